Background: an optimization exercise with open tools, aiming at small area, a short achievable clock period and few clock cycles. Do not read the settings as production practice.
RTL that was checked went through simulation tests only; none was proved equivalent to the original.
The runs stand in the order in which they began. Some may have run side by side, so a run need not build on the results above it, and the first need not be the original design.
The series may have gaps, and a smaller design here may also do less where the tests do not look.
For runs 2 to 15, 17, 20, 24 to 26 and 35, only the layout was checked, not whether the RTL still works.
No activity file was given, so power comes from the tool's default toggle rates.

[design/flow/run.sh]
#!/bin/bash
# synth_recipe.tcl (not shown) runs the flow's synth.tcl, then flattens the netlist and writes it again
# the make line also repeats each setting of config.mk as NAME=value (left out here)
make -C /OpenROAD-flow-scripts/flow DESIGN_CONFIG=/design/flow/config.mk WORK_HOME=/design/flow/orfs CLKGATE_MAP_FILE= SYNTH_SCRIPT=/design/flow/synth_recipe.tcl finish
[design/flow/config.mk]
export PLATFORM = sky130hd
export DESIGN_NAME = SME
export DESIGN_NICKNAME = SME
export VERILOG_FILES = /design/flow/design.v
export SDC_FILE = /design/flow/constraint.sdc
export NUM_CORES = 4
export LEC_CHECK = 0
export CAP_MARGIN = 20
export CORE_MARGIN = 2
export CORE_UTILIZATION = 40
export SLEW_MARGIN = 20
[design/flow/constraint.sdc]
create_clock -name core_clock -period 6.0 [get_ports {clk}]
set_input_delay 1.2000 -clock core_clock [delete_from_list [all_inputs] [get_ports {clk}]]
set_output_delay 1.2000 -clock core_clock [all_outputs]
set_load 0.01 [all_outputs]
[design/flow/design.v]
module SME(clk,reset,chardata,isstring,ispattern,valid,match,match_index);
input clk;
input reset;
input [7:0] chardata;
input isstring;
input ispattern;
output match;
output [4:0] match_index;
output valid;
parameter S_idle = 3'b000 ;
parameter S_comp = 3'b001 ;
parameter S_finish = 3'b110 ;
parameter open = 2'b00 ;
parameter ending = 2'b01 ;
parameter space = 2'b10 ;
parameter others = 2'b11 ;
integer i ;
reg [7:0] string_mem[0:31];  
reg [7:0] pat_mem[0:7];  
reg [7:0] pattern[0:7];  
reg change_string, isstring_ff;  
reg start_compare, ispattern_ff;  
reg refresh_pat ;
reg var_length ;
reg [7:0] word_length_bi ;
reg [2:0] word_length_sum ;
reg [4:0] countdown;
reg found_it;
reg check_var;
reg [2:0]state_w, state_r ;
reg [2:0]progress_pat;
reg [4:0]progress_str;
assign valid = (state_r==S_finish) ;
assign match_index = countdown ;
assign match = found_it ;
always @(*) begin
    case(state_r)
        S_idle : begin
            if(start_compare) state_w = S_comp ;
            else state_w = S_idle ;
        end
        S_comp : begin
            if(found_it) state_w = S_finish ; 
            else begin
                if(countdown!=5'd0) state_w = S_comp ;
                else begin
                    state_w = S_finish ;
                end
            end
        end
        S_finish : begin
            state_w = S_idle ;
        end
        default : state_w = S_idle ;
    endcase
end
always @(*) begin
    change_string = (!isstring_ff & isstring) ;
    start_compare = ispattern_ff & !ispattern ; 
    refresh_pat = ispattern & !ispattern_ff ;
end
always @(*) begin
    if(pat_mem[0]==8'h5E) begin
        for(i=0;i<7;i=i+1) pattern[i] = pat_mem[i+1] ;
        pattern[7] = 8'h00 ;
    end
    else begin
        for(i=0;i<8;i=i+1) pattern[i] = pat_mem[i] ;
    end
end
always @(*) begin
    found_it = 
    (
    (word_length_sum==1)? (pattern[0]==string_mem[0]) :
    (word_length_sum==2)? (pattern[0]==string_mem[0])&&(pattern[1]==string_mem[1]) :
    (word_length_sum==3)? (pattern[0]==string_mem[0])&&(pattern[1]==string_mem[1])&&(pattern[2]==string_mem[2]):
    (word_length_sum==4)? (pattern[0]==string_mem[0])&&(pattern[1]==string_mem[1])&&(pattern[2]==string_mem[2])&&(pattern[3]==string_mem[3]):
    (word_length_sum==5)? (pattern[0]==string_mem[0])&&(pattern[1]==string_mem[1])&&(pattern[2]==string_mem[2])&&(pattern[3]==string_mem[3])&&(pattern[4]==string_mem[4]):
    (word_length_sum==6)? (pattern[0]==string_mem[0])&&(pattern[1]==string_mem[1])&&(pattern[2]==string_mem[2])&&(pattern[3]==string_mem[3])&&(pattern[4]==string_mem[4])&&(pattern[5]==string_mem[5]):
    (word_length_sum==7)? (pattern[0]==string_mem[0])&&(pattern[1]==string_mem[1])&&(pattern[2]==string_mem[2])&&(pattern[3]==string_mem[3])&&(pattern[4]==string_mem[4])&&(pattern[5]==string_mem[5])&&(pattern[6]==string_mem[6]):
    (word_length_sum==8)? (pattern[0]==string_mem[0])&&(pattern[1]==string_mem[1])&&(pattern[2]==string_mem[2])&&(pattern[3]==string_mem[3])&&(pattern[4]==string_mem[4])&&(pattern[5]==string_mem[5])&&(pattern[6]==string_mem[6])&&(pattern[7]==string_mem[7]) :
    0 );
end
always @(*) begin
    check_var = (chardata==8'h5E)||(chardata==8'h2E)||(chardata==8'h2A) ;  
end
always @(*) begin
    var_length = (pat_mem[0]==8'h2A)|| (pat_mem[1]==8'h2A)|| (pat_mem[2]==8'h2A)|| (pat_mem[3]==8'h2A)|| (pat_mem[4]==8'h2A)|| (pat_mem[5]==8'h2A)||(pat_mem[6]==8'h2A)||(pat_mem[7]==8'h2A) ;
end
always @(*) begin
    if(pat_mem[0]==8'h5E) begin
        for(i=1;i<8;i=i+1) begin
            word_length_bi[i] = (pat_mem[i]!=8'hff) && (pat_mem[i]!=8'h24) ;
        end
        word_length_bi[0] = 0 ; 
    end
    else if (var_length) begin
        for(i=0;i<8;i=i+1) begin
            word_length_bi[i] = 1 ;
        end
    end
    else begin
        for(i=0;i<8;i=i+1) begin
            word_length_bi[i] = (pat_mem[i]!=8'hff) && (pat_mem[i]!=8'h24) ;
        end
    end
end
always @(*) begin
    if(pat_mem[0]==8'h5E) begin  
        word_length_sum[2:0] = (!pat_mem[2])? 1: (!pat_mem[3])? 2:  (!pat_mem[4])? 3:  (!pat_mem[5])? 4:  (!pat_mem[6])? 5:  (!pat_mem[7])? 6 : 7 ;
    end
    else begin  
        word_length_sum[2:0] = (!pat_mem[1])? 1:(!pat_mem[2])? 2: (!pat_mem[3])? 3:  (!pat_mem[4])? 4:  (!pat_mem[5])? 5:  (!pat_mem[6])?6 : (!pat_mem[7])? 7 : 0 ;
    end
end
always @(posedge clk or posedge reset) begin
    if(reset) begin
        isstring_ff <= 1'b0 ;
        ispattern_ff <= 1'b0 ;
    end
    else begin
        isstring_ff <= isstring ;
        ispattern_ff <= ispattern ;
    end
end
always @(posedge clk or posedge reset) begin
    if(reset) begin
        for(i=0;i<32;i=i+1) begin
            string_mem[i] <= 0 ;
        end
    end
    else begin
        if(isstring) begin
            string_mem[0] <= (progress_str==0)? chardata : string_mem[0] ;
            for(i=1;i<32;i=i+1) begin
                if(i==progress_str) string_mem[i] <= chardata ;
                else string_mem[i] <= string_mem[i] ;
           end
        end
        else begin 
            if(state_r==S_comp) begin
                for(i=0;i<31;i=i+1) begin
                    string_mem[i] <= string_mem[i+1] ;
                end
                string_mem[31] <= string_mem[0] ;
            end
            else if (state_r==S_finish) begin
                for(i=0;i<32;i=i+1) begin
                    string_mem[i] <= string_mem[i] ;
                end
            end
            else begin
                for(i=0;i<32;i=i+1) begin
                    string_mem[i] <= string_mem[i] ;
                end
            end
        end
    end
end
always @(posedge clk or posedge reset) begin
    if(reset) begin
        progress_pat <= 0 ;
        progress_str <= 0 ;
    end
    else begin
        if(ispattern) begin
            progress_pat <= progress_pat + 3'd1 ;
            progress_str <= 0 ;
        end
        else if (isstring) begin
            progress_pat <= 0 ;
            progress_str <= progress_str + 3'd1 ;
        end
        else begin
            progress_pat <= 0 ;
            progress_str <= 0 ;
        end
    end
end
always @(posedge clk or posedge reset) begin
    if(reset) begin
        countdown <= 0 ;
    end
    else begin
        if(start_compare || (state_r== S_comp) )  countdown <= countdown + 1 ;
        else countdown <= 0 ;
    end
end
always @(posedge clk or posedge reset) begin
    if(reset) begin
            for(i=0;i<8;i=i+1) begin
                pat_mem[i] <= 8'hff ;
            end
    end
    else begin
        if(ispattern) begin
            pat_mem[0] <= (progress_pat==0)? chardata : pat_mem[0] ;
            for(i=1;i<8;i=i+1) begin
                if(i==progress_pat) pat_mem[i] <= chardata ;
                else pat_mem[i] <= pat_mem[i] ;
           end
        end
        else if (progress_pat!=3'd0) begin
            for(i=1;i<8;i=i+1) begin
                if(i==progress_pat) pat_mem[i] <= 8'h00 ;
                else pat_mem[i] <= pat_mem[i] ;
           end
        end
        else begin 
            for(i=0;i<8;i=i+1) begin
                pat_mem[i] <= pat_mem[i] ;
            end
        end
    end
end
always @(posedge clk or posedge reset) begin
    if(reset) begin
        state_r <= S_idle ;
    end
    else begin
        state_r <= state_w ;
    end
end
endmodule
==> impl_metrics.json, run 1 <==
{
  "post-cts-setup-buffers": 0,
  "status": "finished clean",
  "cts-root-buf": "clkbuf_16",
  "wl_met1_um": 19040,
  "fin_crit_ps": 5383,
  "swShare": 0.3397,
  "cts_tree": "yes",
  "hold_violations": 0,
  "overflow": 0,
  "place.port_buffers": 18,
  "top_layer": "met4",
  "antenna_found_initial": 1,
  "pwr-share-comb": 0.229,
  "cp_max_fo": 10,
  "hpwlAfterDp_um": 26020,
  "required_ps": 4800,
  "setup_violations": 0,
  "timing.fmax_ghz": 0.1858,
  "worst-path-buf-inv": 2,
  "grt_pass1_wl_um": 66060,
  "ys_seq_area_frac": 0.5440,
  "gp_congestion": 0.9521,
  "peakVddDrop_v": 0.0001903,
  "die_x_um": 201.5,
  "dp_slack_ps": 1220,
  "cap_viol_max_count": 0,
  "die_h_um": 201.5,
  "cp_slowest_cell": "nor4_4",
  "coreArea_um2": 38560,
  "synth-async-reset-ratio": 1.000,
  "p_sw_uw": 2621,
  "final-max-slew-violation-count": 0,
  "yosys.cell_types.count": 66,
  "holdBufCountCts": 0,
  "clk_pin_slew_worst_paths_ps": 60,
  "nets": 1691,
  "pin_count": 19,
  "clkSinkCount": 336,
  "hold_path_class": "flop to flop",
  "p_per_area_nw_per_um2": 443.6,
  "synth.top_cells.by_area": "dfrtp_1 (44%), a21oi_1 (15%), dfstp_2 (11%)",
  "finalCritPeriodShare": 0.8972,
  "grt_max_degree": 185,
  "grt_pass1_vias": 11720,
  "synth_area_per_cell_um2": 9.141,
  "cts_resized": 0,
  "rows": 72,
  "critical_path.cell_chain": "nand4b_4 -> nor4_4 -> buf_4 -> mux2i_1 -> nor2_1 -> or4_1 -> nor4_2 -> o311ai_1 -> a21boi_1 -> clkdlybuf4s50_1",
  "p_leak_uw": 0.006949,
  "drt_iter0_markers": 1023,
  "rsz0062_at_grt": "false",
  "synth_top_area_frac": 0.4362,
  "clk_latency_ps": 540,
  "finalSetupTns_ps": 0,
  "dr.pass1.iters": 6,
  "synth_seq_cells": 336,
  "via_count": 12280,
  "drc": 0,
  "drt-total-wl_um": 41060,
  "critPathLaunchType": "flop",
  "wl_met3_um": 2162,
  "cpPeakStageDelay_ps": 640,
  "synth_edf_count": 0,
  "slew_headroom": 0.3233,
  "p_clk_frac": 0.287,
  "vias_per_cell": 5.556,
  "start_util": 0.4047,
  "netlist_area_um2": 15600,
  "cts_max_level": 2,
  "yosysTopAreaCell": "dfrtp_1",
  "dr_wl_met2_um": 18440,
  "power.share.sequential": 0.484,
  "clock_skew_ps": 15.85,
  "synth_nets": 1733,
  "setup_ws_ps": 616.9,
  "routedWlPerCell_um": 18.57,
  "synthCells": 1707,
  "grt_use_total": 0.2020,
  "clk_path_buf_depth": 3,
  "worst_slew_pin_slew_ps": 1008,
  "synthToLayoutAreaGrowth_pct": 11.47,
  "dieArea_um2": 40600,
  "crit_family": "simple AND/OR/NAND/NOR gates",
  "drive_above_1_share": 0.1047,
  "synth-main-ff-cell": "dfrtp_1",
  "crit_type": "flop to primary output",
  "ant_nets": 0,
  "cp-end-kind": "primary output",
  "numCtsBuffers": 37,
  "arrival_ps": 4180,
  "p_int_uw": 5094,
  "ys_warn_count": 4
}
## sequential cells by signal (all words and copies together), names as in the netlist
name,cells
string_mem,256
pat_mem,64
countdown,5
progress_str,5
progress_pat,3
state_r,2
ispattern_ff,1
## worst register-to-register path, cell delays in order, from the launching register on
cell and delay [ps]:
dfstp_2 570, nand4b_4 190, nor4_4 640, buf_4 330, mux2i_1 210, nor2_1 50
or4_1 490, nor4_2 160, o311ai_1 200, a21o_1 200
## cell families after synthesis
kind of cell	Yosys count	share of synthesized area
buffers and inverters	143	0.03672
muxes	25	0.01692
xor gates and xnor gates	62	0.03480
adders and majority gates	14	0.01123
DFF	336	0.5440
AOI/OAI and AO/OA	665	0.2268
and+or+nand+nor	462	0.1295
## cells in the final DEF, fill, tap and decap left out, types with 5 or more instances in the layout
cell type        netlist  routed
o21ai_2                0      13
o21ai_0              114     114
a21oi_1              463     462
nor3_1                11      11
mux2_2                 8       8
clkinv_2               0       5
nor2_1               222     219
clkbuf_8               0       8
clkdlybuf4s50_1        0      18
nand3_1               21      21
xor2_1                42      42
nand2_1              133     133
o22ai_1                5       5
a31oi_1                5       5
nor2b_1               14      14
a22o_1                14      14
clkbuf_16              0      38
and2_2                 0       7
dfrtp_1              272     272
nor4_1                18      18
buf_4                  0      10
xnor2_1               20      20
o21ai_1               24      11
mux2i_1               16      16
and2_1                14       7
dfstp_2               64      64
ha_1                  14      14
or4_1                  5       5
nand2b_1               7       7
inv_1                 28      27
clkbuf_1             108      10
## worst paths after layout
path,start,slack (ps),depth (start not counted),endpoint
min reg2reg,string_mem[18][7]$_DFFE_PP0P_,480,2,string_mem[18][7]$_DFFE_PP0P_
max reg2reg,pat_mem[0][3]$_DFFE_PP1P_,2850,9,state_r[0]$_DFF_PP0_
max,pat_mem[0][3]$_DFFE_PP1P_,620,10,match
min,string_mem[18][7]$_DFFE_PP0P_,480,2,string_mem[18][7]$_DFFE_PP0P_
max in group asynchronous,reset,3900,4,progress_pat[0]$_DFF_PP0_
min in group asynchronous,reset,1120,3,string_mem[11][0]$_DFFE_PP0P_
## synth_stat cells, drive strengths merged, types with 7 or more instances
library cell / n
nor4: 20
a22o: 14
xor2: 42
mux2i: 17
nor3: 11
clkbuf: 108
nor2b: 14
nand3: 21
a21oi: 465
nor2: 222
nand2: 133
dfrtp: 272
xnor2: 20
o21ai: 138
mux2: 8
inv: 29
and2: 14
dfstp: 64
nand2b: 7
ha: 14
## stage by stage
stage / std cells / instance area [um^2] / util / hold WS [ps] / power [uW]
floorplan: 1707 / 15610 / - / 450.1 / 4861
global placement: 2140 / 16100 / 0.4176 / 466.4 / 5443
detailed placement: 2140 / 16110 / 0.4178 / 471.1 / 5498
CTS: 2205 / 17290 / 0.4483 / 483.8 / 7750
global route: 2209 / 17390 / 0.4510 / 505.2 / 8190
finish: 2211 / 17390 / 0.4511 / 477.5 / 7715
## power by group through the flow
stage | clock network [uW] | logic, uW | registers, uW
finish | 2210 | 1760 | 3740
global route | 2360 | 2010 | 3820
CTS | 2270 | 1760 | 3720
detailed placement | 0 | 1750 | 3750
global placement | 0 | 1700 | 3740
floorplan | 0 | 1360 | 3500
## cell type report
type	instances	area (um^2)
antenna	2	5.005
clock buffer	56	1099
clock inverter	9	76.32
fill	3815	21160
inverter	30	121.4
multi-input combinational	1228	6625
sequential	336	8488
tap	518	648.1
timing repair buffer	32	330.3
## routing by layer
layer / track usage / vias to the layer above
li1: - / 5869
met1: 0.2872 / 5996
met2: 0.3097 / 335
met3: 0.03401 / 84
met4: 0.07721 / 0
met5: 0 / -
Testbench counts, summed over its fixed seeds: cycles 10,295.
==> inputs of run 2 (changes only) <==
==> design/flow/design.v (replaced) <==
module SME(clk,reset,chardata,isstring,ispattern,valid,match,match_index);
input clk;
input reset;
input [7:0] chardata;
input isstring;
input ispattern;
output match;
output [4:0] match_index;
output valid;
integer i;
reg [7:0] S [0:31];      
reg [7:0] pst [2:7];     
reg [4:0] off;           
reg [4:0] wp;            
reg       pat_ff;        
reg [3:0] jcnt;          
reg       caret;         
reg       stopped;       
reg       rep;           
reg       rend;          
reg [31:0] c;            
reg [4:0] b;             
reg [4:0] nb;            
reg [4:0] d;             
reg       valid_r, match_r;
reg [4:0] idx_r;
assign valid = valid_r;
assign match = match_r;
assign match_index = idx_r;
wire       pv   = ispattern | rep;
wire [7:0] rsrc = (jcnt[2:0] == 3'd2) ? pst[2] :
                  (jcnt[2:0] == 3'd3) ? pst[3] :
                  (jcnt[2:0] == 3'd4) ? pst[4] :
                  (jcnt[2:0] == 3'd5) ? pst[5] :
                  (jcnt[2:0] == 3'd6) ? pst[6] :
                  (jcnt[2:0] == 3'd7) ? pst[7] : 8'h00;
wire [7:0] src  = rep ? rsrc : chardata;
wire       first = (jcnt == 4'd0);
wire       isC  = (src == 8'h5E);
wire       zero = (src == 8'h00);
wire       stopc = zero & (~caret | (jcnt != 4'd1));
wire       cmp  = first ? ~isC : (~stopped & ~stopc);
reg [31:0] eq;
always @(*) begin
    for (i = 0; i < 32; i = i + 1) eq[i] = (S[i] == src);
end
wire [31:0] x = (first ? 32'hFFFFFFFF : c) & eq;
wire term    = pat_ff & ~ispattern;
wire repgo   = term & caret & (jcnt == 4'd1);
wire endc    = (term & ~repgo) | rend;
wire noterm  = ~caret & ~stopped & jcnt[3];
reg [31:0] M;
always @(*) begin
    for (i = 0; i < 32; i = i + 1) M[i] = (i >= b);
end
wire [31:0] hi = c & M;
wire [31:0] v  = (|hi) ? hi : c;
reg  [31:0] f;
reg         seen;
always @(*) begin
    seen = 1'b0;
    for (i = 0; i < 32; i = i + 1) begin
        f[i] = v[i] & ~seen;
        seen = seen | v[i];
    end
end
reg [4:0] ks;
always @(*) begin
    ks = 5'd0;
    for (i = 0; i < 32; i = i + 1) if (f[i]) ks = ks | i[4:0];
end
wire found = (|c) & ~noterm;
wire nxt   = |(f & {c[0], c[31:1]});
wire [4:0] idx  = ks + nb;
wire [4:0] offn = ks + d;
wire [4:0] off_next = (endc & found) ? offn : off;
always @(posedge clk or posedge reset) begin
    if (reset) begin
        for (i = 0; i < 32; i = i + 1) S[i] <= 8'h00;
    end else if (isstring) begin
        for (i = 0; i < 32; i = i + 1) if (wp == i) S[i] <= chardata;
    end
end
always @(posedge clk or posedge reset) begin
    if (reset) begin
        for (i = 2; i < 8; i = i + 1) pst[i] <= 8'hFF;
    end else begin
        for (i = 2; i < 8; i = i + 1) begin
            if (ispattern && jcnt == i) pst[i] <= chardata;
            else if (term && jcnt == i) pst[i] <= 8'h00;
        end
    end
end
always @(posedge clk or posedge reset) begin
    if (reset) begin
        off <= 5'd0;
        wp <= 5'd0;
        pat_ff <= 1'b0;
        jcnt <= 4'd0;
        caret <= 1'b0;
        stopped <= 1'b0;
        rep <= 1'b0;
        rend <= 1'b0;
        c <= 32'd0;
        b <= 5'd0;
        nb <= 5'd0;
        d <= 5'd0;
        valid_r <= 1'b0;
        match_r <= 1'b0;
        idx_r <= 5'd0;
    end else begin
        pat_ff <= ispattern;
        off <= off_next;
        wp <= isstring ? wp + 5'd1 : off_next;
        if (pv) jcnt <= jcnt + 4'd1;
        else if (repgo) jcnt <= 4'd1;
        else jcnt <= 4'd0;
        rep <= repgo | (rep & (jcnt != 4'd7));
        rend <= rep & (jcnt == 4'd7);
        if (pv) begin
            if (first) begin
                caret <= isC;
                stopped <= 1'b0;
                c <= isC ? 32'hFFFFFFFF : {x[30:0], x[31]};
                b <= off + {4'd0, ~isC};
                nb <= 5'd2 - off - {4'd0, ~isC};
                d <= 5'd1 - {4'd0, ~isC};
            end else begin
                if (stopc) stopped <= 1'b1;
                if (cmp) begin
                    c <= {x[30:0], x[31]};
                    b <= b + 5'd1;
                    nb <= nb - 5'd1;
                    d <= d - 5'd1;
                end
            end
        end
        valid_r <= endc;
        if (endc) begin
            match_r <= found & nxt;
            idx_r <= found ? idx : 5'd1;
        end
    end
end
endmodule
==> run 2 against run 1 <==
Total power rose by 85%. Critical endpoint is now wp[4]$_DFF_PP0_. Setup slack got worse by 210 ps. Clock power rose by 19%. Non-clock buffer count rose by 45.
==> impl_metrics.json, run 2 <==
{
  "hold_path_class": "flop to flop",
  "p_leak_uw": 0.009948,
  "clk_pin_slew_worst_paths_ps": 70,
  "place.port_buffers": 18,
  "clk_latency_ps": 590,
  "synth_compound_area_frac": 0.1321,
  "ys_seq_area_frac": 0.4576,
  "dieArea_um2": 53710,
  "top_regs": "S (256), pst (48), c (32)",
  "netlist_area_um2": 20750,
  "synthMuxAreaShare": 0.1468,
  "rsz0062_at_grt": "false",
  "synth-async-reset-ratio": 1.000,
  "hpwlAfterDp_um": 40140,
  "arrival_ps": 6090,
  "synth_top_area_frac": 0.3968,
  "holdBufCountCts": 0,
  "worstHoldStart": "idx_r[1]$_DFFE_PP0P_",
  "die_x_um": 231.7,
  "synthTopCellsByCount": "dfrtp_1 (329), mux2_2 (259), xor2_1 (137)",
  "ant_nets": 0,
  "synthCells": 1848,
  "finalCritPeriodShare": 0.9324,
  "crit_type": "flop to flop",
  "hold_violations": 0,
  "peakVddDrop_v": 0.0002987,
  "cp-end-kind": "flop",
  "largest_reg_flops": 256,
  "finalSetupTns_ps": 0,
  "synth_edf_count": 0,
  "synth-simple-area-share": 0.09227,
  "yosys.cell_count.top_type": "dfrtp_1",
  "grt_pass1_wl_um": 96500,
  "cp_max_fo": 26,
  "drc": 0,
  "regToRegEndpoint": "wp[4]$_DFF_PP0_",
  "clk_path_buf_depth": 3,
  "status": "finished clean",
  "antenna_found_initial": 0,
  "synth_fa_ha_area_frac": 0.02219,
  "gp_congestion": 0.9621,
  "timing.fmax_ghz": 0.1788,
  "ys_warn_count": 3,
  "final_util": 0.4518,
  "antenna_cells": 0,
  "coreArea_um2": 51300,
  "grt_pass1_vias": 15080,
  "cts-root-buf": "clkbuf_16",
  "synth_seq_cells": 377,
  "layout_commonest_cell": "dfrtp_1",
  "drive_above_1_share": 0.2629,
  "r2r-start": "b[1]$_DFFE_PP0P_",
  "grt_use_total": 0.2375,
  "fillerInstances": 4808,
  "drt_iter0_markers": 1280,
  "fin_crit_ps": 5594,
  "critPathLaunchType": "flop",
  "drt-total-wl_um": 63350,
  "numCtsBuffers": 44,
  "synth_xor_xnor_area_share": 0.1140,
  "cts_max_level": 2,
  "yosys.cell_types.count": 95,
  "clock_skew_ps": 49.74,
  "top_register": "S",
  "rrSetupSlack_ps": 410,
  "routedWlPerCell_um": 24.76,
  "dr.pass1.iters": 8,
  "layout_common_cells": "dfrtp_1 (329), mux2_2 (259), xor2_1 (137)",
  "synth_area_per_cell_um2": 11.23,
  "required_ps": 6500,
  "synth_top_family_by_area": "multiplexers",
  "via_count": 15000,
  "synth_nets": 1895,
  "synth-main-ff-cell": "dfrtp_1",
  "crit_start": "b[1]$_DFFE_PP0P_",
  "cts_tree": "yes",
  "rows": 83,
  "slew_headroom": 0.2874,
  "worst_slew_pin_slew_ps": 1069,
  "synthToLayoutAreaGrowth_pct": 11.72,
  "post-cts-setup-buffers": 0,
  "p_per_area_nw_per_um2": 614.8,
  "yosysTopAreaCell": "dfrtp_1",
  "synth.top_cells.by_area": "dfrtp_1 (40%), mux2_2 (14%), dfstp_2 (6.1%)",
  "cap_viol_max_count": 0,
  "start_util": 0.4044,
  "clkSinkCount": 377,
  "grt_max_degree": 115,
  "overflow": 0,
  "rr_worst_depth": 21,
  "nets": 1894,
  "crit_path_end": "wp[4]$_DFF_PP0_",
  "die_h_um": 231.7,
  "vias_per_cell": 5.863,
  "setup_violations": 0,
  "final-max-slew-violation-count": 0,
  "pin_count": 19
}
## run 2: through the flow
step / hold WS [ps] / power, uW / std cells / setup slack [ps] / area, um^2
detailed placement: 474.2 / 11580 / 2481 / 362.2 / 21790
global route: 517.0 / 15120 / 2559 / 2.882 / 23180
floorplan: 488.7 / 9506 / 1848 / -224.9 / 20750
finish: 475.1 / 14250 / 2559 / 405.8 / 23180
CTS: 487.2 / 14240 / 2559 / 365.7 / 23180
global placement: 464.0 / 11480 / 2481 / 539.7 / 21790
## run 2: area by class of cell
cell class              count  area, um^2  share of cell area
clock buffers              68        1281             0.05527
clock inverters            10       111.4            0.004804
inverters                  43       167.7            0.007233
multi-input cells        1304       10640              0.4591
flip-flops and latches    377        9494              0.4096
well taps                 680       850.8             0.03671
repair buffers             77       633.1             0.02731
## run 2: critical path, cell delays in order, from the launching register on
cell and delay [ps]:
dfrtp_1 400, inv_1 130, ha_1 210, o21bai_2 250, a2111oi_1 380, nor2_1 100, a211oi_1 320, and4_2 430
buf_12 210, a21o_1 170, a21oi_1 150, nand4_4 200, nor3_2 100, a221oi_1 390, nand4_1 240, ha_1 280
fa_1 410, a21o_1 190, a21oi_1 170, xnor2_1 160, or4b_1 480, a31oi_1 170
## run 2: layer usage
metal | global-route usage | share of wire | up-vias | wire, um
li1 | - | - | 6684 | -
met1 | 0.3570 | 0.49 | 7768 | 30900
met2 | 0.3570 | 0.43 | 458 | 27490
met3 | 0.03168 | 0.054 | 93 | 3431
met4 | 0.06571 | 0.024 | 0 | 1526
met5 | 0 | 0 | - | 0
## run 2: worst min-delay path by stage
stage / slack [ps] / to / cells after the start
3_5_place_dp: 470 / idx_r[4]$_DFFE_PP0P_ / 2
6_report: 480 / idx_r[1]$_DFFE_PP0P_ / 2
4_1_cts: 490 / idx_r[1]$_DFFE_PP0P_ / 2
2_1_floorplan: 490 / valid_r$_DFF_PP0_ / 2
3_3_place_gp: 460 / idx_r[3]$_DFFE_PP0P_ / 2
5_1_grt: 520 / idx_r[4]$_DFFE_PP0P_ / 2
## run 2: timing repair
action,in CTS,in global routing
setup endpoints to repair,0,1
endpoints found under the hold margin,0,0
resized for setup,0,1
## run 2: logic make-up after synthesis
family | after synthesis
mux | 272
buf+inv | 167
xor+xnor | 270
fa+ha+maj | 35
compound gates | 361
simple gates | 366
flops | 377
## run 2: report_power, final
group / switching (uW) / internal (uW)
Sequential: 999 / 3770
Clock: 1100 / 1510
Combinational: 3850 / 3010
==> inputs of run 3 (changes only) <==
==> design/flow/design.v (replaced) <==
module SME(clk,reset,chardata,isstring,ispattern,valid,match,match_index);
input clk;
input reset;
input [7:0] chardata;
input isstring;
input ispattern;
output match;
output [4:0] match_index;
output valid;
integer i;
reg [7:0] S [0:31];      
reg [7:0] pst [2:7];     
reg [4:0] off;           
reg [4:0] wp;            
reg       str_ff;        
reg       pat_ff;        
reg [3:0] jcnt;          
reg       rep;           
reg       rend;          
reg       valid_r;
reg       caret;         
reg       stopped;       
reg [31:0] c;            
reg [4:0] b;             
reg [4:0] nb;            
reg [4:0] d;             
reg       match_r;
reg [4:0] idx_r;
assign valid = valid_r;
assign match = match_r;
assign match_index = idx_r;
function [6:0] pe32;
    input [31:0] v;
    input [31:0] pb;
    reg [31:0] a, p;
    reg [4:0] ix [0:31];
    integer n, k;
    begin
        a = v; p = pb;
        for (k = 0; k < 32; k = k + 1) ix[k] = 5'd0;
        for (n = 0; n < 5; n = n + 1) begin
            for (k = 0; k < 32; k = k + 1) begin
                if (k % (2 << n) == 0) begin
                    if (!a[k]) begin
                        ix[k] = ix[k + (1 << n)] | (5'd1 << n);
                        p[k] = p[k + (1 << n)];
                    end
                    a[k] = a[k] | a[k + (1 << n)];
                end
            end
        end
        pe32 = {a[0], p[0], ix[0]};
    end
endfunction
wire       pv   = ispattern | rep;
reg  [7:0] rsrc;
always @(*) begin
    case (jcnt[2:0])
        3'd2: rsrc = pst[2];
        3'd3: rsrc = pst[3];
        3'd4: rsrc = pst[4];
        3'd5: rsrc = pst[5];
        3'd6: rsrc = pst[6];
        3'd7: rsrc = pst[7];
        default: rsrc = 8'h00;
    endcase
end
wire [7:0] src   = rep ? rsrc : chardata;
wire       first = (jcnt == 4'd0);
wire       isC   = (src == 8'h5E);
wire       zero  = (src == 8'h00);
wire       stopc = zero & (~caret | (jcnt != 4'd1));
wire       cmpn  = ~stopped & ~stopc;       
reg [31:0] eq;
always @(*) begin
    for (i = 0; i < 32; i = i + 1) eq[i] = (S[i] == src);
end
wire [31:0] x = (first ? 32'hFFFFFFFF : c) & eq;
wire term   = pat_ff & ~ispattern;
wire repgo  = term & caret & (jcnt == 4'd1);
wire endc   = (term & ~repgo) | rend;
wire noterm = ~caret & ~stopped & jcnt[3];
reg [31:0] M;
always @(*) begin
    for (i = 0; i < 32; i = i + 1) M[i] = (i >= b);
end
wire [31:0] pr = c & {c[0], c[31:1]};
wire [6:0] pa = pe32(c & M, pr & M);
wire [6:0] pc = pe32(c, pr);
wire [4:0] ks  = pa[6] ? pa[4:0] : pc[4:0];
wire       nxt = pa[6] ? pa[5] : pc[5];
wire found = pc[6] & ~noterm;
wire [4:0] idx  = ks + nb;
wire [4:0] offn = ks + d;
wire [4:0] slot = str_ff ? wp : off;
always @(posedge clk or posedge reset) begin
    if (reset) begin
        for (i = 0; i < 32; i = i + 1) S[i] <= 8'h00;
    end else if (isstring) begin
        for (i = 0; i < 32; i = i + 1) if (slot == i) S[i] <= chardata;
    end
end
always @(posedge clk or posedge reset) begin
    if (reset) begin
        for (i = 2; i < 8; i = i + 1) pst[i] <= 8'hFF;
    end else begin
        for (i = 2; i < 8; i = i + 1)
            if ((ispattern | term) && jcnt == i) pst[i] <= ispattern ? chardata : 8'h00;
    end
end
always @(posedge clk or posedge reset) begin
    if (reset) begin
        off <= 5'd0;
        wp <= 5'd0;
        str_ff <= 1'b0;
        pat_ff <= 1'b0;
        jcnt <= 4'd0;
        rep <= 1'b0;
        rend <= 1'b0;
        valid_r <= 1'b0;
    end else begin
        str_ff <= isstring;
        pat_ff <= ispattern;
        if (endc & found) off <= offn;
        wp <= slot + 5'd1;
        if (pv) jcnt <= jcnt + 4'd1;
        else if (repgo) jcnt <= 4'd1;
        else jcnt <= 4'd0;
        rep <= repgo | (rep & (jcnt != 4'd7));
        rend <= rep & (jcnt == 4'd7);
        valid_r <= endc;
    end
end
always @(posedge clk) begin
    if (pv) begin
        if (first) begin
            caret <= isC;
            stopped <= 1'b0;
            c <= isC ? 32'hFFFFFFFF : {x[30:0], x[31]};
            b <= isC ? off : off + 5'd1;
            nb <= isC ? 5'd2 - off : 5'd1 - off;
            d <= isC ? 5'd1 : 5'd0;
        end else begin
            if (stopc) stopped <= 1'b1;
            if (cmpn) begin
                c <= {x[30:0], x[31]};
                b <= b + 5'd1;
                nb <= nb - 5'd1;
                d <= d - 5'd1;
            end
        end
    end
    if (endc) begin
        match_r <= found & nxt;
        idx_r <= found ? idx : 5'd1;
    end
end
endmodule
==> run 3 against run 2 <==
Global-route usage fell by 1.8 points. Clock-buffer cell count rose by 2. Sequential power rose by 8.4%. Combinational power fell by 12%. Clock power fell by 3%. Core utilization fell by 0.63 points. Synthesized cell count fell by 3.7%. Still clean. Via count fell by 7.4%. Clock skew fell by 37 ps. Synthesized area fell by 2.4%. Worst hold slack improved by 3.1 ps. Register-to-register slack improved by 1000 ps.
==> impl_metrics.json, run 3 <==
{
  "hold_path_class": "flop to flop",
  "nets": 1798,
  "clk_path_buf_depth": 3,
  "hold_violations": 0,
  "yosys.cell_count.top_type": "dfrtp_1",
  "holdPathStages": 2,
  "dieArea_um2": 52460,
  "cap_viol_max_count": 0,
  "synth_nets": 1822,
  "synthCells": 1779,
  "dr.pass1.iters": 5,
  "p_leak_uw": 0.009428,
  "top_register": "S",
  "grt.met2_usage": 0.3600,
  "cpPeakStageDelay_ps": 790,
  "antenna_found_initial": 0,
  "top_regs": "S (256), pst (48), c (32)",
  "grt_pass1_wl_um": 88460,
  "ant_nets": 0,
  "coreArea_um2": 50070,
  "overflow": 0,
  "vias_per_cell": 5.647,
  "arrival_ps": 4890,
  "setup_ws_ps": 1412,
  "hpwlAfterDp_um": 34500,
  "start_util": 0.4046,
  "cts_resized": 0,
  "synth-main-ff-cell": "dfrtp_1",
  "regToRegEndpoint": "idx_r[4]$_SDFFCE_PN0N_",
  "cts-root-buf": "clkbuf_16",
  "crit_type": "flop to flop",
  "dp_slack_ps": 1471,
  "drive_above_1_share": 0.2420,
  "fin_crit_ps": 4588,
  "ys_warn_count": 5,
  "rsz0062_at_grt": "false",
  "cp-end-kind": "flop",
  "synthToLayoutAreaGrowth_pct": 10.10,
  "timing.fmax_ghz": 0.2179,
  "critPathLaunchType": "flop",
  "synth_area_per_cell_um2": 11.39,
  "cts_max_level": 2,
  "peakVddDrop_v": 0.0002778,
  "rr_worst_depth": 16,
  "yosysTopAreaCell": "dfrtp_1",
  "ys_seq_area_frac": 0.4834,
  "drt-total-wl_um": 56770,
  "worstHoldStart": "pst[6][5]$_DFFE_PP1P_",
  "grt_pass1_vias": 14350,
  "via_count": 13900,
  "r2r-start": "b[4]$_DFFE_PP_",
  "slew_headroom": 0.3281,
  "grtUsageMet3": 0.02851,
  "synth-async-reset-ratio": 0.8545,
  "yosys.cell_types.count": 79,
  "clk_pin_slew_worst_paths_ps": 60,
  "worst-path-buf-inv": 3,
  "drt_iter0_markers": 912,
  "rows": 82,
  "antenna_cells": 0,
  "layout_common_cells": "dfrtp_1 (275), mux2_2 (258), xor2_1 (168)",
  "setup_violations": 0,
  "clk_latency_ps": 570,
  "required_ps": 6300,
  "worst_slew_pin_slew_ps": 1000,
  "critical_path.cell_chain": "inv_1 -> o311a_1 -> a2111o_1 -> nand2b_1 -> a21oi_1 -> o21ai_1 -> a311oi_1 -> ha_1 -> inv_1 -> fa_1 -> inv_1 -> a21o_1 -> a21oi_1 -> xor2_1 -> xnor2_1 -> nor2_1",
  "grt_use_total": 0.2196,
  "synth_edf_count": 55,
  "synth_seq_cells": 378,
  "final-max-slew-violation-count": 0,
  "finalSetupTns_ps": 0,
  "routedWlPerCell_um": 23.07,
  "gp_congestion": 0.9078,
  "cp_slowest_cell": "edfxtp_1",
  "status": "finished clean",
  "layout_commonest_cell": "dfrtp_1",
  "netlist_area_um2": 20260,
  "cp_max_fo": 18,
  "synthTopCellsByCount": "dfrtp_1 (275), mux2_2 (258), xor2_1 (168)",
  "clock_skew_ps": 12.47,
  "holdBufCountCts": 0,
  "top_usage_layer": "met2",
  "die_h_um": 229.1,
  "drc": 0,
  "grt_max_degree": 116,
  "die_x_um": 229.1,
  "pin_count": 19,
  "numCtsBuffers": 44,
  "largest_reg_flops": 256,
  "use_met1": 0.3032,
  "finalCritPeriodShare": 0.7647,
  "rrSetupSlack_ps": 1410,
  "clkSinkCount": 378,
  "p_per_area_nw_per_um2": 617.6,
  "hold_end": "pst[6][5]$_DFFE_PP1P_",
  "critPathMostFrequentCell": "inv_1",
  "synth_top_area_frac": 0.3397,
  "cts_tree": "yes",
  "place.port_buffers": 18,
  "crit_family": "compound AO/OA/AOI/OAI gates",
  "post-cts-setup-buffers": 0,
  "synth.top_cells.by_area": "dfrtp_1 (34%), mux2_2 (14%), edfxtp_1 (8.2%)"
}
[run 3: cell count changes in the layout (fill, tap and decap cells not counted), sizes merged, moves of 20 or more]
cell / delta
a22o: -31
a31oi: -20
buf: -32
dfrtp: -54
edfxtp: +55
nand3: +30
nor4: -28
o211ai: -20
o21ai: +30
o22a: -23
xor2: +31
[run 3: how the worst max path moves through the flow]
stage / from / end / slack (ps) / depth (start not counted)
2_1_floorplan: reset / S[0][0]$_DFFE_PP0P_ / 530 / 1
3_3_place_gp: b[4]$_DFFE_PP_ / idx_r[4]$_SDFFCE_PN0N_ / 1620 / 16
3_5_place_dp: b[1]$_DFFE_PP_ / idx_r[4]$_SDFFCE_PN0N_ / 1470 / 17
4_1_cts: b[1]$_DFFE_PP_ / idx_r[4]$_SDFFCE_PN0N_ / 1460 / 17
5_1_grt: b[0]$_DFFE_PP_ / idx_r[4]$_SDFFCE_PN0N_ / 1050 / 18
6_report: b[4]$_DFFE_PP_ / idx_r[4]$_SDFFCE_PN0N_ / 1410 / 16
[run 3: report_power, final]
part / total [uW] / internal [uW] / switching [uW]
clock: 2540 / 1480 / 1050
combinational: 6070 / 2680 / 3390
sequential: 5170 / 4020 / 1150
[run 3: logic make-up after synthesis]
kind of cell               synth area share
muxes                                0.1474
xor gates and xnor gates             0.1223
AOI/OAI and AO/OA                    0.1075
buffers and inverters               0.03687
and+or+nand+nor                     0.08264
adders and majority gates           0.01989
DFF                                  0.4834
[run 3: layout make-up]
type                       count  area (um^2)
tap                          672        840.8
sequential                   378         9794
multi-input combinational   1233         9751
timing repair buffer          45        367.9
clock inverter                10        48.80
clock buffer                  70         1301
inverter                      53        202.7
fill                        4744        27760
[run 3: tightest hold or removal path: cells and delay by family, from the launching register on]
family          cells  cell delay (ps)
simple gates        1               40
flops               1              370
compound gates      1               70
[run 3: metal layers]
metal | vias to the layer above | part of all wire
li1 | 6278 | -
met1 | 7203 | 0.46
met2 | 311 | 0.47
met3 | 106 | 0.038
met4 | 0 | 0.030
met5 | - | 0
[run 3: metrics by stage]
step / hold WS [ps] / area (um^2) / std cells / power (uW) / utilization
floorplan: 456.8 / 20260 / 1779 / 9498 / -
global placement: 468.5 / 20950 / 2381 / 11100 / 0.4185
detailed placement: 477.0 / 20950 / 2381 / 11260 / 0.4185
CTS: 482.2 / 22300 / 2461 / 13830 / 0.4454
global route: 494.3 / 22310 / 2461 / 14700 / 0.4455
finish: 478.2 / 22310 / 2461 / 13780 / 0.4455
==> inputs of run 4 (changes only) <==
--- a/design/flow/config.mk
+++ b/design/flow/config.mk
@@ -5,7 +5,9 @@
 export SDC_FILE = /design/flow/constraint.sdc
 export NUM_CORES = 4
 export LEC_CHECK = 0
+export ABC_CLOCK_PERIOD_IN_PS = 2000
 export CAP_MARGIN = 20
 export CORE_MARGIN = 2
 export CORE_UTILIZATION = 40
+export SETUP_SLACK_MARGIN = 3.6
 export SLEW_MARGIN = 20
==> run 4 against run 3 <==
Combinational power increased by 54%. First-iteration DRC count increased by 22%. Clock-buffer cell count increased by 2. Design area increased by 18%. Maximum frequency increased by 23%. Sequential cell count unchanged. Critical endpoint is now off[4]$_DFFE_PP0P_. Sequential power decreased by 1%. Non-clock buffer count increased by 184. Clock power increased by 2%. Worst hold slack improved by 5.6 ps. Routed wire length increased by 15%.
==> impl_metrics.json, run 4 <==
{
  "critPathLaunchType": "flop",
  "peakVddDrop_v": 0.0002545,
  "overflow": 0,
  "hold_violations": 0,
  "via_count": 15060,
  "ys_seq_area_frac": 0.4834,
  "required_ps": 6450,
  "die_h_um": 229.1,
  "place_area_um2": 21140,
  "final_util": 0.5249,
  "rr_worst_depth": 16,
  "fin_crit_ps": 3744,
  "synth-async-reset-ratio": 0.8545,
  "clock_skew_ps": 12.10,
  "clk_latency_ps": 570,
  "status": "finished clean",
  "dieArea_um2": 52460,
  "numCtsBuffers": 43,
  "clkSinkCount": 378,
  "clk_path_buf_depth": 3,
  "start_util": 0.4046,
  "clk_pin_slew_worst_paths_ps": 60,
  "yosys.cell_types.count": 79,
  "top_regs": "S (256), pst (48), c (32)",
  "cts-root-buf": "clkbuf_16",
  "layout_commonest_cell": "dfrtp_1",
  "layout_common_cells": "dfrtp_1 (272), mux2_2 (258), xor2_1 (141)",
  "drt-total-wl_um": 65430,
  "synth_edf_count": 55,
  "cap_viol_max_count": 0,
  "pin_count": 19,
  "hpwlAfterDp_um": 35230,
  "yosysTopAreaCell": "dfrtp_1",
  "synth_top_area_frac": 0.3397,
  "rsz0062_at_grt": "true",
  "die_x_um": 229.1,
  "p_total_uw": 17060,
  "gp_congestion": 0.8973,
  "hold_path_class": "flop to flop",
  "fillerInstances": 4328,
  "antenna_cells": 0,
  "finalSetupTns_ps": 0,
  "routedWlPerCell_um": 24.70,
  "netlist_area_um2": 20260,
  "drc": 0,
  "p_leak_uw": 0.01103,
  "regToRegEndpoint": "off[4]$_DFFE_PP0P_",
  "grt_pass1_wl_um": 96500,
  "drt_iter0_markers": 1113,
  "place.port_buffers": 18,
  "rrSetupSlack_ps": 2260,
  "final-max-slew-violation-count": 0,
  "synthCells": 1779,
  "nets": 1986,
  "cp_max_fo": 6,
  "slew_headroom": 0.3420,
  "synth_seq_cells": 378,
  "vias_per_cell": 5.687,
  "crit_type": "flop to flop",
  "largest_reg_flops": 256,
  "timing.fmax_ghz": 0.2671,
  "grt_max_degree": 81,
  "ant_nets": 0,
  "cts_max_level": 2,
  "cts_tree": "yes",
  "holdBufCountCts": 0,
  "synth_nets": 1822,
  "synth_area_per_cell_um2": 11.39,
  "ys_warn_count": 5,
  "synthTopCellsByCount": "dfrtp_1 (275), mux2_2 (258), xor2_1 (168)",
  "antenna_found_initial": 0,
  "finalCritPeriodShare": 0.6239,
  "dr.pass1.iters": 5,
  "top_register": "S",
  "grt_use_total": 0.2418,
  "fin_area_um2": 26280,
  "setup_violations": 0,
  "crit_start": "b[1]$_DFFE_PP_",
  "synth.top_cells.by_area": "dfrtp_1 (34%), mux2_2 (14%), edfxtp_1 (8.2%)",
  "synth-main-ff-cell": "dfrtp_1",
  "p_per_area_nw_per_um2": 649.0,
  "arrival_ps": 4200,
  "rows": 82,
  "worst_slew_pin_slew_ps": 984.9,
  "yosys.cell_count.top_type": "dfrtp_1",
  "r2r-start": "b[1]$_DFFE_PP_",
  "coreArea_um2": 50070,
  "grt_pass1_vias": 15190,
  "crit_path_end": "off[4]$_DFFE_PP0P_",
  "cp-end-kind": "flop",
  "drive_above_1_share": 0.4244,
  "synthToLayoutAreaGrowth_pct": 29.72
}
[run 4: changes by cell type in the layout (fill, tap and decap cells not counted), sizes merged, moves of 2 or more]
cell and delta:
clkinv -3, clkbuf +10, clkdlybuf4s50 -9, bufinv +2
bufbuf +4, buf +179, nand2 +4
[run 4: area by class of cell]
type / count / area (um^2) / share of cell area
well taps: 672 / 840.8 / 0.03199
multi-input cells: 1237 / 11350 / 0.4317
inverters: 53 / 215.2 / 0.008189
repair inverters: 1 / 5.005 / 0.0001904
clock buffers: 72 / 1287 / 0.04899
repair buffers: 229 / 2703 / 0.1028
clock inverters: 7 / 85.08 / 0.003237
flip-flops and latches: 378 / 9798 / 0.3728
[run 4: layer usage]
layer,track usage,share of wire,up-vias
met4,0.09943,0.041,0
met5,0,0,-
li1,-,-,6650
met3,0.04569,0.065,156
met2,0.3779,0.46,500
met1,0.3306,0.43,7758
[run 4: worst min-delay path by stage]
stage / from / to / cells past startpoint
floorplan: pst[2][4]$_DFFE_PP1P_ / pst[2][4]$_DFFE_PP1P_ / 2
global placement: pst[6][1]$_DFFE_PP1P_ / pst[6][1]$_DFFE_PP1P_ / 2
detailed placement: pst[2][5]$_DFFE_PP1P_ / pst[2][5]$_DFFE_PP1P_ / 2
CTS: pst[2][5]$_DFFE_PP1P_ / pst[2][5]$_DFFE_PP1P_ / 2
global route: pst[2][7]$_DFFE_PP1P_ / pst[2][7]$_DFFE_PP1P_ / 2
finish: pst[2][5]$_DFFE_PP1P_ / pst[2][5]$_DFFE_PP1P_ / 2
[run 4: power by group]
group | internal [uW] | switching [uW] | leakage (uW)
registers | 4010 | 1110 | 0.00457
clock network | 1540 | 1050 | 0.000670
logic | 4530 | 4810 | 0.00579
[run 4: critical path, stage by stage, from the launching register on]
cell and delay, ps:
edfxtp_1 400, buf_6 130, inv_4 40, ha_4 150, o21bai_4 200, o211a_1 240, a2111o_1 420, nand3b_1 230
a211oi_4 300, a311oi_2 180, ha_2 240, fa_2 350, a21o_1 180, a21oi_2 150, xor2_1 200, xnor2_1 150
o21ai_1 70
[run 4: cell families after synthesis]
group / Yosys count / synth area share
AO/OA/AOI/OAI: 301 / 0.1075
multiplexers: 266 / 0.1474
AND/OR/NAND/NOR: 352 / 0.08264
adder cells (fa/ha/maj): 31 / 0.01989
flip-flops: 378 / 0.4834
XOR/XNOR: 283 / 0.1223
buffers and inverters: 168 / 0.03687
[run 4: through the flow]
stage	instances	setup slack [ps]	hold slack, ps
finish	2649	2256	483.8
global route	2649	2091	502.9
CTS	2571	2189	484.2
detailed placement	2381	1656	475.9
global placement	2381	1687	473.2
floorplan	1779	530.4	456.8
[run 4: timing repair]
item / in CTS / in global routing
gates cloned: 17 / 6
gates resized for setup: 245 / 162
buffers inserted: 94 / 72
pin swaps: 79 / 111
hold endpoints to repair: 0 / 0
setup endpoints to repair: 700 / 458
==> inputs of run 5 (changes only) <==
--- a/design/flow/design.v
+++ b/design/flow/design.v
@@ -21,9 +21,9 @@
 reg       caret;         
 reg       stopped;       
 reg [31:0] c;            
-reg [4:0] b;             
+reg [31:0] M;            
 reg [4:0] nb;            
-reg [4:0] d;             
+reg [7:0] rb;            
 reg       match_r;
 reg [4:0] idx_r;
 assign valid = valid_r;
@@ -32,40 +32,45 @@
 function [6:0] pe32;
     input [31:0] v;
     input [31:0] pb;
+    input [4:0] add;
     reg [31:0] a, p;
-    reg [4:0] ix [0:31];
+    reg [5:0] sm [0:31];
+    reg h;
     integer n, k;
     begin
         a = v; p = pb;
-        for (k = 0; k < 32; k = k + 1) ix[k] = 5'd0;
+        for (k = 0; k < 32; k = k + 1) sm[k] = 6'd0;
         for (n = 0; n < 5; n = n + 1) begin
             for (k = 0; k < 32; k = k + 1) begin
                 if (k % (2 << n) == 0) begin
-                    if (!a[k]) begin
-                        ix[k] = ix[k + (1 << n)] | (5'd1 << n);
+                    h = ~a[k];
+                    if (h) begin
+                        sm[k] = sm[k + (1 << n)];
                         p[k] = p[k + (1 << n)];
                     end
+                    sm[k] = (sm[k] & ((6'd1 << n) - 6'd1)) |
+                            (({5'd0, sm[k][n]} + {5'd0, h} + {5'd0, add[n]}) << n);
                     a[k] = a[k] | a[k + (1 << n)];
                 end
             end
         end
-        pe32 = {a[0], p[0], ix[0]};
+        pe32 = {a[0], p[0], sm[0][4:0]};
     end
 endfunction
 wire       pv   = ispattern | rep;
-reg  [7:0] rsrc;
+reg  [7:0] rnext;                
 always @(*) begin
     case (jcnt[2:0])
-        3'd2: rsrc = pst[2];
-        3'd3: rsrc = pst[3];
-        3'd4: rsrc = pst[4];
-        3'd5: rsrc = pst[5];
-        3'd6: rsrc = pst[6];
-        3'd7: rsrc = pst[7];
-        default: rsrc = 8'h00;
+        3'd1: rnext = pst[2];
+        3'd2: rnext = pst[3];
+        3'd3: rnext = pst[4];
+        3'd4: rnext = pst[5];
+        3'd5: rnext = pst[6];
+        3'd6: rnext = pst[7];
+        default: rnext = 8'h00;
     endcase
 end
-wire [7:0] src   = rep ? rsrc : chardata;
+wire [7:0] src   = rep ? rb : chardata;
 wire       first = (jcnt == 4'd0);
 wire       isC   = (src == 8'h5E);
 wire       zero  = (src == 8'h00);
@@ -80,18 +85,21 @@
 wire repgo  = term & caret & (jcnt == 4'd1);
 wire endc   = (term & ~repgo) | rend;
 wire noterm = ~caret & ~stopped & jcnt[3];
-reg [31:0] M;
-always @(*) begin
-    for (i = 0; i < 32; i = i + 1) M[i] = (i >= b);
-end
 wire [31:0] pr = c & {c[0], c[31:1]};
-wire [6:0] pa = pe32(c & M, pr & M);
-wire [6:0] pc = pe32(c, pr);
-wire [4:0] ks  = pa[6] ? pa[4:0] : pc[4:0];
+wire [6:0] pa = pe32(c & M, pr & M, nb);
+wire [6:0] pc = pe32(c, pr, nb);
+wire [4:0] idx = pa[6] ? pa[4:0] : pc[4:0];
 wire       nxt = pa[6] ? pa[5] : pc[5];
 wire found = pc[6] & ~noterm;
-wire [4:0] idx  = ks + nb;
-wire [4:0] offn = ks + d;
+wire [4:0] offn = idx + offm1;    
+wire [4:0] offm1 = off - 5'd1;
+reg [31:0] T0, T1;                
+always @(*) begin
+    for (i = 0; i < 32; i = i + 1) begin
+        T0[i] = (i >= off);
+        T1[i] = (i >= off + 1) | (off == 5'd31);
+    end
+end
 wire [4:0] slot = str_ff ? wp : off;
 always @(posedge clk or posedge reset) begin
     if (reset) begin
@@ -137,19 +145,18 @@
             caret <= isC;
             stopped <= 1'b0;
             c <= isC ? 32'hFFFFFFFF : {x[30:0], x[31]};
-            b <= isC ? off : off + 5'd1;
+            M <= isC ? T0 : T1;
             nb <= isC ? 5'd2 - off : 5'd1 - off;
-            d <= isC ? 5'd1 : 5'd0;
         end else begin
             if (stopc) stopped <= 1'b1;
             if (cmpn) begin
                 c <= {x[30:0], x[31]};
-                b <= b + 5'd1;
+                M <= M[30] ? {M[30:0], 1'b0} : 32'hFFFFFFFF;
                 nb <= nb - 5'd1;
-                d <= d - 5'd1;
             end
         end
     end
+    rb <= rep ? rnext : 8'h00;
     if (endc) begin
         match_r <= found & nxt;
         idx_r <= found ? idx : 5'd1;
==> design/flow/config.mk (replaced) <==
export PLATFORM = sky130hd
export DESIGN_NAME = SME
export DESIGN_NICKNAME = SME
export VERILOG_FILES = /design/flow/design.v
export SDC_FILE = /design/flow/constraint.sdc
export NUM_CORES = 4
export LEC_CHECK = 0
export CAP_MARGIN = 20
export CORE_MARGIN = 2
export CORE_UTILIZATION = 40
export SETUP_SLACK_MARGIN = 3.7
export SLEW_MARGIN = 20
==> run 5 against run 4 <==
Synthesized area increased by 12%. Sequential cell count increased by 30. Synthesized cell count increased by 12%. Still clean on timing, DRC and antenna. Clock-buffer cell count decreased by 2.
==> impl_metrics.json, run 5 <==
{
  "hpwlAfterDp_um": 41860,
  "crit_type": "flop to flop",
  "fin_crit_ps": 4452,
  "synth-main-ff-cell": "dfrtp_1",
  "rr_worst_depth": 20,
  "cts_max_level": 2,
  "synthCells": 2001,
  "synth_area_per_cell_um2": 11.30,
  "dp_slack_ps": 1201,
  "gp_congestion": 0.9123,
  "required_ps": 6520,
  "cts-root-buf": "clkbuf_16",
  "clk_latency_ps": 600,
  "hold_violations": 0,
  "dieArea_um2": 58430,
  "rrSetupSlack_ps": 1550,
  "whs_ps": 475.4,
  "largest_reg_flops": 256,
  "synth_seq_cells": 408,
  "setup_ws_ps": 1549,
  "setup_violations": 0,
  "layout_commonest_cell": "dfrtp_1",
  "die_x_um": 241.7,
  "drt-total-wl_um": 76550,
  "ys_warn_count": 5,
  "top_register": "S",
  "timing.fmax_ghz": 0.2246,
  "routedWlPerCell_um": 24.92,
  "crit_path_end": "off[4]$_DFFE_PP0P_",
  "synthToLayoutAreaGrowth_pct": 36.06,
  "ys_seq_area_frac": 0.4696,
  "layout_common_cells": "dfrtp_1 (269), mux2_2 (268), buf_4 (176)",
  "place.port_buffers": 18,
  "final-max-slew-violation-count": 0,
  "cap_viol_max_count": 0,
  "rsz0062_at_grt": "true",
  "holdBufCountCts": 0,
  "synth_nets": 2089,
  "dr.pass1.iters": 6,
  "hold_path_class": "flop to flop",
  "synth_edf_count": 77,
  "grt_max_degree": 130,
  "crit_start": "c[8]$_DFFE_PP_",
  "r2r-start": "c[8]$_DFFE_PP_",
  "peakVddDrop_v": 0.0003647,
  "numCtsBuffers": 46,
  "coreArea_um2": 56170,
  "critPathLaunchType": "flop",
  "synth-async-reset-ratio": 0.7917,
  "cts_tree": "yes",
  "p_leak_uw": 0.01275,
  "ant_nets": 0,
  "cp_max_fo": 6,
  "overflow": 0,
  "rows": 87,
  "clock_skew_ps": 26.76,
  "clk_pin_slew_worst_paths_ps": 60,
  "grt_pass1_wl_um": 114600,
  "via_count": 17660,
  "regToRegEndpoint": "off[4]$_DFFE_PP0P_",
  "vias_per_cell": 5.747,
  "p_per_area_nw_per_um2": 681.4,
  "grt_use_total": 0.2562,
  "arrival_ps": 4970,
  "netlist_area_um2": 22610,
  "nets": 2366,
  "status": "finished clean",
  "drive_above_1_share": 0.4512,
  "worst_slew_pin_slew_ps": 922.6,
  "antenna_found_initial": 0,
  "drc": 0,
  "start_util": 0.4025,
  "clkSinkCount": 408,
  "finalSetupTns_ps": 0,
  "die_h_um": 241.7,
  "pin_count": 19,
  "yosys.cell_count.top_type": "dfrtp_1",
  "slew_headroom": 0.3843,
  "finalCritPeriodShare": 0.7419,
  "cp-end-kind": "flop",
  "clk_path_buf_depth": 3,
  "top_regs": "S (256), pst (48)",
  "synth.top_cells.by_area": "dfrtp_1 (30%), mux2_2 (14%), edfxtp_1 (10%)",
  "drt_iter0_markers": 1677,
  "antenna_cells": 0,
  "yosysTopAreaCell": "dfrtp_1",
  "grt_pass1_vias": 17870,
  "yosys.cell_types.count": 77,
  "synth_top_area_frac": 0.3044,
  "synthTopCellsByCount": "dfrtp_1 (275), mux2_2 (272), o21ai_0 (146)",
  "holdPathStages": 2
}
-- run 5: final cells by class --
cell class | count | area [um^2]
Clock inverter | 16 | 133.9
Inverter | 54 | 222.7
Timing Repair Buffer | 354 | 4388
Timing Repair inverter | 3 | 37.54
Sequential cell | 408 | 10630
Fill cell | 4610 | 25410
Clock buffer | 70 | 1384
Multi-Input combinational cell | 1411 | 13020
Tap cell | 756 | 945.9
-- run 5: logic make-up after synthesis --
family          Yosys count  share of synthesized area
buf+inv                 183                    0.03393
flops                   408                     0.4696
fa+ha+maj                76                    0.05169
xor+xnor                273                     0.1058
simple gates            392                    0.08811
compound gates          365                     0.1003
mux                     304                     0.1506
-- run 5: through the flow --
stage	util	power, uW	cell area (um^2)	cells
2_1_floorplan	-	11640	23180	2001
3_3_place_gp	0.4235	13660	23790	2682
3_5_place_dp	0.4235	13860	23790	2682
4_1_cts	0.5278	19810	29640	3017
5_1_grt	0.5476	22120	30760	3072
6_report	0.5476	20960	30760	3072
-- run 5: power breakdown --
group          internal [uW]  switching [uW]
Combinational           6290            6210
Clock                   1640            1200
Sequential              4420            1190
-- run 5: routing by layer --
| metal | GRT usage | vias up | wire length [um] |
|---|---|---|---|
| li1 | - | 7725 | - |
| met1 | 0.3430 | 9096 | 32380 |
| met2 | 0.4178 | 675 | 36190 |
| met3 | 0.03219 | 160 | 4321 |
| met4 | 0.1129 | 0 | 3657 |
| met5 | 0 | - | 0 |
-- run 5: critical path, cell delays in order, from the launching register on --
cell and delay [ps]:
edfxtp_1 480, buf_4 190, a21oi_2 160, ha_2 210, fa_2 190, mux2i_2 70, fa_2 320, mux2_4 280
fa_1 430, mux2_4 280, nor2_4 120, a31oi_4 50, ha_4 270, inv_2 40, ha_4 240, a21oi_2 150
xor2_1 180, xnor2_1 100, or3_1 320, a21oi_2 140, xor2_1 160
-- run 5: worst min-delay path by stage --
stage,startpoint,endpoint
after floorplan,pst[6][5]$_DFFE_PP1P_,pst[6][5]$_DFFE_PP1P_
after global placement,pst[6][2]$_DFFE_PP1P_,pst[6][2]$_DFFE_PP1P_
after detailed placement,pst[7][5]$_DFFE_PP1P_,pst[7][5]$_DFFE_PP1P_
after CTS,pst[7][5]$_DFFE_PP1P_,pst[7][5]$_DFFE_PP1P_
after global routing,pst[2][4]$_DFFE_PP1P_,pst[2][4]$_DFFE_PP1P_
final,pst[2][2]$_DFFE_PP1P_,pst[2][2]$_DFFE_PP1P_
-- run 5: repair_timing --
| item | in CTS | in global routing |
|---|---|---|
| buffers inserted | 216 | 52 |
| gates cloned | 33 | 3 |
| setup endpoints to repair | 464 | 513 |
| gates resized for setup | 393 | 119 |
| hold endpoints to repair | 0 | 0 |
| pin swaps | 146 | 86 |
==> inputs of run 6 (changes only) <==
--- a/design/flow/config.mk
+++ b/design/flow/config.mk
@@ -8,5 +8,4 @@
 export CAP_MARGIN = 20
 export CORE_MARGIN = 2
 export CORE_UTILIZATION = 40
-export SETUP_SLACK_MARGIN = 3.7
 export SLEW_MARGIN = 20
==> run 6 against run 5 <==
Combinational power is 38% lower. Cell count down 10%. Die area unchanged. Core utilization decreased by 10 points. Total power fell by 22%. Global-route usage is 4.6 points lower. Critical path type unchanged. Largest cell class unchanged.
==> impl_metrics.json, run 6 <==
{
  "cp-end-kind": "flop",
  "p_leak_uw": 0.01020,
  "wl_met3_um": 2975,
  "synth-main-ff-cell": "dfrtp_1",
  "drt_iter0_markers": 1128,
  "p_int_uw": 9601,
  "swShare": 0.4148,
  "yosys.cell_types.count": 77,
  "synth_edf_count": 77,
  "regToRegEndpoint": "off[4]$_DFFE_PP0P_",
  "top_regs": "S (256), pst (48)",
  "power.share.sequential": 0.347,
  "die_x_um": 241.7,
  "setup_violations": 0,
  "antenna_found_initial": 0,
  "rows": 87,
  "grt_max_degree": 122,
  "clk_path_buf_depth": 3,
  "numCtsBuffers": 47,
  "die_h_um": 241.7,
  "synth.top_cells.by_area": "dfrtp_1 (30%), mux2_2 (14%), edfxtp_1 (10%)",
  "clkSinkCount": 408,
  "synthToLayoutAreaGrowth_pct": 10.97,
  "clk_latency_ps": 600,
  "hpwlAfterDp_um": 40120,
  "largest_reg_flops": 256,
  "post-cts-setup-buffers": 0,
  "yosysTopAreaCell": "dfrtp_1",
  "finalSetupTns_ps": 0,
  "p_sw_uw": 6804,
  "cts_tree": "yes",
  "grt_pass1_wl_um": 96550,
  "via_count": 15610,
  "cap_viol_max_count": 0,
  "rsz0062_at_grt": "false",
  "top_register": "S",
  "rrSetupSlack_ps": 1120,
  "drc": 0,
  "synth_top_area_frac": 0.3044,
  "pwr-share-comb": 0.474,
  "crit_path_end": "off[4]$_DFFE_PP0P_",
  "required_ps": 6510,
  "gp_congestion": 0.9248,
  "p_per_area_nw_per_um2": 654.0,
  "dieArea_um2": 58430,
  "grt_use_total": 0.2107,
  "slew_headroom": 0.3472,
  "drt-total-wl_um": 61510,
  "whs_ps": 476.2,
  "fin_cells": 2761,
  "hold_path_class": "flop to flop",
  "peakVddDrop_v": 0.0003497,
  "place.port_buffers": 18,
  "worst_slew_pin_slew_ps": 979.2,
  "clk_pin_slew_worst_paths_ps": 60,
  "grt_pass1_vias": 16010,
  "yosys.cell_count.top_type": "dfrtp_1",
  "crit_start": "c[0]$_DFFE_PP_",
  "nets": 2058,
  "timing.fmax_ghz": 0.2047,
  "synth_nets": 2089,
  "start_util": 0.4025,
  "overflow": 0,
  "wl_met1_um": 28490,
  "synth-async-reset-ratio": 0.7917,
  "layout_common_cells": "dfrtp_1 (275), mux2_2 (272), o21ai_0 (146)",
  "ys_seq_area_frac": 0.4696,
  "final-max-slew-violation-count": 0,
  "hold_violations": 0,
  "synth_seq_cells": 408,
  "dr.pass1.iters": 6,
  "holdBufCountCts": 0,
  "synthTopCellsByCount": "dfrtp_1 (275), mux2_2 (272), o21ai_0 (146)",
  "dr_wl_met2_um": 28660,
  "status": "finished clean",
  "arrival_ps": 5400,
  "cts_max_level": 2,
  "critPathLaunchType": "flop",
  "p_clk_frac": 0.179,
  "top_layer": "met4",
  "drive_above_1_share": 0.2309,
  "rr_worst_depth": 17,
  "cts_resized": 0,
  "cp_max_fo": 12,
  "routedWlPerCell_um": 22.28,
  "crit_type": "flop to flop",
  "pin_count": 19,
  "fin_crit_ps": 4885,
  "coreArea_um2": 56170,
  "ys_warn_count": 5,
  "synth_area_per_cell_um2": 11.30,
  "dp_cells": 2677,
  "layout_commonest_cell": "dfrtp_1",
  "ant_nets": 0,
  "cts-root-buf": "clkbuf_16",
  "r2r-start": "c[0]$_DFFE_PP_",
  "synthCells": 2001,
  "antenna_cells": 0,
  "clock_skew_ps": 29.35,
  "vias_per_cell": 5.653,
  "finalCritPeriodShare": 0.8141,
  "netlist_area_um2": 22610
}
## run 6: kinds of logic (layout without fill, tap and decap cells)
group,Yosys count,after routing,share of synthesized area
flops,408,408,0.4696
mux,304,304,0.1506
xor+xnor,273,273,0.1058
buf+inv,183,187,0.03393
compound gates,365,365,0.1003
simple gates,392,392,0.08811
fa+ha+maj,76,76,0.05169
## run 6: worst min-delay path by stage
stage          slack [ps]  cells after the start                    end             startpoint
2_1_floorplan         460                      2  pst[7][4]$_DFFE_PP1P_  pst[7][4]$_DFFE_PP1P_
3_3_place_gp          460                      2  pst[6][2]$_DFFE_PP1P_  pst[6][2]$_DFFE_PP1P_
3_5_place_dp          470                      2  pst[7][7]$_DFFE_PP1P_  pst[7][7]$_DFFE_PP1P_
4_1_cts               480                      2  pst[7][7]$_DFFE_PP1P_  pst[7][7]$_DFFE_PP1P_
5_1_grt               500                      2  pst[3][6]$_DFFE_PP1P_  pst[3][6]$_DFFE_PP1P_
6_report              480                      2  pst[2][5]$_DFFE_PP1P_  pst[2][5]$_DFFE_PP1P_
## run 6: power groups by stage
stage	sequential, uW	clock (uW)	combinational (uW)
after global routing	5880	3100	8630
final	5700	2930	7780
after floorplan	5190	0	6060
after CTS	5690	3000	7790
after detailed placement	5730	0	7740
after global placement	5660	0	7610
## run 6: worst max-delay path, cell delays in order (launching register included)
cell and delay [ps]:
edfxtp_1 610, nor4_2 600, inv_1 230, fa_1 420
mux2_2 290, fa_1 420, mux2_2 280, nor2_1 100
a31oi_1 90, ha_1 310, inv_1 40, ha_1 310
a21oi_1 170, xor2_1 190, xnor2_1 100, or3_1 330
a21oi_2 150, xor2_1 150
## run 6: stage by stage
step | setup WS [ps] | area, um^2 | util | power [uW]
global route | 865.3 | 25090 | 0.4466 | 17610
global placement | 1220 | 23500 | 0.4184 | 13280
floorplan | 530.4 | 22610 | - | 11250
CTS | 1143 | 25090 | 0.4466 | 16470
detailed placement | 1178 | 23500 | 0.4184 | 13470
finish | 1115 | 25090 | 0.4466 | 16410
## run 6: final cells by class
| type | instances | area, um^2 |
|---|---|---|
| fill | 5267 | 31080 |
| multi-input combinational | 1410 | 11310 |
| sequential | 408 | 10620 |
| clock buffer | 67 | 1395 |
| tap | 756 | 945.9 |
| timing repair buffer | 49 | 427.9 |
| inverter | 54 | 206.4 |
| clock inverter | 17 | 187.7 |
## run 6: layer usage
metal | vias up | track usage
met2 | 371 | 0.3406
met3 | 89 | 0.03285
met4 | 0 | 0.05646
li1 | 7085 | -
met5 | - | 0
met1 | 8064 | 0.2948
==> inputs of run 7 (changes only) <==
--- a/design/flow/design.v
+++ b/design/flow/design.v
@@ -35,7 +35,7 @@
     input [4:0] add;
     reg [31:0] a, p;
     reg [5:0] sm [0:31];
-    reg h;
+    reg h, t;
     integer n, k;
     begin
         a = v; p = pb;
@@ -48,13 +48,38 @@
                         sm[k] = sm[k + (1 << n)];
                         p[k] = p[k + (1 << n)];
                     end
-                    sm[k] = (sm[k] & ((6'd1 << n) - 6'd1)) |
-                            (({5'd0, sm[k][n]} + {5'd0, h} + {5'd0, add[n]}) << n);
+                    t = sm[k][n];
+                    sm[k][n] = t ^ h ^ add[n];
+                    sm[k][n+1] = (t & h) | (t & add[n]) | (h & add[n]);
                     a[k] = a[k] | a[k + (1 << n)];
                 end
             end
         end
         pe32 = {a[0], p[0], sm[0][4:0]};
+    end
+endfunction
+function [4:0] add5;
+    input [4:0] a, b;
+    reg cy;
+    integer n;
+    begin
+        cy = 1'b0;
+        for (n = 0; n < 5; n = n + 1) begin
+            add5[n] = a[n] ^ b[n] ^ cy;
+            cy = (a[n] & b[n]) | (cy & (a[n] ^ b[n]));
+        end
+    end
+endfunction
+function [31:0] thermo;
+    input [4:0] a;
+    reg on;
+    integer n;
+    begin
+        on = 1'b0;
+        for (n = 0; n < 32; n = n + 1) begin
+            on = on | (a == n);
+            thermo[n] = on;
+        end
     end
 endfunction
 wire       pv   = ispattern | rep;
@@ -91,15 +116,10 @@
 wire [4:0] idx = pa[6] ? pa[4:0] : pc[4:0];
 wire       nxt = pa[6] ? pa[5] : pc[5];
 wire found = pc[6] & ~noterm;
-wire [4:0] offn = idx + offm1;    
+wire [4:0] offn = add5(idx, offm1);    
 wire [4:0] offm1 = off - 5'd1;
-reg [31:0] T0, T1;                
-always @(*) begin
-    for (i = 0; i < 32; i = i + 1) begin
-        T0[i] = (i >= off);
-        T1[i] = (i >= off + 1) | (off == 5'd31);
-    end
-end
+wire [31:0] T0 = thermo(off);                           
+wire [31:0] T1 = T0[30] ? {T0[30:0], 1'b0} : 32'hFFFFFFFF;  
 wire [4:0] slot = str_ff ? wp : off;
 always @(posedge clk or posedge reset) begin
     if (reset) begin
==> run 7 against run 6 <==
Cell count is 1.7% lower. Synthesized cell count rose by 0.25%. Setup slack improved by 84 ps. Still clean.
==> impl_metrics.json, run 7 <==
{
  "required_ps": 6460,
  "post-cts-setup-buffers": 0,
  "regToRegEndpoint": "off[4]$_DFFE_PP0P_",
  "via_count": 15750,
  "gp_congestion": 0.9318,
  "synth_area_per_cell_um2": 11.00,
  "cts_tree": "yes",
  "p_total_uw": 15610,
  "hpwlAfterDp_um": 41280,
  "hold_path_class": "flop to flop",
  "finalCritPeriodShare": 0.8000,
  "coreArea_um2": 54770,
  "cp_slowest_cell": "edfxtp_1",
  "yosys.cell_types.count": 73,
  "fin_cells": 2713,
  "p_sw_uw": 6510,
  "final_util": 0.4463,
  "r2r-start": "c[8]$_DFFE_PP_",
  "cts_max_level": 2,
  "rr_worst_depth": 20,
  "numCtsBuffers": 46,
  "synth-main-ff-cell": "dfrtp_1",
  "netlist_area_um2": 22060,
  "p_per_area_nw_per_um2": 638.7,
  "cp-end-kind": "flop",
  "clock_skew_ps": 52.78,
  "synth_seq_cells": 408,
  "setup_violations": 0,
  "drive_above_1_share": 0.2250,
  "dp_cells": 2628,
  "largest_reg_flops": 256,
  "clk_latency_ps": 640,
  "grt_use_total": 0.2251,
  "crit_type": "flop to flop",
  "top_register": "S",
  "crit_start": "c[8]$_DFFE_PP_",
  "ys_seq_area_frac": 0.4812,
  "p_clk_frac": 0.179,
  "die_x_um": 238.8,
  "p_int_uw": 9103,
  "timing.fmax_ghz": 0.2083,
  "antenna_found_initial": 0,
  "grt_max_degree": 114,
  "drt_iter0_markers": 1194,
  "cp_max_fo": 8,
  "layout_common_cells": "dfrtp_1 (275), mux2_2 (267), xnor2_1 (156)",
  "pwr-share-comb": 0.460,
  "fillerInstances": 5071,
  "critical_path.cell_chain": "buf_4 -> a22oi_1 -> nand4_1 -> nor3_2 -> and2_1 -> nand2_1 -> a31oi_1 -> o21a_1 -> nor2_1 -> ha_1 -> inv_1 -> fa_1 -> inv_1 -> fa_1 -> fa_1 -> xor2_1 -> xnor2_1 -> o31a_1 -> o21ai_1 -> xnor2_1",
  "ys_warn_count": 5,
  "rows": 86,
  "dieArea_um2": 57050,
  "clk_path_buf_depth": 3,
  "place.port_buffers": 18,
  "synth_nets": 2058,
  "layout_commonest_cell": "dfrtp_1",
  "slew_headroom": 0.2328,
  "holdPathStages": 2,
  "yosys.cell_count.top_type": "dfrtp_1",
  "synthCells": 2006,
  "ant_nets": 0,
  "clk_pin_slew_worst_paths_ps": 60,
  "swShare": 0.4170,
  "yosysTopAreaCell": "dfrtp_1",
  "drt-total-wl_um": 64090,
  "arrival_ps": 5260,
  "critPathMostFrequentCell": "fa_1",
  "peakVddDrop_v": 0.0003148,
  "rsz0062_at_grt": "false",
  "nets": 2024,
  "routedWlPerCell_um": 23.62,
  "hold_end": "pst[2][5]$_DFFE_PP1P_",
  "cts_resized": 0,
  "fin_crit_ps": 4800,
  "p_leak_uw": 0.01000,
  "status": "finished clean",
  "synth.top_cells.by_area": "dfrtp_1 (31%), mux2_2 (14%), edfxtp_1 (10%)",
  "power.share.sequential": 0.361,
  "cts-root-buf": "clkbuf_16",
  "synthToLayoutAreaGrowth_pct": 10.81,
  "final-max-slew-violation-count": 0,
  "dr.pass1.iters": 6,
  "worstHoldStart": "pst[2][5]$_DFFE_PP1P_",
  "top_regs": "S (256), pst (48)",
  "synth_edf_count": 77,
  "hold_violations": 0,
  "worst_slew_pin_slew_ps": 1141,
  "grt_pass1_wl_um": 97500,
  "overflow": 0,
  "die_h_um": 238.8,
  "rrSetupSlack_ps": 1200,
  "synth-async-reset-ratio": 0.7917,
  "finalSetupTns_ps": 0,
  "cap_viol_max_count": 0,
  "start_util": 0.4028,
  "pin_count": 19,
  "drc": 0,
  "synthTopCellsByCount": "dfrtp_1 (275), mux2_2 (267), xnor2_1 (156)",
  "synth_top_area_frac": 0.3119,
  "grt_pass1_vias": 15660,
  "cpPeakStageDelay_ps": 550,
  "critPathLaunchType": "flop",
  "antenna_cells": 0,
  "vias_per_cell": 5.805,
  "clkSinkCount": 408,
  "holdBufCountCts": 0
}
## run 7: stage by stage
stage / hold slack [ps] / worst slack [ps] / area [um^2]
3_5_place_dp: 469.7 / 1302 / 22930
5_1_grt: 489.2 / 803.6 / 24450
2_1_floorplan: 454.9 / 333.7 / 22060
3_3_place_gp: 465.6 / 1304 / 22930
4_1_cts: 478.3 / 1259 / 24440
6_report: 478.7 / 1200 / 24450
## run 7: layout make-up
type,instances,area [um^2],share of cell area
clock buffers,68,1346,0.05507
well taps,704,880.8,0.03603
repair buffers,52,425.4,0.01740
multi-input cells,1421,10850,0.4439
flip-flops and latches,408,10620,0.4342
clock inverters,17,161.4,0.006603
inverters,43,165.2,0.006756
## run 7: routing by layer
metal	track usage	part of all wire
met3	0.03233	0.050
met4	0.08617	0.035
met5	0	0
met2	0.3545	0.45
met1	0.3144	0.46
## run 7: worst max-delay path by stage
stage,to,slack [ps],depth (start not counted)
2_1_floorplan,M[0]$_DFFE_PP_,330,5
3_5_place_dp,off[4]$_DFFE_PP0P_,1300,20
5_1_grt,off[4]$_DFFE_PP0P_,800,20
3_3_place_gp,off[4]$_DFFE_PP0P_,1300,20
4_1_cts,off[4]$_DFFE_PP0P_,1260,20
6_report,off[4]$_DFFE_PP0P_,1200,20
## run 7: cells by family after synthesis
family	count (synthesis)	share of synthesized area
buffers and inverters	177	0.03193
XOR/XNOR	265	0.1052
AND/OR/NAND/NOR	457	0.1007
adder cells (fa/ha/maj)	40	0.02371
multiplexers	287	0.1457
AO/OA/AOI/OAI	372	0.1116
flip-flops	408	0.4812
## run 7: power by group through the flow
stage | Combinational (uW) | Sequential [uW] | Clock, uW
finish | 7180 | 5640 | 2790
global route | 7840 | 5820 | 2950
CTS | 7160 | 5630 | 2850
detailed placement | 7130 | 5670 | 0
global placement | 7090 | 5600 | 0
floorplan | 5520 | 5120 | 0
## run 7: worst max-delay path: cells and delay by family (launching register included)
family                     cells  cell delay [ps]
and+or+nand+nor                5             1010
buffers and inverters          3              360
DFF                            1              550
xor gates and xnor gates       3              550
AOI/OAI and AO/OA              5             1000
adders and majority gates      4             1180
==> inputs of run 8 (changes only) <==
--- a/design/flow/config.mk
+++ b/design/flow/config.mk
@@ -8,4 +8,5 @@
 export CAP_MARGIN = 20
 export CORE_MARGIN = 2
 export CORE_UTILIZATION = 40
+export SETUP_SLACK_MARGIN = 3.7
 export SLEW_MARGIN = 20
==> run 8 against run 7 <==
Still clean. First-iteration DRC count increased by 44%. Critical path depth decreased by 1. Sequential cell count unchanged. Maximum frequency up 13%.
==> impl_metrics.json, run 8 <==
{
  "synthToLayoutAreaGrowth_pct": 31.20,
  "slew_headroom": 0.4055,
  "crit_type": "flop to flop",
  "routedWlPerCell_um": 25.22,
  "cts-root-buf": "clkbuf_16",
  "antenna_cells": 0,
  "synth.top_cells.by_area": "dfrtp_1 (31%), mux2_2 (14%), edfxtp_1 (10%)",
  "synth_top_area_frac": 0.3119,
  "clk_path_buf_depth": 3,
  "peakVddDrop_v": 0.0002953,
  "setup_ws_ps": 1749,
  "finalSetupTns_ps": 0,
  "regToRegEndpoint": "off[4]$_DFFE_PP0P_",
  "gp_congestion": 0.9295,
  "grt_max_degree": 103,
  "die_h_um": 238.8,
  "swShare": 0.4129,
  "p_clk_frac": 0.144,
  "synth_seq_cells": 408,
  "ys_warn_count": 5,
  "p_per_area_nw_per_um2": 670.1,
  "p_sw_uw": 8007,
  "cpPeakStageDelay_ps": 480,
  "worst_slew_pin_slew_ps": 885.9,
  "antenna_found_initial": 0,
  "synthTopCellsByCount": "dfrtp_1 (275), mux2_2 (267), xnor2_1 (156)",
  "clock_skew_ps": 15.84,
  "synth_area_per_cell_um2": 11.00,
  "worstHoldStart": "pst[2][3]$_DFFE_PP1P_",
  "vias_per_cell": 5.899,
  "final-max-slew-violation-count": 0,
  "cp_slowest_cell": "edfxtp_1",
  "synthCells": 2006,
  "start_util": 0.4028,
  "dr.pass1.iters": 6,
  "clk_pin_slew_worst_paths_ps": 60,
  "setup_violations": 0,
  "netlist_area_um2": 22060,
  "pwr-share-comb": 0.568,
  "fin_crit_ps": 4251,
  "r2r-start": "c[25]$_DFFE_PP_",
  "via_count": 17370,
  "cap_viol_max_count": 0,
  "crit_family": "adder cells",
  "power.share.sequential": 0.288,
  "holdBufCountCts": 0,
  "drc": 0,
  "cp-end-kind": "flop",
  "finalCritPeriodShare": 0.7084,
  "hold_path_class": "flop to flop",
  "dieArea_um2": 57050,
  "grt_use_total": 0.2545,
  "synth-main-ff-cell": "dfrtp_1",
  "clk_latency_ps": 590,
  "layout_common_cells": "dfrtp_1 (268), mux2_2 (266), buf_4 (155)",
  "coreArea_um2": 54770,
  "drt-total-wl_um": 74260,
  "synth_edf_count": 77,
  "holdPathStages": 2,
  "synth_nets": 2058,
  "drt_iter0_markers": 1725,
  "largest_reg_flops": 256,
  "ys_seq_area_frac": 0.4812,
  "yosysTopAreaCell": "dfrtp_1",
  "required_ps": 6460,
  "rr_worst_depth": 19,
  "ant_nets": 0,
  "critPathLaunchType": "flop",
  "layout_commonest_cell": "dfrtp_1",
  "hold_violations": 0,
  "synth-async-reset-ratio": 0.7917,
  "rrSetupSlack_ps": 1750,
  "cts_max_level": 2,
  "clkSinkCount": 408,
  "p_int_uw": 11390,
  "pin_count": 19,
  "drive_above_1_share": 0.4295,
  "numCtsBuffers": 46,
  "nets": 2257,
  "hold_end": "pst[2][3]$_DFFE_PP1P_",
  "cp_max_fo": 5,
  "status": "finished clean",
  "critPathMostFrequentCell": "fa_2",
  "yosys.cell_count.top_type": "dfrtp_1",
  "yosys.cell_types.count": 73,
  "top_register": "S",
  "timing.fmax_ghz": 0.2353,
  "cts_tree": "yes",
  "top_regs": "S (256), pst (48)",
  "critical_path.cell_chain": "buf_4 -> inv_1 -> a211oi_2 -> ha_1 -> mux2i_1 -> a211o_1 -> a31oi_2 -> o22ai_1 -> mux2i_1 -> xnor2_2 -> fa_2 -> inv_2 -> fa_2 -> fa_2 -> xor2_1 -> xnor2_1 -> nor4_1 -> o21ai_1 -> xnor2_1",
  "place.port_buffers": 18,
  "dp_slack_ps": 1410,
  "overflow": 0,
  "rsz0062_at_grt": "true",
  "rows": 86,
  "arrival_ps": 4710,
  "grt_pass1_wl_um": 109900,
  "die_x_um": 238.8,
  "hpwlAfterDp_um": 39910,
  "p_leak_uw": 0.01189,
  "worst-path-buf-inv": 3,
  "grt_pass1_vias": 17470
}
-- run 8: changes by cell type in the layout (fill, tap and decap cells not counted), sizes merged --
cell,previous run,this run
inv,42,43
clkinv,17,14
nand2,155,158
bufbuf,0,4
clkbuf,68,69
clkinvlp,1,4
bufinv,0,1
clkdlybuf4s15,0,2
buf,41,270
clkdlybuf4s50,11,1
-- run 8: worst max path at each step --
stage | from | endpoint | slack, ps | depth (start not counted)
final | c[25]$_DFFE_PP_ | off[4]$_DFFE_PP0P_ | 1750 | 19
after global routing | c[21]$_DFFE_PP_ | off[4]$_DFFE_PP0P_ | 1640 | 17
after floorplan | reset | S[0][0]$_DFFE_PP0P_ | 530 | 1
after detailed placement | c[9]$_DFFE_PP_ | off[4]$_DFFE_PP0P_ | 1410 | 20
after CTS | c[9]$_DFFE_PP_ | off[4]$_DFFE_PP0P_ | 1810 | 20
after global placement | c[9]$_DFFE_PP_ | off[4]$_DFFE_PP0P_ | 1450 | 19
-- run 8: through the flow --
stage                       util  hold WS [ps]  cell area [um^2]  cells  power, uW
after global placement    0.4231         462.0             23170   2625      12810
after detailed placement  0.4233         470.7             23180   2625      12940
final                     0.5285         476.3             28950   2944      19400
after floorplan                -         454.9             22570   2006      10970
after global routing      0.5285         499.8             28950   2944      20370
after CTS                 0.5056         479.4             27690   2891      18210
-- run 8: worst min-delay path, delay by kind of cell (launching register included) --
family | cells | cell delay [ps]
compound gates | 1 | 60
simple gates | 1 | 40
flops | 1 | 370
-- run 8: what timing repair did --
action	in CTS	in global routing
endpoints found under the hold margin	0	0
setup buffers	159	47
setup endpoints to repair	465	554
gates cloned	24	6
gates resized for setup	291	166
pin swaps	81	77
-- run 8: power by group through the flow --
stage | combinational (uW) | sequential, uW | clock (uW)
floorplan | 5860 | 5110 | 0
finish | 11000 | 5580 | 2790
global placement | 7120 | 5690 | 0
global route | 11700 | 5730 | 2940
detailed placement | 7180 | 5760 | 0
CTS | 9860 | 5510 | 2840
-- run 8: final cells by class --
type	instances	area, um^2
clock inverters	18	142.6
well taps	704	880.8
flip-flops and latches	408	10630
inverters	43	172.7
clock buffers	65	1334
fillers	4570	25820
multi-input cells	1424	12470
repair buffers	281	3307
repair inverters	1	5.005
-- run 8: cells by family (layout without fill, tap and decap cells) --
family | after synthesis | count (layout) | share of synthesized area
buf+inv | 177 | 408 | 0.03193
mux | 287 | 287 | 0.1457
fa+ha+maj | 40 | 40 | 0.02371
flops | 408 | 408 | 0.4812
compound gates | 372 | 372 | 0.1116
simple gates | 457 | 460 | 0.1007
xor+xnor | 265 | 265 | 0.1052
-- run 8: layer usage --
metal  vias up  part of all wire  global-route usage
li1       7642                 -                   -
met1      8940              0.44              0.3543
met2       623              0.46              0.3998
met3       162             0.065             0.04284
met4         0             0.038             0.09186
met5         -                 0                   0
==> inputs of run 9 (changes only) <==
--- a/design/flow/design.v
+++ b/design/flow/design.v
@@ -23,6 +23,7 @@
 reg [31:0] c;            
 reg [31:0] M;            
 reg [4:0] nb;            
+reg [4:0] d;             
 reg [7:0] rb;            
 reg       match_r;
 reg [4:0] idx_r;
@@ -32,30 +33,25 @@
 function [6:0] pe32;
     input [31:0] v;
     input [31:0] pb;
-    input [4:0] add;
     reg [31:0] a, p;
-    reg [5:0] sm [0:31];
-    reg h, t;
+    reg [4:0] ix [0:31];
     integer n, k;
     begin
         a = v; p = pb;
-        for (k = 0; k < 32; k = k + 1) sm[k] = 6'd0;
+        for (k = 0; k < 32; k = k + 1) ix[k] = 5'd0;
         for (n = 0; n < 5; n = n + 1) begin
             for (k = 0; k < 32; k = k + 1) begin
                 if (k % (2 << n) == 0) begin
-                    h = ~a[k];
-                    if (h) begin
-                        sm[k] = sm[k + (1 << n)];
+                    if (!a[k]) begin
+                        ix[k] = ix[k + (1 << n)];
                         p[k] = p[k + (1 << n)];
                     end
-                    t = sm[k][n];
-                    sm[k][n] = t ^ h ^ add[n];
-                    sm[k][n+1] = (t & h) | (t & add[n]) | (h & add[n]);
+                    ix[k][n] = ~a[k];
                     a[k] = a[k] | a[k + (1 << n)];
                 end
             end
         end
-        pe32 = {a[0], p[0], sm[0][4:0]};
+        pe32 = {a[0], p[0], ix[0]};
     end
 endfunction
 function [4:0] add5;
@@ -65,8 +61,8 @@
     begin
         cy = 1'b0;
         for (n = 0; n < 5; n = n + 1) begin
-            add5[n] = a[n] ^ b[n] ^ cy;
-            cy = (a[n] & b[n]) | (cy & (a[n] ^ b[n]));
+            add5[n] = cy ? ~(a[n] ^ b[n]) : (a[n] ^ b[n]);
+            cy = (a[n] ^ b[n]) ? cy : a[n];
         end
     end
 endfunction
@@ -111,13 +107,13 @@
 wire endc   = (term & ~repgo) | rend;
 wire noterm = ~caret & ~stopped & jcnt[3];
 wire [31:0] pr = c & {c[0], c[31:1]};
-wire [6:0] pa = pe32(c & M, pr & M, nb);
-wire [6:0] pc = pe32(c, pr, nb);
-wire [4:0] idx = pa[6] ? pa[4:0] : pc[4:0];
+wire [6:0] pa = pe32(c & M, pr & M);
+wire [6:0] pc = pe32(c, pr);
+wire [4:0] ks  = pa[6] ? pa[4:0] : pc[4:0];    
+wire [4:0] idx = add5(ks, nb);
 wire       nxt = pa[6] ? pa[5] : pc[5];
 wire found = pc[6] & ~noterm;
-wire [4:0] offn = add5(idx, offm1);    
-wire [4:0] offm1 = off - 5'd1;
+wire [4:0] offn = add5(ks, d);         
 wire [31:0] T0 = thermo(off);                           
 wire [31:0] T1 = T0[30] ? {T0[30:0], 1'b0} : 32'hFFFFFFFF;  
 wire [4:0] slot = str_ff ? wp : off;
@@ -167,12 +163,14 @@
             c <= isC ? 32'hFFFFFFFF : {x[30:0], x[31]};
             M <= isC ? T0 : T1;
             nb <= isC ? 5'd2 - off : 5'd1 - off;
+            d <= isC ? 5'd1 : 5'd0;
         end else begin
             if (stopc) stopped <= 1'b1;
             if (cmpn) begin
                 c <= {x[30:0], x[31]};
                 M <= M[30] ? {M[30:0], 1'b0} : 32'hFFFFFFFF;
                 nb <= nb - 5'd1;
+                d <= d - 5'd1;
             end
         end
     end
--- a/design/flow/config.mk
+++ b/design/flow/config.mk
@@ -8,5 +8,5 @@
 export CAP_MARGIN = 20
 export CORE_MARGIN = 2
 export CORE_UTILIZATION = 40
-export SETUP_SLACK_MARGIN = 3.7
+export SETUP_SLACK_MARGIN = 3.5
 export SLEW_MARGIN = 20
==> run 9 against run 8 <==
Critical path depth shrank 2. Sequential cell count grew 5. Maximum frequency grew 19%. Synthesized cell count down 1.3%. Critical endpoint is now idx_r[4]$_SDFFCE_PN0N_.
==> impl_metrics.json, run 9 <==
{
  "status": "finished clean",
  "die_x_um": 237.6,
  "vias_per_cell": 6.001,
  "p_leak_uw": 0.01127,
  "clk_latency_ps": 590,
  "synth_top_area_frac": 0.3154,
  "synthTopCellsByCount": "dfrtp_1 (275), mux2_2 (270), nand2_1 (191)",
  "rsz0062_at_grt": "true",
  "ys_warn_count": 5,
  "clock_skew_ps": 19.52,
  "antenna_cells": 0,
  "synth_edf_count": 82,
  "finalCritPeriodShare": 0.5936,
  "start_util": 0.4047,
  "netlist_area_um2": 21820,
  "dieArea_um2": 56440,
  "holdBufCountCts": 0,
  "worst_slew_pin_slew_ps": 784.0,
  "wl_met1_um": 31280,
  "drc": 0,
  "yosys.cell_count.top_type": "dfrtp_1",
  "synthToLayoutAreaGrowth_pct": 27.71,
  "synth-main-ff-cell": "dfrtp_1",
  "crit_type": "flop to flop",
  "dr.pass1.iters": 6,
  "drive_above_1_share": 0.3928,
  "timing.fmax_ghz": 0.2808,
  "cts_max_level": 2,
  "grt_max_degree": 121,
  "die_h_um": 237.6,
  "nets": 2173,
  "synth_nets": 2013,
  "setup_violations": 0,
  "hold_violations": 0,
  "synthCells": 1979,
  "p_per_area_nw_per_um2": 648.4,
  "synth_seq_cells": 413,
  "ant_nets": 0,
  "arrival_ps": 3900,
  "layout_common_cells": "mux2_2 (270), dfrtp_1 (268), xnor2_1 (168)",
  "finalSetupTns_ps": 0,
  "yosysTopAreaCell": "dfrtp_1",
  "overflow": 0,
  "whs_ps": 478.8,
  "cts-root-buf": "clkbuf_16",
  "yosys.cell_types.count": 81,
  "place.port_buffers": 18,
  "critPathLaunchType": "flop",
  "dr_wl_met2_um": 33590,
  "top_regs": "S (256), pst (48)",
  "cap_viol_max_count": 0,
  "coreArea_um2": 53920,
  "clk_pin_slew_worst_paths_ps": 60,
  "grt_pass1_wl_um": 109200,
  "peakVddDrop_v": 0.0002674,
  "routedWlPerCell_um": 25.70,
  "clkSinkCount": 413,
  "hpwlAfterDp_um": 38840,
  "antenna_found_initial": 2,
  "cts_tree": "yes",
  "wl_met3_um": 5965,
  "cp-end-kind": "flop",
  "via_count": 17220,
  "synth-async-reset-ratio": 0.7821,
  "grt_pass1_vias": 17460,
  "synth_area_per_cell_um2": 11.03,
  "p_total_uw": 18070,
  "grt_use_total": 0.2561,
  "hold_path_class": "flop to flop",
  "cp_max_fo": 4,
  "pin_count": 19,
  "top_register": "S",
  "ys_seq_area_frac": 0.4933,
  "drt_iter0_markers": 1816,
  "required_ps": 6330,
  "rows": 85,
  "layout_commonest_cell": "mux2_2",
  "fin_crit_ps": 3562,
  "final-max-slew-violation-count": 0,
  "drt-total-wl_um": 73760,
  "synth.top_cells.by_area": "dfrtp_1 (32%), mux2_2 (14%), edfxtp_1 (11%)",
  "slew_headroom": 0.4762,
  "clk_path_buf_depth": 3,
  "gp_congestion": 0.9003,
  "top_layer": "met5",
  "final_util": 0.5168,
  "numCtsBuffers": 46,
  "largest_reg_flops": 256
}
run 9: cell count changes after synthesis, moves of 17 or more:
cell,change
nor2_1,+21
xor2_1,-23
xnor2_1,+17
o22ai_1,+24
nand3_1,-20
a2111oi_0,+26
a21oi_1,-36
nor4_1,-22
buf_2,-17
nand2_1,+36
run 9: area by class of cell:
| class | count | area, um^2 |
|---|---|---|
| Fill cell | 4606 | 26050 |
| Multi-Input combinational cell | 1400 | 11710 |
| Sequential cell | 413 | 10780 |
| Timing Repair Buffer | 242 | 2918 |
| Clock buffer | 72 | 1369 |
| Tap cell | 696 | 870.8 |
| Inverter | 36 | 138.9 |
| Clock inverter | 11 | 80.08 |
run 9: through the flow:
stage	setup slack (ps)	cells	cell area, um^2
after floorplan	530.4	1979	22290
after global placement	1883	2591	22830
after CTS	2477	2827	26890
after global routing	2350	2870	27870
after detailed placement	1829	2592	22850
final	2438	2870	27870
run 9: path summary, 6_finish.rpt:
path                                        from                      to  slack (ps)  depth (start not counted)
setup / recovery                 c[23]$_DFFE_PP_  idx_r[4]$_SDFFCE_PN0N_        2440                         17
hold / removal             pst[2][0]$_DFFE_PP1P_   pst[2][0]$_DFFE_PP1P_         480                          2
setup reg to reg                 c[23]$_DFFE_PP_  idx_r[4]$_SDFFCE_PN0N_        2440                         17
hold reg to reg            pst[2][0]$_DFFE_PP1P_   pst[2][0]$_DFFE_PP1P_         480                          2
max in group asynchronous                  reset    S[30][2]$_DFFE_PP0P_        3760                          4
min in group asynchronous                  reset   pst[6][7]$_DFFE_PP1P_        1270                          2
run 9: worst max-delay path: stages, from the launching register on:
cell	delay [ps]
edfxtp_1	480
buf_4	180
buf_6	120
a22oi_2	170
nand3_2	140
o211ai_1	230
a22o_1	220
a221oi_4	90
a31oi_4	230
a221oi_4	110
ha_2	220
buf_4	140
nand2_1	80
o21ai_2	90
o32ai_4	330
a21boi_2	100
o21a_1	190
o21ba_1	170
run 9: timing repair:
action,in CTS,in global routing
setup endpoints to repair,453,325
gates resized for setup,270,109
endpoints found under the hold margin,0,0
pin swaps,55,39
cloned,19,9
buffers inserted,133,34
run 9: layer usage:
layer | track usage | up-vias
li1 | - | 7432
met1 | 0.3498 | 8740
met2 | 0.4050 | 835
met3 | 0.04680 | 215
met4 | 0.09815 | 2
met5 | 0 | -
run 9: cells by family (layout without fill, tap and decap cells):
kind of cell | Yosys count | in the layout | synth area share
AND/OR/NAND/NOR | 470 | 473 | 0.09943
flip-flops | 413 | 413 | 0.4933
AO/OA/AOI/OAI | 360 | 360 | 0.1134
multiplexers | 284 | 284 | 0.1458
XOR/XNOR | 259 | 259 | 0.1040
buffers and inverters | 169 | 361 | 0.03050
adder cells (fa/ha/maj) | 24 | 24 | 0.01365
run 9: power by group:
part / leakage [uW] / internal (uW) / switching (uW)
Clock: 0.000717 / 1570 / 1170
Sequential: 0.00486 / 4450 / 1270
Combinational: 0.00569 / 4590 / 5010
Total: 0.0113 / 10600 / 7460
==> inputs of run 10 (changes only) <==
--- a/design/flow/config.mk
+++ b/design/flow/config.mk
@@ -8,5 +8,4 @@
 export CAP_MARGIN = 20
 export CORE_MARGIN = 2
 export CORE_UTILIZATION = 40
-export SETUP_SLACK_MARGIN = 3.5
 export SLEW_MARGIN = 20
==> run 10 against run 9 <==
Clock skew rose by 18 ps. Global-route usage fell by 4.3 points. Sequential cell count did not move. Critical path depth fell by 4. Register-to-register slack got worse by 690 ps. Worst hold slack improved by 1.2 ps. Cell count fell by 6.8%. Maximum frequency fell by 16%. Die area did not move. Routed wire length fell by 19%. Total power fell by 17%. Critical endpoint unchanged.
==> impl_metrics.json, run 10 <==
{
  "rsz0062_at_grt": "false",
  "synth_nets": 2013,
  "peakVddDrop_v": 0.0002831,
  "cts-root-buf": "clkbuf_16",
  "finalSetupTns_ps": 0,
  "synth-main-ff-cell": "dfrtp_1",
  "ys_seq_area_frac": 0.4933,
  "cpPeakStageDelay_ps": 590,
  "swShare": 0.4046,
  "yosys.cell_count.top_type": "dfrtp_1",
  "rr_worst_depth": 13,
  "cts_max_level": 2,
  "clock_skew_ps": 37.03,
  "power.share.sequential": 0.383,
  "hold_end": "pst[7][1]$_DFFE_PP1P_",
  "place_area_um2": 22670,
  "hold_violations": 0,
  "nets": 1974,
  "synth_seq_cells": 413,
  "netlist_area_um2": 21820,
  "layout_common_cells": "dfrtp_1 (275), mux2_2 (270), nand2_1 (191)",
  "synth_area_per_cell_um2": 11.03,
  "synthCells": 1979,
  "crit_type": "flop to flop",
  "grt_max_degree": 180,
  "critPathLaunchType": "flop",
  "fillerInstances": 4932,
  "clk_latency_ps": 620,
  "antenna_cells": 0,
  "p_int_uw": 8933,
  "rows": 85,
  "required_ps": 6340,
  "cap_viol_max_count": 0,
  "clkSinkCount": 413,
  "pwr-share-comb": 0.431,
  "arrival_ps": 4590,
  "gp_congestion": 0.9429,
  "synthToLayoutAreaGrowth_pct": 10.83,
  "rrSetupSlack_ps": 1750,
  "cp_max_fo": 10,
  "top_regs": "S (256), pst (48)",
  "fin_crit_ps": 4250,
  "p_clk_frac": 0.186,
  "die_h_um": 237.6,
  "synthTopCellsByCount": "dfrtp_1 (275), mux2_2 (270), nand2_1 (191)",
  "p_per_area_nw_per_um2": 620.4,
  "yosys.cell_types.count": 81,
  "coreArea_um2": 53920,
  "r2r-start": "c[20]$_DFFE_PP_",
  "fin_area_um2": 24180,
  "place.port_buffers": 18,
  "p_sw_uw": 6071,
  "final-max-slew-violation-count": 0,
  "synthMuxAreaShare": 0.1458,
  "grt_pass1_vias": 15600,
  "numCtsBuffers": 46,
  "vias_per_cell": 5.785,
  "drc": 0,
  "cp-end-kind": "flop",
  "timing.fmax_ghz": 0.2353,
  "regToRegEndpoint": "idx_r[4]$_SDFFCE_PN0N_",
  "status": "finished clean",
  "synth-simple-area-share": 0.09943,
  "synth_top_family_by_area": "multiplexers",
  "top_register": "S",
  "drive_above_1_share": 0.2305,
  "synth_compound_area_frac": 0.1134,
  "p_leak_uw": 0.009671,
  "synth_top_area_frac": 0.3154,
  "yosysTopAreaCell": "dfrtp_1",
  "setup_violations": 0,
  "slew_headroom": 0.2933,
  "clk_pin_slew_worst_paths_ps": 60,
  "synth_edf_count": 82,
  "layout_commonest_cell": "dfrtp_1",
  "via_count": 15470,
  "pin_count": 19,
  "dieArea_um2": 56440,
  "crit_family": "compound AO/OA/AOI/OAI gates",
  "hpwlAfterDp_um": 36820,
  "cts_resized": 0,
  "largest_reg_flops": 256,
  "synth_xor_xnor_area_share": 0.1040,
  "ys_warn_count": 5,
  "cts_tree": "yes",
  "synth_fa_ha_area_frac": 0.01365,
  "die_x_um": 237.6,
  "grt_pass1_wl_um": 93200,
  "hold_path_class": "flop to flop",
  "routedWlPerCell_um": 22.41,
  "regArea_um2": 10770,
  "cp_slowest_cell": "edfxtp_1",
  "dr.pass1.iters": 6,
  "critPathMostFrequentCell": "o32ai_1",
  "worstHoldStart": "pst[7][1]$_DFFE_PP1P_",
  "drt-total-wl_um": 59940,
  "grt_use_total": 0.2135,
  "post-cts-setup-buffers": 0,
  "multiInputGateArea_um2": 10510,
  "worst_slew_pin_slew_ps": 1052,
  "finalCritPeriodShare": 0.7084,
  "start_util": 0.4047,
  "synth.top_cells.by_area": "dfrtp_1 (32%), mux2_2 (14%), edfxtp_1 (11%)",
  "ant_nets": 0,
  "holdBufCountCts": 0,
  "worst-path-buf-inv": 0,
  "drt_iter0_markers": 1242,
  "holdPathStages": 2,
  "synth-async-reset-ratio": 0.7821,
  "antenna_found_initial": 0,
  "clk_path_buf_depth": 3,
  "overflow": 0,
  "critical_path.cell_chain": "or4_1 -> nor4b_2 -> o2111ai_1 -> nand3_1 -> a31oi_1 -> a221oi_1 -> ha_1 -> nand2_1 -> o32ai_1 -> o32ai_1 -> a21boi_1 -> nor3_1 -> o21ba_1"
}
## run 10: cell types whose count changed in the layout (fill, tap and decap cells not counted), sizes merged
| cell | change |
|---|---|
| inv | -1 |
| bufbuf | -10 |
| nand2 | -3 |
| clkinv | +5 |
| clkdlybuf4s50 | +9 |
| clkbuf | -7 |
| clkdlybuf4s15 | -1 |
| dlygate4sd2 | -8 |
| buf | -180 |
## run 10: worst reg2reg max path: cells and delay by family, from the launching register on
kind,cells,cell delay [ps]
AOI/OAI and AO/OA,7,1780
and+or+nand+nor,5,1310
DFF,1,590
adders and majority gates,1,320
## run 10: how the worst max path moves through the flow
| stage | from | end | slack [ps] | cells past startpoint |
|---|---|---|---|---|
| detailed placement | c[22]$_DFFE_PP_ | idx_r[4]$_SDFFCE_PN0N_ | 1860 | 13 |
| finish | c[20]$_DFFE_PP_ | idx_r[4]$_SDFFCE_PN0N_ | 1750 | 13 |
| floorplan | chardata[2] | M[0]$_DFFE_PP_ | 60 | 8 |
| CTS | c[20]$_DFFE_PP_ | idx_r[4]$_SDFFCE_PN0N_ | 1820 | 13 |
| global route | c[20]$_DFFE_PP_ | idx_r[4]$_SDFFCE_PN0N_ | 1460 | 13 |
| global placement | c[21]$_DFFE_PP_ | idx_r[4]$_SDFFCE_PN0N_ | 1970 | 13 |
## run 10: cell families (layout without fill, tap and decap cells)
logic type	after synthesis	count (layout)
simple gates	470	470
compound gates	360	360
fa+ha+maj	24	24
flops	413	413
mux	284	284
xor+xnor	259	259
buf+inv	169	168
## run 10: cell type report
| type | count | area share |
|---|---|---|
| multi-input cells | 1397 | 0.4346 |
| inverters | 36 | 0.005743 |
| repair buffers | 46 | 0.01604 |
| flip-flops and latches | 413 | 0.4452 |
| clock buffers | 71 | 0.05650 |
| clock inverters | 15 | 0.005950 |
| well taps | 696 | 0.03601 |
## run 10: per-layer routing
metal  track usage  wire [um]  vias to the layer above
met5             0          0                        -
met4       0.05813       1289                        0
met3       0.03043       3556                       97
met2        0.3425      27670                      461
met1        0.3025      27420                     7882
li1              -          -                     7029
## run 10: per-stage QoR
stage	cells	utilization	setup WS (ps)	power, uW	hold WS [ps]
after floorplan	1979	-	63.15	10310	455.6
after global placement	2588	0.4204	1967	11990	466.2
after detailed placement	2588	0.4204	1861	12200	473.7
after CTS	2674	0.4484	1816	15010	482.2
after global routing	2674	0.4485	1462	15990	500.5
final	2674	0.4485	1750	15000	480.0
## run 10: power by group through the flow
stage / logic [uW] / registers, uW / clock network (uW)
detailed placement: 6430 / 5770 / 0
global route: 7110 / 5920 / 2960
finish: 6470 / 5750 / 2790
floorplan: 5150 / 5160 / 0
CTS: 6450 / 5730 / 2840
global placement: 6290 / 5700 / 0
==> inputs of run 11 (changes only) <==
--- a/design/flow/design.v
+++ b/design/flow/design.v
@@ -68,13 +68,14 @@
 endfunction
 function [31:0] thermo;
     input [4:0] a;
-    reg on;
-    integer n;
+    reg le;
+    integer n, k;
     begin
-        on = 1'b0;
-        for (n = 0; n < 32; n = n + 1) begin
-            on = on | (a == n);
-            thermo[n] = on;
+        for (k = 0; k < 32; k = k + 1) begin
+            le = 1'b1;                       
+            for (n = 0; n < 5; n = n + 1)
+                le = (a[n] == k[n]) ? le : k[n];
+            thermo[k] = le;
         end
     end
 endfunction
@@ -93,8 +94,8 @@
 end
 wire [7:0] src   = rep ? rb : chardata;
 wire       first = (jcnt == 4'd0);
-wire       isC   = (src == 8'h5E);
-wire       zero  = (src == 8'h00);
+wire       isC   = rep ? (rb == 8'h5E) : (chardata == 8'h5E);
+wire       zero  = rep ? (rb == 8'h00) : (chardata == 8'h00);
 wire       stopc = zero & (~caret | (jcnt != 4'd1));
 wire       cmpn  = ~stopped & ~stopc;       
 reg [31:0] eq;
@@ -160,24 +161,30 @@
         if (first) begin
             caret <= isC;
             stopped <= 1'b0;
+        end else if (stopc) stopped <= 1'b1;
+    end
+    rb <= rep ? rnext : 8'h00;
+    match_r <= found & nxt;
+    idx_r <= found ? idx : 5'd1;
+end
+always @(posedge clk or posedge reset) begin
+    if (reset) begin
+        c <= 32'd0;
+        M <= 32'd0;
+        nb <= 5'd0;
+        d <= 5'd0;
+    end else if (pv) begin
+        if (first) begin
             c <= isC ? 32'hFFFFFFFF : {x[30:0], x[31]};
             M <= isC ? T0 : T1;
             nb <= isC ? 5'd2 - off : 5'd1 - off;
             d <= isC ? 5'd1 : 5'd0;
-        end else begin
-            if (stopc) stopped <= 1'b1;
-            if (cmpn) begin
-                c <= {x[30:0], x[31]};
-                M <= M[30] ? {M[30:0], 1'b0} : 32'hFFFFFFFF;
-                nb <= nb - 5'd1;
-                d <= d - 5'd1;
-            end
+        end else if (cmpn) begin
+            c <= {x[30:0], x[31]};
+            M <= M[30] ? {M[30:0], 1'b0} : 32'hFFFFFFFF;
+            nb <= nb - 5'd1;
+            d <= d - 5'd1;
         end
-    end
-    rb <= rep ? rnext : 8'h00;
-    if (endc) begin
-        match_r <= found & nxt;
-        idx_r <= found ? idx : 5'd1;
     end
 end
 endmodule
--- a/design/flow/config.mk
+++ b/design/flow/config.mk
@@ -8,4 +8,5 @@
 export CAP_MARGIN = 20
 export CORE_MARGIN = 2
 export CORE_UTILIZATION = 40
+export SETUP_SLACK_MARGIN = 3.5
 export SLEW_MARGIN = 20
==> run 11 against run 10 <==
Worst hold slack got worse by 3.2 ps. Sequential share of layout area shrank 7.2 points. First-iteration DRC count grew 31%. Setup slack improved by 710 ps. Core utilization increased by 6.8 points. Critical path type unchanged. Clock skew is 14 ps lower. Via count is 11% higher. Still clean on timing, DRC and antenna. Highest routed layer unchanged. Total power increased by 15%. Clock power up 3%. Clock-buffer cell count grew 3. Non-clock buffer count is 154 higher. Combinational power grew 44%.
==> impl_metrics.json, run 11 <==
{
  "status": "finished clean",
  "clk_path_buf_depth": 3,
  "place.port_buffers": 18,
  "clkSinkCount": 413,
  "timing.fmax_ghz": 0.2826,
  "yosys.cell_count.top_type": "dfrtp_1",
  "cts_tree": "yes",
  "fin_area_um2": 27750,
  "worst_slew_pin_slew_ps": 892.4,
  "largest_reg_flops": 256,
  "place_area_um2": 22720,
  "hold_violations": 0,
  "drc": 0,
  "cts-root-buf": "clkbuf_16",
  "nets": 2196,
  "synth-main-ff-cell": "dfrtp_1",
  "finalCritPeriodShare": 0.5897,
  "grt_pass1_vias": 16530,
  "rows": 85,
  "vias_per_cell": 5.932,
  "dieArea_um2": 56190,
  "cap_viol_max_count": 0,
  "p_leak_uw": 0.01174,
  "critPathMostFrequentCell": "a22o_1",
  "numCtsBuffers": 47,
  "cp-end-kind": "flop",
  "arrival_ps": 4000,
  "via_count": 17140,
  "synthToLayoutAreaGrowth_pct": 27.74,
  "gp_congestion": 0.9132,
  "fin_cells": 2890,
  "critical_path.cell_chain": "a32o_1 -> a22o_1 -> a22o_1 -> a22o_1 -> a22o_1 -> a22o_1 -> a221oi_4 -> a2bb2oi_4 -> ha_4 -> inv_2 -> nor2_2 -> a221oi_2 -> o31ai_2 -> maj3_2 -> xnor2_1 -> a21oi_1",
  "pin_count": 19,
  "setup_violations": 0,
  "clk_pin_slew_worst_paths_ps": 60,
  "fillerInstances": 4555,
  "multiInputGateArea_um2": 12100,
  "coreArea_um2": 53710,
  "synthTopCellsByCount": "dfrtp_1 (349), mux2_2 (264), nand2_1 (205)",
  "ys_seq_area_frac": 0.4757,
  "overflow": 0,
  "fin_crit_ps": 3538,
  "dp_slack_ps": 1879,
  "required_ps": 6460,
  "yosysTopAreaCell": "dfrtp_1",
  "drive_above_1_share": 0.3897,
  "layout_commonest_cell": "dfrtp_1",
  "clock_skew_ps": 22.79,
  "routedWlPerCell_um": 24.69,
  "top_register": "S",
  "synth.top_cells.by_area": "dfrtp_1 (40%), mux2_2 (14%), xnor2_1 (5.8%)",
  "start_util": 0.4045,
  "cp_max_fo": 5,
  "regArea_um2": 10360,
  "grt_use_total": 0.2335,
  "grt_max_degree": 116,
  "peakVddDrop_v": 0.0003582,
  "cts_max_level": 2,
  "hpwlAfterDp_um": 37260,
  "ant_nets": 0,
  "synth_area_per_cell_um2": 10.61,
  "grt_pass1_wl_um": 100900,
  "hold_path_class": "flop to flop",
  "die_h_um": 237.1,
  "critPathLaunchType": "flop",
  "top_regs": "S (256), pst (48)",
  "die_x_um": 237.1,
  "p_per_area_nw_per_um2": 621.8,
  "synthCells": 2048,
  "synth_seq_cells": 413,
  "synth_edf_count": 2,
  "yosys.cell_types.count": 72,
  "slew_headroom": 0.4036,
  "ys_warn_count": 5,
  "cpPeakStageDelay_ps": 470,
  "rsz0062_at_grt": "true",
  "synth-async-reset-ratio": 0.9613,
  "dr.pass1.iters": 7,
  "layout_common_cells": "dfrtp_1 (327), mux2_2 (264), nand2_1 (147)",
  "drt_iter0_markers": 1630,
  "drt-total-wl_um": 71360,
  "netlist_area_um2": 21720,
  "antenna_found_initial": 1,
  "final-max-slew-violation-count": 0,
  "clk_latency_ps": 600,
  "synth_top_area_frac": 0.4020,
  "dp_cells": 2649,
  "cp_slowest_cell": "dfrtp_1",
  "synth_nets": 2087,
  "setup_ws_ps": 2462,
  "crit_type": "flop to flop",
  "antenna_cells": 0
}
[run 11: area by class of cell]
| class | instances | area share |
|---|---|---|
| clock buffers | 74 | 0.05036 |
| multi-input cells | 1456 | 0.4359 |
| clock inverters | 12 | 0.004644 |
| repair buffers | 200 | 0.09843 |
| flip-flops and latches | 413 | 0.3735 |
| inverters | 39 | 0.005771 |
| well taps | 696 | 0.03138 |
[run 11: layer usage]
layer,wire [um],vias to the layer above,track usage
met5,0,-,0
met4,3018,0,0.07852
met3,4864,199,0.03369
met2,32690,713,0.3752
met1,30780,8779,0.3244
li1,-,7452,-
[run 11: worst paths after layout]
check | start | to | slack, ps | depth (start not counted)
worst max register to register | M[12]$_DFFE_PP0P_ | off[4]$_DFFE_PP0P_ | 2460 | 16
worst max-delay path | M[12]$_DFFE_PP0P_ | off[4]$_DFFE_PP0P_ | 2460 | 16
max in group asynchronous | reset | jcnt[2]$_DFF_PP0_ | 3990 | 3
worst min-delay path | pst[2][3]$_DFFE_PP1P_ | pst[2][3]$_DFFE_PP1P_ | 480 | 2
worst min register to register | pst[2][3]$_DFFE_PP1P_ | pst[2][3]$_DFFE_PP1P_ | 480 | 2
min in group asynchronous | reset | S[23][7]$_DFFE_PP0P_ | 920 | 2
[run 11: kinds of logic after synthesis]
group	after synthesis	share of synthesized area
mux	279	0.1440
xor+xnor	280	0.1129
compound gates	384	0.1155
simple gates	477	0.1008
flops	413	0.4757
buf+inv	184	0.03358
fa+ha+maj	31	0.01757
[run 11: repair_timing]
| action | in CTS | in global routing |
|---|---|---|
| setup buffers | 61 | 56 |
| gates resized for setup | 169 | 258 |
| gates cloned | 14 | 24 |
| hold endpoints to repair | 0 | 0 |
| pin swaps | 33 | 79 |
| setup endpoints to repair | 394 | 350 |
| hold buffers | 0 | 0 |
[run 11: per-stage QoR]
step	setup TNS, ps	power, uW	util	hold WS (ps)
4_1_cts	0	15460	0.4793	480.0
6_report	0	17260	0.5167	476.8
3_3_place_gp	0	11450	0.4231	467.4
2_1_floorplan	-176110	10100	-	432.5
3_5_place_dp	0	11650	0.4231	471.4
5_1_grt	0	18080	0.5167	499.2
[run 11: report_power, final]
part	switching, uW	leakage (uW)	internal, uW
combinational	4890	0.00593	4410
clock	1210	0.000754	1650
sequential	1040	0.00506	4050
total	7150	0.0117	10100
[run 11: critical path, delay by kind of cell, from the launching register on]
| family | cells | cell delay, ps |
|---|---|---|
| xor gates and xnor gates | 1 | 110 |
| adders and majority gates | 2 | 430 |
| and+or+nand+nor | 1 | 120 |
| DFF | 1 | 470 |
| AOI/OAI and AO/OA | 11 | 2210 |
| buffers and inverters | 1 | 50 |
==> inputs of run 12 (changes only) <==
--- a/design/flow/config.mk
+++ b/design/flow/config.mk
@@ -5,6 +5,7 @@
 export SDC_FILE = /design/flow/constraint.sdc
 export NUM_CORES = 4
 export LEC_CHECK = 0
+export ABC_CLOCK_PERIOD_IN_PS = 2500
 export CAP_MARGIN = 20
 export CORE_MARGIN = 2
 export CORE_UTILIZATION = 40
==> run 12 against run 11 <==
Routed wire length did not move. Via count stayed put. Maximum frequency unchanged. Sequential cell count did not move. Largest power group unchanged. Cell count unchanged. Die area stayed put. Still clean on timing, DRC and antenna. Synthesized area is the same. Critical path type unchanged.
==> impl_metrics.json, run 12 <==
{
  "grt_pass1_vias": 16530,
  "synth_seq_cells": 413,
  "clock_skew_ps": 22.79,
  "die_h_um": 237.1,
  "synthToLayoutAreaGrowth_pct": 27.74,
  "synth_fa_ha_area_frac": 0.01757,
  "wl_met1_um": 30780,
  "netlist_area_um2": 21720,
  "hold_path_class": "flop to flop",
  "p_leak_uw": 0.01174,
  "start_util": 0.4045,
  "numCtsBuffers": 47,
  "synthMuxAreaShare": 0.1440,
  "synth_nets": 2087,
  "die_x_um": 237.1,
  "dr.pass1.iters": 7,
  "swShare": 0.4142,
  "dieArea_um2": 56190,
  "dp_cells": 2649,
  "crit_family": "compound AO/OA/AOI/OAI gates",
  "nets": 2196,
  "synth_top_area_frac": 0.4020,
  "yosys.cell_types.count": 72,
  "clk_pin_slew_worst_paths_ps": 60,
  "cp_slowest_cell": "dfrtp_1",
  "fin_crit_ps": 3538,
  "synth_compound_area_frac": 0.1155,
  "coreArea_um2": 53710,
  "grt_pass1_wl_um": 100900,
  "gp_congestion": 0.9132,
  "drt_iter0_markers": 1630,
  "layout_common_cells": "dfrtp_1 (327), mux2_2 (264), nand2_1 (147)",
  "clk_path_buf_depth": 3,
  "crit_type": "flop to flop",
  "p_per_area_nw_per_um2": 621.8,
  "synth_top_family_by_area": "multiplexers",
  "cp-end-kind": "flop",
  "required_ps": 6460,
  "clk_latency_ps": 600,
  "timing.fmax_ghz": 0.2826,
  "cp_max_fo": 5,
  "drt-total-wl_um": 71360,
  "fin_area_um2": 27750,
  "routedWlPerCell_um": 24.69,
  "vias_per_cell": 5.932,
  "wl_met3_um": 4864,
  "top_layer": "met4",
  "synth_xor_xnor_area_share": 0.1129,
  "place_area_um2": 22720,
  "slew_headroom": 0.4036,
  "cts-root-buf": "clkbuf_16",
  "setup_violations": 0,
  "rsz0062_at_grt": "true",
  "drc": 0,
  "synth-simple-area-share": 0.1008,
  "clkSinkCount": 413,
  "holdBufCountCts": 0,
  "synth_area_per_cell_um2": 10.61,
  "largest_reg_flops": 256,
  "hpwlAfterDp_um": 37260,
  "pwr-share-comb": 0.539,
  "top_regs": "S (256), pst (48)",
  "synthCells": 2048,
  "grt_use_total": 0.2335,
  "pin_count": 19,
  "arrival_ps": 4000,
  "worst_slew_pin_slew_ps": 892.4,
  "critPathMostFrequentCell": "a22o_1",
  "layout_commonest_cell": "dfrtp_1",
  "p_sw_uw": 7148,
  "finalCritPeriodShare": 0.5897,
  "critical_path.cell_chain": "a32o_1 -> a22o_1 -> a22o_1 -> a22o_1 -> a22o_1 -> a22o_1 -> a221oi_4 -> a2bb2oi_4 -> ha_4 -> inv_2 -> nor2_2 -> a221oi_2 -> o31ai_2 -> maj3_2 -> xnor2_1 -> a21oi_1",
  "synth-main-ff-cell": "dfrtp_1",
  "cap_viol_max_count": 0,
  "p_int_uw": 10110,
  "fillerInstances": 4555,
  "cpPeakStageDelay_ps": 470,
  "drive_above_1_share": 0.3897,
  "critPathLaunchType": "flop",
  "rows": 85,
  "ys_seq_area_frac": 0.4757,
  "top_register": "S",
  "status": "finished clean",
  "synth_edf_count": 2,
  "peakVddDrop_v": 0.0003582,
  "synth-async-reset-ratio": 0.9613,
  "final-max-slew-violation-count": 0,
  "overflow": 0,
  "yosysTopAreaCell": "dfrtp_1",
  "dr_wl_met2_um": 32690,
  "cts_tree": "yes",
  "ys_warn_count": 5,
  "p_clk_frac": 0.166,
  "power.share.sequential": 0.295,
  "synthTopCellsByCount": "dfrtp_1 (349), mux2_2 (264), nand2_1 (205)",
  "yosys.cell_count.top_type": "dfrtp_1",
  "synth.top_cells.by_area": "dfrtp_1 (40%), mux2_2 (14%), xnor2_1 (5.8%)",
  "fin_cells": 2890,
  "hold_violations": 0,
  "grt_max_degree": 116,
  "antenna_found_initial": 1,
  "cts_max_level": 2,
  "worst-path-buf-inv": 1,
  "ant_nets": 0,
  "via_count": 17140,
  "place.port_buffers": 18,
  "antenna_cells": 0
}
run 12: timing repair:
action                                  CTS  global route
buffers inserted                         61            56
pin swaps                                33            79
endpoints found under the setup margin  394           350
gates resized for setup                 169           258
cloned                                   14            24
run 12: per-stage QoR:
stage               setup TNS, ps  power [uW]  utilization  worst slack, ps  hold WS [ps]
finish                          0       17260       0.5167             2462         476.8
global route                    0       18080       0.5167             2349         499.2
CTS                             0       15460       0.4793             2495         480.0
detailed placement              0       11650       0.4231             1879         471.4
global placement                0       11450       0.4231             1958         467.4
floorplan                 -176110       10100            -           -504.6         432.5
run 12: path summary, 6_finish.rpt:
| path | start | endpoint | slack, ps | depth (start not counted) |
|---|---|---|---|---|
| worst max register to register | M[12]$_DFFE_PP0P_ | off[4]$_DFFE_PP0P_ | 2460 | 16 |
| worst max-delay path | M[12]$_DFFE_PP0P_ | off[4]$_DFFE_PP0P_ | 2460 | 16 |
| worst min register to register | pst[2][3]$_DFFE_PP1P_ | pst[2][3]$_DFFE_PP1P_ | 480 | 2 |
| max in group asynchronous | reset | jcnt[2]$_DFF_PP0_ | 3990 | 3 |
| worst min-delay path | pst[2][3]$_DFFE_PP1P_ | pst[2][3]$_DFFE_PP1P_ | 480 | 2 |
| min in group asynchronous | reset | S[23][7]$_DFFE_PP0P_ | 920 | 2 |
run 12: power by group through the flow:
stage,clock (uW),sequential [uW],combinational [uW]
6_report,2860,5090,9300
5_1_grt,3020,5220,9840
4_1_cts,2900,5000,7550
3_5_place_dp,0,5060,6580
3_3_place_gp,0,5000,6450
2_1_floorplan,0,4730,5370
run 12: tightest hold or removal path, delay by kind of cell (launching register included):
family,cells,cell delay [ps]
flops,1,360
compound gates,1,60
simple gates,1,40
run 12: logic make-up (layout without fill, tap and decap cells):
group,after synthesis,in the layout
fa+ha+maj,31,31
buf+inv,184,325
mux,279,279
simple gates,477,482
compound gates,384,384
flops,413,413
xor+xnor,280,280
run 12: area by class of cell:
| class | instances | area, um^2 | area share |
|---|---|---|---|
| well taps | 696 | 870.8 | 0.03138 |
| inverters | 39 | 160.2 | 0.005771 |
| repair buffers | 200 | 2731 | 0.09843 |
| clock buffers | 74 | 1398 | 0.05036 |
| flip-flops and latches | 413 | 10360 | 0.3735 |
| clock inverters | 12 | 128.9 | 0.004644 |
| multi-input cells | 1456 | 12100 | 0.4359 |
run 12: layer usage:
metal | GRT usage | up-vias
met4 | 0.07852 | 0
met5 | 0 | -
met1 | 0.3244 | 8779
li1 | - | 7452
met3 | 0.03369 | 199
met2 | 0.3752 | 713
==> inputs of run 13 (changes only) <==
--- a/design/flow/design.v
+++ b/design/flow/design.v
@@ -111,10 +111,13 @@
 wire [6:0] pa = pe32(c & M, pr & M);
 wire [6:0] pc = pe32(c, pr);
 wire [4:0] ks  = pa[6] ? pa[4:0] : pc[4:0];    
-wire [4:0] idx = add5(ks, nb);
 wire       nxt = pa[6] ? pa[5] : pc[5];
 wire found = pc[6] & ~noterm;
-wire [4:0] offn = add5(ks, d);         
+reg       end2;          
+reg       fnd_r, nxt_r;
+reg [4:0] ks_r;
+wire [4:0] idx  = add5(ks_r, nb);
+wire [4:0] offn = add5(ks_r, d);         
 wire [31:0] T0 = thermo(off);                           
 wire [31:0] T1 = T0[30] ? {T0[30:0], 1'b0} : 32'hFFFFFFFF;  
 wire [4:0] slot = str_ff ? wp : off;
@@ -143,17 +146,19 @@
         rep <= 1'b0;
         rend <= 1'b0;
         valid_r <= 1'b0;
+        end2 <= 1'b0;
     end else begin
         str_ff <= isstring;
         pat_ff <= ispattern;
-        if (endc & found) off <= offn;
+        if (end2 & fnd_r) off <= offn;
         wp <= slot + 5'd1;
         if (pv) jcnt <= jcnt + 4'd1;
         else if (repgo) jcnt <= 4'd1;
         else jcnt <= 4'd0;
         rep <= repgo | (rep & (jcnt != 4'd7));
         rend <= rep & (jcnt == 4'd7);
-        valid_r <= endc;
+        end2 <= endc;
+        valid_r <= end2;
     end
 end
 always @(posedge clk) begin
@@ -164,8 +169,11 @@
         end else if (stopc) stopped <= 1'b1;
     end
     rb <= rep ? rnext : 8'h00;
-    match_r <= found & nxt;
-    idx_r <= found ? idx : 5'd1;
+    fnd_r <= found;
+    nxt_r <= nxt;
+    ks_r <= ks;
+    match_r <= fnd_r & nxt_r;
+    idx_r <= fnd_r ? idx : 5'd1;
 end
 always @(posedge clk or posedge reset) begin
     if (reset) begin
==> design/flow/config.mk (replaced) <==
export PLATFORM = sky130hd
export DESIGN_NAME = SME
export DESIGN_NICKNAME = SME
export VERILOG_FILES = /design/flow/design.v
export SDC_FILE = /design/flow/constraint.sdc
export NUM_CORES = 4
export LEC_CHECK = 0
export CAP_MARGIN = 20
export CORE_MARGIN = 2
export CORE_UTILIZATION = 40
export SETUP_SLACK_MARGIN = 3.6
export SLEW_MARGIN = 20
==> run 13 against run 12 <==
Non-clock buffer count fell by 31. Largest power group unchanged. Design area fell by 1.5%. Critical path depth fell by 5. First-iteration DRC count fell by 14%. Critical path type is now input pin to flop. Clock-buffer cell count fell by 9. Clock power fell by 2%.
==> impl_metrics.json, run 13 <==
{
  "status": "finished clean",
  "numCtsBuffers": 47,
  "whs_ps": 393.5,
  "synthTopCellsByCount": "dfrtp_1 (350), mux2_2 (267), xnor2_1 (240)",
  "die_h_um": 239.5,
  "drive_above_1_share": 0.3633,
  "grt_max_degree": 152,
  "synth.top_cells.by_area": "dfrtp_1 (39%), mux2_2 (14%), xnor2_1 (9.5%)",
  "hold_violations": 0,
  "antenna_found_initial": 1,
  "crit_family": "buffers and inverters",
  "grt_use_total": 0.2440,
  "pin_count": 19,
  "peakVddDrop_v": 0.0002849,
  "dieArea_um2": 57350,
  "fin_crit_ps": 2479,
  "clk_latency_ps": 580,
  "layout_commonest_cell": "dfrtp_1",
  "ys_warn_count": 5,
  "synth-async-reset-ratio": 0.9454,
  "p_total_uw": 17070,
  "synth_edf_count": 2,
  "cpPeakStageDelay_ps": 340,
  "synthToLayoutAreaGrowth_pct": 23.25,
  "rr_worst_depth": 11,
  "p_per_area_nw_per_um2": 624.5,
  "nets": 2129,
  "layout_common_cells": "dfrtp_1 (342), mux2_2 (265), xnor2_1 (239)",
  "ant_nets": 0,
  "critPathMostFrequentCell": "buf_12",
  "top_register": "S",
  "routedWlPerCell_um": 24.03,
  "drc": 0,
  "largest_reg_flops": 256,
  "p_sw_uw": 7033,
  "holdBufCountCts": 0,
  "final-max-slew-violation-count": 0,
  "fillerInstances": 4776,
  "cp_max_fo": 5,
  "timing.fmax_ghz": 0.4033,
  "power.share.sequential": 0.324,
  "holdPathStages": 0,
  "yosys.cell_types.count": 90,
  "coreArea_um2": 54990,
  "cp.depth": 11,
  "synth_seq_cells": 421,
  "grt_pass1_vias": 16850,
  "synth-main-ff-cell": "dfrtp_1",
  "ys_seq_area_frac": 0.4734,
  "critPathLaunchType": "input pin",
  "vias_per_cell": 5.715,
  "slew_headroom": 0.4108,
  "netlist_area_um2": 22180,
  "gp_congestion": 0.8737,
  "synthCells": 2016,
  "overflow": 0,
  "worst_slew_pin_slew_ps": 883.8,
  "required_ps": 6510,
  "rows": 86,
  "worst-path-buf-inv": 6,
  "synth_nets": 2055,
  "setup_violations": 0,
  "via_count": 16410,
  "clkSinkCount": 421,
  "swShare": 0.4120,
  "yosys.cell_count.top_type": "dfrtp_1",
  "clk_path_buf_depth": 3,
  "die_x_um": 239.5,
  "pwr-share-comb": 0.513,
  "cp_slowest_cell": "nor4_1",
  "clk_pin_slew_worst_paths_ps": 60,
  "grt_pass1_wl_um": 105600,
  "cp-end-kind": "flop",
  "hpwlAfterDp_um": 39460,
  "synth_top_area_frac": 0.3949,
  "rsz0062_at_grt": "true",
  "p_int_uw": 10040,
  "critical_path.cell_chain": "buf_12 -> buf_12 -> buf_6 -> mux2i_4 -> buf_12 -> buf_12 -> buf_4 -> xnor2_1 -> nor4_1 -> o2111ai_1 -> a22oi_2",
  "cts-root-buf": "clkbuf_16",
  "yosysTopAreaCell": "dfrtp_1",
  "cts_max_level": 2,
  "p_clk_frac": 0.163,
  "start_util": 0.4034,
  "drt-total-wl_um": 68990,
  "dr.pass1.iters": 7,
  "p_leak_uw": 0.01132,
  "top_regs": "S (256), pst (48)",
  "hold_path_class": "flop to flop",
  "drt_iter0_markers": 1396,
  "synth_area_per_cell_um2": 11.00,
  "clock_skew_ps": 10.43,
  "finalCritPeriodShare": 0.4132,
  "cts_tree": "yes",
  "crit_type": "input pin to flop",
  "place.port_buffers": 18,
  "cap_viol_max_count": 0,
  "arrival_ps": 2990
}
==> run 13: cell count changes after synthesis, sizes merged, moves of 9 or more <==
cell     change
o2111ai     +18
xnor2       +95
o211ai       -9
a22o        -14
clkbuf      -44
buf         +46
nor3        +28
nor2        -37
o21ai       -20
nand2       -41
xor2        -94
==> run 13: cells by family after synthesis <==
group                    synth area share
AO/OA/AOI/OAI                      0.1166
XOR/XNOR                           0.1110
adder cells (fa/ha/maj)           0.01794
buffers and inverters             0.03864
flip-flops                         0.4734
multiplexers                       0.1486
AND/OR/NAND/NOR                   0.09382
==> run 13: path summary, 6_finish.rpt <==
path | from | to | slack (ps)
worst max-delay path | chardata[5] | c[31]$_DFFE_PP0P_ | 3520
worst min-delay path | end2$_DFF_PP0_ | valid_r$_DFF_PP0_ | 390
worst max register to register | jcnt[0]$_DFF_PP0_ | c[31]$_DFFE_PP0P_ | 3540
worst min register to register | end2$_DFF_PP0_ | valid_r$_DFF_PP0_ | 390
max in group asynchronous | reset | c[24]$_DFFE_PP0P_ | 3840
min in group asynchronous | reset | nb[2]$_DFFE_PP0P_ | 970
==> run 13: timing repair <==
action / CTS / global route
pin swaps: 36 / 55
setup endpoints to repair: 392 / 287
gates cloned: 18 / 1
gates resized for setup: 211 / 107
buffers inserted: 84 / 17
==> run 13: final cells by class <==
cell class,instances,area [um^2],area share
Inverter,40,175.2,0.006408
Multi-Input combinational cell,1411,12010,0.4394
Clock buffer,65,1304,0.04769
Antenna cell,1,2.502,0.00009154
Timing Repair Buffer,169,2251,0.08234
Tap cell,748,935.9,0.03424
Sequential cell,421,10510,0.3846
Clock inverter,16,145.1,0.005309
==> run 13: per-layer routing <==
metal  vias up  global-route usage  share of wire
li1       7338                   -              -
met1      8415              0.3228           0.43
met2       497              0.3970           0.47
met3       157             0.03515          0.054
met4         0              0.1110          0.046
met5         -                   0              0
==> run 13: stage by stage <==
| stage | worst slack [ps] | instance area (um^2) | util | TNS [ps] | std cells |
|---|---|---|---|---|---|
| after floorplan | -518.6 | 22510 | - | -181510 | 2016 |
| after global placement | 1709 | 23090 | 0.4199 | 0 | 2669 |
| after detailed placement | 1618 | 23090 | 0.4200 | 0 | 2669 |
| after CTS | 3496 | 26650 | 0.4847 | 0 | 2852 |
| after global routing | 3480 | 27330 | 0.4971 | 0 | 2870 |
| final | 3521 | 27340 | 0.4972 | 0 | 2871 |
==> run 13: power groups by stage <==
stage / combinational [uW] / sequential, uW / clock, uW
after detailed placement: 6620 / 5480 / 0
final: 8750 / 5530 / 2790
after global routing: 9350 / 5680 / 2960
after global placement: 6490 / 5420 / 0
after floorplan: 5470 / 4900 / 0
after CTS: 8130 / 5460 / 2850
==> inputs of run 14 (changes only) <==
--- a/design/flow/design.v
+++ b/design/flow/design.v
@@ -111,13 +111,10 @@
 wire [6:0] pa = pe32(c & M, pr & M);
 wire [6:0] pc = pe32(c, pr);
 wire [4:0] ks  = pa[6] ? pa[4:0] : pc[4:0];    
+wire [4:0] idx = add5(ks, nb);
 wire       nxt = pa[6] ? pa[5] : pc[5];
 wire found = pc[6] & ~noterm;
-reg       end2;          
-reg       fnd_r, nxt_r;
-reg [4:0] ks_r;
-wire [4:0] idx  = add5(ks_r, nb);
-wire [4:0] offn = add5(ks_r, d);         
+wire [4:0] offn = add5(ks, d);         
 wire [31:0] T0 = thermo(off);                           
 wire [31:0] T1 = T0[30] ? {T0[30:0], 1'b0} : 32'hFFFFFFFF;  
 wire [4:0] slot = str_ff ? wp : off;
@@ -146,19 +143,17 @@
         rep <= 1'b0;
         rend <= 1'b0;
         valid_r <= 1'b0;
-        end2 <= 1'b0;
     end else begin
         str_ff <= isstring;
         pat_ff <= ispattern;
-        if (end2 & fnd_r) off <= offn;
+        if (endc & found) off <= offn;
         wp <= slot + 5'd1;
         if (pv) jcnt <= jcnt + 4'd1;
         else if (repgo) jcnt <= 4'd1;
         else jcnt <= 4'd0;
         rep <= repgo | (rep & (jcnt != 4'd7));
         rend <= rep & (jcnt == 4'd7);
-        end2 <= endc;
-        valid_r <= end2;
+        valid_r <= endc;
     end
 end
 always @(posedge clk) begin
@@ -169,11 +164,8 @@
         end else if (stopc) stopped <= 1'b1;
     end
     rb <= rep ? rnext : 8'h00;
-    fnd_r <= found;
-    nxt_r <= nxt;
-    ks_r <= ks;
-    match_r <= fnd_r & nxt_r;
-    idx_r <= fnd_r ? idx : 5'd1;
+    match_r <= found & nxt;
+    idx_r <= found ? idx : 5'd1;
 end
 always @(posedge clk or posedge reset) begin
     if (reset) begin
--- a/design/flow/config.mk
+++ b/design/flow/config.mk
@@ -7,6 +7,6 @@
 export LEC_CHECK = 0
 export CAP_MARGIN = 20
 export CORE_MARGIN = 2
-export CORE_UTILIZATION = 40
-export SETUP_SLACK_MARGIN = 3.6
+export CORE_UTILIZATION = 60
+export SETUP_SLACK_MARGIN = 3.0
 export SLEW_MARGIN = 20
==> run 14 against run 13 <==
Still clean. Total power shrank 11%. Sequential share of layout area grew 4.0 points. Sequential cell count shrank 8. Critical path type is now flop to flop.
==> impl_metrics.json, run 14 <==
{
  "critPathLaunchType": "flop",
  "layout_commonest_cell": "dfrtp_1",
  "dr.pass1.iters": 18,
  "nets": 2074,
  "arrival_ps": 4020,
  "ys_seq_area_frac": 0.4757,
  "vias_per_cell": 6.386,
  "rsz0062_at_grt": "true",
  "fillerInstances": 2763,
  "peakVddDrop_v": 0.0003507,
  "critPathMostFrequentCell": "a22o_1",
  "clk_pin_slew_worst_paths_ps": 60,
  "cpPeakStageDelay_ps": 390,
  "layout_common_cells": "dfrtp_1 (332), mux2_2 (264), nand2_1 (199)",
  "yosys.cell_types.count": 72,
  "numCtsBuffers": 45,
  "crit_type": "flop to flop",
  "critical_path.cell_chain": "nand2_2 -> a32o_1 -> a22o_1 -> a22o_1 -> a22o_1 -> a22o_1 -> a22o_1 -> a221oi_2 -> a2bb2oi_2 -> ha_2 -> buf_4 -> a221oi_1 -> o31ai_2 -> maj3_2 -> xnor2_2 -> a21oi_2",
  "clkSinkCount": 413,
  "grt_pass1_wl_um": 97480,
  "synthTopCellsByCount": "dfrtp_1 (349), mux2_2 (264), nand2_1 (205)",
  "grt_pass1_vias": 16000,
  "top_regs": "S (256), pst (48)",
  "drc": 0,
  "cts_tree": "yes",
  "place.port_buffers": 18,
  "yosysTopAreaCell": "dfrtp_1",
  "synthToLayoutAreaGrowth_pct": 12.16,
  "synth_nets": 2087,
  "yosys.cell_count.top_type": "dfrtp_1",
  "timing.fmax_ghz": 0.2794,
  "rows": 69,
  "cts_max_level": 2,
  "synth_top_area_frac": 0.4020,
  "finalSetupTns_ps": 0,
  "coreArea_um2": 35660,
  "setup_ws_ps": 2420,
  "dieArea_um2": 37750,
  "largest_reg_flops": 256,
  "worst_slew_pin_slew_ps": 960.1,
  "antenna_found_initial": 0,
  "cp_max_fo": 2,
  "clk_latency_ps": 600,
  "start_util": 0.6093,
  "final_util": 0.6834,
  "grt_use_total": 0.3403,
  "hpwlAfterDp_um": 38020,
  "gp_congestion": 0.9580,
  "drive_above_1_share": 0.2656,
  "die_x_um": 194.3,
  "final-max-slew-violation-count": 0,
  "grt_max_degree": 157,
  "pin_count": 19,
  "crit_family": "compound AO/OA/AOI/OAI gates",
  "drt_iter0_markers": 1561,
  "finalCritPeriodShare": 0.5966,
  "overflow": 0,
  "worst-path-buf-inv": 1,
  "clk_path_buf_depth": 3,
  "routedWlPerCell_um": 25.06,
  "fin_crit_ps": 3580,
  "synth_edf_count": 2,
  "p_leak_uw": 0.01045,
  "netlist_area_um2": 21720,
  "hold_path_class": "flop to flop",
  "synth-async-reset-ratio": 0.9613,
  "top_register": "S",
  "synth.top_cells.by_area": "dfrtp_1 (40%), mux2_2 (14%), xnor2_1 (5.8%)",
  "dp_slack_ps": 1853,
  "required_ps": 6440,
  "status": "finished clean",
  "ant_nets": 0,
  "drt-total-wl_um": 63470,
  "die_h_um": 194.3,
  "cp-end-kind": "flop",
  "ys_warn_count": 5,
  "synth-main-ff-cell": "dfrtp_1",
  "cap_viol_max_count": 0,
  "cts-root-buf": "clkbuf_16",
  "synth_area_per_cell_um2": 10.61,
  "whs_ps": 480.0,
  "slew_headroom": 0.3599,
  "synthCells": 2048,
  "clock_skew_ps": 25.26,
  "cp_slowest_cell": "dfrtp_1",
  "p_per_area_nw_per_um2": 623.3,
  "synth_seq_cells": 413,
  "setup_violations": 0,
  "hold_violations": 0,
  "via_count": 16180
}
run 14: final cells by class:
| cell class | count | area, um^2 | area share |
|---|---|---|---|
| sequential | 413 | 10360 | 0.4250 |
| timing repair buffer | 81 | 745.7 | 0.03060 |
| antenna | 1 | 2.502 | 0.0001027 |
| inverter | 39 | 158.9 | 0.006521 |
| multi-input combinational | 1455 | 11070 | 0.4544 |
| clock inverter | 10 | 101.3 | 0.004159 |
| clock buffer | 73 | 1353 | 0.05551 |
| tap | 461 | 576.8 | 0.02367 |
run 14: metrics by stage:
step | power [uW] | cell area (um^2) | instances
2_1_floorplan | 9795 | 21870 | 2048
3_3_place_gp | 11580 | 22330 | 2414
3_5_place_dp | 11700 | 22330 | 2414
4_1_cts | 14850 | 24180 | 2523
5_1_grt | 16040 | 24360 | 2532
6_report | 15190 | 24370 | 2533
run 14: worst min-delay path: stages (launching register included):
cell and delay, ps:
dfstp_2 370, nand2_1 40, o21ai_0 60
run 14: power by group:
| part | switching, uW | internal (uW) |
|---|---|---|
| logic | 4140 | 3270 |
| clock network | 1150 | 1590 |
| registers | 997 | 4040 |
| total | 6290 | 8900 |
run 14: timing repair:
action,in CTS,in global routing
cloned,3,1
gates resized for setup,57,33
setup buffers,23,8
hold buffers,0,0
pin swaps,10,7
endpoints found under the setup margin,79,139
hold endpoints to repair,0,0
run 14: cell families after synthesis:
| kind of cell | Yosys count | share of synthesized area |
|---|---|---|
| AND/OR/NAND/NOR | 477 | 0.1008 |
| flip-flops | 413 | 0.4757 |
| AO/OA/AOI/OAI | 384 | 0.1155 |
| XOR/XNOR | 280 | 0.1129 |
| multiplexers | 279 | 0.1440 |
| buffers and inverters | 184 | 0.03358 |
| adder cells (fa/ha/maj) | 31 | 0.01757 |
run 14: path summary, 6_finish.rpt:
check	from	end	cells past startpoint	slack, ps
worst min-delay path	pst[6][7]$_DFFE_PP1P_	pst[6][7]$_DFFE_PP1P_	2	480
min in group asynchronous	reset	S[20][2]$_DFFE_PP0P_	2	970
worst max register to register	M[13]$_DFFE_PP0P_	off[4]$_DFFE_PP0P_	16	2420
worst max-delay path	M[13]$_DFFE_PP0P_	off[4]$_DFFE_PP0P_	16	2420
worst min register to register	pst[6][7]$_DFFE_PP1P_	pst[6][7]$_DFFE_PP1P_	2	480
max in group asynchronous	reset	S[7][2]$_DFFE_PP0P_	3	3820
run 14: metal layers:
layer	GRT usage	part of all wire	vias up
met5	0	0	-
li1	-	-	7202
met1	0.4879	0.44	8195
met4	0.1063	0.027	0
met2	0.5048	0.44	669
met3	0.09376	0.091	110
==> inputs of run 15 (changes only) <==
--- a/design/flow/design.v
+++ b/design/flow/design.v
@@ -111,10 +111,13 @@
 wire [6:0] pa = pe32(c & M, pr & M);
 wire [6:0] pc = pe32(c, pr);
 wire [4:0] ks  = pa[6] ? pa[4:0] : pc[4:0];    
-wire [4:0] idx = add5(ks, nb);
 wire       nxt = pa[6] ? pa[5] : pc[5];
 wire found = pc[6] & ~noterm;
-wire [4:0] offn = add5(ks, d);         
+reg       end2;          
+reg       fnd_r, nxt_r;
+reg [4:0] ks_r;
+wire [4:0] idx  = add5(ks_r, nb);
+wire [4:0] offn = add5(ks_r, d);         
 wire [31:0] T0 = thermo(off);                           
 wire [31:0] T1 = T0[30] ? {T0[30:0], 1'b0} : 32'hFFFFFFFF;  
 wire [4:0] slot = str_ff ? wp : off;
@@ -143,17 +146,19 @@
         rep <= 1'b0;
         rend <= 1'b0;
         valid_r <= 1'b0;
+        end2 <= 1'b0;
     end else begin
         str_ff <= isstring;
         pat_ff <= ispattern;
-        if (endc & found) off <= offn;
+        if (end2 & fnd_r) off <= offn;
         wp <= slot + 5'd1;
         if (pv) jcnt <= jcnt + 4'd1;
         else if (repgo) jcnt <= 4'd1;
         else jcnt <= 4'd0;
         rep <= repgo | (rep & (jcnt != 4'd7));
         rend <= rep & (jcnt == 4'd7);
-        valid_r <= endc;
+        end2 <= endc;
+        valid_r <= end2;
     end
 end
 always @(posedge clk) begin
@@ -164,8 +169,11 @@
         end else if (stopc) stopped <= 1'b1;
     end
     rb <= rep ? rnext : 8'h00;
-    match_r <= found & nxt;
-    idx_r <= found ? idx : 5'd1;
+    fnd_r <= found;
+    nxt_r <= nxt;
+    ks_r <= ks;
+    match_r <= fnd_r & nxt_r;
+    idx_r <= fnd_r ? idx : 5'd1;
 end
 always @(posedge clk or posedge reset) begin
     if (reset) begin
--- a/design/flow/config.mk
+++ b/design/flow/config.mk
@@ -8,5 +8,5 @@
 export CAP_MARGIN = 20
 export CORE_MARGIN = 2
 export CORE_UTILIZATION = 60
-export SETUP_SLACK_MARGIN = 3.0
+export SETUP_SLACK_MARGIN = 3.6
 export SLEW_MARGIN = 20
==> run 15 against run 14 <==
Combinational power increased by 21%. Total power increased by 15%. Synthesized area increased by 2.1%. Synthesized cell count decreased by 1.6%. Cell count increased by 2.8%. Critical path depth decreased by 7. Design area increased by 11%. Non-clock buffer count increased by 97.
==> impl_metrics.json, run 15 <==
{
  "whs_ps": 405.2,
  "p_per_area_nw_per_um2": 644.7,
  "hold_path_class": "flop to flop",
  "synth_edf_count": 2,
  "synth.top_cells.by_area": "dfrtp_1 (39%), mux2_2 (14%), xnor2_1 (9.5%)",
  "top_regs": "S (256), pst (48)",
  "netlist_area_um2": 22180,
  "cp_max_fo": 15,
  "clock_skew_ps": 25.42,
  "required_ps": 6500,
  "clk_path_buf_depth": 3,
  "worst_slew_pin_slew_ps": 953.4,
  "setup_violations": 0,
  "crit_type": "input pin to flop",
  "synthToLayoutAreaGrowth_pct": 22.43,
  "dieArea_um2": 38520,
  "cts_tree": "yes",
  "p_total_uw": 17510,
  "grt_pass1_vias": 16450,
  "dr.pass1.iters": 5,
  "timing.fmax_ghz": 0.4076,
  "vias_per_cell": 6.413,
  "cpPeakStageDelay_ps": 390,
  "arrival_ps": 2950,
  "via_count": 16690,
  "p_leak_uw": 0.01143,
  "rsz0062_at_grt": "true",
  "grt_pass1_wl_um": 102800,
  "die_h_um": 196.3,
  "hpwlAfterDp_um": 36780,
  "ys_seq_area_frac": 0.4734,
  "synth_area_per_cell_um2": 11.00,
  "final-max-slew-violation-count": 0,
  "rr_worst_depth": 7,
  "drt_iter0_markers": 1479,
  "fillerInstances": 2417,
  "drt-total-wl_um": 68240,
  "rows": 70,
  "cp_slowest_cell": "nor4_2",
  "holdPathStages": 0,
  "cts_max_level": 2,
  "nets": 2136,
  "synthCells": 2016,
  "coreArea_um2": 36520,
  "synth-main-ff-cell": "dfrtp_1",
  "clk_pin_slew_worst_paths_ps": 60,
  "crit_start": "chardata[4]",
  "routedWlPerCell_um": 26.22,
  "cap_viol_max_count": 0,
  "start_util": 0.6073,
  "cp.depth": 9,
  "finalCritPeriodShare": 0.4089,
  "cts-root-buf": "clkbuf_16",
  "clkSinkCount": 421,
  "top_register": "S",
  "status": "finished clean",
  "r2r-start": "str_ff$_DFF_PP0_",
  "synth-async-reset-ratio": 0.9454,
  "crit_family": "buffers and inverters",
  "hold_violations": 0,
  "rrSetupSlack_ps": 3560,
  "cp-end-kind": "flop",
  "gp_congestion": 0.9299,
  "multiInputGateArea_um2": 11840,
  "yosys.cell_types.count": 90,
  "die_x_um": 196.3,
  "critPathMostFrequentCell": "buf_12",
  "drive_above_1_share": 0.3558,
  "grt_max_degree": 171,
  "synth_top_area_frac": 0.3949,
  "worst-path-buf-inv": 4,
  "slew_headroom": 0.3644,
  "overflow": 0,
  "ys_warn_count": 5,
  "numCtsBuffers": 46,
  "yosys.cell_count.top_type": "dfrtp_1",
  "layout_commonest_cell": "dfrtp_1",
  "yosysTopAreaCell": "dfrtp_1",
  "peakVddDrop_v": 0.0003494,
  "place.port_buffers": 18,
  "antenna_found_initial": 1,
  "regArea_um2": 10520,
  "synth_seq_cells": 421,
  "crit_path_end": "c[21]$_DFFE_PP0P_",
  "critPathLaunchType": "input pin",
  "regToRegEndpoint": "S[10][5]$_DFFE_PP0P_",
  "synthTopCellsByCount": "dfrtp_1 (350), mux2_2 (267), xnor2_1 (240)",
  "pin_count": 19,
  "clk_latency_ps": 600,
  "critical_path.cell_chain": "buf_2 -> buf_12 -> mux2i_4 -> buf_12 -> buf_16 -> xnor2_1 -> nor4_2 -> o2111ai_2 -> a22oi_2",
  "drc": 0,
  "fin_crit_ps": 2453,
  "layout_common_cells": "dfrtp_1 (337), mux2_2 (265), xnor2_1 (233)",
  "synth_nets": 2055,
  "grt_use_total": 0.3552,
  "ant_nets": 0,
  "largest_reg_flops": 256
}
## run 15: area by class of cell
class,instances,area share
antenna,2,0.0001843
clock inverter,8,0.005069
tap,468,0.02156
multi-input combinational,1410,0.4359
sequential,421,0.3876
timing repair buffer,178,0.08852
clock buffer,76,0.05483
inverter,40,0.006359
## run 15: cell families (layout without fill, tap and decap cells)
family | after synthesis | in the layout | synth area share
simple gates | 428 | 428 | 0.09382
flops | 421 | 421 | 0.4734
compound gates | 377 | 379 | 0.1166
mux | 289 | 289 | 0.1486
xor+xnor | 281 | 281 | 0.1110
buf+inv | 187 | 302 | 0.03864
fa+ha+maj | 33 | 33 | 0.01794
other cells | 0 | 2 | 0
## run 15: power breakdown
| group | internal [uW] | leakage (uW) | switching (uW) |
|---|---|---|---|
| logic | 4420 | 0.00548 | 4520 |
| registers | 4200 | 0.00515 | 1340 |
| clock network | 1830 | 0.000800 | 1210 |
| total | 10400 | 0.0114 | 7060 |
## run 15: through the flow
step	setup slack (ps)	instances	utilization	setup TNS (ps)	cell area, um^2
after floorplan	-518.6	2016	-	-181510	22510
after global placement	1848	2385	0.6214	0	22690
after detailed placement	1757	2385	0.6214	0	22690
after CTS	3573	2565	0.7190	0	26260
after global routing	3488	2601	0.7433	0	27150
final	3547	2603	0.7435	0	27150
## run 15: timing repair
item	in CTS	in global routing
pin swaps	24	50
gates resized for setup	174	116
cloned	19	4
hold buffers	0	0
setup endpoints to repair	391	269
buffers inserted	77	32
## run 15: layer usage
metal / wire length (um) / track usage / vias up
met4: 3899 / 0.1636 / 0
li1: - / - / 7376
met5: 0 / 0 / -
met2: 30650 / 0.5485 / 699
met3: 5296 / 0.04899 / 199
met1: 28400 / 0.5010 / 8419
## run 15: how the worst min path moves through the flow
stage	start	to
floorplan	end2$_DFF_PP0_	valid_r$_DFF_PP0_
global placement	end2$_DFF_PP0_	valid_r$_DFF_PP0_
detailed placement	end2$_DFF_PP0_	valid_r$_DFF_PP0_
CTS	end2$_DFF_PP0_	valid_r$_DFF_PP0_
global route	end2$_DFF_PP0_	valid_r$_DFF_PP0_
finish	end2$_DFF_PP0_	valid_r$_DFF_PP0_
==> inputs of run 16 (changes only) <==
--- a/design/flow/design.v
+++ b/design/flow/design.v
@@ -21,9 +21,7 @@
 reg       caret;         
 reg       stopped;       
 reg [31:0] c;            
-reg [31:0] M;            
-reg [4:0] nb;            
-reg [4:0] d;             
+reg [4:0] b;             
 reg [7:0] rb;            
 reg       match_r;
 reg [4:0] idx_r;
@@ -107,6 +105,7 @@
 wire repgo  = term & caret & (jcnt == 4'd1);
 wire endc   = (term & ~repgo) | rend;
 wire noterm = ~caret & ~stopped & jcnt[3];
+wire [31:0] M  = thermo(b);                
 wire [31:0] pr = c & {c[0], c[31:1]};
 wire [6:0] pa = pe32(c & M, pr & M);
 wire [6:0] pc = pe32(c, pr);
@@ -116,10 +115,8 @@
 reg       end2;          
 reg       fnd_r, nxt_r;
 reg [4:0] ks_r;
-wire [4:0] idx  = add5(ks_r, nb);
-wire [4:0] offn = add5(ks_r, d);         
-wire [31:0] T0 = thermo(off);                           
-wire [31:0] T1 = T0[30] ? {T0[30:0], 1'b0} : 32'hFFFFFFFF;  
+wire [4:0] idx  = add5(ks_r, 5'd2 - b);   
+wire [4:0] offn = add5(idx, off - 5'd1);   
 wire [4:0] slot = str_ff ? wp : off;
 always @(posedge clk or posedge reset) begin
     if (reset) begin
@@ -178,20 +175,14 @@
 always @(posedge clk or posedge reset) begin
     if (reset) begin
         c <= 32'd0;
-        M <= 32'd0;
-        nb <= 5'd0;
-        d <= 5'd0;
+        b <= 5'd0;
     end else if (pv) begin
         if (first) begin
             c <= isC ? 32'hFFFFFFFF : {x[30:0], x[31]};
-            M <= isC ? T0 : T1;
-            nb <= isC ? 5'd2 - off : 5'd1 - off;
-            d <= isC ? 5'd1 : 5'd0;
+            b <= isC ? off : off + 5'd1;
         end else if (cmpn) begin
             c <= {x[30:0], x[31]};
-            M <= M[30] ? {M[30:0], 1'b0} : 32'hFFFFFFFF;
-            nb <= nb - 5'd1;
-            d <= d - 5'd1;
+            b <= b + 5'd1;
         end
     end
 end
==> run 16 against run 15 <==
Non-clock buffer count is 1 lower. Total power is 10% lower. Sequential share of layout area is 0.39 points higher. Core utilization is 0.81 points higher. Maximum frequency is 5.3% lower. Synthesized area is 10% lower. Routed wire length is 9.0% lower. Cell count is 9.6% lower. Synthesized cell count is 12% lower. Critical endpoint is now ks_r[0]$_DFF_P_.
==> impl_metrics.json, run 16 <==
{
  "cp_slowest_cell": "or4b_4",
  "setup_ws_ps": 3410,
  "cts-root-buf": "clkbuf_16",
  "ant_nets": 0,
  "p_leak_uw": 0.01046,
  "grt_pass1_wl_um": 89930,
  "timing.fmax_ghz": 0.3861,
  "largest_reg_flops": 256,
  "die_x_um": 186.2,
  "routedWlPerCell_um": 26.40,
  "cpPeakStageDelay_ps": 560,
  "rsz0062_at_grt": "true",
  "ys_seq_area_frac": 0.4807,
  "hpwlAfterDp_um": 34280,
  "pin_count": 19,
  "p_per_area_nw_per_um2": 641.8,
  "cts_tree": "yes",
  "yosys.cell_types.count": 84,
  "critical_path.cell_chain": "inv_2 -> ha_4 -> or3b_4 -> a21oi_4 -> or2_4 -> or4b_4 -> nor3_4 -> o21ai_2 -> a311oi_2 -> nor3_1",
  "synth.top_cells.by_area": "dfrtp_1 (39%), mux2_2 (15%), xor2_1 (8.3%)",
  "synth_top_area_frac": 0.3933,
  "finalCritPeriodShare": 0.4317,
  "regArea_um2": 9598,
  "dr.pass1.iters": 6,
  "antenna_cells": 0,
  "rows": 66,
  "clock_skew_ps": 22.24,
  "drt_iter0_markers": 1376,
  "fillerInstances": 2125,
  "place.port_buffers": 18,
  "drt-total-wl_um": 62090,
  "synthToLayoutAreaGrowth_pct": 23.09,
  "fin_crit_ps": 2590,
  "nets": 1911,
  "arrival_ps": 3020,
  "clk_path_buf_depth": 3,
  "dp_slack_ps": 1628,
  "synthTopCellsByCount": "dfrtp_1 (313), mux2_2 (265), xor2_1 (188)",
  "clkSinkCount": 384,
  "worst-path-buf-inv": 1,
  "synth_nets": 1799,
  "synth_area_per_cell_um2": 11.28,
  "multiInputGateArea_um2": 10650,
  "synthCells": 1766,
  "cp_max_fo": 4,
  "overflow": 0,
  "hold_violations": 0,
  "final-max-slew-violation-count": 0,
  "start_util": 0.6106,
  "grt_use_total": 0.3505,
  "setup_violations": 0,
  "numCtsBuffers": 42,
  "cap_viol_max_count": 0,
  "final_util": 0.7516,
  "synth_edf_count": 2,
  "antenna_found_initial": 0,
  "cp-end-kind": "flop",
  "hold_path_class": "flop to flop",
  "status": "finished clean",
  "clk_latency_ps": 560,
  "top_regs": "S (256), pst (48), c (32)",
  "dieArea_um2": 34670,
  "worstHoldStart": "end2$_DFF_PP0_",
  "required_ps": 6430,
  "grt_max_degree": 138,
  "dp_cells": 2136,
  "holdBufCountCts": 0,
  "via_count": 14940,
  "yosysTopAreaCell": "dfrtp_1",
  "yosys.cell_count.top_type": "dfrtp_1",
  "vias_per_cell": 6.350,
  "layout_common_cells": "dfrtp_1 (300), mux2_2 (264), xor2_1 (181)",
  "slew_headroom": 0.4824,
  "critPathLaunchType": "flop",
  "r2r-start": "b[0]$_DFFE_PP0P_",
  "peakVddDrop_v": 0.0004853,
  "cts_max_level": 2,
  "die_h_um": 186.2,
  "top_register": "S",
  "whs_ps": 387.4,
  "finalSetupTns_ps": 0,
  "grt_pass1_vias": 14510,
  "netlist_area_um2": 19920,
  "clk_pin_slew_worst_paths_ps": 60,
  "worst_slew_pin_slew_ps": 776.3,
  "gp_congestion": 0.9292,
  "fin_cells": 2352,
  "layout_commonest_cell": "dfrtp_1",
  "ys_warn_count": 5,
  "drive_above_1_share": 0.3780,
  "drc": 0,
  "crit_family": "simple AND/OR/NAND/NOR gates",
  "crit_type": "flop to flop",
  "synth_seq_cells": 384,
  "crit_start": "b[0]$_DFFE_PP0P_",
  "synth-main-ff-cell": "dfrtp_1",
  "coreArea_um2": 32620,
  "synth-async-reset-ratio": 0.9401
}
-- run 16: cell count changes after synthesis, moves of 14 or more --
cell,before,now
nand2_1,162,112
nand3_1,22,43
a22o_1,25,1
xnor2_1,240,97
buf_4,20,6
o2111ai_1,33,17
dfrtp_1,350,313
a22oi_1,22,6
o22a_1,0,32
nor3_1,48,18
a21oi_1,74,50
o21ai_0,99,82
nor2_2,0,15
xor2_1,41,188
-- run 16: timing repair --
item,in CTS,in global routing
cloned,9,6
setup buffers,79,46
setup endpoints to repair,486,384
pin swaps,37,50
gates resized for setup,182,96
-- run 16: layout make-up --
cell class / count / area share
Clock buffer: 64 / 0.05078
Sequential cell: 384 / 0.3915
Tap cell: 442 / 0.02256
Multi-Input combinational cell: 1233 / 0.4346
Clock inverter: 12 / 0.004491
Inverter: 39 / 0.006328
Timing Repair inverter: 1 / 0.0002041
Timing Repair Buffer: 177 / 0.08957
-- run 16: metal layers --
metal / wire (um) / GRT usage
met5: 0 / 0
met4: 2947 / 0.1291
met3: 4236 / 0.05958
met2: 28750 / 0.5587
met1: 26150 / 0.4859
-- run 16: kinds of logic after synthesis --
family / after synthesis / share of synthesized area
DFF: 384 / 0.4807
muxes: 279 / 0.1582
and+or+nand+nor: 346 / 0.08594
buffers and inverters: 151 / 0.03286
xor gates and xnor gates: 285 / 0.1253
adders and majority gates: 25 / 0.01539
AOI/OAI and AO/OA: 296 / 0.1015
-- run 16: final timing paths --
| check | depth (start not counted) | end | slack, ps |
|---|---|---|---|
| max in group asynchronous | 3 | S[7][6]$_DFFE_PP0P_ | 3840 |
| max | 10 | ks_r[0]$_DFF_P_ | 3410 |
| min reg2reg | 0 | valid_r$_DFF_PP0_ | 390 |
| min | 0 | valid_r$_DFF_PP0_ | 390 |
| min in group asynchronous | 2 | c[28]$_DFFE_PP0P_ | 1100 |
| max reg2reg | 10 | ks_r[0]$_DFF_P_ | 3410 |
-- run 16: power breakdown --
part           switching [uW]  total, uW  internal (uW)
Clock                    1080       2560           1480
Combinational            4100       8060           3950
Sequential               1240       5110           3870
-- run 16: metrics by stage --
step / area [um^2] / power [uW]
after floorplan: 20300 / 9603
after global placement: 20500 / 10980
after detailed placement: 20500 / 11120
after CTS: 23590 / 14900
after global routing: 24520 / 16490
final: 24520 / 15730
Testbench counts for the RTL of run 16, summed over its fixed seeds: cycles 3,383.
==> inputs of run 17 (changes only) <==
--- a/design/flow/design.v
+++ b/design/flow/design.v
@@ -28,28 +28,34 @@
 assign valid = valid_r;
 assign match = match_r;
 assign match_index = idx_r;
-function [6:0] pe32;
-    input [31:0] v;
-    input [31:0] pb;
-    reg [31:0] a, p;
-    reg [4:0] ix [0:31];
+function [6:0] pe8;
+    input [7:0] v;
+    input [23:0] pl;
+    reg [7:0] a;
+    reg [5:0] q [0:7];       
     integer n, k;
     begin
-        a = v; p = pb;
-        for (k = 0; k < 32; k = k + 1) ix[k] = 5'd0;
-        for (n = 0; n < 5; n = n + 1) begin
-            for (k = 0; k < 32; k = k + 1) begin
+        a = v;
+        for (k = 0; k < 8; k = k + 1) q[k] = {3'd0, pl[3*k +: 3]};
+        for (n = 0; n < 3; n = n + 1) begin
+            for (k = 0; k < 8; k = k + 1) begin
                 if (k % (2 << n) == 0) begin
-                    if (!a[k]) begin
-                        ix[k] = ix[k + (1 << n)];
-                        p[k] = p[k + (1 << n)];
-                    end
-                    ix[k][n] = ~a[k];
+                    if (!a[k]) q[k] = q[k + (1 << n)];
+                    q[k][3 + n] = ~a[k];
                     a[k] = a[k] | a[k + (1 << n)];
                 end
             end
         end
-        pe32 = {a[0], p[0], ix[0]};
+        pe8 = {a[0], q[0]};
+    end
+endfunction
+function [3:0] pe4;
+    input [3:0] v;
+    input [3:0] pb;
+    begin
+        pe4[3]   = |v;
+        pe4[2:1] = v[0] ? 2'd0 : v[1] ? 2'd1 : v[2] ? 2'd2 : 2'd3;
+        pe4[0]   = v[0] ? pb[0] : v[1] ? pb[1] : v[2] ? pb[2] : pb[3];
     end
 endfunction
 function [4:0] add5;
@@ -105,18 +111,32 @@
 wire repgo  = term & caret & (jcnt == 4'd1);
 wire endc   = (term & ~repgo) | rend;
 wire noterm = ~caret & ~stopped & jcnt[3];
-wire [31:0] M  = thermo(b);                
 wire [31:0] pr = c & {c[0], c[31:1]};
-wire [6:0] pa = pe32(c & M, pr & M);
-wire [6:0] pc = pe32(c, pr);
-wire [4:0] ks  = pa[6] ? pa[4:0] : pc[4:0];    
-wire       nxt = pa[6] ? pa[5] : pc[5];
+wire [3:0]  ml = {1'b1, b[1:0] != 2'd3, ~b[1], b[1:0] == 2'd0};   
+reg  [7:0]  anyU, anyA;
+reg  [23:0] plU, plA;
+reg  [3:0]  gu, gm;
+always @(*) begin
+    for (i = 0; i < 8; i = i + 1) begin
+        gu = pe4(c[4*i +: 4], pr[4*i +: 4]);
+        gm = pe4(c[4*i +: 4] & ml, pr[4*i +: 4]);
+        anyU[i] = gu[3];
+        plU[3*i +: 3] = gu[2:0];
+        anyA[i] = (i > b[4:2]) ? gu[3] : (i == b[4:2]) ? gm[3] : 1'b0;
+        plA[3*i +: 3] = (i == b[4:2]) ? gm[2:0] : gu[2:0];
+    end
+end
+wire [6:0] pa = pe8(anyA, plA);
+wire [6:0] pc = pe8(anyU, plU);
+wire [4:0] ks  = pa[6] ? {pa[5:3], pa[2:1]} : {pc[5:3], pc[2:1]};   
+wire       nxt = pa[6] ? pa[0] : pc[0];
 wire found = pc[6] & ~noterm;
 reg       end2;          
 reg       fnd_r, nxt_r;
 reg [4:0] ks_r;
-wire [4:0] idx  = add5(ks_r, 5'd2 - b);   
-wire [4:0] offn = add5(idx, off - 5'd1);   
+reg  [4:0] nb_r, d_r;
+wire [4:0] idx  = add5(ks_r, nb_r);     
+wire [4:0] offn = add5(ks_r, d_r);      
 wire [4:0] slot = str_ff ? wp : off;
 always @(posedge clk or posedge reset) begin
     if (reset) begin
@@ -169,6 +189,8 @@
     fnd_r <= found;
     nxt_r <= nxt;
     ks_r <= ks;
+    nb_r <= 5'd2 - b;
+    d_r <= off - b + 5'd1;
     match_r <= fnd_r & nxt_r;
     idx_r <= fnd_r ? idx : 5'd1;
 end
==> run 17 against run 16 <==
Still clean on timing, DRC and antenna. Sequential share of layout area is 0.99 points higher. Global-route usage decreased by 2.1 points. Clock-buffer cell count decreased by 3. First-iteration DRC count shrank 1.8%. Clock power increased by 5%. Setup slack better by 130 ps. Synthesized area rose by 3.7%. Cell count rose by 1.1%. Routed wire length shrank 2.9%. Critical path type unchanged. Highest routed layer unchanged.
==> impl_metrics.json, run 17 <==
{
  "status": "finished clean",
  "grt_max_degree": 151,
  "slew_headroom": 0.4738,
  "synth_nets": 1898,
  "p_per_area_nw_per_um2": 637.5,
  "holdBufCountCts": 0,
  "cp-end-kind": "flop",
  "vias_per_cell": 6.304,
  "worstHoldStart": "end2$_DFF_PP0_",
  "synthToLayoutAreaGrowth_pct": 18.16,
  "synth.top_cells.by_area": "dfrtp_1 (38%), mux2_2 (14%), xnor2_1 (8.5%)",
  "synth-async-reset-ratio": 0.9162,
  "timing.fmax_ghz": 0.4063,
  "coreArea_um2": 33700,
  "worst_slew_pin_slew_ps": 789.3,
  "drt-total-wl_um": 60300,
  "netlist_area_um2": 20660,
  "antenna_cells": 0,
  "cap_viol_max_count": 0,
  "gp_congestion": 0.9055,
  "layout_common_cells": "dfrtp_1 (298), mux2_2 (265), xnor2_1 (199)",
  "critPathLaunchType": "flop",
  "via_count": 15000,
  "hold_path_class": "flop to flop",
  "synth_top_area_frac": 0.3791,
  "finalCritPeriodShare": 0.4102,
  "clkSinkCount": 394,
  "dp_cells": 2226,
  "cp_max_fo": 12,
  "required_ps": 6440,
  "pin_count": 19,
  "synthTopCellsByCount": "dfrtp_1 (313), mux2_2 (265), xnor2_1 (200)",
  "setup_ws_ps": 3539,
  "dp_slack_ps": 1886,
  "hpwlAfterDp_um": 33850,
  "yosysTopAreaCell": "dfrtp_1",
  "synth_area_per_cell_um2": 11.10,
  "drc": 0,
  "synth-main-ff-cell": "dfrtp_1",
  "die_x_um": 189.6,
  "grt_use_total": 0.3298,
  "fin_crit_ps": 2461,
  "arrival_ps": 2900,
  "crit_start": "b[1]$_DFFE_PP0P_",
  "clock_skew_ps": 11.37,
  "ant_nets": 0,
  "routedWlPerCell_um": 25.35,
  "layout_commonest_cell": "dfrtp_1",
  "synthCells": 1862,
  "setup_violations": 0,
  "drive_above_1_share": 0.3382,
  "die_h_um": 189.6,
  "largest_reg_flops": 256,
  "clk_pin_slew_worst_paths_ps": 60,
  "cts-root-buf": "clkbuf_16",
  "clk_latency_ps": 570,
  "ys_seq_area_frac": 0.4731,
  "rows": 67,
  "yosys.cell_types.count": 88,
  "overflow": 0,
  "grt_pass1_wl_um": 90040,
  "numCtsBuffers": 42,
  "p_leak_uw": 0.01008,
  "rrSetupSlack_ps": 3540,
  "fin_cells": 2379,
  "rsz0062_at_grt": "true",
  "top_regs": "S (256), pst (48), c (32)",
  "final-max-slew-violation-count": 0,
  "fillerInstances": 2384,
  "cts_max_level": 2,
  "r2r-start": "b[1]$_DFFE_PP0P_",
  "cts_tree": "yes",
  "crit_type": "flop to flop",
  "place.port_buffers": 18,
  "yosys.cell_count.top_type": "dfrtp_1",
  "dr.pass1.iters": 8,
  "grt_pass1_vias": 15130,
  "peakVddDrop_v": 0.0003971,
  "synth_edf_count": 2,
  "clk_path_buf_depth": 3,
  "start_util": 0.6131,
  "synth_seq_cells": 394,
  "ys_warn_count": 5,
  "dieArea_um2": 35930,
  "top_register": "S",
  "antenna_found_initial": 0,
  "nets": 1935,
  "drt_iter0_markers": 1351,
  "hold_violations": 0
}
[run 17: cell types whose count changed after synthesis, moves of 15 or more]
cell     delta
a22o_1     +15
o22a_1     -28
nor3_1     +16
xor2_1    -122
nor2_2     +15
nor2b_1    +17
xnor2_1   +103
nor2_1     +19
a21oi_1    +28
nand3_1    -16
[run 17: kinds of logic after synthesis]
kind of cell / Yosys count / share of synthesized area
XOR/XNOR: 266 / 0.1128
multiplexers: 282 / 0.1555
flip-flops: 394 / 0.4731
AND/OR/NAND/NOR: 414 / 0.1014
adder cells (fa/ha/maj): 30 / 0.01781
buffers and inverters: 166 / 0.03609
AO/OA/AOI/OAI: 310 / 0.1034
[run 17: cell type report]
| type | count | area, um^2 | share of cell area |
|---|---|---|---|
| flip-flops and latches | 394 | 9798 | 0.4014 |
| multi-input cells | 1303 | 10900 | 0.4465 |
| clock inverters | 15 | 197.7 | 0.008098 |
| well taps | 448 | 560.5 | 0.02296 |
| inverters | 39 | 153.9 | 0.006304 |
| repair buffers | 119 | 1565 | 0.06412 |
| clock buffers | 61 | 1236 | 0.05064 |
[run 17: final timing paths]
check                      cells past startpoint                 end
setup / recovery                              11       nxt_r$_DFF_P_
hold / removal                                 0   valid_r$_DFF_PP0_
setup reg to reg                              11       nxt_r$_DFF_P_
hold reg to reg                                0   valid_r$_DFF_PP0_
max in group asynchronous                      3   c[24]$_DFFE_PP0P_
min in group asynchronous                      2  off[2]$_DFFE_PP0P_
[run 17: per-stage QoR]
stage          area (um^2)  power (uW)  hold WS (ps)  setup TNS [ps]    util
6_report             24410       15560         431.4               0  0.7244
2_1_floorplan        20940        9771         354.0          -337.9       -
4_1_cts              23870       15030         435.5               0  0.7082
5_1_grt              24410       16400         463.4               0  0.7244
3_3_place_gp         21190       11190         423.9               0  0.6287
3_5_place_dp         21190       11350         421.2               0  0.6287
[run 17: report_power, final]
part	switching [uW]	total [uW]	internal, uW	leakage [uW]
combinational	3920	7680	3760	0.00460
clock	1080	2700	1610	0.000710
sequential	1270	5190	3920	0.00477
total	6270	15600	9290	0.0101
[run 17: routing by layer]
layer | GRT usage | vias up | wire, um
met5 | 0 | - | 0
met4 | 0.1160 | 0 | 2548
met3 | 0.05128 | 152 | 4006
met2 | 0.5259 | 554 | 27900
met1 | 0.4627 | 7642 | 25850
li1 | - | 6650 | -
[run 17: worst max-delay path, stage by stage, from the launching register on]
cell and delay, ps:
dfrtp_2 400, buf_8 120, clkinvlp_4 110, ha_4 200, buf_12 150, and2_4 170, o41ai_4 270, o21ai_2 150
nor3_4 280, o221ai_2 140, a31oi_1 210, o32ai_2 120
[run 17: timing repair]
action	4_1_cts	5_1_grt
buffers inserted	40	23
gates cloned	7	7
pin swaps	22	11
endpoints found under the setup margin	404	314
gates resized for setup	170	46
==> inputs of run 18 (changes only) <==
--- a/design/flow/design.v
+++ b/design/flow/design.v
@@ -101,12 +101,12 @@
 wire       isC   = rep ? (rb == 8'h5E) : (chardata == 8'h5E);
 wire       zero  = rep ? (rb == 8'h00) : (chardata == 8'h00);
 wire       stopc = zero & (~caret | (jcnt != 4'd1));
-wire       cmpn  = ~stopped & ~stopc;       
+wire       skip  = first ? isC : (stopped | stopc);
 reg [31:0] eq;
 always @(*) begin
     for (i = 0; i < 32; i = i + 1) eq[i] = (S[i] == src);
 end
-wire [31:0] x = (first ? 32'hFFFFFFFF : c) & eq;
+wire [31:0] x = (first ? 32'hFFFFFFFF : c) & (eq | {32{skip}});
 wire term   = pat_ff & ~ispattern;
 wire repgo  = term & caret & (jcnt == 4'd1);
 wire endc   = (term & ~repgo) | rend;
@@ -199,13 +199,8 @@
         c <= 32'd0;
         b <= 5'd0;
     end else if (pv) begin
-        if (first) begin
-            c <= isC ? 32'hFFFFFFFF : {x[30:0], x[31]};
-            b <= isC ? off : off + 5'd1;
-        end else if (cmpn) begin
-            c <= {x[30:0], x[31]};
-            b <= b + 5'd1;
-        end
+        c <= {x[30:0], x[31]};
+        b <= first ? (isC ? off : off + 5'd1) : b + 5'd1;
     end
 end
 endmodule
==> run 18 against run 17 <==
Total power shrank 2.6%. Die area down 0.12%. Core utilization shrank 0.46 points. Critical path type is now input pin to flop. Non-clock buffer count is 8 lower. Design area decreased by 0.64%. Clock power shrank 3%. Still clean. Synthesized area shrank 0.13%. Synthesized cell count is 0.11% lower. Sequential power decreased by 3%. Maximum frequency grew 1.3%.
==> impl_metrics.json, run 18 <==
{
  "status": "finished clean",
  "arrival_ps": 2880,
  "antenna_found_initial": 0,
  "synth_top_area_frac": 0.3796,
  "top_regs": "S (256), pst (48), c (32)",
  "grt_max_degree": 132,
  "largest_reg_flops": 256,
  "setup_violations": 0,
  "regArea_um2": 9799,
  "final_util": 0.7197,
  "peakVddDrop_v": 0.0003244,
  "p_leak_uw": 0.009757,
  "clkSinkCount": 394,
  "ant_nets": 0,
  "routedWlPerCell_um": 24.96,
  "cts_max_level": 2,
  "rsz0062_at_grt": "true",
  "timing.fmax_ghz": 0.4116,
  "grt_use_total": 0.3300,
  "hold_violations": 0,
  "synthCells": 1860,
  "drc": 0,
  "clock_skew_ps": 12.21,
  "via_count": 14960,
  "worst_slew_pin_slew_ps": 695.6,
  "gp_congestion": 0.8754,
  "p_per_area_nw_per_um2": 624.6,
  "start_util": 0.6123,
  "drt-total-wl_um": 59190,
  "crit_type": "input pin to flop",
  "layout_commonest_cell": "dfrtp_1",
  "nets": 1929,
  "rows": 67,
  "cts_tree": "yes",
  "top_register": "S",
  "place.port_buffers": 18,
  "holdBufCountCts": 0,
  "grt_pass1_vias": 14890,
  "cpPeakStageDelay_ps": 380,
  "synth_seq_cells": 394,
  "cp_slowest_cell": "mux2_2",
  "ys_warn_count": 5,
  "ys_seq_area_frac": 0.4737,
  "finalCritPeriodShare": 0.4049,
  "slew_headroom": 0.5337,
  "cp_max_fo": 8,
  "clk_latency_ps": 580,
  "dieArea_um2": 35890,
  "vias_per_cell": 6.308,
  "clk_pin_slew_worst_paths_ps": 60,
  "synth_edf_count": 2,
  "antenna_cells": 0,
  "yosys.cell_count.top_type": "dfrtp_1",
  "place_area_um2": 21160,
  "cp-end-kind": "flop",
  "clk_path_buf_depth": 3,
  "cts-root-buf": "clkbuf_16",
  "synth_area_per_cell_um2": 11.09,
  "layout_common_cells": "dfrtp_1 (297), xnor2_1 (278), mux2_2 (267)",
  "fillerInstances": 2400,
  "overflow": 0,
  "multiInputGateArea_um2": 10900,
  "final-max-slew-violation-count": 0,
  "synthToLayoutAreaGrowth_pct": 17.55,
  "p_total_uw": 15150,
  "pin_count": 19,
  "grt_pass1_wl_um": 90660,
  "coreArea_um2": 33700,
  "numCtsBuffers": 43,
  "synth-main-ff-cell": "dfrtp_1",
  "dr.pass1.iters": 5,
  "drt_iter0_markers": 1510,
  "synth_nets": 1896,
  "fin_area_um2": 24250,
  "fin_crit_ps": 2429,
  "hold_path_class": "flop to flop",
  "hpwlAfterDp_um": 34830,
  "synth-async-reset-ratio": 0.9162,
  "critical_path.cell_chain": "dlygate4sd2_1 -> and2_1 -> nand2_1 -> nor2_4 -> mux2_2",
  "yosys.cell_types.count": 84,
  "die_h_um": 189.4,
  "yosysTopAreaCell": "dfrtp_1",
  "synthTopCellsByCount": "dfrtp_1 (313), xnor2_1 (278), mux2_2 (267)",
  "finalSetupTns_ps": 0,
  "die_x_um": 189.4,
  "synth.top_cells.by_area": "dfrtp_1 (38%), mux2_2 (15%), xnor2_1 (12%)",
  "critPathLaunchType": "input pin",
  "cap_viol_max_count": 0,
  "netlist_area_um2": 20630,
  "required_ps": 6450,
  "drive_above_1_share": 0.3385
}
## run 18: cell types whose count changed after synthesis, sizes merged, moves of 13 or more
| cell | previous run | this run |
|---|---|---|
| nor3 | 35 | 10 |
| nand3 | 27 | 12 |
| o2111ai | 24 | 1 |
| nor4 | 36 | 76 |
| nor2 | 109 | 66 |
| xnor2 | 200 | 278 |
| o22ai | 8 | 21 |
| o21ai | 74 | 130 |
| xor2 | 66 | 8 |
## run 18: area by class of cell
| class | count | area share |
|---|---|---|
| Multi-Input combinational cell | 1301 | 0.4494 |
| Clock inverter | 15 | 0.005726 |
| Timing Repair inverter | 1 | 0.0002063 |
| Sequential cell | 394 | 0.4040 |
| Clock buffer | 60 | 0.05040 |
| Tap cell | 448 | 0.02311 |
| Timing Repair Buffer | 111 | 0.06046 |
| Inverter | 41 | 0.006655 |
## run 18: cells by family after synthesis
| family | share of synthesized area |
|---|---|
| simple gates | 0.09381 |
| buf+inv | 0.03469 |
| fa+ha+maj | 0.01783 |
| xor+xnor | 0.1214 |
| compound gates | 0.1026 |
| flops | 0.4737 |
| mux | 0.1560 |
## run 18: routing by layer
layer | up-vias | GRT usage | part of all wire
met5 | - | 0 | 0
met4 | 0 | 0.1252 | 0.036
met3 | 134 | 0.04856 | 0.060
met2 | 521 | 0.5131 | 0.46
met1 | 7675 | 0.4712 | 0.44
li1 | 6627 | - | -
## run 18: worst paths after layout
kind | start | endpoint | slack [ps] | depth (start not counted)
worst max-delay path | isstring | S[3][6]$_DFFE_PP0P_ | 3570 | 5
worst min-delay path | end2$_DFF_PP0_ | valid_r$_DFF_PP0_ | 380 | 0
worst max register to register | b[1]$_DFFE_PP0N_ | ks_r[0]$_DFF_P_ | 3580 | 11
worst min register to register | end2$_DFF_PP0_ | valid_r$_DFF_PP0_ | 380 | 0
max in group asynchronous | reset | b[2]$_DFFE_PP0N_ | 3830 | 3
min in group asynchronous | reset | S[14][0]$_DFFE_PP0P_ | 1090 | 2
## run 18: critical path, delay by kind of cell
kind	cells	cell delay, ps
and+or+nand+nor	3	950
muxes	1	380
buffers and inverters	1	350
## run 18: what timing repair did
item                       CTS  global route
setup endpoints to repair  343           172
cloned                       3             9
setup buffers               32            28
hold endpoints to repair     0             0
pin swaps                   17            27
resized for setup          150            78
## run 18: metrics by stage
stage	std cells	setup WS, ps	hold WS [ps]
CTS	2334	3601	384.9
detailed placement	2224	1778	372.0
floorplan	1860	-1.080	354.0
global placement	2224	1765	363.7
finish	2371	3571	378.9
global route	2371	3483	413.8
## run 18: power breakdown
| part | switching (uW) | total, uW | internal [uW] |
|---|---|---|---|
| combinational | 3800 | 7500 | 3700 |
| sequential | 1130 | 5040 | 3910 |
| clock | 1100 | 2610 | 1510 |
Testbench counts for the RTL of run 18, summed over its fixed seeds: cycles 3,383.
==> inputs of run 19 (changes only) <==
--- a/design/flow/config.mk
+++ b/design/flow/config.mk
@@ -8,5 +8,5 @@
 export CAP_MARGIN = 20
 export CORE_MARGIN = 2
 export CORE_UTILIZATION = 60
-export SETUP_SLACK_MARGIN = 3.6
+export SETUP_SLACK_MARGIN = 3.3
 export SLEW_MARGIN = 20
==> run 19 against run 18 <==
Sequential cell count is the same. Global-route usage shrank 1.0 points. First-iteration DRC count shrank 26%. Sequential share of layout area grew 2.5 points. Clock-buffer cell count grew 9. Still clean on timing, DRC and antenna. Clock skew grew 3.7 ps. Combinational power shrank 14%. Clock power shrank 5%. Design area shrank 5.9%. Core utilization shrank 4.3 points. Worst hold slack gained 17 ps. Register-to-register slack lost 290 ps.
==> impl_metrics.json, run 19 <==
{
  "cp-end-kind": "flop",
  "cp_slowest_cell": "clkdlybuf4s50_1",
  "place.port_buffers": 18,
  "routedWlPerCell_um": 24.12,
  "yosysTopAreaCell": "dfrtp_1",
  "start_util": 0.6123,
  "cts-root-buf": "clkbuf_16",
  "p_leak_uw": 0.009187,
  "peakVddDrop_v": 0.0004070,
  "synth_edf_count": 2,
  "synthTopCellsByCount": "dfrtp_1 (313), xnor2_1 (278), mux2_2 (267)",
  "drc": 0,
  "required_ps": 6440,
  "layout_common_cells": "dfrtp_1 (308), xnor2_1 (278), mux2_2 (267)",
  "finalCritPeriodShare": 0.4714,
  "cp_max_fo": 8,
  "whs_ps": 395.9,
  "crit_family": "simple AND/OR/NAND/NOR gates",
  "synth_top_area_frac": 0.3796,
  "fin_crit_ps": 2828,
  "grt_max_degree": 122,
  "cts_tree": "yes",
  "worstHoldStart": "end2$_DFF_PP0_",
  "ant_nets": 0,
  "overflow": 0,
  "r2r-start": "str_ff$_DFF_PP0_",
  "dr.pass1.iters": 5,
  "rsz0062_at_grt": "true",
  "gp_congestion": 0.9475,
  "synth_seq_cells": 394,
  "grt_use_total": 0.3197,
  "setup_violations": 0,
  "clk_pin_slew_worst_paths_ps": 60,
  "drt_iter0_markers": 1120,
  "ys_seq_area_frac": 0.4737,
  "status": "finished clean",
  "timing.fmax_ghz": 0.3535,
  "synth.top_cells.by_area": "dfrtp_1 (38%), mux2_2 (15%), xnor2_1 (12%)",
  "clk_latency_ps": 570,
  "final-max-slew-violation-count": 0,
  "coreArea_um2": 33700,
  "synth_nets": 1896,
  "hpwlAfterDp_um": 34300,
  "synthCells": 1860,
  "worst-path-buf-inv": 1,
  "top_regs": "S (256), pst (48), c (32)",
  "arrival_ps": 3270,
  "cts_max_level": 2,
  "pin_count": 19,
  "grt_pass1_vias": 14790,
  "holdBufCountCts": 0,
  "grt_pass1_wl_um": 87990,
  "hold_violations": 0,
  "yosys.cell_types.count": 84,
  "ys_warn_count": 5,
  "crit_start": "isstring",
  "finalSetupTns_ps": 0,
  "worst_slew_pin_slew_ps": 1037,
  "critPathLaunchType": "input pin",
  "netlist_area_um2": 20630,
  "die_x_um": 189.4,
  "cap_viol_max_count": 0,
  "synthToLayoutAreaGrowth_pct": 10.60,
  "holdPathStages": 0,
  "synth-main-ff-cell": "dfrtp_1",
  "antenna_cells": 0,
  "clkSinkCount": 394,
  "antenna_found_initial": 0,
  "via_count": 14560,
  "yosys.cell_count.top_type": "dfrtp_1",
  "numCtsBuffers": 42,
  "drt-total-wl_um": 55710,
  "clock_skew_ps": 15.96,
  "p_per_area_nw_per_um2": 610.0,
  "cp.depth": 5,
  "largest_reg_flops": 256,
  "top_register": "S",
  "slew_headroom": 0.3084,
  "die_h_um": 189.4,
  "layout_commonest_cell": "dfrtp_1",
  "crit_type": "input pin to flop",
  "synth-async-reset-ratio": 0.9162,
  "p_total_uw": 13920,
  "rows": 67,
  "critical_path.cell_chain": "clkdlybuf4s50_1 -> and2_1 -> nand2_1 -> nor2_4 -> mux2_2",
  "rr_worst_depth": 4,
  "rrSetupSlack_ps": 3290,
  "nets": 1867,
  "cpPeakStageDelay_ps": 610,
  "drive_above_1_share": 0.2718,
  "clk_path_buf_depth": 3,
  "dieArea_um2": 35890,
  "vias_per_cell": 6.305,
  "synth_area_per_cell_um2": 11.09,
  "hold_path_class": "flop to flop"
}
==> run 19: cell type report <==
type | count | area (um^2)
inverters | 41 | 161.4
well taps | 448 | 560.5
fillers | 2619 | 10880
clock buffers | 69 | 1274
clock inverters | 6 | 33.78
repair buffers | 51 | 519.2
flip-flops and latches | 394 | 9783
multi-input cells | 1301 | 10490
==> run 19: cells by family after synthesis <==
family                     share of synthesized area
DFF                                           0.4737
and+or+nand+nor                              0.09381
AOI/OAI and AO/OA                             0.1026
xor gates and xnor gates                      0.1214
muxes                                         0.1560
buffers and inverters                        0.03469
adders and majority gates                    0.01783
==> run 19: report_power, final <==
part	internal, uW	leakage, uW	total, uW	switching [uW]
Sequential	3900	0.00481	5010	1110
Clock	1440	0.000645	2490	1050
Combinational	3070	0.00374	6420	3350
Total	8410	0.00919	13900	5510
==> run 19: final timing paths <==
kind / end
min in group asynchronous: S[25][7]$_DFFE_PP0P_
setup reg to reg: S[11][0]$_DFFE_PP0P_
setup / recovery: S[13][5]$_DFFE_PP0P_
max in group asynchronous: b[1]$_DFFE_PP0N_
hold reg to reg: valid_r$_DFF_PP0_
hold / removal: valid_r$_DFF_PP0_
==> run 19: per-layer routing <==
metal,vias to the layer above,GRT usage,share of wire
li1,6492,-,-
met2,536,0.5113,0.47
met4,0,0.1023,0.028
met3,107,0.04615,0.062
met5,-,0,0
met1,7429,0.4525,0.44
==> run 19: timing repair <==
action                     CTS  global route
setup endpoints to repair  242           264
resized for setup           37            53
gates cloned                 1             0
setup buffers                5             6
pin swaps                    2             8
==> run 19: per-stage QoR <==
step | setup slack (ps) | util | cell area (um^2) | std cells
4_1_cts | 3200 | 0.6684 | 22530 | 2304
3_3_place_gp | 2112 | 0.6234 | 21010 | 2223
5_1_grt | 3133 | 0.6772 | 22820 | 2310
3_5_place_dp | 1941 | 0.6234 | 21010 | 2223
2_1_floorplan | -1.080 | - | 20640 | 1860
6_report | 3172 | 0.6772 | 22820 | 2310
==> inputs of run 20 (changes only) <==
--- a/design/flow/design.v
+++ b/design/flow/design.v
@@ -22,26 +22,28 @@
 reg       stopped;       
 reg [31:0] c;            
 reg [4:0] b;             
+reg [3:0] ML;            
+reg [7:0] GT, GE;        
 reg [7:0] rb;            
 reg       match_r;
 reg [4:0] idx_r;
 assign valid = valid_r;
 assign match = match_r;
 assign match_index = idx_r;
-function [6:0] pe8;
+function [9:0] pe8;
     input [7:0] v;
-    input [23:0] pl;
+    input [47:0] pl;
     reg [7:0] a;
-    reg [5:0] q [0:7];       
+    reg [8:0] q [0:7];       
     integer n, k;
     begin
         a = v;
-        for (k = 0; k < 8; k = k + 1) q[k] = {3'd0, pl[3*k +: 3]};
+        for (k = 0; k < 8; k = k + 1) q[k] = {3'd0, pl[6*k +: 6]};
         for (n = 0; n < 3; n = n + 1) begin
             for (k = 0; k < 8; k = k + 1) begin
                 if (k % (2 << n) == 0) begin
                     if (!a[k]) q[k] = q[k + (1 << n)];
-                    q[k][3 + n] = ~a[k];
+                    q[k][6 + n] = ~a[k];
                     a[k] = a[k] | a[k + (1 << n)];
                 end
             end
@@ -49,13 +51,25 @@
         pe8 = {a[0], q[0]};
     end
 endfunction
-function [3:0] pe4;
+function [6:0] pe4;
     input [3:0] v;
-    input [3:0] pb;
-    begin
-        pe4[3]   = |v;
-        pe4[2:1] = v[0] ? 2'd0 : v[1] ? 2'd1 : v[2] ? 2'd2 : 2'd3;
-        pe4[0]   = v[0] ? pb[0] : v[1] ? pb[1] : v[2] ? pb[2] : pb[3];
+    input [23:0] pl;
+    begin
+        pe4[6]   = |v;
+        pe4[5:0] = v[0] ? pl[5:0] : v[1] ? pl[11:6] : v[2] ? pl[17:12] : pl[23:18];
+    end
+endfunction
+function [2:0] add3;
+    input [2:0] a, b;
+    input ci;
+    reg cy;
+    integer n;
+    begin
+        cy = ci;
+        for (n = 0; n < 3; n = n + 1) begin
+            add3[n] = cy ? ~(a[n] ^ b[n]) : (a[n] ^ b[n]);
+            cy = (a[n] ^ b[n]) ? cy : a[n];
+        end
     end
 endfunction
 function [4:0] add5;
@@ -111,33 +125,40 @@
 wire repgo  = term & caret & (jcnt == 4'd1);
 wire endc   = (term & ~repgo) | rend;
 wire noterm = ~caret & ~stopped & jcnt[3];
+wire [4:0]  nb = 5'd2 - b;
 wire [31:0] pr = c & {c[0], c[31:1]};
-wire [3:0]  ml = {1'b1, b[1:0] != 2'd3, ~b[1], b[1:0] == 2'd0};   
+reg  [23:0] lab;         
 reg  [7:0]  anyU, anyA;
-reg  [23:0] plU, plA;
-reg  [3:0]  gu, gm;
+reg  [47:0] plU, plA;
+reg  [6:0]  gu, gm;
+reg  [2:0]  t;
 always @(*) begin
+    for (i = 0; i < 4; i = i + 1) begin
+        t = i[1:0] + nb[1:0];
+        lab[6*i +: 6] = {(i[1:0] + {1'b0, nb[1:0]}) > 3'd3 ? 1'b1 : 1'b0, t[1:0], i[1:0], 1'b0};
+    end
     for (i = 0; i < 8; i = i + 1) begin
-        gu = pe4(c[4*i +: 4], pr[4*i +: 4]);
-        gm = pe4(c[4*i +: 4] & ml, pr[4*i +: 4]);
-        anyU[i] = gu[3];
-        plU[3*i +: 3] = gu[2:0];
-        anyA[i] = (i > b[4:2]) ? gu[3] : (i == b[4:2]) ? gm[3] : 1'b0;
-        plA[3*i +: 3] = (i == b[4:2]) ? gm[2:0] : gu[2:0];
-    end
-end
-wire [6:0] pa = pe8(anyA, plA);
-wire [6:0] pc = pe8(anyU, plU);
-wire [4:0] ks  = pa[6] ? {pa[5:3], pa[2:1]} : {pc[5:3], pc[2:1]};   
-wire       nxt = pa[6] ? pa[0] : pc[0];
-wire found = pc[6] & ~noterm;
-reg       end2;          
-reg       fnd_r, nxt_r;
-reg [4:0] ks_r;
-reg  [4:0] nb_r, d_r;
-wire [4:0] idx  = add5(ks_r, nb_r);     
-wire [4:0] offn = add5(ks_r, d_r);      
-wire [4:0] slot = str_ff ? wp : off;
+        gu = pe4(c[4*i +: 4], lab | {5'd0, pr[4*i+3], 5'd0, pr[4*i+2], 5'd0, pr[4*i+1], 5'd0, pr[4*i]});
+        gm = pe4(c[4*i +: 4] & ML, lab | {5'd0, pr[4*i+3], 5'd0, pr[4*i+2], 5'd0, pr[4*i+1], 5'd0, pr[4*i]});
+        anyU[i] = gu[6];
+        plU[6*i +: 6] = gu[5:0];
+        anyA[i] = (GT[i] & gu[6]) | (GE[i] & gm[6]);
+        plA[6*i +: 6] = GE[i] ? gm[5:0] : gu[5:0];
+    end
+end
+wire [9:0] pa = pe8(anyA, plA);
+wire [9:0] pc = pe8(anyU, plU);
+wire [2:0] gs  = pa[9] ? pa[8:6] : pc[8:6];         
+wire [5:0] ps  = pa[9] ? pa[5:0] : pc[5:0];         
+wire [4:0] idx = {add3(gs, nb[4:2], ps[5]), ps[4:3]};
+wire [4:0] ks  = {gs, ps[2:1]};                      
+wire       nxt = ps[0];
+wire found = pc[9] & ~noterm;
+reg        pend;         
+reg  [4:0] ks_r, d_r;
+wire [4:0] offe = pend ? add5(ks_r, d_r) : off;      
+wire [4:0] slot = str_ff ? wp : offe;
+wire [4:0] bn = first ? (isC ? offe : offe + 5'd1) : b + 5'd1;
 always @(posedge clk or posedge reset) begin
     if (reset) begin
         for (i = 0; i < 32; i = i + 1) S[i] <= 8'h00;
@@ -163,19 +184,19 @@
         rep <= 1'b0;
         rend <= 1'b0;
         valid_r <= 1'b0;
-        end2 <= 1'b0;
+        pend <= 1'b0;
     end else begin
         str_ff <= isstring;
         pat_ff <= ispattern;
-        if (end2 & fnd_r) off <= offn;
+        off <= offe;
         wp <= slot + 5'd1;
         if (pv) jcnt <= jcnt + 4'd1;
         else if (repgo) jcnt <= 4'd1;
         else jcnt <= 4'd0;
         rep <= repgo | (rep & (jcnt != 4'd7));
         rend <= rep & (jcnt == 4'd7);
-        end2 <= endc;
-        valid_r <= end2;
+        valid_r <= endc;
+        pend <= endc & found;
     end
 end
 always @(posedge clk) begin
@@ -186,21 +207,26 @@
         end else if (stopc) stopped <= 1'b1;
     end
     rb <= rep ? rnext : 8'h00;
-    fnd_r <= found;
-    nxt_r <= nxt;
     ks_r <= ks;
-    nb_r <= 5'd2 - b;
     d_r <= off - b + 5'd1;
-    match_r <= fnd_r & nxt_r;
-    idx_r <= fnd_r ? idx : 5'd1;
+    match_r <= found & nxt;
+    idx_r <= found ? idx : 5'd1;
 end
 always @(posedge clk or posedge reset) begin
     if (reset) begin
         c <= 32'd0;
         b <= 5'd0;
+        ML <= 4'd0;
+        GT <= 8'd0;
+        GE <= 8'd0;
     end else if (pv) begin
         c <= {x[30:0], x[31]};
-        b <= first ? (isC ? off : off + 5'd1) : b + 5'd1;
+        b <= bn;
+        ML <= {1'b1, bn[1:0] != 2'd3, ~bn[1], bn[1:0] == 2'd0};
+        for (i = 0; i < 8; i = i + 1) begin
+            GT[i] <= (i > bn[4:2]);
+            GE[i] <= (i == bn[4:2]);
+        end
     end
 end
 endmodule
--- a/design/flow/config.mk
+++ b/design/flow/config.mk
@@ -8,5 +8,5 @@
 export CAP_MARGIN = 20
 export CORE_MARGIN = 2
 export CORE_UTILIZATION = 60
-export SETUP_SLACK_MARGIN = 3.3
+export SETUP_SLACK_MARGIN = 3.6
 export SLEW_MARGIN = 20
==> run 20 against run 19 <==
Still clean. Routed wire length grew 44%. Register-to-register slack worse by 410 ps. Synthesized cell count rose by 16%. Setup slack worse by 290 ps. Clock skew is 21 ps higher. Critical endpoint is now idx_r[4]$_SDFF_PN0_. Highest routed layer unchanged.
==> impl_metrics.json, run 20 <==
{
  "grt_pass1_vias": 18300,
  "synthCells": 2164,
  "dp_slack_ps": 1931,
  "synthToLayoutAreaGrowth_pct": 30.32,
  "routedWlPerCell_um": 27.84,
  "dr.pass1.iters": 8,
  "critPathLaunchType": "flop",
  "p_leak_uw": 0.01311,
  "drc": 0,
  "fin_area_um2": 29660,
  "drt_iter0_markers": 1833,
  "fin_crit_ps": 3119,
  "rsz0062_at_grt": "true",
  "place.port_buffers": 18,
  "clkSinkCount": 407,
  "ant_nets": 0,
  "synth_nets": 2201,
  "yosys.cell_types.count": 84,
  "clk_latency_ps": 610,
  "cp-end-kind": "flop",
  "die_x_um": 198.8,
  "hold_path_class": "flop to flop",
  "holdBufCountCts": 0,
  "arrival_ps": 3590,
  "synth_area_per_cell_um2": 10.52,
  "synth-async-reset-ratio": 0.9361,
  "synth_edf_count": 2,
  "synth.top_cells.by_area": "dfrtp_1 (37%), mux2_2 (12%), xor2_1 (10%)",
  "drt-total-wl_um": 80110,
  "antenna_found_initial": 1,
  "top_register": "S",
  "synth_seq_cells": 407,
  "cts_max_level": 2,
  "pin_count": 19,
  "status": "finished clean",
  "required_ps": 6470,
  "nets": 2367,
  "largest_reg_flops": 256,
  "die_h_um": 198.8,
  "vias_per_cell": 6.586,
  "synth_top_area_frac": 0.3662,
  "coreArea_um2": 37490,
  "cap_viol_max_count": 0,
  "yosys.cell_count.top_type": "dfrtp_1",
  "setup_ws_ps": 2881,
  "numCtsBuffers": 45,
  "dieArea_um2": 39500,
  "hpwlAfterDp_um": 39650,
  "peakVddDrop_v": 0.0003343,
  "via_count": 18950,
  "gp_congestion": 0.9460,
  "ys_warn_count": 5,
  "synth-main-ff-cell": "dfrtp_1",
  "final-max-slew-violation-count": 0,
  "finalCritPeriodShare": 0.5198,
  "synthTopCellsByCount": "dfrtp_1 (333), xor2_1 (263), mux2_2 (239)",
  "yosysTopAreaCell": "dfrtp_1",
  "top_regs": "S (256), pst (48), c (32)",
  "start_util": 0.6071,
  "cts_tree": "yes",
  "layout_commonest_cell": "dfrtp_1",
  "final_util": 0.7911,
  "slew_headroom": 0.5204,
  "worst_slew_pin_slew_ps": 719.4,
  "grt_pass1_wl_um": 112400,
  "cts-root-buf": "clkbuf_16",
  "clock_skew_ps": 36.71,
  "setup_violations": 0,
  "ys_seq_area_frac": 0.4453,
  "rows": 71,
  "netlist_area_um2": 22760,
  "clk_pin_slew_worst_paths_ps": 60,
  "drive_above_1_share": 0.3799,
  "crit_type": "flop to flop",
  "layout_common_cells": "dfrtp_1 (302), xor2_1 (262), mux2_4 (245)",
  "timing.fmax_ghz": 0.3206,
  "cp_max_fo": 2,
  "overflow": 0,
  "hold_violations": 0,
  "place_area_um2": 23750,
  "clk_path_buf_depth": 3,
  "p_per_area_nw_per_um2": 659.8,
  "grt_use_total": 0.3758,
  "grt_max_degree": 176
}
==> run 20: cells by family (layout without fill, tap and decap cells) <==
| family | count (synthesis) | in the layout | share of synthesized area |
|---|---|---|---|
| adder cells (fa/ha/maj) | 27 | 27 | 0.01539 |
| other | 0 | 2 | 0 |
| flip-flops | 407 | 407 | 0.4453 |
| XOR/XNOR | 296 | 296 | 0.1139 |
| multiplexers | 305 | 305 | 0.1525 |
| AND/OR/NAND/NOR | 537 | 539 | 0.1223 |
| buffers and inverters | 204 | 400 | 0.03546 |
| AO/OA/AOI/OAI | 388 | 390 | 0.1151 |
==> run 20: worst paths after layout <==
check | slack (ps) | to | cells after the start | startpoint
worst max-delay path | 2880 | idx_r[4]$_SDFF_PN0_ | 11 | c[1]$_DFFE_PP0N_
worst min-delay path | 480 | pst[2][1]$_DFFE_PP1P_ | 2 | pst[2][1]$_DFFE_PP1P_
worst max register to register | 2880 | idx_r[4]$_SDFF_PN0_ | 11 | c[1]$_DFFE_PP0N_
worst min register to register | 480 | pst[2][1]$_DFFE_PP1P_ | 2 | pst[2][1]$_DFFE_PP1P_
max in group asynchronous | 3980 | c[15]$_DFFE_PP0N_ | 3 | reset
min in group asynchronous | 1070 | S[22][5]$_DFFE_PP0P_ | 2 | reset
==> run 20: repair_timing <==
item | 4_1_cts | 5_1_grt
pin swaps | 79 | 78
resized for setup | 377 | 125
setup buffers | 163 | 58
gates cloned | 8 | 9
setup endpoints to repair | 385 | 623
==> run 20: area by class of cell <==
| type | count | area [um^2] |
|---|---|---|
| clock buffer | 73 | 1343 |
| fill | 2253 | 7831 |
| tap | 511 | 639.4 |
| clock inverter | 8 | 75.07 |
| multi-input combinational | 1557 | 13900 |
| timing repair buffer | 279 | 3327 |
| inverter | 40 | 180.2 |
| antenna | 2 | 5.005 |
| sequential | 407 | 10190 |
==> run 20: metal layers <==
layer | share of wire | global-route usage
met5 | 0 | 0
met4 | 0.068 | 0.1929
met3 | 0.092 | 0.06952
met2 | 0.44 | 0.5672
met1 | 0.40 | 0.5196
==> run 20: worst max-delay path: stages (launching register included) <==
cell and delay, ps:
dfrtp_4 470, or4_4 560, a22o_4 300, nor4_4 260
buf_4 180, o31ai_4 80, nor2_2 140, o22ai_2 130
fa_2 370, maj3_2 330, xnor2_1 150, nor2_1 60
==> run 20: power by group <==
part	internal [uW]	switching, uW	total (uW)	leakage [uW]
sequential	4080	1100	5180	0.00493
combinational	5520	6130	11700	0.00749
clock	1540	1200	2740	0.000694
total	11100	8430	19600	0.0131
==> run 20: stage by stage <==
step	hold WS [ps]	total power (uW)	TNS, ps	instances
global placement	446.2	12880	0	2555
global route	492.7	20370	0	2875
finish	477.6	19570	0	2877
CTS	479.0	17990	0	2808
floorplan	416.7	11280	-93510	2164
detailed placement	452.1	13060	0	2556
==> inputs of run 21 (changes only) <==
==> design/flow/design.v: back to that of run 18 <==
--- a/design/flow/config.mk
+++ b/design/flow/config.mk
@@ -8,5 +8,8 @@
 export CAP_MARGIN = 20
 export CORE_MARGIN = 2
 export CORE_UTILIZATION = 60
+export CTS_BUF_LIST = sky130_fd_sc_hd__clkbuf_8 sky130_fd_sc_hd__clkbuf_16
+export CTS_CLUSTER_DIAMETER = 80
+export CTS_CLUSTER_SIZE = 30
 export SETUP_SLACK_MARGIN = 3.6
 export SLEW_MARGIN = 20
==> run 21 against run 20 <==
Still clean. Register-to-register slack improved by 640 ps. Die area decreased by 9.1%. Sequential cell count down 13. Synthesized cell count decreased by 14%. Maximum frequency increased by 26%. Sequential share of layout area increased by 7.5 points. Setup slack gained 640 ps. Routed wire length is 28% lower. Cell count is 20% lower. Sequential power shrank 3%. Critical path type unchanged. Largest cell class unchanged.
==> impl_metrics.json, run 21 <==
{
  "status": "finished clean",
  "grt_use_total": 0.3225,
  "place.port_buffers": 18,
  "rrSetupSlack_ps": 3520,
  "rr_worst_depth": 10,
  "ys_seq_area_frac": 0.4737,
  "synth_nets": 1896,
  "top_register": "S",
  "multiInputGateArea_um2": 10840,
  "synth.top_cells.by_area": "dfrtp_1 (38%), mux2_2 (15%), xnor2_1 (12%)",
  "clk_pin_slew_worst_paths_ps": 110,
  "whs_ps": 393.3,
  "synthToLayoutAreaGrowth_pct": 13.43,
  "drive_above_1_share": 0.3206,
  "holdBufCountCts": 0,
  "final_util": 0.6945,
  "rows": 67,
  "worst_slew_pin_slew_ps": 759.6,
  "vias_per_cell": 6.314,
  "synth_area_per_cell_um2": 11.09,
  "largest_reg_flops": 256,
  "synth_seq_cells": 394,
  "dieArea_um2": 35890,
  "cts-root-buf": "clkbuf_16",
  "timing.fmax_ghz": 0.4037,
  "synth_xor_xnor_area_share": 0.1214,
  "drt-total-wl_um": 57850,
  "hold_violations": 0,
  "crit_type": "flop to flop",
  "arrival_ps": 2940,
  "grt_max_degree": 132,
  "clock_skew_ps": 41.08,
  "synthMuxAreaShare": 0.1560,
  "antenna_cells": 0,
  "clkSinkCount": 394,
  "finalCritPeriodShare": 0.4128,
  "coreArea_um2": 33700,
  "final-max-slew-violation-count": 0,
  "p_per_area_nw_per_um2": 605.4,
  "cts_tree": "yes",
  "required_ps": 6470,
  "synth_fa_ha_area_frac": 0.01783,
  "cp-end-kind": "flop",
  "synth_top_area_frac": 0.3796,
  "regToRegEndpoint": "nxt_r$_DFF_P_",
  "start_util": 0.6123,
  "synth-async-reset-ratio": 0.9162,
  "drt_iter0_markers": 1394,
  "overflow": 0,
  "regArea_um2": 9793,
  "synth_compound_area_frac": 0.1026,
  "cts_max_level": 1,
  "place_area_um2": 21160,
  "hold_end": "valid_r$_DFF_PP0_",
  "synth_top_family_by_area": "multiplexers",
  "ant_nets": 0,
  "dp_cells": 2224,
  "yosys.cell_types.count": 84,
  "ys_warn_count": 5,
  "synth-main-ff-cell": "dfrtp_1",
  "synthCells": 1860,
  "via_count": 14610,
  "hold_path_class": "flop to flop",
  "setup_violations": 0,
  "cp_max_fo": 5,
  "hpwlAfterDp_um": 34830,
  "synthTopCellsByCount": "dfrtp_1 (313), xnor2_1 (278), mux2_2 (267)",
  "nets": 1885,
  "cap_viol_max_count": 0,
  "clk_latency_ps": 590,
  "grt_pass1_vias": 14740,
  "critPathLaunchType": "flop",
  "netlist_area_um2": 20630,
  "slew_headroom": 0.4908,
  "worstHoldStart": "end2$_DFF_PP0_",
  "clk_path_buf_depth": 3,
  "die_x_um": 189.4,
  "numCtsBuffers": 22,
  "grt_pass1_wl_um": 89200,
  "fin_area_um2": 23400,
  "antenna_found_initial": 1,
  "holdPathStages": 0,
  "pin_count": 19,
  "dr.pass1.iters": 6,
  "fin_crit_ps": 2477,
  "p_leak_uw": 0.009343,
  "routedWlPerCell_um": 25.01,
  "top_regs": "S (256), pst (48), c (32)",
  "gp_congestion": 0.8754,
  "die_h_um": 189.4,
  "synth_edf_count": 2,
  "peakVddDrop_v": 0.0003742,
  "layout_common_cells": "dfrtp_1 (300), xnor2_1 (278), mux2_2 (267)",
  "drc": 0,
  "layout_commonest_cell": "dfrtp_1",
  "yosys.cell_count.top_type": "dfrtp_1",
  "fin_cells": 2313,
  "rsz0062_at_grt": "true",
  "synth-simple-area-share": 0.09381,
  "yosysTopAreaCell": "dfrtp_1",
  "p_total_uw": 14170,
  "fillerInstances": 2479,
  "r2r-start": "b[1]$_DFFE_PP0N_"
}
[run 21: final cells by class]
| class | instances | area share |
|---|---|---|
| Clock buffer | 24 | 0.02518 |
| Clock inverter | 16 | 0.01123 |
| Inverter | 41 | 0.006897 |
| Multi-Input combinational cell | 1301 | 0.4630 |
| Sequential cell | 394 | 0.4184 |
| Tap cell | 448 | 0.02395 |
| Timing Repair Buffer | 88 | 0.05106 |
| Timing Repair inverter | 1 | 0.0002138 |
[run 21: report_power, final]
part / internal, uW / switching, uW
clock: 876 / 1050
combinational: 3520 / 3690
sequential: 3890 / 1140
[run 21: through the flow]
step	setup TNS [ps]	setup slack, ps
3_3_place_gp	0	1765
2_1_floorplan	-337.9	-1.080
6_report	0	3523
3_5_place_dp	0	1778
4_1_cts	0	3589
5_1_grt	0	3490
[run 21: worst max path at each step]
stage | from | end
after global routing | str_ff$_DFF_PP0_ | S[31][3]$_DFFE_PP0P_
after global placement | chardata[1] | c[23]$_DFFE_PP0N_
after CTS | chardata[7] | c[1]$_DFFE_PP0N_
final | b[1]$_DFFE_PP0N_ | nxt_r$_DFF_P_
after floorplan | reset | S[0][0]$_DFFE_PP0P_
after detailed placement | chardata[1] | c[30]$_DFFE_PP0N_
[run 21: critical path: stages, from the launching register on]
cell and delay [ps]:
dfrtp_4 460, clkinvlp_4 120, ha_4 180, buf_12 130, and2_4 160, a2111o_1 420
a21oi_4 180, nor2b_4 230, and3_4 210, o21ai_2 50, a32oi_1 240
[run 21: metal layers]
metal,routed length (um),global-route usage,vias to the layer above
li1,-,-,6531
met1,25600,0.4540,7448
met2,26510,0.5080,504
met3,3651,0.05338,120
met4,2065,0.1142,2
met5,13,0,-
[run 21: cell families after synthesis]
logic type                 Yosys count
AOI/OAI and AO/OA                  336
xor gates and xnor gates           286
adders and majority gates           30
buffers and inverters              166
DFF                                394
muxes                              282
and+or+nand+nor                    366
[run 21: what timing repair did]
item	4_1_cts	5_1_grt
pin swaps	19	21
setup endpoints to repair	343	175
buffers inserted	29	12
gates cloned	3	5
resized for setup	149	61
Testbench counts for the RTL of run 21, summed over its fixed seeds: cycles 3,383.
==> inputs of run 22 (changes only) <==
--- a/design/flow/config.mk
+++ b/design/flow/config.mk
@@ -9,7 +9,7 @@
 export CORE_MARGIN = 2
 export CORE_UTILIZATION = 60
 export CTS_BUF_LIST = sky130_fd_sc_hd__clkbuf_8 sky130_fd_sc_hd__clkbuf_16
-export CTS_CLUSTER_DIAMETER = 80
-export CTS_CLUSTER_SIZE = 30
-export SETUP_SLACK_MARGIN = 3.6
+export CTS_CLUSTER_DIAMETER = 60
+export CTS_CLUSTER_SIZE = 20
+export SETUP_SLACK_MARGIN = 3.8
 export SLEW_MARGIN = 20
==> run 22 against run 21 <==
Still clean on timing, DRC and antenna. Sequential cell count is the same. Largest power group unchanged. Total power rose by 15%. Cell count up 4.9%. Critical path depth is the same. Clock skew is 18 ps lower. Die area did not move. Via count is 7.8% higher. Maximum frequency increased by 5.3%. Global-route usage increased by 4.4 points. Worst hold slack got worse by 10 ps. Non-clock buffer count grew 94. Setup slack improved by 130 ps. Critical path type unchanged.
==> impl_metrics.json, run 22 <==
{
  "arrival_ps": 2760,
  "synth_edf_count": 2,
  "fillerInstances": 2192,
  "overflow": 0,
  "numCtsBuffers": 34,
  "hpwlAfterDp_um": 34210,
  "hold_path_class": "flop to flop",
  "rrSetupSlack_ps": 3650,
  "pin_count": 19,
  "clock_skew_ps": 23.20,
  "layout_common_cells": "dfrtp_1 (295), xnor2_1 (277), mux2_2 (259)",
  "cp_max_fo": 4,
  "whs_ps": 382.9,
  "yosysTopAreaCell": "dfrtp_1",
  "ys_seq_area_frac": 0.4737,
  "synth_compound_area_frac": 0.1026,
  "rr_worst_depth": 10,
  "p_leak_uw": 0.01041,
  "cp-end-kind": "flop",
  "netlist_area_um2": 20630,
  "top_register": "S",
  "rows": 67,
  "drc": 0,
  "worst_slew_pin_slew_ps": 671.6,
  "final-max-slew-violation-count": 0,
  "ys_warn_count": 5,
  "antenna_cells": 0,
  "nets": 1990,
  "synth-async-reset-ratio": 0.9162,
  "peakVddDrop_v": 0.0004055,
  "finalCritPeriodShare": 0.3919,
  "rsz0062_at_grt": "true",
  "timing.fmax_ghz": 0.4253,
  "synth_fa_ha_area_frac": 0.01783,
  "vias_per_cell": 6.486,
  "clk_path_buf_depth": 3,
  "synth_area_per_cell_um2": 11.09,
  "yosys.cell_types.count": 84,
  "cap_viol_max_count": 0,
  "synthMuxAreaShare": 0.1560,
  "start_util": 0.6123,
  "synthTopCellsByCount": "dfrtp_1 (313), xnor2_1 (278), mux2_2 (267)",
  "dr.pass1.iters": 7,
  "synthToLayoutAreaGrowth_pct": 24.12,
  "setup_violations": 0,
  "synth.top_cells.by_area": "dfrtp_1 (38%), mux2_2 (15%), xnor2_1 (12%)",
  "synth-main-ff-cell": "dfrtp_1",
  "hold_violations": 0,
  "yosys.cell_count.top_type": "dfrtp_1",
  "p_total_uw": 16290,
  "holdBufCountCts": 0,
  "hold_end": "valid_r$_DFF_PP0_",
  "regArea_um2": 9804,
  "required_ps": 6400,
  "grt_max_degree": 141,
  "synth_xor_xnor_area_share": 0.1214,
  "layout_commonest_cell": "dfrtp_1",
  "ant_nets": 0,
  "top_regs": "S (256), pst (48), c (32)",
  "antenna_found_initial": 0,
  "crit_type": "flop to flop",
  "clkSinkCount": 394,
  "synth_seq_cells": 394,
  "coreArea_um2": 33700,
  "regToRegEndpoint": "ks_r[1]$_DFF_P_",
  "die_x_um": 189.4,
  "holdPathStages": 0,
  "gp_congestion": 0.9442,
  "dieArea_um2": 35890,
  "fin_crit_ps": 2351,
  "drt-total-wl_um": 67010,
  "multiInputGateArea_um2": 11430,
  "grt_pass1_wl_um": 98780,
  "p_per_area_nw_per_um2": 635.9,
  "place.port_buffers": 18,
  "synthCells": 1860,
  "grt_use_total": 0.3669,
  "die_h_um": 189.4,
  "clk_pin_slew_worst_paths_ps": 70,
  "critPathLaunchType": "flop",
  "via_count": 15740,
  "cts_max_level": 2,
  "fin_area_um2": 25610,
  "synth_top_area_frac": 0.3796,
  "worstHoldStart": "end2$_DFF_PP0_",
  "r2r-start": "b[1]$_DFFE_PP0N_",
  "status": "finished clean",
  "cts-root-buf": "clkbuf_16",
  "synth_nets": 1896,
  "drive_above_1_share": 0.4012,
  "synth-simple-area-share": 0.09381,
  "drt_iter0_markers": 1766,
  "clk_latency_ps": 550,
  "grt_pass1_vias": 15660,
  "place_area_um2": 21470,
  "synth_top_family_by_area": "multiplexers",
  "routedWlPerCell_um": 27.61,
  "slew_headroom": 0.5513,
  "cts_tree": "yes",
  "largest_reg_flops": 256
}
-- run 22: worst max path at each step --
| stage | from | endpoint | slack [ps] | cells past startpoint |
|---|---|---|---|---|
| finish | b[1]$_DFFE_PP0N_ | ks_r[1]$_DFF_P_ | 3650 | 10 |
| global route | b[1]$_DFFE_PP0N_ | ks_r[1]$_DFF_P_ | 3600 | 10 |
| CTS | b[1]$_DFFE_PP0N_ | ks_r[1]$_DFF_P_ | 3680 | 12 |
| detailed placement | chardata[3] | c[20]$_DFFE_PP0N_ | 1930 | 8 |
| global placement | chardata[3] | c[23]$_DFFE_PP0N_ | 2000 | 8 |
| floorplan | reset | S[0][0]$_DFFE_PP0P_ | -1 | 1 |
-- run 22: final cells by class --
class	instances	area share
clock buffers	37	0.03527
clock inverters	24	0.01006
inverters	41	0.006644
multi-input cells	1301	0.4462
flip-flops and latches	394	0.3828
well taps	448	0.02189
repair buffers	182	0.09707
-- run 22: power breakdown --
group          internal, uW  total (uW)  switching, uW
Clock                  1260        2340           1090
Combinational          4380        8910           4530
Sequential             3910        5030           1120
Total                  9540       16300           6740
-- run 22: what timing repair did --
item                                    in CTS  in global routing
gates resized for setup                    243                 79
buffers inserted                            65                 51
pin swaps                                   46                 38
endpoints found under the setup margin     365                359
gates cloned                                19                  5
-- run 22: worst max-delay path, stage by stage (launching register included) --
cell and delay (ps):
dfrtp_1 370, buf_12 120, ha_4 190, buf_12 150, inv_8 30, a2111o_1 400, a21oi_4 210, nor2b_4 230
nand3_2 100, a311oi_2 290, o31ai_4 110
-- run 22: metrics by stage --
stage / std cells / TNS, ps / utilization / setup WS [ps]
finish: 2427 / 0 / 0.7600 / 3649
global route: 2427 / 0 / 0.7600 / 3601
CTS: 2371 / 0 / 0.7322 / 3679
detailed placement: 2226 / 0 / 0.6370 / 1928
global placement: 2226 / 0 / 0.6370 / 1999
floorplan: 1860 / -337.9 / - / -1.080
-- run 22: cell families after synthesis --
family                     count (synthesis)
adders and majority gates                 30
muxes                                    282
xor gates and xnor gates                 286
buffers and inverters                    166
DFF                                      394
and+or+nand+nor                          366
AOI/OAI and AO/OA                        336
-- run 22: layer usage --
| layer | vias to the layer above | GRT usage | share of wire |
|---|---|---|---|
| met5 | - | 0 | 0 |
| met4 | 0 | 0.1589 | 0.048 |
| met3 | 193 | 0.06432 | 0.089 |
| met2 | 799 | 0.5611 | 0.45 |
| met1 | 7987 | 0.5174 | 0.41 |
| li1 | 6763 | - | - |
==> inputs of run 23 (changes only) <==
==> design/flow/config.mk (replaced) <==
export PLATFORM = sky130hd
export DESIGN_NAME = SME
export DESIGN_NICKNAME = SME
export VERILOG_FILES = /design/flow/design.v
export SDC_FILE = /design/flow/constraint.sdc
export NUM_CORES = 4
export LEC_CHECK = 0
export CAP_MARGIN = 20
export CORE_MARGIN = 2
export CORE_UTILIZATION = 60
export CTS_BUF_LIST = sky130_fd_sc_hd__clkbuf_4 sky130_fd_sc_hd__clkbuf_8
export SETUP_SLACK_MARGIN = 3.6
export SLEW_MARGIN = 20
==> run 23 against run 22 <==
Sequential cell count unchanged. Cell count decreased by 1.4%. Still clean. First-iteration DRC count decreased by 27%. Clock power increased by 12%. Critical path depth unchanged.
==> impl_metrics.json, run 23 <==
{
  "drt-total-wl_um": 58990,
  "layout_commonest_cell": "dfrtp_1",
  "ys_seq_area_frac": 0.4737,
  "gp_congestion": 0.8754,
  "p_leak_uw": 0.009689,
  "synthCells": 1860,
  "timing.fmax_ghz": 0.4132,
  "status": "finished clean",
  "netlist_area_um2": 20630,
  "synthTopCellsByCount": "dfrtp_1 (313), xnor2_1 (278), mux2_2 (267)",
  "fin_cells": 2392,
  "drive_above_1_share": 0.3467,
  "hold_path_class": "flop to flop",
  "setup_violations": 0,
  "start_util": 0.6123,
  "top_register": "S",
  "grt_pass1_vias": 15360,
  "fillerInstances": 2416,
  "top_regs": "S (256), pst (48), c (32)",
  "clock_skew_ps": 30.14,
  "place.port_buffers": 18,
  "synthToLayoutAreaGrowth_pct": 16.37,
  "yosysTopAreaCell": "dfrtp_1",
  "synth.top_cells.by_area": "dfrtp_1 (38%), mux2_2 (15%), xnor2_1 (12%)",
  "clk_latency_ps": 640,
  "setup_ws_ps": 3580,
  "nets": 1929,
  "whs_ps": 381.0,
  "hold_violations": 0,
  "yosys.cell_count.top_type": "dfrtp_1",
  "dp_cells": 2224,
  "grt_use_total": 0.3342,
  "synth-main-ff-cell": "dfrtp_1",
  "clk_pin_slew_worst_paths_ps": 60,
  "cp_slowest_cell": "dfrtp_4",
  "arrival_ps": 2950,
  "clkSinkCount": 394,
  "antenna_found_initial": 1,
  "final-max-slew-violation-count": 0,
  "synth_edf_count": 2,
  "ant_nets": 0,
  "synth-async-reset-ratio": 0.9162,
  "crit_start": "b[1]$_DFFE_PP0N_",
  "layout_common_cells": "dfrtp_1 (300), xnor2_1 (278), mux2_2 (267)",
  "critPathLaunchType": "flop",
  "slew_headroom": 0.5088,
  "holdBufCountCts": 0,
  "coreArea_um2": 33700,
  "ys_warn_count": 5,
  "cp_max_fo": 8,
  "rrSetupSlack_ps": 3580,
  "vias_per_cell": 6.248,
  "rsz0062_at_grt": "true",
  "cts_max_level": 3,
  "peakVddDrop_v": 0.0002946,
  "final_util": 0.7125,
  "p_per_area_nw_per_um2": 618.5,
  "routedWlPerCell_um": 24.66,
  "dp_slack_ps": 1778,
  "synth_seq_cells": 394,
  "crit_path_end": "nxt_r$_DFF_P_",
  "die_x_um": 189.4,
  "required_ps": 6530,
  "synth_nets": 1896,
  "hpwlAfterDp_um": 34830,
  "fin_crit_ps": 2420,
  "crit_type": "flop to flop",
  "grt_max_degree": 132,
  "rows": 67,
  "drt_iter0_markers": 1288,
  "finalCritPeriodShare": 0.4034,
  "die_h_um": 189.4,
  "largest_reg_flops": 256,
  "antenna_cells": 0,
  "worst_slew_pin_slew_ps": 732.7,
  "r2r-start": "b[1]$_DFFE_PP0N_",
  "synth_top_area_frac": 0.3796,
  "drc": 0,
  "cap_viol_max_count": 0,
  "regToRegEndpoint": "nxt_r$_DFF_P_",
  "grt_pass1_wl_um": 91340,
  "synth_area_per_cell_um2": 11.09,
  "cts-root-buf": "clkbuf_8",
  "via_count": 14950,
  "rr_worst_depth": 10,
  "clk_path_buf_depth": 3,
  "cpPeakStageDelay_ps": 440,
  "numCtsBuffers": 68,
  "dr.pass1.iters": 6,
  "pin_count": 19,
  "worstHoldStart": "end2$_DFF_PP0_",
  "dieArea_um2": 35890,
  "yosys.cell_types.count": 84,
  "critical_path.cell_chain": "clkinvlp_4 -> ha_4 -> buf_12 -> and2_4 -> a2111o_1 -> a21oi_4 -> nor2b_4 -> and3_4 -> o21ai_2 -> a32oi_1",
  "cts_tree": "yes",
  "cp-end-kind": "flop",
  "overflow": 0
}
[run 23: changes by cell type in the layout (fill, tap and decap cells not counted), sizes merged]
cell	previous run	this run
bufbuf	8	1
clkbuf	42	121
inv	53	40
clkinv	7	2
bufinv	3	0
buf	168	72
dlygate4sd2	0	1
clkdlybuf4s15	0	5
clkinvlp	2	6
[run 23: worst min path at each step]
| stage | end | slack, ps | cells after the start |
|---|---|---|---|
| after floorplan | valid_r$_DFF_PP0_ | 350 | 0 |
| after global placement | valid_r$_DFF_PP0_ | 360 | 0 |
| after detailed placement | valid_r$_DFF_PP0_ | 370 | 0 |
| after CTS | valid_r$_DFF_PP0_ | 390 | 0 |
| after global routing | valid_r$_DFF_PP0_ | 420 | 0 |
| final | valid_r$_DFF_PP0_ | 380 | 0 |
[run 23: report_power, final]
group | total (uW) | switching (uW) | internal (uW)
clock | 2610 | 1130 | 1490
combinational | 7180 | 3680 | 3500
sequential | 5060 | 1150 | 3910
total | 14800 | 5960 | 8890
[run 23: cell families (layout without fill, tap and decap cells)]
group / after synthesis / in the layout / synth area share
flops: 394 / 394 / 0.4737
simple gates: 366 / 367 / 0.09381
compound gates: 336 / 336 / 0.1026
xor+xnor: 286 / 286 / 0.1214
mux: 282 / 282 / 0.1560
buf+inv: 166 / 249 / 0.03469
fa+ha+maj: 30 / 30 / 0.01783
[run 23: per-stage QoR]
stage	setup TNS [ps]	area (um^2)	power, uW
2_1_floorplan	-337.9	20970	9705
5_1_grt	0	24010	15720
3_5_place_dp	0	21160	11200
4_1_cts	0	23610	14500
6_report	0	24010	14850
3_3_place_gp	0	21160	11070
[run 23: cell type report]
class	instances	area [um^2]	area share
Inverter	41	161.4	0.006722
Timing Repair Buffer	86	1186	0.04940
Clock buffer	115	1420	0.05915
Sequential cell	394	9798	0.4081
Clock inverter	6	43.79	0.001824
Timing Repair inverter	1	5.005	0.0002084
Multi-Input combinational cell	1301	10840	0.4513
Tap cell	448	560.5	0.02335
[run 23: per-layer routing]
layer	GRT usage	part of all wire	vias to the layer above
li1	-	-	6641
met1	0.4536	0.43	7615
met2	0.5124	0.46	546
met3	0.07804	0.069	141
met4	0.1524	0.039	2
met5	0	0.00022	-
[run 23: what timing repair did]
item / CTS / global route
pin swaps: 23 / 15
buffers inserted: 31 / 8
hold endpoints to repair: 0 / 0
resized for setup: 155 / 64
endpoints found under the setup margin: 326 / 157
gates cloned: 3 / 5
[run 23: critical path, delay by kind of cell, from the launching register on]
family | cells | cell delay, ps
and+or+nand+nor | 3 | 590
adders and majority gates | 1 | 190
buffers and inverters | 2 | 260
DFF | 1 | 440
AOI/OAI and AO/OA | 4 | 860
==> inputs of run 24 (changes only) <==
--- a/design/flow/design.v
+++ b/design/flow/design.v
@@ -9,7 +9,7 @@
 output valid;
 integer i;
 reg [7:0] S [0:31];      
-reg [7:0] pst [2:7];     
+reg [7:0] pstn [2:7];    
 reg [4:0] off;           
 reg [4:0] wp;            
 reg       str_ff;        
@@ -87,12 +87,12 @@
 reg  [7:0] rnext;                
 always @(*) begin
     case (jcnt[2:0])
-        3'd1: rnext = pst[2];
-        3'd2: rnext = pst[3];
-        3'd3: rnext = pst[4];
-        3'd4: rnext = pst[5];
-        3'd5: rnext = pst[6];
-        3'd6: rnext = pst[7];
+        3'd1: rnext = ~pstn[2];
+        3'd2: rnext = ~pstn[3];
+        3'd3: rnext = ~pstn[4];
+        3'd4: rnext = ~pstn[5];
+        3'd5: rnext = ~pstn[6];
+        3'd6: rnext = ~pstn[7];
         default: rnext = 8'h00;
     endcase
 end
@@ -134,8 +134,8 @@
 reg       end2;          
 reg       fnd_r, nxt_r;
 reg [4:0] ks_r;
-reg  [4:0] nb_r, d_r;
-wire [4:0] idx  = add5(ks_r, nb_r);     
+reg  [4:0] d_r;
+wire [4:0] idx  = add5(ks_r, 5'd2 - b);  
 wire [4:0] offn = add5(ks_r, d_r);      
 wire [4:0] slot = str_ff ? wp : off;
 always @(posedge clk or posedge reset) begin
@@ -147,10 +147,10 @@
 end
 always @(posedge clk or posedge reset) begin
     if (reset) begin
-        for (i = 2; i < 8; i = i + 1) pst[i] <= 8'hFF;
+        for (i = 2; i < 8; i = i + 1) pstn[i] <= 8'h00;
     end else begin
         for (i = 2; i < 8; i = i + 1)
-            if ((ispattern | term) && jcnt == i) pst[i] <= ispattern ? chardata : 8'h00;
+            if ((ispattern | term) && jcnt == i) pstn[i] <= ispattern ? ~chardata : 8'hFF;
     end
 end
 always @(posedge clk or posedge reset) begin
@@ -189,7 +189,6 @@
     fnd_r <= found;
     nxt_r <= nxt;
     ks_r <= ks;
-    nb_r <= 5'd2 - b;
     d_r <= off - b + 5'd1;
     match_r <= fnd_r & nxt_r;
     idx_r <= fnd_r ? idx : 5'd1;
--- a/design/flow/config.mk
+++ b/design/flow/config.mk
@@ -8,6 +8,8 @@
 export CAP_MARGIN = 20
 export CORE_MARGIN = 2
 export CORE_UTILIZATION = 60
-export CTS_BUF_LIST = sky130_fd_sc_hd__clkbuf_4 sky130_fd_sc_hd__clkbuf_8
+export CTS_BUF_LIST = sky130_fd_sc_hd__clkbuf_8 sky130_fd_sc_hd__clkbuf_16
+export CTS_CLUSTER_DIAMETER = 60
+export CTS_CLUSTER_SIZE = 20
 export SETUP_SLACK_MARGIN = 3.6
 export SLEW_MARGIN = 20
==> run 24 against run 23 <==
Total power is 2.4% lower. Routed wire length is 3.4% lower. Critical path depth up 1. Still clean. Worst hold slack gained 9.0 ps. Core utilization decreased by 0.35 points. Clock skew about the same. Clock power fell by 9.2%. First-iteration DRC count fell by 7.1%. Combinational power grew 0.8%.
==> impl_metrics.json, run 24 <==
{
  "crit_type": "flop to flop",
  "drc": 0,
  "cp_slowest_cell": "dfrtp_1",
  "vias_per_cell": 6.229,
  "required_ps": 6390,
  "place.port_buffers": 18,
  "largest_reg_flops": 256,
  "critical_path.cell_chain": "buf_12 -> ha_2 -> buf_8 -> nand2b_4 -> a41o_1 -> a211o_1 -> buf_4 -> o21ai_0 -> nand3_1 -> a31oi_1 -> a211oi_1",
  "worst-path-buf-inv": 3,
  "synthTopCellsByCount": "dfrtp_1 (361), xnor2_1 (274), mux2_2 (260)",
  "nets": 1931,
  "critPathLaunchType": "flop",
  "via_count": 14750,
  "layout_common_cells": "dfrtp_1 (350), xnor2_1 (274), mux2_2 (258)",
  "grt_pass1_wl_um": 87280,
  "cp-end-kind": "flop",
  "grt_max_degree": 133,
  "slew_headroom": 0.4827,
  "clk_pin_slew_worst_paths_ps": 60,
  "yosys.cell_count.top_type": "dfrtp_1",
  "ant_nets": 0,
  "final_util": 0.7090,
  "status": "finished clean",
  "yosys.cell_types.count": 81,
  "cts_max_level": 2,
  "dp_cells": 2247,
  "p_per_area_nw_per_um2": 609.6,
  "synth_top_area_frac": 0.4416,
  "final-max-slew-violation-count": 0,
  "netlist_area_um2": 20460,
  "grt_pass1_vias": 14870,
  "overflow": 0,
  "synth_edf_count": 2,
  "cpPeakStageDelay_ps": 400,
  "fin_crit_ps": 2457,
  "top_regs": "S (256), pstn (48), c (32)",
  "synthToLayoutAreaGrowth_pct": 16.21,
  "synth-main-ff-cell": "dfrtp_1",
  "cap_viol_max_count": 0,
  "antenna_found_initial": 0,
  "clock_skew_ps": 30.23,
  "crit_family": "compound AO/OA/AOI/OAI gates",
  "hold_violations": 0,
  "dieArea_um2": 35590,
  "fin_cells": 2368,
  "die_h_um": 188.7,
  "hold_path_class": "flop to flop",
  "numCtsBuffers": 34,
  "cp_max_fo": 8,
  "synth_area_per_cell_um2": 10.93,
  "grt_use_total": 0.3174,
  "rows": 67,
  "arrival_ps": 2850,
  "fillerInstances": 2410,
  "clk_path_buf_depth": 3,
  "start_util": 0.6101,
  "setup_violations": 0,
  "yosysTopAreaCell": "dfrtp_1",
  "routedWlPerCell_um": 24.07,
  "clk_latency_ps": 560,
  "timing.fmax_ghz": 0.4070,
  "die_x_um": 188.7,
  "cts_tree": "yes",
  "ys_seq_area_frac": 0.4700,
  "synth-async-reset-ratio": 0.9280,
  "peakVddDrop_v": 0.0003857,
  "drive_above_1_share": 0.2943,
  "ys_warn_count": 5,
  "p_leak_uw": 0.009690,
  "top_register": "S",
  "holdBufCountCts": 0,
  "finalSetupTns_ps": 0,
  "rsz0062_at_grt": "true",
  "dr.pass1.iters": 5,
  "synthCells": 1872,
  "layout_commonest_cell": "dfrtp_1",
  "cts-root-buf": "clkbuf_16",
  "drt-total-wl_um": 57000,
  "antenna_cells": 0,
  "synth_nets": 1908,
  "gp_congestion": 0.9071,
  "hpwlAfterDp_um": 33850,
  "clkSinkCount": 389,
  "pin_count": 19,
  "synth.top_cells.by_area": "dfrtp_1 (44%), mux2_2 (14%), xnor2_1 (12%)",
  "finalCritPeriodShare": 0.4095,
  "coreArea_um2": 33530,
  "drt_iter0_markers": 1196,
  "synth_seq_cells": 389,
  "worst_slew_pin_slew_ps": 776.0
}
run 24: worst paths after layout:
check | from | depth (start not counted) | endpoint | slack [ps]
hold reg to reg | end2$_DFF_PP0_ | 0 | valid_r$_DFF_PP0_ | 390
setup reg to reg | b[1]$_DFFE_PP0N_ | 11 | ks_r[1]$_DFF_P_ | 3540
min in group asynchronous | reset | 3 | S[24][5]$_DFFE_PP0P_ | 1140
max in group asynchronous | reset | 4 | S[9][1]$_DFFE_PP0P_ | 3850
hold / removal | end2$_DFF_PP0_ | 0 | valid_r$_DFF_PP0_ | 390
setup / recovery | b[1]$_DFFE_PP0N_ | 11 | ks_r[1]$_DFF_P_ | 3540
run 24: final cells by class:
type / instances / area (um^2) / area share
inverters: 40 / 158.9 / 0.006684
clock buffers: 41 / 969.7 / 0.04079
clock inverters: 20 / 224.0 / 0.009421
flip-flops and latches: 389 / 9633 / 0.4052
multi-input cells: 1328 / 10860 / 0.4568
repair buffers: 102 / 1369 / 0.05758
well taps: 448 / 560.5 / 0.02358
run 24: per-stage QoR:
stage / hold WS (ps) / instance area, um^2 / power, uW / worst slack [ps]
after floorplan: 354.0 / 20740 / 9429 / -40.27
after global placement: 359.6 / 21020 / 10790 / 2058
after detailed placement: 367.5 / 21020 / 10930 / 2003
after CTS: 397.2 / 23230 / 14040 / 3569
after global routing: 405.4 / 23770 / 15340 / 3510
final: 390.0 / 23770 / 14490 / 3543
run 24: timing repair:
action,4_1_cts,5_1_grt
cloned,0,6
pin swaps,24,10
buffers inserted,40,14
gates resized for setup,162,63
setup endpoints to repair,355,417
run 24: power by group:
part           switching [uW]  total, uW  internal, uW
Combinational            3690       7240          3560
Sequential               1110       4880          3770
Clock                    1030       2370          1340
Total                    5820      14500          8670
run 24: per-layer routing:
metal  up-vias  global-route usage  part of all wire
met4         0              0.1043             0.030
li1       6624                   -                 -
met3       135             0.05606             0.063
met2       497              0.5143              0.47
met1      7494              0.4355              0.43
met5         -                   0                 0
run 24: cells by family (layout without fill, tap and decap cells):
logic type                 count (synthesis)  after routing  share of synthesized area
DFF                                      389            389                     0.4700
muxes                                    284            284                     0.1577
buffers and inverters                    155            203                    0.03370
and+or+nand+nor                          396            396                    0.09890
xor gates and xnor gates                 286            286                     0.1224
AOI/OAI and AO/OA                        333            333                    0.09982
adders and majority gates                 29             29                    0.01749
run 24: worst reg2reg max path, stage by stage (launching register included):
cell,delay (ps)
dfrtp_1,400
buf_12,140
ha_2,190
buf_8,150
nand2b_4,140
a41o_1,280
a211o_1,330
buf_4,160
o21ai_0,100
nand3_1,130
a31oi_1,220
a211oi_1,80
==> inputs of run 25 (changes only) <==
--- a/design/flow/config.mk
+++ b/design/flow/config.mk
@@ -11,5 +11,5 @@
 export CTS_BUF_LIST = sky130_fd_sc_hd__clkbuf_8 sky130_fd_sc_hd__clkbuf_16
 export CTS_CLUSTER_DIAMETER = 60
 export CTS_CLUSTER_SIZE = 20
-export SETUP_SLACK_MARGIN = 3.6
+export SETUP_SLACK_MARGIN = 3.5
 export SLEW_MARGIN = 20
==> run 25 against run 24 <==
Combinational power fell by 6.9%. Total power is 5.1% lower. Setup slack worse by 150 ps. Critical path depth decreased by 6. Sequential power about the same.
==> impl_metrics.json, run 25 <==
{
  "routedWlPerCell_um": 24.50,
  "coreArea_um2": 33530,
  "hpwlAfterDp_um": 35810,
  "drc": 0,
  "crit_type": "flop to flop",
  "layout_common_cells": "dfrtp_1 (348), xnor2_1 (274), mux2_2 (260)",
  "worst-path-buf-inv": 0,
  "power.share.sequential": 0.357,
  "yosys.cell_count.top_type": "dfrtp_1",
  "dp_slack_ps": 1692,
  "die_h_um": 188.7,
  "ant_nets": 0,
  "synthTopCellsByCount": "dfrtp_1 (361), xnor2_1 (274), mux2_2 (260)",
  "pwr-share-comb": 0.490,
  "clk_path_buf_depth": 3,
  "start_util": 0.6101,
  "cpPeakStageDelay_ps": 720,
  "fin_crit_ps": 2605,
  "crit_start": "c[5]$_DFFE_PP0N_",
  "via_count": 14640,
  "slew_headroom": 0.4274,
  "synth_area_per_cell_um2": 10.93,
  "multiInputGateArea_um2": 10720,
  "r2r-start": "c[5]$_DFFE_PP0N_",
  "vias_per_cell": 6.253,
  "critPathLaunchType": "flop",
  "clk_pin_slew_worst_paths_ps": 90,
  "setup_ws_ps": 3395,
  "grt_pass1_vias": 14770,
  "cp_slowest_cell": "or4_1",
  "cap_viol_max_count": 0,
  "regArea_um2": 9635,
  "rrSetupSlack_ps": 3400,
  "cts_tree": "yes",
  "setup_violations": 0,
  "grt_pass1_wl_um": 88980,
  "fillerInstances": 2580,
  "die_x_um": 188.7,
  "yosysTopAreaCell": "dfrtp_1",
  "timing.fmax_ghz": 0.3839,
  "crit_path_end": "fnd_r$_DFF_P_",
  "overflow": 0,
  "clk_latency_ps": 600,
  "synth.top_cells.by_area": "dfrtp_1 (44%), mux2_2 (14%), xnor2_1 (12%)",
  "peakVddDrop_v": 0.0003259,
  "place.port_buffers": 18,
  "synthCells": 1872,
  "p_int_uw": 8029,
  "p_sw_uw": 5726,
  "gp_congestion": 0.9008,
  "swShare": 0.4163,
  "arrival_ps": 3050,
  "required_ps": 6450,
  "clock_skew_ps": 18.60,
  "place_area_um2": 21000,
  "cts-root-buf": "clkbuf_16",
  "antenna_cells": 0,
  "finalCritPeriodShare": 0.4341,
  "fin_area_um2": 23120,
  "regToRegEndpoint": "fnd_r$_DFF_P_",
  "ys_seq_area_frac": 0.4700,
  "hold_path_class": "flop to flop",
  "netlist_area_um2": 20460,
  "cp-end-kind": "flop",
  "grt_use_total": 0.3237,
  "clkSinkCount": 389,
  "status": "finished clean",
  "cp_max_fo": 11,
  "drive_above_1_share": 0.2767,
  "drt_iter0_markers": 1300,
  "final_util": 0.6896,
  "rr_worst_depth": 5,
  "top_regs": "S (256), pstn (48), c (32)",
  "ys_warn_count": 5,
  "synth-async-reset-ratio": 0.9280,
  "rsz0062_at_grt": "true",
  "final-max-slew-violation-count": 0,
  "synth_edf_count": 2,
  "numCtsBuffers": 31,
  "yosys.cell_types.count": 81,
  "finalSetupTns_ps": 0,
  "p_per_area_nw_per_um2": 594.9,
  "p_clk_frac": 0.153,
  "critical_path.cell_chain": "or4_1 -> nor2_1 -> nand2_1 -> nor3_1 -> a21oi_1",
  "grt_max_degree": 147,
  "crit_family": "simple AND/OR/NAND/NOR gates",
  "synth_seq_cells": 389,
  "drt-total-wl_um": 57370,
  "cp.depth": 5,
  "largest_reg_flops": 256,
  "synth_top_area_frac": 0.4416,
  "synthToLayoutAreaGrowth_pct": 13.03,
  "dr.pass1.iters": 5,
  "top_register": "S",
  "p_total_uw": 13760,
  "synth-main-ff-cell": "dfrtp_1",
  "cts_max_level": 1,
  "p_leak_uw": 0.009362,
  "synth_nets": 1908,
  "layout_commonest_cell": "dfrtp_1",
  "rows": 67,
  "worst_slew_pin_slew_ps": 854.1,
  "dieArea_um2": 35590,
  "antenna_found_initial": 0,
  "hold_violations": 0,
  "pin_count": 19,
  "nets": 1906
}
## run 25: cell counts after synthesis
No cell type changed its count.
## run 25: worst min-delay path by stage
stage	slack, ps	from	to	cells past startpoint
2_1_floorplan	350	end2$_DFF_PP0_	valid_r$_DFF_PP0_	0
3_3_place_gp	360	end2$_DFF_PP0_	valid_r$_DFF_PP0_	0
3_5_place_dp	360	end2$_DFF_PP0_	valid_r$_DFF_PP0_	0
4_1_cts	380	end2$_DFF_PP0_	valid_r$_DFF_PP0_	0
5_1_grt	390	end2$_DFF_PP0_	valid_r$_DFF_PP0_	0
6_report	380	end2$_DFF_PP0_	valid_r$_DFF_PP0_	0
## run 25: per-stage QoR
| stage | std cells | hold WS, ps |
|---|---|---|
| detailed placement | 2250 | 362.1 |
| floorplan | 1872 | 354.0 |
| global placement | 2250 | 360.9 |
| CTS | 2332 | 379.4 |
| global route | 2342 | 390.1 |
| finish | 2342 | 375.2 |
## run 25: timing repair
| action | 4_1_cts | 5_1_grt |
|---|---|---|
| hold buffers | 0 | 0 |
| cloned | 2 | 3 |
| endpoints found under the setup margin | 326 | 429 |
| resized for setup | 125 | 44 |
| setup buffers | 23 | 7 |
| pin swaps | 16 | 10 |
## run 25: logic make-up after synthesis
logic type	synth area share
adders and majority gates	0.01749
and+or+nand+nor	0.09890
muxes	0.1577
xor gates and xnor gates	0.1224
buffers and inverters	0.03370
DFF	0.4700
AOI/OAI and AO/OA	0.09982
## run 25: routing by layer
metal,track usage,wire (um),up-vias,part of all wire
met5,0,0,-,0
met4,0.09916,1820,0,0.032
met3,0.03781,3509,117,0.061
met2,0.5219,26720,522,0.47
met1,0.4623,25330,7442,0.44
li1,-,-,6563,-
## run 25: layout make-up
cell class | instances | area share
Sequential cell | 389 | 0.4167
Multi-Input combinational cell | 1329 | 0.4636
Timing Repair inverter | 1 | 0.0002164
Inverter | 40 | 0.006926
Clock inverter | 25 | 0.01055
Clock buffer | 32 | 0.03414
Tap cell | 448 | 0.02424
Timing Repair Buffer | 78 | 0.04361
## run 25: power groups by stage
stage               clock (uW)  sequential, uW  combinational [uW]
global placement             0            4870                5880
global route              2230            5050                7300
floorplan                    0            4430                4940
finish                    2100            4910                6740
CTS                       2130            4880                6490
detailed placement           0            4920                5990
==> inputs of run 26 (changes only) <==
--- a/design/flow/config.mk
+++ b/design/flow/config.mk
@@ -5,11 +5,12 @@
 export SDC_FILE = /design/flow/constraint.sdc
 export NUM_CORES = 4
 export LEC_CHECK = 0
+export ABC_AREA = 1
 export CAP_MARGIN = 20
 export CORE_MARGIN = 2
 export CORE_UTILIZATION = 60
 export CTS_BUF_LIST = sky130_fd_sc_hd__clkbuf_8 sky130_fd_sc_hd__clkbuf_16
 export CTS_CLUSTER_DIAMETER = 60
 export CTS_CLUSTER_SIZE = 20
-export SETUP_SLACK_MARGIN = 3.5
+export SETUP_SLACK_MARGIN = 3.6
 export SLEW_MARGIN = 20
==> run 26 against run 25 <==
Still clean. Via count grew 24%. Combinational power is 9.9% higher. Design area rose by 2.1%.
==> impl_metrics.json, run 26 <==
{
  "synth_top_family_by_area": "simple AND/OR/NAND/NOR gates",
  "grt_pass1_vias": 16930,
  "drt-total-wl_um": 63830,
  "synth_compound_area_frac": 0.1188,
  "fin_crit_ps": 2365,
  "gp_congestion": 0.9758,
  "synth.top_cells.by_area": "dfrtp_1 (43%), nand2_1 (15%), o21ai_1 (5.8%)",
  "swShare": 0.4564,
  "final_util": 0.6868,
  "drive_above_1_share": 0.1134,
  "cts_max_level": 1,
  "via_count": 18150,
  "clock_skew_ps": 28.36,
  "synth_edf_count": 2,
  "clk_path_buf_depth": 3,
  "worst-path-buf-inv": 1,
  "numCtsBuffers": 31,
  "synth_top_area_frac": 0.4337,
  "synth_area_per_cell_um2": 7.848,
  "overflow": 0,
  "largest_reg_flops": 256,
  "antenna_found_initial": 0,
  "synthTopCellsByCount": "nand2_1 (859), dfrtp_1 (361), o21ai_1 (243)",
  "start_util": 0.6059,
  "synth-simple-area-share": 0.2564,
  "status": "finished clean",
  "worstHoldStart": "end2$_DFF_PP0_",
  "grt_pass1_wl_um": 98260,
  "hold_path_class": "flop to flop",
  "grt_use_total": 0.3526,
  "vias_per_cell": 5.755,
  "dr.pass1.iters": 6,
  "peakVddDrop_v": 0.0004079,
  "cp.depth": 1,
  "crit_path_end": "match_index[4]",
  "worst_slew_pin_slew_ps": 965.5,
  "cp-end-kind": "primary output",
  "cts_tree": "yes",
  "die_h_um": 190.3,
  "synth_fa_ha_area_frac": 0.01478,
  "crit_family": "flip-flops",
  "timing.fmax_ghz": 0.4229,
  "p_sw_uw": 6520,
  "clk_pin_slew_worst_paths_ps": 80,
  "rsz0062_at_grt": "true",
  "synth_seq_cells": 389,
  "rows": 68,
  "yosys.cell_count.top_type": "nand2_1",
  "nets": 2710,
  "synth-main-ff-cell": "dfrtp_1",
  "synth_xor_xnor_area_share": 0.08789,
  "top_register": "S",
  "ys_warn_count": 5,
  "yosys.cell_types.count": 50,
  "clk_latency_ps": 610,
  "required_ps": 4800,
  "die_x_um": 190.3,
  "finalCritPeriodShare": 0.3941,
  "routedWlPerCell_um": 20.24,
  "r2r-start": "off[0]$_DFFE_PP0P_",
  "drc": 0,
  "crit_start": "idx_r[4]$_SDFF_PN0_",
  "setup_violations": 0,
  "power.share.sequential": 0.331,
  "final-max-slew-violation-count": 0,
  "clkSinkCount": 389,
  "top_regs": "S (256), pstn (48), c (32)",
  "synthToLayoutAreaGrowth_pct": 13.35,
  "cts-root-buf": "clkbuf_16",
  "ant_nets": 0,
  "critPathLaunchType": "flop",
  "critical_path.cell_chain": "dlygate4sd2_1",
  "cpPeakStageDelay_ps": 300,
  "netlist_area_um2": 20830,
  "hpwlAfterDp_um": 38310,
  "p_int_uw": 7765,
  "ys_seq_area_frac": 0.4616,
  "rrSetupSlack_ps": 3690,
  "synth-async-reset-ratio": 0.9280,
  "fin_area_um2": 23610,
  "drt_iter0_markers": 1719,
  "layout_commonest_cell": "nand2_1",
  "grt_max_degree": 132,
  "p_leak_uw": 0.01138,
  "antenna_cells": 0,
  "finalSetupTns_ps": 0,
  "pin_count": 19,
  "layout_common_cells": "nand2_1 (825), dfrtp_1 (358), o21ai_1 (245)",
  "pwr-share-comb": 0.519,
  "crit_type": "flop to primary output",
  "p_per_area_nw_per_um2": 605.1,
  "arrival_ps": 1160,
  "synthMuxAreaShare": 0,
  "p_clk_frac": 0.150,
  "hold_violations": 0,
  "synth_nets": 2690,
  "place_area_um2": 21110,
  "regToRegEndpoint": "S[31][0]$_DFFE_PP0P_",
  "place.port_buffers": 18,
  "coreArea_um2": 34370,
  "rr_worst_depth": 8,
  "holdPathStages": 0,
  "cap_viol_max_count": 0,
  "slew_headroom": 0.3528,
  "yosysTopAreaCell": "dfrtp_1",
  "synthCells": 2654,
  "dieArea_um2": 36220,
  "cp_max_fo": 1,
  "cp_slowest_cell": "dfxtp_1"
}
[run 26: layout make-up]
cell class | instances | area, um^2
tap | 455 | 569.3
timing repair buffer | 100 | 1285
inverter | 157 | 631.9
multi-input combinational | 1993 | 10450
clock buffer | 32 | 789.5
timing repair inverter | 2 | 13.76
fill | 2868 | 10760
clock inverter | 26 | 254.0
sequential | 389 | 9620
[run 26: cell families after synthesis]
kind of cell | count (synthesis)
and+or+nand+nor | 1277
adders and majority gates | 24
AOI/OAI and AO/OA | 474
DFF | 389
xor gates and xnor gates | 209
buffers and inverters | 281
[run 26: power by group through the flow]
stage | Sequential, uW | Combinational, uW | Clock [uW]
CTS | 4700 | 7110 | 2160
finish | 4730 | 7410 | 2150
detailed placement | 4740 | 6320 | 0
floorplan | 4420 | 5100 | 0
global route | 4860 | 8200 | 2260
global placement | 4700 | 6200 | 0
[run 26: through the flow]
stage / hold WS [ps] / worst slack (ps) / cells / power (uW)
after CTS: 388.4 / 3602 / 3133 / 13980
after global placement: 371.6 / 1974 / 3023 / 10900
final: 393.4 / 3635 / 3154 / 14290
after global routing: 399.8 / 3480 / 3154 / 15320
after detailed placement: 377.6 / 1927 / 3023 / 11060
after floorplan: 354.0 / -40.27 / 2654 / 9527
[run 26: timing repair]
item / CTS / global route
setup buffers: 36 / 17
setup endpoints to repair: 471 / 289
endpoints found under the hold margin: 0 / 0
pin swaps: 18 / 11
hold buffers: 0 / 0
gates resized for setup: 125 / 61
cloned: 16 / 4
[run 26: worst min-delay path by stage]
stage	slack, ps	end
floorplan	350	valid_r$_DFF_PP0_
global placement	370	valid_r$_DFF_PP0_
detailed placement	380	valid_r$_DFF_PP0_
CTS	390	valid_r$_DFF_PP0_
global route	400	valid_r$_DFF_PP0_
finish	390	valid_r$_DFF_PP0_
[run 26: metal layers]
metal	vias to the layer above	routed length (um)	global-route usage
li1	8626	-	-
met3	146	4961	0.05723
met2	722	29020	0.5519
met1	8658	27290	0.5024
met5	-	0	0
met4	0	2553	0.1169
==> inputs of run 27 (changes only) <==
--- a/design/flow/design.v
+++ b/design/flow/design.v
@@ -132,7 +132,7 @@
 wire       nxt = pa[6] ? pa[0] : pc[0];
 wire found = pc[6] & ~noterm;
 reg       end2;          
-reg       fnd_r, nxt_r;
+reg       nxt_r;
 reg [4:0] ks_r;
 reg  [4:0] d_r;
 wire [4:0] idx  = add5(ks_r, 5'd2 - b);  
@@ -167,15 +167,15 @@
     end else begin
         str_ff <= isstring;
         pat_ff <= ispattern;
-        if (end2 & fnd_r) off <= offn;
+        if (end2) off <= offn;
         wp <= slot + 5'd1;
         if (pv) jcnt <= jcnt + 4'd1;
         else if (repgo) jcnt <= 4'd1;
         else jcnt <= 4'd0;
         rep <= repgo | (rep & (jcnt != 4'd7));
         rend <= rep & (jcnt == 4'd7);
-        end2 <= endc;
-        valid_r <= end2;
+        end2 <= endc & found;
+        valid_r <= (endc & ~found) | end2;    
     end
 end
 always @(posedge clk) begin
@@ -186,12 +186,11 @@
         end else if (stopc) stopped <= 1'b1;
     end
     rb <= rep ? rnext : 8'h00;
-    fnd_r <= found;
     nxt_r <= nxt;
     ks_r <= ks;
     d_r <= off - b + 5'd1;
-    match_r <= fnd_r & nxt_r;
-    idx_r <= fnd_r ? idx : 5'd1;
+    match_r <= end2 & nxt_r;
+    idx_r <= end2 ? idx : 5'd1;
 end
 always @(posedge clk or posedge reset) begin
     if (reset) begin
--- a/design/flow/config.mk
+++ b/design/flow/config.mk
@@ -5,7 +5,6 @@
 export SDC_FILE = /design/flow/constraint.sdc
 export NUM_CORES = 4
 export LEC_CHECK = 0
-export ABC_AREA = 1
 export CAP_MARGIN = 20
 export CORE_MARGIN = 2
 export CORE_UTILIZATION = 60
==> run 27 against run 26 <==
Sequential cell count shrank 1. Highest routed layer is now met5. Clock power grew 11%. Clock skew shrank 0.53 ps. Largest cell class unchanged. Die area shrank 2.1%. First-iteration DRC count shrank 22%. Worst hold slack gained 41 ps.
==> impl_metrics.json, run 27 <==
{
  "status": "finished clean",
  "netlist_area_um2": 20370,
  "ant_nets": 0,
  "slew_headroom": 0.4450,
  "clkSinkCount": 388,
  "ys_warn_count": 5,
  "setup_violations": 0,
  "synth_nets": 1922,
  "p_leak_uw": 0.009800,
  "cp_slowest_cell": "dfrtp_2",
  "p_per_area_nw_per_um2": 632.0,
  "gp_congestion": 0.8992,
  "hpwlAfterDp_um": 33320,
  "place.port_buffers": 18,
  "synth_xor_xnor_area_share": 0.1230,
  "synthTopCellsByCount": "dfrtp_1 (361), xnor2_1 (280), mux2_2 (261)",
  "peakVddDrop_v": 0.0003567,
  "hold_path_class": "flop to flop",
  "synthMuxAreaShare": 0.1558,
  "dieArea_um2": 35440,
  "start_util": 0.6091,
  "grt_pass1_vias": 15290,
  "dr.pass1.iters": 5,
  "dp_cells": 2249,
  "drt_iter0_markers": 1341,
  "coreArea_um2": 33450,
  "clock_skew_ps": 27.83,
  "final_util": 0.7229,
  "cp.depth": 11,
  "routedWlPerCell_um": 24.82,
  "largest_reg_flops": 256,
  "drc": 0,
  "synth.top_cells.by_area": "dfrtp_1 (44%), mux2_2 (14%), xnor2_1 (12%)",
  "clk_latency_ps": 550,
  "synth_edf_count": 2,
  "cap_viol_max_count": 0,
  "clk_pin_slew_worst_paths_ps": 70,
  "crit_type": "flop to flop",
  "top_register": "S",
  "finalSetupTns_ps": 0,
  "synth_fa_ha_area_frac": 0.01757,
  "final-max-slew-violation-count": 0,
  "fin_cells": 2393,
  "critPathMostFrequentCell": "buf_4",
  "required_ps": 6420,
  "rows": 67,
  "cts-root-buf": "clkbuf_16",
  "critPathLaunchType": "flop",
  "top_regs": "S (256), pstn (48), c (32)",
  "synthToLayoutAreaGrowth_pct": 18.70,
  "synth_area_per_cell_um2": 10.80,
  "crit_family": "simple AND/OR/NAND/NOR gates",
  "clk_path_buf_depth": 3,
  "yosysTopAreaCell": "dfrtp_1",
  "grt_use_total": 0.3318,
  "yosys.cell_count.top_type": "dfrtp_1",
  "arrival_ps": 2990,
  "grt_max_degree": 147,
  "cts_tree": "yes",
  "holdPathStages": 1,
  "synth_top_area_frac": 0.4434,
  "synth-async-reset-ratio": 0.9304,
  "yosys.cell_types.count": 81,
  "timing.fmax_ghz": 0.3883,
  "cp-end-kind": "flop",
  "die_x_um": 188.3,
  "synth_top_family_by_area": "multiplexers",
  "hold_violations": 0,
  "antenna_found_initial": 1,
  "ys_seq_area_frac": 0.4709,
  "worst-path-buf-inv": 3,
  "die_h_um": 188.3,
  "setup_ws_ps": 3425,
  "worst_slew_pin_slew_ps": 832.5,
  "cpPeakStageDelay_ps": 450,
  "nets": 1956,
  "layout_commonest_cell": "dfrtp_1",
  "dp_slack_ps": 2260,
  "synth_seq_cells": 388,
  "critical_path.cell_chain": "buf_4 -> ha_4 -> buf_4 -> nand2b_1 -> and4_1 -> o221a_2 -> nand4_1 -> buf_4 -> nor3_4 -> and4bb_1 -> a211o_1",
  "rsz0062_at_grt": "true",
  "fin_crit_ps": 2575,
  "drive_above_1_share": 0.3200,
  "pin_count": 19,
  "via_count": 15110,
  "drt-total-wl_um": 59400,
  "p_total_uw": 15280,
  "synth_compound_area_frac": 0.1009,
  "grt_pass1_wl_um": 90420,
  "overflow": 0,
  "vias_per_cell": 6.316,
  "layout_common_cells": "dfrtp_1 (340), xnor2_1 (280), mux2_2 (261)",
  "cp_max_fo": 4,
  "rr_worst_depth": 11,
  "synthCells": 1886,
  "finalCritPeriodShare": 0.4292,
  "synth-simple-area-share": 0.09882,
  "cts_max_level": 2,
  "synth-main-ff-cell": "dfrtp_1",
  "numCtsBuffers": 34
}
==> run 27: per-layer routing <==
| layer | share of wire | GRT usage | vias up |
|---|---|---|---|
| met5 | 0.00022 | 0 | - |
| li1 | - | - | 6715 |
| met1 | 0.44 | 0.4656 | 7715 |
| met3 | 0.064 | 0.04638 | 142 |
| met2 | 0.47 | 0.5332 | 540 |
| met4 | 0.035 | 0.1130 | 2 |
==> run 27: logic make-up (layout without fill, tap and decap cells) <==
| kind of cell | Yosys count | after routing |
|---|---|---|
| AND/OR/NAND/NOR | 397 | 397 |
| XOR/XNOR | 286 | 286 |
| other | 0 | 1 |
| AO/OA/AOI/OAI | 332 | 332 |
| adder cells (fa/ha/maj) | 29 | 29 |
| flip-flops | 388 | 388 |
| buffers and inverters | 170 | 228 |
| multiplexers | 284 | 284 |
==> run 27: power by group <==
part           internal (uW)  switching, uW  total (uW)
Sequential              3810           1190        5000
Combinational           3930           3960        7890
Clock                   1280           1110        2390
==> run 27: cell type report <==
| type | instances | area (um^2) |
|---|---|---|
| multi-input cells | 1328 | 11040 |
| fillers | 2369 | 9268 |
| repair buffers | 124 | 1577 |
| well taps | 448 | 560.5 |
| inverters | 44 | 180.2 |
| flip-flops and latches | 388 | 9623 |
| diodes | 1 | 2.502 |
| clock inverters | 22 | 282.8 |
| clock buffers | 38 | 917.1 |
==> run 27: final timing paths <==
kind,start,to,slack (ps)
max,b[0]$_DFFE_PP0N_,ks_r[0]$_DFF_P_,3420
min,nxt_r$_DFF_P_,match_r$_DFF_P_,430
max reg2reg,b[0]$_DFFE_PP0N_,ks_r[0]$_DFF_P_,3420
min reg2reg,nxt_r$_DFF_P_,match_r$_DFF_P_,430
max in group asynchronous,reset,c[3]$_DFFE_PP0N_,4050
min in group asynchronous,reset,S[16][2]$_DFFE_PP0P_,1210
==> run 27: through the flow <==
stage	hold slack, ps	cell area, um^2
after floorplan	405.7	20770
after global placement	420.5	21140
after detailed placement	426.6	21140
after CTS	444.6	23650
after global routing	461.8	24180
final	434.5	24180
==> run 27: timing repair <==
item / 4_1_cts / 5_1_grt
gates cloned: 8 / 3
hold buffers: 0 / 0
endpoints found under the setup margin: 364 / 176
resized for setup: 168 / 63
buffers inserted: 49 / 23
pin swaps: 31 / 18
==> run 27: worst reg2reg max path, delay by kind of cell (launching register included) <==
| kind | cells | cell delay, ps |
|---|---|---|
| compound gates | 2 | 590 |
| fa+ha+maj | 1 | 190 |
| buf+inv | 3 | 470 |
| flops | 1 | 450 |
| simple gates | 5 | 780 |
Testbench counts for the RTL of run 27, summed over its fixed seeds: cycles 3,283.
==> inputs of run 28 (changes only) <==
--- a/design/flow/config.mk
+++ b/design/flow/config.mk
@@ -5,6 +5,7 @@
 export SDC_FILE = /design/flow/constraint.sdc
 export NUM_CORES = 4
 export LEC_CHECK = 0
+export ABC_AREA = 1
 export CAP_MARGIN = 20
 export CORE_MARGIN = 2
 export CORE_UTILIZATION = 60
==> run 28 against run 27 <==
Synthesized cell count increased by 42%. Still clean. Sequential power shrank 5.4%. Critical endpoint is now S[29][2]$_DFFE_PP0P_. Total power down 6.0%. Largest cell class unchanged. Critical path type is now input pin to flop. Combinational power is 7.2% lower. Synthesized area is 3.0% higher.
==> impl_metrics.json, run 28 <==
{
  "status": "finished clean",
  "drive_above_1_share": 0.1213,
  "top_layer": "met4",
  "top_regs": "S (256), pstn (48), c (32)",
  "dieArea_um2": 36470,
  "synth_area_per_cell_um2": 7.845,
  "drt_iter0_markers": 1569,
  "p_int_uw": 7827,
  "hold_path_class": "flop to flop",
  "cap_viol_max_count": 0,
  "pin_count": 19,
  "die_x_um": 191.0,
  "clk_path_buf_depth": 3,
  "synth_edf_count": 2,
  "holdBufCountCts": 0,
  "synth_nets": 2710,
  "arrival_ps": 2900,
  "wl_met3_um": 4233,
  "drc": 0,
  "p_per_area_nw_per_um2": 607.7,
  "layout_common_cells": "nand2_1 (826), dfrtp_1 (356), o21ai_0 (313)",
  "dr.pass1.iters": 5,
  "via_count": 18000,
  "synth_seq_cells": 388,
  "grt_pass1_wl_um": 98010,
  "synthTopCellsByCount": "nand2_1 (856), dfrtp_1 (361), o21ai_0 (316)",
  "clock_skew_ps": 18.39,
  "antenna_found_initial": 1,
  "swShare": 0.4553,
  "critPathLaunchType": "input pin",
  "synthToLayoutAreaGrowth_pct": 12.73,
  "grt_max_degree": 144,
  "cp_max_fo": 16,
  "multiInputGateArea_um2": 10550,
  "top_register": "S",
  "peakVddDrop_v": 0.0003671,
  "netlist_area_um2": 20980,
  "fin_crit_ps": 2422,
  "clk_latency_ps": 610,
  "crit_type": "input pin to flop",
  "numCtsBuffers": 31,
  "grt_use_total": 0.3517,
  "cts-root-buf": "clkbuf_16",
  "slew_headroom": 0.4108,
  "dp_cells": 3045,
  "cts_max_level": 1,
  "layout_commonest_cell": "nand2_1",
  "yosys.cell_types.count": 44,
  "crit_start": "isstring",
  "vias_per_cell": 5.652,
  "cp-end-kind": "flop",
  "timing.fmax_ghz": 0.4129,
  "p_leak_uw": 0.01157,
  "wl_met1_um": 27350,
  "ys_seq_area_frac": 0.4574,
  "place.port_buffers": 18,
  "dr_wl_met2_um": 28790,
  "worstHoldStart": "nxt_r$_DFF_P_",
  "clk_pin_slew_worst_paths_ps": 80,
  "p_clk_frac": 0.161,
  "fillerInstances": 2913,
  "fin_cells": 3184,
  "ys_warn_count": 5,
  "setup_violations": 0,
  "final-max-slew-violation-count": 0,
  "drt-total-wl_um": 62870,
  "synth.top_cells.by_area": "dfrtp_1 (43%), nand2_1 (15%), o21ai_0 (7.5%)",
  "hold_violations": 0,
  "yosysTopAreaCell": "dfrtp_1",
  "gp_congestion": 0.9171,
  "power.share.sequential": 0.329,
  "hpwlAfterDp_um": 38580,
  "rows": 68,
  "synth-main-ff-cell": "dfrtp_1",
  "r2r-start": "rep$_DFF_PP0_",
  "finalCritPeriodShare": 0.4037,
  "grt_pass1_vias": 16960,
  "synth_top_area_frac": 0.4307,
  "largest_reg_flops": 256,
  "required_ps": 6480,
  "yosys.cell_count.top_type": "nand2_1",
  "cts_tree": "yes",
  "synth-async-reset-ratio": 0.9304,
  "worst_slew_pin_slew_ps": 883.8,
  "routedWlPerCell_um": 19.74,
  "final_util": 0.6863,
  "coreArea_um2": 34460,
  "regArea_um2": 9603,
  "die_h_um": 191.0,
  "pwr-share-comb": 0.510,
  "p_sw_uw": 6543,
  "start_util": 0.6088,
  "overflow": 0,
  "ant_nets": 0,
  "rsz0062_at_grt": "true",
  "clkSinkCount": 388,
  "nets": 2740,
  "synthCells": 2674
}
-- run 28: changes by cell type after synthesis, moves of 77 or more --
cell	delta
nand2_1	+779
inv_1	+109
xnor2_1	-163
nand3_1	+105
o21ai_0	+237
xor2_1	+87
mux2_2	-261
nor4_1	-77
-- run 28: per-layer routing --
metal,global-route usage,vias up
met5,0,-
met4,0.1219,0
met3,0.05691,123
met2,0.5599,613
met1,0.4907,8618
li1,-,8641
-- run 28: power by group through the flow --
stage	Combinational (uW)	Sequential, uW	Clock (uW)
finish	7320	4730	2320
global route	8120	4870	2430
CTS	7010	4690	2340
detailed placement	6370	4730	0
global placement	6250	4690	0
floorplan	5080	4420	0
-- run 28: critical path, stage by stage --
cell,delay (ps)
clkdlybuf4s50_1,590
inv_1,150
nor2_4,300
buf_4,190
nand2_2,200
nand2_1,150
o21ai_0,100
-- run 28: cell type report --
type,count,share of cell area
tap,455,0.02407
clock buffer,31,0.03280
inverter,165,0.02799
sequential,388,0.4061
timing repair inverter,2,0.0006349
timing repair buffer,107,0.04656
multi-input combinational,2009,0.4462
clock inverter,26,0.01550
antenna,1,0.0001058
-- run 28: logic make-up (layout without fill, tap and decap cells) --
group,count (synthesis),count (layout),share of synthesized area
compound gates,472,472,0.1179
xor+xnor,210,210,0.08768
fa+ha+maj,24,24,0.01467
buf+inv,286,331,0.06162
flops,388,388,0.4574
other cells,0,1,0
simple gates,1294,1303,0.2607
-- run 28: path summary, 6_finish.rpt --
check / endpoint / slack (ps) / cells after the start
setup / recovery: S[29][2]$_DFFE_PP0P_ / 3580 / 7
hold / removal: match_r$_DFF_P_ / 410 / 2
setup reg to reg: c[7]$_DFFE_PP0N_ / 3670 / 9
hold reg to reg: match_r$_DFF_P_ / 410 / 2
max in group asynchronous: str_ff$_DFF_PP0_ / 3820 / 3
min in group asynchronous: off[4]$_DFFE_PP0P_ / 970 / 2
-- run 28: repair_timing --
action | in CTS | in global routing
buffers inserted | 47 | 20
setup endpoints to repair | 339 | 194
resized for setup | 93 | 57
pin swaps | 17 | 14
gates cloned | 11 | 3
-- run 28: stage by stage --
step | area, um^2 | hold slack, ps | setup slack, ps | setup TNS, ps | power, uW
after CTS | 23290 | 411.2 | 3416 | 0 | 14050
after global routing | 23650 | 434.2 | 3504 | 0 | 15420
after floorplan | 20980 | 386.4 | -40.27 | -14540 | 9496
after detailed placement | 21240 | 401.5 | 1917 | 0 | 11100
after global placement | 21240 | 404.8 | 1939 | 0 | 10940
final | 23650 | 411.4 | 3578 | 0 | 14370
==> inputs of run 29 (changes only) <==
--- a/design/flow/config.mk
+++ b/design/flow/config.mk
@@ -12,5 +12,5 @@
 export CTS_BUF_LIST = sky130_fd_sc_hd__clkbuf_8 sky130_fd_sc_hd__clkbuf_16
 export CTS_CLUSTER_DIAMETER = 60
 export CTS_CLUSTER_SIZE = 20
-export SETUP_SLACK_MARGIN = 3.6
+export SETUP_SLACK_MARGIN = 3.8
 export SLEW_MARGIN = 20
==> run 29 against run 28 <==
Design area is 2.4% higher. Maximum frequency is 4.4% higher. Global-route usage is 0.18 points higher. Critical path depth is 6 lower. Synthesized cell count stayed put. Largest power group unchanged. Highest routed layer unchanged.
==> impl_metrics.json, run 29 <==
{
  "status": "finished clean",
  "grt_max_degree": 89,
  "synth.top_cells.by_area": "dfrtp_1 (43%), nand2_1 (15%), o21ai_0 (7.5%)",
  "cts-root-buf": "clkbuf_16",
  "p_clk_frac": 0.138,
  "cts_tree": "yes",
  "grt_pass1_vias": 17260,
  "pwr-share-comb": 0.540,
  "ys_seq_area_frac": 0.4574,
  "vias_per_cell": 5.674,
  "die_h_um": 191.0,
  "synthCells": 2674,
  "fillerInstances": 2869,
  "critPathLaunchType": "flop",
  "p_sw_uw": 6673,
  "layout_commonest_cell": "nand2_1",
  "antenna_cells": 0,
  "finalCritPeriodShare": 0.3868,
  "synth-async-reset-ratio": 0.9304,
  "cpPeakStageDelay_ps": 380,
  "p_total_uw": 14550,
  "synth-main-ff-cell": "dfrtp_1",
  "clk_latency_ps": 620,
  "crit_type": "flop to primary output",
  "slew_headroom": 0.6005,
  "antenna_found_initial": 0,
  "synth_edf_count": 2,
  "cts_max_level": 1,
  "synth_top_area_frac": 0.4307,
  "peakVddDrop_v": 0.0003585,
  "place.port_buffers": 18,
  "crit_family": "flip-flops",
  "pin_count": 19,
  "critical_path.cell_chain": "buf_6",
  "arrival_ps": 1120,
  "clk_path_buf_depth": 3,
  "grt_pass1_wl_um": 98970,
  "timing.fmax_ghz": 0.4309,
  "p_leak_uw": 0.01180,
  "synth_compound_area_frac": 0.1179,
  "ant_nets": 0,
  "hold_violations": 0,
  "cp_slowest_cell": "dfrtp_1",
  "top_regs": "S (256), pstn (48), c (32)",
  "synthToLayoutAreaGrowth_pct": 15.47,
  "setup_violations": 0,
  "start_util": 0.6088,
  "gp_congestion": 0.9038,
  "synthTopCellsByCount": "nand2_1 (856), dfrtp_1 (361), o21ai_0 (316)",
  "fin_crit_ps": 2321,
  "p_int_uw": 7881,
  "setup_ws_ps": 3679,
  "synth_seq_cells": 388,
  "nets": 2763,
  "synth_top_family_by_area": "simple AND/OR/NAND/NOR gates",
  "grt_use_total": 0.3536,
  "coreArea_um2": 34460,
  "drt-total-wl_um": 63980,
  "worst-path-buf-inv": 1,
  "top_register": "S",
  "dieArea_um2": 36470,
  "dp_slack_ps": 1834,
  "clkSinkCount": 388,
  "yosys.cell_count.top_type": "nand2_1",
  "dr.pass1.iters": 7,
  "drt_iter0_markers": 1587,
  "routedWlPerCell_um": 19.96,
  "p_per_area_nw_per_um2": 600.9,
  "largest_reg_flops": 256,
  "synth_fa_ha_area_frac": 0.01467,
  "drc": 0,
  "synth-simple-area-share": 0.2607,
  "numCtsBuffers": 29,
  "netlist_area_um2": 20980,
  "hpwlAfterDp_um": 37480,
  "cap_viol_max_count": 0,
  "required_ps": 4800,
  "power.share.sequential": 0.322,
  "whs_ps": 422.1,
  "hold_path_class": "flop to flop",
  "overflow": 0,
  "cp-end-kind": "primary output",
  "swShare": 0.4585,
  "drive_above_1_share": 0.1545,
  "synth_area_per_cell_um2": 7.845,
  "via_count": 18180,
  "worst_slew_pin_slew_ps": 595.9,
  "ys_warn_count": 5,
  "layout_common_cells": "nand2_1 (792), dfrtp_1 (355), o21ai_0 (311)",
  "clock_skew_ps": 20.15,
  "yosysTopAreaCell": "dfrtp_1",
  "final_util": 0.7029,
  "synthMuxAreaShare": 0,
  "final-max-slew-violation-count": 0,
  "cp_max_fo": 1,
  "rsz0062_at_grt": "true",
  "die_x_um": 191.0,
  "yosys.cell_types.count": 44,
  "rows": 68,
  "clk_pin_slew_worst_paths_ps": 80,
  "synth_xor_xnor_area_share": 0.08768,
  "synth_nets": 2710
}
==> run 29: cell types whose count changed in the layout (fill, tap and decap cells not counted), sizes merged <==
cell	previous run	this run
dlygate4sd2	9	0
clkdlybuf4s50	2	1
bufinv	6	1
diode	1	0
clkinv	8	10
inv	173	177
clkdlybuf4s15	5	1
nor2	172	171
clkbuf	31	35
buf	88	117
bufbuf	3	6
==> run 29: layer usage <==
| layer | global-route usage | wire length (um) | vias to the layer above |
|---|---|---|---|
| met2 | 0.5645 | 29520 | 639 |
| met5 | 0 | 0 | - |
| met1 | 0.4900 | 27300 | 8687 |
| met4 | 0.1360 | 2825 | 0 |
| met3 | 0.05085 | 4341 | 165 |
| li1 | - | - | 8693 |
==> run 29: path summary, 6_finish.rpt <==
path                              startpoint                endpoint  slack [ps]  cells past startpoint
max                        valid_r$_DFF_PP0_                   valid        3680                      1
min in group asynchronous              reset        b[3]$_DFFE_PP0N_        1090                      2
max reg2reg                    rep$_DFF_PP0_       c[31]$_DFFE_PP0N_        3800                     12
max in group asynchronous              reset  pstn[7][3]$_DFFE_PP0P_        3970                      3
min                            nxt_r$_DFF_P_         match_r$_DFF_P_         420                      2
min reg2reg                    nxt_r$_DFF_P_         match_r$_DFF_P_         420                      2
==> run 29: layout make-up <==
cell class	count	area, um^2	area share
timing repair inverter	5	38.79	0.001601
sequential	388	9607	0.3966
clock buffer	30	739.5	0.03053
tap	455	569.3	0.02350
timing repair buffer	130	1515	0.06256
clock inverter	24	207.7	0.008575
inverter	165	699.4	0.02888
multi-input combinational	2008	10840	0.4477
==> run 29: stage by stage <==
step                      std cells  instance area [um^2]  setup TNS [ps]
after floorplan                2674                 21060          -14540
after global placement         3045                 21270               0
after detailed placement       3045                 21270               0
after CTS                      3173                 23560               0
after global routing           3205                 24220               0
final                          3205                 24220               0
==> run 29: worst register-to-register path, stage by stage, from the launching register on <==
cell	delay (ps)
dfrtp_4	580
buf_4	180
o21ai_4	270
buf_6	200
buf_8	140
buf_4	110
xnor2_1	100
nand2_1	90
nor3_2	150
nand2_2	130
nand2_2	90
nand2_1	50
nand2_1	50
==> run 29: what timing repair did <==
action,in CTS,in global routing
endpoints found under the hold margin,0,0
buffers inserted,56,30
resized for setup,186,115
hold buffers,0,0
cloned,18,2
setup endpoints to repair,695,341
pin swaps,34,40
==> run 29: kinds of logic after synthesis <==
group,after synthesis
AND/OR/NAND/NOR,1294
AO/OA/AOI/OAI,472
flip-flops,388
buffers and inverters,286
XOR/XNOR,210
adder cells (fa/ha/maj),24
==> run 29: power groups by stage <==
stage	clock network (uW)	logic (uW)	registers, uW
after floorplan	0	5130	4420
after global placement	0	6240	4660
after detailed placement	0	6370	4690
after CTS	2020	7280	4670
after global routing	2110	8680	4830
final	2000	7860	4690
==> inputs of run 30 (changes only) <==
--- a/design/flow/config.mk
+++ b/design/flow/config.mk
@@ -12,5 +12,5 @@
 export CTS_BUF_LIST = sky130_fd_sc_hd__clkbuf_8 sky130_fd_sc_hd__clkbuf_16
 export CTS_CLUSTER_DIAMETER = 60
 export CTS_CLUSTER_SIZE = 20
-export SETUP_SLACK_MARGIN = 3.8
+export SETUP_SLACK_MARGIN = 4.0
 export SLEW_MARGIN = 20
==> run 30 against run 29 <==
Combinational power rose by about 20%. First-iteration DRC count up 20%. Sequential cell count stayed put. Maximum frequency decreased by 1.5%. Critical endpoint is now S[23][5]$_DFFE_PP0P_. Largest power group unchanged.
==> impl_metrics.json, run 30 <==
{
  "start_util": 0.6088,
  "drt_iter0_markers": 1909,
  "yosysTopAreaCell": "dfrtp_1",
  "synth_edf_count": 2,
  "vias_per_cell": 5.930,
  "dieArea_um2": 36470,
  "dr.pass1.iters": 6,
  "synthToLayoutAreaGrowth_pct": 26.20,
  "drc": 0,
  "rows": 68,
  "layout_commonest_cell": "nand2_1",
  "pin_count": 19,
  "cpPeakStageDelay_ps": 500,
  "finalCritPeriodShare": 0.3926,
  "clk_path_buf_depth": 3,
  "setup_ws_ps": 3644,
  "cp-end-kind": "flop",
  "arrival_ps": 2760,
  "worst_slew_pin_slew_ps": 617.8,
  "drive_above_1_share": 0.2337,
  "clkSinkCount": 388,
  "netlist_area_um2": 20980,
  "timing.fmax_ghz": 0.4245,
  "critPathMostFrequentCell": "buf_4",
  "cap_viol_max_count": 0,
  "synth-main-ff-cell": "dfrtp_1",
  "critical_path.cell_chain": "buf_4 -> clkinvlp_4 -> nor2_4 -> buf_4 -> buf_4 -> nand2_8 -> o21ai_0",
  "place.port_buffers": 18,
  "coreArea_um2": 34460,
  "yosys.cell_types.count": 44,
  "cts_max_level": 2,
  "nets": 2832,
  "critPathLaunchType": "input pin",
  "status": "finished clean",
  "crit_type": "input pin to flop",
  "rsz0062_at_grt": "true",
  "top_register": "S",
  "fin_crit_ps": 2356,
  "holdBufCountCts": 0,
  "grt_max_degree": 64,
  "p_leak_uw": 0.01253,
  "synthTopCellsByCount": "nand2_1 (856), dfrtp_1 (361), o21ai_0 (316)",
  "synth.top_cells.by_area": "dfrtp_1 (43%), nand2_1 (15%), o21ai_0 (7.5%)",
  "largest_reg_flops": 256,
  "grt_use_total": 0.3807,
  "cts_tree": "yes",
  "setup_violations": 0,
  "die_h_um": 191.0,
  "top_regs": "S (256), pstn (48), c (32)",
  "synthCells": 2674,
  "cp_max_fo": 16,
  "required_ps": 6400,
  "ant_nets": 0,
  "cts-root-buf": "clkbuf_16",
  "ys_seq_area_frac": 0.4574,
  "overflow": 0,
  "synth_top_area_frac": 0.4307,
  "grt_pass1_wl_um": 105700,
  "numCtsBuffers": 34,
  "synth_nets": 2710,
  "slew_headroom": 0.5877,
  "peakVddDrop_v": 0.0004310,
  "die_x_um": 191.0,
  "routedWlPerCell_um": 22.13,
  "antenna_found_initial": 0,
  "hold_violations": 0,
  "final-max-slew-violation-count": 0,
  "p_total_uw": 16560,
  "yosys.cell_count.top_type": "nand2_1",
  "synth_seq_cells": 388,
  "clk_latency_ps": 570,
  "final_util": 0.7683,
  "clock_skew_ps": 50.05,
  "grt_pass1_vias": 18170,
  "p_per_area_nw_per_um2": 625.7,
  "drt-total-wl_um": 72490,
  "layout_common_cells": "nand2_1 (725), dfrtp_1 (350), o21ai_0 (184)",
  "dp_slack_ps": 1930,
  "via_count": 19430,
  "hpwlAfterDp_um": 39310,
  "clk_pin_slew_worst_paths_ps": 80,
  "cp_slowest_cell": "o21ai_0",
  "synth_area_per_cell_um2": 7.845,
  "ys_warn_count": 5,
  "hold_path_class": "flop to flop",
  "gp_congestion": 0.9273,
  "synth-async-reset-ratio": 0.9304
}
==> run 30: changes by cell type in the layout (fill, tap and decap cells not counted), moves of 18 or more <==
cell,delta
o21ai_1,+124
nand3_2,+18
nand2_2,+34
nand3_1,-23
nand2_8,+23
nand2_1,-67
buf_4,+20
nor2_1,-26
o21ai_0,-127
nor2_4,+25
==> run 30: final timing paths <==
path	slack, ps	cells past startpoint	startpoint	to
worst max-delay path	3640	7	isstring	S[23][5]$_DFFE_PP0P_
worst min-delay path	420	2	nxt_r$_DFF_P_	match_r$_DFF_P_
worst max register to register	3760	9	str_ff$_DFF_PP0_	S[23][5]$_DFFE_PP0P_
worst min register to register	420	2	nxt_r$_DFF_P_	match_r$_DFF_P_
max in group asynchronous	4170	4	reset	c[29]$_DFFE_PP0N_
min in group asynchronous	1120	3	reset	S[5][7]$_DFFE_PP0P_
==> run 30: metal layers <==
layer	track usage	up-vias	routed length, um
li1	-	8871	-
met1	0.5174	9277	28680
met2	0.5927	971	32410
met3	0.06297	309	6495
met4	0.1917	0	4901
met5	0	-	0
==> run 30: what timing repair did <==
action	CTS	global route
cloned	25	7
resized for setup	353	247
pin swaps	98	130
endpoints found under the setup margin	697	529
setup buffers	90	46
==> run 30: cell families after synthesis <==
logic type               after synthesis  synth area share
flip-flops                           388            0.4574
AND/OR/NAND/NOR                     1294            0.2607
AO/OA/AOI/OAI                        472            0.1179
adder cells (fa/ha/maj)               24           0.01467
XOR/XNOR                             210           0.08768
buffers and inverters                286           0.06162
==> run 30: worst max-delay path: cells and delay by family <==
| family | cells | cell delay, ps |
|---|---|---|
| and+or+nand+nor | 2 | 250 |
| buffers and inverters | 4 | 790 |
| AOI/OAI and AO/OA | 1 | 500 |
==> run 30: layout make-up <==
type | instances | area (um^2)
Antenna cell | 1 | 2.502
Clock inverter | 24 | 256.5
Fill cell | 2452 | 7985
Inverter | 165 | 743.2
Timing Repair inverter | 7 | 62.56
Clock buffer | 36 | 889.6
Tap cell | 455 | 569.3
Multi-Input combinational cell | 2013 | 12010
Sequential cell | 388 | 9613
Timing Repair Buffer | 187 | 2325
==> run 30: per-stage QoR <==
stage | instance area (um^2) | hold slack, ps | setup TNS, ps | instances
CTS | 25020 | 440.3 | 0 | 3222
floorplan | 21590 | 386.4 | -14540 | 2674
global placement | 21590 | 422.3 | 0 | 3047
global route | 26470 | 443.4 | 0 | 3275
finish | 26470 | 417.9 | 0 | 3276
detailed placement | 21590 | 425.7 | 0 | 3047
==> run 30: power by group <==
part,total (uW),internal [uW],switching (uW)
Clock,2340,1240,1100
Combinational,9470,3870,5600
Sequential,4750,3750,999
==> inputs of run 31 (changes only) <==
--- a/design/flow/config.mk
+++ b/design/flow/config.mk
@@ -8,9 +8,9 @@
 export ABC_AREA = 1
 export CAP_MARGIN = 20
 export CORE_MARGIN = 2
-export CORE_UTILIZATION = 60
+export CORE_UTILIZATION = 50
 export CTS_BUF_LIST = sky130_fd_sc_hd__clkbuf_8 sky130_fd_sc_hd__clkbuf_16
 export CTS_CLUSTER_DIAMETER = 60
 export CTS_CLUSTER_SIZE = 20
-export SETUP_SLACK_MARGIN = 4.0
+export SETUP_SLACK_MARGIN = 3.8
 export SLEW_MARGIN = 20
==> run 31 against run 30 <==
Still clean on timing, DRC and antenna. Sequential cell count unchanged. Total power down 11%. Worst hold slack better by 9.6 ps. Combinational power fell by 18%. First-iteration DRC count shrank 17%. Non-clock buffer count decreased by 64. Highest routed layer unchanged.
==> impl_metrics.json, run 31 <==
{
  "dr.pass1.iters": 6,
  "power.share.sequential": 0.318,
  "worst-path-buf-inv": 1,
  "grtUsageMet3": 0.02976,
  "rsz0062_at_grt": "true",
  "drt-total-wl_um": 65200,
  "synthMuxAreaShare": 0,
  "final-max-slew-violation-count": 0,
  "cp_max_fo": 1,
  "whs_ps": 427.5,
  "layout_common_cells": "nand2_1 (796), dfrtp_1 (355), o21ai_0 (311)",
  "r2r-start": "rep$_DFF_PP0_",
  "ys_seq_area_frac": 0.4574,
  "critical_path.cell_chain": "buf_2",
  "cp-end-kind": "primary output",
  "drc": 0,
  "numCtsBuffers": 31,
  "synth-simple-area-share": 0.2607,
  "die_x_um": 208.8,
  "gp_congestion": 0.9229,
  "holdBufCountCts": 0,
  "grt_pass1_vias": 17230,
  "status": "finished clean",
  "clk_latency_ps": 610,
  "synth_edf_count": 2,
  "pin_count": 19,
  "ant_nets": 0,
  "p_total_uw": 14780,
  "largest_reg_flops": 256,
  "clkSinkCount": 388,
  "rows": 75,
  "synth-main-ff-cell": "dfrtp_1",
  "p_per_area_nw_per_um2": 605.2,
  "antenna_found_initial": 1,
  "yosys.cell_types.count": 44,
  "finalCritPeriodShare": 0.3845,
  "coreArea_um2": 41670,
  "place.port_buffers": 18,
  "vias_per_cell": 5.440,
  "clk_path_buf_depth": 3,
  "regArea_um2": 9605,
  "fillerInstances": 3860,
  "synth_nets": 2710,
  "synth_compound_area_frac": 0.1179,
  "hold_violations": 0,
  "crit_family": "flip-flops",
  "cts-root-buf": "clkbuf_16",
  "top_regs": "S (256), pstn (48), c (32)",
  "pwr-share-comb": 0.527,
  "synthCells": 2674,
  "top_usage_layer": "met2",
  "slew_headroom": 0.6083,
  "fin_crit_ps": 2307,
  "cap_viol_max_count": 0,
  "nets": 2759,
  "p_sw_uw": 6734,
  "cts_tree": "yes",
  "synth_area_per_cell_um2": 7.845,
  "synth_top_area_frac": 0.4307,
  "synthToLayoutAreaGrowth_pct": 16.42,
  "via_count": 17880,
  "timing.fmax_ghz": 0.4335,
  "p_leak_uw": 0.01181,
  "cp_slowest_cell": "dfrtp_1",
  "grt_max_degree": 129,
  "multiInputGateArea_um2": 10860,
  "cpPeakStageDelay_ps": 370,
  "swShare": 0.4556,
  "cts_max_level": 1,
  "grt_pass1_wl_um": 101000,
  "worstHoldStart": "nxt_r$_DFF_P_",
  "critPathLaunchType": "flop",
  "top_register": "S",
  "hold_path_class": "flop to flop",
  "netlist_area_um2": 20980,
  "clock_skew_ps": 20.82,
  "peakVddDrop_v": 0.0003546,
  "grt.met2_usage": 0.4843,
  "drive_above_1_share": 0.1529,
  "grt_use_total": 0.2961,
  "worst_slew_pin_slew_ps": 587.5,
  "required_ps": 4800,
  "routedWlPerCell_um": 19.83,
  "synth_seq_cells": 388,
  "p_int_uw": 8045,
  "ys_warn_count": 5,
  "hpwlAfterDp_um": 39400,
  "die_h_um": 208.8,
  "synth_fa_ha_area_frac": 0.01467,
  "synth-async-reset-ratio": 0.9304,
  "synth_xor_xnor_area_share": 0.08768,
  "synthTopCellsByCount": "nand2_1 (856), dfrtp_1 (361), o21ai_0 (316)",
  "clk_pin_slew_worst_paths_ps": 80,
  "p_clk_frac": 0.155,
  "drt_iter0_markers": 1575,
  "synth_top_family_by_area": "simple AND/OR/NAND/NOR gates",
  "setup_violations": 0,
  "start_util": 0.5035,
  "crit_type": "flop to primary output",
  "layout_commonest_cell": "nand2_1",
  "arrival_ps": 1110,
  "synth.top_cells.by_area": "dfrtp_1 (43%), nand2_1 (15%), o21ai_0 (7.5%)",
  "crit_start": "valid_r$_DFF_PP0_",
  "use_met1": 0.4202,
  "yosys.cell_count.top_type": "nand2_1",
  "dieArea_um2": 43610,
  "yosysTopAreaCell": "dfrtp_1",
  "overflow": 0
}
[run 31: tightest hold or removal path: cells and delay by family, from the launching register on]
| family | cells | cell delay [ps] |
|---|---|---|
| and+or+nand+nor | 1 | 50 |
| buffers and inverters | 1 | 30 |
| DFF | 1 | 310 |
[run 31: stage by stage]
step | util | instance area [um^2] | worst slack (ps) | setup TNS (ps) | instances
6_report | 0.5861 | 24420 | 3693 | 0 | 3287
3_5_place_dp | 0.5129 | 21370 | 1898 | 0 | 3129
2_1_floorplan | - | 21060 | -40.27 | -14540 | 2674
3_3_place_gp | 0.5129 | 21370 | 1947 | 0 | 3129
4_1_cts | 0.5730 | 23870 | 3666 | 0 | 3270
5_1_grt | 0.5861 | 24420 | 3656 | 0 | 3287
[run 31: per-layer routing]
| metal | wire (um) | vias up |
|---|---|---|
| met3 | 3024 | 118 |
| met5 | 0 | - |
| met1 | 29900 | 8601 |
| met4 | 1936 | 0 |
| met2 | 30340 | 472 |
| li1 | - | 8691 |
[run 31: repair_timing]
item / 4_1_cts / 5_1_grt
buffers inserted: 69 / 12
cloned: 15 / 4
resized for setup: 178 / 115
setup endpoints to repair: 576 / 429
pin swaps: 29 / 24
[run 31: cell families (layout without fill, tap and decap cells)]
| family | count (synthesis) | count (layout) |
|---|---|---|
| adder cells (fa/ha/maj) | 24 | 24 |
| AND/OR/NAND/NOR | 1294 | 1302 |
| flip-flops | 388 | 388 |
| buffers and inverters | 286 | 349 |
| XOR/XNOR | 210 | 210 |
| other | 0 | 1 |
| AO/OA/AOI/OAI | 472 | 474 |
[run 31: path summary, 6_finish.rpt]
check	endpoint	slack, ps	cells after the start
setup / recovery	valid	3690	1
hold / removal	match_r$_DFF_P_	430	2
setup reg to reg	c[8]$_DFFE_PP0N_	3820	12
hold reg to reg	match_r$_DFF_P_	430	2
max in group asynchronous	S[29][7]$_DFFE_PP0P_	3990	3
min in group asynchronous	off[1]$_DFFE_PP0P_	1040	2
[run 31: power groups by stage]
stage / Combinational, uW / Clock (uW) / Sequential [uW]
after floorplan: 5130 / 0 / 4420
after global placement: 6270 / 0 / 4700
after detailed placement: 6360 / 0 / 4730
after CTS: 7300 / 2320 / 4670
after global routing: 8640 / 2430 / 4830
final: 7790 / 2290 / 4700
[run 31: cell type report]
class	count	share of cell area
Multi-Input combinational cell	2010	0.4448
Sequential cell	388	0.3933
Timing Repair Buffer	123	0.05682
Clock buffer	33	0.03289
Inverter	165	0.02951
Tap cell	539	0.02762
Clock inverter	24	0.01322
Timing Repair inverter	4	0.001691
Antenna cell	1	0.0001025
==> inputs of run 32 (changes only) <==
--- a/design/flow/design.v
+++ b/design/flow/design.v
@@ -106,7 +106,7 @@
 always @(*) begin
     for (i = 0; i < 32; i = i + 1) eq[i] = (S[i] == src);
 end
-wire [31:0] x = (first ? 32'hFFFFFFFF : c) & (eq | {32{skip}});
+wire [31:0] x = (first ? 32'hFFFFFFFF : c) & (eq | {32{skip | ~pv}});
 wire term   = pat_ff & ~ispattern;
 wire repgo  = term & caret & (jcnt == 4'd1);
 wire endc   = (term & ~repgo) | rend;
@@ -192,12 +192,11 @@
     match_r <= end2 & nxt_r;
     idx_r <= end2 ? idx : 5'd1;
 end
-always @(posedge clk or posedge reset) begin
-    if (reset) begin
-        c <= 32'd0;
+always @(posedge clk) c <= {x[30:0], x[31]};
+always @(posedge clk or posedge reset) begin
+    if (reset) begin
         b <= 5'd0;
     end else if (pv) begin
-        c <= {x[30:0], x[31]};
         b <= first ? (isC ? off : off + 5'd1) : b + 5'd1;
     end
 end
--- a/design/flow/config.mk
+++ b/design/flow/config.mk
@@ -8,9 +8,9 @@
 export ABC_AREA = 1
 export CAP_MARGIN = 20
 export CORE_MARGIN = 2
-export CORE_UTILIZATION = 50
+export CORE_UTILIZATION = 60
 export CTS_BUF_LIST = sky130_fd_sc_hd__clkbuf_8 sky130_fd_sc_hd__clkbuf_16
 export CTS_CLUSTER_DIAMETER = 60
 export CTS_CLUSTER_SIZE = 20
-export SETUP_SLACK_MARGIN = 3.8
+export SETUP_SLACK_MARGIN = 3.7
 export SLEW_MARGIN = 20
==> run 32 against run 31 <==
Sequential power rose by 4%. Combinational power fell by 5.9%. Sequential cell count stayed put. Clock power fell by 6%. Sequential share of layout area up 0.93 points. Global-route usage rose by 5.3 points. Core utilization rose by 11 points. Via count shrank 3.2%.
==> impl_metrics.json, run 32 <==
{
  "required_ps": 4800,
  "antenna_cells": 0,
  "routedWlPerCell_um": 20.93,
  "netlist_area_um2": 20510,
  "yosys.cell_types.count": 50,
  "power.share.sequential": 0.339,
  "layout_common_cells": "nand2_1 (675), o21ai_0 (332), dfrtp_1 (323)",
  "antenna_found_initial": 0,
  "worst-path-buf-inv": 1,
  "p_leak_uw": 0.01137,
  "yosysTopAreaCell": "dfrtp_1",
  "slew_headroom": 0.5717,
  "ys_warn_count": 5,
  "place.port_buffers": 18,
  "rows": 67,
  "drt-total-wl_um": 62760,
  "final-max-slew-violation-count": 0,
  "p_sw_uw": 6481,
  "r2r-start": "rep$_DFF_PP0_",
  "grt_max_degree": 157,
  "finalSetupTns_ps": 0,
  "top_register": "S",
  "synth.top_cells.by_area": "dfrtp_1 (40%), nand2_1 (13%), o21ai_0 (8.2%)",
  "grt_pass1_wl_um": 95630,
  "holdPathStages": 2,
  "synth_area_per_cell_um2": 8.182,
  "cts_tree": "yes",
  "rrSetupSlack_ps": 3790,
  "crit_type": "flop to primary output",
  "cp_max_fo": 1,
  "clk_pin_slew_worst_paths_ps": 70,
  "ys_seq_area_frac": 0.4599,
  "cp_slowest_cell": "dfrtp_1",
  "crit_start": "valid_r$_DFF_PP0_",
  "pin_count": 19,
  "clkSinkCount": 388,
  "drt_iter0_markers": 1751,
  "start_util": 0.6102,
  "top_regs": "S (256), pstn (48), c (32)",
  "gp_congestion": 0.9239,
  "clk_latency_ps": 620,
  "crit_family": "flip-flops",
  "dr.pass1.iters": 6,
  "worst_slew_pin_slew_ps": 641.1,
  "rr_worst_depth": 9,
  "rsz0062_at_grt": "true",
  "synth-main-ff-cell": "dfrtp_1",
  "swShare": 0.4512,
  "cpPeakStageDelay_ps": 380,
  "p_clk_frac": 0.150,
  "critPathLaunchType": "flop",
  "finalCritPeriodShare": 0.3824,
  "layout_commonest_cell": "nand2_1",
  "drc": 0,
  "cts-root-buf": "clkbuf_16",
  "synthTopCellsByCount": "nand2_1 (700), o21ai_0 (337), dfrtp_1 (329)",
  "cts_max_level": 1,
  "synth-async-reset-ratio": 0.8479,
  "cp.depth": 1,
  "hpwlAfterDp_um": 36040,
  "largest_reg_flops": 256,
  "synth_top_area_frac": 0.4014,
  "arrival_ps": 1090,
  "regToRegEndpoint": "c[6]$_DFF_P_",
  "via_count": 17300,
  "vias_per_cell": 5.770,
  "synthCells": 2507,
  "clk_path_buf_depth": 3,
  "ant_nets": 0,
  "grt_pass1_vias": 16420,
  "p_per_area_nw_per_um2": 612.4,
  "drive_above_1_share": 0.1364,
  "timing.fmax_ghz": 0.4359,
  "overflow": 0,
  "synth_nets": 2543,
  "fin_crit_ps": 2294,
  "peakVddDrop_v": 0.0003380,
  "nets": 2563,
  "dieArea_um2": 35680,
  "synth_edf_count": 2,
  "cap_viol_max_count": 0,
  "grt_use_total": 0.3486,
  "yosys.cell_count.top_type": "nand2_1",
  "hold_violations": 0,
  "numCtsBuffers": 30,
  "synth_seq_cells": 388,
  "synthToLayoutAreaGrowth_pct": 14.35,
  "place_area_um2": 20720,
  "setup_violations": 0,
  "status": "finished clean",
  "hold_path_class": "flop to flop",
  "die_h_um": 188.9,
  "p_int_uw": 7883,
  "coreArea_um2": 33620,
  "cp-end-kind": "primary output",
  "fin_area_um2": 23460,
  "critical_path.cell_chain": "buf_6",
  "pwr-share-comb": 0.510,
  "clock_skew_ps": 33.68,
  "die_x_um": 188.9,
  "crit_path_end": "valid"
}
[run 32: worst min-delay path by stage]
stage               slack [ps]         endpoint          start
detailed placement         400  match_r$_DFF_P_  nxt_r$_DFF_P_
finish                     410  match_r$_DFF_P_  nxt_r$_DFF_P_
floorplan                  390  match_r$_DFF_P_  nxt_r$_DFF_P_
CTS                        410  match_r$_DFF_P_  nxt_r$_DFF_P_
global placement           390  match_r$_DFF_P_  nxt_r$_DFF_P_
global route               440  match_r$_DFF_P_  nxt_r$_DFF_P_
[run 32: cell type report]
class	instances	area [um^2]
Tap cell	448	560.5
Multi-Input combinational cell	1833	10140
Sequential cell	388	9444
Fill cell	2663	10160
Inverter	175	679.4
Clock inverter	22	235.2
Clock buffer	34	817.0
Timing Repair Buffer	99	1580
[run 32: worst register-to-register path, cell delays in order, from the launching register on]
cell	delay, ps
dfrtp_4	590
inv_6	190
nand2_2	120
nand2_8	180
nand2_1	130
nor3_4	280
nand2_4	140
nand2_8	190
nand2_8	150
a21oi_1	180
[run 32: what timing repair did]
action                                  in CTS  in global routing
pin swaps                                   15                 19
gates resized for setup                    168                 58
hold endpoints to repair                     0                  0
gates cloned                                18                  6
hold buffers                                 0                  0
setup buffers                               35                  5
endpoints found under the setup margin     362                350
[run 32: per-stage QoR]
stage | setup slack [ps] | hold slack (ps) | total power [uW] | util | cells
final | 3706 | 408.8 | 14360 | 0.6978 | 2999
after global routing | 3590 | 441.3 | 15340 | 0.6978 | 2999
after CTS | 3594 | 412.7 | 13930 | 0.6873 | 2988
after detailed placement | 2066 | 399.9 | 10910 | 0.6163 | 2879
after global placement | 2151 | 392.5 | 10760 | 0.6163 | 2879
after floorplan | 407.3 | 386.4 | 9369 | - | 2507
[run 32: cell families (layout without fill, tap and decap cells)]
group                    Yosys count  in the layout  synth area share
XOR/XNOR                         240            240            0.1025
AND/OR/NAND/NOR                 1081           1085            0.2237
buffers and inverters            290            330           0.06771
adder cells (fa/ha/maj)           24             24           0.01501
AO/OA/AOI/OAI                    484            484            0.1312
flip-flops                       388            388            0.4599
[run 32: power groups by stage]
stage	combinational, uW	clock, uW	sequential (uW)
5_1_grt	8100	2270	4980
2_1_floorplan	4930	0	4440
4_1_cts	6920	2170	4840
3_5_place_dp	6030	0	4880
6_report	7330	2160	4870
3_3_place_gp	5920	0	4850
[run 32: routing by layer]
layer | track usage | wire [um]
met3 | 0.05060 | 4953
met2 | 0.5510 | 28380
met4 | 0.1424 | 2819
met5 | 0 | 0
met1 | 0.4865 | 26610
Testbench counts for the RTL of run 32, summed over its fixed seeds: cycles 3,283.
==> inputs of run 33 (changes only) <==
--- a/design/flow/config.mk
+++ b/design/flow/config.mk
@@ -12,5 +12,5 @@
 export CTS_BUF_LIST = sky130_fd_sc_hd__clkbuf_8 sky130_fd_sc_hd__clkbuf_16
 export CTS_CLUSTER_DIAMETER = 60
 export CTS_CLUSTER_SIZE = 20
-export SETUP_SLACK_MARGIN = 3.7
+export SETUP_SLACK_MARGIN = 3.8
 export SLEW_MARGIN = 20
==> run 33 against run 32 <==
Still clean on timing, DRC and antenna. Register-to-register slack better by 110 ps. Cell count up 0.47%. Synthesized cell count unchanged. Via count down 1.2%. Design area about the same. Synthesized area unchanged. Maximum frequency up 0.83%. Critical path depth unchanged. Non-clock buffer count up 10. Total power down 0.27%. Clock-buffer cell count up 2. First-iteration DRC count down 21%. Largest cell class unchanged.
==> impl_metrics.json, run 33 <==
{
  "cp.depth": 1,
  "cp_max_fo": 1,
  "crit_start": "valid_r$_DFF_PP0_",
  "cts_tree": "yes",
  "yosys.cell_types.count": 50,
  "critical_path.cell_chain": "buf_2",
  "peakVddDrop_v": 0.0003262,
  "place.port_buffers": 18,
  "final_util": 0.6974,
  "synthTopCellsByCount": "nand2_1 (700), o21ai_0 (337), dfrtp_1 (329)",
  "grt_pass1_wl_um": 93580,
  "finalSetupTns_ps": 0,
  "top_regs": "S (256), pstn (48), c (32)",
  "cp_slowest_cell": "dfrtp_1",
  "synthCells": 2507,
  "p_total_uw": 14330,
  "critPathLaunchType": "flop",
  "setup_violations": 0,
  "synth_top_area_frac": 0.4014,
  "cpPeakStageDelay_ps": 360,
  "r2r-start": "str_ff$_DFF_PP0_",
  "timing.fmax_ghz": 0.4395,
  "cp-end-kind": "primary output",
  "slew_headroom": 0.5382,
  "numCtsBuffers": 31,
  "p_per_area_nw_per_um2": 611.1,
  "hpwlAfterDp_um": 36110,
  "synth_area_per_cell_um2": 8.182,
  "fin_crit_ps": 2275,
  "worst_slew_pin_slew_ps": 691.2,
  "dieArea_um2": 35680,
  "drt-total-wl_um": 61080,
  "synth_nets": 2543,
  "cts_max_level": 1,
  "rsz0062_at_grt": "true",
  "finalCritPeriodShare": 0.3792,
  "hold_violations": 0,
  "coreArea_um2": 33620,
  "clk_path_buf_depth": 3,
  "required_ps": 4800,
  "synth.top_cells.by_area": "dfrtp_1 (40%), nand2_1 (13%), o21ai_0 (8.2%)",
  "final-max-slew-violation-count": 0,
  "layout_commonest_cell": "nand2_1",
  "holdPathStages": 2,
  "dr.pass1.iters": 6,
  "die_h_um": 188.9,
  "largest_reg_flops": 256,
  "nets": 2576,
  "yosysTopAreaCell": "dfrtp_1",
  "synth_edf_count": 2,
  "cts-root-buf": "clkbuf_16",
  "synth-main-ff-cell": "dfrtp_1",
  "drt_iter0_markers": 1376,
  "worst-path-buf-inv": 1,
  "ys_seq_area_frac": 0.4599,
  "top_register": "S",
  "drive_above_1_share": 0.1466,
  "arrival_ps": 1080,
  "synth_seq_cells": 388,
  "start_util": 0.6102,
  "gp_congestion": 0.9397,
  "clk_latency_ps": 610,
  "antenna_found_initial": 0,
  "antenna_cells": 0,
  "p_leak_uw": 0.01138,
  "hold_path_class": "flop to flop",
  "rows": 67,
  "yosys.cell_count.top_type": "nand2_1",
  "clk_pin_slew_worst_paths_ps": 70,
  "fillerInstances": 2699,
  "synth-async-reset-ratio": 0.8479,
  "vias_per_cell": 5.676,
  "die_x_um": 188.9,
  "dp_cells": 2878,
  "overflow": 0,
  "drc": 0,
  "cap_viol_max_count": 0,
  "grt_use_total": 0.3399,
  "grt_max_degree": 153,
  "fin_cells": 3013,
  "crit_family": "flip-flops",
  "via_count": 17100,
  "netlist_area_um2": 20510,
  "grt_pass1_vias": 16180,
  "worstHoldStart": "nxt_r$_DFF_P_",
  "ant_nets": 0,
  "dp_slack_ps": 1855,
  "clkSinkCount": 388,
  "routedWlPerCell_um": 20.27,
  "layout_common_cells": "nand2_1 (671), o21ai_0 (333), dfrtp_1 (322)",
  "status": "finished clean",
  "rr_worst_depth": 9,
  "synthToLayoutAreaGrowth_pct": 14.29,
  "ys_warn_count": 5,
  "pin_count": 19,
  "crit_type": "flop to primary output",
  "clock_skew_ps": 28.73,
  "setup_ws_ps": 3725
}
==> run 33: kinds of logic (layout without fill, tap and decap cells) <==
group,after synthesis,count (layout),share of synthesized area
buffers and inverters,290,344,0.06771
adder cells (fa/ha/maj),24,24,0.01501
AND/OR/NAND/NOR,1081,1085,0.2237
XOR/XNOR,240,240,0.1025
flip-flops,388,388,0.4599
AO/OA/AOI/OAI,484,484,0.1312
==> run 33: final timing paths <==
path / end / slack [ps]
setup / recovery: valid / 3720
min in group asynchronous: pat_ff$_DFF_PP0_ / 1050
hold / removal: match_r$_DFF_P_ / 420
hold reg to reg: match_r$_DFF_P_ / 420
max in group asynchronous: S[3][4]$_DFFE_PP0P_ / 3940
setup reg to reg: S[30][3]$_DFFE_PP0P_ / 3900
==> run 33: layout make-up <==
type,count,area (um^2),share of cell area
multi-input combinational,1833,10190,0.4345
sequential,388,9448,0.4030
timing repair buffer,109,1456,0.06213
clock buffer,36,844.6,0.03603
inverter,175,708.2,0.03021
tap,448,560.5,0.02391
clock inverter,22,222.7,0.009500
timing repair inverter,2,16.27,0.0006939
==> run 33: power by group <==
group	internal, uW	switching [uW]	total, uW
logic	2990	4330	7320
clock network	1130	1050	2180
registers	3770	1060	4830
total	7880	6440	14300
==> run 33: metal layers <==
layer | track usage | wire [um]
met1 | 0.4748 | 26260
met3 | 0.05320 | 4614
met4 | 0.1202 | 2536
met5 | 0 | 0
met2 | 0.5421 | 27670
==> run 33: what timing repair did <==
action                                 CTS  global route
endpoints found under the hold margin    0             0
setup buffers                           33            25
pin swaps                               15            18
hold buffers                             0             0
gates resized for setup                183            62
gates cloned                            15             4
setup endpoints to repair              501           354
==> run 33: tightest hold or removal path, cell delays in order, from the launching register on <==
cell	delay, ps
dfxtp_1	300
nand2_1	50
inv_1	40
==> run 33: stage by stage <==
stage / hold WS (ps) / cell area [um^2]
after detailed placement: 410.7 / 20710
after global placement: 403.3 / 20710
after CTS: 421.6 / 22910
after global routing: 436.5 / 23440
after floorplan: 386.4 / 20550
final: 420.2 / 23440
==> inputs of run 34 (changes only) <==
--- a/design/flow/config.mk
+++ b/design/flow/config.mk
@@ -10,7 +10,7 @@
 export CORE_MARGIN = 2
 export CORE_UTILIZATION = 60
 export CTS_BUF_LIST = sky130_fd_sc_hd__clkbuf_8 sky130_fd_sc_hd__clkbuf_16
-export CTS_CLUSTER_DIAMETER = 60
-export CTS_CLUSTER_SIZE = 20
+export CTS_CLUSTER_DIAMETER = 70
+export CTS_CLUSTER_SIZE = 25
 export SETUP_SLACK_MARGIN = 3.8
 export SLEW_MARGIN = 20
==> run 34 against run 33 <==
First-iteration DRC count increased by 10%. Still clean on timing, DRC and antenna. Largest cell class unchanged. Core utilization decreased by 0.089 points. Global-route usage decreased by 0.076 points. Largest power group unchanged. Routed wire length increased by 0.35%.
==> impl_metrics.json, run 34 <==
{
  "pin_count": 19,
  "swShare": 0.4606,
  "clk_latency_ps": 600,
  "rows": 67,
  "synthTopCellsByCount": "nand2_1 (700), o21ai_0 (337), dfrtp_1 (329)",
  "synth_nets": 2543,
  "slew_headroom": 0.5928,
  "crit_family": "flip-flops",
  "yosysTopAreaCell": "dfrtp_1",
  "vias_per_cell": 5.699,
  "coreArea_um2": 33620,
  "antenna_cells": 0,
  "yosys.cell_types.count": 50,
  "synth-main-ff-cell": "dfrtp_1",
  "dr.pass1.iters": 6,
  "synth_xor_xnor_area_share": 0.1025,
  "p_per_area_nw_per_um2": 606.2,
  "synth-simple-area-share": 0.2237,
  "fillerInstances": 2721,
  "clk_path_buf_depth": 3,
  "top_register": "S",
  "regToRegEndpoint": "c[30]$_DFF_P_",
  "die_x_um": 188.9,
  "cp.depth": 1,
  "cts-root-buf": "clkbuf_16",
  "cts_tree": "yes",
  "fin_crit_ps": 2276,
  "worst-path-buf-inv": 1,
  "critPathLaunchType": "flop",
  "clkSinkCount": 388,
  "finalCritPeriodShare": 0.3794,
  "synth_area_per_cell_um2": 8.182,
  "arrival_ps": 1080,
  "yosys.cell_count.top_type": "nand2_1",
  "r2r-start": "rep$_DFF_PP0_",
  "p_clk_frac": 0.138,
  "hold_path_class": "flop to flop",
  "synth_top_area_frac": 0.4014,
  "gp_congestion": 0.9397,
  "critical_path.cell_chain": "buf_2",
  "die_h_um": 188.9,
  "status": "finished clean",
  "drt_iter0_markers": 1515,
  "nets": 2574,
  "required_ps": 4800,
  "top_regs": "S (256), pstn (48), c (32)",
  "rrSetupSlack_ps": 3860,
  "synth_fa_ha_area_frac": 0.01501,
  "p_int_uw": 7656,
  "hpwlAfterDp_um": 36110,
  "grt_max_degree": 153,
  "overflow": 0,
  "synthToLayoutAreaGrowth_pct": 14.14,
  "peakVddDrop_v": 0.0003357,
  "cp_slowest_cell": "dfrtp_1",
  "cpPeakStageDelay_ps": 370,
  "holdPathStages": 2,
  "final-max-slew-violation-count": 0,
  "drc": 0,
  "start_util": 0.6102,
  "p_sw_uw": 6537,
  "worstHoldStart": "nxt_r$_DFF_P_",
  "worst_slew_pin_slew_ps": 609.9,
  "grt_pass1_vias": 16110,
  "synth-async-reset-ratio": 0.8479,
  "numCtsBuffers": 26,
  "ant_nets": 0,
  "crit_type": "flop to primary output",
  "synth_edf_count": 2,
  "grt_pass1_wl_um": 93560,
  "pwr-share-comb": 0.522,
  "netlist_area_um2": 20510,
  "dieArea_um2": 35680,
  "synthCells": 2507,
  "rsz0062_at_grt": "true",
  "cap_viol_max_count": 0,
  "p_leak_uw": 0.01133,
  "drive_above_1_share": 0.1548,
  "place.port_buffers": 18,
  "power.share.sequential": 0.340,
  "layout_common_cells": "nand2_1 (669), o21ai_0 (331), dfrtp_1 (322)",
  "via_count": 17130,
  "whs_ps": 421.2,
  "cp_max_fo": 1,
  "hold_end": "match_r$_DFF_P_",
  "ys_seq_area_frac": 0.4599,
  "cts_max_level": 1,
  "synth.top_cells.by_area": "dfrtp_1 (40%), nand2_1 (13%), o21ai_0 (8.2%)",
  "grt_use_total": 0.3392,
  "antenna_found_initial": 0,
  "synth_top_family_by_area": "simple AND/OR/NAND/NOR gates",
  "synthMuxAreaShare": 0,
  "largest_reg_flops": 256,
  "synth_seq_cells": 388,
  "hold_violations": 0,
  "rr_worst_depth": 9,
  "clk_pin_slew_worst_paths_ps": 90,
  "layout_commonest_cell": "nand2_1",
  "routedWlPerCell_um": 20.39,
  "timing.fmax_ghz": 0.4393,
  "cp-end-kind": "primary output",
  "setup_violations": 0,
  "synth_compound_area_frac": 0.1312,
  "drt-total-wl_um": 61290,
  "clock_skew_ps": 36.96,
  "ys_warn_count": 5,
  "finalSetupTns_ps": 0
}
run 34: changes by cell type in the layout (fill, tap and decap cells not counted), sizes merged:
| cell | before | now |
|---|---|---|
| clkinv | 6 | 13 |
| dlygate4sd2 | 3 | 2 |
| clkdlybuf4s15 | 2 | 1 |
| inv | 185 | 180 |
| bufinv | 3 | 1 |
| clkbuf | 45 | 36 |
| nand2 | 732 | 733 |
| buf | 91 | 94 |
run 34: power by group through the flow:
| stage | sequential, uW | clock [uW] | combinational, uW |
|---|---|---|---|
| final | 4830 | 1960 | 7400 |
| after global routing | 4950 | 2080 | 8190 |
| after CTS | 4790 | 1980 | 6860 |
| after detailed placement | 4860 | 0 | 6050 |
| after global placement | 4830 | 0 | 5920 |
| after floorplan | 4440 | 0 | 4950 |
run 34: cell families (layout without fill, tap and decap cells):
group / count (synthesis) / after routing
adder cells (fa/ha/maj): 24 / 24
flip-flops: 388 / 388
AND/OR/NAND/NOR: 1081 / 1086
AO/OA/AOI/OAI: 484 / 484
buffers and inverters: 290 / 336
XOR/XNOR: 240 / 240
run 34: how the worst max path moves through the flow:
| stage | startpoint | slack (ps) | to |
|---|---|---|---|
| finish | valid_r$_DFF_PP0_ | 3720 | valid |
| global route | chardata[5] | 3690 | c[4]$_DFF_P_ |
| CTS | valid_r$_DFF_PP0_ | 3710 | valid |
| detailed placement | chardata[5] | 1850 | c[28]$_DFF_P_ |
| global placement | chardata[5] | 1960 | c[18]$_DFF_P_ |
| floorplan | reset | 410 | S[0][0]$_DFFE_PP0P_ |
run 34: what timing repair did:
item,4_1_cts,5_1_grt
gates resized for setup,188,87
hold buffers,0,0
endpoints found under the setup margin,511,389
pin swaps,23,31
setup buffers,31,28
endpoints found under the hold margin,0,0
cloned,16,5
run 34: metrics by stage:
step	util	instance area, um^2	instances	total power, uW	setup WS (ps)
after floorplan	-	20550	2507	9391	407.3
after global placement	0.6162	20710	2878	10750	1964
after detailed placement	0.6162	20710	2878	10910	1855
after CTS	0.6785	22810	2973	13630	3709
after global routing	0.6965	23410	3006	15210	3690
final	0.6965	23410	3006	14190	3724
run 34: routing by layer:
metal / share of wire / track usage / vias to the layer above
li1: - / - / 8123
met1: 0.43 / 0.4826 / 8195
met2: 0.45 / 0.5307 / 646
met3: 0.077 / 0.04745 / 167
met4: 0.046 / 0.1295 / 0
met5: 0 / 0 / -
run 34: layout make-up:
cell class / instances / area (um^2) / area share
Tap cell: 448 / 560.5 / 0.02394
Clock buffer: 27 / 664.4 / 0.02838
Timing Repair Buffer: 110 / 1439 / 0.06146
Inverter: 175 / 718.2 / 0.03068
Multi-Input combinational cell: 1834 / 10290 / 0.4397
Timing Repair inverter: 3 / 21.27 / 0.0009085
Clock inverter: 21 / 266.5 / 0.01138
Sequential cell: 388 / 9448 / 0.4035
==> inputs of run 35 (changes only) <==
--- a/design/flow/design.v
+++ b/design/flow/design.v
@@ -22,7 +22,6 @@
 reg       stopped;       
 reg [31:0] c;            
 reg [4:0] b;             
-reg [7:0] rb;            
 reg       match_r;
 reg [4:0] idx_r;
 assign valid = valid_r;
@@ -84,16 +83,16 @@
     end
 endfunction
 wire       pv   = ispattern | rep;
-reg  [7:0] rnext;                
+reg  [7:0] rb;                   
 always @(*) begin
     case (jcnt[2:0])
-        3'd1: rnext = ~pstn[2];
-        3'd2: rnext = ~pstn[3];
-        3'd3: rnext = ~pstn[4];
-        3'd4: rnext = ~pstn[5];
-        3'd5: rnext = ~pstn[6];
-        3'd6: rnext = ~pstn[7];
-        default: rnext = 8'h00;
+        3'd2: rb = ~pstn[2];
+        3'd3: rb = ~pstn[3];
+        3'd4: rb = ~pstn[4];
+        3'd5: rb = ~pstn[5];
+        3'd6: rb = ~pstn[6];
+        3'd7: rb = ~pstn[7];
+        default: rb = 8'h00;
     endcase
 end
 wire [7:0] src   = rep ? rb : chardata;
@@ -185,7 +184,6 @@
             stopped <= 1'b0;
         end else if (stopc) stopped <= 1'b1;
     end
-    rb <= rep ? rnext : 8'h00;
     nxt_r <= nxt;
     ks_r <= ks;
     d_r <= off - b + 5'd1;
--- a/design/flow/config.mk
+++ b/design/flow/config.mk
@@ -10,7 +10,7 @@
 export CORE_MARGIN = 2
 export CORE_UTILIZATION = 60
 export CTS_BUF_LIST = sky130_fd_sc_hd__clkbuf_8 sky130_fd_sc_hd__clkbuf_16
-export CTS_CLUSTER_DIAMETER = 70
-export CTS_CLUSTER_SIZE = 25
+export CTS_CLUSTER_DIAMETER = 60
+export CTS_CLUSTER_SIZE = 20
 export SETUP_SLACK_MARGIN = 3.8
 export SLEW_MARGIN = 20
==> run 35 against run 34 <==
Critical path depth increased by 13. First-iteration DRC count increased by 51%. Sequential share of layout area is 5.1 points lower. Maximum frequency fell by 9.8%. Routed wire length rose by 32%. Design area is 13% higher. Clock skew is 4.5 ps higher. Clock-buffer cell count is 9 higher. Critical path type is now flop to flop.
==> impl_metrics.json, run 35 <==
{
  "cp-end-kind": "flop",
  "synthCells": 3168,
  "ys_seq_area_frac": 0.4240,
  "worst-path-buf-inv": 3,
  "place_area_um2": 22180,
  "synth_area_per_cell_um2": 6.904,
  "holdBufCountCts": 0,
  "largest_reg_flops": 256,
  "hold_violations": 0,
  "cts_tree": "yes",
  "cpPeakStageDelay_ps": 460,
  "clk_pin_slew_worst_paths_ps": 80,
  "clk_path_buf_depth": 3,
  "slew_headroom": 0.4898,
  "use_met1": 0.5174,
  "die_x_um": 194.9,
  "crit_family": "simple AND/OR/NAND/NOR gates",
  "top_usage_layer": "met2",
  "critPathLaunchType": "flop",
  "setup_violations": 0,
  "hold_path_class": "flop to flop",
  "clk_latency_ps": 590,
  "status": "finished clean",
  "timing.fmax_ghz": 0.3963,
  "grt_max_degree": 150,
  "cts-root-buf": "clkbuf_16",
  "ys_warn_count": 5,
  "netlist_area_um2": 21870,
  "dr.pass1.iters": 6,
  "grt_pass1_vias": 20610,
  "p_per_area_nw_per_um2": 693.7,
  "peakVddDrop_v": 0.0003571,
  "overflow": 0,
  "worst_slew_pin_slew_ps": 762.5,
  "pin_count": 19,
  "grt.met2_usage": 0.6217,
  "finalSetupTns_ps": 0,
  "synth_nets": 3205,
  "layout_common_cells": "nand2_1 (1139), inv_1 (383), o21ai_0 (358)",
  "cp_max_fo": 8,
  "finalCritPeriodShare": 0.4206,
  "top_regs": "S (256), pstn (48), c (32)",
  "p_leak_uw": 0.01341,
  "antenna_found_initial": 5,
  "die_h_um": 194.9,
  "synth.top_cells.by_area": "dfrtp_1 (38%), nand2_1 (21%), o21ai_0 (8.4%)",
  "cp_slowest_cell": "dfrtp_2",
  "grt_pass1_wl_um": 118600,
  "dieArea_um2": 38000,
  "fillerInstances": 2765,
  "cap_viol_max_count": 0,
  "crit_type": "flop to flop",
  "fin_crit_ps": 2524,
  "arrival_ps": 3040,
  "rsz0062_at_grt": "true",
  "routedWlPerCell_um": 21.68,
  "clock_skew_ps": 41.47,
  "synth_edf_count": 2,
  "drt_iter0_markers": 2286,
  "top_register": "S",
  "nets": 3286,
  "synth-async-reset-ratio": 0.8658,
  "start_util": 0.6120,
  "yosys.cell_types.count": 47,
  "synth-main-ff-cell": "dfrtp_1",
  "hpwlAfterDp_um": 41100,
  "numCtsBuffers": 34,
  "yosysTopAreaCell": "dfrtp_1",
  "grt_use_total": 0.4110,
  "via_count": 21800,
  "clkSinkCount": 380,
  "layout_commonest_cell": "nand2_1",
  "drc": 0,
  "gp_congestion": 0.9159,
  "vias_per_cell": 5.834,
  "place.port_buffers": 18,
  "coreArea_um2": 35740,
  "synth_top_area_frac": 0.3764,
  "required_ps": 6520,
  "drt-total-wl_um": 81020,
  "critical_path.cell_chain": "inv_4 -> ha_4 -> buf_6 -> nand3b_1 -> nand3_4 -> o21ai_4 -> buf_12 -> nand2_8 -> nand2_1 -> nor2_4 -> nand2_4 -> nand2_8 -> nand2_8 -> a21oi_2",
  "rows": 69,
  "synth_seq_cells": 380,
  "cts_max_level": 2,
  "grtUsageMet3": 0.1140,
  "synthTopCellsByCount": "nand2_1 (1228), inv_1 (393), o21ai_0 (366)",
  "synthToLayoutAreaGrowth_pct": 20.65,
  "fin_area_um2": 26390,
  "critPathMostFrequentCell": "nand2_8",
  "drive_above_1_share": 0.1567,
  "final-max-slew-violation-count": 0,
  "yosys.cell_count.top_type": "nand2_1",
  "ant_nets": 0
}
## run 35: cell count changes after synthesis, moves of 45 or more
cell      delta
nor3_1      -48
nand2_1    +528
nand3b_1    +45
xor2_1      -81
inv_1      +235
nor2_1      +64
xnor2_1     -89
## run 35: report_power, final
group	switching [uW]	internal [uW]	leakage (uW)
Sequential	1130	3710	0.00463
Combinational	7020	4190	0.00823
Clock	1130	1120	0.000552
## run 35: kinds of logic (layout without fill, tap and decap cells)
kind of cell | after synthesis | count (layout) | synth area share
AND/OR/NAND/NOR | 1680 | 1700 | 0.3141
buffers and inverters | 541 | 625 | 0.09822
AO/OA/AOI/OAI | 472 | 474 | 0.1210
flip-flops | 380 | 380 | 0.4240
XOR/XNOR | 70 | 70 | 0.02803
adder cells (fa/ha/maj) | 25 | 25 | 0.01464
other | 0 | 2 | 0
## run 35: worst reg2reg max path: stages (launching register included)
cell and delay [ps]:
dfrtp_2 460, inv_4 100, ha_4 200, buf_6 140, nand3b_1 130, nand3_4 130
o21ai_4 90, buf_12 190, nand2_8 100, nand2_1 120, nor2_4 180, nand2_4 120
nand2_8 170, nand2_8 160, a21oi_2 170
## run 35: path summary, 6_finish.rpt
path,startpoint,end,slack [ps],depth (start not counted)
worst min register to register,nxt_r$_DFF_P_,match_r$_DFF_P_,410,2
max in group asynchronous,reset,b[0]$_DFFE_PP0N_,3950,3
worst max-delay path,jcnt[0]$_DFF_PP0_,c[8]$_DFF_P_,3480,14
worst min-delay path,nxt_r$_DFF_P_,match_r$_DFF_P_,410,2
min in group asynchronous,reset,S[7][6]$_DFFE_PP0P_,1050,2
worst max register to register,jcnt[0]$_DFF_PP0_,c[8]$_DFF_P_,3480,14
## run 35: final cells by class
| cell class | count | area (um^2) | share of cell area |
|---|---|---|---|
| multi-input cells | 2269 | 11850 | 0.4492 |
| flip-flops and latches | 380 | 9293 | 0.3522 |
| repair buffers | 157 | 1917 | 0.07264 |
| inverters | 404 | 1622 | 0.06145 |
| clock buffers | 36 | 889.6 | 0.03371 |
| well taps | 461 | 576.8 | 0.02186 |
| clock inverters | 25 | 205.2 | 0.007776 |
| repair inverters | 3 | 26.28 | 0.0009957 |
| diodes | 2 | 5.005 | 0.0001897 |
## run 35: layer usage
| layer | vias up | wire length (um) |
|---|---|---|
| met5 | - | 39 |
| met4 | 6 | 6541 |
| met3 | 367 | 10230 |
| met2 | 1331 | 34670 |
| met1 | 10110 | 29540 |
| li1 | 9994 | - |
## run 35: per-stage QoR
| stage | std cells | util | hold WS [ps] | total power (uW) | worst slack, ps |
|---|---|---|---|---|---|
| 6_report | 3737 | 0.7383 | 414.1 | 18310 | 3476 |
| 5_1_grt | 3735 | 0.7382 | 440.3 | 19430 | 3270 |
| 4_1_cts | 3694 | 0.7115 | 420.5 | 16860 | 3607 |
| 3_5_place_dp | 3525 | 0.6206 | 410.9 | 12530 | 1559 |
| 3_3_place_gp | 3525 | 0.6206 | 395.6 | 12320 | 1684 |
| 2_1_floorplan | 3168 | - | 386.4 | 10510 | 407.3 |
## run 35: repair_timing
| item | 4_1_cts | 5_1_grt |
|---|---|---|
| pin swaps | 42 | 68 |
| setup buffers | 79 | 34 |
| endpoints found under the setup margin | 465 | 578 |
| resized for setup | 287 | 144 |
| gates cloned | 29 | 7 |

## what the ideal ports hide
The flow's constraints put no driver on any port. The routed layouts listed below were extracted and timed again, unchanged, in two steps.
Step 1: set_driving_cell puts a clkbuf_16 on clk and a buf_2 on each other input, an assumption about the parent block.
Step 2 times the ports against the registers' clock, not the clock port: input delays grow and output delays shrink by t, the midpoint of the rising clock arrivals with the driver on.
Three values: ideal, step 1, step 2; two values: the first two.
| run | t, ns | setup slack, ns | latest minus earliest clock arrival (ns) | worst data-port slew with drivers (ns) |
|---|---|---|---|---|
| run 1 | 0.589 | 0.617 / 0.562 / 1.108 | 0.021 / 0.021 | 0.08 |
| run 2 | 0.623 | 0.406 / 0.406 / 0.406 | 0.051 / 0.051 | 0.03 |
| run 3 | 0.614 | 1.412 / 1.412 / 1.412 | 0.013 / 0.012 | 0.04 |
| run 4 | 0.613 | 2.256 / 2.256 / 2.256 | 0.013 / 0.013 | 0.05 |
| run 5 | 0.645 | 1.549 / 1.549 / 1.549 | 0.031 / 0.031 | 0.09 |
| run 6 | 0.649 | 1.115 / 1.115 / 1.115 | 0.034 / 0.033 | 0.03 |
| run 7 | 0.666 | 1.200 / 1.200 / 1.200 | 0.053 / 0.053 | 0.04 |
| run 8 | 0.645 | 1.749 / 1.749 / 1.749 | 0.017 / 0.017 | 0.04 |
| run 9 | 0.634 | 2.438 / 2.438 / 2.438 | 0.024 / 0.024 | 0.06 |
| run 10 | 0.651 | 1.750 / 1.750 / 1.750 | 0.037 / 0.037 | 0.05 |
| run 11 | 0.649 | 2.462 / 2.462 / 2.462 | 0.024 / 0.024 | 0.06 |
| run 12 | 0.649 | 2.462 / 2.462 / 2.462 | 0.024 / 0.024 | 0.06 |
| run 13 | 0.639 | 3.521 / 3.532 / 2.893 | 0.012 / 0.012 | 0.16 |
| run 14 | 0.639 | 2.420 / 2.420 / 2.420 | 0.027 / 0.027 | 0.04 |
| run 15 | 0.643 | 3.547 / 3.560 / 2.936 | 0.027 / 0.027 | 0.06 |
| run 16 | 0.601 | 3.410 / 3.410 / 2.858 | 0.024 / 0.025 | 0.22 |
| run 17 | 0.619 | 3.539 / 3.539 / 3.032 | 0.015 / 0.015 | 0.06 |
| run 18 | 0.627 | 3.571 / 3.581 / 2.981 | 0.015 / 0.015 | 0.07 |
| run 19 | 0.616 | 3.172 / 3.202 / 2.586 | 0.021 / 0.020 | 0.04 |
| run 20 | 0.653 | 2.881 / 2.881 / 2.710 | 0.037 / 0.037 | 0.26 |
| run 21 | 0.623 | 3.523 / 3.523 / 2.962 | 0.042 / 0.041 | 0.07 |
| run 22 | 0.597 | 3.649 / 3.649 / 3.086 | 0.025 / 0.025 | 0.06 |
| run 23 | 0.681 | 3.580 / 3.580 / 2.971 | 0.031 / 0.031 | 0.07 |
| run 24 | 0.602 | 3.543 / 3.543 / 2.993 | 0.031 / 0.030 | 0.07 |
| run 25 | 0.646 | 3.395 / 3.395 / 2.873 | 0.019 / 0.018 | 0.06 |
| run 26 | 0.649 | 3.635 / 3.579 / 3.061 | 0.029 / 0.029 | 0.04 |
| run 27 | 0.589 | 3.425 / 3.425 / 2.964 | 0.029 / 0.029 | 0.21 |
| run 28 | 0.655 | 3.578 / 3.578 / 2.946 | 0.021 / 0.021 | 0.04 |
| run 29 | 0.663 | 3.679 / 3.623 / 3.073 | 0.023 / 0.022 | 0.05 |
| run 30 | 0.599 | 3.644 / 3.676 / 3.078 | 0.051 / 0.051 | 0.07 |
| run 31 | 0.650 | 3.693 / 3.638 / 3.179 | 0.027 / 0.026 | 0.04 |
| run 32 | 0.658 | 3.706 / 3.649 / 3.106 | 0.034 / 0.034 | 0.04 |
| run 33 | 0.653 | 3.725 / 3.667 / 3.170 | 0.032 / 0.033 | 0.04 |
| run 34 | 0.641 | 3.724 / 3.665 / 3.124 | 0.038 / 0.039 | 0.06 |
| run 35 | 0.625 | 3.476 / 3.476 / 2.910 | 0.043 / 0.043 | 0.04 |
After both steps setup and hold are still met in every run listed. For run 28, which loses most, drivers alone change the setup slack by 0.000 ns; drivers and shift together by -0.632 ns.
